This design comes from an exercise in tuning for small area, a short achievable clock period and few clock cycles per item on the open sky130 flow, not from production work.
At most, simulation tests tie the RTL to the original design; equivalence was not proved.
Runs are listed by start time; runs that overlapped did not see each other's results, and the first one shown may already differ from the original design.
Not every run is shown, and edits may drop behaviour that the tests do not exercise.
Function not checked in run 1: the RTL went through the layout flow alone.
Power is estimated from default activity; no workload was simulated.

## design/flow/config.mk

```make
export PLATFORM = sky130hd
export DESIGN_NAME = main_sync
export DESIGN_NICKNAME = main_sync
export VERILOG_FILES = /design/flow/design.v
export SDC_FILE = /design/flow/constraint.sdc
export NUM_CORES = 4
export LEC_CHECK = 0
export CAP_MARGIN = 20
export CORE_MARGIN = 2
export CORE_UTILIZATION = 40
export SLEW_MARGIN = 20
```

## design/flow/constraint.sdc

```tcl
create_clock -name core_clock -period 10.0 [get_ports {clk}]
set_input_delay 2.0000 -clock core_clock [delete_from_list [all_inputs] [get_ports {clk}]]
set_output_delay 2.0000 -clock core_clock [all_outputs]
set_load 0.01 [all_outputs]
```

## design/flow/design.v

```verilog
`timescale 1ns / 1ps
module multiplier(    Rs, Rm, result  );
parameter N = 32; 
output wire[N-1:0] result;
input wire[N-1:0] Rs;
input wire[N-1:0] Rm;
assign result = Rm*Rs;
endmodule
`timescale 1ns / 1ps
module reg_sync(in_address_1,in_address_2,in_address_3,
						out_data_1,out_data_2,out_data_3,
						write_address_1, write_address_2,
						write_data_1, write_data_2,
						write_enable_1, write_enable_2,
						read_enable_1, read_enable_2, read_enable_3,
						rst, clk );
parameter N = 32;			  
reg [N-1:0] R [15:0];	 
input [3:0]in_address_1;
input [3:0]in_address_2;
input [3:0]in_address_3;
output reg [N-1:0]out_data_1;
output reg [N-1:0]out_data_2;
output reg [N-1:0]out_data_3;
input [3:0] write_address_1;
input[N-1:0] write_data_1;
input [3:0] write_address_2;
input[N-1:0] write_data_2;
input clk;
input rst;
input write_enable_1;
input write_enable_2;
input read_enable_1;
input read_enable_2;
input read_enable_3;
integer i;
always@(posedge clk) begin
	if (rst) begin
		for (i = 0; i < 16; i = i + 1)
			R[i] <= 0;
		out_data_1 <= 0;
		out_data_2 <= 0;
		out_data_3 <= 0;
	end else begin
		if (read_enable_1 == 1)
		out_data_1 <= R[in_address_1];
		if (read_enable_2 == 1)
		out_data_2 <= R[in_address_2];
		if (read_enable_3 == 1)
		out_data_3 <= R[in_address_3];
		if (write_enable_1 == 1) R[write_address_1] <= write_data_1;
		if (write_enable_2 == 1) R[write_address_2] <= write_data_2;
	end
end
endmodule 
`timescale 1ns / 1ps
module main_sync(clk, rst, ld_we, ld_addr, ld_data, start, a_addr, b_addr, c_addr,
		count, ready, done, result, rd_addr, rd_data);
parameter N = 32;
input clk;
input rst;
input ld_we;
input [3:0] ld_addr;
input [N-1:0] ld_data;
input start;
input [3:0] a_addr;
input [3:0] b_addr;
input [3:0] c_addr;
input [3:0] count;
output ready;
output reg done;
output [N-1:0] result;
input [3:0] rd_addr;
output [N-1:0] rd_data;
localparam IDLE = 2'd0, FIRST = 2'd1, MUL = 2'd2, WB = 2'd3;
reg [1:0] state;
reg [3:0] cnt;
reg [3:0] dst;
reg [N-1:0] reg_C;
wire [N-1:0] reg_A;
wire [N-1:0] reg_B;
wire [N-1:0] product;
wire go = (state == IDLE) && start;
reg_sync register(.in_address_1(a_addr), .in_address_2(b_addr), .in_address_3(rd_addr),
		.out_data_1(reg_A), .out_data_2(reg_B), .out_data_3(rd_data),
		.write_address_1(ld_addr), .write_address_2(dst),
		.write_data_1(ld_data), .write_data_2(reg_C),
		.write_enable_1(ld_we && (state == IDLE) && !start), .write_enable_2(state == WB),
		.read_enable_1(go), .read_enable_2(go), .read_enable_3(1'b1),
		.rst(rst), .clk(clk));
multiplier mult(.Rm(reg_A), .Rs((state == FIRST) ? reg_B : reg_C), .result(product));
assign ready = (state == IDLE);
assign result = reg_C;
always @(posedge clk) begin
	if (rst) begin
		state <= IDLE;
		cnt <= 0;
		dst <= 0;
		reg_C <= 0;
		done <= 0;
	end else begin
		done <= 0;
		case (state)
		IDLE: if (start) begin
			cnt <= count;
			dst <= c_addr;
			state <= FIRST;
		end
		FIRST: begin
			if (cnt == 0) begin
				reg_C <= reg_B;
				state <= WB;
			end else begin
				reg_C <= product;
				cnt <= cnt - 1;
				state <= (cnt == 1) ? WB : MUL;
			end
		end
		MUL: begin
			reg_C <= product;
			cnt <= cnt - 1;
			if (cnt == 1) state <= WB;
		end
		WB: begin
			state <= IDLE;
			done <= 1;
		end
		endcase
	end
end
endmodule
```

## design/flow/run.sh

```bash
#!/bin/bash
# synth_recipe.tcl (not shown) runs the flow's synth.tcl, then flattens the netlist and writes it again
# the make line also repeats each setting of config.mk as NAME=value (left out here)
make -C /OpenROAD-flow-scripts/flow DESIGN_CONFIG=/design/flow/config.mk WORK_HOME=/design/flow/orfs CLKGATE_MAP_FILE= SYNTH_SCRIPT=/design/flow/synth_recipe.tcl finish
```

==> impl_metrics.ini, run 1 <==
[outcome]
status = finished clean

[sta]
period_needed_ns = 9.10
holdWs_ns = 0.466
max_freq_mhz = 110
slew_viol_final = 0
setup-tns-final_ns = 0
finalSetupViolations = 0
finClkSkew_ns = 0.0246
tightest_slew_ns = 1.19
slew_headroom_pct = 20.4
finalHoldViolations = 0
post-route-period-util_pct = 91.0
rsz0062_at_grt = false

[synthesis]
synth_largest_area_cell = edfxtp_1
synth_cell_types = 59
synth.top_cells.by_count = 565 x nor2_1, 512 x edfxtp_1, 480 x mux4_2
synth_top_family_by_area = multiplexers
synth_area_sq_um = 50600
yosys.area_share.adder_pct = 19.3
yosysWarnings = 2
ys_seq_area_share_pct = 35.9
synthCells = 4144
synthMuxAreaShare_pct = 22.9
synth_nets = 4742
synth_top_area_share_pct = 30.4
synthArstFlopShare_pct = 0
post-synth-top-count-cell = nor2_1
synth_xor_area_share_pct = 1.50
yosys.area_share.simple_pct = 12.5
yosys-top-cells-area = edfxtp_1 30%, mux4_2 21%, fa_1 16%
syn_area_per_cell_sq_um = 12.2
synth-seq-cells = 651
synth_edf_count = 512
synth_ff_type = edfxtp_1
synth_compound_area_share_pct = 2.43

[placed_design]
portBuffers = 125
dp_hpwl_microns = 108000
place.gp.congestion = 0.911

[clocking]
cts_inserted_buffers = 76
ctsHoldBuffers = 0
clk_pin_slew_ns = 0.06
post_cts_buffers = 0
post_cts_resized = 0
clk_latency_ns = 0.67
clockRootBuffer = clkbuf_16
htreeDepth = 3
clk_path_buf_depth = 3
cts_tree = done
clock-sinks = 651

[critical_path]
cp_common_cell = fa_1
cp_cell_sequence = inv_1 > ha_2 > buf_4 > mux2_2 > and2_1 > fa_1 > fa_1 > inv_1 > fa_1 > fa_1 > inv_1 > fa_1 > fa_1 > fa_1 > fa_1 > ha_1 > nand4_1 > a211oi_1 > nor3_1 > o21ai_0 > a21oi_1 > xnor2_1 > nand2_1 > a311oi_2
startpoint_type = flop
slowest_delay_ns = 0.60
worst-path-buf-inv = 4
cp.arrival_ns = 9.66
crit_fanout = 22
critPathSlowestCell = mux2_2
timing_worst_setup_path_type = reg -> reg
cp_top_family = adder cells
required_ns = 10.57
end_kind = flop

[floorplanning]
die_w_microns = 360
die_area_sq_um = 129000
core-area_sq_um = 126000
start_util_pct = 40.3
num_rows = 130
io_pins = 126
die-height_microns = 360

[pwr]
p_per_area_nw_per_um2 = 172
ir_drop_v = 0.000133
p_leak_nw = 21.9

[layout]
finish.net_count = 4713
drive_gt1_share_pct = 18.6
areaGrowthSynthToFinish_pct = 10.8
num-fill-cells = 11400
multi_input_area_sq_um = 29900
ff_latch_area_sq_um = 18200

[hold_path]
hold_class = reg -> reg

[flow_run]
cap_viol_max_count = 0

[grt]
grt-ovfl-total = 0
grt_pass1_wl_microns = 253000
grt_max_degree = 78
grtUsageTotal_pct = 26.9
grt_pass1_vias = 36400
antenna_found_initial = 4

[routing]
routedWlPerCell_microns = 29.6
ant_nets = 0
drc = 0
first_pass_iters = 6
routed_wl_microns = 173000
vias = 35100
vias_per_cell = 6.02
drtIter0Drc = 4197
## placed cells by master (no fill, tap or decap), types with 9 or more instances in the layout
cell	instances
edfxtp_1	512
clkbuf_16	79
clkdlybuf4s50_1	112
mux4_2	480
nand2b_4	10
a21o_1	15
nand2b_1	9
o21ai_0	19
ha_1	128
a21oi_1	92
a311oi_1	24
dfxtp_1	139
mux2_4	13
and2_1	305
mux2_2	16
clkinv_2	10
clkbuf_8	10
clkbuf_1	16
mux2i_1	42
nand2_2	20
o211ai_1	9
nand2_1	414
inv_1	384
buf_4	98
xor2_1	13
xnor2_1	71
nor2b_1	42
fa_1	408
nor2_1	565
clkinv_1	9
## worst paths after layout
check | from | end | slack (ns) | depth (start not counted)
worst max-delay path | state[1]$_SDFFE_PP0P_ | reg_C[31]$_SDFFE_PP0N_ | 0.90 | 24
worst min-delay path | cnt[1]$_SDFFE_PP0P_ | cnt[1]$_SDFFE_PP0P_ | 0.47 | 2
worst max register to register | state[1]$_SDFFE_PP0P_ | reg_C[31]$_SDFFE_PP0N_ | 0.90 | 24
worst min register to register | cnt[1]$_SDFFE_PP0P_ | cnt[1]$_SDFFE_PP0P_ | 0.47 | 2
## metal layers
metal	vias to the layer above	wire [microns]	GRT usage, %
li1	14300	-	-
met1	18300	65100	36.0
met2	2215	81300	43.1
met3	361	19800	5.91
met4	4	6630	9.77
met5	-	25	0
## per-stage QoR
step / cell area (sq um) / utilization, % / worst slack (ns) / std cells / power, mW
2_1_floorplan: 50600 / - / 2.38 / 4144 / 5.47
3_3_place_gp: 53500 / 42.6 / 1.08 / 5686 / 6.72
3_5_place_dp: 53500 / 42.6 / 1.09 / 5686 / 6.74
4_1_cts: 56100 / 44.7 / 1.01 / 5827 / 9.65
5_1_grt: 56100 / 44.7 / 0.687 / 5828 / 10.1
6_report: 56100 / 44.7 / 0.904 / 5830 / 9.64
## where the power goes
part	internal, mW	switching, mW	leakage [nW]
sequential	3.12	0.271	6.43
combinational	1.26	2.09	14.2
clock	1.69	1.22	1.25
total	6.07	3.57	21.9
## registers in the layout, summed over array words and instances, names as in the netlist
signal and count:
done 1, reg_C 32, state 2, register.out_data_2 32, cnt 4, register.R 512, register.out_data_3 32, dst 4
register.out_data_1 32
## worst register-to-register path: stages, from the launching register on
cell and delay, ns:
dfxtp_1 0.34, inv_1 0.09, ha_2 0.53, buf_4 0.48
mux2_2 0.61, and2_1 0.29, fa_1 0.52, fa_1 0.55
inv_1 0.07, fa_1 0.48, fa_1 0.52, inv_1 0.06
fa_1 0.58, fa_1 0.45, fa_1 0.52, fa_1 0.43
ha_1 0.41, nand4_1 0.30, a211oi_1 0.59, nor3_1 0.23
o21ai_0 0.32, a21oi_1 0.13, xnor2_1 0.18, nand2_1 0.09
a311oi_2 0.24
## logic make-up (layout without fill, tap and decap cells)
| family | Yosys count | count (layout) |
|---|---|---|
| xor gates and xnor gates | 85 | 85 |
| AOI/OAI and AO/OA | 195 | 195 |
| buffers and inverters | 713 | 747 |
| muxes | 551 | 551 |
| DFF | 651 | 651 |
| other | 0 | 2 |
| and+or+nand+nor | 1411 | 1411 |
| adders and majority gates | 538 | 538 |
## cell type report
class	count	area share, %
Inverter	384	2.57
Antenna cell	2	0.00892
Clock inverter	40	0.787
Multi-Input combinational cell	2780	53.3
Sequential cell	651	32.4
Clock buffer	101	3.78
Timing Repair Buffer	222	3.55
Tap cell	1650	3.68
==> inputs of run 2 (changes only) <==
==> design/flow/design.v (replaced) <==
`timescale 1ns / 1ps
module mul32_booth(input [31:0] x, input [31:0] y, output [31:0] p);
wire t0 = y[0] ^ 1'b0;
wire t1 = (y[1] & ~y[0] & ~1'b0) | (~y[1] & y[0] & 1'b0);
wire t2 = y[1] & ~(y[0] & 1'b0);
wire t3 = ((t0 & x[0]) | (t1 & 1'b0)) ^ t2;
wire t4 = ((t0 & x[1]) | (t1 & x[0])) ^ t2;
wire t5 = ((t0 & x[2]) | (t1 & x[1])) ^ t2;
wire t6 = ((t0 & x[3]) | (t1 & x[2])) ^ t2;
wire t7 = ((t0 & x[4]) | (t1 & x[3])) ^ t2;
wire t8 = ((t0 & x[5]) | (t1 & x[4])) ^ t2;
wire t9 = ((t0 & x[6]) | (t1 & x[5])) ^ t2;
wire t10 = ((t0 & x[7]) | (t1 & x[6])) ^ t2;
wire t11 = ((t0 & x[8]) | (t1 & x[7])) ^ t2;
wire t12 = ((t0 & x[9]) | (t1 & x[8])) ^ t2;
wire t13 = ((t0 & x[10]) | (t1 & x[9])) ^ t2;
wire t14 = ((t0 & x[11]) | (t1 & x[10])) ^ t2;
wire t15 = ((t0 & x[12]) | (t1 & x[11])) ^ t2;
wire t16 = ((t0 & x[13]) | (t1 & x[12])) ^ t2;
wire t17 = ((t0 & x[14]) | (t1 & x[13])) ^ t2;
wire t18 = ((t0 & x[15]) | (t1 & x[14])) ^ t2;
wire t19 = ((t0 & x[16]) | (t1 & x[15])) ^ t2;
wire t20 = ((t0 & x[17]) | (t1 & x[16])) ^ t2;
wire t21 = ((t0 & x[18]) | (t1 & x[17])) ^ t2;
wire t22 = ((t0 & x[19]) | (t1 & x[18])) ^ t2;
wire t23 = ((t0 & x[20]) | (t1 & x[19])) ^ t2;
wire t24 = ((t0 & x[21]) | (t1 & x[20])) ^ t2;
wire t25 = ((t0 & x[22]) | (t1 & x[21])) ^ t2;
wire t26 = ((t0 & x[23]) | (t1 & x[22])) ^ t2;
wire t27 = ((t0 & x[24]) | (t1 & x[23])) ^ t2;
wire t28 = ((t0 & x[25]) | (t1 & x[24])) ^ t2;
wire t29 = ((t0 & x[26]) | (t1 & x[25])) ^ t2;
wire t30 = ((t0 & x[27]) | (t1 & x[26])) ^ t2;
wire t31 = ((t0 & x[28]) | (t1 & x[27])) ^ t2;
wire t32 = ((t0 & x[29]) | (t1 & x[28])) ^ t2;
wire t33 = ((t0 & x[30]) | (t1 & x[29])) ^ t2;
wire t34 = ((t0 & x[31]) | (t1 & x[30])) ^ t2;
wire t35 = y[2] ^ y[1];
wire t36 = (y[3] & ~y[2] & ~y[1]) | (~y[3] & y[2] & y[1]);
wire t37 = y[3] & ~(y[2] & y[1]);
wire t38 = ((t35 & x[0]) | (t36 & 1'b0)) ^ t37;
wire t39 = ((t35 & x[1]) | (t36 & x[0])) ^ t37;
wire t40 = ((t35 & x[2]) | (t36 & x[1])) ^ t37;
wire t41 = ((t35 & x[3]) | (t36 & x[2])) ^ t37;
wire t42 = ((t35 & x[4]) | (t36 & x[3])) ^ t37;
wire t43 = ((t35 & x[5]) | (t36 & x[4])) ^ t37;
wire t44 = ((t35 & x[6]) | (t36 & x[5])) ^ t37;
wire t45 = ((t35 & x[7]) | (t36 & x[6])) ^ t37;
wire t46 = ((t35 & x[8]) | (t36 & x[7])) ^ t37;
wire t47 = ((t35 & x[9]) | (t36 & x[8])) ^ t37;
wire t48 = ((t35 & x[10]) | (t36 & x[9])) ^ t37;
wire t49 = ((t35 & x[11]) | (t36 & x[10])) ^ t37;
wire t50 = ((t35 & x[12]) | (t36 & x[11])) ^ t37;
wire t51 = ((t35 & x[13]) | (t36 & x[12])) ^ t37;
wire t52 = ((t35 & x[14]) | (t36 & x[13])) ^ t37;
wire t53 = ((t35 & x[15]) | (t36 & x[14])) ^ t37;
wire t54 = ((t35 & x[16]) | (t36 & x[15])) ^ t37;
wire t55 = ((t35 & x[17]) | (t36 & x[16])) ^ t37;
wire t56 = ((t35 & x[18]) | (t36 & x[17])) ^ t37;
wire t57 = ((t35 & x[19]) | (t36 & x[18])) ^ t37;
wire t58 = ((t35 & x[20]) | (t36 & x[19])) ^ t37;
wire t59 = ((t35 & x[21]) | (t36 & x[20])) ^ t37;
wire t60 = ((t35 & x[22]) | (t36 & x[21])) ^ t37;
wire t61 = ((t35 & x[23]) | (t36 & x[22])) ^ t37;
wire t62 = ((t35 & x[24]) | (t36 & x[23])) ^ t37;
wire t63 = ((t35 & x[25]) | (t36 & x[24])) ^ t37;
wire t64 = ((t35 & x[26]) | (t36 & x[25])) ^ t37;
wire t65 = ((t35 & x[27]) | (t36 & x[26])) ^ t37;
wire t66 = ((t35 & x[28]) | (t36 & x[27])) ^ t37;
wire t67 = ((t35 & x[29]) | (t36 & x[28])) ^ t37;
wire t68 = y[4] ^ y[3];
wire t69 = (y[5] & ~y[4] & ~y[3]) | (~y[5] & y[4] & y[3]);
wire t70 = y[5] & ~(y[4] & y[3]);
wire t71 = ((t68 & x[0]) | (t69 & 1'b0)) ^ t70;
wire t72 = ((t68 & x[1]) | (t69 & x[0])) ^ t70;
wire t73 = ((t68 & x[2]) | (t69 & x[1])) ^ t70;
wire t74 = ((t68 & x[3]) | (t69 & x[2])) ^ t70;
wire t75 = ((t68 & x[4]) | (t69 & x[3])) ^ t70;
wire t76 = ((t68 & x[5]) | (t69 & x[4])) ^ t70;
wire t77 = ((t68 & x[6]) | (t69 & x[5])) ^ t70;
wire t78 = ((t68 & x[7]) | (t69 & x[6])) ^ t70;
wire t79 = ((t68 & x[8]) | (t69 & x[7])) ^ t70;
wire t80 = ((t68 & x[9]) | (t69 & x[8])) ^ t70;
wire t81 = ((t68 & x[10]) | (t69 & x[9])) ^ t70;
wire t82 = ((t68 & x[11]) | (t69 & x[10])) ^ t70;
wire t83 = ((t68 & x[12]) | (t69 & x[11])) ^ t70;
wire t84 = ((t68 & x[13]) | (t69 & x[12])) ^ t70;
wire t85 = ((t68 & x[14]) | (t69 & x[13])) ^ t70;
wire t86 = ((t68 & x[15]) | (t69 & x[14])) ^ t70;
wire t87 = ((t68 & x[16]) | (t69 & x[15])) ^ t70;
wire t88 = ((t68 & x[17]) | (t69 & x[16])) ^ t70;
wire t89 = ((t68 & x[18]) | (t69 & x[17])) ^ t70;
wire t90 = ((t68 & x[19]) | (t69 & x[18])) ^ t70;
wire t91 = ((t68 & x[20]) | (t69 & x[19])) ^ t70;
wire t92 = ((t68 & x[21]) | (t69 & x[20])) ^ t70;
wire t93 = ((t68 & x[22]) | (t69 & x[21])) ^ t70;
wire t94 = ((t68 & x[23]) | (t69 & x[22])) ^ t70;
wire t95 = ((t68 & x[24]) | (t69 & x[23])) ^ t70;
wire t96 = ((t68 & x[25]) | (t69 & x[24])) ^ t70;
wire t97 = ((t68 & x[26]) | (t69 & x[25])) ^ t70;
wire t98 = ((t68 & x[27]) | (t69 & x[26])) ^ t70;
wire t99 = y[6] ^ y[5];
wire t100 = (y[7] & ~y[6] & ~y[5]) | (~y[7] & y[6] & y[5]);
wire t101 = y[7] & ~(y[6] & y[5]);
wire t102 = ((t99 & x[0]) | (t100 & 1'b0)) ^ t101;
wire t103 = ((t99 & x[1]) | (t100 & x[0])) ^ t101;
wire t104 = ((t99 & x[2]) | (t100 & x[1])) ^ t101;
wire t105 = ((t99 & x[3]) | (t100 & x[2])) ^ t101;
wire t106 = ((t99 & x[4]) | (t100 & x[3])) ^ t101;
wire t107 = ((t99 & x[5]) | (t100 & x[4])) ^ t101;
wire t108 = ((t99 & x[6]) | (t100 & x[5])) ^ t101;
wire t109 = ((t99 & x[7]) | (t100 & x[6])) ^ t101;
wire t110 = ((t99 & x[8]) | (t100 & x[7])) ^ t101;
wire t111 = ((t99 & x[9]) | (t100 & x[8])) ^ t101;
wire t112 = ((t99 & x[10]) | (t100 & x[9])) ^ t101;
wire t113 = ((t99 & x[11]) | (t100 & x[10])) ^ t101;
wire t114 = ((t99 & x[12]) | (t100 & x[11])) ^ t101;
wire t115 = ((t99 & x[13]) | (t100 & x[12])) ^ t101;
wire t116 = ((t99 & x[14]) | (t100 & x[13])) ^ t101;
wire t117 = ((t99 & x[15]) | (t100 & x[14])) ^ t101;
wire t118 = ((t99 & x[16]) | (t100 & x[15])) ^ t101;
wire t119 = ((t99 & x[17]) | (t100 & x[16])) ^ t101;
wire t120 = ((t99 & x[18]) | (t100 & x[17])) ^ t101;
wire t121 = ((t99 & x[19]) | (t100 & x[18])) ^ t101;
wire t122 = ((t99 & x[20]) | (t100 & x[19])) ^ t101;
wire t123 = ((t99 & x[21]) | (t100 & x[20])) ^ t101;
wire t124 = ((t99 & x[22]) | (t100 & x[21])) ^ t101;
wire t125 = ((t99 & x[23]) | (t100 & x[22])) ^ t101;
wire t126 = ((t99 & x[24]) | (t100 & x[23])) ^ t101;
wire t127 = ((t99 & x[25]) | (t100 & x[24])) ^ t101;
wire t128 = y[8] ^ y[7];
wire t129 = (y[9] & ~y[8] & ~y[7]) | (~y[9] & y[8] & y[7]);
wire t130 = y[9] & ~(y[8] & y[7]);
wire t131 = ((t128 & x[0]) | (t129 & 1'b0)) ^ t130;
wire t132 = ((t128 & x[1]) | (t129 & x[0])) ^ t130;
wire t133 = ((t128 & x[2]) | (t129 & x[1])) ^ t130;
wire t134 = ((t128 & x[3]) | (t129 & x[2])) ^ t130;
wire t135 = ((t128 & x[4]) | (t129 & x[3])) ^ t130;
wire t136 = ((t128 & x[5]) | (t129 & x[4])) ^ t130;
wire t137 = ((t128 & x[6]) | (t129 & x[5])) ^ t130;
wire t138 = ((t128 & x[7]) | (t129 & x[6])) ^ t130;
wire t139 = ((t128 & x[8]) | (t129 & x[7])) ^ t130;
wire t140 = ((t128 & x[9]) | (t129 & x[8])) ^ t130;
wire t141 = ((t128 & x[10]) | (t129 & x[9])) ^ t130;
wire t142 = ((t128 & x[11]) | (t129 & x[10])) ^ t130;
wire t143 = ((t128 & x[12]) | (t129 & x[11])) ^ t130;
wire t144 = ((t128 & x[13]) | (t129 & x[12])) ^ t130;
wire t145 = ((t128 & x[14]) | (t129 & x[13])) ^ t130;
wire t146 = ((t128 & x[15]) | (t129 & x[14])) ^ t130;
wire t147 = ((t128 & x[16]) | (t129 & x[15])) ^ t130;
wire t148 = ((t128 & x[17]) | (t129 & x[16])) ^ t130;
wire t149 = ((t128 & x[18]) | (t129 & x[17])) ^ t130;
wire t150 = ((t128 & x[19]) | (t129 & x[18])) ^ t130;
wire t151 = ((t128 & x[20]) | (t129 & x[19])) ^ t130;
wire t152 = ((t128 & x[21]) | (t129 & x[20])) ^ t130;
wire t153 = ((t128 & x[22]) | (t129 & x[21])) ^ t130;
wire t154 = ((t128 & x[23]) | (t129 & x[22])) ^ t130;
wire t155 = y[10] ^ y[9];
wire t156 = (y[11] & ~y[10] & ~y[9]) | (~y[11] & y[10] & y[9]);
wire t157 = y[11] & ~(y[10] & y[9]);
wire t158 = ((t155 & x[0]) | (t156 & 1'b0)) ^ t157;
wire t159 = ((t155 & x[1]) | (t156 & x[0])) ^ t157;
wire t160 = ((t155 & x[2]) | (t156 & x[1])) ^ t157;
wire t161 = ((t155 & x[3]) | (t156 & x[2])) ^ t157;
wire t162 = ((t155 & x[4]) | (t156 & x[3])) ^ t157;
wire t163 = ((t155 & x[5]) | (t156 & x[4])) ^ t157;
wire t164 = ((t155 & x[6]) | (t156 & x[5])) ^ t157;
wire t165 = ((t155 & x[7]) | (t156 & x[6])) ^ t157;
wire t166 = ((t155 & x[8]) | (t156 & x[7])) ^ t157;
wire t167 = ((t155 & x[9]) | (t156 & x[8])) ^ t157;
wire t168 = ((t155 & x[10]) | (t156 & x[9])) ^ t157;
wire t169 = ((t155 & x[11]) | (t156 & x[10])) ^ t157;
wire t170 = ((t155 & x[12]) | (t156 & x[11])) ^ t157;
wire t171 = ((t155 & x[13]) | (t156 & x[12])) ^ t157;
wire t172 = ((t155 & x[14]) | (t156 & x[13])) ^ t157;
wire t173 = ((t155 & x[15]) | (t156 & x[14])) ^ t157;
wire t174 = ((t155 & x[16]) | (t156 & x[15])) ^ t157;
wire t175 = ((t155 & x[17]) | (t156 & x[16])) ^ t157;
wire t176 = ((t155 & x[18]) | (t156 & x[17])) ^ t157;
wire t177 = ((t155 & x[19]) | (t156 & x[18])) ^ t157;
wire t178 = ((t155 & x[20]) | (t156 & x[19])) ^ t157;
wire t179 = ((t155 & x[21]) | (t156 & x[20])) ^ t157;
wire t180 = y[12] ^ y[11];
wire t181 = (y[13] & ~y[12] & ~y[11]) | (~y[13] & y[12] & y[11]);
wire t182 = y[13] & ~(y[12] & y[11]);
wire t183 = ((t180 & x[0]) | (t181 & 1'b0)) ^ t182;
wire t184 = ((t180 & x[1]) | (t181 & x[0])) ^ t182;
wire t185 = ((t180 & x[2]) | (t181 & x[1])) ^ t182;
wire t186 = ((t180 & x[3]) | (t181 & x[2])) ^ t182;
wire t187 = ((t180 & x[4]) | (t181 & x[3])) ^ t182;
wire t188 = ((t180 & x[5]) | (t181 & x[4])) ^ t182;
wire t189 = ((t180 & x[6]) | (t181 & x[5])) ^ t182;
wire t190 = ((t180 & x[7]) | (t181 & x[6])) ^ t182;
wire t191 = ((t180 & x[8]) | (t181 & x[7])) ^ t182;
wire t192 = ((t180 & x[9]) | (t181 & x[8])) ^ t182;
wire t193 = ((t180 & x[10]) | (t181 & x[9])) ^ t182;
wire t194 = ((t180 & x[11]) | (t181 & x[10])) ^ t182;
wire t195 = ((t180 & x[12]) | (t181 & x[11])) ^ t182;
wire t196 = ((t180 & x[13]) | (t181 & x[12])) ^ t182;
wire t197 = ((t180 & x[14]) | (t181 & x[13])) ^ t182;
wire t198 = ((t180 & x[15]) | (t181 & x[14])) ^ t182;
wire t199 = ((t180 & x[16]) | (t181 & x[15])) ^ t182;
wire t200 = ((t180 & x[17]) | (t181 & x[16])) ^ t182;
wire t201 = ((t180 & x[18]) | (t181 & x[17])) ^ t182;
wire t202 = ((t180 & x[19]) | (t181 & x[18])) ^ t182;
wire t203 = y[14] ^ y[13];
wire t204 = (y[15] & ~y[14] & ~y[13]) | (~y[15] & y[14] & y[13]);
wire t205 = y[15] & ~(y[14] & y[13]);
wire t206 = ((t203 & x[0]) | (t204 & 1'b0)) ^ t205;
wire t207 = ((t203 & x[1]) | (t204 & x[0])) ^ t205;
wire t208 = ((t203 & x[2]) | (t204 & x[1])) ^ t205;
wire t209 = ((t203 & x[3]) | (t204 & x[2])) ^ t205;
wire t210 = ((t203 & x[4]) | (t204 & x[3])) ^ t205;
wire t211 = ((t203 & x[5]) | (t204 & x[4])) ^ t205;
wire t212 = ((t203 & x[6]) | (t204 & x[5])) ^ t205;
wire t213 = ((t203 & x[7]) | (t204 & x[6])) ^ t205;
wire t214 = ((t203 & x[8]) | (t204 & x[7])) ^ t205;
wire t215 = ((t203 & x[9]) | (t204 & x[8])) ^ t205;
wire t216 = ((t203 & x[10]) | (t204 & x[9])) ^ t205;
wire t217 = ((t203 & x[11]) | (t204 & x[10])) ^ t205;
wire t218 = ((t203 & x[12]) | (t204 & x[11])) ^ t205;
wire t219 = ((t203 & x[13]) | (t204 & x[12])) ^ t205;
wire t220 = ((t203 & x[14]) | (t204 & x[13])) ^ t205;
wire t221 = ((t203 & x[15]) | (t204 & x[14])) ^ t205;
wire t222 = ((t203 & x[16]) | (t204 & x[15])) ^ t205;
wire t223 = ((t203 & x[17]) | (t204 & x[16])) ^ t205;
wire t224 = y[16] ^ y[15];
wire t225 = (y[17] & ~y[16] & ~y[15]) | (~y[17] & y[16] & y[15]);
wire t226 = y[17] & ~(y[16] & y[15]);
wire t227 = ((t224 & x[0]) | (t225 & 1'b0)) ^ t226;
wire t228 = ((t224 & x[1]) | (t225 & x[0])) ^ t226;
wire t229 = ((t224 & x[2]) | (t225 & x[1])) ^ t226;
wire t230 = ((t224 & x[3]) | (t225 & x[2])) ^ t226;
wire t231 = ((t224 & x[4]) | (t225 & x[3])) ^ t226;
wire t232 = ((t224 & x[5]) | (t225 & x[4])) ^ t226;
wire t233 = ((t224 & x[6]) | (t225 & x[5])) ^ t226;
wire t234 = ((t224 & x[7]) | (t225 & x[6])) ^ t226;
wire t235 = ((t224 & x[8]) | (t225 & x[7])) ^ t226;
wire t236 = ((t224 & x[9]) | (t225 & x[8])) ^ t226;
wire t237 = ((t224 & x[10]) | (t225 & x[9])) ^ t226;
wire t238 = ((t224 & x[11]) | (t225 & x[10])) ^ t226;
wire t239 = ((t224 & x[12]) | (t225 & x[11])) ^ t226;
wire t240 = ((t224 & x[13]) | (t225 & x[12])) ^ t226;
wire t241 = ((t224 & x[14]) | (t225 & x[13])) ^ t226;
wire t242 = ((t224 & x[15]) | (t225 & x[14])) ^ t226;
wire t243 = y[18] ^ y[17];
wire t244 = (y[19] & ~y[18] & ~y[17]) | (~y[19] & y[18] & y[17]);
wire t245 = y[19] & ~(y[18] & y[17]);
wire t246 = ((t243 & x[0]) | (t244 & 1'b0)) ^ t245;
wire t247 = ((t243 & x[1]) | (t244 & x[0])) ^ t245;
wire t248 = ((t243 & x[2]) | (t244 & x[1])) ^ t245;
wire t249 = ((t243 & x[3]) | (t244 & x[2])) ^ t245;
wire t250 = ((t243 & x[4]) | (t244 & x[3])) ^ t245;
wire t251 = ((t243 & x[5]) | (t244 & x[4])) ^ t245;
wire t252 = ((t243 & x[6]) | (t244 & x[5])) ^ t245;
wire t253 = ((t243 & x[7]) | (t244 & x[6])) ^ t245;
wire t254 = ((t243 & x[8]) | (t244 & x[7])) ^ t245;
wire t255 = ((t243 & x[9]) | (t244 & x[8])) ^ t245;
wire t256 = ((t243 & x[10]) | (t244 & x[9])) ^ t245;
wire t257 = ((t243 & x[11]) | (t244 & x[10])) ^ t245;
wire t258 = ((t243 & x[12]) | (t244 & x[11])) ^ t245;
wire t259 = ((t243 & x[13]) | (t244 & x[12])) ^ t245;
wire t260 = y[20] ^ y[19];
wire t261 = (y[21] & ~y[20] & ~y[19]) | (~y[21] & y[20] & y[19]);
wire t262 = y[21] & ~(y[20] & y[19]);
wire t263 = ((t260 & x[0]) | (t261 & 1'b0)) ^ t262;
wire t264 = ((t260 & x[1]) | (t261 & x[0])) ^ t262;
wire t265 = ((t260 & x[2]) | (t261 & x[1])) ^ t262;
wire t266 = ((t260 & x[3]) | (t261 & x[2])) ^ t262;
wire t267 = ((t260 & x[4]) | (t261 & x[3])) ^ t262;
wire t268 = ((t260 & x[5]) | (t261 & x[4])) ^ t262;
wire t269 = ((t260 & x[6]) | (t261 & x[5])) ^ t262;
wire t270 = ((t260 & x[7]) | (t261 & x[6])) ^ t262;
wire t271 = ((t260 & x[8]) | (t261 & x[7])) ^ t262;
wire t272 = ((t260 & x[9]) | (t261 & x[8])) ^ t262;
wire t273 = ((t260 & x[10]) | (t261 & x[9])) ^ t262;
wire t274 = ((t260 & x[11]) | (t261 & x[10])) ^ t262;
wire t275 = y[22] ^ y[21];
wire t276 = (y[23] & ~y[22] & ~y[21]) | (~y[23] & y[22] & y[21]);
wire t277 = y[23] & ~(y[22] & y[21]);
wire t278 = ((t275 & x[0]) | (t276 & 1'b0)) ^ t277;
wire t279 = ((t275 & x[1]) | (t276 & x[0])) ^ t277;
wire t280 = ((t275 & x[2]) | (t276 & x[1])) ^ t277;
wire t281 = ((t275 & x[3]) | (t276 & x[2])) ^ t277;
wire t282 = ((t275 & x[4]) | (t276 & x[3])) ^ t277;
wire t283 = ((t275 & x[5]) | (t276 & x[4])) ^ t277;
wire t284 = ((t275 & x[6]) | (t276 & x[5])) ^ t277;
wire t285 = ((t275 & x[7]) | (t276 & x[6])) ^ t277;
wire t286 = ((t275 & x[8]) | (t276 & x[7])) ^ t277;
wire t287 = ((t275 & x[9]) | (t276 & x[8])) ^ t277;
wire t288 = y[24] ^ y[23];
wire t289 = (y[25] & ~y[24] & ~y[23]) | (~y[25] & y[24] & y[23]);
wire t290 = y[25] & ~(y[24] & y[23]);
wire t291 = ((t288 & x[0]) | (t289 & 1'b0)) ^ t290;
wire t292 = ((t288 & x[1]) | (t289 & x[0])) ^ t290;
wire t293 = ((t288 & x[2]) | (t289 & x[1])) ^ t290;
wire t294 = ((t288 & x[3]) | (t289 & x[2])) ^ t290;
wire t295 = ((t288 & x[4]) | (t289 & x[3])) ^ t290;
wire t296 = ((t288 & x[5]) | (t289 & x[4])) ^ t290;
wire t297 = ((t288 & x[6]) | (t289 & x[5])) ^ t290;
wire t298 = ((t288 & x[7]) | (t289 & x[6])) ^ t290;
wire t299 = y[26] ^ y[25];
wire t300 = (y[27] & ~y[26] & ~y[25]) | (~y[27] & y[26] & y[25]);
wire t301 = y[27] & ~(y[26] & y[25]);
wire t302 = ((t299 & x[0]) | (t300 & 1'b0)) ^ t301;
wire t303 = ((t299 & x[1]) | (t300 & x[0])) ^ t301;
wire t304 = ((t299 & x[2]) | (t300 & x[1])) ^ t301;
wire t305 = ((t299 & x[3]) | (t300 & x[2])) ^ t301;
wire t306 = ((t299 & x[4]) | (t300 & x[3])) ^ t301;
wire t307 = ((t299 & x[5]) | (t300 & x[4])) ^ t301;
wire t308 = y[28] ^ y[27];
wire t309 = (y[29] & ~y[28] & ~y[27]) | (~y[29] & y[28] & y[27]);
wire t310 = y[29] & ~(y[28] & y[27]);
wire t311 = ((t308 & x[0]) | (t309 & 1'b0)) ^ t310;
wire t312 = ((t308 & x[1]) | (t309 & x[0])) ^ t310;
wire t313 = ((t308 & x[2]) | (t309 & x[1])) ^ t310;
wire t314 = ((t308 & x[3]) | (t309 & x[2])) ^ t310;
wire t315 = y[30] ^ y[29];
wire t316 = (y[31] & ~y[30] & ~y[29]) | (~y[31] & y[30] & y[29]);
wire t317 = y[31] & ~(y[30] & y[29]);
wire t318 = ((t315 & x[0]) | (t316 & 1'b0)) ^ t317;
wire t319 = ((t315 & x[1]) | (t316 & x[0])) ^ t317;
wire t320 = t27 ^ t60;
wire t321 = t27 & t60;
wire t322 = t28 ^ t61;
wire t323 = t28 & t61;
wire t324 = t29 ^ t62 ^ t93;
wire t325 = (t29 & t62) | (t29 & t93) | (t62 & t93);
wire t326 = t122 ^ t149;
wire t327 = t122 & t149;
wire t328 = t30 ^ t63 ^ t94;
wire t329 = (t30 & t63) | (t30 & t94) | (t63 & t94);
wire t330 = t123 ^ t150;
wire t331 = t123 & t150;
wire t332 = t31 ^ t64 ^ t95;
wire t333 = (t31 & t64) | (t31 & t95) | (t64 & t95);
wire t334 = t124 ^ t151 ^ t176;
wire t335 = (t124 & t151) | (t124 & t176) | (t151 & t176);
wire t336 = t199 ^ t220;
wire t337 = t199 & t220;
wire t338 = t32 ^ t65 ^ t96;
wire t339 = (t32 & t65) | (t32 & t96) | (t65 & t96);
wire t340 = t125 ^ t152 ^ t177;
wire t341 = (t125 & t152) | (t125 & t177) | (t152 & t177);
wire t342 = t200 ^ t221;
wire t343 = t200 & t221;
wire t344 = t33 ^ t66 ^ t97;
wire t345 = (t33 & t66) | (t33 & t97) | (t66 & t97);
wire t346 = t126 ^ t153 ^ t178;
wire t347 = (t126 & t153) | (t126 & t178) | (t153 & t178);
wire t348 = t201 ^ t222 ^ t241;
wire t349 = (t201 & t222) | (t201 & t241) | (t222 & t241);
wire t350 = t258 ^ t273;
wire t351 = t258 & t273;
wire t352 = t34 ^ t67 ^ t98;
wire t353 = (t34 & t67) | (t34 & t98) | (t67 & t98);
wire t354 = t127 ^ t154 ^ t179;
wire t355 = (t127 & t154) | (t127 & t179) | (t154 & t179);
wire t356 = t202 ^ t223 ^ t242;
wire t357 = (t202 & t223) | (t202 & t242) | (t223 & t242);
wire t358 = t259 ^ t274;
wire t359 = t19 ^ t52;
wire t360 = t19 & t52;
wire t361 = t20 ^ t53;
wire t362 = t20 & t53;
wire t363 = t21 ^ t54 ^ t85;
wire t364 = (t21 & t54) | (t21 & t85) | (t54 & t85);
wire t365 = t114 ^ t141;
wire t366 = t114 & t141;
wire t367 = t22 ^ t55 ^ t86;
wire t368 = (t22 & t55) | (t22 & t86) | (t55 & t86);
wire t369 = t115 ^ t142;
wire t370 = t115 & t142;
wire t371 = t23 ^ t56 ^ t87;
wire t372 = (t23 & t56) | (t23 & t87) | (t56 & t87);
wire t373 = t116 ^ t143 ^ t168;
wire t374 = (t116 & t143) | (t116 & t168) | (t143 & t168);
wire t375 = t191 ^ t212;
wire t376 = t191 & t212;
wire t377 = t24 ^ t57 ^ t88;
wire t378 = (t24 & t57) | (t24 & t88) | (t57 & t88);
wire t379 = t117 ^ t144 ^ t169;
wire t380 = (t117 & t144) | (t117 & t169) | (t144 & t169);
wire t381 = t192 ^ t213;
wire t382 = t192 & t213;
wire t383 = t25 ^ t58 ^ t89;
wire t384 = (t25 & t58) | (t25 & t89) | (t58 & t89);
wire t385 = t118 ^ t145 ^ t170;
wire t386 = (t118 & t145) | (t118 & t170) | (t145 & t170);
wire t387 = t193 ^ t214 ^ t233;
wire t388 = (t193 & t214) | (t193 & t233) | (t214 & t233);
wire t389 = t250 ^ t265;
wire t390 = t250 & t265;
wire t391 = t26 ^ t59 ^ t90;
wire t392 = (t26 & t59) | (t26 & t90) | (t59 & t90);
wire t393 = t119 ^ t146 ^ t171;
wire t394 = (t119 & t146) | (t119 & t171) | (t146 & t171);
wire t395 = t194 ^ t215 ^ t234;
wire t396 = (t194 & t215) | (t194 & t234) | (t215 & t234);
wire t397 = t251 ^ t266;
wire t398 = t251 & t266;
wire t399 = t320 ^ t91 ^ t120;
wire t400 = (t320 & t91) | (t320 & t120) | (t91 & t120);
wire t401 = t147 ^ t172 ^ t195;
wire t402 = (t147 & t172) | (t147 & t195) | (t172 & t195);
wire t403 = t216 ^ t235 ^ t252;
wire t404 = (t216 & t235) | (t216 & t252) | (t235 & t252);
wire t405 = t267 ^ t280 ^ t291;
wire t406 = (t267 & t280) | (t267 & t291) | (t280 & t291);
wire t407 = t321 ^ t322 ^ t92;
wire t408 = (t321 & t322) | (t321 & t92) | (t322 & t92);
wire t409 = t121 ^ t148 ^ t173;
wire t410 = (t121 & t148) | (t121 & t173) | (t148 & t173);
wire t411 = t196 ^ t217 ^ t236;
wire t412 = (t196 & t217) | (t196 & t236) | (t217 & t236);
wire t413 = t253 ^ t268 ^ t281;
wire t414 = (t253 & t268) | (t253 & t281) | (t268 & t281);
wire t415 = t323 ^ t324 ^ t326;
wire t416 = (t323 & t324) | (t323 & t326) | (t324 & t326);
wire t417 = t174 ^ t197 ^ t218;
wire t418 = (t174 & t197) | (t174 & t218) | (t197 & t218);
wire t419 = t237 ^ t254 ^ t269;
wire t420 = (t237 & t254) | (t237 & t269) | (t254 & t269);
wire t421 = t282 ^ t293 ^ t302;
wire t422 = (t282 & t293) | (t282 & t302) | (t293 & t302);
wire t423 = t325 ^ t327 ^ t328;
wire t424 = (t325 & t327) | (t325 & t328) | (t327 & t328);
wire t425 = t330 ^ t175 ^ t198;
wire t426 = (t330 & t175) | (t330 & t198) | (t175 & t198);
wire t427 = t219 ^ t238 ^ t255;
wire t428 = (t219 & t238) | (t219 & t255) | (t238 & t255);
wire t429 = t270 ^ t283 ^ t294;
wire t430 = (t270 & t283) | (t270 & t294) | (t283 & t294);
wire t431 = t329 ^ t331 ^ t332;
wire t432 = (t329 & t331) | (t329 & t332) | (t331 & t332);
wire t433 = t334 ^ t336 ^ t239;
wire t434 = (t334 & t336) | (t334 & t239) | (t336 & t239);
wire t435 = t256 ^ t271 ^ t284;
wire t436 = (t256 & t271) | (t256 & t284) | (t271 & t284);
wire t437 = t295 ^ t304 ^ t311;
wire t438 = (t295 & t304) | (t295 & t311) | (t304 & t311);
wire t439 = t333 ^ t335 ^ t337;
wire t440 = (t333 & t335) | (t333 & t337) | (t335 & t337);
wire t441 = t338 ^ t340 ^ t342;
wire t442 = (t338 & t340) | (t338 & t342) | (t340 & t342);
wire t443 = t240 ^ t257 ^ t272;
wire t444 = (t240 & t257) | (t240 & t272) | (t257 & t272);
wire t445 = t285 ^ t296 ^ t305;
wire t446 = (t285 & t296) | (t285 & t305) | (t296 & t305);
wire t447 = t339 ^ t341 ^ t343;
wire t448 = (t339 & t341) | (t339 & t343) | (t341 & t343);
wire t449 = t344 ^ t346 ^ t348;
wire t450 = (t344 & t346) | (t344 & t348) | (t346 & t348);
wire t451 = t350 ^ t286 ^ t297;
wire t452 = (t350 & t286) | (t350 & t297) | (t286 & t297);
wire t453 = t306 ^ t313 ^ t318;
wire t454 = (t306 & t313) | (t306 & t318) | (t313 & t318);
wire t455 = t345 ^ t347 ^ t349;
wire t456 = (t345 & t347) | (t345 & t349) | (t347 & t349);
wire t457 = t351 ^ t352 ^ t354;
wire t458 = (t351 & t352) | (t351 & t354) | (t352 & t354);
wire t459 = t356 ^ t358 ^ t287;
wire t460 = (t356 & t358) | (t356 & t287) | (t358 & t287);
wire t461 = t298 ^ t307 ^ t314;
wire t462 = (t298 & t307) | (t298 & t314) | (t307 & t314);
wire t463 = t13 ^ t46;
wire t464 = t13 & t46;
wire t465 = t14 ^ t47;
wire t466 = t14 & t47;
wire t467 = t15 ^ t48 ^ t79;
wire t468 = (t15 & t48) | (t15 & t79) | (t48 & t79);
wire t469 = t108 ^ t135;
wire t470 = t108 & t135;
wire t471 = t16 ^ t49 ^ t80;
wire t472 = (t16 & t49) | (t16 & t80) | (t49 & t80);
wire t473 = t109 ^ t136;
wire t474 = t109 & t136;
wire t475 = t17 ^ t50 ^ t81;
wire t476 = (t17 & t50) | (t17 & t81) | (t50 & t81);
wire t477 = t110 ^ t137 ^ t162;
wire t478 = (t110 & t137) | (t110 & t162) | (t137 & t162);
wire t479 = t185 ^ t206;
wire t480 = t185 & t206;
wire t481 = t18 ^ t51 ^ t82;
wire t482 = (t18 & t51) | (t18 & t82) | (t51 & t82);
wire t483 = t111 ^ t138 ^ t163;
wire t484 = (t111 & t138) | (t111 & t163) | (t138 & t163);
wire t485 = t186 ^ t207;
wire t486 = t186 & t207;
wire t487 = t359 ^ t83 ^ t112;
wire t488 = (t359 & t83) | (t359 & t112) | (t83 & t112);
wire t489 = t139 ^ t164 ^ t187;
wire t490 = (t139 & t164) | (t139 & t187) | (t164 & t187);
wire t491 = t208 ^ t227 ^ t226;
wire t492 = (t208 & t227) | (t208 & t226) | (t227 & t226);
wire t493 = t360 ^ t361 ^ t84;
wire t494 = (t360 & t361) | (t360 & t84) | (t361 & t84);
wire t495 = t113 ^ t140 ^ t165;
wire t496 = (t113 & t140) | (t113 & t165) | (t140 & t165);
wire t497 = t188 ^ t209 ^ t228;
wire t498 = (t188 & t209) | (t188 & t228) | (t209 & t228);
wire t499 = t362 ^ t363 ^ t365;
wire t500 = (t362 & t363) | (t362 & t365) | (t363 & t365);
wire t501 = t166 ^ t189 ^ t210;
wire t502 = (t166 & t189) | (t166 & t210) | (t189 & t210);
wire t503 = t229 ^ t246 ^ t245;
wire t504 = (t229 & t246) | (t229 & t245) | (t246 & t245);
wire t505 = t364 ^ t366 ^ t367;
wire t506 = (t364 & t366) | (t364 & t367) | (t366 & t367);
wire t507 = t369 ^ t167 ^ t190;
wire t508 = (t369 & t167) | (t369 & t190) | (t167 & t190);
wire t509 = t211 ^ t230 ^ t247;
wire t510 = (t211 & t230) | (t211 & t247) | (t230 & t247);
wire t511 = t368 ^ t370 ^ t371;
wire t512 = (t368 & t370) | (t368 & t371) | (t370 & t371);
wire t513 = t373 ^ t375 ^ t231;
wire t514 = (t373 & t375) | (t373 & t231) | (t375 & t231);
wire t515 = t248 ^ t263 ^ t262;
wire t516 = (t248 & t263) | (t248 & t262) | (t263 & t262);
wire t517 = t372 ^ t374 ^ t376;
wire t518 = (t372 & t374) | (t372 & t376) | (t374 & t376);
wire t519 = t377 ^ t379 ^ t381;
wire t520 = (t377 & t379) | (t377 & t381) | (t379 & t381);
wire t521 = t232 ^ t249 ^ t264;
wire t522 = (t232 & t249) | (t232 & t264) | (t249 & t264);
wire t523 = t378 ^ t380 ^ t382;
wire t524 = (t378 & t380) | (t378 & t382) | (t380 & t382);
wire t525 = t383 ^ t385 ^ t387;
wire t526 = (t383 & t385) | (t383 & t387) | (t385 & t387);
wire t527 = t389 ^ t278 ^ t277;
wire t528 = (t389 & t278) | (t389 & t277) | (t278 & t277);
wire t529 = t384 ^ t386 ^ t388;
wire t530 = (t384 & t386) | (t384 & t388) | (t386 & t388);
wire t531 = t390 ^ t391 ^ t393;
wire t532 = (t390 & t391) | (t390 & t393) | (t391 & t393);
wire t533 = t395 ^ t397 ^ t279;
wire t534 = (t395 & t397) | (t395 & t279) | (t397 & t279);
wire t535 = t392 ^ t394 ^ t396;
wire t536 = (t392 & t394) | (t392 & t396) | (t394 & t396);
wire t537 = t398 ^ t399 ^ t401;
wire t538 = (t398 & t399) | (t398 & t401) | (t399 & t401);
wire t539 = t403 ^ t405 ^ t290;
wire t540 = (t403 & t405) | (t403 & t290) | (t405 & t290);
wire t541 = t400 ^ t402 ^ t404;
wire t542 = (t400 & t402) | (t400 & t404) | (t402 & t404);
wire t543 = t406 ^ t407 ^ t409;
wire t544 = (t406 & t407) | (t406 & t409) | (t407 & t409);
wire t545 = t411 ^ t413 ^ t292;
wire t546 = (t411 & t413) | (t411 & t292) | (t413 & t292);
wire t547 = t408 ^ t410 ^ t412;
wire t548 = (t408 & t410) | (t408 & t412) | (t410 & t412);
wire t549 = t414 ^ t415 ^ t417;
wire t550 = (t414 & t415) | (t414 & t417) | (t415 & t417);
wire t551 = t419 ^ t421 ^ t301;
wire t552 = (t419 & t421) | (t419 & t301) | (t421 & t301);
wire t553 = t416 ^ t418 ^ t420;
wire t554 = (t416 & t418) | (t416 & t420) | (t418 & t420);
wire t555 = t422 ^ t423 ^ t425;
wire t556 = (t422 & t423) | (t422 & t425) | (t423 & t425);
wire t557 = t427 ^ t429 ^ t303;
wire t558 = (t427 & t429) | (t427 & t303) | (t429 & t303);
wire t559 = t424 ^ t426 ^ t428;
wire t560 = (t424 & t426) | (t424 & t428) | (t426 & t428);
wire t561 = t430 ^ t431 ^ t433;
wire t562 = (t430 & t431) | (t430 & t433) | (t431 & t433);
wire t563 = t435 ^ t437 ^ t310;
wire t564 = (t435 & t437) | (t435 & t310) | (t437 & t310);
wire t565 = t432 ^ t434 ^ t436;
wire t566 = (t432 & t434) | (t432 & t436) | (t434 & t436);
wire t567 = t438 ^ t439 ^ t441;
wire t568 = (t438 & t439) | (t438 & t441) | (t439 & t441);
wire t569 = t443 ^ t445 ^ t312;
wire t570 = (t443 & t445) | (t443 & t312) | (t445 & t312);
wire t571 = t440 ^ t442 ^ t444;
wire t572 = (t440 & t442) | (t440 & t444) | (t442 & t444);
wire t573 = t446 ^ t447 ^ t449;
wire t574 = (t446 & t447) | (t446 & t449) | (t447 & t449);
wire t575 = t451 ^ t453 ^ t317;
wire t576 = (t451 & t453) | (t451 & t317) | (t453 & t317);
wire t577 = t448 ^ t450 ^ t452;
wire t578 = (t448 & t450) | (t448 & t452) | (t450 & t452);
wire t579 = t454 ^ t455 ^ t457;
wire t580 = (t454 & t455) | (t454 & t457) | (t455 & t457);
wire t581 = t459 ^ t461 ^ t319;
wire t582 = (t459 & t461) | (t459 & t319) | (t461 & t319);
wire t583 = t9 ^ t42;
wire t584 = t9 & t42;
wire t585 = t10 ^ t43;
wire t586 = t10 & t43;
wire t587 = t11 ^ t44 ^ t75;
wire t588 = (t11 & t44) | (t11 & t75) | (t44 & t75);
wire t589 = t104 ^ t131;
wire t590 = t104 & t131;
wire t591 = t12 ^ t45 ^ t76;
wire t592 = (t12 & t45) | (t12 & t76) | (t45 & t76);
wire t593 = t105 ^ t132;
wire t594 = t105 & t132;
wire t595 = t463 ^ t77 ^ t106;
wire t596 = (t463 & t77) | (t463 & t106) | (t77 & t106);
wire t597 = t133 ^ t158 ^ t157;
wire t598 = (t133 & t158) | (t133 & t157) | (t158 & t157);
wire t599 = t464 ^ t465 ^ t78;
wire t600 = (t464 & t465) | (t464 & t78) | (t465 & t78);
wire t601 = t107 ^ t134 ^ t159;
wire t602 = (t107 & t134) | (t107 & t159) | (t134 & t159);
wire t603 = t466 ^ t467 ^ t469;
wire t604 = (t466 & t467) | (t466 & t469) | (t467 & t469);
wire t605 = t160 ^ t183 ^ t182;
wire t606 = (t160 & t183) | (t160 & t182) | (t183 & t182);
wire t607 = t468 ^ t470 ^ t471;
wire t608 = (t468 & t470) | (t468 & t471) | (t470 & t471);
wire t609 = t473 ^ t161 ^ t184;
wire t610 = (t473 & t161) | (t473 & t184) | (t161 & t184);
wire t611 = t472 ^ t474 ^ t475;
wire t612 = (t472 & t474) | (t472 & t475) | (t474 & t475);
wire t613 = t477 ^ t479 ^ t205;
wire t614 = (t477 & t479) | (t477 & t205) | (t479 & t205);
wire t615 = t476 ^ t478 ^ t480;
wire t616 = (t476 & t478) | (t476 & t480) | (t478 & t480);
wire t617 = t481 ^ t483 ^ t485;
wire t618 = (t481 & t483) | (t481 & t485) | (t483 & t485);
wire t619 = t482 ^ t484 ^ t486;
wire t620 = (t482 & t484) | (t482 & t486) | (t484 & t486);
wire t621 = t487 ^ t489 ^ t491;
wire t622 = (t487 & t489) | (t487 & t491) | (t489 & t491);
wire t623 = t488 ^ t490 ^ t492;
wire t624 = (t488 & t490) | (t488 & t492) | (t490 & t492);
wire t625 = t493 ^ t495 ^ t497;
wire t626 = (t493 & t495) | (t493 & t497) | (t495 & t497);
wire t627 = t494 ^ t496 ^ t498;
wire t628 = (t494 & t496) | (t494 & t498) | (t496 & t498);
wire t629 = t499 ^ t501 ^ t503;
wire t630 = (t499 & t501) | (t499 & t503) | (t501 & t503);
wire t631 = t500 ^ t502 ^ t504;
wire t632 = (t500 & t502) | (t500 & t504) | (t502 & t504);
wire t633 = t505 ^ t507 ^ t509;
wire t634 = (t505 & t507) | (t505 & t509) | (t507 & t509);
wire t635 = t506 ^ t508 ^ t510;
wire t636 = (t506 & t508) | (t506 & t510) | (t508 & t510);
wire t637 = t511 ^ t513 ^ t515;
wire t638 = (t511 & t513) | (t511 & t515) | (t513 & t515);
wire t639 = t512 ^ t514 ^ t516;
wire t640 = (t512 & t514) | (t512 & t516) | (t514 & t516);
wire t641 = t517 ^ t519 ^ t521;
wire t642 = (t517 & t519) | (t517 & t521) | (t519 & t521);
wire t643 = t518 ^ t520 ^ t522;
wire t644 = (t518 & t520) | (t518 & t522) | (t520 & t522);
wire t645 = t523 ^ t525 ^ t527;
wire t646 = (t523 & t525) | (t523 & t527) | (t525 & t527);
wire t647 = t524 ^ t526 ^ t528;
wire t648 = (t524 & t526) | (t524 & t528) | (t526 & t528);
wire t649 = t529 ^ t531 ^ t533;
wire t650 = (t529 & t531) | (t529 & t533) | (t531 & t533);
wire t651 = t530 ^ t532 ^ t534;
wire t652 = (t530 & t532) | (t530 & t534) | (t532 & t534);
wire t653 = t535 ^ t537 ^ t539;
wire t654 = (t535 & t537) | (t535 & t539) | (t537 & t539);
wire t655 = t536 ^ t538 ^ t540;
wire t656 = (t536 & t538) | (t536 & t540) | (t538 & t540);
wire t657 = t541 ^ t543 ^ t545;
wire t658 = (t541 & t543) | (t541 & t545) | (t543 & t545);
wire t659 = t542 ^ t544 ^ t546;
wire t660 = (t542 & t544) | (t542 & t546) | (t544 & t546);
wire t661 = t547 ^ t549 ^ t551;
wire t662 = (t547 & t549) | (t547 & t551) | (t549 & t551);
wire t663 = t548 ^ t550 ^ t552;
wire t664 = (t548 & t550) | (t548 & t552) | (t550 & t552);
wire t665 = t553 ^ t555 ^ t557;
wire t666 = (t553 & t555) | (t553 & t557) | (t555 & t557);
wire t667 = t554 ^ t556 ^ t558;
wire t668 = (t554 & t556) | (t554 & t558) | (t556 & t558);
wire t669 = t559 ^ t561 ^ t563;
wire t670 = (t559 & t561) | (t559 & t563) | (t561 & t563);
wire t671 = t560 ^ t562 ^ t564;
wire t672 = (t560 & t562) | (t560 & t564) | (t562 & t564);
wire t673 = t565 ^ t567 ^ t569;
wire t674 = (t565 & t567) | (t565 & t569) | (t567 & t569);
wire t675 = t566 ^ t568 ^ t570;
wire t676 = (t566 & t568) | (t566 & t570) | (t568 & t570);
wire t677 = t571 ^ t573 ^ t575;
wire t678 = (t571 & t573) | (t571 & t575) | (t573 & t575);
wire t679 = t572 ^ t574 ^ t576;
wire t680 = (t572 & t574) | (t572 & t576) | (t574 & t576);
wire t681 = t577 ^ t579 ^ t581;
wire t682 = (t577 & t579) | (t577 & t581) | (t579 & t581);
wire t683 = t7 ^ t40;
wire t684 = t7 & t40;
wire t685 = t8 ^ t41;
wire t686 = t8 & t41;
wire t687 = t583 ^ t73 ^ t102;
wire t688 = (t583 & t73) | (t583 & t102) | (t73 & t102);
wire t689 = t584 ^ t585 ^ t74;
wire t690 = (t584 & t585) | (t584 & t74) | (t585 & t74);
wire t691 = t586 ^ t587 ^ t589;
wire t692 = (t586 & t587) | (t586 & t589) | (t587 & t589);
wire t693 = t588 ^ t590 ^ t591;
wire t694 = (t588 & t590) | (t588 & t591) | (t590 & t591);
wire t695 = t592 ^ t594 ^ t595;
wire t696 = (t592 & t594) | (t592 & t595) | (t594 & t595);
wire t697 = t596 ^ t598 ^ t599;
wire t698 = (t596 & t598) | (t596 & t599) | (t598 & t599);
wire t699 = t600 ^ t602 ^ t603;
wire t700 = (t600 & t602) | (t600 & t603) | (t602 & t603);
wire t701 = t604 ^ t606 ^ t607;
wire t702 = (t604 & t606) | (t604 & t607) | (t606 & t607);
wire t703 = t608 ^ t610 ^ t611;
wire t704 = (t608 & t610) | (t608 & t611) | (t610 & t611);
wire t705 = t612 ^ t614 ^ t615;
wire t706 = (t612 & t614) | (t612 & t615) | (t614 & t615);
wire t707 = t616 ^ t618 ^ t619;
wire t708 = (t616 & t618) | (t616 & t619) | (t618 & t619);
wire t709 = t620 ^ t622 ^ t623;
wire t710 = (t620 & t622) | (t620 & t623) | (t622 & t623);
wire t711 = t624 ^ t626 ^ t627;
wire t712 = (t624 & t626) | (t624 & t627) | (t626 & t627);
wire t713 = t628 ^ t630 ^ t631;
wire t714 = (t628 & t630) | (t628 & t631) | (t630 & t631);
wire t715 = t632 ^ t634 ^ t635;
wire t716 = (t632 & t634) | (t632 & t635) | (t634 & t635);
wire t717 = t636 ^ t638 ^ t639;
wire t718 = (t636 & t638) | (t636 & t639) | (t638 & t639);
wire t719 = t640 ^ t642 ^ t643;
wire t720 = (t640 & t642) | (t640 & t643) | (t642 & t643);
wire t721 = t644 ^ t646 ^ t647;
wire t722 = (t644 & t646) | (t644 & t647) | (t646 & t647);
wire t723 = t648 ^ t650 ^ t651;
wire t724 = (t648 & t650) | (t648 & t651) | (t650 & t651);
wire t725 = t652 ^ t654 ^ t655;
wire t726 = (t652 & t654) | (t652 & t655) | (t654 & t655);
wire t727 = t656 ^ t658 ^ t659;
wire t728 = (t656 & t658) | (t656 & t659) | (t658 & t659);
wire t729 = t660 ^ t662 ^ t663;
wire t730 = (t660 & t662) | (t660 & t663) | (t662 & t663);
wire t731 = t664 ^ t666 ^ t667;
wire t732 = (t664 & t666) | (t664 & t667) | (t666 & t667);
wire t733 = t668 ^ t670 ^ t671;
wire t734 = (t668 & t670) | (t668 & t671) | (t670 & t671);
wire t735 = t672 ^ t674 ^ t675;
wire t736 = (t672 & t674) | (t672 & t675) | (t674 & t675);
wire t737 = t676 ^ t678 ^ t679;
wire t738 = (t676 & t678) | (t676 & t679) | (t678 & t679);
wire t739 = t5 ^ t38;
wire t740 = t5 & t38;
wire t741 = t6 ^ t39;
wire t742 = t6 & t39;
wire t743 = t683 ^ t71 ^ t70;
wire t744 = (t683 & t71) | (t683 & t70) | (t71 & t70);
wire t745 = t684 ^ t685 ^ t72;
wire t746 = (t684 & t685) | (t684 & t72) | (t685 & t72);
wire t747 = t686 ^ t687 ^ t101;
wire t748 = (t686 & t687) | (t686 & t101) | (t687 & t101);
wire t749 = t688 ^ t689 ^ t103;
wire t750 = (t688 & t689) | (t688 & t103) | (t689 & t103);
wire t751 = t690 ^ t691 ^ t130;
wire t752 = (t690 & t691) | (t690 & t130) | (t691 & t130);
wire t753 = t692 ^ t693 ^ t593;
wire t754 = (t692 & t693) | (t692 & t593) | (t693 & t593);
wire t755 = t694 ^ t695 ^ t597;
wire t756 = (t694 & t695) | (t694 & t597) | (t695 & t597);
wire t757 = t696 ^ t697 ^ t601;
wire t758 = (t696 & t697) | (t696 & t601) | (t697 & t601);
wire t759 = t698 ^ t699 ^ t605;
wire t760 = (t698 & t699) | (t698 & t605) | (t699 & t605);
wire t761 = t700 ^ t701 ^ t609;
wire t762 = (t700 & t701) | (t700 & t609) | (t701 & t609);
wire t763 = t702 ^ t703 ^ t613;
wire t764 = (t702 & t703) | (t702 & t613) | (t703 & t613);
wire t765 = t704 ^ t705 ^ t617;
wire t766 = (t704 & t705) | (t704 & t617) | (t705 & t617);
wire t767 = t706 ^ t707 ^ t621;
wire t768 = (t706 & t707) | (t706 & t621) | (t707 & t621);
wire t769 = t708 ^ t709 ^ t625;
wire t770 = (t708 & t709) | (t708 & t625) | (t709 & t625);
wire t771 = t710 ^ t711 ^ t629;
wire t772 = (t710 & t711) | (t710 & t629) | (t711 & t629);
wire t773 = t712 ^ t713 ^ t633;
wire t774 = (t712 & t713) | (t712 & t633) | (t713 & t633);
wire t775 = t714 ^ t715 ^ t637;
wire t776 = (t714 & t715) | (t714 & t637) | (t715 & t637);
wire t777 = t716 ^ t717 ^ t641;
wire t778 = (t716 & t717) | (t716 & t641) | (t717 & t641);
wire t779 = t718 ^ t719 ^ t645;
wire t780 = (t718 & t719) | (t718 & t645) | (t719 & t645);
wire t781 = t720 ^ t721 ^ t649;
wire t782 = (t720 & t721) | (t720 & t649) | (t721 & t649);
wire t783 = t722 ^ t723 ^ t653;
wire t784 = (t722 & t723) | (t722 & t653) | (t723 & t653);
wire t785 = t724 ^ t725 ^ t657;
wire t786 = (t724 & t725) | (t724 & t657) | (t725 & t657);
wire t787 = t726 ^ t727 ^ t661;
wire t788 = (t726 & t727) | (t726 & t661) | (t727 & t661);
wire t789 = t728 ^ t729 ^ t665;
wire t790 = (t728 & t729) | (t728 & t665) | (t729 & t665);
wire t791 = t730 ^ t731 ^ t669;
wire t792 = (t730 & t731) | (t730 & t669) | (t731 & t669);
wire t793 = t732 ^ t733 ^ t673;
wire t794 = (t732 & t733) | (t732 & t673) | (t733 & t673);
wire t795 = t734 ^ t735 ^ t677;
wire t796 = (t734 & t735) | (t734 & t677) | (t735 & t677);
wire t797 = t736 ^ t737 ^ t681;
wire t798 = (t736 & t737) | (t736 & t681) | (t737 & t681);
wire [31:0] r0 = {t796, t794, t792, t790, t788, t786, t784, t782, t780, t778, t776, t774, t772, t770, t768, t766, t764, t762, t760, t758, t756, t754, t752, t750, t748, t746, t744, t742, t740, t739, t4, t3};
wire [31:0] r1 = {t797, t795, t793, t791, t789, t787, t785, t783, t781, t779, t777, t775, t773, t771, t769, t767, t765, t763, t761, t759, t757, t755, t753, t751, t749, t747, t745, t743, t741, t37, 1'b0, t2};
assign p = r0 + r1;
endmodule
module sq32(input [31:0] x, output [31:0] p);
wire t0 = x[0] & x[1];
wire t1 = x[0] & x[2];
wire t2 = x[0] & x[3];
wire t3 = x[0] & x[4];
wire t4 = x[0] & x[5];
wire t5 = x[0] & x[6];
wire t6 = x[0] & x[7];
wire t7 = x[0] & x[8];
wire t8 = x[0] & x[9];
wire t9 = x[0] & x[10];
wire t10 = x[0] & x[11];
wire t11 = x[0] & x[12];
wire t12 = x[0] & x[13];
wire t13 = x[0] & x[14];
wire t14 = x[0] & x[15];
wire t15 = x[0] & x[16];
wire t16 = x[0] & x[17];
wire t17 = x[0] & x[18];
wire t18 = x[0] & x[19];
wire t19 = x[0] & x[20];
wire t20 = x[0] & x[21];
wire t21 = x[0] & x[22];
wire t22 = x[0] & x[23];
wire t23 = x[0] & x[24];
wire t24 = x[0] & x[25];
wire t25 = x[0] & x[26];
wire t26 = x[0] & x[27];
wire t27 = x[0] & x[28];
wire t28 = x[0] & x[29];
wire t29 = x[0] & x[30];
wire t30 = x[1] & x[2];
wire t31 = x[1] & x[3];
wire t32 = x[1] & x[4];
wire t33 = x[1] & x[5];
wire t34 = x[1] & x[6];
wire t35 = x[1] & x[7];
wire t36 = x[1] & x[8];
wire t37 = x[1] & x[9];
wire t38 = x[1] & x[10];
wire t39 = x[1] & x[11];
wire t40 = x[1] & x[12];
wire t41 = x[1] & x[13];
wire t42 = x[1] & x[14];
wire t43 = x[1] & x[15];
wire t44 = x[1] & x[16];
wire t45 = x[1] & x[17];
wire t46 = x[1] & x[18];
wire t47 = x[1] & x[19];
wire t48 = x[1] & x[20];
wire t49 = x[1] & x[21];
wire t50 = x[1] & x[22];
wire t51 = x[1] & x[23];
wire t52 = x[1] & x[24];
wire t53 = x[1] & x[25];
wire t54 = x[1] & x[26];
wire t55 = x[1] & x[27];
wire t56 = x[1] & x[28];
wire t57 = x[1] & x[29];
wire t58 = x[2] & x[3];
wire t59 = x[2] & x[4];
wire t60 = x[2] & x[5];
wire t61 = x[2] & x[6];
wire t62 = x[2] & x[7];
wire t63 = x[2] & x[8];
wire t64 = x[2] & x[9];
wire t65 = x[2] & x[10];
wire t66 = x[2] & x[11];
wire t67 = x[2] & x[12];
wire t68 = x[2] & x[13];
wire t69 = x[2] & x[14];
wire t70 = x[2] & x[15];
wire t71 = x[2] & x[16];
wire t72 = x[2] & x[17];
wire t73 = x[2] & x[18];
wire t74 = x[2] & x[19];
wire t75 = x[2] & x[20];
wire t76 = x[2] & x[21];
wire t77 = x[2] & x[22];
wire t78 = x[2] & x[23];
wire t79 = x[2] & x[24];
wire t80 = x[2] & x[25];
wire t81 = x[2] & x[26];
wire t82 = x[2] & x[27];
wire t83 = x[2] & x[28];
wire t84 = x[3] & x[4];
wire t85 = x[3] & x[5];
wire t86 = x[3] & x[6];
wire t87 = x[3] & x[7];
wire t88 = x[3] & x[8];
wire t89 = x[3] & x[9];
wire t90 = x[3] & x[10];
wire t91 = x[3] & x[11];
wire t92 = x[3] & x[12];
wire t93 = x[3] & x[13];
wire t94 = x[3] & x[14];
wire t95 = x[3] & x[15];
wire t96 = x[3] & x[16];
wire t97 = x[3] & x[17];
wire t98 = x[3] & x[18];
wire t99 = x[3] & x[19];
wire t100 = x[3] & x[20];
wire t101 = x[3] & x[21];
wire t102 = x[3] & x[22];
wire t103 = x[3] & x[23];
wire t104 = x[3] & x[24];
wire t105 = x[3] & x[25];
wire t106 = x[3] & x[26];
wire t107 = x[3] & x[27];
wire t108 = x[4] & x[5];
wire t109 = x[4] & x[6];
wire t110 = x[4] & x[7];
wire t111 = x[4] & x[8];
wire t112 = x[4] & x[9];
wire t113 = x[4] & x[10];
wire t114 = x[4] & x[11];
wire t115 = x[4] & x[12];
wire t116 = x[4] & x[13];
wire t117 = x[4] & x[14];
wire t118 = x[4] & x[15];
wire t119 = x[4] & x[16];
wire t120 = x[4] & x[17];
wire t121 = x[4] & x[18];
wire t122 = x[4] & x[19];
wire t123 = x[4] & x[20];
wire t124 = x[4] & x[21];
wire t125 = x[4] & x[22];
wire t126 = x[4] & x[23];
wire t127 = x[4] & x[24];
wire t128 = x[4] & x[25];
wire t129 = x[4] & x[26];
wire t130 = x[5] & x[6];
wire t131 = x[5] & x[7];
wire t132 = x[5] & x[8];
wire t133 = x[5] & x[9];
wire t134 = x[5] & x[10];
wire t135 = x[5] & x[11];
wire t136 = x[5] & x[12];
wire t137 = x[5] & x[13];
wire t138 = x[5] & x[14];
wire t139 = x[5] & x[15];
wire t140 = x[5] & x[16];
wire t141 = x[5] & x[17];
wire t142 = x[5] & x[18];
wire t143 = x[5] & x[19];
wire t144 = x[5] & x[20];
wire t145 = x[5] & x[21];
wire t146 = x[5] & x[22];
wire t147 = x[5] & x[23];
wire t148 = x[5] & x[24];
wire t149 = x[5] & x[25];
wire t150 = x[6] & x[7];
wire t151 = x[6] & x[8];
wire t152 = x[6] & x[9];
wire t153 = x[6] & x[10];
wire t154 = x[6] & x[11];
wire t155 = x[6] & x[12];
wire t156 = x[6] & x[13];
wire t157 = x[6] & x[14];
wire t158 = x[6] & x[15];
wire t159 = x[6] & x[16];
wire t160 = x[6] & x[17];
wire t161 = x[6] & x[18];
wire t162 = x[6] & x[19];
wire t163 = x[6] & x[20];
wire t164 = x[6] & x[21];
wire t165 = x[6] & x[22];
wire t166 = x[6] & x[23];
wire t167 = x[6] & x[24];
wire t168 = x[7] & x[8];
wire t169 = x[7] & x[9];
wire t170 = x[7] & x[10];
wire t171 = x[7] & x[11];
wire t172 = x[7] & x[12];
wire t173 = x[7] & x[13];
wire t174 = x[7] & x[14];
wire t175 = x[7] & x[15];
wire t176 = x[7] & x[16];
wire t177 = x[7] & x[17];
wire t178 = x[7] & x[18];
wire t179 = x[7] & x[19];
wire t180 = x[7] & x[20];
wire t181 = x[7] & x[21];
wire t182 = x[7] & x[22];
wire t183 = x[7] & x[23];
wire t184 = x[8] & x[9];
wire t185 = x[8] & x[10];
wire t186 = x[8] & x[11];
wire t187 = x[8] & x[12];
wire t188 = x[8] & x[13];
wire t189 = x[8] & x[14];
wire t190 = x[8] & x[15];
wire t191 = x[8] & x[16];
wire t192 = x[8] & x[17];
wire t193 = x[8] & x[18];
wire t194 = x[8] & x[19];
wire t195 = x[8] & x[20];
wire t196 = x[8] & x[21];
wire t197 = x[8] & x[22];
wire t198 = x[9] & x[10];
wire t199 = x[9] & x[11];
wire t200 = x[9] & x[12];
wire t201 = x[9] & x[13];
wire t202 = x[9] & x[14];
wire t203 = x[9] & x[15];
wire t204 = x[9] & x[16];
wire t205 = x[9] & x[17];
wire t206 = x[9] & x[18];
wire t207 = x[9] & x[19];
wire t208 = x[9] & x[20];
wire t209 = x[9] & x[21];
wire t210 = x[10] & x[11];
wire t211 = x[10] & x[12];
wire t212 = x[10] & x[13];
wire t213 = x[10] & x[14];
wire t214 = x[10] & x[15];
wire t215 = x[10] & x[16];
wire t216 = x[10] & x[17];
wire t217 = x[10] & x[18];
wire t218 = x[10] & x[19];
wire t219 = x[10] & x[20];
wire t220 = x[11] & x[12];
wire t221 = x[11] & x[13];
wire t222 = x[11] & x[14];
wire t223 = x[11] & x[15];
wire t224 = x[11] & x[16];
wire t225 = x[11] & x[17];
wire t226 = x[11] & x[18];
wire t227 = x[11] & x[19];
wire t228 = x[12] & x[13];
wire t229 = x[12] & x[14];
wire t230 = x[12] & x[15];
wire t231 = x[12] & x[16];
wire t232 = x[12] & x[17];
wire t233 = x[12] & x[18];
wire t234 = x[13] & x[14];
wire t235 = x[13] & x[15];
wire t236 = x[13] & x[16];
wire t237 = x[13] & x[17];
wire t238 = x[14] & x[15];
wire t239 = x[14] & x[16];
wire t240 = x[13] ^ t24;
wire t241 = x[13] & t24;
wire t242 = t25 ^ t53;
wire t243 = t25 & t53;
wire t244 = x[14] ^ t26 ^ t54;
wire t245 = (x[14] & t26) | (x[14] & t54) | (t26 & t54);
wire t246 = t80 ^ t104;
wire t247 = t80 & t104;
wire t248 = t27 ^ t55 ^ t81;
wire t249 = (t27 & t55) | (t27 & t81) | (t55 & t81);
wire t250 = t105 ^ t127;
wire t251 = t105 & t127;
wire t252 = x[15] ^ t28 ^ t56;
wire t253 = (x[15] & t28) | (x[15] & t56) | (t28 & t56);
wire t254 = t82 ^ t106 ^ t128;
wire t255 = (t82 & t106) | (t82 & t128) | (t106 & t128);
wire t256 = t148 ^ t166;
wire t257 = t148 & t166;
wire t258 = t29 ^ t57 ^ t83;
wire t259 = (t29 & t57) | (t29 & t83) | (t57 & t83);
wire t260 = t107 ^ t129 ^ t149;
wire t261 = (t107 & t129) | (t107 & t149) | (t129 & t149);
wire t262 = t167 ^ t183;
wire t263 = x[9] ^ t16;
wire t264 = x[9] & t16;
wire t265 = t17 ^ t45;
wire t266 = t17 & t45;
wire t267 = x[10] ^ t18 ^ t46;
wire t268 = (x[10] & t18) | (x[10] & t46) | (t18 & t46);
wire t269 = t72 ^ t96;
wire t270 = t72 & t96;
wire t271 = t19 ^ t47 ^ t73;
wire t272 = (t19 & t47) | (t19 & t73) | (t47 & t73);
wire t273 = t97 ^ t119;
wire t274 = t97 & t119;
wire t275 = x[11] ^ t20 ^ t48;
wire t276 = (x[11] & t20) | (x[11] & t48) | (t20 & t48);
wire t277 = t74 ^ t98 ^ t120;
wire t278 = (t74 & t98) | (t74 & t120) | (t98 & t120);
wire t279 = t140 ^ t158;
wire t280 = t140 & t158;
wire t281 = t21 ^ t49 ^ t75;
wire t282 = (t21 & t49) | (t21 & t75) | (t49 & t75);
wire t283 = t99 ^ t121 ^ t141;
wire t284 = (t99 & t121) | (t99 & t141) | (t121 & t141);
wire t285 = t159 ^ t175;
wire t286 = t159 & t175;
wire t287 = x[12] ^ t22 ^ t50;
wire t288 = (x[12] & t22) | (x[12] & t50) | (t22 & t50);
wire t289 = t76 ^ t100 ^ t122;
wire t290 = (t76 & t100) | (t76 & t122) | (t100 & t122);
wire t291 = t142 ^ t160 ^ t176;
wire t292 = (t142 & t160) | (t142 & t176) | (t160 & t176);
wire t293 = t190 ^ t202;
wire t294 = t190 & t202;
wire t295 = t23 ^ t51 ^ t77;
wire t296 = (t23 & t51) | (t23 & t77) | (t51 & t77);
wire t297 = t101 ^ t123 ^ t143;
wire t298 = (t101 & t123) | (t101 & t143) | (t123 & t143);
wire t299 = t161 ^ t177 ^ t191;
wire t300 = (t161 & t177) | (t161 & t191) | (t177 & t191);
wire t301 = t203 ^ t213;
wire t302 = t203 & t213;
wire t303 = t240 ^ t52 ^ t78;
wire t304 = (t240 & t52) | (t240 & t78) | (t52 & t78);
wire t305 = t102 ^ t124 ^ t144;
wire t306 = (t102 & t124) | (t102 & t144) | (t124 & t144);
wire t307 = t162 ^ t178 ^ t192;
wire t308 = (t162 & t178) | (t162 & t192) | (t178 & t192);
wire t309 = t204 ^ t214 ^ t222;
wire t310 = (t204 & t214) | (t204 & t222) | (t214 & t222);
wire t311 = t241 ^ t242 ^ t79;
wire t312 = (t241 & t242) | (t241 & t79) | (t242 & t79);
wire t313 = t103 ^ t125 ^ t145;
wire t314 = (t103 & t125) | (t103 & t145) | (t125 & t145);
wire t315 = t163 ^ t179 ^ t193;
wire t316 = (t163 & t179) | (t163 & t193) | (t179 & t193);
wire t317 = t205 ^ t215 ^ t223;
wire t318 = (t205 & t215) | (t205 & t223) | (t215 & t223);
wire t319 = t243 ^ t244 ^ t246;
wire t320 = (t243 & t244) | (t243 & t246) | (t244 & t246);
wire t321 = t126 ^ t146 ^ t164;
wire t322 = (t126 & t146) | (t126 & t164) | (t146 & t164);
wire t323 = t180 ^ t194 ^ t206;
wire t324 = (t180 & t194) | (t180 & t206) | (t194 & t206);
wire t325 = t216 ^ t224 ^ t230;
wire t326 = (t216 & t224) | (t216 & t230) | (t224 & t230);
wire t327 = t245 ^ t247 ^ t248;
wire t328 = (t245 & t247) | (t245 & t248) | (t247 & t248);
wire t329 = t250 ^ t147 ^ t165;
wire t330 = (t250 & t147) | (t250 & t165) | (t147 & t165);
wire t331 = t181 ^ t195 ^ t207;
wire t332 = (t181 & t195) | (t181 & t207) | (t195 & t207);
wire t333 = t217 ^ t225 ^ t231;
wire t334 = (t217 & t225) | (t217 & t231) | (t225 & t231);
wire t335 = t249 ^ t251 ^ t252;
wire t336 = (t249 & t251) | (t249 & t252) | (t251 & t252);
wire t337 = t254 ^ t256 ^ t182;
wire t338 = (t254 & t256) | (t254 & t182) | (t256 & t182);
wire t339 = t196 ^ t208 ^ t218;
wire t340 = (t196 & t208) | (t196 & t218) | (t208 & t218);
wire t341 = t226 ^ t232 ^ t236;
wire t342 = (t226 & t232) | (t226 & t236) | (t232 & t236);
wire t343 = t253 ^ t255 ^ t257;
wire t344 = (t253 & t255) | (t253 & t257) | (t255 & t257);
wire t345 = t258 ^ t260 ^ t262;
wire t346 = (t258 & t260) | (t258 & t262) | (t260 & t262);
wire t347 = t197 ^ t209 ^ t219;
wire t348 = (t197 & t209) | (t197 & t219) | (t209 & t219);
wire t349 = t227 ^ t233 ^ t237;
wire t350 = (t227 & t233) | (t227 & t237) | (t233 & t237);
wire t351 = x[6] ^ t10;
wire t352 = x[6] & t10;
wire t353 = t11 ^ t39;
wire t354 = t11 & t39;
wire t355 = x[7] ^ t12 ^ t40;
wire t356 = (x[7] & t12) | (x[7] & t40) | (t12 & t40);
wire t357 = t66 ^ t90;
wire t358 = t66 & t90;
wire t359 = t13 ^ t41 ^ t67;
wire t360 = (t13 & t41) | (t13 & t67) | (t41 & t67);
wire t361 = t91 ^ t113;
wire t362 = t91 & t113;
wire t363 = x[8] ^ t14 ^ t42;
wire t364 = (x[8] & t14) | (x[8] & t42) | (t14 & t42);
wire t365 = t68 ^ t92 ^ t114;
wire t366 = (t68 & t92) | (t68 & t114) | (t92 & t114);
wire t367 = t134 ^ t152;
wire t368 = t134 & t152;
wire t369 = t15 ^ t43 ^ t69;
wire t370 = (t15 & t43) | (t15 & t69) | (t43 & t69);
wire t371 = t93 ^ t115 ^ t135;
wire t372 = (t93 & t115) | (t93 & t135) | (t115 & t135);
wire t373 = t153 ^ t169;
wire t374 = t153 & t169;
wire t375 = t263 ^ t44 ^ t70;
wire t376 = (t263 & t44) | (t263 & t70) | (t44 & t70);
wire t377 = t94 ^ t116 ^ t136;
wire t378 = (t94 & t116) | (t94 & t136) | (t116 & t136);
wire t379 = t154 ^ t170 ^ t184;
wire t380 = (t154 & t170) | (t154 & t184) | (t170 & t184);
wire t381 = t264 ^ t265 ^ t71;
wire t382 = (t264 & t265) | (t264 & t71) | (t265 & t71);
wire t383 = t95 ^ t117 ^ t137;
wire t384 = (t95 & t117) | (t95 & t137) | (t117 & t137);
wire t385 = t155 ^ t171 ^ t185;
wire t386 = (t155 & t171) | (t155 & t185) | (t171 & t185);
wire t387 = t266 ^ t267 ^ t269;
wire t388 = (t266 & t267) | (t266 & t269) | (t267 & t269);
wire t389 = t118 ^ t138 ^ t156;
wire t390 = (t118 & t138) | (t118 & t156) | (t138 & t156);
wire t391 = t172 ^ t186 ^ t198;
wire t392 = (t172 & t186) | (t172 & t198) | (t186 & t198);
wire t393 = t268 ^ t270 ^ t271;
wire t394 = (t268 & t270) | (t268 & t271) | (t270 & t271);
wire t395 = t273 ^ t139 ^ t157;
wire t396 = (t273 & t139) | (t273 & t157) | (t139 & t157);
wire t397 = t173 ^ t187 ^ t199;
wire t398 = (t173 & t187) | (t173 & t199) | (t187 & t199);
wire t399 = t272 ^ t274 ^ t275;
wire t400 = (t272 & t274) | (t272 & t275) | (t274 & t275);
wire t401 = t277 ^ t279 ^ t174;
wire t402 = (t277 & t279) | (t277 & t174) | (t279 & t174);
wire t403 = t188 ^ t200 ^ t210;
wire t404 = (t188 & t200) | (t188 & t210) | (t200 & t210);
wire t405 = t276 ^ t278 ^ t280;
wire t406 = (t276 & t278) | (t276 & t280) | (t278 & t280);
wire t407 = t281 ^ t283 ^ t285;
wire t408 = (t281 & t283) | (t281 & t285) | (t283 & t285);
wire t409 = t189 ^ t201 ^ t211;
wire t410 = (t189 & t201) | (t189 & t211) | (t201 & t211);
wire t411 = t282 ^ t284 ^ t286;
wire t412 = (t282 & t284) | (t282 & t286) | (t284 & t286);
wire t413 = t287 ^ t289 ^ t291;
wire t414 = (t287 & t289) | (t287 & t291) | (t289 & t291);
wire t415 = t293 ^ t212 ^ t220;
wire t416 = (t293 & t212) | (t293 & t220) | (t212 & t220);
wire t417 = t288 ^ t290 ^ t292;
wire t418 = (t288 & t290) | (t288 & t292) | (t290 & t292);
wire t419 = t294 ^ t295 ^ t297;
wire t420 = (t294 & t295) | (t294 & t297) | (t295 & t297);
wire t421 = t299 ^ t301 ^ t221;
wire t422 = (t299 & t301) | (t299 & t221) | (t301 & t221);
wire t423 = t296 ^ t298 ^ t300;
wire t424 = (t296 & t298) | (t296 & t300) | (t298 & t300);
wire t425 = t302 ^ t303 ^ t305;
wire t426 = (t302 & t303) | (t302 & t305) | (t303 & t305);
wire t427 = t307 ^ t309 ^ t228;
wire t428 = (t307 & t309) | (t307 & t228) | (t309 & t228);
wire t429 = t304 ^ t306 ^ t308;
wire t430 = (t304 & t306) | (t304 & t308) | (t306 & t308);
wire t431 = t310 ^ t311 ^ t313;
wire t432 = (t310 & t311) | (t310 & t313) | (t311 & t313);
wire t433 = t315 ^ t317 ^ t229;
wire t434 = (t315 & t317) | (t315 & t229) | (t317 & t229);
wire t435 = t312 ^ t314 ^ t316;
wire t436 = (t312 & t314) | (t312 & t316) | (t314 & t316);
wire t437 = t318 ^ t319 ^ t321;
wire t438 = (t318 & t319) | (t318 & t321) | (t319 & t321);
wire t439 = t323 ^ t325 ^ t234;
wire t440 = (t323 & t325) | (t323 & t234) | (t325 & t234);
wire t441 = t320 ^ t322 ^ t324;
wire t442 = (t320 & t322) | (t320 & t324) | (t322 & t324);
wire t443 = t326 ^ t327 ^ t329;
wire t444 = (t326 & t327) | (t326 & t329) | (t327 & t329);
wire t445 = t331 ^ t333 ^ t235;
wire t446 = (t331 & t333) | (t331 & t235) | (t333 & t235);
wire t447 = t328 ^ t330 ^ t332;
wire t448 = (t328 & t330) | (t328 & t332) | (t330 & t332);
wire t449 = t334 ^ t335 ^ t337;
wire t450 = (t334 & t335) | (t334 & t337) | (t335 & t337);
wire t451 = t339 ^ t341 ^ t238;
wire t452 = (t339 & t341) | (t339 & t238) | (t341 & t238);
wire t453 = t336 ^ t338 ^ t340;
wire t454 = (t336 & t338) | (t336 & t340) | (t338 & t340);
wire t455 = t342 ^ t343 ^ t345;
wire t456 = (t342 & t343) | (t342 & t345) | (t343 & t345);
wire t457 = t347 ^ t349 ^ t239;
wire t458 = (t347 & t349) | (t347 & t239) | (t349 & t239);
wire t459 = x[4] ^ t6;
wire t460 = x[4] & t6;
wire t461 = t7 ^ t35;
wire t462 = t7 & t35;
wire t463 = x[5] ^ t8 ^ t36;
wire t464 = (x[5] & t8) | (x[5] & t36) | (t8 & t36);
wire t465 = t62 ^ t86;
wire t466 = t62 & t86;
wire t467 = t9 ^ t37 ^ t63;
wire t468 = (t9 & t37) | (t9 & t63) | (t37 & t63);
wire t469 = t87 ^ t109;
wire t470 = t87 & t109;
wire t471 = t351 ^ t38 ^ t64;
wire t472 = (t351 & t38) | (t351 & t64) | (t38 & t64);
wire t473 = t88 ^ t110 ^ t130;
wire t474 = (t88 & t110) | (t88 & t130) | (t110 & t130);
wire t475 = t352 ^ t353 ^ t65;
wire t476 = (t352 & t353) | (t352 & t65) | (t353 & t65);
wire t477 = t89 ^ t111 ^ t131;
wire t478 = (t89 & t111) | (t89 & t131) | (t111 & t131);
wire t479 = t354 ^ t355 ^ t357;
wire t480 = (t354 & t355) | (t354 & t357) | (t355 & t357);
wire t481 = t112 ^ t132 ^ t150;
wire t482 = (t112 & t132) | (t112 & t150) | (t132 & t150);
wire t483 = t356 ^ t358 ^ t359;
wire t484 = (t356 & t358) | (t356 & t359) | (t358 & t359);
wire t485 = t361 ^ t133 ^ t151;
wire t486 = (t361 & t133) | (t361 & t151) | (t133 & t151);
wire t487 = t360 ^ t362 ^ t363;
wire t488 = (t360 & t362) | (t360 & t363) | (t362 & t363);
wire t489 = t365 ^ t367 ^ t168;
wire t490 = (t365 & t367) | (t365 & t168) | (t367 & t168);
wire t491 = t364 ^ t366 ^ t368;
wire t492 = (t364 & t366) | (t364 & t368) | (t366 & t368);
wire t493 = t369 ^ t371 ^ t373;
wire t494 = (t369 & t371) | (t369 & t373) | (t371 & t373);
wire t495 = t370 ^ t372 ^ t374;
wire t496 = (t370 & t372) | (t370 & t374) | (t372 & t374);
wire t497 = t375 ^ t377 ^ t379;
wire t498 = (t375 & t377) | (t375 & t379) | (t377 & t379);
wire t499 = t376 ^ t378 ^ t380;
wire t500 = (t376 & t378) | (t376 & t380) | (t378 & t380);
wire t501 = t381 ^ t383 ^ t385;
wire t502 = (t381 & t383) | (t381 & t385) | (t383 & t385);
wire t503 = t382 ^ t384 ^ t386;
wire t504 = (t382 & t384) | (t382 & t386) | (t384 & t386);
wire t505 = t387 ^ t389 ^ t391;
wire t506 = (t387 & t389) | (t387 & t391) | (t389 & t391);
wire t507 = t388 ^ t390 ^ t392;
wire t508 = (t388 & t390) | (t388 & t392) | (t390 & t392);
wire t509 = t393 ^ t395 ^ t397;
wire t510 = (t393 & t395) | (t393 & t397) | (t395 & t397);
wire t511 = t394 ^ t396 ^ t398;
wire t512 = (t394 & t396) | (t394 & t398) | (t396 & t398);
wire t513 = t399 ^ t401 ^ t403;
wire t514 = (t399 & t401) | (t399 & t403) | (t401 & t403);
wire t515 = t400 ^ t402 ^ t404;
wire t516 = (t400 & t402) | (t400 & t404) | (t402 & t404);
wire t517 = t405 ^ t407 ^ t409;
wire t518 = (t405 & t407) | (t405 & t409) | (t407 & t409);
wire t519 = t406 ^ t408 ^ t410;
wire t520 = (t406 & t408) | (t406 & t410) | (t408 & t410);
wire t521 = t411 ^ t413 ^ t415;
wire t522 = (t411 & t413) | (t411 & t415) | (t413 & t415);
wire t523 = t412 ^ t414 ^ t416;
wire t524 = (t412 & t414) | (t412 & t416) | (t414 & t416);
wire t525 = t417 ^ t419 ^ t421;
wire t526 = (t417 & t419) | (t417 & t421) | (t419 & t421);
wire t527 = t418 ^ t420 ^ t422;
wire t528 = (t418 & t420) | (t418 & t422) | (t420 & t422);
wire t529 = t423 ^ t425 ^ t427;
wire t530 = (t423 & t425) | (t423 & t427) | (t425 & t427);
wire t531 = t424 ^ t426 ^ t428;
wire t532 = (t424 & t426) | (t424 & t428) | (t426 & t428);
wire t533 = t429 ^ t431 ^ t433;
wire t534 = (t429 & t431) | (t429 & t433) | (t431 & t433);
wire t535 = t430 ^ t432 ^ t434;
wire t536 = (t430 & t432) | (t430 & t434) | (t432 & t434);
wire t537 = t435 ^ t437 ^ t439;
wire t538 = (t435 & t437) | (t435 & t439) | (t437 & t439);
wire t539 = t436 ^ t438 ^ t440;
wire t540 = (t436 & t438) | (t436 & t440) | (t438 & t440);
wire t541 = t441 ^ t443 ^ t445;
wire t542 = (t441 & t443) | (t441 & t445) | (t443 & t445);
wire t543 = t442 ^ t444 ^ t446;
wire t544 = (t442 & t444) | (t442 & t446) | (t444 & t446);
wire t545 = t447 ^ t449 ^ t451;
wire t546 = (t447 & t449) | (t447 & t451) | (t449 & t451);
wire t547 = t448 ^ t450 ^ t452;
wire t548 = (t448 & t450) | (t448 & t452) | (t450 & t452);
wire t549 = t453 ^ t455 ^ t457;
wire t550 = (t453 & t455) | (t453 & t457) | (t455 & t457);
wire t551 = x[3] ^ t4;
wire t552 = x[3] & t4;
wire t553 = t5 ^ t33;
wire t554 = t5 & t33;
wire t555 = t459 ^ t34 ^ t60;
wire t556 = (t459 & t34) | (t459 & t60) | (t34 & t60);
wire t557 = t460 ^ t461 ^ t61;
wire t558 = (t460 & t461) | (t460 & t61) | (t461 & t61);
wire t559 = t462 ^ t463 ^ t465;
wire t560 = (t462 & t463) | (t462 & t465) | (t463 & t465);
wire t561 = t464 ^ t466 ^ t467;
wire t562 = (t464 & t466) | (t464 & t467) | (t466 & t467);
wire t563 = t468 ^ t470 ^ t471;
wire t564 = (t468 & t470) | (t468 & t471) | (t470 & t471);
wire t565 = t472 ^ t474 ^ t475;
wire t566 = (t472 & t474) | (t472 & t475) | (t474 & t475);
wire t567 = t476 ^ t478 ^ t479;
wire t568 = (t476 & t478) | (t476 & t479) | (t478 & t479);
wire t569 = t480 ^ t482 ^ t483;
wire t570 = (t480 & t482) | (t480 & t483) | (t482 & t483);
wire t571 = t484 ^ t486 ^ t487;
wire t572 = (t484 & t486) | (t484 & t487) | (t486 & t487);
wire t573 = t488 ^ t490 ^ t491;
wire t574 = (t488 & t490) | (t488 & t491) | (t490 & t491);
wire t575 = t492 ^ t494 ^ t495;
wire t576 = (t492 & t494) | (t492 & t495) | (t494 & t495);
wire t577 = t496 ^ t498 ^ t499;
wire t578 = (t496 & t498) | (t496 & t499) | (t498 & t499);
wire t579 = t500 ^ t502 ^ t503;
wire t580 = (t500 & t502) | (t500 & t503) | (t502 & t503);
wire t581 = t504 ^ t506 ^ t507;
wire t582 = (t504 & t506) | (t504 & t507) | (t506 & t507);
wire t583 = t508 ^ t510 ^ t511;
wire t584 = (t508 & t510) | (t508 & t511) | (t510 & t511);
wire t585 = t512 ^ t514 ^ t515;
wire t586 = (t512 & t514) | (t512 & t515) | (t514 & t515);
wire t587 = t516 ^ t518 ^ t519;
wire t588 = (t516 & t518) | (t516 & t519) | (t518 & t519);
wire t589 = t520 ^ t522 ^ t523;
wire t590 = (t520 & t522) | (t520 & t523) | (t522 & t523);
wire t591 = t524 ^ t526 ^ t527;
wire t592 = (t524 & t526) | (t524 & t527) | (t526 & t527);
wire t593 = t528 ^ t530 ^ t531;
wire t594 = (t528 & t530) | (t528 & t531) | (t530 & t531);
wire t595 = t532 ^ t534 ^ t535;
wire t596 = (t532 & t534) | (t532 & t535) | (t534 & t535);
wire t597 = t536 ^ t538 ^ t539;
wire t598 = (t536 & t538) | (t536 & t539) | (t538 & t539);
wire t599 = t540 ^ t542 ^ t543;
wire t600 = (t540 & t542) | (t540 & t543) | (t542 & t543);
wire t601 = t544 ^ t546 ^ t547;
wire t602 = (t544 & t546) | (t544 & t547) | (t546 & t547);
wire t603 = x[2] ^ t2;
wire t604 = x[2] & t2;
wire t605 = t3 ^ t31;
wire t606 = t3 & t31;
wire t607 = t551 ^ t32 ^ t58;
wire t608 = (t551 & t32) | (t551 & t58) | (t32 & t58);
wire t609 = t552 ^ t553 ^ t59;
wire t610 = (t552 & t553) | (t552 & t59) | (t553 & t59);
wire t611 = t554 ^ t555 ^ t84;
wire t612 = (t554 & t555) | (t554 & t84) | (t555 & t84);
wire t613 = t556 ^ t557 ^ t85;
wire t614 = (t556 & t557) | (t556 & t85) | (t557 & t85);
wire t615 = t558 ^ t559 ^ t108;
wire t616 = (t558 & t559) | (t558 & t108) | (t559 & t108);
wire t617 = t560 ^ t561 ^ t469;
wire t618 = (t560 & t561) | (t560 & t469) | (t561 & t469);
wire t619 = t562 ^ t563 ^ t473;
wire t620 = (t562 & t563) | (t562 & t473) | (t563 & t473);
wire t621 = t564 ^ t565 ^ t477;
wire t622 = (t564 & t565) | (t564 & t477) | (t565 & t477);
wire t623 = t566 ^ t567 ^ t481;
wire t624 = (t566 & t567) | (t566 & t481) | (t567 & t481);
wire t625 = t568 ^ t569 ^ t485;
wire t626 = (t568 & t569) | (t568 & t485) | (t569 & t485);
wire t627 = t570 ^ t571 ^ t489;
wire t628 = (t570 & t571) | (t570 & t489) | (t571 & t489);
wire t629 = t572 ^ t573 ^ t493;
wire t630 = (t572 & t573) | (t572 & t493) | (t573 & t493);
wire t631 = t574 ^ t575 ^ t497;
wire t632 = (t574 & t575) | (t574 & t497) | (t575 & t497);
wire t633 = t576 ^ t577 ^ t501;
wire t634 = (t576 & t577) | (t576 & t501) | (t577 & t501);
wire t635 = t578 ^ t579 ^ t505;
wire t636 = (t578 & t579) | (t578 & t505) | (t579 & t505);
wire t637 = t580 ^ t581 ^ t509;
wire t638 = (t580 & t581) | (t580 & t509) | (t581 & t509);
wire t639 = t582 ^ t583 ^ t513;
wire t640 = (t582 & t583) | (t582 & t513) | (t583 & t513);
wire t641 = t584 ^ t585 ^ t517;
wire t642 = (t584 & t585) | (t584 & t517) | (t585 & t517);
wire t643 = t586 ^ t587 ^ t521;
wire t644 = (t586 & t587) | (t586 & t521) | (t587 & t521);
wire t645 = t588 ^ t589 ^ t525;
wire t646 = (t588 & t589) | (t588 & t525) | (t589 & t525);
wire t647 = t590 ^ t591 ^ t529;
wire t648 = (t590 & t591) | (t590 & t529) | (t591 & t529);
wire t649 = t592 ^ t593 ^ t533;
wire t650 = (t592 & t593) | (t592 & t533) | (t593 & t533);
wire t651 = t594 ^ t595 ^ t537;
wire t652 = (t594 & t595) | (t594 & t537) | (t595 & t537);
wire t653 = t596 ^ t597 ^ t541;
wire t654 = (t596 & t597) | (t596 & t541) | (t597 & t541);
wire t655 = t598 ^ t599 ^ t545;
wire t656 = (t598 & t599) | (t598 & t545) | (t599 & t545);
wire t657 = t600 ^ t601 ^ t549;
wire t658 = (t600 & t601) | (t600 & t549) | (t601 & t549);
wire [31:0] r0 = {t656, t654, t652, t650, t648, t646, t644, t642, t640, t638, t636, t634, t632, t630, t628, t626, t624, t622, t620, t618, t616, t614, t612, t610, t608, t606, t604, t603, t1, x[1], 1'b0, x[0]};
wire [31:0] r1 = {t657, t655, t653, t651, t649, t647, t645, t643, t641, t639, t637, t635, t633, t631, t629, t627, t625, t623, t621, t619, t617, t615, t613, t611, t609, t607, t605, t30, 1'b0, t0, 1'b0, 1'b0};
assign p = r0 + r1;
endmodule
`timescale 1ns / 1ps
module reg_sync(clk, rst, we, waddr, wdata, raddr_1, raddr_2, raddr_3,
		rdata_1, rdata_2, rdata_3);
parameter N = 32;
input clk;
input rst;
input we;
input [3:0] waddr;
input [N-1:0] wdata;
input [3:0] raddr_1;
input [3:0] raddr_2;
input [3:0] raddr_3;
output [N-1:0] rdata_1;
output [N-1:0] rdata_2;
output [N-1:0] rdata_3;
reg [N-1:0] R [0:15];
wire [N-1:0] wd = wdata & {N{~rst}};
integer i;
always @(posedge clk)
	for (i = 0; i < 16; i = i + 1)
		if (rst | (we & (waddr == i))) R[i] <= wd;
assign rdata_1 = R[raddr_1];
assign rdata_2 = R[raddr_2];
assign rdata_3 = R[raddr_3];
endmodule
`timescale 1ns / 1ps
module main_sync(clk, rst, ld_we, ld_addr, ld_data, start, a_addr, b_addr, c_addr,
		count, ready, done, result, rd_addr, rd_data);
parameter N = 32;
input clk;
input rst;
input ld_we;
input [3:0] ld_addr;
input [N-1:0] ld_data;
input start;
input [3:0] a_addr;
input [3:0] b_addr;
input [3:0] c_addr;
input [3:0] count;
output ready;
output reg done;
output [N-1:0] result;
input [3:0] rd_addr;
output reg [N-1:0] rd_data;
reg busy;
reg [3:0] e;       
reg [3:0] dst;
reg [N-1:0] X;     
reg [N-1:0] P;     
wire [N-1:0] ra, rb, rr;
wire [N-1:0] sq, prod;
wire last = busy & (e[3:1] == 3'd0);
wire we = busy ? last : (start ? (count == 4'd0) : ld_we);
wire [3:0] waddr = busy ? dst : (start ? c_addr : ld_addr);
wire [N-1:0] wdata = busy ? prod : (start ? rb : ld_data);
reg_sync register(.clk(clk), .rst(rst), .we(we), .waddr(waddr), .wdata(wdata),
		.raddr_1(a_addr), .raddr_2(b_addr), .raddr_3(rd_addr),
		.rdata_1(ra), .rdata_2(rb), .rdata_3(rr));
sq32 square(.x(X), .p(sq));
mul32_booth mult(.x(X), .y(P), .p(prod));
assign ready = ~busy;
assign result = P;
always @(posedge clk) begin
	rd_data <= rr;
	if (busy) begin
		X <= sq;
		if (e[0]) P <= prod;
		e <= e >> 1;
	end else begin
		X <= ra;
		P <= rb;
		e <= count;
		dst <= c_addr;
	end
	if (rst) begin
		busy <= 1'b0;
		done <= 1'b0;
	end else begin
		done <= busy ? last : (start & (count == 4'd0));
		if (busy) busy <= ~last;
		else busy <= start & (count != 4'd0);
	end
end
endmodule
==> run 2 against run 1 <==
  * Global-route usage increased by 7.3 points
  * Sequential cell count shrank 33
  * Die area is 5.4% lower
  * First-iteration DRC count up 100%
  * Via count grew 20%
  * Highest routed layer unchanged
  * Still clean on timing, DRC and antenna
  * Worst setup slack improved by 0.65 ns
  * Clock-buffer cell count is 13 lower
==> impl_metrics.ini, run 2 <==
[synthesis]
post-synth-top-count-cell = a22oi_1
synth_edf_count = 549
synth_cell_types = 76
synthArstFlopShare_pct = 0
synth_area_sq_um = 47800
synth_nets = 5112
synth-seq-cells = 618
synth_largest_area_cell = edfxtp_1
synth_ff_type = edfxtp_1
syn_area_per_cell_sq_um = 10.5
ys_seq_area_share_pct = 37.3
synthCells = 4564
synth_top_area_share_pct = 34.5
yosysWarnings = 3
synth.top_cells.by_count = 725 x a22oi_1, 549 x edfxtp_1, 452 x inv_1
yosys-top-cells-area = edfxtp_1 34%, fa_1 15%, a22oi_1 11%

[clocking]
clock-sinks = 618
cts_inserted_buffers = 69
post_cts_resized = 0
cts_tree = done
post_cts_buffers = 0
htreeDepth = 3
clk_latency_ns = 0.64
ctsHoldBuffers = 0
clk_pin_slew_ns = 0.06
clockRootBuffer = clkbuf_16
clk_path_buf_depth = 3

[layout]
areaGrowthSynthToFinish_pct = 12.6
regMostFlops = register.R
drive_gt1_share_pct = 9.09
largest_reg_flops = 512
finish.net_count = 5103
layout_common_cells = 725 x a22oi_1, 549 x edfxtp_1, 451 x inv_1
layout_commonest_cell = a22oi_1

[grt]
grtUsageMet2_pct = 49.6
grt-ovfl-total = 0
grtUsageMet1_pct = 42.7
grt_pass1_vias = 41400
grtUsageTotal_pct = 34.2
antenna_found_initial = 17
grt_pass1_wl_microns = 301000
met3_usage_pct = 14.8
globalRoute.busiestLayer = met2
grt_max_degree = 69

[routing]
routed_wl_microns = 212000
routedWlPerCell_microns = 34.2
vias = 42200
drc = 0
vias_per_cell = 6.79
ant_nets = 0
first_pass_iters = 11
drtIter0Drc = 8551

[critical_path]
end_kind = flop
cp.arrival_ns = 8.81
crit_fanout = 47
required_ns = 10.36
startpoint_type = flop
timing_worst_setup_path_type = reg -> reg

[floorplanning]
die_w_microns = 350
die-height_microns = 350
core-area_sq_um = 118000
num_rows = 126
die_area_sq_um = 122000
io_pins = 126
start_util_pct = 40.4

[sta]
setup-tns-final_ns = 0
finalSetupViolations = 0
period_needed_ns = 8.45
slew_viol_final = 0
max_freq_mhz = 118
finClkSkew_ns = 0.0254
finalHoldViolations = 0
slew_headroom_pct = 15.5
tightest_slew_ns = 1.27
rsz0062_at_grt = false
post-route-period-util_pct = 84.5

[flow_run]
cap_viol_max_count = 0

[outcome]
status = finished clean

[placed_design]
portBuffers = 125
place.gp.congestion = 0.963
dp_hpwl_microns = 130000

[hold_path]
hold_class = reg -> reg
-- run 2: changes by cell type after synthesis, moves of 164 or more --
cell,delta
a22oi_1,+722
mux4_2,-480
nor2_1,-362
nand2_1,-257
and2_1,-247
xnor2_1,+164
-- run 2: per-stage QoR --
step	util (%)	hold WS [ns]	std cells	cell area, sq um	setup WS [ns]
floorplan	-	0.457	4564	47800	2.87
global placement	43.5	0.468	6081	51500	1.77
detailed placement	43.5	0.471	6082	51500	1.70
CTS	45.4	0.485	6208	53800	1.62
global route	45.5	0.509	6212	53900	1.19
finish	45.5	0.486	6217	53900	1.55
-- run 2: final cells by class --
class / count / area [sq um]
fillers: 11100 / 64500
well taps: 1600 / 2000
diodes: 7 / 17.5
flip-flops and latches: 618 / 17900
clock buffers: 88 / 1890
inverters: 460 / 1730
repair buffers: 293 / 2510
clock inverters: 38 / 418
multi-input cells: 3113 / 27400
-- run 2: path summary, 6_finish.rpt --
kind              slack, ns  cells past startpoint                           end       startpoint
setup / recovery       1.55                     25  register.R[12][28]$_DFFE_PP_   P[1]$_DFFE_PP_
hold / removal         0.49                      1                  e[2]$_DFF_P_  e[3]$_SDFF_PP0_
setup reg to reg       1.55                     25  register.R[12][28]$_DFFE_PP_   P[1]$_DFFE_PP_
hold reg to reg        0.49                      1                  e[2]$_DFF_P_  e[3]$_SDFF_PP0_
-- run 2: worst max-delay path, cell delays in order, from the launching register on --
cell      delay [ns]
edfxtp_1        0.84
buf_4           0.63
nand3b_1        0.16
o21ai_2         0.08
buf_4           0.35
a22oi_1         0.14
xnor2_1         0.18
fa_1            0.53
inv_1           0.05
fa_1            0.43
fa_1            0.49
inv_1           0.06
fa_1            0.54
inv_1           0.05
fa_1            0.52
inv_1           0.05
ha_1            0.34
nand3_1         0.21
nand2b_1        0.13
a21boi_0        0.14
o31ai_1         0.75
o21bai_1        0.12
a21oi_1         0.20
xor2_1          0.71
a221oi_1        0.21
buf_4           0.24
-- run 2: logic make-up after synthesis --
family                     Yosys count  share of synthesized area (%)
AOI/OAI and AO/OA                 1421                           21.7
buffers and inverters              833                           6.62
and+or+nand+nor                    776                           7.93
DFF                                618                           37.3
adders and majority gates          488                           18.4
xor gates and xnor gates           380                           6.98
muxes                               48                           1.05
-- run 2: per-layer routing --
layer,up-vias,share of wire (%)
li1,16700,-
met1,20400,35
met2,3916,42
met3,1102,16
met4,26,7.0
met5,-,0.078
Testbench counts for the RTL of run 2, summed over its fixed seeds: cycles 35,421, commands 8,192.
Power of run 2 is not shown: default switching activity piles up to over one toggle a cycle in this logic, so the estimate is an artifact.
==> inputs of run 3 (changes only) <==
--- a/design/flow/config.mk
+++ b/design/flow/config.mk
@@ -5,7 +5,9 @@
 export SDC_FILE = /design/flow/constraint.sdc
 export NUM_CORES = 4
 export LEC_CHECK = 0
+export ABC_CLOCK_PERIOD_IN_PS = 7000
 export CAP_MARGIN = 20
 export CORE_MARGIN = 2
 export CORE_UTILIZATION = 40
+export SETUP_SLACK_MARGIN = 3
 export SLEW_MARGIN = 20
==> run 3 against run 2 <==
  * First-iteration DRC count up 4.2%
  * Synthesized cell count unchanged
  * Final cell count up 0.48%
  * Clock-buffer cell count down 8
  * Sequential cell count unchanged
  * Critical endpoint is now register.R[4][25]$_DFFE_PP_
==> impl_metrics.ini, run 3 <==
[sta]
max_freq_mhz = 145
rsz0062_at_grt = true
setup-tns-final_ns = 0
slew_viol_final = 0
finalSetupViolations = 0
period_needed_ns = 6.88
finalHoldViolations = 0
slew_headroom_pct = 15.9
tightest_slew_ns = 1.26
finClkSkew_ns = 0.0266
post-route-period-util_pct = 68.8

[synthesis]
yosysWarnings = 3
synth.top_cells.by_count = 725 x a22oi_1, 549 x edfxtp_1, 452 x inv_1
yosys-top-cells-area = edfxtp_1 34%, fa_1 15%, a22oi_1 11%
yosys.area_share.adder_pct = 18.4
synth_ff_type = edfxtp_1
syn_area_per_cell_sq_um = 10.5
synth_largest_area_cell = edfxtp_1
synth_compound_area_share_pct = 21.7
synth_nets = 5112
synth_area_sq_um = 47800
post-synth-top-count-cell = a22oi_1
synth_top_area_share_pct = 34.5
synthArstFlopShare_pct = 0
synth_edf_count = 549
yosys.area_share.simple_pct = 7.93
synth_top_family_by_area = compound AO/OA/AOI/OAI gates
ys_seq_area_share_pct = 37.3
synthMuxAreaShare_pct = 1.05
synth_cell_types = 76
synthCells = 4564
synth_xor_area_share_pct = 6.98
synth-seq-cells = 618

[critical_path]
end_kind = flop
startpoint_type = flop
crit_fanout = 16
required_ns = 10.33
timing_worst_setup_path_type = reg -> reg
cp.arrival_ns = 7.22

[routing]
first_pass_iters = 16
ant_nets = 0
drtIter0Drc = 8913
drc = 0
routed_wl_microns = 216000
routedWlPerCell_microns = 34.5
vias = 42600
vias_per_cell = 6.82

[floorplanning]
io_pins = 126
num_rows = 126
die-height_microns = 350
die_w_microns = 350
start_util_pct = 40.4
core-area_sq_um = 118000
die_area_sq_um = 122000

[clocking]
clk_pin_slew_ns = 0.06
cts_inserted_buffers = 68
clk_path_buf_depth = 3
clock-sinks = 618
clockRootBuffer = clkbuf_16
htreeDepth = 3
clk_latency_ns = 0.64
cts_tree = done

[flow_run]
cap_viol_max_count = 0

[layout]
ff_latch_area_sq_um = 17900
multi_input_area_sq_um = 27700
layout_common_cells = 725 x a22oi_1, 549 x edfxtp_1, 448 x inv_1
finish.net_count = 5132
layout_commonest_cell = a22oi_1
areaGrowthSynthToFinish_pct = 14.1
drive_gt1_share_pct = 10.3
largest_reg_flops = 512
num-fill-cells = 10900
regMostFlops = register.R

[grt]
grt_max_degree = 67
grtUsageTotal_pct = 34.3
antenna_found_initial = 20
grt_pass1_vias = 40800
grt_pass1_wl_microns = 301000
grt-ovfl-total = 0

[placed_design]
place.gp.congestion = 0.979
portBuffers = 125
dp_hpwl_microns = 133000

[hold_path]
hold_class = reg -> reg

[outcome]
status = finished clean
[run 3: cell counts after synthesis]
No cell type changed its count.
[run 3: metrics by stage]
step	std cells	utilization, %	instance area, sq um	worst slack [ns]	hold slack [ns]
floorplan	4564	-	47900	3.02	0.457
global placement	6078	43.4	51400	1.77	0.464
detailed placement	6079	43.4	51400	1.56	0.469
CTS	6210	45.7	54100	3.00	0.484
global route	6240	46.1	54600	2.92	0.508
finish	6247	46.1	54600	3.12	0.482
[run 3: final timing paths]
path / startpoint / endpoint / slack, ns / cells after the start
max reg2reg: P[12]$_DFFE_PP_ / register.R[4][25]$_DFFE_PP_ / 3.12 / 21
max: P[12]$_DFFE_PP_ / register.R[4][25]$_DFFE_PP_ / 3.12 / 21
min reg2reg: e[3]$_SDFF_PP0_ / e[2]$_DFF_P_ / 0.48 / 1
min: e[3]$_SDFF_PP0_ / e[2]$_DFF_P_ / 0.48 / 1
[run 3: final cells by class]
cell class                 count  share of cell area [%]
clock buffer                  80                    3.35
tap                         1600                    3.67
antenna                        9                  0.0412
multi-input combinational   3113                    50.6
clock inverter                44                    1.11
timing repair buffer         323                    5.27
sequential                   618                    32.7
inverter                     460                    3.20
[run 3: per-layer routing]
layer  GRT usage (%)  vias to the layer above  wire length [microns]  share of wire (%)
met5               0                        -                    244               0.11
met4            18.5                       24                  15000                6.9
met3            13.6                     1100                  33800                 16
met2            50.6                     4034                  90400                 42
met1            43.2                    20700                  76400                 35
li1                -                    16800                      -                  -
[run 3: critical path, cell delays in order, from the launching register on]
cell and delay (ns):
edfxtp_1 0.52, ha_2 0.49, buf_4 0.30, a22oi_1 0.14, xor2_1 0.19, fa_1 0.49, inv_1 0.05, fa_1 0.42
fa_1 0.55, inv_1 0.05, fa_1 0.53, inv_1 0.05, fa_1 0.50, inv_1 0.09, ha_1 0.39, and3_1 0.21
nand2_1 0.11, o41ai_4 0.47, xor2_1 0.19, nand2_1 0.12, o21a_1 0.21, nor2_2 0.50
[run 3: cell families (layout without fill, tap and decap cells)]
logic type               count (synthesis)  after routing
AND/OR/NAND/NOR                        776            776
adder cells (fa/ha/maj)                488            488
multiplexers                            48             48
AO/OA/AOI/OAI                         1421           1421
XOR/XNOR                               380            380
other                                    0              9
buffers and inverters                  833            907
flip-flops                             618            618
[run 3: repair_timing]
| item | CTS | global route |
|---|---|---|
| pin swaps | 3 | 8 |
| hold buffers | 0 | 0 |
| buffers inserted | 7 | 25 |
| hold endpoints to repair | 0 | 0 |
| setup endpoints to repair | 334 | 231 |
| gates cloned | 0 | 2 |
| resized for setup | 34 | 32 |
Power of run 3 is left out for the same reason.
## Run 4: large edit since run 3, in outline
design/flow/design.v: 1553 -> 1561 lines; modules unchanged: 2
  booth_enc: new, 50 lines
  mul32_booth_enc: new, 756 lines, shown in part
  main_sync: edited, 58 -> 64 lines
  removed: mul32_booth
==> module booth_enc as of run 4 <==
module booth_enc(input [31:0] y, output [15:0] one, output [15:0] two, output [15:0] neg);
assign one[0] = y[0] ^ 1'b0;
assign two[0] = (y[1] & ~y[0] & ~1'b0) | (~y[1] & y[0] & 1'b0);
assign neg[0] = y[1] & ~(y[0] & 1'b0);
assign one[1] = y[2] ^ y[1];
assign two[1] = (y[3] & ~y[2] & ~y[1]) | (~y[3] & y[2] & y[1]);
assign neg[1] = y[3] & ~(y[2] & y[1]);
assign one[2] = y[4] ^ y[3];
assign two[2] = (y[5] & ~y[4] & ~y[3]) | (~y[5] & y[4] & y[3]);
assign neg[2] = y[5] & ~(y[4] & y[3]);
assign one[3] = y[6] ^ y[5];
assign two[3] = (y[7] & ~y[6] & ~y[5]) | (~y[7] & y[6] & y[5]);
assign neg[3] = y[7] & ~(y[6] & y[5]);
assign one[4] = y[8] ^ y[7];
assign two[4] = (y[9] & ~y[8] & ~y[7]) | (~y[9] & y[8] & y[7]);
assign neg[4] = y[9] & ~(y[8] & y[7]);
assign one[5] = y[10] ^ y[9];
assign two[5] = (y[11] & ~y[10] & ~y[9]) | (~y[11] & y[10] & y[9]);
assign neg[5] = y[11] & ~(y[10] & y[9]);
assign one[6] = y[12] ^ y[11];
assign two[6] = (y[13] & ~y[12] & ~y[11]) | (~y[13] & y[12] & y[11]);
assign neg[6] = y[13] & ~(y[12] & y[11]);
assign one[7] = y[14] ^ y[13];
assign two[7] = (y[15] & ~y[14] & ~y[13]) | (~y[15] & y[14] & y[13]);
assign neg[7] = y[15] & ~(y[14] & y[13]);
assign one[8] = y[16] ^ y[15];
assign two[8] = (y[17] & ~y[16] & ~y[15]) | (~y[17] & y[16] & y[15]);
assign neg[8] = y[17] & ~(y[16] & y[15]);
assign one[9] = y[18] ^ y[17];
assign two[9] = (y[19] & ~y[18] & ~y[17]) | (~y[19] & y[18] & y[17]);
assign neg[9] = y[19] & ~(y[18] & y[17]);
assign one[10] = y[20] ^ y[19];
assign two[10] = (y[21] & ~y[20] & ~y[19]) | (~y[21] & y[20] & y[19]);
assign neg[10] = y[21] & ~(y[20] & y[19]);
assign one[11] = y[22] ^ y[21];
assign two[11] = (y[23] & ~y[22] & ~y[21]) | (~y[23] & y[22] & y[21]);
assign neg[11] = y[23] & ~(y[22] & y[21]);
assign one[12] = y[24] ^ y[23];
assign two[12] = (y[25] & ~y[24] & ~y[23]) | (~y[25] & y[24] & y[23]);
assign neg[12] = y[25] & ~(y[24] & y[23]);
assign one[13] = y[26] ^ y[25];
assign two[13] = (y[27] & ~y[26] & ~y[25]) | (~y[27] & y[26] & y[25]);
assign neg[13] = y[27] & ~(y[26] & y[25]);
assign one[14] = y[28] ^ y[27];
assign two[14] = (y[29] & ~y[28] & ~y[27]) | (~y[29] & y[28] & y[27]);
assign neg[14] = y[29] & ~(y[28] & y[27]);
assign one[15] = y[30] ^ y[29];
assign two[15] = (y[31] & ~y[30] & ~y[29]) | (~y[31] & y[30] & y[29]);
assign neg[15] = y[31] & ~(y[30] & y[29]);
endmodule
==> module mul32_booth_enc as of run 4, first 30 of 756 lines <==
module mul32_booth_enc(input [31:0] x, input [15:0] one, input [15:0] two, input [15:0] neg, output [31:0] p);
wire t0 = ((one[0] & x[0]) | (two[0] & 1'b0)) ^ neg[0];
wire t1 = ((one[0] & x[1]) | (two[0] & x[0])) ^ neg[0];
wire t2 = ((one[0] & x[2]) | (two[0] & x[1])) ^ neg[0];
wire t3 = ((one[0] & x[3]) | (two[0] & x[2])) ^ neg[0];
wire t4 = ((one[0] & x[4]) | (two[0] & x[3])) ^ neg[0];
wire t5 = ((one[0] & x[5]) | (two[0] & x[4])) ^ neg[0];
wire t6 = ((one[0] & x[6]) | (two[0] & x[5])) ^ neg[0];
wire t7 = ((one[0] & x[7]) | (two[0] & x[6])) ^ neg[0];
wire t8 = ((one[0] & x[8]) | (two[0] & x[7])) ^ neg[0];
wire t9 = ((one[0] & x[9]) | (two[0] & x[8])) ^ neg[0];
wire t10 = ((one[0] & x[10]) | (two[0] & x[9])) ^ neg[0];
wire t11 = ((one[0] & x[11]) | (two[0] & x[10])) ^ neg[0];
wire t12 = ((one[0] & x[12]) | (two[0] & x[11])) ^ neg[0];
wire t13 = ((one[0] & x[13]) | (two[0] & x[12])) ^ neg[0];
wire t14 = ((one[0] & x[14]) | (two[0] & x[13])) ^ neg[0];
wire t15 = ((one[0] & x[15]) | (two[0] & x[14])) ^ neg[0];
wire t16 = ((one[0] & x[16]) | (two[0] & x[15])) ^ neg[0];
wire t17 = ((one[0] & x[17]) | (two[0] & x[16])) ^ neg[0];
wire t18 = ((one[0] & x[18]) | (two[0] & x[17])) ^ neg[0];
wire t19 = ((one[0] & x[19]) | (two[0] & x[18])) ^ neg[0];
wire t20 = ((one[0] & x[20]) | (two[0] & x[19])) ^ neg[0];
wire t21 = ((one[0] & x[21]) | (two[0] & x[20])) ^ neg[0];
wire t22 = ((one[0] & x[22]) | (two[0] & x[21])) ^ neg[0];
wire t23 = ((one[0] & x[23]) | (two[0] & x[22])) ^ neg[0];
wire t24 = ((one[0] & x[24]) | (two[0] & x[23])) ^ neg[0];
wire t25 = ((one[0] & x[25]) | (two[0] & x[24])) ^ neg[0];
wire t26 = ((one[0] & x[26]) | (two[0] & x[25])) ^ neg[0];
wire t27 = ((one[0] & x[27]) | (two[0] & x[26])) ^ neg[0];
wire t28 = ((one[0] & x[28]) | (two[0] & x[27])) ^ neg[0];
==> module main_sync, changes in run 4 <==
@@ -20,9 +20,12 @@
 reg [3:0] e;       
 reg [3:0] dst;
 reg [N-1:0] X;     
+reg [15:0] X_one, X_two, X_neg;   
 reg [N-1:0] P;     
 wire [N-1:0] ra, rb, rr;
 wire [N-1:0] sq, prod;
+wire [N-1:0] X_next = busy ? sq : ra;
+wire [15:0] one_next, two_next, neg_next;
 wire last = busy & (e[3:1] == 3'd0);
 wire we = busy ? last : (start ? (count == 4'd0) : ld_we);
 wire [3:0] waddr = busy ? dst : (start ? c_addr : ld_addr);
@@ -31,17 +34,20 @@
 		.raddr_1(a_addr), .raddr_2(b_addr), .raddr_3(rd_addr),
 		.rdata_1(ra), .rdata_2(rb), .rdata_3(rr));
 sq32 square(.x(X), .p(sq));
-mul32_booth mult(.x(X), .y(P), .p(prod));
+booth_enc encode(.y(X_next), .one(one_next), .two(two_next), .neg(neg_next));
+mul32_booth_enc mult(.x(P), .one(X_one), .two(X_two), .neg(X_neg), .p(prod));
 assign ready = ~busy;
 assign result = P;
 always @(posedge clk) begin
 	rd_data <= rr;
+	X <= X_next;
+	X_one <= one_next;
+	X_two <= two_next;
+	X_neg <= neg_next;
 	if (busy) begin
-		X <= sq;
 		if (e[0]) P <= prod;
 		e <= e >> 1;
 	end else begin
-		X <= ra;
 		P <= rb;
 		e <= count;
 		dst <= c_addr;
==> design/flow/config.mk (replaced) <==
export PLATFORM = sky130hd
export DESIGN_NAME = main_sync
export DESIGN_NICKNAME = main_sync
export VERILOG_FILES = /design/flow/design.v
export SDC_FILE = /design/flow/constraint.sdc
export NUM_CORES = 4
export LEC_CHECK = 0
export CAP_MARGIN = 20
export CORE_MARGIN = 2
export CORE_UTILIZATION = 40
export SLEW_MARGIN = 20
==> run 4 against run 3 <==
  * Critical path type unchanged
  * Clock skew up 0.039 ns
  * Still clean on timing, DRC and antenna
  * Via count rose by 1.4%
  * Maximum frequency fell by 6.5%
  * Core utilization decreased by 0.82 points
  * Sequential cell count grew 45
  * Worst setup slack worse by 0.48 ns
  * Clock-buffer cell count grew 7
  * Global-route usage is 0.85 points lower
  * Highest routed layer unchanged
  * Wire length up 0.11%
  * Non-clock buffer count fell by 48
==> impl_metrics.ini, run 4 <==
[grt]
grt_max_degree = 72
grt_pass1_vias = 42100
antenna_found_initial = 14
grt-ovfl-total = 0
grtUsageTotal_pct = 33.5
grt_pass1_wl_microns = 306000

[clocking]
post_cts_resized = 0
ctsHoldBuffers = 0
cts_tree = done
clockRootBuffer = clkbuf_16
htreeDepth = 3
post_cts_buffers = 0
cts_inserted_buffers = 71
clk_path_buf_depth = 3
clk_pin_slew_ns = 0.08
clk_latency_ns = 0.68
clock-sinks = 663

[sta]
slew_viol_final = 0
slew_headroom_pct = 13.6
finClkSkew_ns = 0.0652
max_freq_mhz = 136
post-route-period-util_pct = 73.6
finalSetupViolations = 0
rsz0062_at_grt = false
finalHoldViolations = 0
setup-tns-final_ns = 0
period_needed_ns = 7.36
worst_slack_ns = 2.64
tightest_slew_ns = 1.28

[routing]
wl_met3_microns = 34600
wl_met2_microns = 89300
dr.max_layer_used = met5
routedWlPerCell_microns = 34.1
ant_nets = 0
vias_per_cell = 6.82
routed_wl_microns = 216000
drtIter0Drc = 8458
wl_met1_microns = 78000
vias = 43200
first_pass_iters = 9
drc = 0

[outcome]
status = finished clean

[synthesis]
synth_nets = 5219
synth_edf_count = 548
synth-seq-cells = 663
synthCells = 4671
synth_top_area_share_pct = 33.4
syn_area_per_cell_sq_um = 10.6
synth_largest_area_cell = edfxtp_1
yosys-top-cells-area = edfxtp_1 33%, fa_1 15%, a22oi_1 11%
post-synth-top-count-cell = a22oi_1
synth_ff_type = edfxtp_1
ys_seq_area_share_pct = 38.0
synth_cell_types = 85
synth.top_cells.by_count = 744 x a22oi_1, 548 x edfxtp_1, 471 x inv_1
synthArstFlopShare_pct = 0
synth_area_sq_um = 49300
yosysWarnings = 3

[layout]
regMostFlops = register.R
multi_input_area_sq_um = 27900
areaGrowthSynthToFinish_pct = 12.1
layout_commonest_cell = a22oi_1
fin_cells = 6331
layout_common_cells = 744 x a22oi_1, 548 x edfxtp_1, 471 x inv_1
num-fill-cells = 11400
ff_latch_area_sq_um = 18800
largest_reg_flops = 512
drive_gt1_share_pct = 8.40
finish.net_count = 5192
reg.largest.list = register.R x512, P x32, rd_data x32

[placed_design]
placed_cells = 6196
portBuffers = 125
place.gp.congestion = 0.985
place_ws_ns = 2.52
dp_hpwl_microns = 133000

[floorplanning]
die_area_sq_um = 126000
start_util_pct = 40.4
die-height_microns = 355
core-area_sq_um = 122000
io_pins = 126
die_w_microns = 355
num_rows = 128

[flow_run]
cap_viol_max_count = 0

[hold_path]
hold_class = reg -> reg
hold-path-cell-count = 1

[critical_path]
crit_fanout = 24
required_ns = 10.26
end_kind = flop
timing_worst_setup_path_type = reg -> reg
startpoint_type = flop
cp.arrival_ns = 7.62
ff2ff_setup_slack_ns = 2.64
r2r_cells = 17
## run 4: cell types whose count changed in the layout (fill, tap and decap cells not counted), sizes merged, moves of 18 or more
cell,delta
nand2b,-24
nor2,-88
buf,-46
inv,+18
nand2,+58
and2,+67
dfxtp,+46
a22oi,+19
o22ai,-21
a21oi,-41
## run 4: through the flow
stage	util, %	instance area (sq um)	hold slack (ns)
3_3_place_gp	43.2	52700	0.473
5_1_grt	45.3	55300	0.514
6_report	45.3	55300	0.485
3_5_place_dp	43.2	52800	0.480
2_1_floorplan	-	49300	0.457
4_1_cts	45.2	55200	0.484
## run 4: layer usage
layer | vias up | GRT usage (%)
met5 | - | 0.528
met3 | 1110 | 14.2
met2 | 4011 | 48.2
met4 | 16 | 16.7
li1 | 17100 | -
met1 | 21000 | 43.0
## run 4: final timing paths
kind                                      from                          end
worst max-delay path            P[9]$_DFFE_PP_  register.R[3][29]$_DFFE_PP_
worst min-delay path              e[2]$_DFF_P_                 e[1]$_DFF_P_
worst max register to register  P[9]$_DFFE_PP_  register.R[3][29]$_DFFE_PP_
worst min register to register    e[2]$_DFF_P_                 e[1]$_DFF_P_
## run 4: kinds of logic (layout without fill, tap and decap cells)
kind of cell | after synthesis | count (layout) | share of synthesized area (%)
AO/OA/AOI/OAI | 1381 | 1381 | 20.5
buffers and inverters | 848 | 878 | 6.55
AND/OR/NAND/NOR | 843 | 843 | 8.89
flip-flops | 663 | 663 | 38.0
adder cells (fa/ha/maj) | 488 | 488 | 17.8
XOR/XNOR | 373 | 373 | 6.64
multiplexers | 75 | 75 | 1.59
other | 0 | 5 | 0
## run 4: worst max-delay path, stage by stage (launching register included)
cell and delay (ns):
edfxtp_1 1.10, a22oi_1 0.25, xor2_1 0.21, fa_1 0.59, inv_1 0.07, fa_1 0.51, fa_1 0.55, inv_1 0.06
fa_1 0.51, inv_1 0.04, ha_1 0.39, nand4_1 0.17, or4_1 0.62, a31oi_2 0.32, o211ai_1 0.16, a31oi_1 0.26
mux2i_1 0.16, a211oi_2 0.96
## run 4: cell type report
| type | instances | area share [%] |
|---|---|---|
| clock inverter | 43 | 1.05 |
| timing repair buffer | 275 | 4.27 |
| tap | 1625 | 3.68 |
| antenna | 5 | 0.0226 |
| multi-input combinational | 3160 | 50.4 |
| inverter | 473 | 3.21 |
| sequential | 663 | 33.9 |
| clock buffer | 87 | 3.40 |
Testbench counts for the RTL of run 4, summed over its fixed seeds: cycles 35,421, commands 8,192.
Power of run 4 is left out for the same reason.
==> inputs of run 5 (changes only) <==
==> design/flow/flow/run.sh (new file) <==
#!/bin/bash
# Own flow: the standard layout, with Yosys's synth told not to run its
# early "abc -fast" pass (SYNTH_ARGS=-noabc). That pass rewrites the
# multiplier's full-adder logic so that extract_fa later finds most full
# adders with an inverted input or output, and the flow then adds about one
# inverter per full adder. Everything else, including the later ABC mapping,
# the flip-flops and their names, is the standard flow's.
set -euo pipefail
cd "$(dirname "$0")/.."
bash standard.sh SYNTH_ARGS=-noabc finish > run_standard.log 2>&1
==> design/flow/standard.sh (new file) <==
#!/bin/bash
# synth_recipe.tcl (not shown) runs the flow's synth.tcl, then flattens the netlist and writes it again
# the make line also repeats each setting of config.mk as NAME=value (left out here)
make -C /OpenROAD-flow-scripts/flow DESIGN_CONFIG=/design/flow/config.mk WORK_HOME=/design/flow/orfs CLKGATE_MAP_FILE= SYNTH_SCRIPT=/design/flow/synth_recipe.tcl "${@:-finish}"
--- a/design/flow/config.mk
+++ b/design/flow/config.mk
@@ -5,7 +5,10 @@
 export SDC_FILE = /design/flow/constraint.sdc
 export NUM_CORES = 4
 export LEC_CHECK = 0
+export ABC_CLOCK_PERIOD_IN_PS = 6500
 export CAP_MARGIN = 20
 export CORE_MARGIN = 2
-export CORE_UTILIZATION = 40
+export CORE_UTILIZATION = 35
+export PLACE_DENSITY = 0.5
+export SETUP_SLACK_MARGIN = 3.5
 export SLEW_MARGIN = 20
removed: design/flow/run.sh
==> run 5 against run 4 <==
  * Final area shrank 1.0%
  * Final cell count shrank 4.5%
  * Via count shrank 5.6%
  * Die area grew 10%
  * Maximum frequency grew 17%
  * Critical path depth shrank 2
  * Non-clock buffer count grew 35
  * Synthesized cell count shrank 11%
  * First-iteration DRC count shrank 7.0%
  * Worst hold slack gained 0.0066 ns
  * Critical path type unchanged
  * Largest cell class unchanged
==> impl_metrics.ini, run 5 <==
[outcome]
status = finished clean

[routing]
ant_nets = 0
routedWlPerCell_microns = 37.1
routed_wl_microns = 224000
drc = 0
vias_per_cell = 6.74
first_pass_iters = 7
vias = 40800
drtIter0Drc = 7866

[sta]
setup-tns-final_ns = 0
period_needed_ns = 6.28
finalHoldViolations = 0
max_freq_mhz = 159
slew_headroom_pct = 16.1
rsz0062_at_grt = false
slew_viol_final = 0
finClkSkew_ns = 0.0576
post-route-period-util_pct = 62.8
tightest_slew_ns = 1.26
finalSetupViolations = 0

[synthesis]
synth_nets = 4725
post-synth-top-count-cell = a22oi_1
synth_largest_area_cell = edfxtp_1
yosysWarnings = 3
synth_cell_types = 71
synth_ff_type = edfxtp_1
synth_top_area_share_pct = 34.6
synthCells = 4161
synth.top_cells.by_count = 776 x a22oi_1, 548 x edfxtp_1, 365 x fa_1
synth_area_sq_um = 47600
syn_area_per_cell_sq_um = 11.4
ys_seq_area_share_pct = 39.4
synth-seq-cells = 663
synth_edf_count = 548
yosys-top-cells-area = edfxtp_1 35%, fa_1 15%, a22oi_1 12%
synthArstFlopShare_pct = 0

[floorplanning]
start_util_pct = 35.2
num_rows = 135
core-area_sq_um = 135000
die_w_microns = 373
die_area_sq_um = 139000
die-height_microns = 373
io_pins = 126

[clocking]
htreeDepth = 3
cts_inserted_buffers = 81
clk_pin_slew_ns = 0.06
cts_tree = done
clockRootBuffer = clkbuf_16
clk_latency_ns = 0.72
clk_path_buf_depth = 3
clock-sinks = 663

[layout]
reg.largest.list = register.R x512, P x32, rd_data x32
finish.net_count = 4757
layout_common_cells = 776 x a22oi_1, 548 x edfxtp_1, 364 x fa_1
areaGrowthSynthToFinish_pct = 15.0
layout_commonest_cell = a22oi_1
largest_reg_flops = 512
regMostFlops = register.R
drive_gt1_share_pct = 11.2

[grt]
grtUsageTotal_pct = 31.4
grt_max_degree = 51
grt-ovfl-total = 0
antenna_found_initial = 17
grt_pass1_vias = 39800
grt_pass1_wl_microns = 312000

[critical_path]
crit_fanout = 22
end_kind = flop
required_ns = 10.31
timing_worst_setup_path_type = reg -> reg
startpoint_type = flop
cp.arrival_ns = 6.58

[flow_run]
cap_viol_max_count = 0

[placed_design]
dp_hpwl_microns = 133000
place.gp.congestion = 0.907
portBuffers = 125

[hold_path]
hold_class = reg -> reg
-- run 5: cell count changes in the layout (fill, tap and decap cells not counted), sizes merged, moves of 24 or more --
cell   change
a22oi     +33
buf       +34
xor2      -99
inv      -422
nor2      -24
xnor2     +97
and2     +105
nand2    -114
-- run 5: worst paths after layout --
kind                    start                           to  slack (ns)  depth (start not counted)
max          X_neg[1]$_DFF_P_  register.R[4][21]$_DFFE_PP_        3.72                         15
min           e[3]$_SDFF_PP0_                 e[2]$_DFF_P_        0.49                          1
min reg2reg   e[3]$_SDFF_PP0_                 e[2]$_DFF_P_        0.49                          1
max reg2reg  X_neg[1]$_DFF_P_  register.R[4][21]$_DFFE_PP_        3.72                         15
-- run 5: worst max-delay path: stages (launching register included) --
cell	delay (ns)
dfxtp_2	0.59
buf_6	0.35
xnor2_1	0.20
fa_1	0.48
fa_1	0.52
fa_1	0.52
fa_1	0.49
ha_1	0.39
a21oi_1	0.19
and2_1	0.17
nand4b_1	0.17
a31oi_1	0.33
o21ai_0	0.17
xor2_1	0.16
nand2_1	0.11
a21oi_2	1.02
-- run 5: final cells by class --
type,instances,area [sq um]
fillers,12900,80400
multi-input cells,3090,27900
flip-flops and latches,663,18800
repair buffers,310,2820
well taps,1781,2230
clock buffers,95,2150
clock inverters,57,616
inverters,47,179
diodes,4,10.0
-- run 5: what timing repair did --
action / in CTS / in global routing
pin swaps: 4 / 3
resized for setup: 23 / 31
buffers inserted: 14 / 24
endpoints found under the setup margin: 152 / 178
hold buffers: 0 / 0
-- run 5: per-stage QoR --
step	cell area (sq um)	instances	hold WS, ns	setup WS (ns)	utilization, %
finish	54700	6047	0.491	3.72	40.5
global route	54700	6043	0.516	3.49	40.5
CTS	54300	6019	0.493	3.51	40.2
detailed placement	51300	5853	0.479	2.41	38.0
global placement	51300	5853	0.472	2.58	38.0
floorplan	47600	4161	0.457	3.51	-
-- run 5: cell families after synthesis --
logic type,count (synthesis),synth area share (%)
fa+ha+maj,504,19.0
mux,54,1.19
xor+xnor,371,6.83
buf+inv,408,3.28
flops,663,39.4
simple gates,762,8.71
compound gates,1399,21.5
-- run 5: routing by layer --
layer	up-vias	GRT usage (%)	wire, microns	share of wire [%]
li1	16000	-	-	-
met1	20300	42.4	87400	39
met2	3512	44.9	91800	41
met3	876	10.7	31200	14
met4	12	15.0	13900	6.2
met5	-	0.140	92	0.041
Power of run 5 is left out for the same reason.
==> inputs of run 6 (changes only) <==
==> design/flow/run.sh (new file) <==
#!/bin/bash
# synth_recipe.tcl (not shown) runs the flow's synth.tcl, then flattens the netlist and writes it again
# the make line also repeats each setting of config.mk as NAME=value (left out here)
make -C /OpenROAD-flow-scripts/flow DESIGN_CONFIG=/design/flow/config.mk WORK_HOME=/design/flow/orfs CLKGATE_MAP_FILE= SYNTH_SCRIPT=/design/flow/synth_recipe.tcl finish
==> design/flow/config.mk (replaced) <==
export PLATFORM = sky130hd
export DESIGN_NAME = main_sync
export DESIGN_NICKNAME = main_sync
export VERILOG_FILES = /design/flow/design.v
export SDC_FILE = /design/flow/constraint.sdc
export NUM_CORES = 4
export LEC_CHECK = 0
export ABC_CLOCK_PERIOD_IN_PS = 6000
export CAP_MARGIN = 20
export CORE_MARGIN = 2
export CORE_UTILIZATION = 35
export PLACE_DENSITY = 0.5
export SETUP_SLACK_MARGIN = 4
export SLEW_MARGIN = 20
removed: design/flow/flow/run.sh
removed: design/flow/standard.sh
==> run 6 against run 5 <==
  * Synthesized area up 3.7%
  * Clock skew down 0.022 ns
  * Register-to-register slack better by 0.06 ns
  * Via count up 5.9%
  * Final cell count up 11%
  * Sequential share of layout area down 1.8 points
  * Highest routed layer unchanged
==> impl_metrics.ini, run 6 <==
[sta]
post-route-period-util_pct = 64.5
setup-tns-final_ns = 0
rsz0062_at_grt = true
finClkSkew_ns = 0.0358
finalHoldViolations = 0
period_needed_ns = 6.45
finalSetupViolations = 0
slew_viol_final = 0
max_freq_mhz = 155
tightest_slew_ns = 1.25
slew_headroom_pct = 16.2

[layout]
drive_gt1_share_pct = 14.0
layout_commonest_cell = a22oi_1
largest_reg_flops = 512
areaGrowthSynthToFinish_pct = 17.2
fin_cells = 6716
reg.largest.list = register.R x512, P x32, rd_data x32
final_cell_area_sq_um = 57800
regMostFlops = register.R
finish.net_count = 5320
layout_common_cells = 716 x a22oi_1, 548 x edfxtp_1, 459 x inv_1

[floorplanning]
die_area_sq_um = 144000
core-area_sq_um = 140000
num_rows = 137
die_w_microns = 379
start_util_pct = 35.3
die-height_microns = 379
io_pins = 126

[clocking]
clk_path_buf_depth = 3
clockRootBuffer = clkbuf_16
clk_latency_ns = 0.69
clk_pin_slew_ns = 0.06
cts_inserted_buffers = 75
htreeDepth = 3
ctsHoldBuffers = 0
clock-sinks = 663
cts_tree = done

[placed_design]
dpl-instance-area_sq_um = 53200
placed_cells = 6449
dp_hpwl_microns = 142000
portBuffers = 125
place.gp.congestion = 0.930

[synthesis]
synth-seq-cells = 663
synth_nets = 5219
synth_ff_type = edfxtp_1
yosys-top-cells-area = edfxtp_1 33%, fa_1 15%, a22oi_1 11%
post-synth-top-count-cell = a22oi_1
synthArstFlopShare_pct = 0
synth_edf_count = 548
synthCells = 4671
synth.top_cells.by_count = 744 x a22oi_1, 548 x edfxtp_1, 471 x inv_1
synth_top_area_share_pct = 33.4
synth_area_sq_um = 49300
syn_area_per_cell_sq_um = 10.6
synth_cell_types = 85
ys_seq_area_share_pct = 38.0
synth_largest_area_cell = edfxtp_1
yosysWarnings = 3

[critical_path]
cp.arrival_ns = 6.75
startpoint_type = input port
end_kind = flop
timing_worst_setup_path_type = in -> reg
crit_fanout = 16
required_ns = 10.30

[outcome]
status = finished clean

[routing]
drtIter0Drc = 7836
vias = 43200
routed_wl_microns = 231000
ant_nets = 0
first_pass_iters = 10
drc = 0
routedWlPerCell_microns = 34.4
vias_per_cell = 6.43

[grt]
grt-ovfl-total = 0
grt_pass1_vias = 42100
grtUsageTotal_pct = 31.4
antenna_found_initial = 16
grt_max_degree = 59
grt_pass1_wl_microns = 321000

[hold_path]
hold_class = reg -> reg

[flow_run]
cap_viol_max_count = 0
-- run 6: kinds of logic (layout without fill, tap and decap cells) --
logic type | Yosys count | after routing | synth area share (%)
xor gates and xnor gates | 373 | 373 | 6.64
DFF | 663 | 663 | 38.0
adders and majority gates | 488 | 488 | 17.8
muxes | 75 | 75 | 1.59
and+or+nand+nor | 843 | 844 | 8.89
buffers and inverters | 848 | 1010 | 6.55
AOI/OAI and AO/OA | 1381 | 1381 | 20.5
other | 0 | 6 | 0
-- run 6: routing by layer --
metal / global-route usage, % / wire, microns / vias up
met5: 0.103 / 38 / -
met4: 14.8 / 13900 / 6
met3: 10.9 / 32000 / 936
met2: 46.2 / 96700 / 3583
met1: 41.2 / 88300 / 21300
li1: - / - / 17300
-- run 6: final timing paths --
path | startpoint | end | slack (ns) | depth (start not counted)
worst min-delay path | e[3]$_SDFF_PP0_ | e[2]$_DFF_P_ | 0.49 | 1
worst min register to register | e[3]$_SDFF_PP0_ | e[2]$_DFF_P_ | 0.49 | 1
worst max register to register | P[23]$_DFFE_PP_ | register.R[8][31]$_DFFE_PP_ | 3.78 | 18
worst max-delay path | b_addr[2] | register.R[6][11]$_DFFE_PP_ | 3.55 | 11
-- run 6: through the flow --
| stage | utilization, % | hold slack [ns] | setup slack (ns) |
|---|---|---|---|
| after global routing | 41.4 | 0.517 | 3.63 |
| final | 41.4 | 0.492 | 3.55 |
| after floorplan | - | 0.457 | 4.00 |
| after detailed placement | 38.1 | 0.478 | 2.74 |
| after CTS | 40.9 | 0.491 | 3.80 |
| after global placement | 38.1 | 0.470 | 2.78 |
-- run 6: final cells by class --
cell class	count	area, sq um
Fill cell	13300	81900
Multi-Input combinational cell	3161	28600
Sequential cell	663	18800
Timing Repair Buffer	398	3750
Tap cell	1876	2350
Clock buffer	98	2090
Inverter	473	1780
Clock inverter	41	417
Antenna cell	6	15.0
-- run 6: worst max-delay path, stage by stage --
cell	delay [ns]
clkdlybuf4s50_1	0.46
buf_4	0.32
nand2b_1	0.46
nor2_4	0.85
buf_4	0.53
a221oi_1	0.18
nand3_1	0.13
o22a_1	0.50
mux2_2	0.26
nand2_1	0.06
a21oi_2	0.92
-- run 6: timing repair --
item | 4_1_cts | 5_1_grt
setup endpoints to repair | 340 | 226
resized for setup | 107 | 93
setup buffers | 86 | 30
gates cloned | 2 | 2
pin swaps | 37 | 43
Power of run 6 is left out for the same reason.
==> inputs of run 7 (changes only) <==
==> design/flow/design.v (replaced) <==
`timescale 1ns / 1ps
module booth_enc(input [31:0] y, output [15:0] one, output [15:0] two, output [15:0] neg);
assign one[0] = y[0] ^ 1'b0;
assign two[0] = (y[1] & ~y[0] & ~1'b0) | (~y[1] & y[0] & 1'b0);
assign neg[0] = y[1] & ~(y[0] & 1'b0);
assign one[1] = y[2] ^ y[1];
assign two[1] = (y[3] & ~y[2] & ~y[1]) | (~y[3] & y[2] & y[1]);
assign neg[1] = y[3] & ~(y[2] & y[1]);
assign one[2] = y[4] ^ y[3];
assign two[2] = (y[5] & ~y[4] & ~y[3]) | (~y[5] & y[4] & y[3]);
assign neg[2] = y[5] & ~(y[4] & y[3]);
assign one[3] = y[6] ^ y[5];
assign two[3] = (y[7] & ~y[6] & ~y[5]) | (~y[7] & y[6] & y[5]);
assign neg[3] = y[7] & ~(y[6] & y[5]);
assign one[4] = y[8] ^ y[7];
assign two[4] = (y[9] & ~y[8] & ~y[7]) | (~y[9] & y[8] & y[7]);
assign neg[4] = y[9] & ~(y[8] & y[7]);
assign one[5] = y[10] ^ y[9];
assign two[5] = (y[11] & ~y[10] & ~y[9]) | (~y[11] & y[10] & y[9]);
assign neg[5] = y[11] & ~(y[10] & y[9]);
assign one[6] = y[12] ^ y[11];
assign two[6] = (y[13] & ~y[12] & ~y[11]) | (~y[13] & y[12] & y[11]);
assign neg[6] = y[13] & ~(y[12] & y[11]);
assign one[7] = y[14] ^ y[13];
assign two[7] = (y[15] & ~y[14] & ~y[13]) | (~y[15] & y[14] & y[13]);
assign neg[7] = y[15] & ~(y[14] & y[13]);
assign one[8] = y[16] ^ y[15];
assign two[8] = (y[17] & ~y[16] & ~y[15]) | (~y[17] & y[16] & y[15]);
assign neg[8] = y[17] & ~(y[16] & y[15]);
assign one[9] = y[18] ^ y[17];
assign two[9] = (y[19] & ~y[18] & ~y[17]) | (~y[19] & y[18] & y[17]);
assign neg[9] = y[19] & ~(y[18] & y[17]);
assign one[10] = y[20] ^ y[19];
assign two[10] = (y[21] & ~y[20] & ~y[19]) | (~y[21] & y[20] & y[19]);
assign neg[10] = y[21] & ~(y[20] & y[19]);
assign one[11] = y[22] ^ y[21];
assign two[11] = (y[23] & ~y[22] & ~y[21]) | (~y[23] & y[22] & y[21]);
assign neg[11] = y[23] & ~(y[22] & y[21]);
assign one[12] = y[24] ^ y[23];
assign two[12] = (y[25] & ~y[24] & ~y[23]) | (~y[25] & y[24] & y[23]);
assign neg[12] = y[25] & ~(y[24] & y[23]);
assign one[13] = y[26] ^ y[25];
assign two[13] = (y[27] & ~y[26] & ~y[25]) | (~y[27] & y[26] & y[25]);
assign neg[13] = y[27] & ~(y[26] & y[25]);
assign one[14] = y[28] ^ y[27];
assign two[14] = (y[29] & ~y[28] & ~y[27]) | (~y[29] & y[28] & y[27]);
assign neg[14] = y[29] & ~(y[28] & y[27]);
assign one[15] = y[30] ^ y[29];
assign two[15] = (y[31] & ~y[30] & ~y[29]) | (~y[31] & y[30] & y[29]);
assign neg[15] = y[31] & ~(y[30] & y[29]);
endmodule
module mul32_booth_enc(input [31:0] x, input [15:0] one, input [15:0] two, input [15:0] neg, output [31:0] p);
wire t0 = ((one[0] & x[0]) | (two[0] & 1'b0)) ^ neg[0];
wire t1 = ((one[0] & x[1]) | (two[0] & x[0])) ^ neg[0];
wire t2 = ((one[0] & x[2]) | (two[0] & x[1])) ^ neg[0];
wire t3 = ((one[0] & x[3]) | (two[0] & x[2])) ^ neg[0];
wire t4 = ((one[0] & x[4]) | (two[0] & x[3])) ^ neg[0];
wire t5 = ((one[0] & x[5]) | (two[0] & x[4])) ^ neg[0];
wire t6 = ((one[0] & x[6]) | (two[0] & x[5])) ^ neg[0];
wire t7 = ((one[0] & x[7]) | (two[0] & x[6])) ^ neg[0];
wire t8 = ((one[0] & x[8]) | (two[0] & x[7])) ^ neg[0];
wire t9 = ((one[0] & x[9]) | (two[0] & x[8])) ^ neg[0];
wire t10 = ((one[0] & x[10]) | (two[0] & x[9])) ^ neg[0];
wire t11 = ((one[0] & x[11]) | (two[0] & x[10])) ^ neg[0];
wire t12 = ((one[0] & x[12]) | (two[0] & x[11])) ^ neg[0];
wire t13 = ((one[0] & x[13]) | (two[0] & x[12])) ^ neg[0];
wire t14 = ((one[0] & x[14]) | (two[0] & x[13])) ^ neg[0];
wire t15 = ((one[0] & x[15]) | (two[0] & x[14])) ^ neg[0];
wire t16 = ((one[0] & x[16]) | (two[0] & x[15])) ^ neg[0];
wire t17 = ((one[0] & x[17]) | (two[0] & x[16])) ^ neg[0];
wire t18 = ((one[0] & x[18]) | (two[0] & x[17])) ^ neg[0];
wire t19 = ((one[0] & x[19]) | (two[0] & x[18])) ^ neg[0];
wire t20 = ((one[0] & x[20]) | (two[0] & x[19])) ^ neg[0];
wire t21 = ((one[0] & x[21]) | (two[0] & x[20])) ^ neg[0];
wire t22 = ((one[0] & x[22]) | (two[0] & x[21])) ^ neg[0];
wire t23 = ((one[0] & x[23]) | (two[0] & x[22])) ^ neg[0];
wire t24 = ((one[0] & x[24]) | (two[0] & x[23])) ^ neg[0];
wire t25 = ((one[0] & x[25]) | (two[0] & x[24])) ^ neg[0];
wire t26 = ((one[0] & x[26]) | (two[0] & x[25])) ^ neg[0];
wire t27 = ((one[0] & x[27]) | (two[0] & x[26])) ^ neg[0];
wire t28 = ((one[0] & x[28]) | (two[0] & x[27])) ^ neg[0];
wire t29 = ((one[0] & x[29]) | (two[0] & x[28])) ^ neg[0];
wire t30 = ((one[0] & x[30]) | (two[0] & x[29])) ^ neg[0];
wire t31 = ((one[0] & x[31]) | (two[0] & x[30])) ^ neg[0];
wire t32 = ((one[1] & x[0]) | (two[1] & 1'b0)) ^ neg[1];
wire t33 = ((one[1] & x[1]) | (two[1] & x[0])) ^ neg[1];
wire t34 = ((one[1] & x[2]) | (two[1] & x[1])) ^ neg[1];
wire t35 = ((one[1] & x[3]) | (two[1] & x[2])) ^ neg[1];
wire t36 = ((one[1] & x[4]) | (two[1] & x[3])) ^ neg[1];
wire t37 = ((one[1] & x[5]) | (two[1] & x[4])) ^ neg[1];
wire t38 = ((one[1] & x[6]) | (two[1] & x[5])) ^ neg[1];
wire t39 = ((one[1] & x[7]) | (two[1] & x[6])) ^ neg[1];
wire t40 = ((one[1] & x[8]) | (two[1] & x[7])) ^ neg[1];
wire t41 = ((one[1] & x[9]) | (two[1] & x[8])) ^ neg[1];
wire t42 = ((one[1] & x[10]) | (two[1] & x[9])) ^ neg[1];
wire t43 = ((one[1] & x[11]) | (two[1] & x[10])) ^ neg[1];
wire t44 = ((one[1] & x[12]) | (two[1] & x[11])) ^ neg[1];
wire t45 = ((one[1] & x[13]) | (two[1] & x[12])) ^ neg[1];
wire t46 = ((one[1] & x[14]) | (two[1] & x[13])) ^ neg[1];
wire t47 = ((one[1] & x[15]) | (two[1] & x[14])) ^ neg[1];
wire t48 = ((one[1] & x[16]) | (two[1] & x[15])) ^ neg[1];
wire t49 = ((one[1] & x[17]) | (two[1] & x[16])) ^ neg[1];
wire t50 = ((one[1] & x[18]) | (two[1] & x[17])) ^ neg[1];
wire t51 = ((one[1] & x[19]) | (two[1] & x[18])) ^ neg[1];
wire t52 = ((one[1] & x[20]) | (two[1] & x[19])) ^ neg[1];
wire t53 = ((one[1] & x[21]) | (two[1] & x[20])) ^ neg[1];
wire t54 = ((one[1] & x[22]) | (two[1] & x[21])) ^ neg[1];
wire t55 = ((one[1] & x[23]) | (two[1] & x[22])) ^ neg[1];
wire t56 = ((one[1] & x[24]) | (two[1] & x[23])) ^ neg[1];
wire t57 = ((one[1] & x[25]) | (two[1] & x[24])) ^ neg[1];
wire t58 = ((one[1] & x[26]) | (two[1] & x[25])) ^ neg[1];
wire t59 = ((one[1] & x[27]) | (two[1] & x[26])) ^ neg[1];
wire t60 = ((one[1] & x[28]) | (two[1] & x[27])) ^ neg[1];
wire t61 = ((one[1] & x[29]) | (two[1] & x[28])) ^ neg[1];
wire t62 = ((one[2] & x[0]) | (two[2] & 1'b0)) ^ neg[2];
wire t63 = ((one[2] & x[1]) | (two[2] & x[0])) ^ neg[2];
wire t64 = ((one[2] & x[2]) | (two[2] & x[1])) ^ neg[2];
wire t65 = ((one[2] & x[3]) | (two[2] & x[2])) ^ neg[2];
wire t66 = ((one[2] & x[4]) | (two[2] & x[3])) ^ neg[2];
wire t67 = ((one[2] & x[5]) | (two[2] & x[4])) ^ neg[2];
wire t68 = ((one[2] & x[6]) | (two[2] & x[5])) ^ neg[2];
wire t69 = ((one[2] & x[7]) | (two[2] & x[6])) ^ neg[2];
wire t70 = ((one[2] & x[8]) | (two[2] & x[7])) ^ neg[2];
wire t71 = ((one[2] & x[9]) | (two[2] & x[8])) ^ neg[2];
wire t72 = ((one[2] & x[10]) | (two[2] & x[9])) ^ neg[2];
wire t73 = ((one[2] & x[11]) | (two[2] & x[10])) ^ neg[2];
wire t74 = ((one[2] & x[12]) | (two[2] & x[11])) ^ neg[2];
wire t75 = ((one[2] & x[13]) | (two[2] & x[12])) ^ neg[2];
wire t76 = ((one[2] & x[14]) | (two[2] & x[13])) ^ neg[2];
wire t77 = ((one[2] & x[15]) | (two[2] & x[14])) ^ neg[2];
wire t78 = ((one[2] & x[16]) | (two[2] & x[15])) ^ neg[2];
wire t79 = ((one[2] & x[17]) | (two[2] & x[16])) ^ neg[2];
wire t80 = ((one[2] & x[18]) | (two[2] & x[17])) ^ neg[2];
wire t81 = ((one[2] & x[19]) | (two[2] & x[18])) ^ neg[2];
wire t82 = ((one[2] & x[20]) | (two[2] & x[19])) ^ neg[2];
wire t83 = ((one[2] & x[21]) | (two[2] & x[20])) ^ neg[2];
wire t84 = ((one[2] & x[22]) | (two[2] & x[21])) ^ neg[2];
wire t85 = ((one[2] & x[23]) | (two[2] & x[22])) ^ neg[2];
wire t86 = ((one[2] & x[24]) | (two[2] & x[23])) ^ neg[2];
wire t87 = ((one[2] & x[25]) | (two[2] & x[24])) ^ neg[2];
wire t88 = ((one[2] & x[26]) | (two[2] & x[25])) ^ neg[2];
wire t89 = ((one[2] & x[27]) | (two[2] & x[26])) ^ neg[2];
wire t90 = ((one[3] & x[0]) | (two[3] & 1'b0)) ^ neg[3];
wire t91 = ((one[3] & x[1]) | (two[3] & x[0])) ^ neg[3];
wire t92 = ((one[3] & x[2]) | (two[3] & x[1])) ^ neg[3];
wire t93 = ((one[3] & x[3]) | (two[3] & x[2])) ^ neg[3];
wire t94 = ((one[3] & x[4]) | (two[3] & x[3])) ^ neg[3];
wire t95 = ((one[3] & x[5]) | (two[3] & x[4])) ^ neg[3];
wire t96 = ((one[3] & x[6]) | (two[3] & x[5])) ^ neg[3];
wire t97 = ((one[3] & x[7]) | (two[3] & x[6])) ^ neg[3];
wire t98 = ((one[3] & x[8]) | (two[3] & x[7])) ^ neg[3];
wire t99 = ((one[3] & x[9]) | (two[3] & x[8])) ^ neg[3];
wire t100 = ((one[3] & x[10]) | (two[3] & x[9])) ^ neg[3];
wire t101 = ((one[3] & x[11]) | (two[3] & x[10])) ^ neg[3];
wire t102 = ((one[3] & x[12]) | (two[3] & x[11])) ^ neg[3];
wire t103 = ((one[3] & x[13]) | (two[3] & x[12])) ^ neg[3];
wire t104 = ((one[3] & x[14]) | (two[3] & x[13])) ^ neg[3];
wire t105 = ((one[3] & x[15]) | (two[3] & x[14])) ^ neg[3];
wire t106 = ((one[3] & x[16]) | (two[3] & x[15])) ^ neg[3];
wire t107 = ((one[3] & x[17]) | (two[3] & x[16])) ^ neg[3];
wire t108 = ((one[3] & x[18]) | (two[3] & x[17])) ^ neg[3];
wire t109 = ((one[3] & x[19]) | (two[3] & x[18])) ^ neg[3];
wire t110 = ((one[3] & x[20]) | (two[3] & x[19])) ^ neg[3];
wire t111 = ((one[3] & x[21]) | (two[3] & x[20])) ^ neg[3];
wire t112 = ((one[3] & x[22]) | (two[3] & x[21])) ^ neg[3];
wire t113 = ((one[3] & x[23]) | (two[3] & x[22])) ^ neg[3];
wire t114 = ((one[3] & x[24]) | (two[3] & x[23])) ^ neg[3];
wire t115 = ((one[3] & x[25]) | (two[3] & x[24])) ^ neg[3];
wire t116 = ((one[4] & x[0]) | (two[4] & 1'b0)) ^ neg[4];
wire t117 = ((one[4] & x[1]) | (two[4] & x[0])) ^ neg[4];
wire t118 = ((one[4] & x[2]) | (two[4] & x[1])) ^ neg[4];
wire t119 = ((one[4] & x[3]) | (two[4] & x[2])) ^ neg[4];
wire t120 = ((one[4] & x[4]) | (two[4] & x[3])) ^ neg[4];
wire t121 = ((one[4] & x[5]) | (two[4] & x[4])) ^ neg[4];
wire t122 = ((one[4] & x[6]) | (two[4] & x[5])) ^ neg[4];
wire t123 = ((one[4] & x[7]) | (two[4] & x[6])) ^ neg[4];
wire t124 = ((one[4] & x[8]) | (two[4] & x[7])) ^ neg[4];
wire t125 = ((one[4] & x[9]) | (two[4] & x[8])) ^ neg[4];
wire t126 = ((one[4] & x[10]) | (two[4] & x[9])) ^ neg[4];
wire t127 = ((one[4] & x[11]) | (two[4] & x[10])) ^ neg[4];
wire t128 = ((one[4] & x[12]) | (two[4] & x[11])) ^ neg[4];
wire t129 = ((one[4] & x[13]) | (two[4] & x[12])) ^ neg[4];
wire t130 = ((one[4] & x[14]) | (two[4] & x[13])) ^ neg[4];
wire t131 = ((one[4] & x[15]) | (two[4] & x[14])) ^ neg[4];
wire t132 = ((one[4] & x[16]) | (two[4] & x[15])) ^ neg[4];
wire t133 = ((one[4] & x[17]) | (two[4] & x[16])) ^ neg[4];
wire t134 = ((one[4] & x[18]) | (two[4] & x[17])) ^ neg[4];
wire t135 = ((one[4] & x[19]) | (two[4] & x[18])) ^ neg[4];
wire t136 = ((one[4] & x[20]) | (two[4] & x[19])) ^ neg[4];
wire t137 = ((one[4] & x[21]) | (two[4] & x[20])) ^ neg[4];
wire t138 = ((one[4] & x[22]) | (two[4] & x[21])) ^ neg[4];
wire t139 = ((one[4] & x[23]) | (two[4] & x[22])) ^ neg[4];
wire t140 = ((one[5] & x[0]) | (two[5] & 1'b0)) ^ neg[5];
wire t141 = ((one[5] & x[1]) | (two[5] & x[0])) ^ neg[5];
wire t142 = ((one[5] & x[2]) | (two[5] & x[1])) ^ neg[5];
wire t143 = ((one[5] & x[3]) | (two[5] & x[2])) ^ neg[5];
wire t144 = ((one[5] & x[4]) | (two[5] & x[3])) ^ neg[5];
wire t145 = ((one[5] & x[5]) | (two[5] & x[4])) ^ neg[5];
wire t146 = ((one[5] & x[6]) | (two[5] & x[5])) ^ neg[5];
wire t147 = ((one[5] & x[7]) | (two[5] & x[6])) ^ neg[5];
wire t148 = ((one[5] & x[8]) | (two[5] & x[7])) ^ neg[5];
wire t149 = ((one[5] & x[9]) | (two[5] & x[8])) ^ neg[5];
wire t150 = ((one[5] & x[10]) | (two[5] & x[9])) ^ neg[5];
wire t151 = ((one[5] & x[11]) | (two[5] & x[10])) ^ neg[5];
wire t152 = ((one[5] & x[12]) | (two[5] & x[11])) ^ neg[5];
wire t153 = ((one[5] & x[13]) | (two[5] & x[12])) ^ neg[5];
wire t154 = ((one[5] & x[14]) | (two[5] & x[13])) ^ neg[5];
wire t155 = ((one[5] & x[15]) | (two[5] & x[14])) ^ neg[5];
wire t156 = ((one[5] & x[16]) | (two[5] & x[15])) ^ neg[5];
wire t157 = ((one[5] & x[17]) | (two[5] & x[16])) ^ neg[5];
wire t158 = ((one[5] & x[18]) | (two[5] & x[17])) ^ neg[5];
wire t159 = ((one[5] & x[19]) | (two[5] & x[18])) ^ neg[5];
wire t160 = ((one[5] & x[20]) | (two[5] & x[19])) ^ neg[5];
wire t161 = ((one[5] & x[21]) | (two[5] & x[20])) ^ neg[5];
wire t162 = ((one[6] & x[0]) | (two[6] & 1'b0)) ^ neg[6];
wire t163 = ((one[6] & x[1]) | (two[6] & x[0])) ^ neg[6];
wire t164 = ((one[6] & x[2]) | (two[6] & x[1])) ^ neg[6];
wire t165 = ((one[6] & x[3]) | (two[6] & x[2])) ^ neg[6];
wire t166 = ((one[6] & x[4]) | (two[6] & x[3])) ^ neg[6];
wire t167 = ((one[6] & x[5]) | (two[6] & x[4])) ^ neg[6];
wire t168 = ((one[6] & x[6]) | (two[6] & x[5])) ^ neg[6];
wire t169 = ((one[6] & x[7]) | (two[6] & x[6])) ^ neg[6];
wire t170 = ((one[6] & x[8]) | (two[6] & x[7])) ^ neg[6];
wire t171 = ((one[6] & x[9]) | (two[6] & x[8])) ^ neg[6];
wire t172 = ((one[6] & x[10]) | (two[6] & x[9])) ^ neg[6];
wire t173 = ((one[6] & x[11]) | (two[6] & x[10])) ^ neg[6];
wire t174 = ((one[6] & x[12]) | (two[6] & x[11])) ^ neg[6];
wire t175 = ((one[6] & x[13]) | (two[6] & x[12])) ^ neg[6];
wire t176 = ((one[6] & x[14]) | (two[6] & x[13])) ^ neg[6];
wire t177 = ((one[6] & x[15]) | (two[6] & x[14])) ^ neg[6];
wire t178 = ((one[6] & x[16]) | (two[6] & x[15])) ^ neg[6];
wire t179 = ((one[6] & x[17]) | (two[6] & x[16])) ^ neg[6];
wire t180 = ((one[6] & x[18]) | (two[6] & x[17])) ^ neg[6];
wire t181 = ((one[6] & x[19]) | (two[6] & x[18])) ^ neg[6];
wire t182 = ((one[7] & x[0]) | (two[7] & 1'b0)) ^ neg[7];
wire t183 = ((one[7] & x[1]) | (two[7] & x[0])) ^ neg[7];
wire t184 = ((one[7] & x[2]) | (two[7] & x[1])) ^ neg[7];
wire t185 = ((one[7] & x[3]) | (two[7] & x[2])) ^ neg[7];
wire t186 = ((one[7] & x[4]) | (two[7] & x[3])) ^ neg[7];
wire t187 = ((one[7] & x[5]) | (two[7] & x[4])) ^ neg[7];
wire t188 = ((one[7] & x[6]) | (two[7] & x[5])) ^ neg[7];
wire t189 = ((one[7] & x[7]) | (two[7] & x[6])) ^ neg[7];
wire t190 = ((one[7] & x[8]) | (two[7] & x[7])) ^ neg[7];
wire t191 = ((one[7] & x[9]) | (two[7] & x[8])) ^ neg[7];
wire t192 = ((one[7] & x[10]) | (two[7] & x[9])) ^ neg[7];
wire t193 = ((one[7] & x[11]) | (two[7] & x[10])) ^ neg[7];
wire t194 = ((one[7] & x[12]) | (two[7] & x[11])) ^ neg[7];
wire t195 = ((one[7] & x[13]) | (two[7] & x[12])) ^ neg[7];
wire t196 = ((one[7] & x[14]) | (two[7] & x[13])) ^ neg[7];
wire t197 = ((one[7] & x[15]) | (two[7] & x[14])) ^ neg[7];
wire t198 = ((one[7] & x[16]) | (two[7] & x[15])) ^ neg[7];
wire t199 = ((one[7] & x[17]) | (two[7] & x[16])) ^ neg[7];
wire t200 = ((one[8] & x[0]) | (two[8] & 1'b0)) ^ neg[8];
wire t201 = ((one[8] & x[1]) | (two[8] & x[0])) ^ neg[8];
wire t202 = ((one[8] & x[2]) | (two[8] & x[1])) ^ neg[8];
wire t203 = ((one[8] & x[3]) | (two[8] & x[2])) ^ neg[8];
wire t204 = ((one[8] & x[4]) | (two[8] & x[3])) ^ neg[8];
wire t205 = ((one[8] & x[5]) | (two[8] & x[4])) ^ neg[8];
wire t206 = ((one[8] & x[6]) | (two[8] & x[5])) ^ neg[8];
wire t207 = ((one[8] & x[7]) | (two[8] & x[6])) ^ neg[8];
wire t208 = ((one[8] & x[8]) | (two[8] & x[7])) ^ neg[8];
wire t209 = ((one[8] & x[9]) | (two[8] & x[8])) ^ neg[8];
wire t210 = ((one[8] & x[10]) | (two[8] & x[9])) ^ neg[8];
wire t211 = ((one[8] & x[11]) | (two[8] & x[10])) ^ neg[8];
wire t212 = ((one[8] & x[12]) | (two[8] & x[11])) ^ neg[8];
wire t213 = ((one[8] & x[13]) | (two[8] & x[12])) ^ neg[8];
wire t214 = ((one[8] & x[14]) | (two[8] & x[13])) ^ neg[8];
wire t215 = ((one[8] & x[15]) | (two[8] & x[14])) ^ neg[8];
wire t216 = ((one[9] & x[0]) | (two[9] & 1'b0)) ^ neg[9];
wire t217 = ((one[9] & x[1]) | (two[9] & x[0])) ^ neg[9];
wire t218 = ((one[9] & x[2]) | (two[9] & x[1])) ^ neg[9];
wire t219 = ((one[9] & x[3]) | (two[9] & x[2])) ^ neg[9];
wire t220 = ((one[9] & x[4]) | (two[9] & x[3])) ^ neg[9];
wire t221 = ((one[9] & x[5]) | (two[9] & x[4])) ^ neg[9];
wire t222 = ((one[9] & x[6]) | (two[9] & x[5])) ^ neg[9];
wire t223 = ((one[9] & x[7]) | (two[9] & x[6])) ^ neg[9];
wire t224 = ((one[9] & x[8]) | (two[9] & x[7])) ^ neg[9];
wire t225 = ((one[9] & x[9]) | (two[9] & x[8])) ^ neg[9];
wire t226 = ((one[9] & x[10]) | (two[9] & x[9])) ^ neg[9];
wire t227 = ((one[9] & x[11]) | (two[9] & x[10])) ^ neg[9];
wire t228 = ((one[9] & x[12]) | (two[9] & x[11])) ^ neg[9];
wire t229 = ((one[9] & x[13]) | (two[9] & x[12])) ^ neg[9];
wire t230 = ((one[10] & x[0]) | (two[10] & 1'b0)) ^ neg[10];
wire t231 = ((one[10] & x[1]) | (two[10] & x[0])) ^ neg[10];
wire t232 = ((one[10] & x[2]) | (two[10] & x[1])) ^ neg[10];
wire t233 = ((one[10] & x[3]) | (two[10] & x[2])) ^ neg[10];
wire t234 = ((one[10] & x[4]) | (two[10] & x[3])) ^ neg[10];
wire t235 = ((one[10] & x[5]) | (two[10] & x[4])) ^ neg[10];
wire t236 = ((one[10] & x[6]) | (two[10] & x[5])) ^ neg[10];
wire t237 = ((one[10] & x[7]) | (two[10] & x[6])) ^ neg[10];
wire t238 = ((one[10] & x[8]) | (two[10] & x[7])) ^ neg[10];
wire t239 = ((one[10] & x[9]) | (two[10] & x[8])) ^ neg[10];
wire t240 = ((one[10] & x[10]) | (two[10] & x[9])) ^ neg[10];
wire t241 = ((one[10] & x[11]) | (two[10] & x[10])) ^ neg[10];
wire t242 = ((one[11] & x[0]) | (two[11] & 1'b0)) ^ neg[11];
wire t243 = ((one[11] & x[1]) | (two[11] & x[0])) ^ neg[11];
wire t244 = ((one[11] & x[2]) | (two[11] & x[1])) ^ neg[11];
wire t245 = ((one[11] & x[3]) | (two[11] & x[2])) ^ neg[11];
wire t246 = ((one[11] & x[4]) | (two[11] & x[3])) ^ neg[11];
wire t247 = ((one[11] & x[5]) | (two[11] & x[4])) ^ neg[11];
wire t248 = ((one[11] & x[6]) | (two[11] & x[5])) ^ neg[11];
wire t249 = ((one[11] & x[7]) | (two[11] & x[6])) ^ neg[11];
wire t250 = ((one[11] & x[8]) | (two[11] & x[7])) ^ neg[11];
wire t251 = ((one[11] & x[9]) | (two[11] & x[8])) ^ neg[11];
wire t252 = ((one[12] & x[0]) | (two[12] & 1'b0)) ^ neg[12];
wire t253 = ((one[12] & x[1]) | (two[12] & x[0])) ^ neg[12];
wire t254 = ((one[12] & x[2]) | (two[12] & x[1])) ^ neg[12];
wire t255 = ((one[12] & x[3]) | (two[12] & x[2])) ^ neg[12];
wire t256 = ((one[12] & x[4]) | (two[12] & x[3])) ^ neg[12];
wire t257 = ((one[12] & x[5]) | (two[12] & x[4])) ^ neg[12];
wire t258 = ((one[12] & x[6]) | (two[12] & x[5])) ^ neg[12];
wire t259 = ((one[12] & x[7]) | (two[12] & x[6])) ^ neg[12];
wire t260 = ((one[13] & x[0]) | (two[13] & 1'b0)) ^ neg[13];
wire t261 = ((one[13] & x[1]) | (two[13] & x[0])) ^ neg[13];
wire t262 = ((one[13] & x[2]) | (two[13] & x[1])) ^ neg[13];
wire t263 = ((one[13] & x[3]) | (two[13] & x[2])) ^ neg[13];
wire t264 = ((one[13] & x[4]) | (two[13] & x[3])) ^ neg[13];
wire t265 = ((one[13] & x[5]) | (two[13] & x[4])) ^ neg[13];
wire t266 = ((one[14] & x[0]) | (two[14] & 1'b0)) ^ neg[14];
wire t267 = ((one[14] & x[1]) | (two[14] & x[0])) ^ neg[14];
wire t268 = ((one[14] & x[2]) | (two[14] & x[1])) ^ neg[14];
wire t269 = ((one[14] & x[3]) | (two[14] & x[2])) ^ neg[14];
wire t270 = ((one[15] & x[0]) | (two[15] & 1'b0)) ^ neg[15];
wire t271 = ((one[15] & x[1]) | (two[15] & x[0])) ^ neg[15];
wire t272 = t24 ^ t54;
wire t273 = t24 & t54;
wire t274 = t25 ^ t55;
wire t275 = t25 & t55;
wire t276 = t26 ^ t56 ^ t84;
wire t277 = (t26 & t56) | (t26 & t84) | (t56 & t84);
wire t278 = t110 ^ t134;
wire t279 = t110 & t134;
wire t280 = t27 ^ t57 ^ t85;
wire t281 = (t27 & t57) | (t27 & t85) | (t57 & t85);
wire t282 = t111 ^ t135;
wire t283 = t111 & t135;
wire t284 = t28 ^ t58 ^ t86;
wire t285 = (t28 & t58) | (t28 & t86) | (t58 & t86);
wire t286 = t112 ^ t136 ^ t158;
wire t287 = (t112 & t136) | (t112 & t158) | (t136 & t158);
wire t288 = t178 ^ t196;
wire t289 = t178 & t196;
wire t290 = t29 ^ t59 ^ t87;
wire t291 = (t29 & t59) | (t29 & t87) | (t59 & t87);
wire t292 = t113 ^ t137 ^ t159;
wire t293 = (t113 & t137) | (t113 & t159) | (t137 & t159);
wire t294 = t179 ^ t197;
wire t295 = t179 & t197;
wire t296 = t30 ^ t60 ^ t88;
wire t297 = (t30 & t60) | (t30 & t88) | (t60 & t88);
wire t298 = t114 ^ t138 ^ t160;
wire t299 = (t114 & t138) | (t114 & t160) | (t138 & t160);
wire t300 = t180 ^ t198 ^ t214;
wire t301 = (t180 & t198) | (t180 & t214) | (t198 & t214);
wire t302 = t228 ^ t240;
wire t303 = t228 & t240;
wire t304 = t31 ^ t61 ^ t89;
wire t305 = t115 ^ t139 ^ t161;
wire t306 = t181 ^ t199 ^ t215;
wire t307 = t229 ^ t241;
wire t308 = t16 ^ t46;
wire t309 = t16 & t46;
wire t310 = t17 ^ t47;
wire t311 = t17 & t47;
wire t312 = t18 ^ t48 ^ t76;
wire t313 = (t18 & t48) | (t18 & t76) | (t48 & t76);
wire t314 = t102 ^ t126;
wire t315 = t102 & t126;
wire t316 = t19 ^ t49 ^ t77;
wire t317 = (t19 & t49) | (t19 & t77) | (t49 & t77);
wire t318 = t103 ^ t127;
wire t319 = t103 & t127;
wire t320 = t20 ^ t50 ^ t78;
wire t321 = (t20 & t50) | (t20 & t78) | (t50 & t78);
wire t322 = t104 ^ t128 ^ t150;
wire t323 = (t104 & t128) | (t104 & t150) | (t128 & t150);
wire t324 = t170 ^ t188;
wire t325 = t170 & t188;
wire t326 = t21 ^ t51 ^ t79;
wire t327 = (t21 & t51) | (t21 & t79) | (t51 & t79);
wire t328 = t105 ^ t129 ^ t151;
wire t329 = (t105 & t129) | (t105 & t151) | (t129 & t151);
wire t330 = t171 ^ t189;
wire t331 = t171 & t189;
wire t332 = t22 ^ t52 ^ t80;
wire t333 = (t22 & t52) | (t22 & t80) | (t52 & t80);
wire t334 = t106 ^ t130 ^ t152;
wire t335 = (t106 & t130) | (t106 & t152) | (t130 & t152);
wire t336 = t172 ^ t190 ^ t206;
wire t337 = (t172 & t190) | (t172 & t206) | (t190 & t206);
wire t338 = t220 ^ t232;
wire t339 = t220 & t232;
wire t340 = t23 ^ t53 ^ t81;
wire t341 = (t23 & t53) | (t23 & t81) | (t53 & t81);
wire t342 = t107 ^ t131 ^ t153;
wire t343 = (t107 & t131) | (t107 & t153) | (t131 & t153);
wire t344 = t173 ^ t191 ^ t207;
wire t345 = (t173 & t191) | (t173 & t207) | (t191 & t207);
wire t346 = t221 ^ t233;
wire t347 = t221 & t233;
wire t348 = t82 ^ t108 ^ t132;
wire t349 = (t82 & t108) | (t82 & t132) | (t108 & t132);
wire t350 = t154 ^ t174 ^ t192;
wire t351 = (t154 & t174) | (t154 & t192) | (t174 & t192);
wire t352 = t208 ^ t222 ^ t234;
wire t353 = (t208 & t222) | (t208 & t234) | (t222 & t234);
wire t354 = t244 ^ t252 ^ neg[12];
wire t355 = (t244 & t252) | (t244 & neg[12]) | (t252 & neg[12]);
wire t356 = t83 ^ t109 ^ t133;
wire t357 = (t83 & t109) | (t83 & t133) | (t109 & t133);
wire t358 = t155 ^ t175 ^ t193;
wire t359 = (t155 & t175) | (t155 & t193) | (t175 & t193);
wire t360 = t209 ^ t223 ^ t235;
wire t361 = (t209 & t223) | (t209 & t235) | (t223 & t235);
wire t362 = t245 ^ t253 ^ t273;
wire t363 = (t245 & t253) | (t245 & t273) | (t253 & t273);
wire t364 = t156 ^ t176 ^ t194;
wire t365 = (t156 & t176) | (t156 & t194) | (t176 & t194);
wire t366 = t210 ^ t224 ^ t236;
wire t367 = (t210 & t224) | (t210 & t236) | (t224 & t236);
wire t368 = t246 ^ t254 ^ t260;
wire t369 = (t246 & t254) | (t246 & t260) | (t254 & t260);
wire t370 = neg[13] ^ t275 ^ t278;
wire t371 = (neg[13] & t275) | (neg[13] & t278) | (t275 & t278);
wire t372 = t157 ^ t177 ^ t195;
wire t373 = (t157 & t177) | (t157 & t195) | (t177 & t195);
wire t374 = t211 ^ t225 ^ t237;
wire t375 = (t211 & t225) | (t211 & t237) | (t225 & t237);
wire t376 = t247 ^ t255 ^ t261;
wire t377 = (t247 & t255) | (t247 & t261) | (t255 & t261);
wire t378 = t279 ^ t282 ^ t277;
wire t379 = (t279 & t282) | (t279 & t277) | (t282 & t277);
wire t380 = t212 ^ t226 ^ t238;
wire t381 = (t212 & t226) | (t212 & t238) | (t226 & t238);
wire t382 = t248 ^ t256 ^ t262;
wire t383 = (t248 & t256) | (t248 & t262) | (t256 & t262);
wire t384 = t266 ^ neg[14] ^ t283;
wire t385 = (t266 & neg[14]) | (t266 & t283) | (neg[14] & t283);
wire t386 = t288 ^ t281 ^ t284;
wire t387 = (t288 & t281) | (t288 & t284) | (t281 & t284);
wire t388 = t213 ^ t227 ^ t239;
wire t389 = (t213 & t227) | (t213 & t239) | (t227 & t239);
wire t390 = t249 ^ t257 ^ t263;
wire t391 = (t249 & t257) | (t249 & t263) | (t257 & t263);
wire t392 = t267 ^ t289 ^ t294;
wire t393 = (t267 & t289) | (t267 & t294) | (t289 & t294);
wire t394 = t285 ^ t287 ^ t290;
wire t395 = (t285 & t287) | (t285 & t290) | (t287 & t290);
wire t396 = t250 ^ t258 ^ t264;
wire t397 = (t250 & t258) | (t250 & t264) | (t258 & t264);
wire t398 = t268 ^ t270 ^ neg[15];
wire t399 = (t268 & t270) | (t268 & neg[15]) | (t270 & neg[15]);
wire t400 = t295 ^ t302 ^ t291;
wire t401 = (t295 & t302) | (t295 & t291) | (t302 & t291);
wire t402 = t293 ^ t296 ^ t298;
wire t403 = (t293 & t296) | (t293 & t298) | (t296 & t298);
wire t404 = t251 ^ t259 ^ t265;
wire t405 = t269 ^ t271 ^ t303;
wire t406 = t307 ^ t297 ^ t299;
wire t407 = t301 ^ t304 ^ t305;
wire t408 = t10 ^ t40;
wire t409 = t10 & t40;
wire t410 = t11 ^ t41;
wire t411 = t11 & t41;
wire t412 = t12 ^ t42 ^ t70;
wire t413 = (t12 & t42) | (t12 & t70) | (t42 & t70);
wire t414 = t96 ^ t120;
wire t415 = t96 & t120;
wire t416 = t13 ^ t43 ^ t71;
wire t417 = (t13 & t43) | (t13 & t71) | (t43 & t71);
wire t418 = t97 ^ t121;
wire t419 = t97 & t121;
wire t420 = t14 ^ t44 ^ t72;
wire t421 = (t14 & t44) | (t14 & t72) | (t44 & t72);
wire t422 = t98 ^ t122 ^ t144;
wire t423 = (t98 & t122) | (t98 & t144) | (t122 & t144);
wire t424 = t164 ^ t182;
wire t425 = t164 & t182;
wire t426 = t15 ^ t45 ^ t73;
wire t427 = (t15 & t45) | (t15 & t73) | (t45 & t73);
wire t428 = t99 ^ t123 ^ t145;
wire t429 = (t99 & t123) | (t99 & t145) | (t123 & t145);
wire t430 = t165 ^ t183;
wire t431 = t165 & t183;
wire t432 = t74 ^ t100 ^ t124;
wire t433 = (t74 & t100) | (t74 & t124) | (t100 & t124);
wire t434 = t146 ^ t166 ^ t184;
wire t435 = (t146 & t166) | (t146 & t184) | (t166 & t184);
wire t436 = t200 ^ neg[8] ^ t308;
wire t437 = (t200 & neg[8]) | (t200 & t308) | (neg[8] & t308);
wire t438 = t75 ^ t101 ^ t125;
wire t439 = (t75 & t101) | (t75 & t125) | (t101 & t125);
wire t440 = t147 ^ t167 ^ t185;
wire t441 = (t147 & t167) | (t147 & t185) | (t167 & t185);
wire t442 = t201 ^ t309 ^ t310;
wire t443 = (t201 & t309) | (t201 & t310) | (t309 & t310);
wire t444 = t148 ^ t168 ^ t186;
wire t445 = (t148 & t168) | (t148 & t186) | (t168 & t186);
wire t446 = t202 ^ t216 ^ neg[9];
wire t447 = (t202 & t216) | (t202 & neg[9]) | (t216 & neg[9]);
wire t448 = t311 ^ t314 ^ t312;
wire t449 = (t311 & t314) | (t311 & t312) | (t314 & t312);
wire t450 = t149 ^ t169 ^ t187;
wire t451 = (t149 & t169) | (t149 & t187) | (t169 & t187);
wire t452 = t203 ^ t217 ^ t315;
wire t453 = (t203 & t217) | (t203 & t315) | (t217 & t315);
wire t454 = t318 ^ t313 ^ t316;
wire t455 = (t318 & t313) | (t318 & t316) | (t313 & t316);
wire t456 = t204 ^ t218 ^ t230;
wire t457 = (t204 & t218) | (t204 & t230) | (t218 & t230);
wire t458 = neg[10] ^ t319 ^ t324;
wire t459 = (neg[10] & t319) | (neg[10] & t324) | (t319 & t324);
wire t460 = t317 ^ t320 ^ t322;
wire t461 = (t317 & t320) | (t317 & t322) | (t320 & t322);
wire t462 = t205 ^ t219 ^ t231;
wire t463 = (t205 & t219) | (t205 & t231) | (t219 & t231);
wire t464 = t325 ^ t330 ^ t321;
wire t465 = (t325 & t330) | (t325 & t321) | (t330 & t321);
wire t466 = t323 ^ t326 ^ t328;
wire t467 = (t323 & t326) | (t323 & t328) | (t326 & t328);
wire t468 = t242 ^ neg[11] ^ t331;
wire t469 = (t242 & neg[11]) | (t242 & t331) | (neg[11] & t331);
wire t470 = t338 ^ t327 ^ t329;
wire t471 = (t338 & t327) | (t338 & t329) | (t327 & t329);
wire t472 = t332 ^ t334 ^ t336;
wire t473 = (t332 & t334) | (t332 & t336) | (t334 & t336);
wire t474 = t243 ^ t339 ^ t346;
wire t475 = (t243 & t339) | (t243 & t346) | (t339 & t346);
wire t476 = t333 ^ t335 ^ t337;
wire t477 = (t333 & t335) | (t333 & t337) | (t335 & t337);
wire t478 = t340 ^ t342 ^ t344;
wire t479 = (t340 & t342) | (t340 & t344) | (t342 & t344);
wire t480 = t347 ^ t272 ^ t341;
wire t481 = (t347 & t272) | (t347 & t341) | (t272 & t341);
wire t482 = t343 ^ t345 ^ t348;
wire t483 = (t343 & t345) | (t343 & t348) | (t345 & t348);
wire t484 = t350 ^ t352 ^ t354;
wire t485 = (t350 & t352) | (t350 & t354) | (t352 & t354);
wire t486 = t274 ^ t349 ^ t351;
wire t487 = (t274 & t349) | (t274 & t351) | (t349 & t351);
wire t488 = t353 ^ t355 ^ t356;
wire t489 = (t353 & t355) | (t353 & t356) | (t355 & t356);
wire t490 = t358 ^ t360 ^ t362;
wire t491 = (t358 & t360) | (t358 & t362) | (t360 & t362);
wire t492 = t357 ^ t359 ^ t361;
wire t493 = (t357 & t359) | (t357 & t361) | (t359 & t361);
wire t494 = t364 ^ t366 ^ t368;
wire t495 = (t364 & t366) | (t364 & t368) | (t366 & t368);
wire t496 = t276 ^ t363 ^ t370;
wire t497 = (t276 & t363) | (t276 & t370) | (t363 & t370);
wire t498 = t365 ^ t367 ^ t369;
wire t499 = (t365 & t367) | (t365 & t369) | (t367 & t369);
wire t500 = t372 ^ t374 ^ t376;
wire t501 = (t372 & t374) | (t372 & t376) | (t374 & t376);
wire t502 = t280 ^ t371 ^ t378;
wire t503 = (t280 & t371) | (t280 & t378) | (t371 & t378);
wire t504 = t373 ^ t375 ^ t377;
wire t505 = (t373 & t375) | (t373 & t377) | (t375 & t377);
wire t506 = t380 ^ t382 ^ t286;
wire t507 = (t380 & t382) | (t380 & t286) | (t382 & t286);
wire t508 = t384 ^ t379 ^ t386;
wire t509 = (t384 & t379) | (t384 & t386) | (t379 & t386);
wire t510 = t381 ^ t383 ^ t388;
wire t511 = (t381 & t383) | (t381 & t388) | (t383 & t388);
wire t512 = t390 ^ t292 ^ t385;
wire t513 = (t390 & t292) | (t390 & t385) | (t292 & t385);
wire t514 = t392 ^ t387 ^ t394;
wire t515 = (t392 & t387) | (t392 & t394) | (t387 & t394);
wire t516 = t389 ^ t391 ^ t396;
wire t517 = (t389 & t391) | (t389 & t396) | (t391 & t396);
wire t518 = t398 ^ t300 ^ t393;
wire t519 = (t398 & t300) | (t398 & t393) | (t300 & t393);
wire t520 = t395 ^ t400 ^ t402;
wire t521 = (t395 & t400) | (t395 & t402) | (t400 & t402);
wire t522 = t397 ^ t399 ^ t404;
wire t523 = t306 ^ t405 ^ t401;
wire t524 = t403 ^ t406 ^ t407;
wire t525 = t6 ^ t36;
wire t526 = t6 & t36;
wire t527 = t7 ^ t37;
wire t528 = t7 & t37;
wire t529 = t8 ^ t38 ^ t66;
wire t530 = (t8 & t38) | (t8 & t66) | (t38 & t66);
wire t531 = t92 ^ t116;
wire t532 = t92 & t116;
wire t533 = t9 ^ t39 ^ t67;
wire t534 = (t9 & t39) | (t9 & t67) | (t39 & t67);
wire t535 = t93 ^ t117;
wire t536 = t93 & t117;
wire t537 = t68 ^ t94 ^ t118;
wire t538 = (t68 & t94) | (t68 & t118) | (t94 & t118);
wire t539 = t140 ^ neg[5] ^ t408;
wire t540 = (t140 & neg[5]) | (t140 & t408) | (neg[5] & t408);
wire t541 = t69 ^ t95 ^ t119;
wire t542 = (t69 & t95) | (t69 & t119) | (t95 & t119);
wire t543 = t141 ^ t409 ^ t410;
wire t544 = (t141 & t409) | (t141 & t410) | (t409 & t410);
wire t545 = t142 ^ t162 ^ neg[6];
wire t546 = (t142 & t162) | (t142 & neg[6]) | (t162 & neg[6]);
wire t547 = t411 ^ t414 ^ t412;
wire t548 = (t411 & t414) | (t411 & t412) | (t414 & t412);
wire t549 = t143 ^ t163 ^ t415;
wire t550 = (t143 & t163) | (t143 & t415) | (t163 & t415);
wire t551 = t418 ^ t413 ^ t416;
wire t552 = (t418 & t413) | (t418 & t416) | (t413 & t416);
wire t553 = neg[7] ^ t419 ^ t424;
wire t554 = (neg[7] & t419) | (neg[7] & t424) | (t419 & t424);
wire t555 = t417 ^ t420 ^ t422;
wire t556 = (t417 & t420) | (t417 & t422) | (t420 & t422);
wire t557 = t425 ^ t430 ^ t421;
wire t558 = (t425 & t430) | (t425 & t421) | (t430 & t421);
wire t559 = t423 ^ t426 ^ t428;
wire t560 = (t423 & t426) | (t423 & t428) | (t426 & t428);
wire t561 = t431 ^ t427 ^ t429;
wire t562 = (t431 & t427) | (t431 & t429) | (t427 & t429);
wire t563 = t432 ^ t434 ^ t436;
wire t564 = (t432 & t434) | (t432 & t436) | (t434 & t436);
wire t565 = t433 ^ t435 ^ t438;
wire t566 = (t433 & t435) | (t433 & t438) | (t435 & t438);
wire t567 = t440 ^ t437 ^ t442;
wire t568 = (t440 & t437) | (t440 & t442) | (t437 & t442);
wire t569 = t439 ^ t441 ^ t444;
wire t570 = (t439 & t441) | (t439 & t444) | (t441 & t444);
wire t571 = t446 ^ t443 ^ t448;
wire t572 = (t446 & t443) | (t446 & t448) | (t443 & t448);
wire t573 = t445 ^ t447 ^ t450;
wire t574 = (t445 & t447) | (t445 & t450) | (t447 & t450);
wire t575 = t452 ^ t449 ^ t454;
wire t576 = (t452 & t449) | (t452 & t454) | (t449 & t454);
wire t577 = t451 ^ t456 ^ t453;
wire t578 = (t451 & t456) | (t451 & t453) | (t456 & t453);
wire t579 = t458 ^ t455 ^ t460;
wire t580 = (t458 & t455) | (t458 & t460) | (t455 & t460);
wire t581 = t457 ^ t462 ^ t459;
wire t582 = (t457 & t462) | (t457 & t459) | (t462 & t459);
wire t583 = t461 ^ t464 ^ t466;
wire t584 = (t461 & t464) | (t461 & t466) | (t464 & t466);
wire t585 = t463 ^ t468 ^ t465;
wire t586 = (t463 & t468) | (t463 & t465) | (t468 & t465);
wire t587 = t467 ^ t470 ^ t472;
wire t588 = (t467 & t470) | (t467 & t472) | (t470 & t472);
wire t589 = t469 ^ t474 ^ t471;
wire t590 = (t469 & t474) | (t469 & t471) | (t474 & t471);
wire t591 = t473 ^ t476 ^ t478;
wire t592 = (t473 & t476) | (t473 & t478) | (t476 & t478);
wire t593 = t475 ^ t477 ^ t479;
wire t594 = (t475 & t477) | (t475 & t479) | (t477 & t479);
wire t595 = t480 ^ t482 ^ t484;
wire t596 = (t480 & t482) | (t480 & t484) | (t482 & t484);
wire t597 = t481 ^ t483 ^ t485;
wire t598 = (t481 & t483) | (t481 & t485) | (t483 & t485);
wire t599 = t486 ^ t488 ^ t490;
wire t600 = (t486 & t488) | (t486 & t490) | (t488 & t490);
wire t601 = t487 ^ t489 ^ t492;
wire t602 = (t487 & t489) | (t487 & t492) | (t489 & t492);
wire t603 = t494 ^ t491 ^ t496;
wire t604 = (t494 & t491) | (t494 & t496) | (t491 & t496);
wire t605 = t493 ^ t495 ^ t498;
wire t606 = (t493 & t495) | (t493 & t498) | (t495 & t498);
wire t607 = t500 ^ t497 ^ t502;
wire t608 = (t500 & t497) | (t500 & t502) | (t497 & t502);
wire t609 = t499 ^ t501 ^ t504;
wire t610 = (t499 & t501) | (t499 & t504) | (t501 & t504);
wire t611 = t506 ^ t503 ^ t508;
wire t612 = (t506 & t503) | (t506 & t508) | (t503 & t508);
wire t613 = t505 ^ t507 ^ t510;
wire t614 = (t505 & t507) | (t505 & t510) | (t507 & t510);
wire t615 = t512 ^ t509 ^ t514;
wire t616 = (t512 & t509) | (t512 & t514) | (t509 & t514);
wire t617 = t511 ^ t516 ^ t513;
wire t618 = (t511 & t516) | (t511 & t513) | (t516 & t513);
wire t619 = t518 ^ t515 ^ t520;
wire t620 = (t518 & t515) | (t518 & t520) | (t515 & t520);
wire t621 = t517 ^ t522 ^ t519;
wire t622 = t523 ^ t521 ^ t524;
wire t623 = t4 ^ t34;
wire t624 = t4 & t34;
wire t625 = t5 ^ t35;
wire t626 = t5 & t35;
wire t627 = t64 ^ t90 ^ neg[3];
wire t628 = (t64 & t90) | (t64 & neg[3]) | (t90 & neg[3]);
wire t629 = t65 ^ t91 ^ t526;
wire t630 = (t65 & t91) | (t65 & t526) | (t91 & t526);
wire t631 = neg[4] ^ t528 ^ t531;
wire t632 = (neg[4] & t528) | (neg[4] & t531) | (t528 & t531);
wire t633 = t532 ^ t535 ^ t530;
wire t634 = (t532 & t535) | (t532 & t530) | (t535 & t530);
wire t635 = t536 ^ t534 ^ t537;
wire t636 = (t536 & t534) | (t536 & t537) | (t534 & t537);
wire t637 = t538 ^ t541 ^ t540;
wire t638 = (t538 & t541) | (t538 & t540) | (t541 & t540);
wire t639 = t542 ^ t545 ^ t544;
wire t640 = (t542 & t545) | (t542 & t544) | (t545 & t544);
wire t641 = t546 ^ t549 ^ t548;
wire t642 = (t546 & t549) | (t546 & t548) | (t549 & t548);
wire t643 = t550 ^ t553 ^ t552;
wire t644 = (t550 & t553) | (t550 & t552) | (t553 & t552);
wire t645 = t554 ^ t556 ^ t557;
wire t646 = (t554 & t556) | (t554 & t557) | (t556 & t557);
wire t647 = t558 ^ t560 ^ t561;
wire t648 = (t558 & t560) | (t558 & t561) | (t560 & t561);
wire t649 = t562 ^ t565 ^ t564;
wire t650 = (t562 & t565) | (t562 & t564) | (t565 & t564);
wire t651 = t566 ^ t569 ^ t568;
wire t652 = (t566 & t569) | (t566 & t568) | (t569 & t568);
wire t653 = t570 ^ t573 ^ t572;
wire t654 = (t570 & t573) | (t570 & t572) | (t573 & t572);
wire t655 = t574 ^ t577 ^ t576;
wire t656 = (t574 & t577) | (t574 & t576) | (t577 & t576);
wire t657 = t578 ^ t581 ^ t580;
wire t658 = (t578 & t581) | (t578 & t580) | (t581 & t580);
wire t659 = t582 ^ t585 ^ t584;
wire t660 = (t582 & t585) | (t582 & t584) | (t585 & t584);
wire t661 = t586 ^ t589 ^ t588;
wire t662 = (t586 & t589) | (t586 & t588) | (t589 & t588);
wire t663 = t590 ^ t592 ^ t593;
wire t664 = (t590 & t592) | (t590 & t593) | (t592 & t593);
wire t665 = t594 ^ t596 ^ t597;
wire t666 = (t594 & t596) | (t594 & t597) | (t596 & t597);
wire t667 = t598 ^ t601 ^ t600;
wire t668 = (t598 & t601) | (t598 & t600) | (t601 & t600);
wire t669 = t602 ^ t605 ^ t604;
wire t670 = (t602 & t605) | (t602 & t604) | (t605 & t604);
wire t671 = t606 ^ t609 ^ t608;
wire t672 = (t606 & t609) | (t606 & t608) | (t609 & t608);
wire t673 = t610 ^ t613 ^ t612;
wire t674 = (t610 & t613) | (t610 & t612) | (t613 & t612);
wire t675 = t614 ^ t617 ^ t616;
wire t676 = (t614 & t617) | (t614 & t616) | (t617 & t616);
wire t677 = t618 ^ t621 ^ t620;
wire t678 = t2 ^ t32;
wire t679 = t2 & t32;
wire t680 = t3 ^ t33;
wire t681 = t3 & t33;
wire t682 = t62 ^ neg[2] ^ t623;
wire t683 = (t62 & neg[2]) | (t62 & t623) | (neg[2] & t623);
wire t684 = t63 ^ t624 ^ t625;
wire t685 = (t63 & t624) | (t63 & t625) | (t624 & t625);
wire t686 = t626 ^ t525 ^ t627;
wire t687 = (t626 & t525) | (t626 & t627) | (t525 & t627);
wire t688 = t527 ^ t628 ^ t629;
wire t689 = (t527 & t628) | (t527 & t629) | (t628 & t629);
wire t690 = t529 ^ t630 ^ t631;
wire t691 = (t529 & t630) | (t529 & t631) | (t630 & t631);
wire t692 = t533 ^ t632 ^ t633;
wire t693 = (t533 & t632) | (t533 & t633) | (t632 & t633);
wire t694 = t539 ^ t634 ^ t635;
wire t695 = (t539 & t634) | (t539 & t635) | (t634 & t635);
wire t696 = t543 ^ t636 ^ t637;
wire t697 = (t543 & t636) | (t543 & t637) | (t636 & t637);
wire t698 = t547 ^ t638 ^ t639;
wire t699 = (t547 & t638) | (t547 & t639) | (t638 & t639);
wire t700 = t551 ^ t640 ^ t641;
wire t701 = (t551 & t640) | (t551 & t641) | (t640 & t641);
wire t702 = t555 ^ t642 ^ t643;
wire t703 = (t555 & t642) | (t555 & t643) | (t642 & t643);
wire t704 = t559 ^ t644 ^ t645;
wire t705 = (t559 & t644) | (t559 & t645) | (t644 & t645);
wire t706 = t563 ^ t646 ^ t647;
wire t707 = (t563 & t646) | (t563 & t647) | (t646 & t647);
wire t708 = t567 ^ t648 ^ t649;
wire t709 = (t567 & t648) | (t567 & t649) | (t648 & t649);
wire t710 = t571 ^ t650 ^ t651;
wire t711 = (t571 & t650) | (t571 & t651) | (t650 & t651);
wire t712 = t575 ^ t652 ^ t653;
wire t713 = (t575 & t652) | (t575 & t653) | (t652 & t653);
wire t714 = t579 ^ t654 ^ t655;
wire t715 = (t579 & t654) | (t579 & t655) | (t654 & t655);
wire t716 = t583 ^ t656 ^ t657;
wire t717 = (t583 & t656) | (t583 & t657) | (t656 & t657);
wire t718 = t587 ^ t658 ^ t659;
wire t719 = (t587 & t658) | (t587 & t659) | (t658 & t659);
wire t720 = t591 ^ t660 ^ t661;
wire t721 = (t591 & t660) | (t591 & t661) | (t660 & t661);
wire t722 = t595 ^ t662 ^ t663;
wire t723 = (t595 & t662) | (t595 & t663) | (t662 & t663);
wire t724 = t599 ^ t664 ^ t665;
wire t725 = (t599 & t664) | (t599 & t665) | (t664 & t665);
wire t726 = t603 ^ t666 ^ t667;
wire t727 = (t603 & t666) | (t603 & t667) | (t666 & t667);
wire t728 = t607 ^ t668 ^ t669;
wire t729 = (t607 & t668) | (t607 & t669) | (t668 & t669);
wire t730 = t611 ^ t670 ^ t671;
wire t731 = (t611 & t670) | (t611 & t671) | (t670 & t671);
wire t732 = t615 ^ t672 ^ t673;
wire t733 = (t615 & t672) | (t615 & t673) | (t672 & t673);
wire t734 = t619 ^ t674 ^ t675;
wire t735 = (t619 & t674) | (t619 & t675) | (t674 & t675);
wire t736 = t622 ^ t676 ^ t677;
wire [31:0] r0 = {t735, t733, t731, t729, t727, t725, t723, t721, t719, t717, t715, t713, t711, t709, t707, t705, t703, t701, t699, t697, t695, t693, t691, t689, t687, t685, t683, t681, t679, t678, t1, t0};
wire [31:0] r1 = {t736, t734, t732, t730, t728, t726, t724, t722, t720, t718, t716, t714, t712, t710, t708, t706, t704, t702, t700, t698, t696, t694, t692, t690, t688, t686, t684, t682, t680, neg[1], 1'b0, neg[0]};
assign p = r0 + r1;
endmodule
module sq32(input [31:0] x, output [31:0] p);
wire t0 = x[0] & x[1];
wire t1 = x[0] & x[2];
wire t2 = x[0] & x[3];
wire t3 = x[0] & x[4];
wire t4 = x[0] & x[5];
wire t5 = x[0] & x[6];
wire t6 = x[0] & x[7];
wire t7 = x[0] & x[8];
wire t8 = x[0] & x[9];
wire t9 = x[0] & x[10];
wire t10 = x[0] & x[11];
wire t11 = x[0] & x[12];
wire t12 = x[0] & x[13];
wire t13 = x[0] & x[14];
wire t14 = x[0] & x[15];
wire t15 = x[0] & x[16];
wire t16 = x[0] & x[17];
wire t17 = x[0] & x[18];
wire t18 = x[0] & x[19];
wire t19 = x[0] & x[20];
wire t20 = x[0] & x[21];
wire t21 = x[0] & x[22];
wire t22 = x[0] & x[23];
wire t23 = x[0] & x[24];
wire t24 = x[0] & x[25];
wire t25 = x[0] & x[26];
wire t26 = x[0] & x[27];
wire t27 = x[0] & x[28];
wire t28 = x[0] & x[29];
wire t29 = x[0] & x[30];
wire t30 = x[1] & x[2];
wire t31 = x[1] & x[3];
wire t32 = x[1] & x[4];
wire t33 = x[1] & x[5];
wire t34 = x[1] & x[6];
wire t35 = x[1] & x[7];
wire t36 = x[1] & x[8];
wire t37 = x[1] & x[9];
wire t38 = x[1] & x[10];
wire t39 = x[1] & x[11];
wire t40 = x[1] & x[12];
wire t41 = x[1] & x[13];
wire t42 = x[1] & x[14];
wire t43 = x[1] & x[15];
wire t44 = x[1] & x[16];
wire t45 = x[1] & x[17];
wire t46 = x[1] & x[18];
wire t47 = x[1] & x[19];
wire t48 = x[1] & x[20];
wire t49 = x[1] & x[21];
wire t50 = x[1] & x[22];
wire t51 = x[1] & x[23];
wire t52 = x[1] & x[24];
wire t53 = x[1] & x[25];
wire t54 = x[1] & x[26];
wire t55 = x[1] & x[27];
wire t56 = x[1] & x[28];
wire t57 = x[1] & x[29];
wire t58 = x[2] & x[3];
wire t59 = x[2] & x[4];
wire t60 = x[2] & x[5];
wire t61 = x[2] & x[6];
wire t62 = x[2] & x[7];
wire t63 = x[2] & x[8];
wire t64 = x[2] & x[9];
wire t65 = x[2] & x[10];
wire t66 = x[2] & x[11];
wire t67 = x[2] & x[12];
wire t68 = x[2] & x[13];
wire t69 = x[2] & x[14];
wire t70 = x[2] & x[15];
wire t71 = x[2] & x[16];
wire t72 = x[2] & x[17];
wire t73 = x[2] & x[18];
wire t74 = x[2] & x[19];
wire t75 = x[2] & x[20];
wire t76 = x[2] & x[21];
wire t77 = x[2] & x[22];
wire t78 = x[2] & x[23];
wire t79 = x[2] & x[24];
wire t80 = x[2] & x[25];
wire t81 = x[2] & x[26];
wire t82 = x[2] & x[27];
wire t83 = x[2] & x[28];
wire t84 = x[3] & x[4];
wire t85 = x[3] & x[5];
wire t86 = x[3] & x[6];
wire t87 = x[3] & x[7];
wire t88 = x[3] & x[8];
wire t89 = x[3] & x[9];
wire t90 = x[3] & x[10];
wire t91 = x[3] & x[11];
wire t92 = x[3] & x[12];
wire t93 = x[3] & x[13];
wire t94 = x[3] & x[14];
wire t95 = x[3] & x[15];
wire t96 = x[3] & x[16];
wire t97 = x[3] & x[17];
wire t98 = x[3] & x[18];
wire t99 = x[3] & x[19];
wire t100 = x[3] & x[20];
wire t101 = x[3] & x[21];
wire t102 = x[3] & x[22];
wire t103 = x[3] & x[23];
wire t104 = x[3] & x[24];
wire t105 = x[3] & x[25];
wire t106 = x[3] & x[26];
wire t107 = x[3] & x[27];
wire t108 = x[4] & x[5];
wire t109 = x[4] & x[6];
wire t110 = x[4] & x[7];
wire t111 = x[4] & x[8];
wire t112 = x[4] & x[9];
wire t113 = x[4] & x[10];
wire t114 = x[4] & x[11];
wire t115 = x[4] & x[12];
wire t116 = x[4] & x[13];
wire t117 = x[4] & x[14];
wire t118 = x[4] & x[15];
wire t119 = x[4] & x[16];
wire t120 = x[4] & x[17];
wire t121 = x[4] & x[18];
wire t122 = x[4] & x[19];
wire t123 = x[4] & x[20];
wire t124 = x[4] & x[21];
wire t125 = x[4] & x[22];
wire t126 = x[4] & x[23];
wire t127 = x[4] & x[24];
wire t128 = x[4] & x[25];
wire t129 = x[4] & x[26];
wire t130 = x[5] & x[6];
wire t131 = x[5] & x[7];
wire t132 = x[5] & x[8];
wire t133 = x[5] & x[9];
wire t134 = x[5] & x[10];
wire t135 = x[5] & x[11];
wire t136 = x[5] & x[12];
wire t137 = x[5] & x[13];
wire t138 = x[5] & x[14];
wire t139 = x[5] & x[15];
wire t140 = x[5] & x[16];
wire t141 = x[5] & x[17];
wire t142 = x[5] & x[18];
wire t143 = x[5] & x[19];
wire t144 = x[5] & x[20];
wire t145 = x[5] & x[21];
wire t146 = x[5] & x[22];
wire t147 = x[5] & x[23];
wire t148 = x[5] & x[24];
wire t149 = x[5] & x[25];
wire t150 = x[6] & x[7];
wire t151 = x[6] & x[8];
wire t152 = x[6] & x[9];
wire t153 = x[6] & x[10];
wire t154 = x[6] & x[11];
wire t155 = x[6] & x[12];
wire t156 = x[6] & x[13];
wire t157 = x[6] & x[14];
wire t158 = x[6] & x[15];
wire t159 = x[6] & x[16];
wire t160 = x[6] & x[17];
wire t161 = x[6] & x[18];
wire t162 = x[6] & x[19];
wire t163 = x[6] & x[20];
wire t164 = x[6] & x[21];
wire t165 = x[6] & x[22];
wire t166 = x[6] & x[23];
wire t167 = x[6] & x[24];
wire t168 = x[7] & x[8];
wire t169 = x[7] & x[9];
wire t170 = x[7] & x[10];
wire t171 = x[7] & x[11];
wire t172 = x[7] & x[12];
wire t173 = x[7] & x[13];
wire t174 = x[7] & x[14];
wire t175 = x[7] & x[15];
wire t176 = x[7] & x[16];
wire t177 = x[7] & x[17];
wire t178 = x[7] & x[18];
wire t179 = x[7] & x[19];
wire t180 = x[7] & x[20];
wire t181 = x[7] & x[21];
wire t182 = x[7] & x[22];
wire t183 = x[7] & x[23];
wire t184 = x[8] & x[9];
wire t185 = x[8] & x[10];
wire t186 = x[8] & x[11];
wire t187 = x[8] & x[12];
wire t188 = x[8] & x[13];
wire t189 = x[8] & x[14];
wire t190 = x[8] & x[15];
wire t191 = x[8] & x[16];
wire t192 = x[8] & x[17];
wire t193 = x[8] & x[18];
wire t194 = x[8] & x[19];
wire t195 = x[8] & x[20];
wire t196 = x[8] & x[21];
wire t197 = x[8] & x[22];
wire t198 = x[9] & x[10];
wire t199 = x[9] & x[11];
wire t200 = x[9] & x[12];
wire t201 = x[9] & x[13];
wire t202 = x[9] & x[14];
wire t203 = x[9] & x[15];
wire t204 = x[9] & x[16];
wire t205 = x[9] & x[17];
wire t206 = x[9] & x[18];
wire t207 = x[9] & x[19];
wire t208 = x[9] & x[20];
wire t209 = x[9] & x[21];
wire t210 = x[10] & x[11];
wire t211 = x[10] & x[12];
wire t212 = x[10] & x[13];
wire t213 = x[10] & x[14];
wire t214 = x[10] & x[15];
wire t215 = x[10] & x[16];
wire t216 = x[10] & x[17];
wire t217 = x[10] & x[18];
wire t218 = x[10] & x[19];
wire t219 = x[10] & x[20];
wire t220 = x[11] & x[12];
wire t221 = x[11] & x[13];
wire t222 = x[11] & x[14];
wire t223 = x[11] & x[15];
wire t224 = x[11] & x[16];
wire t225 = x[11] & x[17];
wire t226 = x[11] & x[18];
wire t227 = x[11] & x[19];
wire t228 = x[12] & x[13];
wire t229 = x[12] & x[14];
wire t230 = x[12] & x[15];
wire t231 = x[12] & x[16];
wire t232 = x[12] & x[17];
wire t233 = x[12] & x[18];
wire t234 = x[13] & x[14];
wire t235 = x[13] & x[15];
wire t236 = x[13] & x[16];
wire t237 = x[13] & x[17];
wire t238 = x[14] & x[15];
wire t239 = x[14] & x[16];
wire t240 = x[13] ^ t24;
wire t241 = x[13] & t24;
wire t242 = t25 ^ t53;
wire t243 = t25 & t53;
wire t244 = x[14] ^ t26 ^ t54;
wire t245 = (x[14] & t26) | (x[14] & t54) | (t26 & t54);
wire t246 = t80 ^ t104;
wire t247 = t80 & t104;
wire t248 = t27 ^ t55 ^ t81;
wire t249 = (t27 & t55) | (t27 & t81) | (t55 & t81);
wire t250 = t105 ^ t127;
wire t251 = t105 & t127;
wire t252 = x[15] ^ t28 ^ t56;
wire t253 = (x[15] & t28) | (x[15] & t56) | (t28 & t56);
wire t254 = t82 ^ t106 ^ t128;
wire t255 = (t82 & t106) | (t82 & t128) | (t106 & t128);
wire t256 = t148 ^ t166;
wire t257 = t148 & t166;
wire t258 = t29 ^ t57 ^ t83;
wire t259 = t107 ^ t129 ^ t149;
wire t260 = t167 ^ t183;
wire t261 = x[9] ^ t16;
wire t262 = x[9] & t16;
wire t263 = t17 ^ t45;
wire t264 = t17 & t45;
wire t265 = x[10] ^ t18 ^ t46;
wire t266 = (x[10] & t18) | (x[10] & t46) | (t18 & t46);
wire t267 = t72 ^ t96;
wire t268 = t72 & t96;
wire t269 = t19 ^ t47 ^ t73;
wire t270 = (t19 & t47) | (t19 & t73) | (t47 & t73);
wire t271 = t97 ^ t119;
wire t272 = t97 & t119;
wire t273 = x[11] ^ t20 ^ t48;
wire t274 = (x[11] & t20) | (x[11] & t48) | (t20 & t48);
wire t275 = t74 ^ t98 ^ t120;
wire t276 = (t74 & t98) | (t74 & t120) | (t98 & t120);
wire t277 = t140 ^ t158;
wire t278 = t140 & t158;
wire t279 = t21 ^ t49 ^ t75;
wire t280 = (t21 & t49) | (t21 & t75) | (t49 & t75);
wire t281 = t99 ^ t121 ^ t141;
wire t282 = (t99 & t121) | (t99 & t141) | (t121 & t141);
wire t283 = t159 ^ t175;
wire t284 = t159 & t175;
wire t285 = x[12] ^ t22 ^ t50;
wire t286 = (x[12] & t22) | (x[12] & t50) | (t22 & t50);
wire t287 = t76 ^ t100 ^ t122;
wire t288 = (t76 & t100) | (t76 & t122) | (t100 & t122);
wire t289 = t142 ^ t160 ^ t176;
wire t290 = (t142 & t160) | (t142 & t176) | (t160 & t176);
wire t291 = t190 ^ t202;
wire t292 = t190 & t202;
wire t293 = t23 ^ t51 ^ t77;
wire t294 = (t23 & t51) | (t23 & t77) | (t51 & t77);
wire t295 = t101 ^ t123 ^ t143;
wire t296 = (t101 & t123) | (t101 & t143) | (t123 & t143);
wire t297 = t161 ^ t177 ^ t191;
wire t298 = (t161 & t177) | (t161 & t191) | (t177 & t191);
wire t299 = t203 ^ t213;
wire t300 = t203 & t213;
wire t301 = t52 ^ t78 ^ t102;
wire t302 = (t52 & t78) | (t52 & t102) | (t78 & t102);
wire t303 = t124 ^ t144 ^ t162;
wire t304 = (t124 & t144) | (t124 & t162) | (t144 & t162);
wire t305 = t178 ^ t192 ^ t204;
wire t306 = (t178 & t192) | (t178 & t204) | (t192 & t204);
wire t307 = t214 ^ t222 ^ t228;
wire t308 = (t214 & t222) | (t214 & t228) | (t222 & t228);
wire t309 = t79 ^ t103 ^ t125;
wire t310 = (t79 & t103) | (t79 & t125) | (t103 & t125);
wire t311 = t145 ^ t163 ^ t179;
wire t312 = (t145 & t163) | (t145 & t179) | (t163 & t179);
wire t313 = t193 ^ t205 ^ t215;
wire t314 = (t193 & t205) | (t193 & t215) | (t205 & t215);
wire t315 = t223 ^ t229 ^ t241;
wire t316 = (t223 & t229) | (t223 & t241) | (t229 & t241);
wire t317 = t126 ^ t146 ^ t164;
wire t318 = (t126 & t146) | (t126 & t164) | (t146 & t164);
wire t319 = t180 ^ t194 ^ t206;
wire t320 = (t180 & t194) | (t180 & t206) | (t194 & t206);
wire t321 = t216 ^ t224 ^ t230;
wire t322 = (t216 & t224) | (t216 & t230) | (t224 & t230);
wire t323 = t234 ^ t243 ^ t246;
wire t324 = (t234 & t243) | (t234 & t246) | (t243 & t246);
wire t325 = t147 ^ t165 ^ t181;
wire t326 = (t147 & t165) | (t147 & t181) | (t165 & t181);
wire t327 = t195 ^ t207 ^ t217;
wire t328 = (t195 & t207) | (t195 & t217) | (t207 & t217);
wire t329 = t225 ^ t231 ^ t235;
wire t330 = (t225 & t231) | (t225 & t235) | (t231 & t235);
wire t331 = t247 ^ t250 ^ t245;
wire t332 = (t247 & t250) | (t247 & t245) | (t250 & t245);
wire t333 = t182 ^ t196 ^ t208;
wire t334 = (t182 & t196) | (t182 & t208) | (t196 & t208);
wire t335 = t218 ^ t226 ^ t232;
wire t336 = (t218 & t226) | (t218 & t232) | (t226 & t232);
wire t337 = t236 ^ t238 ^ t251;
wire t338 = (t236 & t238) | (t236 & t251) | (t238 & t251);
wire t339 = t256 ^ t249 ^ t252;
wire t340 = (t256 & t249) | (t256 & t252) | (t249 & t252);
wire t341 = t197 ^ t209 ^ t219;
wire t342 = t227 ^ t233 ^ t237;
wire t343 = t239 ^ t257 ^ t260;
wire t344 = t253 ^ t255 ^ t258;
wire t345 = x[6] ^ t10;
wire t346 = x[6] & t10;
wire t347 = t11 ^ t39;
wire t348 = t11 & t39;
wire t349 = x[7] ^ t12 ^ t40;
wire t350 = (x[7] & t12) | (x[7] & t40) | (t12 & t40);
wire t351 = t66 ^ t90;
wire t352 = t66 & t90;
wire t353 = t13 ^ t41 ^ t67;
wire t354 = (t13 & t41) | (t13 & t67) | (t41 & t67);
wire t355 = t91 ^ t113;
wire t356 = t91 & t113;
wire t357 = x[8] ^ t14 ^ t42;
wire t358 = (x[8] & t14) | (x[8] & t42) | (t14 & t42);
wire t359 = t68 ^ t92 ^ t114;
wire t360 = (t68 & t92) | (t68 & t114) | (t92 & t114);
wire t361 = t134 ^ t152;
wire t362 = t134 & t152;
wire t363 = t15 ^ t43 ^ t69;
wire t364 = (t15 & t43) | (t15 & t69) | (t43 & t69);
wire t365 = t93 ^ t115 ^ t135;
wire t366 = (t93 & t115) | (t93 & t135) | (t115 & t135);
wire t367 = t153 ^ t169;
wire t368 = t153 & t169;
wire t369 = t44 ^ t70 ^ t94;
wire t370 = (t44 & t70) | (t44 & t94) | (t70 & t94);
wire t371 = t116 ^ t136 ^ t154;
wire t372 = (t116 & t136) | (t116 & t154) | (t136 & t154);
wire t373 = t170 ^ t184 ^ t261;
wire t374 = (t170 & t184) | (t170 & t261) | (t184 & t261);
wire t375 = t71 ^ t95 ^ t117;
wire t376 = (t71 & t95) | (t71 & t117) | (t95 & t117);
wire t377 = t137 ^ t155 ^ t171;
wire t378 = (t137 & t155) | (t137 & t171) | (t155 & t171);
wire t379 = t185 ^ t262 ^ t263;
wire t380 = (t185 & t262) | (t185 & t263) | (t262 & t263);
wire t381 = t118 ^ t138 ^ t156;
wire t382 = (t118 & t138) | (t118 & t156) | (t138 & t156);
wire t383 = t172 ^ t186 ^ t198;
wire t384 = (t172 & t186) | (t172 & t198) | (t186 & t198);
wire t385 = t264 ^ t267 ^ t265;
wire t386 = (t264 & t267) | (t264 & t265) | (t267 & t265);
wire t387 = t139 ^ t157 ^ t173;
wire t388 = (t139 & t157) | (t139 & t173) | (t157 & t173);
wire t389 = t187 ^ t199 ^ t268;
wire t390 = (t187 & t199) | (t187 & t268) | (t199 & t268);
wire t391 = t271 ^ t266 ^ t269;
wire t392 = (t271 & t266) | (t271 & t269) | (t266 & t269);
wire t393 = t174 ^ t188 ^ t200;
wire t394 = (t174 & t188) | (t174 & t200) | (t188 & t200);
wire t395 = t210 ^ t272 ^ t277;
wire t396 = (t210 & t272) | (t210 & t277) | (t272 & t277);
wire t397 = t270 ^ t273 ^ t275;
wire t398 = (t270 & t273) | (t270 & t275) | (t273 & t275);
wire t399 = t189 ^ t201 ^ t211;
wire t400 = (t189 & t201) | (t189 & t211) | (t201 & t211);
wire t401 = t278 ^ t283 ^ t274;
wire t402 = (t278 & t283) | (t278 & t274) | (t283 & t274);
wire t403 = t276 ^ t279 ^ t281;
wire t404 = (t276 & t279) | (t276 & t281) | (t279 & t281);
wire t405 = t212 ^ t220 ^ t284;
wire t406 = (t212 & t220) | (t212 & t284) | (t220 & t284);
wire t407 = t291 ^ t280 ^ t282;
wire t408 = (t291 & t280) | (t291 & t282) | (t280 & t282);
wire t409 = t285 ^ t287 ^ t289;
wire t410 = (t285 & t287) | (t285 & t289) | (t287 & t289);
wire t411 = t221 ^ t292 ^ t299;
wire t412 = (t221 & t292) | (t221 & t299) | (t292 & t299);
wire t413 = t286 ^ t288 ^ t290;
wire t414 = (t286 & t288) | (t286 & t290) | (t288 & t290);
wire t415 = t293 ^ t295 ^ t297;
wire t416 = (t293 & t295) | (t293 & t297) | (t295 & t297);
wire t417 = t300 ^ t240 ^ t294;
wire t418 = (t300 & t240) | (t300 & t294) | (t240 & t294);
wire t419 = t296 ^ t298 ^ t301;
wire t420 = (t296 & t298) | (t296 & t301) | (t298 & t301);
wire t421 = t303 ^ t305 ^ t307;
wire t422 = (t303 & t305) | (t303 & t307) | (t305 & t307);
wire t423 = t242 ^ t302 ^ t304;
wire t424 = (t242 & t302) | (t242 & t304) | (t302 & t304);
wire t425 = t306 ^ t308 ^ t309;
wire t426 = (t306 & t308) | (t306 & t309) | (t308 & t309);
wire t427 = t311 ^ t313 ^ t315;
wire t428 = (t311 & t313) | (t311 & t315) | (t313 & t315);
wire t429 = t310 ^ t312 ^ t314;
wire t430 = (t310 & t312) | (t310 & t314) | (t312 & t314);
wire t431 = t317 ^ t319 ^ t321;
wire t432 = (t317 & t319) | (t317 & t321) | (t319 & t321);
wire t433 = t244 ^ t316 ^ t323;
wire t434 = (t244 & t316) | (t244 & t323) | (t316 & t323);
wire t435 = t318 ^ t320 ^ t322;
wire t436 = (t318 & t320) | (t318 & t322) | (t320 & t322);
wire t437 = t325 ^ t327 ^ t329;
wire t438 = (t325 & t327) | (t325 & t329) | (t327 & t329);
wire t439 = t248 ^ t324 ^ t331;
wire t440 = (t248 & t324) | (t248 & t331) | (t324 & t331);
wire t441 = t326 ^ t328 ^ t330;
wire t442 = (t326 & t328) | (t326 & t330) | (t328 & t330);
wire t443 = t333 ^ t335 ^ t254;
wire t444 = (t333 & t335) | (t333 & t254) | (t335 & t254);
wire t445 = t337 ^ t332 ^ t339;
wire t446 = (t337 & t332) | (t337 & t339) | (t332 & t339);
wire t447 = t334 ^ t336 ^ t341;
wire t448 = t342 ^ t259 ^ t338;
wire t449 = t343 ^ t340 ^ t344;
wire t450 = x[4] ^ t6;
wire t451 = x[4] & t6;
wire t452 = t7 ^ t35;
wire t453 = t7 & t35;
wire t454 = x[5] ^ t8 ^ t36;
wire t455 = (x[5] & t8) | (x[5] & t36) | (t8 & t36);
wire t456 = t62 ^ t86;
wire t457 = t62 & t86;
wire t458 = t9 ^ t37 ^ t63;
wire t459 = (t9 & t37) | (t9 & t63) | (t37 & t63);
wire t460 = t87 ^ t109;
wire t461 = t87 & t109;
wire t462 = t38 ^ t64 ^ t88;
wire t463 = (t38 & t64) | (t38 & t88) | (t64 & t88);
wire t464 = t110 ^ t130 ^ t345;
wire t465 = (t110 & t130) | (t110 & t345) | (t130 & t345);
wire t466 = t65 ^ t89 ^ t111;
wire t467 = (t65 & t89) | (t65 & t111) | (t89 & t111);
wire t468 = t131 ^ t346 ^ t347;
wire t469 = (t131 & t346) | (t131 & t347) | (t346 & t347);
wire t470 = t112 ^ t132 ^ t150;
wire t471 = (t112 & t132) | (t112 & t150) | (t132 & t150);
wire t472 = t348 ^ t351 ^ t349;
wire t473 = (t348 & t351) | (t348 & t349) | (t351 & t349);
wire t474 = t133 ^ t151 ^ t352;
wire t475 = (t133 & t151) | (t133 & t352) | (t151 & t352);
wire t476 = t355 ^ t350 ^ t353;
wire t477 = (t355 & t350) | (t355 & t353) | (t350 & t353);
wire t478 = t168 ^ t356 ^ t361;
wire t479 = (t168 & t356) | (t168 & t361) | (t356 & t361);
wire t480 = t354 ^ t357 ^ t359;
wire t481 = (t354 & t357) | (t354 & t359) | (t357 & t359);
wire t482 = t362 ^ t367 ^ t358;
wire t483 = (t362 & t367) | (t362 & t358) | (t367 & t358);
wire t484 = t360 ^ t363 ^ t365;
wire t485 = (t360 & t363) | (t360 & t365) | (t363 & t365);
wire t486 = t368 ^ t364 ^ t366;
wire t487 = (t368 & t364) | (t368 & t366) | (t364 & t366);
wire t488 = t369 ^ t371 ^ t373;
wire t489 = (t369 & t371) | (t369 & t373) | (t371 & t373);
wire t490 = t370 ^ t372 ^ t375;
wire t491 = (t370 & t372) | (t370 & t375) | (t372 & t375);
wire t492 = t377 ^ t374 ^ t379;
wire t493 = (t377 & t374) | (t377 & t379) | (t374 & t379);
wire t494 = t376 ^ t378 ^ t381;
wire t495 = (t376 & t378) | (t376 & t381) | (t378 & t381);
wire t496 = t383 ^ t380 ^ t385;
wire t497 = (t383 & t380) | (t383 & t385) | (t380 & t385);
wire t498 = t382 ^ t384 ^ t387;
wire t499 = (t382 & t384) | (t382 & t387) | (t384 & t387);
wire t500 = t389 ^ t386 ^ t391;
wire t501 = (t389 & t386) | (t389 & t391) | (t386 & t391);
wire t502 = t388 ^ t393 ^ t390;
wire t503 = (t388 & t393) | (t388 & t390) | (t393 & t390);
wire t504 = t395 ^ t392 ^ t397;
wire t505 = (t395 & t392) | (t395 & t397) | (t392 & t397);
wire t506 = t394 ^ t399 ^ t396;
wire t507 = (t394 & t399) | (t394 & t396) | (t399 & t396);
wire t508 = t398 ^ t401 ^ t403;
wire t509 = (t398 & t401) | (t398 & t403) | (t401 & t403);
wire t510 = t400 ^ t405 ^ t402;
wire t511 = (t400 & t405) | (t400 & t402) | (t405 & t402);
wire t512 = t404 ^ t407 ^ t409;
wire t513 = (t404 & t407) | (t404 & t409) | (t407 & t409);
wire t514 = t406 ^ t411 ^ t408;
wire t515 = (t406 & t411) | (t406 & t408) | (t411 & t408);
wire t516 = t410 ^ t413 ^ t415;
wire t517 = (t410 & t413) | (t410 & t415) | (t413 & t415);
wire t518 = t412 ^ t414 ^ t416;
wire t519 = (t412 & t414) | (t412 & t416) | (t414 & t416);
wire t520 = t417 ^ t419 ^ t421;
wire t521 = (t417 & t419) | (t417 & t421) | (t419 & t421);
wire t522 = t418 ^ t420 ^ t422;
wire t523 = (t418 & t420) | (t418 & t422) | (t420 & t422);
wire t524 = t423 ^ t425 ^ t427;
wire t525 = (t423 & t425) | (t423 & t427) | (t425 & t427);
wire t526 = t424 ^ t426 ^ t429;
wire t527 = (t424 & t426) | (t424 & t429) | (t426 & t429);
wire t528 = t431 ^ t428 ^ t433;
wire t529 = (t431 & t428) | (t431 & t433) | (t428 & t433);
wire t530 = t430 ^ t432 ^ t435;
wire t531 = (t430 & t432) | (t430 & t435) | (t432 & t435);
wire t532 = t437 ^ t434 ^ t439;
wire t533 = (t437 & t434) | (t437 & t439) | (t434 & t439);
wire t534 = t436 ^ t438 ^ t441;
wire t535 = (t436 & t438) | (t436 & t441) | (t438 & t441);
wire t536 = t443 ^ t440 ^ t445;
wire t537 = (t443 & t440) | (t443 & t445) | (t440 & t445);
wire t538 = t442 ^ t444 ^ t447;
wire t539 = t448 ^ t446 ^ t449;
wire t540 = x[3] ^ t4;
wire t541 = x[3] & t4;
wire t542 = t5 ^ t33;
wire t543 = t5 & t33;
wire t544 = t34 ^ t60 ^ t84;
wire t545 = (t34 & t60) | (t34 & t84) | (t60 & t84);
wire t546 = t61 ^ t85 ^ t451;
wire t547 = (t61 & t85) | (t61 & t451) | (t85 & t451);
wire t548 = t108 ^ t453 ^ t456;
wire t549 = (t108 & t453) | (t108 & t456) | (t453 & t456);
wire t550 = t457 ^ t460 ^ t455;
wire t551 = (t457 & t460) | (t457 & t455) | (t460 & t455);
wire t552 = t461 ^ t459 ^ t462;
wire t553 = (t461 & t459) | (t461 & t462) | (t459 & t462);
wire t554 = t463 ^ t466 ^ t465;
wire t555 = (t463 & t466) | (t463 & t465) | (t466 & t465);
wire t556 = t467 ^ t470 ^ t469;
wire t557 = (t467 & t470) | (t467 & t469) | (t470 & t469);
wire t558 = t471 ^ t474 ^ t473;
wire t559 = (t471 & t474) | (t471 & t473) | (t474 & t473);
wire t560 = t475 ^ t478 ^ t477;
wire t561 = (t475 & t478) | (t475 & t477) | (t478 & t477);
wire t562 = t479 ^ t481 ^ t482;
wire t563 = (t479 & t481) | (t479 & t482) | (t481 & t482);
wire t564 = t483 ^ t485 ^ t486;
wire t565 = (t483 & t485) | (t483 & t486) | (t485 & t486);
wire t566 = t487 ^ t490 ^ t489;
wire t567 = (t487 & t490) | (t487 & t489) | (t490 & t489);
wire t568 = t491 ^ t494 ^ t493;
wire t569 = (t491 & t494) | (t491 & t493) | (t494 & t493);
wire t570 = t495 ^ t498 ^ t497;
wire t571 = (t495 & t498) | (t495 & t497) | (t498 & t497);
wire t572 = t499 ^ t502 ^ t501;
wire t573 = (t499 & t502) | (t499 & t501) | (t502 & t501);
wire t574 = t503 ^ t506 ^ t505;
wire t575 = (t503 & t506) | (t503 & t505) | (t506 & t505);
wire t576 = t507 ^ t510 ^ t509;
wire t577 = (t507 & t510) | (t507 & t509) | (t510 & t509);
wire t578 = t511 ^ t514 ^ t513;
wire t579 = (t511 & t514) | (t511 & t513) | (t514 & t513);
wire t580 = t515 ^ t517 ^ t518;
wire t581 = (t515 & t517) | (t515 & t518) | (t517 & t518);
wire t582 = t519 ^ t521 ^ t522;
wire t583 = (t519 & t521) | (t519 & t522) | (t521 & t522);
wire t584 = t523 ^ t526 ^ t525;
wire t585 = (t523 & t526) | (t523 & t525) | (t526 & t525);
wire t586 = t527 ^ t530 ^ t529;
wire t587 = (t527 & t530) | (t527 & t529) | (t530 & t529);
wire t588 = t531 ^ t534 ^ t533;
wire t589 = (t531 & t534) | (t531 & t533) | (t534 & t533);
wire t590 = t535 ^ t538 ^ t537;
wire t591 = x[2] ^ t2;
wire t592 = x[2] & t2;
wire t593 = t3 ^ t31;
wire t594 = t3 & t31;
wire t595 = t32 ^ t58 ^ t540;
wire t596 = (t32 & t58) | (t32 & t540) | (t58 & t540);
wire t597 = t59 ^ t541 ^ t542;
wire t598 = (t59 & t541) | (t59 & t542) | (t541 & t542);
wire t599 = t543 ^ t450 ^ t544;
wire t600 = (t543 & t450) | (t543 & t544) | (t450 & t544);
wire t601 = t452 ^ t545 ^ t546;
wire t602 = (t452 & t545) | (t452 & t546) | (t545 & t546);
wire t603 = t454 ^ t547 ^ t548;
wire t604 = (t454 & t547) | (t454 & t548) | (t547 & t548);
wire t605 = t458 ^ t549 ^ t550;
wire t606 = (t458 & t549) | (t458 & t550) | (t549 & t550);
wire t607 = t464 ^ t551 ^ t552;
wire t608 = (t464 & t551) | (t464 & t552) | (t551 & t552);
wire t609 = t468 ^ t553 ^ t554;
wire t610 = (t468 & t553) | (t468 & t554) | (t553 & t554);
wire t611 = t472 ^ t555 ^ t556;
wire t612 = (t472 & t555) | (t472 & t556) | (t555 & t556);
wire t613 = t476 ^ t557 ^ t558;
wire t614 = (t476 & t557) | (t476 & t558) | (t557 & t558);
wire t615 = t480 ^ t559 ^ t560;
wire t616 = (t480 & t559) | (t480 & t560) | (t559 & t560);
wire t617 = t484 ^ t561 ^ t562;
wire t618 = (t484 & t561) | (t484 & t562) | (t561 & t562);
wire t619 = t488 ^ t563 ^ t564;
wire t620 = (t488 & t563) | (t488 & t564) | (t563 & t564);
wire t621 = t492 ^ t565 ^ t566;
wire t622 = (t492 & t565) | (t492 & t566) | (t565 & t566);
wire t623 = t496 ^ t567 ^ t568;
wire t624 = (t496 & t567) | (t496 & t568) | (t567 & t568);
wire t625 = t500 ^ t569 ^ t570;
wire t626 = (t500 & t569) | (t500 & t570) | (t569 & t570);
wire t627 = t504 ^ t571 ^ t572;
wire t628 = (t504 & t571) | (t504 & t572) | (t571 & t572);
wire t629 = t508 ^ t573 ^ t574;
wire t630 = (t508 & t573) | (t508 & t574) | (t573 & t574);
wire t631 = t512 ^ t575 ^ t576;
wire t632 = (t512 & t575) | (t512 & t576) | (t575 & t576);
wire t633 = t516 ^ t577 ^ t578;
wire t634 = (t516 & t577) | (t516 & t578) | (t577 & t578);
wire t635 = t520 ^ t579 ^ t580;
wire t636 = (t520 & t579) | (t520 & t580) | (t579 & t580);
wire t637 = t524 ^ t581 ^ t582;
wire t638 = (t524 & t581) | (t524 & t582) | (t581 & t582);
wire t639 = t528 ^ t583 ^ t584;
wire t640 = (t528 & t583) | (t528 & t584) | (t583 & t584);
wire t641 = t532 ^ t585 ^ t586;
wire t642 = (t532 & t585) | (t532 & t586) | (t585 & t586);
wire t643 = t536 ^ t587 ^ t588;
wire t644 = (t536 & t587) | (t536 & t588) | (t587 & t588);
wire t645 = t539 ^ t589 ^ t590;
wire [31:0] r0 = {t644, t642, t640, t638, t636, t634, t632, t630, t628, t626, t624, t622, t620, t618, t616, t614, t612, t610, t608, t606, t604, t602, t600, t598, t596, t594, t592, t591, t1, x[1], 1'b0, x[0]};
wire [31:0] r1 = {t645, t643, t641, t639, t637, t635, t633, t631, t629, t627, t625, t623, t621, t619, t617, t615, t613, t611, t609, t607, t605, t603, t601, t599, t597, t595, t593, t30, 1'b0, t0, 1'b0, 1'b0};
assign p = r0 + r1;
endmodule
`timescale 1ns / 1ps
module reg_sync(clk, rst, we, waddr, wdata, raddr_1, raddr_2, raddr_3,
		rdata_1, rdata_2, rdata_3);
parameter N = 32;
input clk;
input rst;
input we;
input [3:0] waddr;
input [N-1:0] wdata;
input [3:0] raddr_1;
input [3:0] raddr_2;
input [3:0] raddr_3;
output [N-1:0] rdata_1;
output [N-1:0] rdata_2;
output [N-1:0] rdata_3;
reg [N-1:0] R [0:15];
wire [N-1:0] wd = wdata & {N{~rst}};
integer i;
always @(posedge clk)
	for (i = 0; i < 16; i = i + 1)
		if (rst | (we & (waddr == i))) R[i] <= wd;
assign rdata_1 = R[raddr_1];
assign rdata_2 = R[raddr_2];
assign rdata_3 = R[raddr_3];
endmodule
`timescale 1ns / 1ps
module main_sync(clk, rst, ld_we, ld_addr, ld_data, start, a_addr, b_addr, c_addr,
		count, ready, done, result, rd_addr, rd_data);
parameter N = 32;
input clk;
input rst;
input ld_we;
input [3:0] ld_addr;
input [N-1:0] ld_data;
input start;
input [3:0] a_addr;
input [3:0] b_addr;
input [3:0] c_addr;
input [3:0] count;
output ready;
output reg done;
output [N-1:0] result;
input [3:0] rd_addr;
output reg [N-1:0] rd_data;
reg busy;
reg [3:0] e;       
reg [3:0] dst;
reg [N-1:0] X;     
reg [15:0] X_one, X_two, X_neg;   
reg [N-1:0] P;     
wire [N-1:0] ra, rb, rr;
wire [N-1:0] sq, prod;
wire [N-1:0] X_next = busy ? sq : ra;
wire [15:0] one_next, two_next, neg_next;
wire last = busy & (e[3:1] == 3'd0);
wire we = busy ? last : (start ? (count == 4'd0) : ld_we);
wire [3:0] waddr = busy ? dst : (start ? c_addr : ld_addr);
wire [N-1:0] wdata = busy ? prod : (start ? rb : ld_data);
reg_sync register(.clk(clk), .rst(rst), .we(we), .waddr(waddr), .wdata(wdata),
		.raddr_1(a_addr), .raddr_2(b_addr), .raddr_3(rd_addr),
		.rdata_1(ra), .rdata_2(rb), .rdata_3(rr));
sq32 square(.x(X), .p(sq));
booth_enc encode(.y(X_next), .one(one_next), .two(two_next), .neg(neg_next));
mul32_booth_enc mult(.x(P), .one(X_one), .two(X_two), .neg(X_neg), .p(prod));
assign ready = ~busy;
assign result = P;
always @(posedge clk) begin
	rd_data <= rr;
	X <= X_next;
	X_one <= one_next;
	X_two <= two_next;
	X_neg <= neg_next;
	if (busy) begin
		if (e[0]) P <= prod;
		e <= e >> 1;
	end else begin
		P <= rb;
		e <= count;
		dst <= c_addr;
	end
	if (rst) begin
		busy <= 1'b0;
		done <= 1'b0;
	end else begin
		done <= busy ? last : (start & (count == 4'd0));
		if (busy) busy <= ~last;
		else busy <= start & (count != 4'd0);
	end
end
endmodule
==> design/flow/flow/run.sh (new file) <==
#!/bin/bash
# Own flow: the standard layout, with Yosys's synth told not to run its
# early "abc -fast" pass (SYNTH_ARGS=-noabc). That pass rewrites the
# multiplier's full-adder logic so that extract_fa later finds most full
# adders with an inverted input or output, and the flow then adds about one
# inverter per full adder. Everything else, including the later ABC mapping,
# the flip-flops and their names, is the standard flow's.
set -euo pipefail
cd "$(dirname "$0")/.."
bash standard.sh SYNTH_ARGS=-noabc finish > run_standard.log 2>&1
==> design/flow/standard.sh (new file) <==
#!/bin/bash
# synth_recipe.tcl (not shown) runs the flow's synth.tcl, then flattens the netlist and writes it again
# the make line also repeats each setting of config.mk as NAME=value (left out here)
make -C /OpenROAD-flow-scripts/flow DESIGN_CONFIG=/design/flow/config.mk WORK_HOME=/design/flow/orfs CLKGATE_MAP_FILE= SYNTH_SCRIPT=/design/flow/synth_recipe.tcl "${@:-finish}"
removed: design/flow/run.sh
==> run 7 against run 6 <==
  * Register-to-register slack improved by 0.26 ns
  * First-iteration DRC count rose by 6.9%
  * Final area fell by 2.5%
  * Worst setup slack improved by 0.49 ns
  * Synthesized area fell by 3.2%
  * Core utilization rose by 0.21 points
  * Wire length fell by 0.89%
  * Still clean on timing, DRC and antenna
  * Maximum frequency rose by 8.2%
==> impl_metrics.ini, run 7 <==
[routing]
first_pass_iters = 13
vias = 41200
routed_wl_microns = 229000
vias_per_cell = 6.73
drtIter0Drc = 8378
routedWlPerCell_microns = 37.4
ant_nets = 0
drc = 0

[layout]
finish.net_count = 4840
ff_latch_area_sq_um = 18800
final_cell_area_sq_um = 56400
areaGrowthSynthToFinish_pct = 18.0
num-fill-cells = 12800
largest_reg_flops = 512
fin_cells = 6122
drive_gt1_share_pct = 15.2
reg.largest.list = register.R x512, P x32, rd_data x32
multi_input_area_sq_um = 28600
layout_common_cells = 693 x a22oi_1, 548 x edfxtp_1, 333 x fa_1
regMostFlops = register.R
layout_commonest_cell = a22oi_1

[placed_design]
place_ws_ns = 3.04
portBuffers = 125
dp_hpwl_microns = 135000
dpl-instance-area_sq_um = 51400
place.gp.congestion = 0.920
placed_cells = 5873

[critical_path]
timing_worst_setup_path_type = reg -> reg
cp_cell_sequence = buf_4 > buf_4 > a22oi_1 > xnor2_1 > fa_1 > fa_1 > fa_1 > fa_1 > fa_1 > ha_4 > nand4_1 > or2_2 > o31ai_4 > a21o_1 > a21oi_2 > xor2_1 > buf_4 > a21oi_4 > clkbuf_16
end_kind = flop
cp-startpoint = P[18]$_DFFE_PP_
cp_top_family = adder cells
crit-reg2reg-launch = P[18]$_DFFE_PP_
slowest_delay_ns = 0.56
cp.arrival_ns = 6.52
critPathSlowestCell = fa_1
cp_common_cell = fa_1
required_ns = 10.56
startpoint_type = flop
worst-path-buf-inv = 4
crit_fanout = 8

[clocking]
htreeDepth = 3
clock-sinks = 663
ctsHoldBuffers = 0
cts_tree = done
clk_latency_ns = 0.71
clk_path_buf_depth = 3
clk_pin_slew_ns = 0.06
clockRootBuffer = clkbuf_16
cts_inserted_buffers = 78

[grt]
grt_pass1_wl_microns = 317000
grtUsageTotal_pct = 31.8
grt_max_degree = 64
grt-ovfl-total = 0
grt_pass1_vias = 40400
antenna_found_initial = 11

[sta]
finalSetupViolations = 0
period_needed_ns = 5.96
rsz0062_at_grt = true
finClkSkew_ns = 0.0527
slew_viol_final = 0
post-route-period-util_pct = 59.6
setup-tns-final_ns = 0
slew_headroom_pct = 24.3
tightest_slew_ns = 1.13
worst_slack_ns = 4.04
finalHoldViolations = 0
max_freq_mhz = 168

[synthesis]
synth.top_cells.by_count = 722 x a22oi_1, 548 x edfxtp_1, 365 x fa_1
synthArstFlopShare_pct = 0
synth_edf_count = 548
synth_nets = 4759
syn_area_per_cell_sq_um = 11.4
synth_top_area_share_pct = 34.4
synthCells = 4192
synth_area_sq_um = 47800
synth_ff_type = edfxtp_1
yosysWarnings = 3
ys_seq_area_share_pct = 39.3
yosys-top-cells-area = edfxtp_1 34%, fa_1 15%, a22oi_1 11%
synth_largest_area_cell = edfxtp_1
post-synth-top-count-cell = a22oi_1
synth-seq-cells = 663
synth_cell_types = 85

[floorplanning]
start_util_pct = 35.3
io_pins = 126
die-height_microns = 373
die_w_microns = 373
core-area_sq_um = 135000
num_rows = 135
die_area_sq_um = 139000

[outcome]
status = finished clean

[flow_run]
cap_viol_max_count = 0

[hold_path]
hold_class = reg -> reg
hp-start = e[3]$_SDFF_PP0_
[run 7: path summary, 6_finish.rpt]
| path | slack (ns) | cells after the start | to |
|---|---|---|---|
| setup / recovery | 4.04 | 19 | register.R[15][30]$_DFFE_PP_ |
| hold reg to reg | 0.49 | 1 | e[2]$_DFF_P_ |
| setup reg to reg | 4.04 | 19 | register.R[15][30]$_DFFE_PP_ |
| hold / removal | 0.49 | 1 | e[2]$_DFF_P_ |
[run 7: cell type report]
type,instances,share of cell area (%)
clock inverters,40,1.15
clock buffers,106,3.92
inverters,62,0.417
well taps,1781,3.95
diodes,2,0.00888
flip-flops and latches,663,33.4
multi-input cells,3102,50.8
repair buffers,366,6.41
[run 7: what timing repair did]
| action | CTS | global route |
|---|---|---|
| pin swaps | 13 | 71 |
| gates cloned | 1 | 5 |
| endpoints found under the setup margin | 253 | 211 |
| resized for setup | 93 | 159 |
| buffers inserted | 59 | 36 |
[run 7: per-stage QoR]
step	hold WS, ns	util, %
finish	0.488	41.6
global route	0.514	41.6
CTS	0.490	40.8
detailed placement	0.469	38.0
global placement	0.469	37.9
floorplan	0.457	-
[run 7: worst register-to-register path: cells and delay by family, from the launching register on]
family	cells	cell delay (ns)
buf+inv	4	0.71
fa+ha+maj	6	2.84
simple gates	2	0.50
xor+xnor	2	0.33
flops	1	0.51
compound gates	5	0.96
[run 7: metal layers]
| layer | vias up | GRT usage [%] | routed length, microns |
|---|---|---|---|
| li1 | 16200 | - | - |
| met4 | 24 | 15.4 | 13700 |
| met5 | - | 0.995 | 391 |
| met2 | 3671 | 45.6 | 94900 |
| met3 | 955 | 12.5 | 34400 |
| met1 | 20300 | 41.5 | 85400 |
[run 7: logic make-up after synthesis]
group	after synthesis	share of synthesized area (%)
mux	53	1.19
flops	663	39.3
fa+ha+maj	507	19.0
simple gates	797	8.91
xor+xnor	371	6.80
buf+inv	428	3.52
compound gates	1373	21.3
Testbench counts for the RTL of run 7, summed over its fixed seeds: cycles 35,421, commands 8,192.
Power of run 7 is left out for the same reason.
==> inputs of run 8 (changes only) <==
==> design/flow/config.mk (replaced) <==
export PLATFORM = sky130hd
export DESIGN_NAME = main_sync
export DESIGN_NICKNAME = main_sync
export VERILOG_FILES = /design/flow/design.v
export SDC_FILE = /design/flow/constraint.sdc
export NUM_CORES = 4
export LEC_CHECK = 0
export ABC_CLOCK_PERIOD_IN_PS = 6500
export CAP_MARGIN = 20
export CORE_MARGIN = 2
export CORE_UTILIZATION = 35
export PLACE_DENSITY = 0.5
export SETUP_SLACK_MARGIN = 3.5
export SLEW_MARGIN = 20
==> run 8 against run 7 <==
  * Sequential cell count stayed put
  * Maximum frequency down 5.8%
  * First-iteration DRC count up 1.3%
  * Final cell count fell by 0.82%
  * Synthesized cell count stayed put
  * Worst hold slack got worse by 0.0016 ns
  * Synthesized area unchanged
  * Die area did not move
  * Register-to-register slack lost 0.37 ns
  * Non-clock buffer count decreased by 49
  * Via count shrank 0.66%
==> impl_metrics.ini, run 8 <==
[flow_run]
cap_viol_max_count = 0

[critical_path]
startpoint_type = flop
cp_cell_sequence = buf_6 > a22oi_1 > xnor2_1 > ha_1 > fa_1 > fa_1 > fa_1 > fa_1 > ha_2 > a21o_1 > a211o_1 > a221o_1 > a21oi_2 > o21bai_1 > o21bai_1 > a21oi_1 > xnor2_1 > o211a_4
slowest_delay_ns = 0.59
cp.arrival_ns = 6.83
cp_common_cell = fa_1
crit_fanout = 16
timing_worst_setup_path_type = reg -> reg
worst-path-buf-inv = 1
ff2ff_setup_slack_ns = 3.67
end_kind = flop
cp_top_family = adder cells
required_ns = 10.50
critPathSlowestCell = fa_1

[sta]
slew_viol_final = 0
period_needed_ns = 6.33
finClkSkew_ns = 0.0689
setup-tns-final_ns = 0
finalHoldViolations = 0
rsz0062_at_grt = false
max_freq_mhz = 158
slew_headroom_pct = 18.3
tightest_slew_ns = 1.22
post-route-period-util_pct = 63.3
finalSetupViolations = 0

[synthesis]
synth.top_cells.by_count = 722 x a22oi_1, 548 x edfxtp_1, 365 x fa_1
synth_largest_area_cell = edfxtp_1
synthArstFlopShare_pct = 0
synth-seq-cells = 663
synth_ff_type = edfxtp_1
synth_top_area_share_pct = 34.4
synthCells = 4192
ys_seq_area_share_pct = 39.3
synth_cell_types = 85
synth_area_sq_um = 47800
synth_edf_count = 548
post-synth-top-count-cell = a22oi_1
syn_area_per_cell_sq_um = 11.4
yosys-top-cells-area = edfxtp_1 34%, fa_1 15%, a22oi_1 11%
synth_nets = 4759
yosysWarnings = 3

[layout]
layout_common_cells = 722 x a22oi_1, 548 x edfxtp_1, 365 x fa_1
layout_commonest_cell = a22oi_1
reg.largest.list = register.R x512, P x32, rd_data x32
largest_reg_flops = 512
drive_gt1_share_pct = 11.6
fin_cells = 6072
finish.net_count = 4790
regMostFlops = register.R
areaGrowthSynthToFinish_pct = 15.0

[grt]
antenna_found_initial = 10
grt_pass1_vias = 40100
grtUsageTotal_pct = 31.4
grt_max_degree = 54
grt-ovfl-total = 0
grt_pass1_wl_microns = 315000

[routing]
drtIter0Drc = 8489
ant_nets = 0
first_pass_iters = 12
vias_per_cell = 6.74
vias = 40900
drc = 0
routed_wl_microns = 226000
routedWlPerCell_microns = 37.2

[floorplanning]
core-area_sq_um = 135000
die_w_microns = 373
num_rows = 135
io_pins = 126
die-height_microns = 373
start_util_pct = 35.3
die_area_sq_um = 139000

[placed_design]
placed_cells = 5869
portBuffers = 125
dp_hpwl_microns = 135000
place.gp.congestion = 0.907

[clocking]
htreeDepth = 3
clockRootBuffer = clkbuf_16
clk_latency_ns = 0.72
clk_pin_slew_ns = 0.05
cts_tree = done
clk_path_buf_depth = 3
clock-sinks = 663
cts_inserted_buffers = 78
ctsHoldBuffers = 0

[hold_path]
hold_class = reg -> reg

[outcome]
status = finished clean
-- run 8: cell families (layout without fill, tap and decap cells) --
kind of cell	Yosys count	in the layout	synth area share [%]
muxes	53	53	1.19
xor gates and xnor gates	371	371	6.80
DFF	663	663	39.3
and+or+nand+nor	797	797	8.91
adders and majority gates	507	507	19.0
buffers and inverters	428	525	3.52
AOI/OAI and AO/OA	1373	1373	21.3
other	0	2	0
-- run 8: layout make-up --
cell class	count	area [sq um]
flip-flops and latches	663	18800
inverters	62	235
diodes	2	5.00
fillers	13000	80500
repair buffers	317	2870
clock buffers	101	2100
multi-input cells	3101	28000
clock inverters	45	629
well taps	1781	2230
-- run 8: metrics by stage --
step	utilization (%)	hold WS [ns]	cell area [sq um]	setup WS [ns]
3_3_place_gp	37.9	0.469	51400	2.58
5_1_grt	40.5	0.505	54900	3.49
2_1_floorplan	-	0.457	47800	3.51
6_report	40.5	0.486	54900	3.67
4_1_cts	40.2	0.485	54500	3.50
3_5_place_dp	37.9	0.472	51400	2.47
-- run 8: timing repair --
item | in CTS | in global routing
endpoints found under the hold margin | 0 | 0
pin swaps | 5 | 5
gates resized for setup | 26 | 42
cloned | 0 | 1
setup endpoints to repair | 139 | 168
buffers inserted | 27 | 27
-- run 8: layer usage --
layer | GRT usage (%) | part of all wire (%) | wire (microns)
met1 | 40.8 | 37 | 84100
met2 | 47.0 | 43 | 96600
met3 | 10.4 | 14 | 30700
met4 | 15.4 | 6.3 | 14300
met5 | 0 | 0.033 | 74
-- run 8: final timing paths --
path / startpoint / endpoint / cells after the start
max: P[9]$_DFFE_PP_ / register.R[1][24]$_DFFE_PP_ / 18
min: e[3]$_SDFF_PP0_ / e[2]$_DFF_P_ / 1
max reg2reg: P[9]$_DFFE_PP_ / register.R[1][24]$_DFFE_PP_ / 18
min reg2reg: e[3]$_SDFF_PP0_ / e[2]$_DFF_P_ / 1
-- run 8: worst reg2reg max path, stage by stage, from the launching register on --
cell	delay (ns)
edfxtp_1	0.55
buf_6	0.25
a22oi_1	0.20
xnor2_1	0.09
ha_1	0.35
fa_1	0.52
fa_1	0.46
fa_1	0.52
fa_1	0.59
ha_2	0.35
a21o_1	0.19
a211o_1	0.29
a221o_1	0.27
a21oi_2	0.24
o21bai_1	0.23
o21bai_1	0.10
a21oi_1	0.20
xnor2_1	0.35
o211a_4	0.41
Power of run 8 is left out for the same reason.
==> inputs of run 9 (changes only) <==
==> design/flow/flow/run.sh (replaced) <==
#!/bin/bash
# Own flow: the standard layout with two changes.
# 1. Yosys's synth does not run its early "abc -fast" pass (SYNTH_ARGS=-noabc).
#    That pass rewrites the multiplier's full-adder logic so that extract_fa
#    later finds most full adders with an inverted input or output, and about
#    one inverter per full adder is added. The later ABC mapping, the
#    flip-flops and their names are the standard flow's.
# 2. Every input and output port still gets its own buffer, but a buf_1
#    (BUFFER_PORTS_ARGS) instead of the delay buffer buffer_ports picks by
#    default; repair may still resize it.
set -euo pipefail
cd "$(dirname "$0")/.."
bash standard.sh SYNTH_ARGS=-noabc "BUFFER_PORTS_ARGS=-buffer_cell sky130_fd_sc_hd__buf_1" finish > run_standard.log 2>&1
==> design/flow/config.mk (replaced) <==
export PLATFORM = sky130hd
export DESIGN_NAME = main_sync
export DESIGN_NICKNAME = main_sync
export VERILOG_FILES = /design/flow/design.v
export SDC_FILE = /design/flow/constraint.sdc
export NUM_CORES = 4
export LEC_CHECK = 0
export ABC_CLOCK_PERIOD_IN_PS = 5500
export CAP_MARGIN = 20
export CORE_MARGIN = 2
export CORE_UTILIZATION = 35
export PLACE_DENSITY = 0.5
export SETUP_SLACK_MARGIN = 4.5
export SLEW_MARGIN = 20
==> run 9 against run 8 <==
  * Sequential share of layout area decreased by 1.4 points
  * First-iteration DRC count fell by 3.5%
  * Wire length up 4.1%
  * Worst hold slack gained 0.0075 ns
  * Die area stayed put
==> impl_metrics.ini, run 9 <==
[outcome]
status = finished clean

[critical_path]
end_kind = flop
worst-path-buf-inv = 3
critPathSlowestCell = fa_1
slowest_delay_ns = 0.65
required_ns = 10.41
startpoint_type = flop
crit_fanout = 8
timing_worst_setup_path_type = reg -> reg
r2r_end = register.R[14][30]$_DFFE_PP_
cp_top_family = adder cells
cp.arrival_ns = 6.34
cp_cell_sequence = buf_12 > buf_12 > a22oi_2 > xnor2_2 > fa_1 > fa_2 > fa_1 > fa_1 > fa_1 > ha_4 > a21o_1 > a21o_1 > a21o_1 > a21oi_2 > o31ai_4 > a21o_1 > a21oi_2 > xor2_2 > a21oi_4 > buf_12
ff2ff_setup_slack_ns = 4.08
crit-reg2reg-launch = P[11]$_DFFE_PP_
r2r_cells = 20

[sta]
rsz0062_at_grt = true
slew_headroom_pct = 22.0
finalHoldViolations = 0
setup-tns-final_ns = 0
finalSetupViolations = 0
finClkSkew_ns = 0.0294
max_freq_mhz = 169
period_needed_ns = 5.92
post-route-period-util_pct = 59.2
slew_viol_final = 0
tightest_slew_ns = 1.17

[synthesis]
synth_area_sq_um = 47800
synth_largest_area_cell = edfxtp_1
ys_seq_area_share_pct = 39.3
synthArstFlopShare_pct = 0
synth-seq-cells = 663
synth_cell_types = 85
synthCells = 4192
synth_edf_count = 548
yosysWarnings = 3
synth.top_cells.by_count = 722 x a22oi_1, 548 x edfxtp_1, 365 x fa_1
post-synth-top-count-cell = a22oi_1
yosys-top-cells-area = edfxtp_1 34%, fa_1 15%, a22oi_1 11%
synth_nets = 4759
synth_ff_type = edfxtp_1
synth_top_area_share_pct = 34.4
syn_area_per_cell_sq_um = 11.4

[clocking]
cts_tree = done
clk_pin_slew_ns = 0.06
cts_inserted_buffers = 77
clk_latency_ns = 0.68
clock-sinks = 663
clockRootBuffer = clkbuf_16
clk_path_buf_depth = 3
htreeDepth = 3

[floorplanning]
die_area_sq_um = 139000
die-height_microns = 373
die_w_microns = 373
num_rows = 135
start_util_pct = 35.3
core-area_sq_um = 135000
io_pins = 126

[layout]
finish.net_count = 4909
largest_reg_flops = 512
layout_commonest_cell = a22oi_1
reg.largest.list = register.R x512, P x32, rd_data x32
layout_common_cells = 664 x a22oi_1, 548 x edfxtp_1, 312 x fa_1
post-route-util_pct = 42.3
regMostFlops = register.R
fin_cells = 6189
areaGrowthSynthToFinish_pct = 20.1
drive_gt1_share_pct = 19.5
num-fill-cells = 12800

[routing]
vias_per_cell = 6.78
ant_nets = 0
drc = 0
vias = 41900
routed_wl_microns = 235000
routedWlPerCell_microns = 38.0
first_pass_iters = 14
drtIter0Drc = 8189

[flow_run]
cap_viol_max_count = 0

[placed_design]
dp_hpwl_microns = 133000
placed_cells = 5873
portBuffers = 125
place.gp.congestion = 0.938

[hold_path]
hold-path-cell-count = 1
hp-start = e[2]$_DFF_P_
hold_class = reg -> reg
worstHoldEndpoint = e[1]$_DFF_P_

[grt]
grt_pass1_vias = 41400
grt-ovfl-total = 0
grtUsageTotal_pct = 32.5
grt_pass1_wl_microns = 324000
antenna_found_initial = 16
grt_max_degree = 60
[run 9: cell counts after synthesis]
Identical to the previous run, type by type.
[run 9: what timing repair did]
action                                  in CTS  in global routing
buffers inserted                           120                 32
resized for setup                          276                135
hold buffers                                 0                  0
gates cloned                                10                  9
endpoints found under the setup margin     368                292
pin swaps                                  133                111
[run 9: cells by family (layout without fill, tap and decap cells)]
logic type	after synthesis	after routing	share of synthesized area, %
and+or+nand+nor	797	798	8.91
AOI/OAI and AO/OA	1373	1374	21.3
adders and majority gates	507	507	19.0
muxes	53	53	1.19
xor gates and xnor gates	371	371	6.80
buffers and inverters	428	638	3.52
DFF	663	663	39.3
other	0	4	0
[run 9: cell type report]
cell class / count / area, sq um / share of cell area, %
Antenna cell: 4 / 10.0 / 0.0175
Clock inverter: 48 / 522 / 0.910
Timing Repair Buffer: 435 / 3990 / 6.95
Tap cell: 1781 / 2230 / 3.88
Multi-Input combinational cell: 3103 / 29400 / 51.3
Clock buffer: 93 / 2110 / 3.67
Inverter: 62 / 239 / 0.417
Sequential cell: 663 / 18900 / 32.9
[run 9: worst register-to-register path, stage by stage (launching register included)]
cell,delay (ns)
edfxtp_1,0.41
buf_12,0.16
buf_12,0.14
a22oi_2,0.22
xnor2_2,0.15
fa_1,0.49
fa_2,0.41
fa_1,0.54
fa_1,0.46
fa_1,0.65
ha_4,0.25
a21o_1,0.17
a21o_1,0.17
a21o_1,0.17
a21oi_2,0.17
o31ai_4,0.10
a21o_1,0.20
a21oi_2,0.18
xor2_2,0.26
a21oi_4,0.15
buf_12,0.20
[run 9: metrics by stage]
stage | area (sq um) | worst slack, ns | hold WS [ns]
global route | 57400 | 3.98 | 0.520
finish | 57400 | 4.08 | 0.494
floorplan | 48300 | 4.12 | 0.457
detailed placement | 50900 | 3.12 | 0.482
CTS | 56300 | 4.15 | 0.496
global placement | 50800 | 3.15 | 0.472
[run 9: worst max path at each step]
stage	start	end	slack, ns	cells after the start
4_1_cts	P[3]$_DFFE_PP_	register.R[14][30]$_DFFE_PP_	4.15	20
5_1_grt	P[11]$_DFFE_PP_	register.R[14][30]$_DFFE_PP_	3.98	20
3_3_place_gp	X_neg[0]$_DFF_P_	register.R[7][28]$_DFFE_PP_	3.15	15
3_5_place_dp	X_neg[0]$_DFF_P_	register.R[4][31]$_DFFE_PP_	3.12	14
2_1_floorplan	start	register.R[7][0]$_DFFE_PP_	4.12	6
6_report	P[11]$_DFFE_PP_	register.R[14][30]$_DFFE_PP_	4.08	20
[run 9: per-layer routing]
layer	global-route usage (%)	up-vias	part of all wire, %
met2	48.2	3883	42
met4	15.9	14	6.5
met1	41.5	20600	36
met3	12.3	1058	15
met5	0.0686	-	0.032
li1	-	16400	-
Power of run 9 is left out for the same reason.
==> inputs of run 10 (changes only) <==
==> design/flow/config.mk (replaced) <==
export PLATFORM = sky130hd
export DESIGN_NAME = main_sync
export DESIGN_NICKNAME = main_sync
export VERILOG_FILES = /design/flow/design.v
export SDC_FILE = /design/flow/constraint.sdc
export NUM_CORES = 4
export LEC_CHECK = 0
export ABC_CLOCK_PERIOD_IN_PS = 6000
export CAP_MARGIN = 20
export CORE_MARGIN = 2
export CORE_UTILIZATION = 35
export PLACE_DENSITY = 0.5
export SETUP_SLACK_MARGIN = 4
export SLEW_MARGIN = 20
==> run 10 against run 9 <==
  * Still clean
  * Final cell count decreased by 1.4%
  * Worst setup slack lost 0.0044 ns
  * Final area decreased by 4.1%
  * First-iteration DRC count increased by 0.71%
  * Via count fell by 2.0%
  * Wire length fell by 4.1%
  * Core utilization down 1.7 points
  * Critical path depth down 2
  * Sequential cell count unchanged
  * Sequential share of layout area grew 1.3 points
  * Non-clock buffer count shrank 85
  * Critical endpoint is now register.R[12][30]$_DFFE_PP_
==> impl_metrics.ini, run 10 <==
[outcome]
status = finished clean

[synthesis]
post-synth-top-count-cell = a22oi_1
synthArstFlopShare_pct = 0
yosys-top-cells-area = edfxtp_1 34%, fa_1 15%, a22oi_1 11%
yosysWarnings = 3
synth_cell_types = 85
synth_area_sq_um = 47800
synthCells = 4192
synth-seq-cells = 663
synth.top_cells.by_count = 722 x a22oi_1, 548 x edfxtp_1, 365 x fa_1
syn_area_per_cell_sq_um = 11.4
synth_nets = 4759
synth_ff_type = edfxtp_1
synth_largest_area_cell = edfxtp_1
ys_seq_area_share_pct = 39.3
synth_top_area_share_pct = 34.4
synth_edf_count = 548

[grt]
grt_max_degree = 56
globalRoute.busiestLayer = met2
antenna_found_initial = 11
grtUsageMet2_pct = 45.1
grt_pass1_vias = 40100
grt_pass1_wl_microns = 313000
grt-ovfl-total = 0
grtUsageTotal_pct = 31.3
grtUsageMet1_pct = 41.1
met3_usage_pct = 12.1

[routing]
drtIter0Drc = 8247
vias = 41100
ant_nets = 0
routedWlPerCell_microns = 36.9
routed_wl_microns = 225000
first_pass_iters = 12
drc = 0
vias_per_cell = 6.74

[layout]
multi_input_area_sq_um = 28400
layout_commonest_cell = a22oi_1
regMostFlops = register.R
reg.largest.list = register.R x512, P x32, rd_data x32
num-fill-cells = 13000
finish.net_count = 4822
ff_latch_area_sq_um = 18800
areaGrowthSynthToFinish_pct = 15.1
drive_gt1_share_pct = 13.9
largest_reg_flops = 512
layout_common_cells = 703 x a22oi_1, 548 x edfxtp_1, 346 x fa_1

[sta]
holdWs_ns = 0.493
slew_viol_final = 0
finClkSkew_ns = 0.0434
finalHoldViolations = 0
tightest_slew_ns = 1.21
post-route-period-util_pct = 59.3
period_needed_ns = 5.93
finalSetupViolations = 0
rsz0062_at_grt = true
max_freq_mhz = 169
slew_headroom_pct = 19.6
setup-tns-final_ns = 0

[clocking]
cts_inserted_buffers = 77
clk_latency_ns = 0.71
clk_path_buf_depth = 3
clock-sinks = 663
clk_pin_slew_ns = 0.06
htreeDepth = 3
ctsHoldBuffers = 0
clockRootBuffer = clkbuf_16
cts_tree = done

[hold_path]
hold_class = reg -> reg

[critical_path]
cp_common_cell = fa_1
end_kind = flop
worst-path-buf-inv = 3
crit_fanout = 8
startpoint_type = flop
slowest_delay_ns = 0.54
cp.arrival_ns = 6.36
cp_cell_sequence = buf_4 > a22oi_1 > xnor2_1 > ha_1 > fa_1 > fa_1 > fa_2 > fa_1 > fa_1 > ha_1 > inv_1 > or2_2 > o31ai_2 > a21o_1 > a21oi_2 > xor2_2 > a21oi_4 > clkbuf_16
timing_worst_setup_path_type = reg -> reg
required_ns = 10.43
critPathSlowestCell = edfxtp_1
cp_top_family = adder cells

[floorplanning]
num_rows = 135
core-area_sq_um = 135000
start_util_pct = 35.3
die_area_sq_um = 139000
die-height_microns = 373
io_pins = 126
die_w_microns = 373

[placed_design]
place.gp.congestion = 0.937
portBuffers = 125
dp_hpwl_microns = 132000

[flow_run]
cap_viol_max_count = 0
## run 10: per-layer routing
layer | routed length [microns] | up-vias
met4 | 13600 | 12
met2 | 93700 | 3652
met5 | 99 | -
met3 | 33200 | 880
met1 | 84800 | 20400
li1 | - | 16200
## run 10: cell type report
| type | count | area share (%) |
|---|---|---|
| Antenna cell | 1 | 0.00455 |
| Clock buffer | 98 | 3.77 |
| Clock inverter | 46 | 1.06 |
| Inverter | 62 | 0.428 |
| Multi-Input combinational cell | 3101 | 51.7 |
| Sequential cell | 663 | 34.2 |
| Tap cell | 1781 | 4.05 |
| Timing Repair Buffer | 350 | 4.83 |
## run 10: final timing paths
kind,startpoint,endpoint,slack (ns),cells past startpoint
setup / recovery,P[23]$_DFFE_PP_,register.R[12][30]$_DFFE_PP_,4.07,18
hold / removal,e[2]$_DFF_P_,e[1]$_DFF_P_,0.49,1
setup reg to reg,P[23]$_DFFE_PP_,register.R[12][30]$_DFFE_PP_,4.07,18
hold reg to reg,e[2]$_DFF_P_,e[1]$_DFF_P_,0.49,1
## run 10: per-stage QoR
stage / std cells / setup slack, ns / area, sq um / util [%]
floorplan: 4192 / 4.00 / 47900 / -
global placement: 5874 / 3.24 / 50600 / 37.4
detailed placement: 5874 / 3.21 / 50700 / 37.4
CTS: 6078 / 4.00 / 54300 / 40.1
global route: 6101 / 3.84 / 55000 / 40.6
finish: 6102 / 4.07 / 55000 / 40.6
## run 10: what timing repair did
item | in CTS | in global routing
cloned | 1 | 4
pin swaps | 15 | 46
gates resized for setup | 98 | 97
endpoints found under the setup margin | 236 | 167
setup buffers | 59 | 19
## run 10: cells by family (layout without fill, tap and decap cells)
logic type	Yosys count	after routing	synth area share, %
AOI/OAI and AO/OA	1373	1373	21.3
xor gates and xnor gates	371	371	6.80
adders and majority gates	507	507	19.0
buffers and inverters	428	556	3.52
DFF	663	663	39.3
muxes	53	53	1.19
other	0	1	0
and+or+nand+nor	797	797	8.91
## run 10: worst reg2reg max path: stages (launching register included)
cell and delay [ns]:
edfxtp_1 0.54, buf_4 0.21, a22oi_1 0.20, xnor2_1 0.10, ha_1 0.23, fa_1 0.51
fa_1 0.52, fa_2 0.47, fa_1 0.51, fa_1 0.50, ha_1 0.36, inv_1 0.08
or2_2 0.34, o31ai_2 0.29, a21o_1 0.17, a21oi_2 0.06, xor2_2 0.25, a21oi_4 0.13
clkbuf_16 0.20
Power of run 10 is left out for the same reason.
==> inputs of run 11 (changes only) <==
--- a/design/flow/config.mk
+++ b/design/flow/config.mk
@@ -9,6 +9,9 @@
 export CAP_MARGIN = 20
 export CORE_MARGIN = 2
 export CORE_UTILIZATION = 35
+export CTS_BUF_LIST = sky130_fd_sc_hd__clkbuf_16
+export CTS_CLUSTER_DIAMETER = 60
+export CTS_CLUSTER_SIZE = 16
 export PLACE_DENSITY = 0.5
 export SETUP_SLACK_MARGIN = 4
 export SLEW_MARGIN = 20
==> run 11 against run 10 <==
  * Still clean on timing, DRC and antenna
  * Core utilization is 0.090 points higher
  * Wire length is 0.37% higher
  * Non-clock buffer count is 23 higher
==> impl_metrics.ini, run 11 <==
[outcome]
status = finished clean

[floorplanning]
die_area_sq_um = 139000
die-height_microns = 373
num_rows = 135
start_util_pct = 35.3
core-area_sq_um = 135000
io_pins = 126
die_w_microns = 373

[layout]
drive_gt1_share_pct = 14.6
num-fill-cells = 13000
finish.net_count = 4839
post-route-util_pct = 40.7
largest_reg_flops = 512
layout_common_cells = 694 x a22oi_1, 548 x edfxtp_1, 336 x fa_1
areaGrowthSynthToFinish_pct = 15.4
reg.largest.list = register.R x512, P x32, rd_data x32
ff_latch_area_sq_um = 18800
multi_input_area_sq_um = 28500
regMostFlops = register.R
final_cell_area_sq_um = 55100
layout_commonest_cell = a22oi_1

[sta]
finalHoldViolations = 0
post-route-period-util_pct = 59.5
worst_slack_ns = 4.05
max_freq_mhz = 168
rsz0062_at_grt = true
slew_viol_final = 0
finalSetupViolations = 0
slew_headroom_pct = 15.9
setup-tns-final_ns = 0
period_needed_ns = 5.95
tightest_slew_ns = 1.26
finClkSkew_ns = 0.0770

[clocking]
htreeDepth = 3
ctsHoldBuffers = 0
clockRootBuffer = clkbuf_16
cts_inserted_buffers = 71
clk_pin_slew_ns = 0.06
clock-sinks = 663
clk_path_buf_depth = 3
cts_tree = done
clk_latency_ns = 0.69

[synthesis]
synth_nets = 4759
synth_edf_count = 548
yosysWarnings = 3
post-synth-top-count-cell = a22oi_1
synth_top_family_by_area = compound AO/OA/AOI/OAI gates
yosys.area_share.adder_pct = 19.0
yosys-top-cells-area = edfxtp_1 34%, fa_1 15%, a22oi_1 11%
yosys.area_share.simple_pct = 8.91
synth_xor_area_share_pct = 6.80
synth.top_cells.by_count = 722 x a22oi_1, 548 x edfxtp_1, 365 x fa_1
syn_area_per_cell_sq_um = 11.4
synth_ff_type = edfxtp_1
synth_compound_area_share_pct = 21.3
synth_largest_area_cell = edfxtp_1
synth_area_sq_um = 47800
synth_top_area_share_pct = 34.4
synth-seq-cells = 663
synthCells = 4192
synthArstFlopShare_pct = 0
ys_seq_area_share_pct = 39.3
synth_cell_types = 85
synthMuxAreaShare_pct = 1.19

[critical_path]
crit_fanout = 27
crit-reg2reg-launch = X[4]$_DFF_P_
cp.arrival_ns = 6.48
startpoint_type = flop
critPathSlowestCell = fa_1
cp_cell_sequence = buf_6 > and2_1 > fa_1 > fa_1 > fa_1 > fa_1 > fa_1 > ha_4 > a21o_1 > a21o_1 > a21oi_1 > nor2_1 > a211oi_2 > o31ai_4 > o31ai_2 > xor2_1 > mux2i_4 > ha_1 > a211oi_1
timing_worst_setup_path_type = reg -> reg
cp-startpoint = X[4]$_DFF_P_
slowest_delay_ns = 0.61
required_ns = 10.53
cp_common_cell = fa_1
end_kind = flop
cp_top_family = adder cells
worst-path-buf-inv = 1

[routing]
ant_nets = 0
routedWlPerCell_microns = 37.0
drtIter0Drc = 8144
drc = 0
vias = 41500
first_pass_iters = 13
routed_wl_microns = 226000
vias_per_cell = 6.78

[placed_design]
portBuffers = 125
dpl-instance-area_sq_um = 50700
place_ws_ns = 3.21
place.gp.congestion = 0.937
dp_hpwl_microns = 132000

[grt]
antenna_found_initial = 13
grt_pass1_wl_microns = 313000
grt_pass1_vias = 40200
grtUsageTotal_pct = 31.2
grt_max_degree = 56
grt-ovfl-total = 0

[hold_path]
hold_class = reg -> reg
hp-start = e[2]$_DFF_P_

[flow_run]
cap_viol_max_count = 0
## run 11: cell counts after synthesis
No cell type changed its count.
## run 11: layout make-up
class / count / area share, %
Tap cell: 1781 / 4.04
Multi-Input combinational cell: 3101 / 51.8
Clock buffer: 74 / 3.36
Clock inverter: 57 / 0.824
Timing Repair Buffer: 373 / 5.42
Inverter: 62 / 0.427
Antenna cell: 8 / 0.0363
Sequential cell: 663 / 34.1
## run 11: logic make-up (layout without fill, tap and decap cells)
kind of cell | count (synthesis) | in the layout
AOI/OAI and AO/OA | 1373 | 1373
xor gates and xnor gates | 371 | 371
adders and majority gates | 507 | 507
buffers and inverters | 428 | 566
DFF | 663 | 663
muxes | 53 | 53
other | 0 | 8
and+or+nand+nor | 797 | 797
## run 11: worst paths after layout
path / to / slack (ns) / cells after the start
setup / recovery: X_neg[15]$_DFF_P_ / 4.05 / 19
setup reg to reg: X_neg[15]$_DFF_P_ / 4.05 / 19
hold reg to reg: e[1]$_DFF_P_ / 0.49 / 1
hold / removal: e[1]$_DFF_P_ / 0.49 / 1
## run 11: layer usage
metal	track usage [%]	vias up	wire length [microns]
met5	0	-	41
li1	-	16200	-
met1	40.8	20600	84700
met2	45.1	3641	94300
met3	12.4	951	33100
met4	14.5	6	14100
## run 11: timing repair
action,in CTS,in global routing
endpoints found under the hold margin,0,0
pin swaps,16,101
setup buffers,60,36
resized for setup,99,137
setup endpoints to repair,236,161
gates cloned,1,9
## run 11: worst register-to-register path, stage by stage (launching register included)
cell	delay, ns
dfxtp_1	0.30
buf_6	0.18
and2_1	0.22
fa_1	0.55
fa_1	0.54
fa_1	0.47
fa_1	0.50
fa_1	0.61
ha_4	0.24
a21o_1	0.17
a21o_1	0.18
a21oi_1	0.18
nor2_1	0.08
a211oi_2	0.24
o31ai_4	0.15
o31ai_2	0.22
xor2_1	0.36
mux2i_4	0.21
ha_1	0.25
a211oi_1	0.17
## run 11: through the flow
stage / cells / hold WS (ns)
floorplan: 4192 / 0.457
finish: 6119 / 0.486
global route: 6111 / 0.510
global placement: 5874 / 0.467
detailed placement: 5874 / 0.472
CTS: 6066 / 0.487
Power of run 11 is left out for the same reason.
==> inputs of run 12 (changes only) <==
--- a/design/flow/config.mk
+++ b/design/flow/config.mk
@@ -10,8 +10,8 @@
 export CORE_MARGIN = 2
 export CORE_UTILIZATION = 35
 export CTS_BUF_LIST = sky130_fd_sc_hd__clkbuf_16
-export CTS_CLUSTER_DIAMETER = 60
-export CTS_CLUSTER_SIZE = 16
+export CTS_CLUSTER_DIAMETER = 80
+export CTS_CLUSTER_SIZE = 20
 export PLACE_DENSITY = 0.5
-export SETUP_SLACK_MARGIN = 4
+export SETUP_SLACK_MARGIN = 4.2
 export SLEW_MARGIN = 20
==> run 12 against run 11 <==
  * Final area is 0.64% lower
  * Via count is 1.1% lower
  * Core utilization is 0.26 points lower
  * Worst hold slack gained 0.0067 ns
  * First-iteration DRC count decreased by 1.1%
  * Synthesized area unchanged
  * Critical path type unchanged
  * Largest cell class unchanged
==> impl_metrics.ini, run 12 <==
[clocking]
htreeDepth = 2
clock-sinks = 663
cts_tree = done
clk_pin_slew_ns = 0.09
cts_inserted_buffers = 44
ctsHoldBuffers = 0
clk_path_buf_depth = 3
clk_latency_ns = 0.71
clockRootBuffer = clkbuf_16

[layout]
layout_common_cells = 692 x a22oi_1, 548 x edfxtp_1, 329 x xnor2_1
regMostFlops = register.R
layout_commonest_cell = a22oi_1
drive_gt1_share_pct = 15.4
areaGrowthSynthToFinish_pct = 14.7
reg.largest.list = register.R x512, P x32, rd_data x32
finish.net_count = 4851
largest_reg_flops = 512

[critical_path]
required_ns = 10.42
startpoint_type = flop
cp_cell_sequence = buf_4 > a22oi_1 > xnor2_1 > fa_1 > fa_1 > fa_1 > fa_2 > fa_1 > fa_2 > xnor2_1 > xnor2_1 > xnor2_1 > xnor2_1 > xnor2_1 > xnor2_2 > xnor2_2 > a211oi_4 > buf_4 > buf_12
cp.arrival_ns = 6.29
cp_common_cell = xnor2_1
critPathSlowestCell = fa_1
end_kind = flop
slowest_delay_ns = 0.56
crit_fanout = 8
timing_worst_setup_path_type = reg -> reg

[sta]
finClkSkew_ns = 0.0848
max_freq_mhz = 170
slew_headroom_pct = 16.1
post-route-period-util_pct = 58.7
slew_viol_final = 0
rsz0062_at_grt = true
finalSetupViolations = 0
period_needed_ns = 5.87
finalHoldViolations = 0
setup-tns-final_ns = 0
tightest_slew_ns = 1.25

[synthesis]
synth-seq-cells = 663
synth_ff_type = edfxtp_1
synthCells = 4192
yosysWarnings = 3
synthArstFlopShare_pct = 0
ys_seq_area_share_pct = 39.3
post-synth-top-count-cell = a22oi_1
synth_nets = 4759
yosys-top-cells-area = edfxtp_1 34%, fa_1 15%, a22oi_1 11%
synth_area_sq_um = 47800
synth_edf_count = 548
synth_top_area_share_pct = 34.4
syn_area_per_cell_sq_um = 11.4
synth.top_cells.by_count = 722 x a22oi_1, 548 x edfxtp_1, 365 x fa_1
synth_largest_area_cell = edfxtp_1
synth_cell_types = 85

[floorplanning]
io_pins = 126
die-height_microns = 373
die_w_microns = 373
core-area_sq_um = 135000
start_util_pct = 35.3
die_area_sq_um = 139000
num_rows = 135

[routing]
drc = 0
vias = 41000
vias_per_cell = 6.71
routedWlPerCell_microns = 36.9
drtIter0Drc = 8056
first_pass_iters = 11
ant_nets = 0
routed_wl_microns = 225000

[grt]
grt_pass1_wl_microns = 314000
globalRoute.busiestLayer = met2
antenna_found_initial = 21
grtUsageTotal_pct = 31.4
grt_max_degree = 50
met3_usage_pct = 12.2
grt_pass1_vias = 40700
grtUsageMet1_pct = 40.9
grt-ovfl-total = 0
grtUsageMet2_pct = 45.7

[hold_path]
hold_class = reg -> reg

[placed_design]
portBuffers = 125
place.gp.congestion = 0.919
dp_hpwl_microns = 133000

[outcome]
status = finished clean

[flow_run]
cap_viol_max_count = 0
run 12: logic make-up (layout without fill, tap and decap cells):
group	Yosys count	after routing	share of synthesized area, %
other	0	5	0
buffers and inverters	428	554	3.52
and+or+nand+nor	797	797	8.91
muxes	53	53	1.19
AOI/OAI and AO/OA	1373	1374	21.3
DFF	663	663	39.3
adders and majority gates	507	507	19.0
xor gates and xnor gates	371	371	6.80
run 12: path summary, 6_finish.rpt:
kind	startpoint	end	slack [ns]	cells past startpoint
max	P[24]$_DFFE_PP_	register.R[0][31]$_DFFE_PP_	4.13	19
min	e[3]$_SDFF_PP0_	e[2]$_DFF_P_	0.49	1
max reg2reg	P[24]$_DFFE_PP_	register.R[0][31]$_DFFE_PP_	4.13	19
min reg2reg	e[3]$_SDFF_PP0_	e[2]$_DFF_P_	0.49	1
run 12: area by class of cell:
| class | count | area (sq um) |
|---|---|---|
| Multi-Input combinational cell | 3102 | 28700 |
| Clock buffer | 45 | 1130 |
| Fill cell | 13000 | 80700 |
| Inverter | 62 | 235 |
| Antenna cell | 5 | 12.5 |
| Timing Repair Buffer | 411 | 3330 |
| Tap cell | 1781 | 2230 |
| Sequential cell | 663 | 18800 |
| Clock inverter | 36 | 302 |
run 12: timing repair:
action                     4_1_cts  5_1_grt
resized for setup              185       84
setup endpoints to repair      288      233
pin swaps                       86       73
cloned                           5        3
buffers inserted               120       14
run 12: routing by layer:
metal | vias up | wire length [microns]
met5 | - | 327
li1 | 16200 | -
met2 | 3566 | 94100
met3 | 930 | 33700
met4 | 26 | 12700
met1 | 20300 | 84200
run 12: critical path: cells and delay by family (launching register included):
family                   cells  cell delay, ns
AO/OA/AOI/OAI                2            0.28
XOR/XNOR                     8            1.52
adder cells (fa/ha/maj)      6            2.83
buffers and inverters        3            0.50
flip-flops                   1            0.48
run 12: stage by stage:
stage	hold slack, ns	setup slack [ns]	utilization (%)	instances	area [sq um]
2_1_floorplan	0.457	4.12	-	4192	48000
3_3_place_gp	0.470	3.16	37.4	5876	50700
3_5_place_dp	0.486	3.11	37.4	5876	50700
4_1_cts	0.490	4.11	40.0	6082	54200
5_1_grt	0.485	4.02	40.4	6103	54800
6_report	0.493	4.13	40.4	6105	54800
Power of run 12 is left out for the same reason.
==> inputs of run 13 (changes only) <==
--- a/design/flow/config.mk
+++ b/design/flow/config.mk
@@ -13,5 +13,5 @@
 export CTS_CLUSTER_DIAMETER = 80
 export CTS_CLUSTER_SIZE = 20
 export PLACE_DENSITY = 0.5
-export SETUP_SLACK_MARGIN = 4.2
+export SETUP_SLACK_MARGIN = 4
 export SLEW_MARGIN = 20
==> run 13 against run 12 <==
  * Still clean on timing, DRC and antenna
  * Sequential cell count unchanged
  * Register-to-register slack worse by 0.02 ns
  * Maximum frequency is 0.37% lower
  * Synthesized cell count is the same
  * Synthesized area unchanged
  * Clock skew down 0.015 ns
  * Critical path type unchanged
  * Critical endpoint is now X_neg[15]$_DFF_P_
==> impl_metrics.ini, run 13 <==
[placed_design]
placed_cells = 5874
place.gp.congestion = 0.937
place_ws_ns = 3.21
portBuffers = 125
dp_hpwl_microns = 132000

[clocking]
ctsHoldBuffers = 0
htreeDepth = 2
clk_pin_slew_ns = 0.10
clock-sinks = 663
cts_inserted_buffers = 44
clk_path_buf_depth = 3
cts_tree = done
clockRootBuffer = clkbuf_16
clk_latency_ns = 0.68

[routing]
drc = 0
vias_per_cell = 6.77
routedWlPerCell_microns = 37.3
first_pass_iters = 12
vias = 41000
drtIter0Drc = 8385
routed_wl_microns = 226000
ant_nets = 0

[critical_path]
crit-reg2reg-launch = X[4]$_DFF_P_
startpoint_type = flop
ff2ff_setup_slack_ns = 4.11
end_kind = flop
required_ns = 10.53
crit_fanout = 27
cp.arrival_ns = 6.42
timing_worst_setup_path_type = reg -> reg
r2r_end = X_neg[15]$_DFF_P_
r2r_cells = 19

[layout]
areaGrowthSynthToFinish_pct = 13.3
fin_cells = 6063
drive_gt1_share_pct = 13.5
regMostFlops = register.R
layout_commonest_cell = a22oi_1
reg.largest.list = register.R x512, P x32, rd_data x32
layout_common_cells = 698 x a22oi_1, 548 x edfxtp_1, 341 x fa_1
largest_reg_flops = 512
finish.net_count = 4812

[floorplanning]
die-height_microns = 373
die_area_sq_um = 139000
num_rows = 135
core-area_sq_um = 135000
io_pins = 126
die_w_microns = 373
start_util_pct = 35.3

[sta]
tightest_slew_ns = 1.30
setup-tns-final_ns = 0
period_needed_ns = 5.89
finalSetupViolations = 0
post-route-period-util_pct = 58.9
finalHoldViolations = 0
rsz0062_at_grt = false
slew_headroom_pct = 13.4
slew_viol_final = 0
max_freq_mhz = 170
worst_slack_ns = 4.11
finClkSkew_ns = 0.0701

[hold_path]
hold_class = reg -> reg
worstHoldEndpoint = e[1]$_DFF_P_
hold-path-cell-count = 1
hp-start = e[2]$_DFF_P_

[synthesis]
syn_area_per_cell_sq_um = 11.4
ys_seq_area_share_pct = 39.3
synth_largest_area_cell = edfxtp_1
post-synth-top-count-cell = a22oi_1
synth-seq-cells = 663
synthCells = 4192
yosysWarnings = 3
synth_cell_types = 85
synth_area_sq_um = 47800
synth_ff_type = edfxtp_1
synth_edf_count = 548
synthArstFlopShare_pct = 0
synth_top_area_share_pct = 34.4
synth_nets = 4759
synth.top_cells.by_count = 722 x a22oi_1, 548 x edfxtp_1, 365 x fa_1
yosys-top-cells-area = edfxtp_1 34%, fa_1 15%, a22oi_1 11%

[outcome]
status = finished clean

[flow_run]
cap_viol_max_count = 0

[grt]
grt_max_degree = 56
grt_pass1_vias = 39800
grtUsageTotal_pct = 31.0
grt-ovfl-total = 0
antenna_found_initial = 12
grt_pass1_wl_microns = 311000
## run 13: worst max-delay path, stage by stage (launching register included)
cell      delay, ns
dfxtp_1        0.33
buf_8          0.17
and2_1         0.20
fa_1           0.55
fa_1           0.53
fa_1           0.47
fa_1           0.49
fa_1           0.58
ha_4           0.24
a21o_1         0.17
a21o_1         0.19
a21oi_2        0.14
nor2_1         0.07
a211oi_2       0.19
o31ai_2        0.14
o31ai_1        0.27
xor2_1         0.37
mux2i_4        0.21
ha_1           0.25
a211oi_1       0.18
## run 13: cell families (layout without fill, tap and decap cells)
logic type	after synthesis	count (layout)	share of synthesized area, %
flops	663	663	39.3
mux	53	53	1.19
simple gates	797	797	8.91
buf+inv	428	515	3.52
xor+xnor	371	371	6.80
fa+ha+maj	507	507	19.0
compound gates	1373	1373	21.3
other cells	0	3	0
## run 13: final cells by class
type	count	area [sq um]
Fill cell	13000	81300
Multi-Input combinational cell	3101	28500
Sequential cell	663	18800
Timing Repair Buffer	373	2950
Tap cell	1781	2230
Clock buffer	44	1100
Clock inverter	36	310
Inverter	62	235
Antenna cell	3	7.51
## run 13: per-layer routing
layer	global-route usage, %	part of all wire (%)	wire, microns	up-vias
met1	40.8	37	84300	20400
met5	0	0.038	85	-
met4	13.8	6.2	13900	12
met2	45.2	42	93900	3583
met3	11.7	15	33700	908
li1	-	-	-	16100
## run 13: worst max-delay path by stage
stage,depth (start not counted),end,start
final,19,X_neg[15]$_DFF_P_,X[4]$_DFF_P_
after global routing,19,X_neg[15]$_DFF_P_,X[4]$_DFF_P_
after global placement,17,register.R[12][26]$_DFFE_PP_,X_neg[0]$_DFF_P_
after CTS,17,X_two[15]$_DFF_P_,X[7]$_DFF_P_
after floorplan,20,register.R[0][30]$_DFFE_PP_,P[13]$_DFFE_PP_
after detailed placement,17,register.R[9][26]$_DFFE_PP_,X_neg[0]$_DFF_P_
## run 13: what timing repair did
| action | CTS | global route |
|---|---|---|
| endpoints found under the setup margin | 204 | 170 |
| pin swaps | 18 | 95 |
| cloned | 1 | 10 |
| buffers inserted | 60 | 35 |
| resized for setup | 99 | 119 |
## run 13: stage by stage
step | hold slack [ns] | cell area [sq um] | util (%)
6_report | 0.494 | 54100 | 40.0
4_1_cts | 0.493 | 53100 | 39.2
3_5_place_dp | 0.472 | 50700 | 37.4
2_1_floorplan | 0.457 | 47900 | -
5_1_grt | 0.516 | 54100 | 40.0
3_3_place_gp | 0.467 | 50600 | 37.4
Power of run 13 is left out for the same reason.
==> inputs of run 14 (changes only) <==
--- a/design/flow/config.mk
+++ b/design/flow/config.mk
@@ -6,7 +6,7 @@
 export NUM_CORES = 4
 export LEC_CHECK = 0
 export ABC_CLOCK_PERIOD_IN_PS = 6000
-export CAP_MARGIN = 20
+export CAP_MARGIN = 10
 export CORE_MARGIN = 2
 export CORE_UTILIZATION = 35
 export CTS_BUF_LIST = sky130_fd_sc_hd__clkbuf_16
@@ -14,4 +14,4 @@
 export CTS_CLUSTER_SIZE = 20
 export PLACE_DENSITY = 0.5
 export SETUP_SLACK_MARGIN = 4
-export SLEW_MARGIN = 20
+export SLEW_MARGIN = 10
==> run 14 against run 13 <==
  * Still clean
  * Worst setup slack got worse by 0.032 ns
  * Via count rose by 0.37%
  * Maximum frequency fell by 0.54%
  * Synthesized area did not move
  * Sequential share of layout area rose by 0.080 points
  * Final area fell by 0.28%
  * Register-to-register slack got worse by 0.03 ns
  * Sequential cell count did not move
  * Worst hold slack improved by 0.00075 ns
==> impl_metrics.ini, run 14 <==
[outcome]
status = finished clean

[sta]
tightest_slew_ns = 1.42
slew_viol_final = 0
post-route-period-util_pct = 59.2
finClkSkew_ns = 0.0697
finalSetupViolations = 0
period_needed_ns = 5.92
setup-tns-final_ns = 0
max_freq_mhz = 169
slew_headroom_pct = 5.62
rsz0062_at_grt = true
finalHoldViolations = 0

[critical_path]
end_kind = flop
required_ns = 10.49
crit_fanout = 7
cp.arrival_ns = 6.41
timing_worst_setup_path_type = reg -> reg
startpoint_type = flop

[floorplanning]
num_rows = 135
die_w_microns = 373
die-height_microns = 373
start_util_pct = 35.3
core-area_sq_um = 135000
io_pins = 126
die_area_sq_um = 139000

[routing]
drtIter0Drc = 8306
drc = 0
first_pass_iters = 20
vias = 41200
ant_nets = 0
routed_wl_microns = 226000
routedWlPerCell_microns = 37.3
vias_per_cell = 6.80

[grt]
grt_pass1_wl_microns = 313000
grt_max_degree = 56
grt-ovfl-total = 0
antenna_found_initial = 13
grt_pass1_vias = 39700
grtUsageTotal_pct = 31.2

[flow_run]
cap_viol_max_count = 0

[clocking]
clk_latency_ns = 0.68
clockRootBuffer = clkbuf_16
cts_inserted_buffers = 46
clk_path_buf_depth = 3
clk_pin_slew_ns = 0.08
htreeDepth = 2
clock-sinks = 663
cts_tree = done

[layout]
regMostFlops = register.R
layout_commonest_cell = a22oi_1
num-fill-cells = 13000
layout_common_cells = 701 x a22oi_1, 548 x edfxtp_1, 343 x fa_1
reg.largest.list = register.R x512, P x32, rd_data x32
drive_gt1_share_pct = 13.1
finish.net_count = 4798
areaGrowthSynthToFinish_pct = 13.0
largest_reg_flops = 512

[synthesis]
yosys-top-cells-area = edfxtp_1 34%, fa_1 15%, a22oi_1 11%
synth_area_sq_um = 47800
synth_nets = 4759
synth_cell_types = 85
synth_edf_count = 548
post-synth-top-count-cell = a22oi_1
synthCells = 4192
synth_ff_type = edfxtp_1
synth.top_cells.by_count = 722 x a22oi_1, 548 x edfxtp_1, 365 x fa_1
synth-seq-cells = 663
syn_area_per_cell_sq_um = 11.4
ys_seq_area_share_pct = 39.3
synth_largest_area_cell = edfxtp_1
yosysWarnings = 3
synth_top_area_share_pct = 34.4
synthArstFlopShare_pct = 0

[placed_design]
place.gp.congestion = 0.937
dp_hpwl_microns = 132000
portBuffers = 125

[hold_path]
hold_class = reg -> reg
==> run 14: cell counts after synthesis <==
Identical to the previous run, type by type.
==> run 14: logic make-up (layout without fill, tap and decap cells) <==
family	count (synthesis)	count (layout)	synth area share [%]
compound gates	1373	1373	21.3
simple gates	797	797	8.91
flops	663	663	39.3
fa+ha+maj	507	507	19.0
buf+inv	428	504	3.52
xor+xnor	371	371	6.80
mux	53	53	1.19
other cells	0	6	0
==> run 14: what timing repair did <==
item                       4_1_cts  5_1_grt
gates resized for setup         89      122
pin swaps                       18       81
hold endpoints to repair         0        0
setup buffers                   57       24
setup endpoints to repair      220      190
hold buffers                     0        0
gates cloned                     1        7
==> run 14: metrics by stage <==
stage	hold WS, ns	setup WS (ns)	instance area [sq um]	std cells	util [%]
after floorplan	0.457	4.00	47900	4192	-
after global placement	0.467	3.24	50600	5874	37.4
after detailed placement	0.472	3.19	50600	5874	37.4
after CTS	0.493	4.00	53000	6017	39.2
after global routing	0.516	3.92	54000	6050	39.8
final	0.495	4.08	54000	6055	39.9
==> run 14: critical path: stages, from the launching register on <==
cell and delay, ns:
edfxtp_1 0.49, buf_4 0.21, buf_4 0.13, a22oi_1 0.19, xnor2_1 0.15, ha_1 0.27
fa_1 0.51, fa_1 0.53, fa_1 0.45, fa_1 0.47, fa_2 0.65, ha_4 0.26
a21oi_4 0.16, inv_1 0.07, a21oi_1 0.16, o21a_1 0.19, o31ai_4 0.09, a21oi_2 0.19
xnor2_2 0.12, a211oi_4 0.33, buf_6 0.18
==> run 14: worst paths after layout <==
kind / slack, ns / cells after the start / startpoint / end
setup reg to reg: 4.08 / 20 / P[21]$_DFFE_PP_ / register.R[5][31]$_DFFE_PP_
hold reg to reg: 0.49 / 1 / e[2]$_DFF_P_ / e[1]$_DFF_P_
hold / removal: 0.49 / 1 / e[2]$_DFF_P_ / e[1]$_DFF_P_
setup / recovery: 4.08 / 20 / P[21]$_DFFE_PP_ / register.R[5][31]$_DFFE_PP_
==> run 14: cell type report <==
class	count	area [sq um]	area share [%]
diodes	6	15.0	0.0278
clock buffers	48	1200	2.22
clock inverters	37	304	0.563
inverters	62	235	0.436
multi-input cells	3101	28500	52.7
flip-flops and latches	663	18800	34.8
well taps	1781	2230	4.13
repair buffers	357	2730	5.05
==> run 14: metal layers <==
metal | up-vias | share of wire (%) | track usage (%) | wire (microns)
met2 | 3618 | 42 | 45.4 | 94100
met1 | 20500 | 38 | 41.3 | 84800
li1 | 16100 | - | - | -
met3 | 940 | 15 | 11.7 | 33400
met5 | - | 0.070 | 0 | 158
met4 | 18 | 6.0 | 13.3 | 13400
Power of run 14 is left out for the same reason.
==> inputs of run 15 (changes only) <==
--- a/design/flow/config.mk
+++ b/design/flow/config.mk
@@ -6,12 +6,12 @@
 export NUM_CORES = 4
 export LEC_CHECK = 0
 export ABC_CLOCK_PERIOD_IN_PS = 6000
-export CAP_MARGIN = 10
+export CAP_MARGIN = 20
 export CORE_MARGIN = 2
 export CORE_UTILIZATION = 35
 export CTS_BUF_LIST = sky130_fd_sc_hd__clkbuf_16
 export CTS_CLUSTER_DIAMETER = 80
 export CTS_CLUSTER_SIZE = 20
 export PLACE_DENSITY = 0.5
-export SETUP_SLACK_MARGIN = 4
-export SLEW_MARGIN = 10
+export SETUP_SLACK_MARGIN = 3.8
+export SLEW_MARGIN = 20
==> run 15 against run 14 <==
  * Clock skew is 0.027 ns higher
  * Via count fell by 0.67%
  * Worst setup slack got worse by 0.24 ns
  * Non-clock buffer count grew 3
  * Critical path depth is 1 lower
  * Final cell count barely moved
  * Clock-buffer cell count fell by 4
==> impl_metrics.ini, run 15 <==
[sta]
period_needed_ns = 6.16
finClkSkew_ns = 0.0967
post-route-period-util_pct = 61.6
slew_viol_final = 0
setup-tns-final_ns = 0
holdWs_ns = 0.504
finalSetupViolations = 0
worst_slack_ns = 3.84
tightest_slew_ns = 1.22
slew_headroom_pct = 18.6
max_freq_mhz = 162
rsz0062_at_grt = true
finalHoldViolations = 0

[hold_path]
hold_class = reg -> reg

[layout]
largest_reg_flops = 512
regMostFlops = register.R
reg.largest.list = register.R x512, P x32, rd_data x32
drive_gt1_share_pct = 11.6
finish.net_count = 4799
layout_common_cells = 717 x a22oi_1, 548 x edfxtp_1, 364 x fa_1
num-fill-cells = 13100
multi_input_area_sq_um = 28100
ff_latch_area_sq_um = 18800
areaGrowthSynthToFinish_pct = 11.6
fin_cells = 6056
layout_commonest_cell = a22oi_1

[clocking]
clockRootBuffer = clkbuf_16
cts_tree = done
htreeDepth = 2
clock-sinks = 663
ctsHoldBuffers = 0
clk_pin_slew_ns = 0.08
cts_inserted_buffers = 44
clk_latency_ns = 0.70
clk_path_buf_depth = 3

[routing]
routed_wl_microns = 227000
vias = 40900
drtIter0Drc = 8516
ant_nets = 0
routedWlPerCell_microns = 37.4
drc = 0
first_pass_iters = 13
vias_per_cell = 6.75

[synthesis]
synth-seq-cells = 663
synth_edf_count = 548
synth_area_sq_um = 47800
synthCells = 4192
synth_top_area_share_pct = 34.4
synth_nets = 4759
synth_ff_type = edfxtp_1
syn_area_per_cell_sq_um = 11.4
synth_largest_area_cell = edfxtp_1
synth_cell_types = 85
yosys-top-cells-area = edfxtp_1 34%, fa_1 15%, a22oi_1 11%
synthArstFlopShare_pct = 0
post-synth-top-count-cell = a22oi_1
synth.top_cells.by_count = 722 x a22oi_1, 548 x edfxtp_1, 365 x fa_1
yosysWarnings = 3
ys_seq_area_share_pct = 39.3

[floorplanning]
die_area_sq_um = 139000
die-height_microns = 373
start_util_pct = 35.3
core-area_sq_um = 135000
die_w_microns = 373
io_pins = 126
num_rows = 135

[grt]
antenna_found_initial = 10
grt_max_degree = 64
grt-ovfl-total = 0
grtUsageTotal_pct = 31.4
grt_pass1_wl_microns = 313000
grt_pass1_vias = 39400

[critical_path]
required_ns = 10.49
end_kind = flop
startpoint_type = flop
slowest_delay_ns = 0.67
cp_cell_sequence = buf_4 > a22oi_2 > xnor2_2 > fa_1 > fa_1 > fa_1 > fa_1 > fa_1 > fa_2 > ha_2 > a21oi_4 > inv_1 > a21oi_1 > o21a_1 > o31ai_2 > a21oi_2 > xnor2_2 > a211oi_4 > buf_4
cp.arrival_ns = 6.65
timing_worst_setup_path_type = reg -> reg
critPathSlowestCell = fa_2
cp_common_cell = fa_1
crit_fanout = 6

[placed_design]
dp_hpwl_microns = 136000
place.gp.congestion = 0.924
place_ws_ns = 3.10
placed_cells = 5871
portBuffers = 125

[flow_run]
cap_viol_max_count = 0

[outcome]
status = finished clean
run 15: changes by cell type in the layout (fill, tap and decap cells not counted), sizes merged:
cell,before,now
inv,90,91
diode,6,8
clkinvlp,2,1
clkbuf,58,49
buf,346,355
bufbuf,1,0
run 15: what timing repair did:
action                                 CTS  global route
setup endpoints to repair              161           200
cloned                                   0             1
setup buffers                           58            37
endpoints found under the hold margin    0             0
gates resized for setup                 36            66
pin swaps                                5            16
run 15: final timing paths:
kind	cells after the start	endpoint	from	slack, ns
hold reg to reg	1	e[2]$_DFF_P_	e[3]$_SDFF_PP0_	0.50
setup / recovery	19	register.R[14][31]$_DFFE_PP_	P[25]$_DFFE_PP_	3.84
hold / removal	1	e[2]$_DFF_P_	e[3]$_SDFF_PP0_	0.50
setup reg to reg	19	register.R[14][31]$_DFFE_PP_	P[25]$_DFFE_PP_	3.84
run 15: final cells by class:
cell class	count	share of cell area (%)
antenna	8	0.0376
clock buffer	44	2.07
clock inverter	37	0.561
inverter	62	0.441
multi-input combinational	3101	52.7
sequential	663	35.3
tap	1781	4.18
timing repair buffer	360	4.73
run 15: cells by family (layout without fill, tap and decap cells):
kind of cell / after synthesis / in the layout / synth area share (%)
AO/OA/AOI/OAI: 1373 / 1373 / 21.3
other: 0 / 8 / 0
multiplexers: 53 / 53 / 1.19
adder cells (fa/ha/maj): 507 / 507 / 19.0
buffers and inverters: 428 / 503 / 3.52
flip-flops: 663 / 663 / 39.3
AND/OR/NAND/NOR: 797 / 797 / 8.91
XOR/XNOR: 371 / 371 / 6.80
run 15: per-stage QoR:
stage	utilization, %	area (sq um)
floorplan	-	47800
global placement	37.4	50600
detailed placement	37.4	50600
CTS	38.9	52700
global route	39.3	53300
finish	39.4	53300
run 15: worst max-delay path: cells and delay by family (launching register included):
family                   cells  cell delay [ns]
XOR/XNOR                     2             0.27
adder cells (fa/ha/maj)      7             3.44
AO/OA/AOI/OAI                7             1.25
buffers and inverters        3             0.48
flip-flops                   1             0.57
run 15: per-layer routing:
| layer | wire [microns] | share of wire (%) | track usage, % |
|---|---|---|---|
| met3 | 33300 | 15 | 11.5 |
| met4 | 13100 | 5.8 | 13.5 |
| met5 | 242 | 0.11 | 0 |
| met2 | 94700 | 42 | 45.7 |
| met1 | 85200 | 38 | 41.6 |
Power of run 15 is left out for the same reason.

==> afterwards: timing with drivers on the ports <==
The results above use ideal ports. As a check the final layouts listed here were re-extracted and re-timed, cells and wires unchanged.
Step 1: set_driving_cell puts a clkbuf_16 on clk and a buf_2 on each other input, an assumption about the parent block.
Step 2 moves the port delays by t, midway between the first and last clock arrival at a register: inputs arrive t later, outputs are due t later. That takes back most of the time a late clock gives input paths.
Three values: ideal, step 1, step 2; two values: the first two.
| run | t (ns) | setup WS [ns] | hold slack, ns | clock arrival spread, ns |
|---|---|---|---|---|
| run 1 | 0.730 | 0.904 / 0.904 / 0.904 | 0.466 / 0.466 / 0.466 | 0.028 / 0.028 |
| run 2 | 0.691 | 1.551 / 1.551 / 1.551 | 0.486 / 0.486 / 0.486 | 0.031 / 0.032 |
| run 3 | 0.693 | 3.117 / 3.117 / 2.673 | 0.482 / 0.482 / 0.482 | 0.028 / 0.029 |
| run 4 | 0.722 | 2.638 / 2.638 / 2.638 | 0.484 / 0.484 / 0.484 | 0.065 / 0.065 |
| run 5 | 0.760 | 3.724 / 3.724 / 3.113 | 0.491 / 0.491 / 0.491 | 0.058 / 0.058 |
| run 6 | 0.750 | 3.548 / 3.597 / 2.847 | 0.492 / 0.492 / 0.492 | 0.035 / 0.036 |
| run 7 | 0.760 | 4.035 / 4.035 / 3.383 | 0.488 / 0.488 / 0.488 | 0.056 / 0.055 |
| run 8 | 0.753 | 3.669 / 3.669 / 3.406 | 0.486 / 0.486 / 0.486 | 0.069 / 0.070 |
| run 9 | 0.738 | 4.078 / 4.078 / 3.809 | 0.494 / 0.494 / 0.494 | 0.035 / 0.035 |
| run 10 | 0.762 | 4.073 / 4.073 / 3.448 | 0.493 / 0.493 / 0.493 | 0.045 / 0.045 |
| run 11 | 0.736 | 4.052 / 4.052 / 3.538 | 0.486 / 0.486 / 0.486 | 0.078 / 0.077 |
| run 12 | 0.749 | 4.130 / 4.130 / 3.977 | 0.493 / 0.493 / 0.493 | 0.085 / 0.084 |
| run 13 | 0.723 | 4.109 / 4.109 / 3.529 | 0.494 / 0.494 / 0.494 | 0.075 / 0.075 |
| run 14 | 0.726 | 4.077 / 4.077 / 3.442 | 0.495 / 0.495 / 0.495 | 0.071 / 0.071 |
| run 15 | 0.728 | 3.840 / 3.840 / 3.693 | 0.504 / 0.504 / 0.504 | 0.097 / 0.096 |
After both steps setup and hold are still met in every run listed. For run 6, which loses most, drivers alone change the setup slack by +0.049 ns; drivers and shift together by -0.701 ns.
